Context: an optimization exercise on an open-source flow, tuned for small area, a short achievable clock period and few clock cycles per item. The choices shown serve that exercise and are no tape-out recipe. RTL that was checked went through simulation tests only; none was proved equivalent to the original. The runs stand in the order in which they began. Some may have run side by side, so a run need not build on the results above it, and the first need not be the original design. Some runs may be left out. An edit can pass the tests and still lose a function that they never use. For runs 5, 6, 12, 14 to 16, 18, 21, 27, 32 and 35, only the layout was checked, not whether the RTL still works.

### flow/run.sh
#!/bin/bash
# synth_recipe.tcl (not shown) runs the flow's synth.tcl, then flattens the netlist and writes it again
# the make line also repeats each setting of config.mk as NAME=value (left out here)
make -C /OpenROAD-flow-scripts/flow DESIGN_CONFIG=/design/flow/config.mk WORK_HOME=/design/flow/orfs CLKGATE_MAP_FILE= SYNTH_SCRIPT=/design/flow/synth_recipe.tcl finish
### flow/config.mk
export PLATFORM = sky130hd
export DESIGN_NAME = fast_power
export DESIGN_NICKNAME = fast_power
export VERILOG_FILES = /design/flow/design.v
export SDC_FILE = /design/flow/constraint.sdc
export NUM_CORES = 4
export LEC_CHECK = 0
export CAP_MARGIN = 20
export CORE_MARGIN = 2
export CORE_UTILIZATION = 40
export SLEW_MARGIN = 20
### flow/constraint.sdc
create_clock -name core_clock -period 24.0 [get_ports {clk}]
set_input_delay 4.8000 -clock core_clock [delete_from_list [all_inputs] [get_ports {clk}]]
set_output_delay 4.8000 -clock core_clock [all_outputs]
set_load 0.01 [all_outputs]
### flow/design.v
module fpu_multiply #(parameter
  double = 0
) (
  a,
  b,
  result
);
  localparam  size = (double == 0 ? 32 : 64);
  localparam exponent = (double == 0 ? 8: 11);
  localparam mantissa = (double == 0 ? 23 : 52);
  localparam bias = (double == 0 ? 127 : 1023);
  input [size-1:0] a;
  input [size-1:0] b;
  output [size-1:0] result;
  wire sign_a;
  wire [exponent-1:0] exp_a;
  wire [mantissa:0] frac_a;
  wire sign_b;
  wire [exponent-1:0] exp_b;
  wire [mantissa:0] frac_b;
  assign sign_a = a[size-1];
  assign sign_b = b[size-1];
  assign exp_a = a[size-2:size-2-exponent + 1];
  assign exp_b = b[size-2:size-2-exponent + 1];
  assign frac_a = ((exp_a == 0)) ? {1'b0, a[size-2-exponent:0]} : {1'b1, a[size-2-exponent:0]};
  assign frac_b = ((exp_b == 0)) ? {1'b0, b[size-2-exponent:0]} : {1'b1, b[size-2-exponent:0]};
  wire new_sign_bit;
  wire [exponent:0] sum_exp;
  wire [(mantissa+1)*2-1:0] prod_mantissa;
  assign new_sign_bit = sign_a ^ sign_b;
  assign sum_exp = exp_a + exp_b;
  assign prod_mantissa = {{(mantissa+1){1'b0}}, frac_a} * {{(mantissa+1){1'b0}}, frac_b} ;
  localparam steps = (mantissa + 1)*2;
  wire [(mantissa+1)*2-1:0] m_stage [0:steps];
  wire [exponent:0]         e_stage [0:steps];
  wire                      f_stage [0:steps];
  assign m_stage[0] = prod_mantissa;
  assign e_stage[0] = sum_exp - bias + 1;
  assign f_stage[0] = 1'b0;
  genvar i;
  generate
    for (i = 0; i < steps; i = i + 1) begin : norm_loop
      wire hit = f_stage[i] | m_stage[i][(mantissa + 1)*2 - 1];
      assign f_stage[i+1] = hit;
      localparam LO = (i + 1 > mantissa + 1) ? (i + 1 - (mantissa + 1)) : 0;
      if (LO == 0) begin : full
        assign m_stage[i+1] = hit ? m_stage[i] : (m_stage[i] << 1);
      end else begin : part
        assign m_stage[i+1][steps-1:LO] = hit ? m_stage[i][steps-1:LO] : m_stage[i][steps-2:LO-1];
        assign m_stage[i+1][LO-1:0] = {LO{1'b0}};
      end
      assign e_stage[i+1] = hit ? e_stage[i] : (e_stage[i] - 1'b1);
    end
  endgenerate
  wire [exponent:0] new_exp;
  wire [(mantissa+1)*2-1:0] diff_mantissa;
  assign new_exp = (prod_mantissa != 0) ? e_stage[steps] : {(exponent+1){1'b0}};
  assign diff_mantissa = m_stage[steps];
  assign result = {new_sign_bit, new_exp[exponent-1:0], diff_mantissa[(mantissa+1)*2-2:mantissa+1]};
endmodule
module fast_power #(
    parameter double = 0,
    parameter WIDTH = (double == 1) ? 64 : 32
)(
    input                   clk,
    input                   rst,
    input                   start,
    input      [WIDTH-1:0]  base,
    input      [31:0]       exponent,   
    output reg [WIDTH-1:0]  result,
    output reg              done
);
  localparam ONE = (double == 1) ? 64'h3ff0000000000000 : 32'h3f800000;
  localparam STATE_IDLE = 2'd0;
  localparam STATE_INIT = 2'd1;
  localparam STATE_CALC = 2'd2;
  localparam STATE_DONE = 2'd3;
  reg [1:0] state;
  reg [WIDTH-1:0] base_reg;
  reg [WIDTH-1:0] result_reg;
  reg [31:0]      exp_reg;
  wire [WIDTH-1:0] base_square;
  wire [WIDTH-1:0] result_mult;
  fpu_multiply #(.double(double)) mult_inst_base (
      .a(base_reg),
      .b(base_reg),
      .result(base_square)
  );
  fpu_multiply #(.double(double)) mult_inst_result (
      .a(result_reg),
      .b(base_reg),
      .result(result_mult)
  );
  always @(posedge clk) begin
    if (rst) begin
      state      <= STATE_IDLE;
      done       <= 1'b0;
      base_reg   <= {WIDTH{1'b0}};
      result_reg <= {WIDTH{1'b0}};
      exp_reg    <= 32'd0;
      result     <= {WIDTH{1'b0}};
    end else begin
      case (state)
        STATE_IDLE: begin
          done <= 1'b0;
          if (start)
            state <= STATE_INIT;
        end
        STATE_INIT: begin
          base_reg   <= base;
          result_reg <= ONE;
          exp_reg    <= exponent;
          state      <= STATE_CALC;
        end
        STATE_CALC: begin
          if (exp_reg == 0) begin
            state <= STATE_DONE;
          end else begin
            if (exp_reg[0])
              result_reg <= result_mult;
            base_reg <= base_square;
            exp_reg <= exp_reg >> 1;
            state <= STATE_CALC;
          end
        end
        STATE_DONE: begin
          result <= result_reg;
          done   <= 1'b1;
          if (!start) begin
            state <= STATE_IDLE;
            done  <= 1'b0;
          end
        end
        default: state <= STATE_IDLE;
      endcase
    end
  end
endmodule
==> results of run 1 <==
[per-layer routing]
| layer | track usage (%) | up-vias | wire length, um |
|---|---|---|---|
| met1 | 50.8 | 40200 | 153000 |
| li1 | - | 35000 | - |
| met5 | 0 | - | 80 |
| met4 | 10.3 | 10 | 11800 |
| met3 | 7.45 | 672 | 36200 |
| met2 | 52.3 | 4637 | 147000 |
[worst max-delay path: cells and delay by family (launching register included)]
| kind | cells | cell delay, ns |
|---|---|---|
| XOR/XNOR | 1 | 0.07 |
| AND/OR/NAND/NOR | 23 | 6.31 |
| adder cells (fa/ha/maj) | 13 | 5.45 |
| AO/OA/AOI/OAI | 16 | 6.90 |
| flip-flops | 1 | 0.59 |
| buffers and inverters | 6 | 1.44 |
| multiplexers | 3 | 0.89 |
[cell families after synthesis]
kind of cell             share of synthesized area (%)
AND/OR/NAND/NOR                                   23.0
AO/OA/AOI/OAI                                     26.6
buffers and inverters                             9.44
adder cells (fa/ha/maj)                           30.3
XOR/XNOR                                          4.31
multiplexers                                      2.87
flip-flops                                        3.45
[how the worst max path moves through the flow]
stage | start | to | slack (ns)
global placement | base_reg[28] | base_reg[27] | 2.71
CTS | base_reg[28] | base_reg[27] | 2.68
finish | base_reg[28] | base_reg[27] | 2.07
global route | base_reg[28] | base_reg[30] | 1.08
detailed placement | base_reg[28] | base_reg[27] | 2.71
floorplan | base_reg[23] | base_reg[29] | 7.64
[synthesized netlist by cell type (37+ instances only)]
master / instances
nand2_1: 1130
inv_1: 1081
fa_1: 905
nor2_1: 706
a21oi_1: 578
and2_1: 434
clkbuf_1: 430
o21ai_0: 405
ha_1: 387
nand3_1: 287
nor3_1: 253
a211oi_1: 232
xnor2_1: 204
o211ai_1: 167
mux2i_1: 158
o22ai_1: 134
dfxtp_1: 131
xor2_1: 113
buf_2: 111
a21o_1: 106
a22oi_1: 105
a31oi_1: 103
nand4_1: 102
nor4_1: 85
and3_1: 72
a221oi_1: 70
o21a_1: 64
or3_1: 64
o21ai_1: 63
o31ai_1: 61
o221ai_1: 59
mux2_2: 46
a211o_1: 40
nand2b_1: 39
a311oi_1: 38
buf_6: 37
[layout by cell type, fill, tap and decap left out, types with 105 or more instances in the layout]
master and instances:
o22ai_1 134, ha_1 385, xnor2_1 203, inv_1 1081
nor3_1 252, a211oi_1 232, buf_4 312, fa_1 905
nand3_1 287, mux2i_1 158, nor2_1 703, a21o_1 106
a21oi_1 577, o211ai_1 167, a22oi_1 105, o21ai_0 405
nand2_1 1130, and2_1 434, dfxtp_1 105, xor2_1 111
[area by class of cell]
cell class / instances / area (um2)
clock inverters: 14 / 229
repair buffers: 412 / 3360
multi-input cells: 8183 / 66400
clock buffers: 18 / 429
diodes: 2 / 5.00
flip-flops and latches: 131 / 2660
well taps: 2495 / 3120
fillers: 19500 / 108000
inverters: 1088 / 4080
[through the flow]
step	cell area [um2]	util (%)	instances	setup slack, ns
after floorplan	76000	-	10000	7.64
after global placement	79600	42.3	12300	2.71
after detailed placement	79600	42.3	12300	2.71
after CTS	80200	42.6	12300	2.68
after global routing	80300	42.6	12300	1.08
final	80300	42.6	12300	2.07
==> out/results.tsv, run 1 <==
metric	value	unit
Req. time, crit path	24.36	ns
Remaining DRCs	0	
Post-Syn Area	76000	um2
initial drt markers	10000	
Unique masters post-synth	176	
Syn. warnings	2	
flop2flop setup slack	2.07	ns
post-synth top area share	23.8	%
Post-synth EDFFs	0	
Hold Path Origin	base_reg[31]	
Worst-Skew Late Latency	0.54	ns
setup violators final	0	
sequential area share after synthesis	3.45	%
Max Fclk	45.6	MHz
Antenna Nets Post-Route	0	
initial antenna violation count	7	
CTS Sinks	131	
hold crit path type	flop to flop	
Final Slew Violations	0	
top cells by area, synth	fa_1 24%, ha_1 6.4%, nand2_1 5.6%	
Buffers on Ports	99	
Via-to-Cell Ratio	6.53	
RR Endpoint	base_reg[27]	
Via Count	80500	
final net count	11200	
crit end category	flop	
Resized cells post-CTS	0	
Crit Reg-Reg Startpoint	base_reg[28]	
Worst EP arrival	22.29	ns
Die Ht	440	um
largest net degree at the start of global routing	72	
Hold WS	0.465	ns
Net Count, Synth	11400	
Global Route Usage Sum	35.2	%
clock-pin slew on the worst setup and hold paths	0.07	ns
max-cap viol count	0	
die area	193000	um2
Worst Hold End	base_reg[31]	
most frequent CP cell	nor2_1	
Setup Skew	0.0214	ns
Startpoint Class	flop	
#FFs+latches synth	131	
crit-path max cell delay	0.93	ns
Top Ports	100	
Hold Crit Depth	2	
P&R area growth vs syn	5.62	%
Reg2Reg Depth	62	
GPL Wtd Cong	1.02	
final setup TNS	0	ns
Site Rows	159	
CTS tree	built	
vias in the first global route	78800	
Post-synth ARST share	0	%
CTS max path bufs	2	
clock root buffer	clkbuf_16	
# hold bufs at CTS	0	
flip-flop count of the largest register after layout	64	
Synth Instances	10000	
cell taking the most area after synthesis	fa_1	
share of layout cells above drive strength 1	8.75	%
synthesized area per cell	7.56	um2
unrepaired setup endpoints after global routing	false	
Final period util	91.4	%
initial core utilization	40.4	%
post-CTS setup buffers	0	
Routed WL	348000	um
CTS buffer count	17	
grt total ovfl	0	
Slew HR	16.3	%
first-pass GRT wire length	521000	um
chip width	440	um
Max stage delay cell, worst path	nor2_1	
HPWL Detailed	275000	um
Core Area	188000	um2
ys flop type	dfxtp_1	
critical-path maximum fanout	34	
status	timing/DRC/antenna clean	
routed len/inst	28.2	um
Slew @ Worst Pin	1.25	ns
Final min period	21.93	ns
final hold violations	0	
H-Tree Level Count	4	
Setup CP Type	flop to flop	
TritonRoute pass-1 iters	10	
Testbench counts, summed over its fixed seeds: cycles 50,679, items 2,400.
Power of run 1 is not shown: default switching activity piles up to over one toggle a cycle in this logic, so the estimate is an artifact.
==> run 2: changes to the inputs <==
==> flow/design.v (replaced) <==
module fpu_multiply (
  input  [22:0] x,
  input  [22:0] y,
  output [47:0] p
);
  wire neg0 = y[1];
  wire one0 = y[0] ^ 0;
  wire two0 = (y[1] & ~y[0] & ~0) | (~y[1] & y[0] & 0);
  wire pp0_0 = ((one0 & x[0])) ^ neg0;
  wire pp0_1 = ((one0 & x[1]) | (two0 & x[0])) ^ neg0;
  wire pp0_2 = ((one0 & x[2]) | (two0 & x[1])) ^ neg0;
  wire pp0_3 = ((one0 & x[3]) | (two0 & x[2])) ^ neg0;
  wire pp0_4 = ((one0 & x[4]) | (two0 & x[3])) ^ neg0;
  wire pp0_5 = ((one0 & x[5]) | (two0 & x[4])) ^ neg0;
  wire pp0_6 = ((one0 & x[6]) | (two0 & x[5])) ^ neg0;
  wire pp0_7 = ((one0 & x[7]) | (two0 & x[6])) ^ neg0;
  wire pp0_8 = ((one0 & x[8]) | (two0 & x[7])) ^ neg0;
  wire pp0_9 = ((one0 & x[9]) | (two0 & x[8])) ^ neg0;
  wire pp0_10 = ((one0 & x[10]) | (two0 & x[9])) ^ neg0;
  wire pp0_11 = ((one0 & x[11]) | (two0 & x[10])) ^ neg0;
  wire pp0_12 = ((one0 & x[12]) | (two0 & x[11])) ^ neg0;
  wire pp0_13 = ((one0 & x[13]) | (two0 & x[12])) ^ neg0;
  wire pp0_14 = ((one0 & x[14]) | (two0 & x[13])) ^ neg0;
  wire pp0_15 = ((one0 & x[15]) | (two0 & x[14])) ^ neg0;
  wire pp0_16 = ((one0 & x[16]) | (two0 & x[15])) ^ neg0;
  wire pp0_17 = ((one0 & x[17]) | (two0 & x[16])) ^ neg0;
  wire pp0_18 = ((one0 & x[18]) | (two0 & x[17])) ^ neg0;
  wire pp0_19 = ((one0 & x[19]) | (two0 & x[18])) ^ neg0;
  wire pp0_20 = ((one0 & x[20]) | (two0 & x[19])) ^ neg0;
  wire pp0_21 = ((one0 & x[21]) | (two0 & x[20])) ^ neg0;
  wire pp0_22 = ((one0 & x[22]) | (two0 & x[21])) ^ neg0;
  wire pp0_23 = (one0 | (two0 & x[22])) ^ neg0;
  wire pp0_24 = (two0) ^ neg0;
  wire ns0 = ~neg0;
  wire neg1 = y[3];
  wire one1 = y[2] ^ y[1];
  wire two1 = (y[3] & ~y[2] & ~y[1]) | (~y[3] & y[2] & y[1]);
  wire pp1_0 = ((one1 & x[0])) ^ neg1;
  wire pp1_1 = ((one1 & x[1]) | (two1 & x[0])) ^ neg1;
  wire pp1_2 = ((one1 & x[2]) | (two1 & x[1])) ^ neg1;
  wire pp1_3 = ((one1 & x[3]) | (two1 & x[2])) ^ neg1;
  wire pp1_4 = ((one1 & x[4]) | (two1 & x[3])) ^ neg1;
  wire pp1_5 = ((one1 & x[5]) | (two1 & x[4])) ^ neg1;
  wire pp1_6 = ((one1 & x[6]) | (two1 & x[5])) ^ neg1;
  wire pp1_7 = ((one1 & x[7]) | (two1 & x[6])) ^ neg1;
  wire pp1_8 = ((one1 & x[8]) | (two1 & x[7])) ^ neg1;
  wire pp1_9 = ((one1 & x[9]) | (two1 & x[8])) ^ neg1;
  wire pp1_10 = ((one1 & x[10]) | (two1 & x[9])) ^ neg1;
  wire pp1_11 = ((one1 & x[11]) | (two1 & x[10])) ^ neg1;
  wire pp1_12 = ((one1 & x[12]) | (two1 & x[11])) ^ neg1;
  wire pp1_13 = ((one1 & x[13]) | (two1 & x[12])) ^ neg1;
  wire pp1_14 = ((one1 & x[14]) | (two1 & x[13])) ^ neg1;
  wire pp1_15 = ((one1 & x[15]) | (two1 & x[14])) ^ neg1;
  wire pp1_16 = ((one1 & x[16]) | (two1 & x[15])) ^ neg1;
  wire pp1_17 = ((one1 & x[17]) | (two1 & x[16])) ^ neg1;
  wire pp1_18 = ((one1 & x[18]) | (two1 & x[17])) ^ neg1;
  wire pp1_19 = ((one1 & x[19]) | (two1 & x[18])) ^ neg1;
  wire pp1_20 = ((one1 & x[20]) | (two1 & x[19])) ^ neg1;
  wire pp1_21 = ((one1 & x[21]) | (two1 & x[20])) ^ neg1;
  wire pp1_22 = ((one1 & x[22]) | (two1 & x[21])) ^ neg1;
  wire pp1_23 = (one1 | (two1 & x[22])) ^ neg1;
  wire pp1_24 = (two1) ^ neg1;
  wire ns1 = ~neg1;
  wire neg2 = y[5];
  wire one2 = y[4] ^ y[3];
  wire two2 = (y[5] & ~y[4] & ~y[3]) | (~y[5] & y[4] & y[3]);
  wire pp2_0 = ((one2 & x[0])) ^ neg2;
  wire pp2_1 = ((one2 & x[1]) | (two2 & x[0])) ^ neg2;
  wire pp2_2 = ((one2 & x[2]) | (two2 & x[1])) ^ neg2;
  wire pp2_3 = ((one2 & x[3]) | (two2 & x[2])) ^ neg2;
  wire pp2_4 = ((one2 & x[4]) | (two2 & x[3])) ^ neg2;
  wire pp2_5 = ((one2 & x[5]) | (two2 & x[4])) ^ neg2;
  wire pp2_6 = ((one2 & x[6]) | (two2 & x[5])) ^ neg2;
  wire pp2_7 = ((one2 & x[7]) | (two2 & x[6])) ^ neg2;
  wire pp2_8 = ((one2 & x[8]) | (two2 & x[7])) ^ neg2;
  wire pp2_9 = ((one2 & x[9]) | (two2 & x[8])) ^ neg2;
  wire pp2_10 = ((one2 & x[10]) | (two2 & x[9])) ^ neg2;
  wire pp2_11 = ((one2 & x[11]) | (two2 & x[10])) ^ neg2;
  wire pp2_12 = ((one2 & x[12]) | (two2 & x[11])) ^ neg2;
  wire pp2_13 = ((one2 & x[13]) | (two2 & x[12])) ^ neg2;
  wire pp2_14 = ((one2 & x[14]) | (two2 & x[13])) ^ neg2;
  wire pp2_15 = ((one2 & x[15]) | (two2 & x[14])) ^ neg2;
  wire pp2_16 = ((one2 & x[16]) | (two2 & x[15])) ^ neg2;
  wire pp2_17 = ((one2 & x[17]) | (two2 & x[16])) ^ neg2;
  wire pp2_18 = ((one2 & x[18]) | (two2 & x[17])) ^ neg2;
  wire pp2_19 = ((one2 & x[19]) | (two2 & x[18])) ^ neg2;
  wire pp2_20 = ((one2 & x[20]) | (two2 & x[19])) ^ neg2;
  wire pp2_21 = ((one2 & x[21]) | (two2 & x[20])) ^ neg2;
  wire pp2_22 = ((one2 & x[22]) | (two2 & x[21])) ^ neg2;
  wire pp2_23 = (one2 | (two2 & x[22])) ^ neg2;
  wire pp2_24 = (two2) ^ neg2;
  wire ns2 = ~neg2;
  wire neg3 = y[7];
  wire one3 = y[6] ^ y[5];
  wire two3 = (y[7] & ~y[6] & ~y[5]) | (~y[7] & y[6] & y[5]);
  wire pp3_0 = ((one3 & x[0])) ^ neg3;
  wire pp3_1 = ((one3 & x[1]) | (two3 & x[0])) ^ neg3;
  wire pp3_2 = ((one3 & x[2]) | (two3 & x[1])) ^ neg3;
  wire pp3_3 = ((one3 & x[3]) | (two3 & x[2])) ^ neg3;
  wire pp3_4 = ((one3 & x[4]) | (two3 & x[3])) ^ neg3;
  wire pp3_5 = ((one3 & x[5]) | (two3 & x[4])) ^ neg3;
  wire pp3_6 = ((one3 & x[6]) | (two3 & x[5])) ^ neg3;
  wire pp3_7 = ((one3 & x[7]) | (two3 & x[6])) ^ neg3;
  wire pp3_8 = ((one3 & x[8]) | (two3 & x[7])) ^ neg3;
  wire pp3_9 = ((one3 & x[9]) | (two3 & x[8])) ^ neg3;
  wire pp3_10 = ((one3 & x[10]) | (two3 & x[9])) ^ neg3;
  wire pp3_11 = ((one3 & x[11]) | (two3 & x[10])) ^ neg3;
  wire pp3_12 = ((one3 & x[12]) | (two3 & x[11])) ^ neg3;
  wire pp3_13 = ((one3 & x[13]) | (two3 & x[12])) ^ neg3;
  wire pp3_14 = ((one3 & x[14]) | (two3 & x[13])) ^ neg3;
  wire pp3_15 = ((one3 & x[15]) | (two3 & x[14])) ^ neg3;
  wire pp3_16 = ((one3 & x[16]) | (two3 & x[15])) ^ neg3;
  wire pp3_17 = ((one3 & x[17]) | (two3 & x[16])) ^ neg3;
  wire pp3_18 = ((one3 & x[18]) | (two3 & x[17])) ^ neg3;
  wire pp3_19 = ((one3 & x[19]) | (two3 & x[18])) ^ neg3;
  wire pp3_20 = ((one3 & x[20]) | (two3 & x[19])) ^ neg3;
  wire pp3_21 = ((one3 & x[21]) | (two3 & x[20])) ^ neg3;
  wire pp3_22 = ((one3 & x[22]) | (two3 & x[21])) ^ neg3;
  wire pp3_23 = (one3 | (two3 & x[22])) ^ neg3;
  wire pp3_24 = (two3) ^ neg3;
  wire ns3 = ~neg3;
  wire neg4 = y[9];
  wire one4 = y[8] ^ y[7];
  wire two4 = (y[9] & ~y[8] & ~y[7]) | (~y[9] & y[8] & y[7]);
  wire pp4_0 = ((one4 & x[0])) ^ neg4;
  wire pp4_1 = ((one4 & x[1]) | (two4 & x[0])) ^ neg4;
  wire pp4_2 = ((one4 & x[2]) | (two4 & x[1])) ^ neg4;
  wire pp4_3 = ((one4 & x[3]) | (two4 & x[2])) ^ neg4;
  wire pp4_4 = ((one4 & x[4]) | (two4 & x[3])) ^ neg4;
  wire pp4_5 = ((one4 & x[5]) | (two4 & x[4])) ^ neg4;
  wire pp4_6 = ((one4 & x[6]) | (two4 & x[5])) ^ neg4;
  wire pp4_7 = ((one4 & x[7]) | (two4 & x[6])) ^ neg4;
  wire pp4_8 = ((one4 & x[8]) | (two4 & x[7])) ^ neg4;
  wire pp4_9 = ((one4 & x[9]) | (two4 & x[8])) ^ neg4;
  wire pp4_10 = ((one4 & x[10]) | (two4 & x[9])) ^ neg4;
  wire pp4_11 = ((one4 & x[11]) | (two4 & x[10])) ^ neg4;
  wire pp4_12 = ((one4 & x[12]) | (two4 & x[11])) ^ neg4;
  wire pp4_13 = ((one4 & x[13]) | (two4 & x[12])) ^ neg4;
  wire pp4_14 = ((one4 & x[14]) | (two4 & x[13])) ^ neg4;
  wire pp4_15 = ((one4 & x[15]) | (two4 & x[14])) ^ neg4;
  wire pp4_16 = ((one4 & x[16]) | (two4 & x[15])) ^ neg4;
  wire pp4_17 = ((one4 & x[17]) | (two4 & x[16])) ^ neg4;
  wire pp4_18 = ((one4 & x[18]) | (two4 & x[17])) ^ neg4;
  wire pp4_19 = ((one4 & x[19]) | (two4 & x[18])) ^ neg4;
  wire pp4_20 = ((one4 & x[20]) | (two4 & x[19])) ^ neg4;
  wire pp4_21 = ((one4 & x[21]) | (two4 & x[20])) ^ neg4;
  wire pp4_22 = ((one4 & x[22]) | (two4 & x[21])) ^ neg4;
  wire pp4_23 = (one4 | (two4 & x[22])) ^ neg4;
  wire pp4_24 = (two4) ^ neg4;
  wire ns4 = ~neg4;
  wire neg5 = y[11];
  wire one5 = y[10] ^ y[9];
  wire two5 = (y[11] & ~y[10] & ~y[9]) | (~y[11] & y[10] & y[9]);
  wire pp5_0 = ((one5 & x[0])) ^ neg5;
  wire pp5_1 = ((one5 & x[1]) | (two5 & x[0])) ^ neg5;
  wire pp5_2 = ((one5 & x[2]) | (two5 & x[1])) ^ neg5;
  wire pp5_3 = ((one5 & x[3]) | (two5 & x[2])) ^ neg5;
  wire pp5_4 = ((one5 & x[4]) | (two5 & x[3])) ^ neg5;
  wire pp5_5 = ((one5 & x[5]) | (two5 & x[4])) ^ neg5;
  wire pp5_6 = ((one5 & x[6]) | (two5 & x[5])) ^ neg5;
  wire pp5_7 = ((one5 & x[7]) | (two5 & x[6])) ^ neg5;
  wire pp5_8 = ((one5 & x[8]) | (two5 & x[7])) ^ neg5;
  wire pp5_9 = ((one5 & x[9]) | (two5 & x[8])) ^ neg5;
  wire pp5_10 = ((one5 & x[10]) | (two5 & x[9])) ^ neg5;
  wire pp5_11 = ((one5 & x[11]) | (two5 & x[10])) ^ neg5;
  wire pp5_12 = ((one5 & x[12]) | (two5 & x[11])) ^ neg5;
  wire pp5_13 = ((one5 & x[13]) | (two5 & x[12])) ^ neg5;
  wire pp5_14 = ((one5 & x[14]) | (two5 & x[13])) ^ neg5;
  wire pp5_15 = ((one5 & x[15]) | (two5 & x[14])) ^ neg5;
  wire pp5_16 = ((one5 & x[16]) | (two5 & x[15])) ^ neg5;
  wire pp5_17 = ((one5 & x[17]) | (two5 & x[16])) ^ neg5;
  wire pp5_18 = ((one5 & x[18]) | (two5 & x[17])) ^ neg5;
  wire pp5_19 = ((one5 & x[19]) | (two5 & x[18])) ^ neg5;
  wire pp5_20 = ((one5 & x[20]) | (two5 & x[19])) ^ neg5;
  wire pp5_21 = ((one5 & x[21]) | (two5 & x[20])) ^ neg5;
  wire pp5_22 = ((one5 & x[22]) | (two5 & x[21])) ^ neg5;
  wire pp5_23 = (one5 | (two5 & x[22])) ^ neg5;
  wire pp5_24 = (two5) ^ neg5;
  wire ns5 = ~neg5;
  wire neg6 = y[13];
  wire one6 = y[12] ^ y[11];
  wire two6 = (y[13] & ~y[12] & ~y[11]) | (~y[13] & y[12] & y[11]);
  wire pp6_0 = ((one6 & x[0])) ^ neg6;
  wire pp6_1 = ((one6 & x[1]) | (two6 & x[0])) ^ neg6;
  wire pp6_2 = ((one6 & x[2]) | (two6 & x[1])) ^ neg6;
  wire pp6_3 = ((one6 & x[3]) | (two6 & x[2])) ^ neg6;
  wire pp6_4 = ((one6 & x[4]) | (two6 & x[3])) ^ neg6;
  wire pp6_5 = ((one6 & x[5]) | (two6 & x[4])) ^ neg6;
  wire pp6_6 = ((one6 & x[6]) | (two6 & x[5])) ^ neg6;
  wire pp6_7 = ((one6 & x[7]) | (two6 & x[6])) ^ neg6;
  wire pp6_8 = ((one6 & x[8]) | (two6 & x[7])) ^ neg6;
  wire pp6_9 = ((one6 & x[9]) | (two6 & x[8])) ^ neg6;
  wire pp6_10 = ((one6 & x[10]) | (two6 & x[9])) ^ neg6;
  wire pp6_11 = ((one6 & x[11]) | (two6 & x[10])) ^ neg6;
  wire pp6_12 = ((one6 & x[12]) | (two6 & x[11])) ^ neg6;
  wire pp6_13 = ((one6 & x[13]) | (two6 & x[12])) ^ neg6;
  wire pp6_14 = ((one6 & x[14]) | (two6 & x[13])) ^ neg6;
  wire pp6_15 = ((one6 & x[15]) | (two6 & x[14])) ^ neg6;
  wire pp6_16 = ((one6 & x[16]) | (two6 & x[15])) ^ neg6;
  wire pp6_17 = ((one6 & x[17]) | (two6 & x[16])) ^ neg6;
  wire pp6_18 = ((one6 & x[18]) | (two6 & x[17])) ^ neg6;
  wire pp6_19 = ((one6 & x[19]) | (two6 & x[18])) ^ neg6;
  wire pp6_20 = ((one6 & x[20]) | (two6 & x[19])) ^ neg6;
  wire pp6_21 = ((one6 & x[21]) | (two6 & x[20])) ^ neg6;
  wire pp6_22 = ((one6 & x[22]) | (two6 & x[21])) ^ neg6;
  wire pp6_23 = (one6 | (two6 & x[22])) ^ neg6;
  wire pp6_24 = (two6) ^ neg6;
  wire ns6 = ~neg6;
  wire neg7 = y[15];
  wire one7 = y[14] ^ y[13];
  wire two7 = (y[15] & ~y[14] & ~y[13]) | (~y[15] & y[14] & y[13]);
  wire pp7_0 = ((one7 & x[0])) ^ neg7;
  wire pp7_1 = ((one7 & x[1]) | (two7 & x[0])) ^ neg7;
  wire pp7_2 = ((one7 & x[2]) | (two7 & x[1])) ^ neg7;
  wire pp7_3 = ((one7 & x[3]) | (two7 & x[2])) ^ neg7;
  wire pp7_4 = ((one7 & x[4]) | (two7 & x[3])) ^ neg7;
  wire pp7_5 = ((one7 & x[5]) | (two7 & x[4])) ^ neg7;
  wire pp7_6 = ((one7 & x[6]) | (two7 & x[5])) ^ neg7;
  wire pp7_7 = ((one7 & x[7]) | (two7 & x[6])) ^ neg7;
  wire pp7_8 = ((one7 & x[8]) | (two7 & x[7])) ^ neg7;
  wire pp7_9 = ((one7 & x[9]) | (two7 & x[8])) ^ neg7;
  wire pp7_10 = ((one7 & x[10]) | (two7 & x[9])) ^ neg7;
  wire pp7_11 = ((one7 & x[11]) | (two7 & x[10])) ^ neg7;
  wire pp7_12 = ((one7 & x[12]) | (two7 & x[11])) ^ neg7;
  wire pp7_13 = ((one7 & x[13]) | (two7 & x[12])) ^ neg7;
  wire pp7_14 = ((one7 & x[14]) | (two7 & x[13])) ^ neg7;
  wire pp7_15 = ((one7 & x[15]) | (two7 & x[14])) ^ neg7;
  wire pp7_16 = ((one7 & x[16]) | (two7 & x[15])) ^ neg7;
  wire pp7_17 = ((one7 & x[17]) | (two7 & x[16])) ^ neg7;
  wire pp7_18 = ((one7 & x[18]) | (two7 & x[17])) ^ neg7;
  wire pp7_19 = ((one7 & x[19]) | (two7 & x[18])) ^ neg7;
  wire pp7_20 = ((one7 & x[20]) | (two7 & x[19])) ^ neg7;
  wire pp7_21 = ((one7 & x[21]) | (two7 & x[20])) ^ neg7;
  wire pp7_22 = ((one7 & x[22]) | (two7 & x[21])) ^ neg7;
  wire pp7_23 = (one7 | (two7 & x[22])) ^ neg7;
  wire pp7_24 = (two7) ^ neg7;
  wire ns7 = ~neg7;
  wire neg8 = y[17];
  wire one8 = y[16] ^ y[15];
  wire two8 = (y[17] & ~y[16] & ~y[15]) | (~y[17] & y[16] & y[15]);
  wire pp8_0 = ((one8 & x[0])) ^ neg8;
  wire pp8_1 = ((one8 & x[1]) | (two8 & x[0])) ^ neg8;
  wire pp8_2 = ((one8 & x[2]) | (two8 & x[1])) ^ neg8;
  wire pp8_3 = ((one8 & x[3]) | (two8 & x[2])) ^ neg8;
  wire pp8_4 = ((one8 & x[4]) | (two8 & x[3])) ^ neg8;
  wire pp8_5 = ((one8 & x[5]) | (two8 & x[4])) ^ neg8;
  wire pp8_6 = ((one8 & x[6]) | (two8 & x[5])) ^ neg8;
  wire pp8_7 = ((one8 & x[7]) | (two8 & x[6])) ^ neg8;
  wire pp8_8 = ((one8 & x[8]) | (two8 & x[7])) ^ neg8;
  wire pp8_9 = ((one8 & x[9]) | (two8 & x[8])) ^ neg8;
  wire pp8_10 = ((one8 & x[10]) | (two8 & x[9])) ^ neg8;
  wire pp8_11 = ((one8 & x[11]) | (two8 & x[10])) ^ neg8;
  wire pp8_12 = ((one8 & x[12]) | (two8 & x[11])) ^ neg8;
  wire pp8_13 = ((one8 & x[13]) | (two8 & x[12])) ^ neg8;
  wire pp8_14 = ((one8 & x[14]) | (two8 & x[13])) ^ neg8;
  wire pp8_15 = ((one8 & x[15]) | (two8 & x[14])) ^ neg8;
  wire pp8_16 = ((one8 & x[16]) | (two8 & x[15])) ^ neg8;
  wire pp8_17 = ((one8 & x[17]) | (two8 & x[16])) ^ neg8;
  wire pp8_18 = ((one8 & x[18]) | (two8 & x[17])) ^ neg8;
  wire pp8_19 = ((one8 & x[19]) | (two8 & x[18])) ^ neg8;
  wire pp8_20 = ((one8 & x[20]) | (two8 & x[19])) ^ neg8;
  wire pp8_21 = ((one8 & x[21]) | (two8 & x[20])) ^ neg8;
  wire pp8_22 = ((one8 & x[22]) | (two8 & x[21])) ^ neg8;
  wire pp8_23 = (one8 | (two8 & x[22])) ^ neg8;
  wire pp8_24 = (two8) ^ neg8;
  wire ns8 = ~neg8;
  wire neg9 = y[19];
  wire one9 = y[18] ^ y[17];
  wire two9 = (y[19] & ~y[18] & ~y[17]) | (~y[19] & y[18] & y[17]);
  wire pp9_0 = ((one9 & x[0])) ^ neg9;
  wire pp9_1 = ((one9 & x[1]) | (two9 & x[0])) ^ neg9;
  wire pp9_2 = ((one9 & x[2]) | (two9 & x[1])) ^ neg9;
  wire pp9_3 = ((one9 & x[3]) | (two9 & x[2])) ^ neg9;
  wire pp9_4 = ((one9 & x[4]) | (two9 & x[3])) ^ neg9;
  wire pp9_5 = ((one9 & x[5]) | (two9 & x[4])) ^ neg9;
  wire pp9_6 = ((one9 & x[6]) | (two9 & x[5])) ^ neg9;
  wire pp9_7 = ((one9 & x[7]) | (two9 & x[6])) ^ neg9;
  wire pp9_8 = ((one9 & x[8]) | (two9 & x[7])) ^ neg9;
  wire pp9_9 = ((one9 & x[9]) | (two9 & x[8])) ^ neg9;
  wire pp9_10 = ((one9 & x[10]) | (two9 & x[9])) ^ neg9;
  wire pp9_11 = ((one9 & x[11]) | (two9 & x[10])) ^ neg9;
  wire pp9_12 = ((one9 & x[12]) | (two9 & x[11])) ^ neg9;
  wire pp9_13 = ((one9 & x[13]) | (two9 & x[12])) ^ neg9;
  wire pp9_14 = ((one9 & x[14]) | (two9 & x[13])) ^ neg9;
  wire pp9_15 = ((one9 & x[15]) | (two9 & x[14])) ^ neg9;
  wire pp9_16 = ((one9 & x[16]) | (two9 & x[15])) ^ neg9;
  wire pp9_17 = ((one9 & x[17]) | (two9 & x[16])) ^ neg9;
  wire pp9_18 = ((one9 & x[18]) | (two9 & x[17])) ^ neg9;
  wire pp9_19 = ((one9 & x[19]) | (two9 & x[18])) ^ neg9;
  wire pp9_20 = ((one9 & x[20]) | (two9 & x[19])) ^ neg9;
  wire pp9_21 = ((one9 & x[21]) | (two9 & x[20])) ^ neg9;
  wire pp9_22 = ((one9 & x[22]) | (two9 & x[21])) ^ neg9;
  wire pp9_23 = (one9 | (two9 & x[22])) ^ neg9;
  wire pp9_24 = (two9) ^ neg9;
  wire ns9 = ~neg9;
  wire neg10 = y[21];
  wire one10 = y[20] ^ y[19];
  wire two10 = (y[21] & ~y[20] & ~y[19]) | (~y[21] & y[20] & y[19]);
  wire pp10_0 = ((one10 & x[0])) ^ neg10;
  wire pp10_1 = ((one10 & x[1]) | (two10 & x[0])) ^ neg10;
  wire pp10_2 = ((one10 & x[2]) | (two10 & x[1])) ^ neg10;
  wire pp10_3 = ((one10 & x[3]) | (two10 & x[2])) ^ neg10;
  wire pp10_4 = ((one10 & x[4]) | (two10 & x[3])) ^ neg10;
  wire pp10_5 = ((one10 & x[5]) | (two10 & x[4])) ^ neg10;
  wire pp10_6 = ((one10 & x[6]) | (two10 & x[5])) ^ neg10;
  wire pp10_7 = ((one10 & x[7]) | (two10 & x[6])) ^ neg10;
  wire pp10_8 = ((one10 & x[8]) | (two10 & x[7])) ^ neg10;
  wire pp10_9 = ((one10 & x[9]) | (two10 & x[8])) ^ neg10;
  wire pp10_10 = ((one10 & x[10]) | (two10 & x[9])) ^ neg10;
  wire pp10_11 = ((one10 & x[11]) | (two10 & x[10])) ^ neg10;
  wire pp10_12 = ((one10 & x[12]) | (two10 & x[11])) ^ neg10;
  wire pp10_13 = ((one10 & x[13]) | (two10 & x[12])) ^ neg10;
  wire pp10_14 = ((one10 & x[14]) | (two10 & x[13])) ^ neg10;
  wire pp10_15 = ((one10 & x[15]) | (two10 & x[14])) ^ neg10;
  wire pp10_16 = ((one10 & x[16]) | (two10 & x[15])) ^ neg10;
  wire pp10_17 = ((one10 & x[17]) | (two10 & x[16])) ^ neg10;
  wire pp10_18 = ((one10 & x[18]) | (two10 & x[17])) ^ neg10;
  wire pp10_19 = ((one10 & x[19]) | (two10 & x[18])) ^ neg10;
  wire pp10_20 = ((one10 & x[20]) | (two10 & x[19])) ^ neg10;
  wire pp10_21 = ((one10 & x[21]) | (two10 & x[20])) ^ neg10;
  wire pp10_22 = ((one10 & x[22]) | (two10 & x[21])) ^ neg10;
  wire pp10_23 = (one10 | (two10 & x[22])) ^ neg10;
  wire pp10_24 = (two10) ^ neg10;
  wire ns10 = ~neg10;
  wire neg11 = 1;
  wire one11 = y[22] ^ y[21];
  wire two11 = (1 & ~y[22] & ~y[21]) | (~1 & y[22] & y[21]);
  wire pp11_0 = ((one11 & x[0])) ^ neg11;
  wire pp11_1 = ((one11 & x[1]) | (two11 & x[0])) ^ neg11;
  wire pp11_2 = ((one11 & x[2]) | (two11 & x[1])) ^ neg11;
  wire pp11_3 = ((one11 & x[3]) | (two11 & x[2])) ^ neg11;
  wire pp11_4 = ((one11 & x[4]) | (two11 & x[3])) ^ neg11;
  wire pp11_5 = ((one11 & x[5]) | (two11 & x[4])) ^ neg11;
  wire pp11_6 = ((one11 & x[6]) | (two11 & x[5])) ^ neg11;
  wire pp11_7 = ((one11 & x[7]) | (two11 & x[6])) ^ neg11;
  wire pp11_8 = ((one11 & x[8]) | (two11 & x[7])) ^ neg11;
  wire pp11_9 = ((one11 & x[9]) | (two11 & x[8])) ^ neg11;
  wire pp11_10 = ((one11 & x[10]) | (two11 & x[9])) ^ neg11;
  wire pp11_11 = ((one11 & x[11]) | (two11 & x[10])) ^ neg11;
  wire pp11_12 = ((one11 & x[12]) | (two11 & x[11])) ^ neg11;
  wire pp11_13 = ((one11 & x[13]) | (two11 & x[12])) ^ neg11;
  wire pp11_14 = ((one11 & x[14]) | (two11 & x[13])) ^ neg11;
  wire pp11_15 = ((one11 & x[15]) | (two11 & x[14])) ^ neg11;
  wire pp11_16 = ((one11 & x[16]) | (two11 & x[15])) ^ neg11;
  wire pp11_17 = ((one11 & x[17]) | (two11 & x[16])) ^ neg11;
  wire pp11_18 = ((one11 & x[18]) | (two11 & x[17])) ^ neg11;
  wire pp11_19 = ((one11 & x[19]) | (two11 & x[18])) ^ neg11;
  wire pp11_20 = ((one11 & x[20]) | (two11 & x[19])) ^ neg11;
  wire pp11_21 = ((one11 & x[21]) | (two11 & x[20])) ^ neg11;
  wire pp11_22 = ((one11 & x[22]) | (two11 & x[21])) ^ neg11;
  wire pp11_23 = (one11 | (two11 & x[22])) ^ neg11;
  wire pp11_24 = (two11) ^ neg11;
  wire ns11 = ~neg11;
  wire hs0 = ns0 ^ pp1_23;
  wire hc0 = ns0 & pp1_23;
  wire hs1 = pp1_24 ^ pp2_22;
  wire hc1 = pp1_24 & pp2_22;
  wire hs2 = pp0_16 ^ pp1_14;
  wire hc2 = pp0_16 & pp1_14;
  wire hs3 = pp0_17 ^ pp1_15;
  wire hc3 = pp0_17 & pp1_15;
  wire fs4 = pp0_18 ^ pp1_16 ^ pp2_14;
  wire fc4 = (pp0_18 & pp1_16) | (pp0_18 & pp2_14) | (pp1_16 & pp2_14);
  wire hs5 = pp3_12 ^ pp4_10;
  wire hc5 = pp3_12 & pp4_10;
  wire fs6 = pp0_19 ^ pp1_17 ^ pp2_15;
  wire fc6 = (pp0_19 & pp1_17) | (pp0_19 & pp2_15) | (pp1_17 & pp2_15);
  wire hs7 = pp3_13 ^ pp4_11;
  wire hc7 = pp3_13 & pp4_11;
  wire fs8 = pp0_20 ^ pp1_18 ^ pp2_16;
  wire fc8 = (pp0_20 & pp1_18) | (pp0_20 & pp2_16) | (pp1_18 & pp2_16);
  wire fs9 = pp3_14 ^ pp4_12 ^ pp5_10;
  wire fc9 = (pp3_14 & pp4_12) | (pp3_14 & pp5_10) | (pp4_12 & pp5_10);
  wire hs10 = pp6_8 ^ pp7_6;
  wire hc10 = pp6_8 & pp7_6;
  wire fs11 = pp0_21 ^ pp1_19 ^ pp2_17;
  wire fc11 = (pp0_21 & pp1_19) | (pp0_21 & pp2_17) | (pp1_19 & pp2_17);
  wire fs12 = pp3_15 ^ pp4_13 ^ pp5_11;
  wire fc12 = (pp3_15 & pp4_13) | (pp3_15 & pp5_11) | (pp4_13 & pp5_11);
  wire hs13 = pp6_9 ^ pp7_7;
  wire hc13 = pp6_9 & pp7_7;
  wire fs14 = pp0_22 ^ pp1_20 ^ pp2_18;
  wire fc14 = (pp0_22 & pp1_20) | (pp0_22 & pp2_18) | (pp1_20 & pp2_18);
  wire fs15 = pp3_16 ^ pp4_14 ^ pp5_12;
  wire fc15 = (pp3_16 & pp4_14) | (pp3_16 & pp5_12) | (pp4_14 & pp5_12);
  wire fs16 = pp6_10 ^ pp7_8 ^ pp8_6;
  wire fc16 = (pp6_10 & pp7_8) | (pp6_10 & pp8_6) | (pp7_8 & pp8_6);
  wire hs17 = pp9_4 ^ pp10_2;
  wire hc17 = pp9_4 & pp10_2;
  wire fs18 = pp0_23 ^ pp1_21 ^ pp2_19;
  wire fc18 = (pp0_23 & pp1_21) | (pp0_23 & pp2_19) | (pp1_21 & pp2_19);
  wire fs19 = pp3_17 ^ pp4_15 ^ pp5_13;
  wire fc19 = (pp3_17 & pp4_15) | (pp3_17 & pp5_13) | (pp4_15 & pp5_13);
  wire fs20 = pp6_11 ^ pp7_9 ^ pp8_7;
  wire fc20 = (pp6_11 & pp7_9) | (pp6_11 & pp8_7) | (pp7_9 & pp8_7);
  wire hs21 = pp9_5 ^ pp10_3;
  wire hc21 = pp9_5 & pp10_3;
  wire fs22 = pp0_24 ^ pp1_22 ^ pp2_20;
  wire fc22 = (pp0_24 & pp1_22) | (pp0_24 & pp2_20) | (pp1_22 & pp2_20);
  wire fs23 = pp3_18 ^ pp4_16 ^ pp5_14;
  wire fc23 = (pp3_18 & pp4_16) | (pp3_18 & pp5_14) | (pp4_16 & pp5_14);
  wire fs24 = pp6_12 ^ pp7_10 ^ pp8_8;
  wire fc24 = (pp6_12 & pp7_10) | (pp6_12 & pp8_8) | (pp7_10 & pp8_8);
  wire fs25 = pp9_6 ^ pp10_4 ^ pp11_2;
  wire fc25 = (pp9_6 & pp10_4) | (pp9_6 & pp11_2) | (pp10_4 & pp11_2);
  wire fs26 = pp2_21 ^ pp3_19 ^ pp4_17;
  wire fc26 = (pp2_21 & pp3_19) | (pp2_21 & pp4_17) | (pp3_19 & pp4_17);
  wire fs27 = pp5_15 ^ pp6_13 ^ pp7_11;
  wire fc27 = (pp5_15 & pp6_13) | (pp5_15 & pp7_11) | (pp6_13 & pp7_11);
  wire fs28 = pp8_9 ^ pp9_7 ^ pp10_5;
  wire fc28 = (pp8_9 & pp9_7) | (pp8_9 & pp10_5) | (pp9_7 & pp10_5);
  wire fs29 = pp11_3 ^ x[1] ^ 1'b1;
  wire fc29 = (pp11_3 & x[1]) | (pp11_3 & 1'b1) | (x[1] & 1'b1);
  wire fs30 = pp3_20 ^ pp4_18 ^ pp5_16;
  wire fc30 = (pp3_20 & pp4_18) | (pp3_20 & pp5_16) | (pp4_18 & pp5_16);
  wire fs31 = pp6_14 ^ pp7_12 ^ pp8_10;
  wire fc31 = (pp6_14 & pp7_12) | (pp6_14 & pp8_10) | (pp7_12 & pp8_10);
  wire fs32 = pp9_8 ^ pp10_6 ^ pp11_4;
  wire fc32 = (pp9_8 & pp10_6) | (pp9_8 & pp11_4) | (pp10_6 & pp11_4);
  wire fs33 = x[2] ^ 1'b1 ^ hs1;
  wire fc33 = (x[2] & 1'b1) | (x[2] & hs1) | (1'b1 & hs1);
  wire fs34 = ns1 ^ pp2_23 ^ pp3_21;
  wire fc34 = (ns1 & pp2_23) | (ns1 & pp3_21) | (pp2_23 & pp3_21);
  wire fs35 = pp4_19 ^ pp5_17 ^ pp6_15;
  wire fc35 = (pp4_19 & pp5_17) | (pp4_19 & pp6_15) | (pp5_17 & pp6_15);
  wire fs36 = pp7_13 ^ pp8_11 ^ pp9_9;
  wire fc36 = (pp7_13 & pp8_11) | (pp7_13 & pp9_9) | (pp8_11 & pp9_9);
  wire fs37 = pp10_7 ^ pp11_5 ^ x[3];
  wire fc37 = (pp10_7 & pp11_5) | (pp10_7 & x[3]) | (pp11_5 & x[3]);
  wire fs38 = pp2_24 ^ pp3_22 ^ pp4_20;
  wire fc38 = (pp2_24 & pp3_22) | (pp2_24 & pp4_20) | (pp3_22 & pp4_20);
  wire fs39 = pp5_18 ^ pp6_16 ^ pp7_14;
  wire fc39 = (pp5_18 & pp6_16) | (pp5_18 & pp7_14) | (pp6_16 & pp7_14);
  wire fs40 = pp8_12 ^ pp9_10 ^ pp10_8;
  wire fc40 = (pp8_12 & pp9_10) | (pp8_12 & pp10_8) | (pp9_10 & pp10_8);
  wire hs41 = pp11_6 ^ x[4];
  wire hc41 = pp11_6 & x[4];
  wire fs42 = ns2 ^ pp3_23 ^ pp4_21;
  wire fc42 = (ns2 & pp3_23) | (ns2 & pp4_21) | (pp3_23 & pp4_21);
  wire fs43 = pp5_19 ^ pp6_17 ^ pp7_15;
  wire fc43 = (pp5_19 & pp6_17) | (pp5_19 & pp7_15) | (pp6_17 & pp7_15);
  wire fs44 = pp8_13 ^ pp9_11 ^ pp10_9;
  wire fc44 = (pp8_13 & pp9_11) | (pp8_13 & pp10_9) | (pp9_11 & pp10_9);
  wire fs45 = pp3_24 ^ pp4_22 ^ pp5_20;
  wire fc45 = (pp3_24 & pp4_22) | (pp3_24 & pp5_20) | (pp4_22 & pp5_20);
  wire fs46 = pp6_18 ^ pp7_16 ^ pp8_14;
  wire fc46 = (pp6_18 & pp7_16) | (pp6_18 & pp8_14) | (pp7_16 & pp8_14);
  wire hs47 = pp9_12 ^ pp10_10;
  wire hc47 = pp9_12 & pp10_10;
  wire fs48 = ns3 ^ pp4_23 ^ pp5_21;
  wire fc48 = (ns3 & pp4_23) | (ns3 & pp5_21) | (pp4_23 & pp5_21);
  wire fs49 = pp6_19 ^ pp7_17 ^ pp8_15;
  wire fc49 = (pp6_19 & pp7_17) | (pp6_19 & pp8_15) | (pp7_17 & pp8_15);
  wire fs50 = pp4_24 ^ pp5_22 ^ pp6_20;
  wire fc50 = (pp4_24 & pp5_22) | (pp4_24 & pp6_20) | (pp5_22 & pp6_20);
  wire hs51 = pp7_18 ^ pp8_16;
  wire hc51 = pp7_18 & pp8_16;
  wire fs52 = ns4 ^ pp5_23 ^ pp6_21;
  wire fc52 = (ns4 & pp5_23) | (ns4 & pp6_21) | (pp5_23 & pp6_21);
  wire hs53 = pp5_24 ^ pp6_22;
  wire hc53 = pp5_24 & pp6_22;
  wire hs54 = pp0_10 ^ pp1_8;
  wire hc54 = pp0_10 & pp1_8;
  wire hs55 = pp0_11 ^ pp1_9;
  wire hc55 = pp0_11 & pp1_9;
  wire fs56 = pp0_12 ^ pp1_10 ^ pp2_8;
  wire fc56 = (pp0_12 & pp1_10) | (pp0_12 & pp2_8) | (pp1_10 & pp2_8);
  wire hs57 = pp3_6 ^ pp4_4;
  wire hc57 = pp3_6 & pp4_4;
  wire fs58 = pp0_13 ^ pp1_11 ^ pp2_9;
  wire fc58 = (pp0_13 & pp1_11) | (pp0_13 & pp2_9) | (pp1_11 & pp2_9);
  wire hs59 = pp3_7 ^ pp4_5;
  wire hc59 = pp3_7 & pp4_5;
  wire fs60 = pp0_14 ^ pp1_12 ^ pp2_10;
  wire fc60 = (pp0_14 & pp1_12) | (pp0_14 & pp2_10) | (pp1_12 & pp2_10);
  wire fs61 = pp3_8 ^ pp4_6 ^ pp5_4;
  wire fc61 = (pp3_8 & pp4_6) | (pp3_8 & pp5_4) | (pp4_6 & pp5_4);
  wire hs62 = pp6_2 ^ pp7_0;
  wire hc62 = pp6_2 & pp7_0;
  wire fs63 = pp0_15 ^ pp1_13 ^ pp2_11;
  wire fc63 = (pp0_15 & pp1_13) | (pp0_15 & pp2_11) | (pp1_13 & pp2_11);
  wire fs64 = pp3_9 ^ pp4_7 ^ pp5_5;
  wire fc64 = (pp3_9 & pp4_7) | (pp3_9 & pp5_5) | (pp4_7 & pp5_5);
  wire hs65 = pp6_3 ^ pp7_1;
  wire hc65 = pp6_3 & pp7_1;
  wire fs66 = pp2_12 ^ pp3_10 ^ pp4_8;
  wire fc66 = (pp2_12 & pp3_10) | (pp2_12 & pp4_8) | (pp3_10 & pp4_8);
  wire fs67 = pp5_6 ^ pp6_4 ^ pp7_2;
  wire fc67 = (pp5_6 & pp6_4) | (pp5_6 & pp7_2) | (pp6_4 & pp7_2);
  wire fs68 = pp8_0 ^ neg8 ^ hs2;
  wire fc68 = (pp8_0 & neg8) | (pp8_0 & hs2) | (neg8 & hs2);
  wire fs69 = pp2_13 ^ pp3_11 ^ pp4_9;
  wire fc69 = (pp2_13 & pp3_11) | (pp2_13 & pp4_9) | (pp3_11 & pp4_9);
  wire fs70 = pp5_7 ^ pp6_5 ^ pp7_3;
  wire fc70 = (pp5_7 & pp6_5) | (pp5_7 & pp7_3) | (pp6_5 & pp7_3);
  wire fs71 = pp8_1 ^ hs3 ^ hc2;
  wire fc71 = (pp8_1 & hs3) | (pp8_1 & hc2) | (hs3 & hc2);
  wire fs72 = pp5_8 ^ pp6_6 ^ pp7_4;
  wire fc72 = (pp5_8 & pp6_6) | (pp5_8 & pp7_4) | (pp6_6 & pp7_4);
  wire fs73 = pp8_2 ^ pp9_0 ^ neg9;
  wire fc73 = (pp8_2 & pp9_0) | (pp8_2 & neg9) | (pp9_0 & neg9);
  wire fs74 = fs4 ^ hs5 ^ hc3;
  wire fc74 = (fs4 & hs5) | (fs4 & hc3) | (hs5 & hc3);
  wire fs75 = pp5_9 ^ pp6_7 ^ pp7_5;
  wire fc75 = (pp5_9 & pp6_7) | (pp5_9 & pp7_5) | (pp6_7 & pp7_5);
  wire fs76 = pp8_3 ^ pp9_1 ^ fs6;
  wire fc76 = (pp8_3 & pp9_1) | (pp8_3 & fs6) | (pp9_1 & fs6);
  wire fs77 = hs7 ^ fc4 ^ hc5;
  wire fc77 = (hs7 & fc4) | (hs7 & hc5) | (fc4 & hc5);
  wire fs78 = pp8_4 ^ pp9_2 ^ pp10_0;
  wire fc78 = (pp8_4 & pp9_2) | (pp8_4 & pp10_0) | (pp9_2 & pp10_0);
  wire fs79 = neg10 ^ fs8 ^ fs9;
  wire fc79 = (neg10 & fs8) | (neg10 & fs9) | (fs8 & fs9);
  wire fs80 = hs10 ^ fc6 ^ hc7;
  wire fc80 = (hs10 & fc6) | (hs10 & hc7) | (fc6 & hc7);
  wire fs81 = pp8_5 ^ pp9_3 ^ pp10_1;
  wire fc81 = (pp8_5 & pp9_3) | (pp8_5 & pp10_1) | (pp9_3 & pp10_1);
  wire fs82 = fs11 ^ fs12 ^ hs13;
  wire fc82 = (fs11 & fs12) | (fs11 & hs13) | (fs12 & hs13);
  wire fs83 = fc8 ^ fc9 ^ hc10;
  wire fc83 = (fc8 & fc9) | (fc8 & hc10) | (fc9 & hc10);
  wire fs84 = pp11_0 ^ neg11 ^ fs14;
  wire fc84 = (pp11_0 & neg11) | (pp11_0 & fs14) | (neg11 & fs14);
  wire fs85 = fs15 ^ fs16 ^ hs17;
  wire fc85 = (fs15 & fs16) | (fs15 & hs17) | (fs16 & hs17);
  wire fs86 = fc11 ^ fc12 ^ hc13;
  wire fc86 = (fc11 & fc12) | (fc11 & hc13) | (fc12 & hc13);
  wire fs87 = pp11_1 ^ fs18 ^ fs19;
  wire fc87 = (pp11_1 & fs18) | (pp11_1 & fs19) | (fs18 & fs19);
  wire fs88 = fs20 ^ hs21 ^ fc14;
  wire fc88 = (fs20 & hs21) | (fs20 & fc14) | (hs21 & fc14);
  wire fs89 = fc15 ^ fc16 ^ hc17;
  wire fc89 = (fc15 & fc16) | (fc15 & hc17) | (fc16 & hc17);
  wire fs90 = x[0] ^ fs22 ^ fs23;
  wire fc90 = (x[0] & fs22) | (x[0] & fs23) | (fs22 & fs23);
  wire fs91 = fs24 ^ fs25 ^ fc18;
  wire fc91 = (fs24 & fs25) | (fs24 & fc18) | (fs25 & fc18);
  wire fs92 = fc19 ^ fc20 ^ hc21;
  wire fc92 = (fc19 & fc20) | (fc19 & hc21) | (fc20 & hc21);
  wire fs93 = hs0 ^ fs26 ^ fs27;
  wire fc93 = (hs0 & fs26) | (hs0 & fs27) | (fs26 & fs27);
  wire fs94 = fs28 ^ fs29 ^ fc22;
  wire fc94 = (fs28 & fs29) | (fs28 & fc22) | (fs29 & fc22);
  wire fs95 = fc23 ^ fc24 ^ fc25;
  wire fc95 = (fc23 & fc24) | (fc23 & fc25) | (fc24 & fc25);
  wire fs96 = hc0 ^ fs30 ^ fs31;
  wire fc96 = (hc0 & fs30) | (hc0 & fs31) | (fs30 & fs31);
  wire fs97 = fs32 ^ fs33 ^ fc26;
  wire fc97 = (fs32 & fs33) | (fs32 & fc26) | (fs33 & fc26);
  wire fs98 = fc27 ^ fc28 ^ fc29;
  wire fc98 = (fc27 & fc28) | (fc27 & fc29) | (fc28 & fc29);
  wire fs99 = hc1 ^ fs34 ^ fs35;
  wire fc99 = (hc1 & fs34) | (hc1 & fs35) | (fs34 & fs35);
  wire fs100 = fs36 ^ fs37 ^ fc30;
  wire fc100 = (fs36 & fs37) | (fs36 & fc30) | (fs37 & fc30);
  wire fs101 = fc31 ^ fc32 ^ fc33;
  wire fc101 = (fc31 & fc32) | (fc31 & fc33) | (fc32 & fc33);
  wire fs102 = 1'b1 ^ fs38 ^ fs39;
  wire fc102 = (1'b1 & fs38) | (1'b1 & fs39) | (fs38 & fs39);
  wire fs103 = fs40 ^ hs41 ^ fc34;
  wire fc103 = (fs40 & hs41) | (fs40 & fc34) | (hs41 & fc34);
  wire fs104 = fc35 ^ fc36 ^ fc37;
  wire fc104 = (fc35 & fc36) | (fc35 & fc37) | (fc36 & fc37);
  wire fs105 = pp11_7 ^ x[5] ^ fs42;
  wire fc105 = (pp11_7 & x[5]) | (pp11_7 & fs42) | (x[5] & fs42);
  wire fs106 = fs43 ^ fs44 ^ fc38;
  wire fc106 = (fs43 & fs44) | (fs43 & fc38) | (fs44 & fc38);
  wire fs107 = fc39 ^ fc40 ^ hc41;
  wire fc107 = (fc39 & fc40) | (fc39 & hc41) | (fc40 & hc41);
  wire fs108 = pp11_8 ^ x[6] ^ 1'b1;
  wire fc108 = (pp11_8 & x[6]) | (pp11_8 & 1'b1) | (x[6] & 1'b1);
  wire fs109 = fs45 ^ fs46 ^ hs47;
  wire fc109 = (fs45 & fs46) | (fs45 & hs47) | (fs46 & hs47);
  wire fs110 = fc42 ^ fc43 ^ fc44;
  wire fc110 = (fc42 & fc43) | (fc42 & fc44) | (fc43 & fc44);
  wire fs111 = pp9_13 ^ pp10_11 ^ pp11_9;
  wire fc111 = (pp9_13 & pp10_11) | (pp9_13 & pp11_9) | (pp10_11 & pp11_9);
  wire fs112 = x[7] ^ fs48 ^ fs49;
  wire fc112 = (x[7] & fs48) | (x[7] & fs49) | (fs48 & fs49);
  wire fs113 = fc45 ^ fc46 ^ hc47;
  wire fc113 = (fc45 & fc46) | (fc45 & hc47) | (fc46 & hc47);
  wire fs114 = pp9_14 ^ pp10_12 ^ pp11_10;
  wire fc114 = (pp9_14 & pp10_12) | (pp9_14 & pp11_10) | (pp10_12 & pp11_10);
  wire fs115 = x[8] ^ 1'b1 ^ fs50;
  wire fc115 = (x[8] & 1'b1) | (x[8] & fs50) | (1'b1 & fs50);
  wire fs116 = hs51 ^ fc48 ^ fc49;
  wire fc116 = (hs51 & fc48) | (hs51 & fc49) | (fc48 & fc49);
  wire fs117 = pp7_19 ^ pp8_17 ^ pp9_15;
  wire fc117 = (pp7_19 & pp8_17) | (pp7_19 & pp9_15) | (pp8_17 & pp9_15);
  wire fs118 = pp10_13 ^ pp11_11 ^ x[9];
  wire fc118 = (pp10_13 & pp11_11) | (pp10_13 & x[9]) | (pp11_11 & x[9]);
  wire fs119 = fs52 ^ fc50 ^ hc51;
  wire fc119 = (fs52 & fc50) | (fs52 & hc51) | (fc50 & hc51);
  wire fs120 = pp7_20 ^ pp8_18 ^ pp9_16;
  wire fc120 = (pp7_20 & pp8_18) | (pp7_20 & pp9_16) | (pp8_18 & pp9_16);
  wire fs121 = pp10_14 ^ pp11_12 ^ x[10];
  wire fc121 = (pp10_14 & pp11_12) | (pp10_14 & x[10]) | (pp11_12 & x[10]);
  wire fs122 = 1'b1 ^ hs53 ^ fc52;
  wire fc122 = (1'b1 & hs53) | (1'b1 & fc52) | (hs53 & fc52);
  wire fs123 = ns5 ^ pp6_23 ^ pp7_21;
  wire fc123 = (ns5 & pp6_23) | (ns5 & pp7_21) | (pp6_23 & pp7_21);
  wire fs124 = pp8_19 ^ pp9_17 ^ pp10_15;
  wire fc124 = (pp8_19 & pp9_17) | (pp8_19 & pp10_15) | (pp9_17 & pp10_15);
  wire fs125 = pp11_13 ^ x[11] ^ hc53;
  wire fc125 = (pp11_13 & x[11]) | (pp11_13 & hc53) | (x[11] & hc53);
  wire fs126 = pp6_24 ^ pp7_22 ^ pp8_20;
  wire fc126 = (pp6_24 & pp7_22) | (pp6_24 & pp8_20) | (pp7_22 & pp8_20);
  wire fs127 = pp9_18 ^ pp10_16 ^ pp11_14;
  wire fc127 = (pp9_18 & pp10_16) | (pp9_18 & pp11_14) | (pp10_16 & pp11_14);
  wire hs128 = x[12] ^ 1'b1;
  wire hc128 = x[12] & 1'b1;
  wire fs129 = ns6 ^ pp7_23 ^ pp8_21;
  wire fc129 = (ns6 & pp7_23) | (ns6 & pp8_21) | (pp7_23 & pp8_21);
  wire fs130 = pp9_19 ^ pp10_17 ^ pp11_15;
  wire fc130 = (pp9_19 & pp10_17) | (pp9_19 & pp11_15) | (pp10_17 & pp11_15);
  wire fs131 = pp7_24 ^ pp8_22 ^ pp9_20;
  wire fc131 = (pp7_24 & pp8_22) | (pp7_24 & pp9_20) | (pp8_22 & pp9_20);
  wire hs132 = pp10_18 ^ pp11_16;
  wire hc132 = pp10_18 & pp11_16;
  wire fs133 = ns7 ^ pp8_23 ^ pp9_21;
  wire fc133 = (ns7 & pp8_23) | (ns7 & pp9_21) | (pp8_23 & pp9_21);
  wire hs134 = pp8_24 ^ pp9_22;
  wire hc134 = pp8_24 & pp9_22;
  wire hs135 = pp0_6 ^ pp1_4;
  wire hc135 = pp0_6 & pp1_4;
  wire hs136 = pp0_7 ^ pp1_5;
  wire hc136 = pp0_7 & pp1_5;
  wire fs137 = pp0_8 ^ pp1_6 ^ pp2_4;
  wire fc137 = (pp0_8 & pp1_6) | (pp0_8 & pp2_4) | (pp1_6 & pp2_4);
  wire hs138 = pp3_2 ^ pp4_0;
  wire hc138 = pp3_2 & pp4_0;
  wire fs139 = pp0_9 ^ pp1_7 ^ pp2_5;
  wire fc139 = (pp0_9 & pp1_7) | (pp0_9 & pp2_5) | (pp1_7 & pp2_5);
  wire hs140 = pp3_3 ^ pp4_1;
  wire hc140 = pp3_3 & pp4_1;
  wire fs141 = pp2_6 ^ pp3_4 ^ pp4_2;
  wire fc141 = (pp2_6 & pp3_4) | (pp2_6 & pp4_2) | (pp3_4 & pp4_2);
  wire fs142 = pp5_0 ^ neg5 ^ hs54;
  wire fc142 = (pp5_0 & neg5) | (pp5_0 & hs54) | (neg5 & hs54);
  wire fs143 = pp2_7 ^ pp3_5 ^ pp4_3;
  wire fc143 = (pp2_7 & pp3_5) | (pp2_7 & pp4_3) | (pp3_5 & pp4_3);
  wire fs144 = pp5_1 ^ hs55 ^ hc54;
  wire fc144 = (pp5_1 & hs55) | (pp5_1 & hc54) | (hs55 & hc54);
  wire fs145 = pp5_2 ^ pp6_0 ^ neg6;
  wire fc145 = (pp5_2 & pp6_0) | (pp5_2 & neg6) | (pp6_0 & neg6);
  wire fs146 = fs56 ^ hs57 ^ hc55;
  wire fc146 = (fs56 & hs57) | (fs56 & hc55) | (hs57 & hc55);
  wire fs147 = pp5_3 ^ pp6_1 ^ fs58;
  wire fc147 = (pp5_3 & pp6_1) | (pp5_3 & fs58) | (pp6_1 & fs58);
  wire fs148 = hs59 ^ fc56 ^ hc57;
  wire fc148 = (hs59 & fc56) | (hs59 & hc57) | (fc56 & hc57);
  wire fs149 = neg7 ^ fs60 ^ fs61;
  wire fc149 = (neg7 & fs60) | (neg7 & fs61) | (fs60 & fs61);
  wire fs150 = hs62 ^ fc58 ^ hc59;
  wire fc150 = (hs62 & fc58) | (hs62 & hc59) | (fc58 & hc59);
  wire fs151 = fs63 ^ fs64 ^ hs65;
  wire fc151 = (fs63 & fs64) | (fs63 & hs65) | (fs64 & hs65);
  wire fs152 = fc60 ^ fc61 ^ hc62;
  wire fc152 = (fc60 & fc61) | (fc60 & hc62) | (fc61 & hc62);
  wire fs153 = fs66 ^ fs67 ^ fs68;
  wire fc153 = (fs66 & fs67) | (fs66 & fs68) | (fs67 & fs68);
  wire fs154 = fc63 ^ fc64 ^ hc65;
  wire fc154 = (fc63 & fc64) | (fc63 & hc65) | (fc64 & hc65);
  wire fs155 = fs69 ^ fs70 ^ fs71;
  wire fc155 = (fs69 & fs70) | (fs69 & fs71) | (fs70 & fs71);
  wire fs156 = fc66 ^ fc67 ^ fc68;
  wire fc156 = (fc66 & fc67) | (fc66 & fc68) | (fc67 & fc68);
  wire fs157 = fs72 ^ fs73 ^ fs74;
  wire fc157 = (fs72 & fs73) | (fs72 & fs74) | (fs73 & fs74);
  wire fs158 = fc69 ^ fc70 ^ fc71;
  wire fc158 = (fc69 & fc70) | (fc69 & fc71) | (fc70 & fc71);
  wire fs159 = fs75 ^ fs76 ^ fs77;
  wire fc159 = (fs75 & fs76) | (fs75 & fs77) | (fs76 & fs77);
  wire fs160 = fc72 ^ fc73 ^ fc74;
  wire fc160 = (fc72 & fc73) | (fc72 & fc74) | (fc73 & fc74);
  wire fs161 = fs78 ^ fs79 ^ fs80;
  wire fc161 = (fs78 & fs79) | (fs78 & fs80) | (fs79 & fs80);
  wire fs162 = fc75 ^ fc76 ^ fc77;
  wire fc162 = (fc75 & fc76) | (fc75 & fc77) | (fc76 & fc77);
  wire fs163 = fs81 ^ fs82 ^ fs83;
  wire fc163 = (fs81 & fs82) | (fs81 & fs83) | (fs82 & fs83);
  wire fs164 = fc78 ^ fc79 ^ fc80;
  wire fc164 = (fc78 & fc79) | (fc78 & fc80) | (fc79 & fc80);
  wire fs165 = fs84 ^ fs85 ^ fs86;
  wire fc165 = (fs84 & fs85) | (fs84 & fs86) | (fs85 & fs86);
  wire fs166 = fc81 ^ fc82 ^ fc83;
  wire fc166 = (fc81 & fc82) | (fc81 & fc83) | (fc82 & fc83);
  wire fs167 = fs87 ^ fs88 ^ fs89;
  wire fc167 = (fs87 & fs88) | (fs87 & fs89) | (fs88 & fs89);
  wire fs168 = fc84 ^ fc85 ^ fc86;
  wire fc168 = (fc84 & fc85) | (fc84 & fc86) | (fc85 & fc86);
  wire fs169 = fs90 ^ fs91 ^ fs92;
  wire fc169 = (fs90 & fs91) | (fs90 & fs92) | (fs91 & fs92);
  wire fs170 = fc87 ^ fc88 ^ fc89;
  wire fc170 = (fc87 & fc88) | (fc87 & fc89) | (fc88 & fc89);
  wire fs171 = fs93 ^ fs94 ^ fs95;
  wire fc171 = (fs93 & fs94) | (fs93 & fs95) | (fs94 & fs95);
  wire fs172 = fc90 ^ fc91 ^ fc92;
  wire fc172 = (fc90 & fc91) | (fc90 & fc92) | (fc91 & fc92);
  wire fs173 = fs96 ^ fs97 ^ fs98;
  wire fc173 = (fs96 & fs97) | (fs96 & fs98) | (fs97 & fs98);
  wire fs174 = fc93 ^ fc94 ^ fc95;
  wire fc174 = (fc93 & fc94) | (fc93 & fc95) | (fc94 & fc95);
  wire fs175 = fs99 ^ fs100 ^ fs101;
  wire fc175 = (fs99 & fs100) | (fs99 & fs101) | (fs100 & fs101);
  wire fs176 = fc96 ^ fc97 ^ fc98;
  wire fc176 = (fc96 & fc97) | (fc96 & fc98) | (fc97 & fc98);
  wire fs177 = fs102 ^ fs103 ^ fs104;
  wire fc177 = (fs102 & fs103) | (fs102 & fs104) | (fs103 & fs104);
  wire fs178 = fc99 ^ fc100 ^ fc101;
  wire fc178 = (fc99 & fc100) | (fc99 & fc101) | (fc100 & fc101);
  wire fs179 = fs105 ^ fs106 ^ fs107;
  wire fc179 = (fs105 & fs106) | (fs105 & fs107) | (fs106 & fs107);
  wire fs180 = fc102 ^ fc103 ^ fc104;
  wire fc180 = (fc102 & fc103) | (fc102 & fc104) | (fc103 & fc104);
  wire fs181 = fs108 ^ fs109 ^ fs110;
  wire fc181 = (fs108 & fs109) | (fs108 & fs110) | (fs109 & fs110);
  wire fs182 = fc105 ^ fc106 ^ fc107;
  wire fc182 = (fc105 & fc106) | (fc105 & fc107) | (fc106 & fc107);
  wire fs183 = fs111 ^ fs112 ^ fs113;
  wire fc183 = (fs111 & fs112) | (fs111 & fs113) | (fs112 & fs113);
  wire fs184 = fc108 ^ fc109 ^ fc110;
  wire fc184 = (fc108 & fc109) | (fc108 & fc110) | (fc109 & fc110);
  wire fs185 = fs114 ^ fs115 ^ fs116;
  wire fc185 = (fs114 & fs115) | (fs114 & fs116) | (fs115 & fs116);
  wire fs186 = fc111 ^ fc112 ^ fc113;
  wire fc186 = (fc111 & fc112) | (fc111 & fc113) | (fc112 & fc113);
  wire fs187 = fs117 ^ fs118 ^ fs119;
  wire fc187 = (fs117 & fs118) | (fs117 & fs119) | (fs118 & fs119);
  wire fs188 = fc114 ^ fc115 ^ fc116;
  wire fc188 = (fc114 & fc115) | (fc114 & fc116) | (fc115 & fc116);
  wire fs189 = fs120 ^ fs121 ^ fs122;
  wire fc189 = (fs120 & fs121) | (fs120 & fs122) | (fs121 & fs122);
  wire fs190 = fc117 ^ fc118 ^ fc119;
  wire fc190 = (fc117 & fc118) | (fc117 & fc119) | (fc118 & fc119);
  wire fs191 = fs123 ^ fs124 ^ fs125;
  wire fc191 = (fs123 & fs124) | (fs123 & fs125) | (fs124 & fs125);
  wire fs192 = fc120 ^ fc121 ^ fc122;
  wire fc192 = (fc120 & fc121) | (fc120 & fc122) | (fc121 & fc122);
  wire fs193 = fs126 ^ fs127 ^ hs128;
  wire fc193 = (fs126 & fs127) | (fs126 & hs128) | (fs127 & hs128);
  wire fs194 = fc123 ^ fc124 ^ fc125;
  wire fc194 = (fc123 & fc124) | (fc123 & fc125) | (fc124 & fc125);
  wire fs195 = x[13] ^ fs129 ^ fs130;
  wire fc195 = (x[13] & fs129) | (x[13] & fs130) | (fs129 & fs130);
  wire fs196 = fc126 ^ fc127 ^ hc128;
  wire fc196 = (fc126 & fc127) | (fc126 & hc128) | (fc127 & hc128);
  wire fs197 = x[14] ^ 1'b1 ^ fs131;
  wire fc197 = (x[14] & 1'b1) | (x[14] & fs131) | (1'b1 & fs131);
  wire fs198 = hs132 ^ fc129 ^ fc130;
  wire fc198 = (hs132 & fc129) | (hs132 & fc130) | (fc129 & fc130);
  wire fs199 = pp10_19 ^ pp11_17 ^ x[15];
  wire fc199 = (pp10_19 & pp11_17) | (pp10_19 & x[15]) | (pp11_17 & x[15]);
  wire fs200 = fs133 ^ fc131 ^ hc132;
  wire fc200 = (fs133 & fc131) | (fs133 & hc132) | (fc131 & hc132);
  wire fs201 = pp10_20 ^ pp11_18 ^ x[16];
  wire fc201 = (pp10_20 & pp11_18) | (pp10_20 & x[16]) | (pp11_18 & x[16]);
  wire fs202 = 1'b1 ^ hs134 ^ fc133;
  wire fc202 = (1'b1 & hs134) | (1'b1 & fc133) | (hs134 & fc133);
  wire fs203 = ns8 ^ pp9_23 ^ pp10_21;
  wire fc203 = (ns8 & pp9_23) | (ns8 & pp10_21) | (pp9_23 & pp10_21);
  wire fs204 = pp11_19 ^ x[17] ^ hc134;
  wire fc204 = (pp11_19 & x[17]) | (pp11_19 & hc134) | (x[17] & hc134);
  wire fs205 = pp9_24 ^ pp10_22 ^ pp11_20;
  wire fc205 = (pp9_24 & pp10_22) | (pp9_24 & pp11_20) | (pp10_22 & pp11_20);
  wire hs206 = x[18] ^ 1'b1;
  wire hc206 = x[18] & 1'b1;
  wire fs207 = ns9 ^ pp10_23 ^ pp11_21;
  wire fc207 = (ns9 & pp10_23) | (ns9 & pp11_21) | (pp10_23 & pp11_21);
  wire hs208 = pp10_24 ^ pp11_22;
  wire hc208 = pp10_24 & pp11_22;
  wire hs209 = pp0_4 ^ pp1_2;
  wire hc209 = pp0_4 & pp1_2;
  wire hs210 = pp0_5 ^ pp1_3;
  wire hc210 = pp0_5 & pp1_3;
  wire fs211 = pp2_2 ^ pp3_0 ^ neg3;
  wire fc211 = (pp2_2 & pp3_0) | (pp2_2 & neg3) | (pp3_0 & neg3);
  wire fs212 = pp2_3 ^ pp3_1 ^ hs136;
  wire fc212 = (pp2_3 & pp3_1) | (pp2_3 & hs136) | (pp3_1 & hs136);
  wire fs213 = neg4 ^ fs137 ^ hs138;
  wire fc213 = (neg4 & fs137) | (neg4 & hs138) | (fs137 & hs138);
  wire fs214 = fs139 ^ hs140 ^ fc137;
  wire fc214 = (fs139 & hs140) | (fs139 & fc137) | (hs140 & fc137);
  wire fs215 = fs141 ^ fs142 ^ fc139;
  wire fc215 = (fs141 & fs142) | (fs141 & fc139) | (fs142 & fc139);
  wire fs216 = fs143 ^ fs144 ^ fc141;
  wire fc216 = (fs143 & fs144) | (fs143 & fc141) | (fs144 & fc141);
  wire fs217 = fs145 ^ fs146 ^ fc143;
  wire fc217 = (fs145 & fs146) | (fs145 & fc143) | (fs146 & fc143);
  wire fs218 = fs147 ^ fs148 ^ fc145;
  wire fc218 = (fs147 & fs148) | (fs147 & fc145) | (fs148 & fc145);
  wire fs219 = fs149 ^ fs150 ^ fc147;
  wire fc219 = (fs149 & fs150) | (fs149 & fc147) | (fs150 & fc147);
  wire fs220 = fs151 ^ fs152 ^ fc149;
  wire fc220 = (fs151 & fs152) | (fs151 & fc149) | (fs152 & fc149);
  wire fs221 = fs153 ^ fs154 ^ fc151;
  wire fc221 = (fs153 & fs154) | (fs153 & fc151) | (fs154 & fc151);
  wire fs222 = fs155 ^ fs156 ^ fc153;
  wire fc222 = (fs155 & fs156) | (fs155 & fc153) | (fs156 & fc153);
  wire fs223 = fs157 ^ fs158 ^ fc155;
  wire fc223 = (fs157 & fs158) | (fs157 & fc155) | (fs158 & fc155);
  wire fs224 = fs159 ^ fs160 ^ fc157;
  wire fc224 = (fs159 & fs160) | (fs159 & fc157) | (fs160 & fc157);
  wire fs225 = fs161 ^ fs162 ^ fc159;
  wire fc225 = (fs161 & fs162) | (fs161 & fc159) | (fs162 & fc159);
  wire fs226 = fs163 ^ fs164 ^ fc161;
  wire fc226 = (fs163 & fs164) | (fs163 & fc161) | (fs164 & fc161);
  wire fs227 = fs165 ^ fs166 ^ fc163;
  wire fc227 = (fs165 & fs166) | (fs165 & fc163) | (fs166 & fc163);
  wire fs228 = fs167 ^ fs168 ^ fc165;
  wire fc228 = (fs167 & fs168) | (fs167 & fc165) | (fs168 & fc165);
  wire fs229 = fs169 ^ fs170 ^ fc167;
  wire fc229 = (fs169 & fs170) | (fs169 & fc167) | (fs170 & fc167);
  wire fs230 = fs171 ^ fs172 ^ fc169;
  wire fc230 = (fs171 & fs172) | (fs171 & fc169) | (fs172 & fc169);
  wire fs231 = fs173 ^ fs174 ^ fc171;
  wire fc231 = (fs173 & fs174) | (fs173 & fc171) | (fs174 & fc171);
  wire fs232 = fs175 ^ fs176 ^ fc173;
  wire fc232 = (fs175 & fs176) | (fs175 & fc173) | (fs176 & fc173);
  wire fs233 = fs177 ^ fs178 ^ fc175;
  wire fc233 = (fs177 & fs178) | (fs177 & fc175) | (fs178 & fc175);
  wire fs234 = fs179 ^ fs180 ^ fc177;
  wire fc234 = (fs179 & fs180) | (fs179 & fc177) | (fs180 & fc177);
  wire fs235 = fs181 ^ fs182 ^ fc179;
  wire fc235 = (fs181 & fs182) | (fs181 & fc179) | (fs182 & fc179);
  wire fs236 = fs183 ^ fs184 ^ fc181;
  wire fc236 = (fs183 & fs184) | (fs183 & fc181) | (fs184 & fc181);
  wire fs237 = fs185 ^ fs186 ^ fc183;
  wire fc237 = (fs185 & fs186) | (fs185 & fc183) | (fs186 & fc183);
  wire fs238 = fs187 ^ fs188 ^ fc185;
  wire fc238 = (fs187 & fs188) | (fs187 & fc185) | (fs188 & fc185);
  wire fs239 = fs189 ^ fs190 ^ fc187;
  wire fc239 = (fs189 & fs190) | (fs189 & fc187) | (fs190 & fc187);
  wire fs240 = fs191 ^ fs192 ^ fc189;
  wire fc240 = (fs191 & fs192) | (fs191 & fc189) | (fs192 & fc189);
  wire fs241 = fs193 ^ fs194 ^ fc191;
  wire fc241 = (fs193 & fs194) | (fs193 & fc191) | (fs194 & fc191);
  wire fs242 = fs195 ^ fs196 ^ fc193;
  wire fc242 = (fs195 & fs196) | (fs195 & fc193) | (fs196 & fc193);
  wire fs243 = fs197 ^ fs198 ^ fc195;
  wire fc243 = (fs197 & fs198) | (fs197 & fc195) | (fs198 & fc195);
  wire fs244 = fs199 ^ fs200 ^ fc197;
  wire fc244 = (fs199 & fs200) | (fs199 & fc197) | (fs200 & fc197);
  wire fs245 = fs201 ^ fs202 ^ fc199;
  wire fc245 = (fs201 & fs202) | (fs201 & fc199) | (fs202 & fc199);
  wire fs246 = fs203 ^ fs204 ^ fc201;
  wire fc246 = (fs203 & fs204) | (fs203 & fc201) | (fs204 & fc201);
  wire fs247 = fs205 ^ hs206 ^ fc203;
  wire fc247 = (fs205 & hs206) | (fs205 & fc203) | (hs206 & fc203);
  wire fs248 = x[19] ^ fs207 ^ fc205;
  wire fc248 = (x[19] & fs207) | (x[19] & fc205) | (fs207 & fc205);
  wire fs249 = x[20] ^ 1'b1 ^ hs208;
  wire fc249 = (x[20] & 1'b1) | (x[20] & hs208) | (1'b1 & hs208);
  wire fs250 = ns10 ^ pp11_23 ^ x[21];
  wire fc250 = (ns10 & pp11_23) | (ns10 & x[21]) | (pp11_23 & x[21]);
  wire hs251 = pp11_24 ^ x[22];
  wire hc251 = pp11_24 & x[22];
  wire hs252 = pp0_2 ^ pp1_0;
  wire hc252 = pp0_2 & pp1_0;
  wire hs253 = pp0_3 ^ pp1_1;
  wire hc253 = pp0_3 & pp1_1;
  wire fs254 = pp2_0 ^ neg2 ^ hs209;
  wire fc254 = (pp2_0 & neg2) | (pp2_0 & hs209) | (neg2 & hs209);
  wire fs255 = pp2_1 ^ hs210 ^ hc209;
  wire fc255 = (pp2_1 & hs210) | (pp2_1 & hc209) | (hs210 & hc209);
  wire fs256 = hs135 ^ fs211 ^ hc210;
  wire fc256 = (hs135 & fs211) | (hs135 & hc210) | (fs211 & hc210);
  wire fs257 = hc135 ^ fs212 ^ fc211;
  wire fc257 = (hc135 & fs212) | (hc135 & fc211) | (fs212 & fc211);
  wire fs258 = hc136 ^ fs213 ^ fc212;
  wire fc258 = (hc136 & fs213) | (hc136 & fc212) | (fs213 & fc212);
  wire fs259 = hc138 ^ fs214 ^ fc213;
  wire fc259 = (hc138 & fs214) | (hc138 & fc213) | (fs214 & fc213);
  wire fs260 = hc140 ^ fs215 ^ fc214;
  wire fc260 = (hc140 & fs215) | (hc140 & fc214) | (fs215 & fc214);
  wire fs261 = fc142 ^ fs216 ^ fc215;
  wire fc261 = (fc142 & fs216) | (fc142 & fc215) | (fs216 & fc215);
  wire fs262 = fc144 ^ fs217 ^ fc216;
  wire fc262 = (fc144 & fs217) | (fc144 & fc216) | (fs217 & fc216);
  wire fs263 = fc146 ^ fs218 ^ fc217;
  wire fc263 = (fc146 & fs218) | (fc146 & fc217) | (fs218 & fc217);
  wire fs264 = fc148 ^ fs219 ^ fc218;
  wire fc264 = (fc148 & fs219) | (fc148 & fc218) | (fs219 & fc218);
  wire fs265 = fc150 ^ fs220 ^ fc219;
  wire fc265 = (fc150 & fs220) | (fc150 & fc219) | (fs220 & fc219);
  wire fs266 = fc152 ^ fs221 ^ fc220;
  wire fc266 = (fc152 & fs221) | (fc152 & fc220) | (fs221 & fc220);
  wire fs267 = fc154 ^ fs222 ^ fc221;
  wire fc267 = (fc154 & fs222) | (fc154 & fc221) | (fs222 & fc221);
  wire fs268 = fc156 ^ fs223 ^ fc222;
  wire fc268 = (fc156 & fs223) | (fc156 & fc222) | (fs223 & fc222);
  wire fs269 = fc158 ^ fs224 ^ fc223;
  wire fc269 = (fc158 & fs224) | (fc158 & fc223) | (fs224 & fc223);
  wire fs270 = fc160 ^ fs225 ^ fc224;
  wire fc270 = (fc160 & fs225) | (fc160 & fc224) | (fs225 & fc224);
  wire fs271 = fc162 ^ fs226 ^ fc225;
  wire fc271 = (fc162 & fs226) | (fc162 & fc225) | (fs226 & fc225);
  wire fs272 = fc164 ^ fs227 ^ fc226;
  wire fc272 = (fc164 & fs227) | (fc164 & fc226) | (fs227 & fc226);
  wire fs273 = fc166 ^ fs228 ^ fc227;
  wire fc273 = (fc166 & fs228) | (fc166 & fc227) | (fs228 & fc227);
  wire fs274 = fc168 ^ fs229 ^ fc228;
  wire fc274 = (fc168 & fs229) | (fc168 & fc228) | (fs229 & fc228);
  wire fs275 = fc170 ^ fs230 ^ fc229;
  wire fc275 = (fc170 & fs230) | (fc170 & fc229) | (fs230 & fc229);
  wire fs276 = fc172 ^ fs231 ^ fc230;
  wire fc276 = (fc172 & fs231) | (fc172 & fc230) | (fs231 & fc230);
  wire fs277 = fc174 ^ fs232 ^ fc231;
  wire fc277 = (fc174 & fs232) | (fc174 & fc231) | (fs232 & fc231);
  wire fs278 = fc176 ^ fs233 ^ fc232;
  wire fc278 = (fc176 & fs233) | (fc176 & fc232) | (fs233 & fc232);
  wire fs279 = fc178 ^ fs234 ^ fc233;
  wire fc279 = (fc178 & fs234) | (fc178 & fc233) | (fs234 & fc233);
  wire fs280 = fc180 ^ fs235 ^ fc234;
  wire fc280 = (fc180 & fs235) | (fc180 & fc234) | (fs235 & fc234);
  wire fs281 = fc182 ^ fs236 ^ fc235;
  wire fc281 = (fc182 & fs236) | (fc182 & fc235) | (fs236 & fc235);
  wire fs282 = fc184 ^ fs237 ^ fc236;
  wire fc282 = (fc184 & fs237) | (fc184 & fc236) | (fs237 & fc236);
  wire fs283 = fc186 ^ fs238 ^ fc237;
  wire fc283 = (fc186 & fs238) | (fc186 & fc237) | (fs238 & fc237);
  wire fs284 = fc188 ^ fs239 ^ fc238;
  wire fc284 = (fc188 & fs239) | (fc188 & fc238) | (fs239 & fc238);
  wire fs285 = fc190 ^ fs240 ^ fc239;
  wire fc285 = (fc190 & fs240) | (fc190 & fc239) | (fs240 & fc239);
  wire fs286 = fc192 ^ fs241 ^ fc240;
  wire fc286 = (fc192 & fs241) | (fc192 & fc240) | (fs241 & fc240);
  wire fs287 = fc194 ^ fs242 ^ fc241;
  wire fc287 = (fc194 & fs242) | (fc194 & fc241) | (fs242 & fc241);
  wire fs288 = fc196 ^ fs243 ^ fc242;
  wire fc288 = (fc196 & fs243) | (fc196 & fc242) | (fs243 & fc242);
  wire fs289 = fc198 ^ fs244 ^ fc243;
  wire fc289 = (fc198 & fs244) | (fc198 & fc243) | (fs244 & fc243);
  wire fs290 = fc200 ^ fs245 ^ fc244;
  wire fc290 = (fc200 & fs245) | (fc200 & fc244) | (fs245 & fc244);
  wire fs291 = fc202 ^ fs246 ^ fc245;
  wire fc291 = (fc202 & fs246) | (fc202 & fc245) | (fs246 & fc245);
  wire fs292 = fc204 ^ fs247 ^ fc246;
  wire fc292 = (fc204 & fs247) | (fc204 & fc246) | (fs247 & fc246);
  wire fs293 = hc206 ^ fs248 ^ fc247;
  wire fc293 = (hc206 & fs248) | (hc206 & fc247) | (fs248 & fc247);
  wire fs294 = fc207 ^ fs249 ^ fc248;
  wire fc294 = (fc207 & fs249) | (fc207 & fc248) | (fs249 & fc248);
  wire fs295 = hc208 ^ fs250 ^ fc249;
  wire fc295 = (hc208 & fs250) | (hc208 & fc249) | (fs250 & fc249);
  wire fs296 = 1'b1 ^ hs251 ^ fc250;
  wire fc296 = (1'b1 & hs251) | (1'b1 & fc250) | (hs251 & fc250);
  wire fs297 = ns11 ^ 1'b1 ^ hc251;
  wire fc297 = (ns11 & 1'b1) | (ns11 & hc251) | (1'b1 & hc251);
  wire [47:0] ra = {fs297, fs296, fs295, fs294, fs293, fs292, fs291, fs290, fs289, fs288, fs287, fs286, fs285, fs284, fs283, fs282, fs281, fs280, fs279, fs278, fs277, fs276, fs275, fs274, fs273, fs272, fs271, fs270, fs269, fs268, fs267, fs266, fs265, fs264, fs263, fs262, fs261, fs260, fs259, fs258, fs257, fs256, fs255, fs254, hs253, neg1, pp0_1, pp0_0};
  wire [47:0] rb = {fc296, fc295, fc294, fc293, fc292, fc291, fc290, fc289, fc288, fc287, fc286, fc285, fc284, fc283, fc282, fc281, fc280, fc279, fc278, fc277, fc276, fc275, fc274, fc273, fc272, fc271, fc270, fc269, fc268, fc267, fc266, fc265, fc264, fc263, fc262, fc261, fc260, fc259, fc258, fc257, fc256, fc255, fc254, hc253, hc252, hs252, 1'b0, neg0};
  assign p = ra + rb;
endmodule
module fast_power (
    input             clk,
    input             rst,
    input             start,
    input      [31:0] base,
    input      [31:0] exponent,
    output     [31:0] result,
    output reg        done
);
  reg        busy;
  reg        r_one;    
  reg        ph;       
  reg [31:0] e;
  reg        b_s;
  reg  [7:0] b_e;
  reg        b_l;
  reg [22:0] b_f;
  reg        r_s;
  reg  [7:0] r_e;
  reg        r_l;
  reg [22:0] r_f;
  assign result = {r_s, r_e, r_f};
  wire b_den  = ~b_l & (|b_f);           
  wire r_den  = ~r_l & (|r_f);
  wire e_last = ~(|e[31:1]);
  wire op_r   = e[0] & ~r_one & ~ph;     
  wire        x_s = op_r ? r_s : b_s;
  wire  [7:0] x_e = op_r ? r_e : b_e;
  wire        x_l = op_r ? r_l : b_l;
  wire [22:0] x_f = op_r ? r_f : b_f;
  wire [47:0] p;
  fpu_multiply mul (.x(x_f), .y(b_f), .p(p));
  wire        m_zero = ~(x_l & b_l);
  wire  [7:0] e_sum  = x_e + b_e + 8'd130;           
  wire  [7:0] m_e    = m_zero ? 8'd0 : (p[47] ? e_sum : e_sum - 8'd1);
  wire [22:0] m_f    = m_zero ? 23'd0 : (p[47] ? p[46:24] : p[45:23]);
  wire        m_s    = x_s ^ b_s;
  wire        m_l    = |m_e;
  always @(posedge clk) begin
    if (rst) begin
      busy <= 1'b0;
      done <= 1'b0;
    end else if (!busy) begin
      if (done) begin
        if (!start) done <= 1'b0;
      end else if (start) begin
        busy <= 1'b1;
      end
    end else if (!start) begin
      busy <= 1'b0;
    end else if (e == 32'd0) begin
      busy <= 1'b0;
      done <= 1'b1;
    end else if (!b_den && op_r && !r_den) begin
      if (e_last) begin
        busy <= 1'b0;
        done <= 1'b1;
      end
    end else if (!b_den && !op_r) begin
      if (e_last) begin
        busy <= 1'b0;
        done <= 1'b1;
      end
    end
  end
  always @(posedge clk) begin
    if (!busy) begin
      if (!done && start) begin
        e     <= exponent;
        b_s   <= base[31];
        b_e   <= base[30:23];
        b_l   <= |base[30:23];
        b_f   <= base[22:0];
        r_s   <= 1'b0;
        r_e   <= 8'd127;
        r_l   <= 1'b1;
        r_f   <= 23'd0;
        r_one <= 1'b1;
        ph    <= 1'b0;
      end
    end else if (b_den) begin
      {b_l, b_f} <= {b_f, 1'b0};
      b_e        <= b_e - 8'd1;
    end else if (op_r) begin
      if (r_den) begin
        {r_l, r_f} <= {r_f, 1'b0};
        r_e        <= r_e - 8'd1;
      end else begin
        r_s <= m_s;
        r_e <= m_e;
        r_l <= m_l;
        r_f <= m_f;
        ph  <= 1'b1;
      end
    end else if (e != 32'd0) begin
      if (e[0] && r_one) begin
        r_s   <= b_s;
        r_e   <= b_e;
        r_l   <= b_l;
        r_f   <= b_f;
        r_one <= 1'b0;
      end
      if (!e_last) begin
        b_s <= m_s;
        b_e <= m_e;
        b_l <= m_l;
        b_f <= m_f;
      end
      e  <= e >> 1;
      ph <= 1'b0;
    end
  end
endmodule
--- a/flow/config.mk
+++ b/flow/config.mk
@@ -6,4 +6,5 @@
 export NUM_CORES = 4
 export LEC_CHECK = 0
+export ABC_AREA = 1
 export CAP_MARGIN = 20
 export CORE_MARGIN = 2
==> run 2 against run 1 <==
Highest routed layer is now met4. Maximum frequency rose by 140%. Die area fell by 72%. Still clean. First-iteration DRC count fell by 76%. Routed wire length fell by 76%. Sequential share of layout area rose by 9.9 points. Critical path type unchanged. Utilization rose by 2.0 points. Sequential cell count fell by 29. Largest cell class unchanged. Synthesized cell count fell by 73%.
==> out/results.tsv, run 2 <==
metric	value	unit
status	timing/DRC/antenna clean	
initial core utilization	40.6	%
max-cap viol count	0	
Buffers on Ports	99	
CTS buffer count	9	
routed len/inst	24.4	um
Via-to-Cell Ratio	5.98	
Synth Area in Simple Gates	15.6	%
clock root buffer	clkbuf_16	
final hold violations	0	
Setup CP Type	flop to flop	
die area	54300	um2
final net count	3142	
Setup Skew	0.00826	ns
top cells by area, synth	fa_1 23%, edfxtp_1 14%, xor2_1 12%	
GPL Wtd Cong	0.991	
Net Count, Synth	3139	
grt total ovfl	0	
post-synth top area share	23.0	%
cell area after layout	23000	um2
Global Route Usage Sum	30.9	%
Crit path max-delay family	adder cells	
Final period util	38.7	%
CTS tree	built	
sequential area share after synthesis	14.5	%
synthesized area per cell	7.70	um2
initial drt markers	2414	
Slew @ Worst Pin	1.14	ns
Routed WL	83400	um
setup violators final	0	
Fill cells	5240	
TritonRoute pass-1 iters	6	
clock-pin slew on the worst setup and hold paths	0.07	ns
# hold bufs at CTS	0	
Final Slew Violations	0	
commonest cells in the netlist	452 x nand2_1, 436 x inv_1, 278 x xor2_1	
area of the multi-input gates	15700	um2
Final min period	9.30	ns
vias in the first global route	20700	
cell taking the most area after synthesis	fa_1	
Post-synth ARST share	0	%
initial antenna violation count	0	
chip width	233	um
Synth Area in Compound Gates	16.7	%
Max stage delay cell, worst path	o21ai_0	
Slew HR	24.0	%
Worst-Skew Late Latency	0.36	ns
Site Rows	83	
#FFs+latches synth	102	
Top Ports	100	
Post-synth EDFFs	100	
Die Ht	233	um
Worst EP arrival	9.43	ns
Post-Syn Area	21000	um2
hold crit path type	flop to flop	
register area	3040	um2
Startpoint Class	flop	
placed cell area	22700	um2
P&R area growth vs syn	9.85	%
Resized cells post-CTS	0	
post-synthesis mux area share	0.143	%
H-Tree Level Count	3	
first-pass GRT wire length	126000	um
Max Fclk	108	MHz
commonest non-fill, non-tap cell in the layout	nand2_1	
Req. time, crit path	24.13	ns
CTS max path bufs	2	
share of layout cells above drive strength 1	4.98	%
Via Count	20400	
ys flop type	edfxtp_1	
Unique masters post-synth	48	
adder-cell area share of the yosys netlist	29.5	%
commonest non-fill, non-tap cells in the layout	452 x nand2_1, 435 x inv_1, 278 x xor2_1, 253 x o22ai_1, 241 x fa_1	
top-count cell post-synth	nand2_1	
critical-path maximum fanout	46	
diodes inserted	0	
HPWL Detailed	61300	um
Biggest register	e	
flip-flop count of the largest register after layout	32	
post-CTS setup buffers	0	
largest family of logic cells by synthesized area	adder cells	
largest net degree at the start of global routing	73	
Syn. warnings	1	
Core Area	51600	um2
final setup TNS	0	ns
Antenna Nets Post-Route	0	
post-synthesis xor/xnor area fraction	12.4	%
sum of buffers and inverters on the critical path	5	
unrepaired setup endpoints after global routing	false	
crit end category	flop	
crit-path max cell delay	0.92	ns
Remaining DRCs	0	
CTS Sinks	102	
Synth Instances	2723	
[run 2: cell types whose count changed in the layout (fill, tap and decap cells not counted), sizes merged, moves of 369 or more]
cell,previous run,this run
o21ai,478,109
nand2,1149,467
fa,905,241
a21oi,599,133
and2,447,1
inv,1086,443
nor2,743,182
[run 2: cell families after synthesis]
group / count (synthesis)
multiplexers: 3
AO/OA/AOI/OAI: 582
AND/OR/NAND/NOR: 779
flip-flops: 102
adder cells (fa/ha/maj): 349
buffers and inverters: 610
XOR/XNOR: 298
[run 2: per-stage QoR]
step / hold slack, ns / util (%) / setup slack [ns] / cells
2_1_floorplan: 0.518 / - / 17.04 / 2723
3_3_place_gp: 0.528 / 44.0 / 15.09 / 3394
3_5_place_dp: 0.542 / 44.0 / 14.94 / 3394
4_1_cts: 0.559 / 44.6 / 14.89 / 3410
5_1_grt: 0.582 / 44.6 / 14.22 / 3411
6_report: 0.556 / 44.6 / 14.70 / 3411
[run 2: tightest hold or removal path, stage by stage (launching register included)]
cell	delay (ns)
edfxtp_1	0.35
nand2_1	0.06
nand2_1	0.05
[run 2: final timing paths]
check / startpoint / end / slack (ns) / cells past startpoint
setup / recovery: r_one / r_l / 14.70 / 32
hold / removal: e[23] / e[22] / 0.56 / 2
setup reg to reg: r_one / r_l / 14.70 / 32
hold reg to reg: e[23] / e[22] / 0.56 / 2
[run 2: area by class of cell]
class | count | area share, %
Inverter | 441 | 7.19
Tap cell | 680 | 3.69
Multi-Input combinational cell | 2011 | 68.2
Clock inverter | 7 | 0.272
Timing Repair Buffer | 161 | 6.41
Sequential cell | 102 | 13.2
Clock buffer | 9 | 0.978
[run 2: routing by layer]
metal	global-route usage [%]	routed length, um	vias to the layer above
li1	-	-	8937
met1	40.7	34100	10000
met3	6.54	8050	220
met2	49.3	37900	1229
met4	12.3	3380	0
met5	0	0	-
Testbench counts for the RTL of run 2, summed over its fixed seeds: cycles 59,928, items 2,400.
Power of run 2 is left out for the same reason.
==> run 3: changes to the inputs <==
--- a/flow/config.mk
+++ b/flow/config.mk
@@ -7,6 +7,6 @@
 export LEC_CHECK = 0
 export ABC_AREA = 1
-export CAP_MARGIN = 20
+export CAP_MARGIN = 60
 export CORE_MARGIN = 2
 export CORE_UTILIZATION = 40
-export SLEW_MARGIN = 20
+export SLEW_MARGIN = 60
==> run 3 against run 2 <==
Still clean on timing, DRC and antenna. Final cell count increased by 0.18%. Non-clock buffer count is 6 higher. Register-to-register slack improved by 0.61 ns. Critical path depth is 1 lower. First-iteration DRC count shrank 2.8%. Sequential share of layout area barely moved. Synthesized cell count did not move. Critical path type unchanged. Critical endpoint unchanged. Highest routed layer unchanged.
==> out/results.tsv, run 3 <==
metric	value	unit
post-synthesis mux area share	0.143	%
post-synth top area share	23.0	%
synthesized area per cell	7.70	um2
Synth Area in Simple Gates	15.6	%
CTS tree	built	
Syn. warnings	1	
Global Route Usage Sum	30.9	%
# hold bufs at CTS	0	
Post-synth EDFFs	100	
Fill cells	5240	
CTS max path bufs	2	
sequential area share after synthesis	14.5	%
Synth Instances	2723	
first-pass GRT wire length	126000	um
Post-synth ARST share	0	%
diodes inserted	0	
Worst-Skew Late Latency	0.36	ns
HPWL Detailed	61800	um
initial drt markers	2347	
share of layout cells above drive strength 1	5.66	%
Via-to-Cell Ratio	5.96	
final hold violations	0	
cell taking the most area after synthesis	fa_1	
H-Tree Level Count	3	
ys flop type	edfxtp_1	
Die Ht	233	um
Core Area	51600	um2
Routed WL	83500	um
Final Slew Violations	0	
Max Fclk	115	MHz
Final period util	36.2	%
pre-CTS setup slack	15.35	ns
post-synthesis xor/xnor area fraction	12.4	%
Net Count, Synth	3139	
Remaining DRCs	0	
max-cap viol count	0	
CTS buffer count	9	
final setup TNS	0	ns
post-CTS setup buffers	0	
clock root buffer	clkbuf_16	
Biggest register	e	
Via Count	20400	
setup violators final	0	
most frequent CP cell	fa_1	
Final min period	8.69	ns
Antenna Nets Post-Route	0	
largest net degree at the start of global routing	73	
clock-pin slew on the worst setup and hold paths	0.07	ns
crit-path max cell delay	0.62	ns
Synth Area in Compound Gates	16.7	%
#FFs+latches synth	102	
Setup Skew	0.00950	ns
die area	54300	um2
Req. time, crit path	24.12	ns
Resized cells post-CTS	0	
Slew HR	58.9	%
Unique masters post-synth	48	
GPL Wtd Cong	0.991	
Util after Layout	44.7	%
P&R area growth vs syn	10.1	%
post-route worst setup slack	15.31	ns
hold crit path type	flop to flop	
commonest cells in the netlist	452 x nand2_1, 436 x inv_1, 278 x xor2_1	
vias in the first global route	20900	
Post-Syn Area	21000	um2
Buffers on Ports	99	
crit end category	flop	
chip width	233	um
Worst EP arrival	8.81	ns
CTS Sinks	102	
Slew @ Worst Pin	0.612	ns
routed len/inst	24.4	um
flip-flop count of the largest register after layout	32	
final net count	3148	
top-count cell post-synth	nand2_1	
initial antenna violation count	0	
grt total ovfl	0	
Setup CP Type	flop to flop	
TritonRoute pass-1 iters	6	
commonest non-fill, non-tap cells in the layout	450 x nand2_1, 425 x inv_1, 278 x xor2_1, 253 x o22ai_1, 241 x fa_1	
status	timing/DRC/antenna clean	
Max stage delay cell, worst path	clkinv_2	
Site Rows	83	
unrepaired setup endpoints after global routing	false	
adder-cell area share of the yosys netlist	29.5	%
Top Ports	100	
critical-path maximum fanout	46	
commonest non-fill, non-tap cell in the layout	nand2_1	
top cells by area, synth	fa_1 23%, edfxtp_1 14%, xor2_1 12%	
initial core utilization	40.6	%
Startpoint Class	flop	
largest family of logic cells by synthesized area	adder cells	
run 3: logic make-up after synthesis:
logic type | count (synthesis)
muxes | 3
buffers and inverters | 610
adders and majority gates | 349
DFF | 102
AOI/OAI and AO/OA | 582
and+or+nand+nor | 779
xor gates and xnor gates | 298
run 3: final timing paths:
kind         from  endpoint  slack (ns)  depth (start not counted)
max reg2reg  e[0]       r_l       15.31                         31
min          done      done        0.55                          2
min reg2reg  done      done        0.55                          2
max          e[0]       r_l       15.31                         31
run 3: layer usage:
layer  track usage [%]  up-vias  part of all wire (%)
li1                  -     8950                     -
met1              40.6     9937                    40
met2              49.2     1230                    45
met3              6.70      242                    10
met4              12.8        0                   4.5
met5                 0        -                     0
run 3: metrics by stage:
| stage | hold WS [ns] | cell area, um2 | instances |
|---|---|---|---|
| floorplan | 0.518 | 21000 | 2723 |
| global placement | 0.528 | 22700 | 3394 |
| detailed placement | 0.538 | 22800 | 3401 |
| global route | 0.582 | 23100 | 3417 |
| CTS | 0.553 | 23100 | 3417 |
| finish | 0.549 | 23100 | 3417 |
run 3: worst max-delay path: cells and delay by family (launching register included):
| family | cells | cell delay (ns) |
|---|---|---|
| AO/OA/AOI/OAI | 5 | 1.34 |
| buffers and inverters | 5 | 1.20 |
| flip-flops | 1 | 0.51 |
| AND/OR/NAND/NOR | 14 | 2.25 |
| XOR/XNOR | 1 | 0.13 |
| adder cells (fa/ha/maj) | 6 | 2.99 |
run 3: area by class of cell:
type                    instances  area [um2]  area share, %
inverters                     441        1670           7.22
clock buffers                   9         225          0.975
repair buffers                167        1510           6.53
clock inverters                 7        56.3          0.244
well taps                     680         851           3.68
multi-input cells            2011       15700           68.2
flip-flops and latches        102        3040           13.2
Power of run 3 is left out for the same reason.
==> run 4: changes to the inputs <==
--- a/flow/config.mk
+++ b/flow/config.mk
@@ -7,6 +7,6 @@
 export LEC_CHECK = 0
 export ABC_AREA = 1
-export CAP_MARGIN = 60
+export CAP_MARGIN = 85
 export CORE_MARGIN = 2
 export CORE_UTILIZATION = 40
-export SLEW_MARGIN = 60
+export SLEW_MARGIN = 85
==> run 4 against run 3 <==
Still clean. Maximum frequency shrank 11%. Final cell count grew 6.4%. Routed wire length grew 5.9%. Clock skew shrank 0.00081 ns. Utilization grew 14 points. Via count grew 5.7%. Critical path depth grew 8. Global-route usage grew 1.5 points. Synthesized area is the same. Critical endpoint is now r_f[18]. Largest cell class unchanged.
==> out/results.tsv, run 4 <==
metric	value	unit
status	timing/DRC/antenna clean	
chip width	233	um
Die Ht	233	um
Setup CP Type	flop to flop	
#FFs+latches synth	102	
ys flop type	edfxtp_1	
Final min period	9.73	ns
Worst Hold End	done	
Hold Path Origin	done	
commonest cells in the netlist	452 x nand2_1, 436 x inv_1, 278 x xor2_1	
Top Ports	100	
cell taking the most area after synthesis	fa_1	
P&R area growth vs syn	44.7	%
Slew HR	82.1	%
crit-path max cell delay	0.55	ns
post-route worst setup slack	14.27	ns
Worst-Skew Late Latency	0.37	ns
share of layout cells above drive strength 1	29.5	%
Post-Syn Area	21000	um2
final net count	3365	
placed cell area	28200	um2
clock-pin slew on the worst setup and hold paths	0.07	ns
pre-CTS setup slack	14.56	ns
initial antenna violation count	0	
CTS buffer count	9	
Unique masters post-synth	48	
Global Route Usage Sum	32.4	%
Biggest register	e	
Reg2Reg Depth	39	
diodes inserted	0	
CTS Sinks	102	
final setup TNS	0	ns
die area	54300	um2
Resized cells post-CTS	0	
setup violators final	0	
initial drt markers	2441	
TritonRoute pass-1 iters	6	
max-cap viol count	0	
Remaining DRCs	0	
Core Area	51600	um2
vias in the first global route	22200	
post-CTS setup buffers	0	
Synth Instances	2723	
Net Count, Synth	3139	
critical-path maximum fanout	21	
Crit Reg-Reg Startpoint	e[0]	
# hold bufs at CTS	0	
Slew @ Worst Pin	0.268	ns
Post-synth EDFFs	100	
largest net degree at the start of global routing	31	
HPWL Detailed	70200	um
post-synth top area share	23.0	%
Hold Crit Depth	2	
Max stage delay cell, worst path	fa_2	
Routed WL	88400	um
commonest non-fill, non-tap cells in the layout	427 x nand2_1, 410 x inv_1, 239 x fa_1, 176 x xor2_1, 123 x o22ai_1	
grt total ovfl	0	
top-count cell post-synth	nand2_1	
Buffers on Ports	99	
sequential area share after synthesis	14.5	%
most frequent CP cell	buf_2	
Post-synth ARST share	0	%
synthesized area per cell	7.70	um2
final hold violations	0	
flop2flop setup slack	14.27	ns
commonest non-fill, non-tap cell in the layout	nand2_1	
Site Rows	83	
CTS max path bufs	2	
flip-flop count of the largest register after layout	32	
routed len/inst	24.3	um
Via-to-Cell Ratio	5.92	
Max Fclk	103	MHz
Final period util	40.6	%
Syn. warnings	1	
hold crit path type	flop to flop	
first-pass GRT wire length	133000	um
GPL Wtd Cong	0.991	
Req. time, crit path	24.12	ns
H-Tree Level Count	3	
cell area after layout	30300	um2
RR Endpoint	r_f[18]	
Worst EP arrival	9.85	ns
Final Slew Violations	0	
Antenna Nets Post-Route	0	
Setup Skew	0.00868	ns
initial core utilization	40.6	%
top cells by area, synth	fa_1 23%, edfxtp_1 14%, xor2_1 12%	
unrepaired setup endpoints after global routing	false	
crit end category	flop	
clock root buffer	clkbuf_16	
Via Count	21500	
CTS tree	built	
Startpoint Class	flop	
==> run 4: worst max-delay path by stage <==
stage | startpoint | endpoint | slack (ns)
after CTS | e[0] | r_f[18] | 14.52
after detailed placement | e[0] | r_f[18] | 14.56
final | e[0] | r_f[18] | 14.27
after floorplan | r_one | r_l | 17.04
after global placement | r_one | r_l | 15.09
after global routing | e[0] | r_f[19] | 13.98
==> run 4: per-layer routing <==
metal  GRT usage (%)  up-vias  part of all wire, %
li1                -     9361                    -
met1            42.0    10500                   38
met2            52.9     1360                   47
met3            6.47      295                   11
met4            12.9        0                  4.8
met5               0        -                    0
==> run 4: worst max-delay path, delay by kind of cell, from the launching register on <==
kind            cells  cell delay [ns]
simple gates       10             1.30
flops               1             0.39
fa+ha+maj           6             2.93
compound gates      4             0.34
buf+inv            17             4.18
xor+xnor            2             0.30
==> run 4: stage by stage <==
| step | instances | hold WS (ns) | util (%) |
|---|---|---|---|
| after floorplan | 2723 | 0.518 | - |
| after global placement | 3394 | 0.528 | 44.0 |
| after detailed placement | 3591 | 0.542 | 54.6 |
| after CTS | 3607 | 0.555 | 55.1 |
| after global routing | 3634 | 0.584 | 58.8 |
| final | 3634 | 0.550 | 58.8 |
==> run 4: area by class of cell <==
class | count | area (um2)
well taps | 680 | 851
inverters | 441 | 1800
clock buffers | 9 | 225
multi-input cells | 2011 | 19900
repair buffers | 384 | 4480
fillers | 4263 | 21300
clock inverters | 7 | 66.3
flip-flops and latches | 102 | 3040
==> run 4: cell families (layout without fill, tap and decap cells) <==
logic type               Yosys count  in the layout  synth area share [%]
AO/OA/AOI/OAI                    582            582                  16.7
XOR/XNOR                         298            298                  12.4
adder cells (fa/ha/maj)          349            349                  29.5
buffers and inverters            610            841                  11.1
flip-flops                       102            102                  14.5
multiplexers                       3              3                 0.143
AND/OR/NAND/NOR                  779            779                  15.6
Power of run 4 is left out for the same reason.
--- run 5: outline of the changes from run 4 ---
flow/design.v: 1066 -> 1060 lines; modules unchanged: 0
  fpu_multiply: edited, 953 -> 949 lines, not shown
  fast_power: edited, 113 -> 111 lines, not shown
--- a/flow/config.mk
+++ b/flow/config.mk
@@ -7,6 +7,6 @@
 export LEC_CHECK = 0
 export ABC_AREA = 1
-export CAP_MARGIN = 85
+export CAP_MARGIN = 40
 export CORE_MARGIN = 2
 export CORE_UTILIZATION = 40
-export SLEW_MARGIN = 85
+export SLEW_MARGIN = 40
==> run 5 against run 4 <==
Highest routed layer unchanged. Critical path depth fell by 7. Utilization decreased by 15 points. Synthesized area increased by 7.1%. Maximum frequency grew 4.3%. Synthesized cell count up 11%. Sequential cell count unchanged. Routed wire length increased by 0.85%.
==> out/results.tsv, run 5 <==
metric	value	unit
status	timing/DRC/antenna clean	
Fill cells	5744	
post-CTS setup buffers	0	
Max stage delay cell, worst path	buf_4	
post-synth top area share	21.9	%
Die Ht	241	um
# hold bufs at CTS	0	
sequential area share after synthesis	13.6	%
Core Area	55300	um2
Startpoint Class	flop	
initial drt markers	2371	
Slew @ Worst Pin	0.901	ns
Synth Instances	3010	
Final min period	9.33	ns
Antenna Nets Post-Route	0	
Resized cells post-CTS	0	
Worst-Skew Late Latency	0.37	ns
placed cell count	3724	
share of layout cells above drive strength 1	5.75	%
Top Ports	100	
TritonRoute pass-1 iters	6	
flip-flop count of the largest register after layout	32	
die area	58000	um2
max-cap viol count	0	
final setup TNS	0	ns
Remaining DRCs	0	
HPWL Detailed	66400	um
GPL Wtd Cong	0.966	
most frequent CP cell	nand2_1	
Post-Syn Area	22500	um2
Global Route Usage Sum	30.5	%
Post-synth ARST share	0	%
Hold Path Origin	done	
#FFs+latches synth	102	
final net count	3403	
Via-to-Cell Ratio	5.94	
unrepaired setup endpoints after global routing	false	
Setup Skew	0.0140	ns
first-pass GRT wire length	133000	um
crit end category	flop	
hold crit path type	flop to flop	
Slew HR	39.7	%
Final Slew Violations	0	
synthesized area per cell	7.46	um2
Worst EP arrival	9.45	ns
largest net degree at the start of global routing	77	
critical-path maximum fanout	66	
setup violators final	0	
Routed WL	89100	um
Req. time, crit path	24.12	ns
Setup CP Type	flop to flop	
Crit Reg-Reg Startpoint	op_r	
Final period util	38.9	%
CTS Sinks	102	
commonest non-fill, non-tap cell in the layout	nand2_1	
top cells by area, synth	fa_1 22%, edfxtp_1 13%, nand2_1 11%	
Site Rows	86	
P&R area growth vs syn	7.69	%
Biggest register	e	
routed len/inst	23.8	um
crit-path max cell delay	0.63	ns
commonest non-fill, non-tap cells in the layout	632 x nand2_1, 440 x inv_1, 272 x xor2_1, 249 x o22ai_1, 246 x fa_1	
Post-Layout Cell Count	3742	
CTS tree	built	
Unique masters post-synth	45	
Hold Crit Depth	2	
Syn. warnings	1	
chip width	241	um
vias in the first global route	21900	
final hold violations	0	
H-Tree Level Count	3	
Max Fclk	107	MHz
Net Count, Synth	3425	
Buffers on Ports	99	
grt total ovfl	0	
CTS buffer count	9	
ys flop type	edfxtp_1	
commonest cells in the netlist	644 x nand2_1, 444 x inv_1, 272 x xor2_1	
Post-synth EDFFs	100	
initial core utilization	40.6	%
clock root buffer	clkbuf_16	
CTS max path bufs	2	
cell taking the most area after synthesis	fa_1	
initial antenna violation count	0	
Reg2Reg Depth	32	
Via Count	22200	
top-count cell post-synth	nand2_1	
clock-pin slew on the worst setup and hold paths	0.08	ns
crit path launch	op_r	
==> run 5: changes by cell type after synthesis, sizes merged, moves of 12 or more <==
cell    delta
o22ai     +23
nand2    +197
nor2      -14
o21ai     +26
clkbuf    -64
nand4     +65
inv       +30
nand3     +28
clkinv    +12
buf       +64
o221ai    -25
a21oi     -34
==> run 5: final timing paths <==
path,endpoint,slack (ns)
max,r_l,14.67
min reg2reg,done,0.53
min,done,0.53
max reg2reg,r_l,14.67
==> run 5: worst max-delay path, delay by kind of cell (launching register included) <==
| kind | cells | cell delay [ns] |
|---|---|---|
| adders and majority gates | 6 | 3.07 |
| AOI/OAI and AO/OA | 5 | 1.13 |
| DFF | 1 | 0.33 |
| and+or+nand+nor | 14 | 2.72 |
| xor gates and xnor gates | 1 | 0.21 |
| buffers and inverters | 6 | 1.57 |
==> run 5: stage by stage <==
step	cell area, um2	utilization, %	hold WS (ns)	worst slack [ns]
finish	24200	43.7	0.532	14.67
global route	24200	43.7	0.558	14.33
global placement	23800	43.1	0.509	14.61
detailed placement	23900	43.2	0.515	14.91
floorplan	22500	-	0.517	17.10
CTS	24200	43.7	0.530	14.87
==> run 5: routing by layer <==
metal	GRT usage, %	share of wire [%]	wire length [um]	vias to the layer above
met5	0	0	0	-
met4	16.1	5.7	5120	0
met3	5.57	10	9270	258
met2	47.6	45	39900	1460
met1	40.3	39	34800	10700
li1	-	-	-	9783
==> run 5: kinds of logic (layout without fill, tap and decap cells) <==
family                     after synthesis  after routing  synth area share (%)
xor gates and xnor gates               287            287                  11.2
AOI/OAI and AO/OA                      552            552                  15.3
adders and majority gates              348            348                  27.6
DFF                                    102            102                  13.6
and+or+nand+nor                       1066           1066                  20.3
other                                    0              1                     0
muxes                                    3              3                 0.134
buffers and inverters                  652            635                  11.8
==> run 5: layout make-up <==
cell class / count / area, um2 / area share (%)
Clock inverter: 7 / 68.8 / 0.285
Inverter: 483 / 1820 / 7.52
Timing Repair Buffer: 136 / 1270 / 5.26
Antenna cell: 1 / 2.50 / 0.0103
Tap cell: 748 / 936 / 3.87
Clock buffer: 9 / 225 / 0.931
Sequential cell: 102 / 3040 / 12.6
Multi-Input combinational cell: 2256 / 16800 / 69.5
Power of run 5 is left out for the same reason.
==> run 6: changes to the inputs <==
--- a/flow/config.mk
+++ b/flow/config.mk
@@ -7,6 +7,6 @@
 export LEC_CHECK = 0
 export ABC_AREA = 1
-export CAP_MARGIN = 40
+export CAP_MARGIN = 60
 export CORE_MARGIN = 2
 export CORE_UTILIZATION = 40
-export SLEW_MARGIN = 40
+export SLEW_MARGIN = 60
==> run 6 against run 5 <==
Global-route usage increased by 0.066 points. Synthesized cell count unchanged. Clock-buffer cell count unchanged. Non-clock buffer count increased by 2. Highest routed layer unchanged.
==> out/results.tsv, run 6 <==
metric	value	unit
Post-Layout Cell Count	3744	
grt total ovfl	0	
Hold WS	0.547	ns
CTS buffer count	9	
Net Count, Synth	3425	
Slew @ Worst Pin	0.638	ns
setup violators final	0	
GPL Wtd Cong	0.966	
initial core utilization	40.6	%
Crit path max-delay family	adder cells	
Max Fclk	116	MHz
flip-flop count of the largest register after layout	32	
CTS tree	built	
unrepaired setup endpoints after global routing	false	
TritonRoute pass-1 iters	7	
routed len/inst	23.8	um
initial antenna violation count	0	
synthesized area per cell	7.46	um2
Setup Skew	0.0127	ns
Remaining DRCs	0	
Antenna Nets Post-Route	0	
hold crit path type	flop to flop	
Final period util	36.0	%
Synth Instances	3010	
Via-to-Cell Ratio	5.91	
Setup CP Type	flop to flop	
die area	58000	um2
Max stage delay cell, worst path	fa_1	
Slew HR	57.0	%
Worst-Skew Late Latency	0.38	ns
max-cap viol count	0	
area of the multi-input gates	16900	um2
post-CTS setup buffers	0	
commonest non-fill, non-tap cell in the layout	nand2_1	
sequential area share after synthesis	13.6	%
Routed WL	89200	um
HPWL Detailed	66500	um
Fill cells	5697	
Die Ht	241	um
Hold Path Origin	done	
Via Count	22100	
Top Ports	100	
sum of buffers and inverters on the critical path	6	
Unique masters post-synth	45	
final hold violations	0	
chip width	241	um
Startpoint Class	flop	
critical-path maximum fanout	66	
#FFs+latches synth	102	
crit path launch	op_r	
initial drt markers	2552	
Core Area	55300	um2
Final min period	8.64	ns
register area	3040	um2
final setup TNS	0	ns
first-pass GRT wire length	133000	um
ys flop type	edfxtp_1	
post-synth top area share	21.9	%
top cells by area, synth	fa_1 22%, edfxtp_1 13%, nand2_1 11%	
CTS Sinks	102	
Resized cells post-CTS	0	
largest net degree at the start of global routing	77	
Biggest register	e	
H-Tree Level Count	3	
CTS max path bufs	2	
crit-path max cell delay	0.61	ns
P&R area growth vs syn	8.53	%
Final Slew Violations	0	
status	timing/DRC/antenna clean	
Buffers on Ports	99	
top-count cell post-synth	nand2_1	
commonest cells in the netlist	644 x nand2_1, 444 x inv_1, 272 x xor2_1	
Req. time, crit path	24.13	ns
vias in the first global route	21600	
placed cell count	3726	
# hold bufs at CTS	0	
Site Rows	86	
crit end category	flop	
Post-Syn Area	22500	um2
Post-synth ARST share	0	%
clock-pin slew on the worst setup and hold paths	0.08	ns
Syn. warnings	1	
cell taking the most area after synthesis	fa_1	
share of layout cells above drive strength 1	6.04	%
final net count	3405	
commonest non-fill, non-tap cells in the layout	631 x nand2_1, 439 x inv_1, 272 x xor2_1, 249 x o22ai_1, 246 x fa_1	
Worst EP arrival	8.77	ns
Global Route Usage Sum	30.6	%
Post-synth EDFFs	100	
Crit Reg-Reg Startpoint	op_r	
clock root buffer	clkbuf_16	
most frequent CP cell	nand2_1	
-- run 6: path summary, 6_finish.rpt --
| check | endpoint | slack [ns] | cells after the start |
|---|---|---|---|
| hold / removal | done | 0.55 | 2 |
| hold reg to reg | done | 0.55 | 2 |
| setup reg to reg | r_l | 15.36 | 33 |
| setup / recovery | r_l | 15.36 | 33 |
-- run 6: worst reg2reg max path: cells and delay by family (launching register included) --
kind                       cells  cell delay [ns]
AOI/OAI and AO/OA              5             1.24
adders and majority gates      6             3.03
xor gates and xnor gates       1             0.13
buffers and inverters          6             1.30
DFF                            1             0.34
and+or+nand+nor               15             2.36
-- run 6: kinds of logic (layout without fill, tap and decap cells) --
logic type | Yosys count | in the layout | synth area share (%)
flops | 102 | 102 | 13.6
fa+ha+maj | 348 | 348 | 27.6
xor+xnor | 287 | 287 | 11.2
mux | 3 | 3 | 0.134
compound gates | 552 | 552 | 15.3
simple gates | 1066 | 1066 | 20.3
buf+inv | 652 | 637 | 11.8
other cells | 0 | 1 | 0
-- run 6: final cells by class --
class                           instances  area share [%]
Timing Repair Buffer                  138            5.45
Tap cell                              748            3.84
Clock buffer                            9           0.924
Clock inverter                          7           0.257
Multi-Input combinational cell       2256            69.4
Sequential cell                       102            12.5
Inverter                              483            7.62
Antenna cell                            1          0.0103
-- run 6: metal layers --
layer  up-vias  global-route usage (%)  wire, um
met5         -                       0         0
met3       308                    5.89      9220
li1       9796                       -         -
met4         0                    15.4      5400
met2      1430                    47.4     39500
met1     10600                    40.6     35100
-- run 6: metrics by stage --
| step | setup slack (ns) | utilization (%) | instance area (um2) |
|---|---|---|---|
| 2_1_floorplan | 17.10 | - | 22500 |
| 3_3_place_gp | 14.61 | 43.1 | 23800 |
| 3_5_place_dp | 15.50 | 43.4 | 24000 |
| 4_1_cts | 15.46 | 44.0 | 24300 |
| 5_1_grt | 15.02 | 44.1 | 24400 |
| 6_report | 15.36 | 44.1 | 24400 |
Power of run 6 is left out for the same reason.
==> run 7: changes to the inputs <==
--- a/flow/design.v
+++ b/flow/design.v
@@ -969,4 +969,5 @@
   reg        r_l;
   reg [22:0] r_f;
+  reg [22:0] x_f;
   assign result = {r_s, r_e, r_f};
   wire b_den  = ~b_l & (|b_f);           
@@ -977,5 +978,4 @@
   wire  [7:0] x_e = op_r ? r_e : b_e;
   wire        x_l = op_r ? r_l : b_l;
-  wire [22:0] x_f = op_r ? r_f : b_f;
   wire [47:0] p;
   fpu_multiply mul (.x(b_f), .y(x_f), .p(p));
@@ -987,10 +987,69 @@
   wire        m_s    = x_s ^ b_s;
   wire        m_l    = ~m_zero & (p[47] ? (|e_hi) : (|e_lo));
-  wire do_bnorm = b_den;
-  wire do_rnorm = ~b_den & op_r & r_den;
-  wire do_rmul  = ~b_den & op_r & ~r_den;
-  wire do_step  = ~b_den & ~op_r & ~e_zero;    
+  wire cap      = ~busy & ~done;               
+  wire do_bnorm = busy & b_den;
+  wire do_rnorm = busy & ~b_den & op_r & r_den;
+  wire do_rmul  = busy & ~b_den & op_r & ~r_den;
+  wire do_step  = busy & ~b_den & ~op_r & ~e_zero;    
   wire do_copy  = do_step & e[0] & r_one;
   wire finish   = e_zero | ((do_rmul | do_step) & e_last);
+  reg        b_s_n, r_s_n, b_l_n, r_l_n, op_r_n, r_one_n;
+  reg  [7:0] b_e_n, r_e_n;
+  reg [22:0] b_f_n, r_f_n;
+  reg [31:0] e_n;
+  always @(*) begin
+    b_s_n = b_s;  b_e_n = b_e;  b_l_n = b_l;  b_f_n = b_f;
+    r_s_n = r_s;  r_e_n = r_e;  r_l_n = r_l;  r_f_n = r_f;
+    e_n = e;  op_r_n = op_r;  r_one_n = r_one;
+    if (cap) begin
+      e_n   = exponent;
+      b_s_n = base[31];
+      b_e_n = base[30:23];
+      b_l_n = |base[30:23];
+      b_f_n = base[22:0];
+      r_s_n = 1'b0;
+      r_e_n = 8'd127;
+      r_l_n = 1'b1;
+      r_f_n = 23'd0;
+      r_one_n = 1'b1;
+      op_r_n  = 1'b0;
+    end
+    if (do_bnorm) begin
+      {b_l_n, b_f_n} = {b_f, 1'b0};
+      b_e_n          = b_e - 8'd1;
+    end
+    if (do_rnorm) begin
+      {r_l_n, r_f_n} = {r_f, 1'b0};
+      r_e_n          = r_e - 8'd1;
+    end
+    if (do_rmul) begin
+      r_s_n  = m_s;
+      r_e_n  = m_e;
+      r_l_n  = m_l;
+      r_f_n  = m_f;
+      op_r_n = 1'b0;
+    end
+    if (do_step) begin
+      if (do_copy) begin
+        r_s_n   = b_s;
+        r_e_n   = b_e;
+        r_l_n   = b_l;
+        r_f_n   = b_f;
+        r_one_n = 1'b0;
+      end
+      b_s_n  = m_s;
+      b_e_n  = m_e;
+      b_l_n  = m_l;
+      b_f_n  = m_f;
+      e_n    = e >> 1;
+      op_r_n = e[1] & ~(r_one & ~e[0]);
+    end
+  end
+  always @(posedge clk) begin
+    b_s <= b_s_n;  b_e <= b_e_n;  b_l <= b_l_n;  b_f <= b_f_n;
+    r_s <= r_s_n;  r_e <= r_e_n;  r_l <= r_l_n;  r_f <= r_f_n;
+    e <= e_n;  op_r <= op_r_n;  r_one <= r_one_n;
+    x_f <= op_r_n ? r_f_n : b_f_n;
+  end
   always @(posedge clk) begin
     if (rst) begin
@@ -1010,51 +1069,3 @@
     end
   end
-  always @(posedge clk) begin
-    if (!busy) begin
-      if (!done && start) begin
-        e     <= exponent;
-        b_s   <= base[31];
-        b_e   <= base[30:23];
-        b_l   <= |base[30:23];
-        b_f   <= base[22:0];
-        r_s   <= 1'b0;
-        r_e   <= 8'd127;
-        r_l   <= 1'b1;
-        r_f   <= 23'd0;
-        r_one <= 1'b1;
-        op_r  <= 1'b0;
-      end
-    end else begin
-      if (do_bnorm) begin
-        {b_l, b_f} <= {b_f, 1'b0};
-        b_e        <= b_e - 8'd1;
-      end
-      if (do_rnorm) begin
-        {r_l, r_f} <= {r_f, 1'b0};
-        r_e        <= r_e - 8'd1;
-      end
-      if (do_rmul) begin
-        r_s  <= m_s;
-        r_e  <= m_e;
-        r_l  <= m_l;
-        r_f  <= m_f;
-        op_r <= 1'b0;
-      end
-      if (do_step) begin
-        if (do_copy) begin
-          r_s   <= b_s;
-          r_e   <= b_e;
-          r_l   <= b_l;
-          r_f   <= b_f;
-          r_one <= 1'b0;
-        end
-        b_s  <= m_s;
-        b_e  <= m_e;
-        b_l  <= m_l;
-        b_f  <= m_f;
-        e    <= e >> 1;
-        op_r <= e[1] & ~(r_one & ~e[0]);
-      end
-    end
-  end
 endmodule
==> run 7 against run 6 <==
Clock-buffer cell count is 13 higher. Routed wire length down 2.2%. Still clean on timing, DRC and antenna. Die area is 2.6% higher. Critical path depth is 6 lower. Sequential cell count up 23. Via count rose by 2.4%. Synthesized area grew 2.6%. Utilization up 0.77 points. Highest routed layer unchanged.
==> out/results.tsv, run 7 <==
metric	value	unit
commonest cells in the netlist	772 x nand2_1, 544 x inv_1, 273 x xor2_1	
CTS tree	built	
TritonRoute pass-1 iters	6	
largest net degree at the start of global routing	64	
CTS buffer count	17	
Post-Syn Area	23000	um2
placed cell count	4014	
Post-synth EDFFs	41	
top-count cell post-synth	nand2_1	
met2 routed wirelength	39600	um
max-cap viol count	0	
Fill cells	5832	
Top Ports	100	
met3 wire length	7600	um
final net count	3693	
crit end category	flop	
final hold violations	0	
initial core utilization	40.6	%
Routed WL	87200	um
hold crit path type	flop to flop	
grt total ovfl	0	
Unique masters post-synth	47	
Resized cells post-CTS	0	
Hold WS	0.488	ns
Remaining DRCs	0	
vias in the first global route	22100	
Setup CP Type	flop to flop	
unrepaired setup endpoints after global routing	false	
Startpoint Class	flop	
sum of buffers and inverters on the critical path	7	
cell area after layout	25400	um2
Synth Instances	3295	
area of the multi-input gates	17300	um2
Site Rows	87	
top routing layer used	met4	
Via-to-Cell Ratio	5.60	
CTS max path bufs	2	
M1 WL	35800	um
clock-pin slew on the worst setup and hold paths	0.06	ns
Max Fclk	133	MHz
Antenna Nets Post-Route	0	
final setup TNS	0	ns
post-CTS setup buffers	0	
ys flop type	dfxtp_1	
routed len/inst	21.6	um
Post-synth ARST share	0	%
critical-path maximum fanout	26	
Buffers on Ports	99	
top cells by area, synth	fa_1 22%, nand2_1 13%, xor2_1 10%	
flip-flop count of the largest register after layout	32	
share of layout cells above drive strength 1	5.81	%
GPL Wtd Cong	1.02	
H-Tree Level Count	4	
Syn. warnings	1	
register area	2920	um2
Post-Layout Cell Count	4046	
# hold bufs at CTS	0	
die area	59600	um2
#FFs+latches synth	125	
synthesized area per cell	6.99	um2
Final Slew Violations	0	
sequential area share after synthesis	12.6	%
commonest non-fill, non-tap cell in the layout	nand2_1	
chip width	244	um
Slew @ Worst Pin	0.618	ns
setup violators final	0	
Final min period	7.54	ns
Via Count	22600	
Worst EP arrival	7.70	ns
placed cell area	24800	um2
initial antenna violation count	0	
initial drt markers	2421	
post-synth top area share	21.5	%
P&R area growth vs syn	10.3	%
crit-path max cell delay	0.54	ns
Biggest register	e	
Net Count, Synth	3710	
most frequent CP cell	fa_1	
Core Area	56700	um2
Crit path max-delay family	adder cells	
commonest non-fill, non-tap cells in the layout	762 x nand2_1, 538 x inv_1, 273 x xor2_1, 264 x o22ai_1, 248 x fa_1	
Setup Skew	0.0119	ns
Worst-Skew Late Latency	0.43	ns
clock root buffer	clkbuf_16	
HPWL Detailed	64600	um
Final period util	31.4	%
Max stage delay cell, worst path	o21ai_2	
CTS Sinks	125	
Die Ht	244	um
Global Route Usage Sum	29.0	%
status	timing/DRC/antenna clean	
Slew HR	58.7	%
diodes inserted	0	
cell taking the most area after synthesis	fa_1	
first-pass GRT wire length	133000	um
Req. time, crit path	24.16	ns
run 7: worst min-delay path, cell delays in order (launching register included):
cell,delay (ns)
dfxtp_1,0.32
inv_1,0.07
a21oi_1,0.06
run 7: metal layers:
metal	global-route usage [%]	vias to the layer above
met1	37.9	10700
li1	-	10500
met5	0	-
met3	4.98	247
met2	47.0	1218
met4	12.7	0
run 7: worst paths after layout:
check        slack [ns]  endpoint  cells after the start    from
max               16.46    b_e[4]                     27  x_f[3]
min                0.49     r_one                      2   r_one
max reg2reg       16.46    b_e[4]                     27  x_f[3]
min reg2reg        0.49     r_one                      2   r_one
run 7: metrics by stage:
step	util, %	setup slack (ns)
after floorplan	-	17.76
after global placement	43.4	16.41
after detailed placement	43.7	16.67
after CTS	44.8	16.64
after global routing	44.8	16.10
final	44.8	16.46
run 7: area by class of cell:
class | count | area share, %
Clock buffer | 22 | 2.09
Clock inverter | 9 | 0.281
Inverter | 573 | 8.54
Multi-Input combinational cell | 2401 | 68.0
Sequential cell | 125 | 11.5
Tap cell | 756 | 3.72
Timing Repair Buffer | 160 | 5.93
run 7: cells by family after synthesis:
family | synth area share [%]
XOR/XNOR | 10.7
AND/OR/NAND/NOR | 22.1
adder cells (fa/ha/maj) | 27.0
AO/OA/AOI/OAI | 14.6
buffers and inverters | 12.8
multiplexers | 0.130
flip-flops | 12.6
Testbench counts for the RTL of run 7, summed over its fixed seeds: cycles 59,928, items 2,400.
Power of run 7 is left out for the same reason.
==> run 8: changes to the inputs <==
--- a/flow/config.mk
+++ b/flow/config.mk
@@ -9,4 +9,4 @@
 export CAP_MARGIN = 60
 export CORE_MARGIN = 2
-export CORE_UTILIZATION = 40
+export CORE_UTILIZATION = 60
 export SLEW_MARGIN = 60
==> run 8 against run 7 <==
First-iteration DRC count rose by 12%. Worst setup slack got worse by 0.10 ns. Via count rose by 4.8%. Synthesized cell count did not move. Critical path type unchanged. Critical endpoint is now b_e[6]. Highest routed layer unchanged.
==> out/results.tsv, run 8 <==
metric	value	unit
Buffers on Ports	99	
Die Ht	200	um
commonest non-fill, non-tap cell in the layout	nand2_1	
commonest cells in the netlist	772 x nand2_1, 544 x inv_1, 273 x xor2_1	
vias in the first global route	22800	
hold crit path type	flop to flop	
Via Count	23700	
Slew @ Worst Pin	0.601	ns
Net Count, Synth	3710	
synthesized area per cell	6.99	um2
Final Slew Violations	0	
flip-flop count of the largest register after layout	32	
Core Area	37800	um2
top cells by area, synth	fa_1 22%, nand2_1 13%, xor2_1 10%	
Resized cells post-CTS	0	
adder-cell area share of the yosys netlist	27.0	%
H-Tree Level Count	4	
setup violators final	0	
chip width	200	um
Worst-Skew Late Latency	0.43	ns
#FFs+latches synth	125	
Startpoint Class	flop	
Fill cells	3359	
initial antenna violation count	0	
CTS tree	built	
largest net degree at the start of global routing	69	
CTS Sinks	125	
Global Route Usage Sum	43.8	%
HPWL Detailed	63300	um
Routed WL	87500	um
Final period util	31.8	%
sequential area share after synthesis	12.6	%
post-synthesis xor/xnor area fraction	10.7	%
Slew HR	58.8	%
CTS max path bufs	2	
Setup CP Type	flop to flop	
top-count cell post-synth	nand2_1	
first-pass GRT wire length	132000	um
Max Fclk	131	MHz
CTS buffer count	17	
GPL Wtd Cong	1.05	
Top Ports	100	
status	timing/DRC/antenna clean	
TritonRoute pass-1 iters	7	
max-cap viol count	0	
Util after Layout	66.2	%
Worst EP arrival	7.80	ns
Hold WS	0.493	ns
Synth Instances	3295	
Biggest register	e	
crit end category	flop	
Req. time, crit path	24.16	ns
diodes inserted	0	
P&R area growth vs syn	8.49	%
post-synthesis mux area share	0.130	%
Post-synth ARST share	0	%
clock-pin slew on the worst setup and hold paths	0.07	ns
Unique masters post-synth	47	
post-CTS setup buffers	0	
Synth Area in Compound Gates	14.6	%
share of layout cells above drive strength 1	5.61	%
crit-path max cell delay	0.62	ns
grt total ovfl	0	
cell taking the most area after synthesis	fa_1	
post-synth top area share	21.5	%
initial core utilization	61.0	%
routed len/inst	23.1	um
most frequent CP cell	nand2_1	
Antenna Nets Post-Route	0	
Remaining DRCs	0	
unrepaired setup endpoints after global routing	false	
Synth Area in Simple Gates	22.1	%
final setup TNS	0	ns
Setup Skew	0.00923	ns
Final min period	7.64	ns
Post-Layout Cell Count	3793	
largest family of logic cells by synthesized area	adder cells	
Post-synth EDFFs	41	
final net count	3684	
clock root buffer	clkbuf_16	
die area	40000	um2
Via-to-Cell Ratio	6.26	
critical-path maximum fanout	26	
ys flop type	dfxtp_1	
commonest non-fill, non-tap cells in the layout	760 x nand2_1, 539 x inv_1, 273 x xor2_1, 264 x o22ai_1, 248 x fa_1	
placed cell count	3758	
initial drt markers	2712	
# hold bufs at CTS	0	
Post-Syn Area	23000	um2
Site Rows	71	
final hold violations	0	
Max stage delay cell, worst path	fa_1	
Syn. warnings	1	
-- run 8: cell counts after synthesis --
Identical to the previous run, type by type.
-- run 8: worst paths after layout --
path / start / end / slack, ns / cells past startpoint
worst max-delay path: x_f[9] / b_e[6] / 16.36 / 29
worst min register to register: r_one / r_one / 0.49 / 2
worst min-delay path: r_one / r_one / 0.49 / 2
worst max register to register: x_f[9] / b_e[6] / 16.36 / 29
-- run 8: routing by layer --
layer  vias to the layer above  wire length, um  part of all wire (%)  GRT usage (%)
met1                     11000            32100                    37           55.9
met5                         -                0                     0              0
met2                      1836            37200                    43           66.4
li1                      10500                -                     -              -
met3                       418            11600                    13           11.4
met4                         0             6610                   7.6           27.7
-- run 8: worst max-delay path: cells and delay by family, from the launching register on --
kind | cells | cell delay [ns]
compound gates | 4 | 0.73
xor+xnor | 1 | 0.18
fa+ha+maj | 6 | 2.91
buf+inv | 8 | 1.47
flops | 1 | 0.39
simple gates | 10 | 1.63
-- run 8: stage by stage --
| stage | area, um2 | setup slack, ns |
|---|---|---|
| after floorplan | 23000 | 17.76 |
| after global placement | 24200 | 15.63 |
| after detailed placement | 24300 | 16.57 |
| after CTS | 24900 | 16.56 |
| after global routing | 25000 | 16.17 |
| final | 25000 | 16.36 |
-- run 8: cell type report --
class | count | area (um2) | share of cell area, %
Sequential cell | 125 | 2920 | 11.7
Clock inverter | 14 | 160 | 0.641
Inverter | 573 | 2180 | 8.71
Multi-Input combinational cell | 2401 | 17300 | 69.0
Timing Repair Buffer | 151 | 1410 | 5.64
Tap cell | 511 | 639 | 2.56
Clock buffer | 18 | 439 | 1.76
-- run 8: cells by family after synthesis --
kind of cell	after synthesis
simple gates	1201
buf+inv	769
compound gates	567
fa+ha+maj	348
xor+xnor	282
flops	125
mux	3
Power of run 8 is left out for the same reason.
==> run 9: changes to the inputs <==
--- a/flow/config.mk
+++ b/flow/config.mk
@@ -6,7 +6,7 @@
 export NUM_CORES = 4
 export LEC_CHECK = 0
-export ABC_AREA = 1
+export ABC_AREA = 0
 export CAP_MARGIN = 60
 export CORE_MARGIN = 2
-export CORE_UTILIZATION = 60
+export CORE_UTILIZATION = 40
 export SLEW_MARGIN = 60
==> run 9 against run 8 <==
Register-to-register slack got worse by 0.74 ns. Utilization fell by 23 points. Clock skew rose by 0.0068 ns. Maximum frequency fell by 8.8%. Synthesized cell count rose by 5.3%. Worst setup slack got worse by 0.74 ns. Synthesized area rose by 10%. Non-clock buffer count rose by 40.
==> out/results.tsv, run 9 <==
metric	value	unit
status	timing/DRC/antenna clean	
clock-pin slew on the worst setup and hold paths	0.06	ns
Slew @ Worst Pin	0.618	ns
most frequent CP cell	fa_1	
Req. time, crit path	24.32	ns
Syn. warnings	1	
CTS max path bufs	2	
Site Rows	92	
post-CTS setup buffers	0	
HPWL Detailed	71400	um
initial antenna violation count	2	
# hold bufs at CTS	0	
cell area after layout	27500	um2
ys flop type	dfxtp_1	
Slew HR	58.7	%
routed len/inst	24.5	um
post-synth top area share	19.5	%
Setup Skew	0.0160	ns
Antenna Nets Post-Route	0	
Worst-Skew Late Latency	0.44	ns
Unique masters post-synth	90	
commonest non-fill, non-tap cells in the layout	355 x nand2_1, 341 x a21oi_1, 337 x o21ai_0, 296 x nor2_1, 248 x fa_1	
initial core utilization	40.4	%
Buffers on Ports	99	
post-route worst setup slack	15.62	ns
Post-Syn Area	25400	um2
Global Route Usage Sum	30.1	%
sum of buffers and inverters on the critical path	7	
Post-synth EDFFs	41	
Remaining DRCs	0	
crit-path max cell delay	0.57	ns
Final Slew Violations	0	
flip-flop count of the largest register after layout	32	
Max Fclk	119	MHz
Top Ports	100	
die area	65600	um2
share of layout cells above drive strength 1	7.28	%
Final period util	34.9	%
CTS Sinks	125	
chip width	256	um
cell taking the most area after synthesis	fa_1	
unrepaired setup endpoints after global routing	false	
Resized cells post-CTS	0	
TritonRoute pass-1 iters	8	
CTS buffer count	17	
final net count	3699	
sequential area share after synthesis	11.5	%
clock root buffer	clkbuf_16	
#FFs+latches synth	125	
Post-synth ARST share	0	%
Via Count	26500	
largest net degree at the start of global routing	93	
setup violators final	0	
Final min period	8.38	ns
first-pass GRT wire length	154000	um
grt total ovfl	0	
Max stage delay cell, worst path	a2111oi_4	
P&R area growth vs syn	8.26	%
initial drt markers	3496	
placed cell area	26900	um2
Biggest register	e	
Die Ht	256	um
Crit path max-delay family	adder cells	
Post-Layout Cell Count	4144	
Synth Instances	3470	
top cells by area, synth	fa_1 20%, a21oi_1 6.7%, o21ai_0 6.7%	
hold crit path type	flop to flop	
Core Area	63000	um2
commonest cells in the netlist	358 x nand2_1, 342 x a21oi_1, 340 x o21ai_0	
critical-path maximum fanout	51	
top-count cell post-synth	nand2_1	
Net Count, Synth	3885	
Setup CP Type	flop to flop	
commonest non-fill, non-tap cell in the layout	nand2_1	
GPL Wtd Cong	0.973	
final setup TNS	0	ns
CTS tree	built	
final hold violations	0	
H-Tree Level Count	4	
crit end category	flop	
max-cap viol count	0	
vias in the first global route	24500	
Routed WL	102000	um
Startpoint Class	flop	
placed cell count	4109	
Worst EP arrival	8.71	ns
pre-CTS setup slack	15.75	ns
synthesized area per cell	7.33	um2
Via-to-Cell Ratio	6.40	
## run 9: changes by cell type after synthesis, sizes merged, moves of 155 or more
cell | before | now
nand2 | 794 | 358
a21oi | 83 | 343
xor2 | 273 | 26
nor2 | 146 | 301
a22oi | 6 | 165
clkbuf | 120 | 320
o21ai | 162 | 349
inv | 564 | 236
## run 9: metal layers
| layer | global-route usage, % | up-vias | wire length, um | share of wire, % |
|---|---|---|---|---|
| li1 | - | 12100 | - | - |
| met1 | 42.2 | 12700 | 42000 | 41 |
| met2 | 45.7 | 1600 | 44800 | 44 |
| met3 | 6.29 | 197 | 11300 | 11 |
| met4 | 10.5 | 4 | 3560 | 3.5 |
| met5 | 0 | - | 27 | 0.027 |
## run 9: kinds of logic (layout without fill, tap and decap cells)
| kind of cell | after synthesis | count (layout) | share of synthesized area, % |
|---|---|---|---|
| AO/OA/AOI/OAI | 1337 | 1337 | 33.6 |
| AND/OR/NAND/NOR | 874 | 874 | 15.1 |
| XOR/XNOR | 54 | 54 | 1.89 |
| buffers and inverters | 635 | 462 | 9.56 |
| multiplexers | 61 | 61 | 2.56 |
| flip-flops | 125 | 125 | 11.5 |
| other | 0 | 1 | 0 |
| adder cells (fa/ha/maj) | 384 | 384 | 25.9 |
## run 9: layout make-up
type / instances / area [um2]
Timing Repair Buffer: 191 / 1790
Inverter: 239 / 898
Fill cell: 6424 / 35400
Antenna cell: 1 / 2.50
Clock inverter: 13 / 116
Clock buffer: 19 / 437
Sequential cell: 125 / 2980
Tap cell: 846 / 1060
Multi-Input combinational cell: 2710 / 20300
## run 9: worst register-to-register path, cell delays in order, from the launching register on
cell	delay (ns)
dfxtp_2	0.34
buf_4	0.39
buf_4	0.58
nor2_1	0.15
buf_4	0.27
a211oi_1	0.25
a21oi_1	0.09
fa_1	0.54
inv_1	0.06
fa_1	0.53
inv_1	0.08
fa_1	0.51
fa_1	0.46
fa_1	0.54
inv_1	0.09
ha_1	0.45
a21oi_1	0.30
o21ai_1	0.16
a41oi_4	0.30
a21oi_2	0.11
a2111oi_4	0.57
xnor2_4	0.26
buf_4	0.40
mux2_2	0.41
o21a_1	0.18
mux2_2	0.26
## run 9: worst paths after layout
| kind | startpoint | to | cells after the start | slack [ns] |
|---|---|---|---|---|
| hold / removal | r_one | r_one | 2 | 0.48 |
| setup / recovery | x_f[9] | x_f[3] | 25 | 15.62 |
| hold reg to reg | r_one | r_one | 2 | 0.48 |
| setup reg to reg | x_f[9] | x_f[3] | 25 | 15.62 |
## run 9: metrics by stage
stage,utilization (%),hold slack [ns]
after floorplan,-,0.450
after global routing,43.7,0.506
after global placement,42.4,0.467
after CTS,43.6,0.478
final,43.7,0.477
after detailed placement,42.7,0.470
Power of run 9 is left out for the same reason.
==> run 10: changes to the inputs <==
--- a/flow/config.mk
+++ b/flow/config.mk
@@ -6,7 +6,7 @@
 export NUM_CORES = 4
 export LEC_CHECK = 0
-export ABC_AREA = 0
-export CAP_MARGIN = 60
+export ABC_AREA = 1
+export CAP_MARGIN = 20
 export CORE_MARGIN = 2
 export CORE_UTILIZATION = 40
-export SLEW_MARGIN = 60
+export SLEW_MARGIN = 90
==> run 10 against run 9 <==
The run now fails in 5_1_grt. Synthesized cell count is 5.0% lower. Synthesized area is 9.4% lower.
==> out/results.tsv, run 10 <==
metric	value	unit
Error	[ERROR GRT-0116] Global routing finished with congestion. Check the congestion regions in the DRC Viewer.	
Post-synth EDFFs	41	
initial core utilization	40.6	%
sequential area share after synthesis	12.6	%
Unique masters post-synth	47	
Top Ports	100	
first-pass GRT wire length	268000	um
grt total ovfl	161	
Syn. warnings	1	
chip width	244	um
stage reached	5_1_grt	
Post-synth ARST share	0	%
synthesized area per cell	6.99	um2
top cells by area, synth	fa_1 22%, nand2_1 13%, xor2_1 10%	
ys flop type	dfxtp_1	
Buffers on Ports	99	
Site Rows	87	
#FFs+latches synth	125	
# hold bufs at CTS	0	
largest net degree at the start of global routing	20	
post-CTS setup buffers	0	
status	stopped before the end	
Die Ht	244	um
Synth Instances	3295	
Post-Syn Area	23000	um2
CTS Sinks	125	
Net Count, Synth	3710	
clock root buffer	clkbuf_16	
top-count cell post-synth	nand2_1	
H-Tree Level Count	4	
Resized cells post-CTS	0	
CTS buffer count	17	
CTS max path bufs	2	
Global Route Usage Sum	63.0	%
GPL Wtd Cong	1.02	
post-synth top area share	21.5	%
vias in the first global route	36500	
HPWL Detailed	119000	um
cell taking the most area after synthesis	fa_1	
commonest cells in the netlist	772 x nand2_1, 544 x inv_1, 273 x xor2_1	
[run 10: cell types whose count changed after synthesis, moves of 151 or more]
cell | before | now
clkbuf_1 | 318 | 119
a22oi_1 | 165 | 6
o21ai_0 | 340 | 135
nand2_1 | 358 | 772
a21oi_1 | 342 | 81
inv_1 | 236 | 544
xor2_1 | 25 | 273
o22ai_1 | 113 | 264
nor2_1 | 301 | 138
[run 10: cell families after synthesis]
family,synth area share (%)
compound gates,14.6
fa+ha+maj,27.0
xor+xnor,10.7
flops,12.6
simple gates,22.1
buf+inv,12.8
mux,0.130
[run 10: how the worst max path moves through the flow]
stage	endpoint	slack, ns	cells past startpoint
CTS	x_f[22]	14.66	38
detailed placement	x_f[22]	14.74	39
global placement	b_e[6]	16.41	27
floorplan	b_e[1]	17.76	29
[run 10: metal layers]
layer,GRT usage (%),overflow
met1,59.8,5
met2,77.6,79
met3,55.1,6
met4,60.0,70
met5,28.5,1
[run 10: stage by stage]
step           setup WS, ns  instances  hold WS [ns]  util, %  area [um2]
2_1_floorplan         17.76       3295         0.459        -       23000
4_1_cts               14.66       4830         0.502     75.6       42900
3_3_place_gp          16.41       4008         0.474     43.4       24600
3_5_place_dp          14.74       4798         0.491     74.5       42300
==> run 11: changes to the inputs <==
--- a/flow/config.mk
+++ b/flow/config.mk
@@ -7,6 +7,6 @@
 export LEC_CHECK = 0
 export ABC_AREA = 1
-export CAP_MARGIN = 20
+export CAP_MARGIN = 60
 export CORE_MARGIN = 2
 export CORE_UTILIZATION = 40
-export SLEW_MARGIN = 90
+export SLEW_MARGIN = 85
==> run 11 against run 10 <==
Now clean on timing, DRC and antenna. Synthesized area stayed put. Synthesized cell count stayed put.
==> out/results.tsv, run 11 <==
metric	value	unit
status	timing/DRC/antenna clean	
crit end category	flop	
clock-pin slew on the worst setup and hold paths	0.06	ns
Unique masters post-synth	47	
max-cap viol count	0	
Synth Area in Simple Gates	22.1	%
first-pass GRT wire length	143000	um
Setup CP Type	flop to flop	
post-CTS setup buffers	0	
critical-path maximum fanout	16	
Antenna Nets Post-Route	0	
adder-cell area share of the yosys netlist	27.0	%
cell taking the most area after synthesis	fa_1	
most frequent CP cell	nand2_1	
Core Area	56700	um2
unrepaired setup endpoints after global routing	false	
Post-synth ARST share	0	%
Slew @ Worst Pin	0.265	ns
Setup Skew	0.0111	ns
Final Slew Violations	0	
Worst EP arrival	7.82	ns
Post-Syn Area	23000	um2
final setup TNS	0	ns
Routed WL	95400	um
CTS buffer count	17	
#FFs+latches synth	125	
Fill cells	4899	
Worst-Skew Late Latency	0.44	ns
# hold bufs at CTS	0	
post-synth top area share	21.5	%
RR Endpoint	b_l	
chip width	244	um
Synth Instances	3295	
crit-path max cell delay	0.58	ns
top cells by area, synth	fa_1 22%, nand2_1 13%, xor2_1 10%	
largest net degree at the start of global routing	31	
flop2flop setup slack	16.37	ns
Die Ht	244	um
Global Route Usage Sum	31.1	%
placed cell area	30700	um2
final hold violations	0	
diodes inserted	0	
CTS tree	built	
CTS Sinks	125	
HPWL Detailed	76100	um
synthesized area per cell	6.99	um2
Site Rows	87	
H-Tree Level Count	4	
Net Count, Synth	3710	
CTS max path bufs	2	
initial drt markers	2269	
crit path launch	x_f[5]	
Synth Area in Compound Gates	14.6	%
Via-to-Cell Ratio	5.70	
initial antenna violation count	0	
TritonRoute pass-1 iters	8	
cell area after layout	32600	um2
post-synthesis xor/xnor area fraction	10.7	%
Via Count	24100	
Reg2Reg Depth	38	
Buffers on Ports	99	
Remaining DRCs	0	
Slew HR	82.3	%
largest family of logic cells by synthesized area	adder cells	
Syn. warnings	1	
Final period util	31.8	%
die area	59600	um2
final net count	3881	
share of layout cells above drive strength 1	25.4	%
Post-synth EDFFs	41	
Final min period	7.64	ns
Max stage delay cell, worst path	fa_1	
ys flop type	dfxtp_1	
P&R area growth vs syn	41.3	%
sequential area share after synthesis	12.6	%
top-count cell post-synth	nand2_1	
Biggest register	e	
vias in the first global route	24100	
commonest non-fill, non-tap cell in the layout	nand2_1	
clock root buffer	clkbuf_16	
Req. time, crit path	24.18	ns
setup violators final	0	
Max Fclk	131	MHz
routed len/inst	22.5	um
grt total ovfl	0	
Startpoint Class	flop	
Resized cells post-CTS	0	
Setup crit end	b_l	
flip-flop count of the largest register after layout	32	
GPL Wtd Cong	1.02	
hold crit path type	flop to flop	
Top Ports	100	
commonest cells in the netlist	772 x nand2_1, 544 x inv_1, 273 x xor2_1	
initial core utilization	40.6	%
Crit Reg-Reg Startpoint	x_f[5]	
commonest non-fill, non-tap cells in the layout	748 x nand2_1, 527 x inv_1, 244 x fa_1, 158 x xor2_1, 136 x nand3_1	
post-synthesis mux area share	0.130	%
Util after Layout	57.4	%
run 11: cell counts after synthesis:
No cell type changed its count.
run 11: per-stage QoR:
| step | hold slack (ns) | worst slack (ns) | std cells |
|---|---|---|---|
| after floorplan | 0.459 | 17.76 | 3295 |
| after global routing | 0.558 | 16.07 | 4235 |
| after CTS | 0.506 | 16.60 | 4209 |
| after detailed placement | 0.498 | 16.61 | 4177 |
| after global placement | 0.474 | 16.41 | 4008 |
| final | 0.526 | 16.37 | 4235 |
run 11: worst max-delay path, delay by kind of cell, from the launching register on:
kind	cells	cell delay (ns)
fa+ha+maj	6	2.86
compound gates	3	0.33
buf+inv	13	2.10
flops	1	0.30
xor+xnor	1	0.16
simple gates	15	1.55
run 11: area by class of cell:
class | count | area [um2] | share of cell area (%)
Clock buffer | 23 | 522 | 1.60
Clock inverter | 9 | 53.8 | 0.165
Inverter | 573 | 2310 | 7.09
Multi-Input combinational cell | 2401 | 21300 | 65.5
Sequential cell | 125 | 2970 | 9.11
Tap cell | 756 | 946 | 2.90
Timing Repair Buffer | 348 | 4440 | 13.6
run 11: layer usage:
metal / vias to the layer above / global-route usage (%) / routed length, um
li1: 10900 / - / -
met1: 11500 / 39.6 / 36600
met3: 348 / 5.38 / 8500
met5: - / 0 / 0
met2: 1378 / 49.9 / 44400
met4: 0 / 17.5 / 5880
run 11: kinds of logic (layout without fill, tap and decap cells):
group / count (synthesis) / in the layout
compound gates: 567 / 567
xor+xnor: 282 / 282
fa+ha+maj: 348 / 348
buf+inv: 769 / 953
flops: 125 / 125
mux: 3 / 3
simple gates: 1201 / 1201
run 11: worst min-delay path by stage:
| stage | to | cells past startpoint | from | slack [ns] |
|---|---|---|---|---|
| 2_1_floorplan | r_one | 2 | r_one | 0.46 |
| 3_3_place_gp | r_one | 2 | r_one | 0.47 |
| 3_5_place_dp | r_one | 2 | r_one | 0.50 |
| 4_1_cts | r_one | 2 | r_one | 0.51 |
| 5_1_grt | r_one | 2 | r_one | 0.56 |
| 6_report | busy | 2 | busy | 0.53 |
Power of run 11 is left out for the same reason.
==> run 12: changes to the inputs <==
--- a/flow/design.v
+++ b/flow/design.v
@@ -1,10 +1,54 @@
+module fpu_booth (
+  input  [22:0] y,
+  output [10:0] neg,
+  output [11:0] one,
+  output [11:0] two
+);
+  assign neg[0] = y[1];
+  assign one[0] = y[0] ^ 1'b0;
+  assign two[0] = (y[1] & ~y[0] & ~1'b0) | (~y[1] & y[0] & 1'b0);
+  assign neg[1] = y[3];
+  assign one[1] = y[2] ^ y[1];
+  assign two[1] = (y[3] & ~y[2] & ~y[1]) | (~y[3] & y[2] & y[1]);
+  assign neg[2] = y[5];
+  assign one[2] = y[4] ^ y[3];
+  assign two[2] = (y[5] & ~y[4] & ~y[3]) | (~y[5] & y[4] & y[3]);
+  assign neg[3] = y[7];
+  assign one[3] = y[6] ^ y[5];
+  assign two[3] = (y[7] & ~y[6] & ~y[5]) | (~y[7] & y[6] & y[5]);
+  assign neg[4] = y[9];
+  assign one[4] = y[8] ^ y[7];
+  assign two[4] = (y[9] & ~y[8] & ~y[7]) | (~y[9] & y[8] & y[7]);
+  assign neg[5] = y[11];
+  assign one[5] = y[10] ^ y[9];
+  assign two[5] = (y[11] & ~y[10] & ~y[9]) | (~y[11] & y[10] & y[9]);
+  assign neg[6] = y[13];
+  assign one[6] = y[12] ^ y[11];
+  assign two[6] = (y[13] & ~y[12] & ~y[11]) | (~y[13] & y[12] & y[11]);
+  assign neg[7] = y[15];
+  assign one[7] = y[14] ^ y[13];
+  assign two[7] = (y[15] & ~y[14] & ~y[13]) | (~y[15] & y[14] & y[13]);
+  assign neg[8] = y[17];
+  assign one[8] = y[16] ^ y[15];
+  assign two[8] = (y[17] & ~y[16] & ~y[15]) | (~y[17] & y[16] & y[15]);
+  assign neg[9] = y[19];
+  assign one[9] = y[18] ^ y[17];
+  assign two[9] = (y[19] & ~y[18] & ~y[17]) | (~y[19] & y[18] & y[17]);
+  assign neg[10] = y[21];
+  assign one[10] = y[20] ^ y[19];
+  assign two[10] = (y[21] & ~y[20] & ~y[19]) | (~y[21] & y[20] & y[19]);
+  assign one[11] = y[22] ^ y[21];
+  assign two[11] = (1'b1 & ~y[22] & ~y[21]) | (~1'b1 & y[22] & y[21]);
+endmodule
 module fpu_multiply (
   input  [22:0] x,
-  input  [22:0] y,
+  input  [10:0] neg,
+  input  [11:0] one,
+  input  [11:0] two,
   output [47:0] p
 );
-  wire neg0 = y[1];
-  wire one0 = y[0] ^ 0;
-  wire two0 = (y[1] & ~y[0] & ~0) | (~y[1] & y[0] & 0);
+  wire neg0 = neg[0];
+  wire one0 = one[0];
+  wire two0 = two[0];
   wire pp0_0 = ((one0 & x[0])) ^ neg0;
   wire pp0_1 = ((one0 & x[1]) | (two0 & x[0])) ^ neg0;
@@ -33,7 +77,7 @@
   wire pp0_24 = (two0) ^ neg0;
   wire ns0 = ~neg0;
-  wire neg1 = y[3];
-  wire one1 = y[2] ^ y[1];
-  wire two1 = (y[3] & ~y[2] & ~y[1]) | (~y[3] & y[2] & y[1]);
+  wire neg1 = neg[1];
+  wire one1 = one[1];
+  wire two1 = two[1];
   wire pp1_0 = ((one1 & x[0])) ^ neg1;
   wire pp1_1 = ((one1 & x[1]) | (two1 & x[0])) ^ neg1;
@@ -62,7 +106,7 @@
   wire pp1_24 = (two1) ^ neg1;
   wire ns1 = ~neg1;
-  wire neg2 = y[5];
-  wire one2 = y[4] ^ y[3];
-  wire two2 = (y[5] & ~y[4] & ~y[3]) | (~y[5] & y[4] & y[3]);
+  wire neg2 = neg[2];
+  wire one2 = one[2];
+  wire two2 = two[2];
   wire pp2_0 = ((one2 & x[0])) ^ neg2;
   wire pp2_1 = ((one2 & x[1]) | (two2 & x[0])) ^ neg2;
@@ -91,7 +135,7 @@
   wire pp2_24 = (two2) ^ neg2;
   wire ns2 = ~neg2;
-  wire neg3 = y[7];
-  wire one3 = y[6] ^ y[5];
-  wire two3 = (y[7] & ~y[6] & ~y[5]) | (~y[7] & y[6] & y[5]);
+  wire neg3 = neg[3];
+  wire one3 = one[3];
+  wire two3 = two[3];
   wire pp3_0 = ((one3 & x[0])) ^ neg3;
   wire pp3_1 = ((one3 & x[1]) | (two3 & x[0])) ^ neg3;
@@ -120,7 +164,7 @@
   wire pp3_24 = (two3) ^ neg3;
   wire ns3 = ~neg3;
-  wire neg4 = y[9];
-  wire one4 = y[8] ^ y[7];
-  wire two4 = (y[9] & ~y[8] & ~y[7]) | (~y[9] & y[8] & y[7]);
+  wire neg4 = neg[4];
+  wire one4 = one[4];
+  wire two4 = two[4];
   wire pp4_0 = ((one4 & x[0])) ^ neg4;
   wire pp4_1 = ((one4 & x[1]) | (two4 & x[0])) ^ neg4;
@@ -149,7 +193,7 @@
   wire pp4_24 = (two4) ^ neg4;
   wire ns4 = ~neg4;
-  wire neg5 = y[11];
-  wire one5 = y[10] ^ y[9];
-  wire two5 = (y[11] & ~y[10] & ~y[9]) | (~y[11] & y[10] & y[9]);
+  wire neg5 = neg[5];
+  wire one5 = one[5];
+  wire two5 = two[5];
   wire pp5_0 = ((one5 & x[0])) ^ neg5;
   wire pp5_1 = ((one5 & x[1]) | (two5 & x[0])) ^ neg5;
@@ -178,7 +222,7 @@
   wire pp5_24 = (two5) ^ neg5;
   wire ns5 = ~neg5;
-  wire neg6 = y[13];
-  wire one6 = y[12] ^ y[11];
-  wire two6 = (y[13] & ~y[12] & ~y[11]) | (~y[13] & y[12] & y[11]);
+  wire neg6 = neg[6];
+  wire one6 = one[6];
+  wire two6 = two[6];
   wire pp6_0 = ((one6 & x[0])) ^ neg6;
   wire pp6_1 = ((one6 & x[1]) | (two6 & x[0])) ^ neg6;
@@ -207,7 +251,7 @@
   wire pp6_24 = (two6) ^ neg6;
   wire ns6 = ~neg6;
-  wire neg7 = y[15];
-  wire one7 = y[14] ^ y[13];
-  wire two7 = (y[15] & ~y[14] & ~y[13]) | (~y[15] & y[14] & y[13]);
+  wire neg7 = neg[7];
+  wire one7 = one[7];
+  wire two7 = two[7];
   wire pp7_0 = ((one7 & x[0])) ^ neg7;
   wire pp7_1 = ((one7 & x[1]) | (two7 & x[0])) ^ neg7;
@@ -236,7 +280,7 @@
   wire pp7_24 = (two7) ^ neg7;
   wire ns7 = ~neg7;
-  wire neg8 = y[17];
-  wire one8 = y[16] ^ y[15];
-  wire two8 = (y[17] & ~y[16] & ~y[15]) | (~y[17] & y[16] & y[15]);
+  wire neg8 = neg[8];
+  wire one8 = one[8];
+  wire two8 = two[8];
   wire pp8_0 = ((one8 & x[0])) ^ neg8;
   wire pp8_1 = ((one8 & x[1]) | (two8 & x[0])) ^ neg8;
@@ -265,7 +309,7 @@
   wire pp8_24 = (two8) ^ neg8;
   wire ns8 = ~neg8;
-  wire neg9 = y[19];
-  wire one9 = y[18] ^ y[17];
-  wire two9 = (y[19] & ~y[18] & ~y[17]) | (~y[19] & y[18] & y[17]);
+  wire neg9 = neg[9];
+  wire one9 = one[9];
+  wire two9 = two[9];
   wire pp9_0 = ((one9 & x[0])) ^ neg9;
   wire pp9_1 = ((one9 & x[1]) | (two9 & x[0])) ^ neg9;
@@ -294,7 +338,7 @@
   wire pp9_24 = (two9) ^ neg9;
   wire ns9 = ~neg9;
-  wire neg10 = y[21];
-  wire one10 = y[20] ^ y[19];
-  wire two10 = (y[21] & ~y[20] & ~y[19]) | (~y[21] & y[20] & y[19]);
+  wire neg10 = neg[10];
+  wire one10 = one[10];
+  wire two10 = two[10];
   wire pp10_0 = ((one10 & x[0])) ^ neg10;
   wire pp10_1 = ((one10 & x[1]) | (two10 & x[0])) ^ neg10;
@@ -323,7 +367,7 @@
   wire pp10_24 = (two10) ^ neg10;
   wire ns10 = ~neg10;
-  wire neg11 = 1;
-  wire one11 = y[22] ^ y[21];
-  wire two11 = (1 & ~y[22] & ~y[21]) | (~1 & y[22] & y[21]);
+  wire neg11 = 1'b1;
+  wire one11 = one[11];
+  wire two11 = two[11];
   wire pp11_0 = ((one11 & x[0])) ^ neg11;
   wire pp11_1 = ((one11 & x[1]) | (two11 & x[0])) ^ neg11;
@@ -969,5 +1013,7 @@
   reg        r_l;
   reg [22:0] r_f;
-  reg [22:0] x_f;
+  reg [10:0] x_neg;
+  reg [11:0] x_one;
+  reg [11:0] x_two;
   assign result = {r_s, r_e, r_f};
   wire b_den  = ~b_l & (|b_f);           
@@ -979,5 +1025,5 @@
   wire        x_l = op_r ? r_l : b_l;
   wire [47:0] p;
-  fpu_multiply mul (.x(b_f), .y(x_f), .p(p));
+  fpu_multiply mul (.x(b_f), .neg(x_neg), .one(x_one), .two(x_two), .p(p));
   wire        m_zero = ~(x_l & b_l);
   wire  [7:0] e_hi   = x_e + b_e + 8'd130;           
@@ -1050,6 +1096,24 @@
     r_s <= r_s_n;  r_e <= r_e_n;  r_l <= r_l_n;  r_f <= r_f_n;
     e <= e_n;  op_r <= op_r_n;  r_one <= r_one_n;
-    x_f <= op_r_n ? r_f_n : b_f_n;
+    x_neg <= x_late ? (p[47] ? hi_neg : lo_neg) : ea_neg;
+    x_one <= x_late ? (p[47] ? hi_one : lo_one) : ea_one;
+    x_two <= x_late ? (p[47] ? hi_two : lo_two) : ea_two;
+  end
+  wire        x_late = do_step & ~op_r_n;
+  reg  [22:0] x_ea;
+  always @(*) begin
+    if (cap)           x_ea = base[22:0];
+    else if (do_bnorm) x_ea = op_r ? r_f : {b_f[21:0], 1'b0};
+    else if (do_rnorm) x_ea = {r_f[21:0], 1'b0};
+    else if (do_rmul)  x_ea = b_f;
+    else if (do_copy)  x_ea = b_f;
+    else               x_ea = r_f;
   end
+  wire [10:0] ea_neg, hi_neg, lo_neg;
+  wire [11:0] ea_one, hi_one, lo_one;
+  wire [11:0] ea_two, hi_two, lo_two;
+  fpu_booth enc_ea (.y(x_ea), .neg(ea_neg), .one(ea_one), .two(ea_two));
+  fpu_booth enc_hi (.y(p[46:24]), .neg(hi_neg), .one(hi_one), .two(hi_two));
+  fpu_booth enc_lo (.y(p[45:23]), .neg(lo_neg), .one(lo_one), .two(lo_two));
   always @(posedge clk) begin
     if (rst) begin
--- a/flow/config.mk
+++ b/flow/config.mk
@@ -10,3 +10,3 @@
 export CORE_MARGIN = 2
 export CORE_UTILIZATION = 40
-export SLEW_MARGIN = 85
+export SLEW_MARGIN = 75
==> run 12 against run 11 <==
Maximum frequency grew 11%. Worst hold slack lost 0.055 ns. Synthesized area grew 7.5%. Worst setup slack gained 0.79 ns. Die area grew 7.4%. Largest cell class unchanged. Synthesized cell count grew 9.3%. Register-to-register slack gained 0.79 ns. Final cell count grew 3.7%. Critical endpoint is now b_f[15]. Highest routed layer unchanged. Non-clock buffer count shrank 178.
==> out/results.tsv, run 12 <==
metric	value	unit
CTS buffer count	17	
Syn. warnings	1	
Startpoint Class	flop	
vias in the first global route	24500	
final hold violations	0	
critical-path maximum fanout	25	
adder-cell area share of the yosys netlist	25.1	%
post-synth top area share	20.0	%
commonest non-fill, non-tap cells in the layout	895 x nand2_1, 461 x inv_1, 275 x o22ai_1, 273 x xor2_1, 248 x fa_1	
P&R area growth vs syn	11.3	%
die area	64000	um2
chip width	253	um
setup violators final	0	
Remaining DRCs	0	
Net Count, Synth	4016	
Biggest register	e	
CTS tree	built	
Post-Syn Area	24800	um2
Crit Reg-Reg Startpoint	b_f[21]	
status	timing/DRC/antenna clean	
Max Fclk	146	MHz
Final period util	28.5	%
H-Tree Level Count	4	
routed len/inst	22.7	um
post-synthesis mux area share	0.0909	%
RR Endpoint	b_f[15]	
cell taking the most area after synthesis	fa_1	
initial drt markers	2882	
Worst EP arrival	7.06	ns
#FFs+latches synth	137	
GPL Wtd Cong	0.986	
# hold bufs at CTS	0	
initial antenna violation count	1	
Die Ht	253	um
Core Area	61500	um2
Synth Area in Simple Gates	24.3	%
Worst-Skew Late Latency	0.46	ns
clock-pin slew on the worst setup and hold paths	0.07	ns
final setup TNS	0	ns
Antenna Nets Post-Route	0	
post-synthesis xor/xnor area fraction	10.2	%
commonest cells in the netlist	902 x nand2_1, 489 x inv_1, 276 x xor2_1	
Post-synth ARST share	0	%
most frequent CP cell	fa_1	
worst-path cell chain	clkinv_1 > buf_6 > o22ai_1 > xor2_1 > fa_1 > inv_1 > fa_1 > inv_1 > fa_1 > fa_1 > fa_1 > inv_1 > ha_1 > nand2_1 > nor2_1 > nand3_1 > nor2_1 > nand4_1 > nand3_1 > nand2_1 > nand2_1 > nand2_1 > nand4_1 > o21ai_0	
Setup Skew	0.0102	ns
CTS Sinks	137	
Routed WL	99600	um
crit end category	flop	
Final Slew Violations	0	
crit-path max cell delay	0.58	ns
unrepaired setup endpoints after global routing	false	
Req. time, crit path	24.21	ns
TritonRoute pass-1 iters	6	
flip-flop count of the largest register after layout	32	
Post-synth EDFFs	64	
Max stage delay cell, worst path	fa_1	
Hold Path Origin	r_one	
Hold WS	0.471	ns
HPWL Detailed	72200	um
post-CTS setup buffers	0	
Slew @ Worst Pin	0.390	ns
Resized cells post-CTS	0	
largest net degree at the start of global routing	56	
Worst Hold End	r_one	
Site Rows	91	
share of layout cells above drive strength 1	6.00	%
top cells by area, synth	fa_1 20%, nand2_1 14%, xor2_1 9.8%	
Via-to-Cell Ratio	5.82	
commonest non-fill, non-tap cell in the layout	nand2_1	
Final min period	6.85	ns
largest family of logic cells by synthesized area	adder cells	
initial core utilization	40.3	%
Synth Area in Compound Gates	15.2	%
Slew HR	73.9	%
Setup CP Type	flop to flop	
CTS max path bufs	2	
Via Count	25600	
final net count	4000	
clock root buffer	clkbuf_16	
Global Route Usage Sum	31.2	%
synthesized area per cell	6.88	um2
hold crit path type	flop to flop	
flop2flop setup slack	17.15	ns
Buffers on Ports	99	
Top Ports	100	
max-cap viol count	0	
sequential area share after synthesis	13.7	%
top-count cell post-synth	nand2_1	
Unique masters post-synth	51	
first-pass GRT wire length	152000	um
Hold Crit Depth	2	
Synth Instances	3601	
grt total ovfl	0	
ys flop type	dfxtp_1	
Reg2Reg Depth	24	
[run 12: cell count changes after synthesis, moves of 12 or more]
cell | previous run | this run
inv_1 | 544 | 489
a21boi_0 | 18 | 2
edfxtp_1 | 41 | 64
nand2_2 | 19 | 4
o21ai_2 | 12 | 0
a21oi_1 | 81 | 139
nand3_1 | 140 | 199
buf_1 | 53 | 24
o21ai_0 | 135 | 169
clkbuf_1 | 119 | 147
nor2_1 | 138 | 233
nand2_1 | 772 | 902
[run 12: logic make-up (layout without fill, tap and decap cells)]
group	count (synthesis)	count (layout)
adder cells (fa/ha/maj)	348	348
AO/OA/AOI/OAI	648	648
other	0	2
AND/OR/NAND/NOR	1453	1453
multiplexers	2	2
buffers and inverters	725	722
XOR/XNOR	288	288
flip-flops	137	137
[run 12: metal layers]
| layer | GRT usage [%] | wire, um |
|---|---|---|
| met5 | 0 | 0 |
| met4 | 13.7 | 4580 |
| met1 | 42.1 | 41300 |
| met2 | 49.0 | 44400 |
| met3 | 5.43 | 9260 |
[run 12: worst max-delay path by stage]
| stage | start | endpoint | cells past startpoint |
|---|---|---|---|
| final | b_f[21] | b_f[15] | 24 |
| after CTS | b_f[12] | x_one[6] | 28 |
| after global placement | b_f[18] | x_one[6] | 26 |
| after floorplan | x_neg[4] | b_e[5] | 26 |
| after global routing | b_f[12] | x_one[6] | 30 |
| after detailed placement | b_f[12] | x_one[6] | 28 |
[run 12: metrics by stage]
step	cells	worst slack, ns	instance area, um2	util, %
after global placement	4327	16.41	26200	42.6
after global routing	4388	16.91	27600	44.9
after floorplan	3601	17.89	24800	-
after detailed placement	4350	17.26	26800	43.6
after CTS	4382	17.26	27400	44.6
final	4390	17.15	27600	44.9
[run 12: cell type report]
class,instances,area (um2)
well taps,790,988
multi-input cells,2739,18800
inverters,520,2090
clock inverters,15,190
clock buffers,17,425
diodes,2,5.00
repair buffers,170,1730
flip-flops and latches,137,3410
fillers,6456,33900
[run 12: worst max-delay path: cells and delay by family (launching register included)]
kind / cells / cell delay, ns
adders and majority gates: 6 / 3.10
and+or+nand+nor: 10 / 1.96
buffers and inverters: 5 / 0.57
DFF: 1 / 0.50
AOI/OAI and AO/OA: 2 / 0.24
xor gates and xnor gates: 1 / 0.18
Power of run 12 is left out for the same reason.
==> run 13: changes to the inputs <==
==> flow/design.v: back to that of run 7 <==
==> run 13 against run 12 <==
Routed wire length is 12% lower. Sequential cell count is 12 lower. Global-route usage decreased by 2.1 points. Synthesized cell count shrank 8.5%. Critical path depth rose by 8. Utilization increased by 0.59 points. Worst hold slack improved by 0.039 ns. Critical path type unchanged. Highest routed layer unchanged.
==> out/results.tsv, run 13 <==
metric	value	unit
P&R area growth vs syn	11.9	%
clock root buffer	clkbuf_16	
most frequent CP cell	nand2_1	
vias in the first global route	22200	
Final Slew Violations	0	
chip width	244	um
Setup Skew	0.0121	ns
Final min period	7.11	ns
Setup CP Type	flop to flop	
critical-path maximum fanout	23	
flip-flop count of the largest register after layout	32	
max-cap viol count	0	
Remaining DRCs	0	
CTS Sinks	125	
status	timing/DRC/antenna clean	
initial antenna violation count	0	
Crit path max-delay family	adder cells	
Slew HR	73.8	%
final setup TNS	0	ns
Startpoint Class	flop	
Routed WL	87400	um
die area	59600	um2
synthesized area per cell	6.99	um2
top cells by area, synth	fa_1 22%, nand2_1 13%, xor2_1 10%	
CTS tree	built	
sequential area share after synthesis	12.6	%
Final period util	29.6	%
largest net degree at the start of global routing	57	
TritonRoute pass-1 iters	6	
Core Area	56700	um2
Syn. warnings	1	
diodes inserted	0	
Buffers on Ports	99	
Max stage delay cell, worst path	fa_1	
commonest non-fill, non-tap cells in the layout	762 x nand2_1, 537 x inv_1, 271 x xor2_1, 264 x o22ai_1, 248 x fa_1	
initial core utilization	40.6	%
Post-synth EDFFs	41	
Worst EP arrival	7.42	ns
commonest non-fill, non-tap cell in the layout	nand2_1	
Resized cells post-CTS	0	
clock-pin slew on the worst setup and hold paths	0.06	ns
crit end category	flop	
hold crit path type	flop to flop	
HPWL Detailed	64600	um
Antenna Nets Post-Route	0	
Top Ports	100	
ys flop type	dfxtp_1	
final net count	3696	
sum of buffers and inverters on the critical path	8	
Via Count	22700	
Post-Syn Area	23000	um2
Post-synth ARST share	0	%
post-CTS setup buffers	0	
post-synth top area share	21.5	%
first-pass GRT wire length	134000	um
cell taking the most area after synthesis	fa_1	
Synth Instances	3295	
top-count cell post-synth	nand2_1	
final hold violations	0	
Req. time, crit path	24.31	ns
routed len/inst	21.6	um
Max Fclk	141	MHz
unrepaired setup endpoints after global routing	false	
Slew @ Worst Pin	0.393	ns
GPL Wtd Cong	1.02	
Worst-Skew Late Latency	0.43	ns
#FFs+latches synth	125	
Site Rows	87	
Biggest register	e	
CTS max path bufs	2	
Global Route Usage Sum	29.1	%
share of layout cells above drive strength 1	6.41	%
CTS buffer count	17	
Unique masters post-synth	47	
Via-to-Cell Ratio	5.61	
grt total ovfl	0	
crit-path max cell delay	0.55	ns
Die Ht	244	um
# hold bufs at CTS	0	
H-Tree Level Count	4	
commonest cells in the netlist	772 x nand2_1, 544 x inv_1, 273 x xor2_1	
initial drt markers	2326	
setup violators final	0	
Net Count, Synth	3710	
==> run 13: area by class of cell <==
class                      count  area (um2)
fill                        5840       30900
multi-input combinational   2401       17400
sequential                   125        2930
inverter                     573        2210
timing repair buffer         163        1630
tap                          756         946
clock buffer                  23         533
clock inverter                 9        95.1
==> run 13: tightest hold or removal path, cell delays in order (launching register included) <==
cell and delay, ns:
dfxtp_1 0.33, inv_1 0.07, a21oi_1 0.06
==> run 13: cells by family (layout without fill, tap and decap cells) <==
| logic type | Yosys count | after routing | share of synthesized area (%) |
|---|---|---|---|
| AO/OA/AOI/OAI | 567 | 567 | 14.6 |
| XOR/XNOR | 282 | 282 | 10.7 |
| adder cells (fa/ha/maj) | 348 | 348 | 27.0 |
| buffers and inverters | 769 | 768 | 12.8 |
| flip-flops | 125 | 125 | 12.6 |
| multiplexers | 3 | 3 | 0.130 |
| AND/OR/NAND/NOR | 1201 | 1201 | 22.1 |
==> run 13: final timing paths <==
kind	from	endpoint	slack, ns	cells after the start
setup reg to reg	x_f[13]	x_f[18]	16.89	32
setup / recovery	x_f[13]	x_f[18]	16.89	32
hold / removal	r_one	r_one	0.51	2
hold reg to reg	r_one	r_one	0.51	2
==> run 13: metrics by stage <==
step / setup WS [ns] / area (um2) / hold WS [ns] / cells / util [%]
2_1_floorplan: 17.76 / 23000 / 0.459 / 3295 / -
3_3_place_gp: 16.41 / 24600 / 0.474 / 4008 / 43.4
3_5_place_dp: 17.00 / 25000 / 0.498 / 4014 / 44.1
4_1_cts: 16.99 / 25600 / 0.507 / 4046 / 45.2
5_1_grt: 16.52 / 25800 / 0.538 / 4050 / 45.5
6_report: 16.89 / 25800 / 0.509 / 4050 / 45.5
==> run 13: routing by layer <==
layer	part of all wire, %	GRT usage (%)	vias up	wire length (um)
met3	8.8	4.95	207	7730
met4	4.5	12.2	0	3910
li1	-	-	10500	-
met5	0	0	-	0
met1	41	38.3	10800	36000
met2	45	47.1	1202	39700
Testbench counts for the RTL of run 13, summed over its fixed seeds: cycles 59,928, items 2,400.
Power of run 13 is left out for the same reason.
==> run 14: changes to the inputs <==
--- a/flow/design.v
+++ b/flow/design.v
@@ -969,5 +969,4 @@
   reg        r_l;
   reg [22:0] r_f;
-  reg [22:0] x_f;
   assign result = {r_s, r_e, r_f};
   wire b_den  = ~b_l & (|b_f);           
@@ -978,6 +977,7 @@
   wire  [7:0] x_e = op_r ? r_e : b_e;
   wire        x_l = op_r ? r_l : b_l;
+  wire [22:0] x_f = op_r ? r_f : b_f;
   wire [47:0] p;
-  fpu_multiply mul (.x(b_f), .y(x_f), .p(p));
+  fpu_multiply mul (.x(x_f), .y(b_f), .p(p));
   wire        m_zero = ~(x_l & b_l);
   wire  [7:0] e_hi   = x_e + b_e + 8'd130;           
@@ -994,61 +994,27 @@
   wire do_copy  = do_step & e[0] & r_one;
   wire finish   = e_zero | ((do_rmul | do_step) & e_last);
-  reg        b_s_n, r_s_n, b_l_n, r_l_n, op_r_n, r_one_n;
-  reg  [7:0] b_e_n, r_e_n;
-  reg [22:0] b_f_n, r_f_n;
-  reg [31:0] e_n;
-  always @(*) begin
-    b_s_n = b_s;  b_e_n = b_e;  b_l_n = b_l;  b_f_n = b_f;
-    r_s_n = r_s;  r_e_n = r_e;  r_l_n = r_l;  r_f_n = r_f;
-    e_n = e;  op_r_n = op_r;  r_one_n = r_one;
-    if (cap) begin
-      e_n   = exponent;
-      b_s_n = base[31];
-      b_e_n = base[30:23];
-      b_l_n = |base[30:23];
-      b_f_n = base[22:0];
-      r_s_n = 1'b0;
-      r_e_n = 8'd127;
-      r_l_n = 1'b1;
-      r_f_n = 23'd0;
-      r_one_n = 1'b1;
-      op_r_n  = 1'b0;
-    end
-    if (do_bnorm) begin
-      {b_l_n, b_f_n} = {b_f, 1'b0};
-      b_e_n          = b_e - 8'd1;
-    end
-    if (do_rnorm) begin
-      {r_l_n, r_f_n} = {r_f, 1'b0};
-      r_e_n          = r_e - 8'd1;
-    end
-    if (do_rmul) begin
-      r_s_n  = m_s;
-      r_e_n  = m_e;
-      r_l_n  = m_l;
-      r_f_n  = m_f;
-      op_r_n = 1'b0;
-    end
-    if (do_step) begin
-      if (do_copy) begin
-        r_s_n   = b_s;
-        r_e_n   = b_e;
-        r_l_n   = b_l;
-        r_f_n   = b_f;
-        r_one_n = 1'b0;
-      end
-      b_s_n  = m_s;
-      b_e_n  = m_e;
-      b_l_n  = m_l;
-      b_f_n  = m_f;
-      e_n    = e >> 1;
-      op_r_n = e[1] & ~(r_one & ~e[0]);
-    end
-  end
+  wire [32:0] b_v    = {b_s, b_e, b_l, b_f};
+  wire [32:0] r_v    = {r_s, r_e, r_l, r_f};
+  wire [32:0] m_v    = {m_s, m_e, m_l, m_f};
+  wire [32:0] base_v = {base[31], base[30:23], |base[30:23], base[22:0]};
+  wire [32:0] one_v  = {1'b0, 8'd127, 1'b1, 23'd0};
+  wire [32:0] b_sh   = {b_s, b_e - 8'd1, b_f, 1'b0};
+  wire [32:0] r_sh   = {r_s, r_e - 8'd1, r_f, 1'b0};
+  wire b_hold = ~(cap | do_bnorm | do_step);
+  wire r_hold = ~(cap | do_rnorm | do_rmul | do_copy);
+  wire [32:0] b_n = ({33{cap}} & base_v) | ({33{do_bnorm}} & b_sh) |
+                    ({33{do_step}} & m_v) | ({33{b_hold}} & b_v);
+  wire [32:0] r_n = ({33{cap}} & one_v) | ({33{do_rnorm}} & r_sh) |
+                    ({33{do_rmul}} & m_v) | ({33{do_copy}} & b_v) |
+                    ({33{r_hold}} & r_v);
+  wire        op_r_n  = cap ? 1'b0 :
+                        do_rmul ? 1'b0 :
+                        do_step ? (e[1] & ~(r_one & ~e[0])) : op_r;
+  wire        r_one_n = cap | (r_one & ~do_copy);
+  wire [31:0] e_n     = cap ? exponent : (do_step ? {1'b0, e[31:1]} : e);
   always @(posedge clk) begin
-    b_s <= b_s_n;  b_e <= b_e_n;  b_l <= b_l_n;  b_f <= b_f_n;
-    r_s <= r_s_n;  r_e <= r_e_n;  r_l <= r_l_n;  r_f <= r_f_n;
+    {b_s, b_e, b_l, b_f} <= b_n;
+    {r_s, r_e, r_l, r_f} <= r_n;
     e <= e_n;  op_r <= op_r_n;  r_one <= r_one_n;
-    x_f <= op_r_n ? r_f_n : b_f_n;
   end
   always @(posedge clk) begin
==> run 14 against run 13 <==
Synthesized cell count decreased by 9.4%. Utilization increased by 0.17 points. Worst setup slack got worse by 0.10 ns. First-iteration DRC count decreased by 7.9%. Register-to-register slack got worse by 0.10 ns. Sequential cell count decreased by 23. Clock-buffer cell count decreased by 13. Clock skew increased by 0.0027 ns. Critical path type unchanged. Largest cell class unchanged.
==> out/results.tsv, run 14 <==
metric	value	unit
Syn. warnings	1	
crit-path max cell delay	0.61	ns
sequential area share after synthesis	11.1	%
H-Tree Level Count	3	
flip-flop count of the largest register after layout	32	
diodes inserted	0	
post-synth top area share	23.3	%
ys flop type	dfxtp_1	
grt total ovfl	0	
initial drt markers	2142	
top cells by area, synth	fa_1 23%, nand2_1 12%, xor2_1 11%	
post-CTS setup buffers	0	
# hold bufs at CTS	0	
commonest non-fill, non-tap cell in the layout	nand2_1	
Site Rows	84	
GRT met2 Usage	51.3	%
crit end category	flop	
Startpoint Class	flop	
Slew @ Worst Pin	0.393	ns
vias in the first global route	22100	
Via Count	21900	
P&R area growth vs syn	12.7	%
Biggest register	e	
Resized cells post-CTS	0	
hold crit path type	flop to flop	
Global Route Usage Sum	31.5	%
final hold violations	0	
Routed WL	89300	um
Die Ht	235	um
GPL Wtd Cong	0.998	
HPWL Detailed	67000	um
chip width	235	um
Net Count, Synth	3397	
CTS tree	built	
#FFs+latches synth	102	
Util after Layout	45.6	%
Final min period	7.21	ns
Slew HR	73.8	%
Unique masters post-synth	48	
register area	2380	um2
Remaining DRCs	0	
Final period util	30.0	%
commonest cells in the netlist	657 x nand2_1, 426 x inv_1, 271 x xor2_1	
Setup crit end	r_e[7]	
Worst EP arrival	7.49	ns
Reg2Reg Depth	28	
busiest grt layer	met2	
largest net degree at the start of global routing	53	
Global Route met1 Usage	40.5	%
area of the multi-input gates	16900	um2
max-cap viol count	0	
CTS buffer count	9	
share of layout cells above drive strength 1	8.03	%
top-count cell post-synth	nand2_1	
routed len/inst	24.2	um
TritonRoute pass-1 iters	6	
first-pass GRT wire length	134000	um
final net count	3408	
Fill cells	5329	
Setup Skew	0.0148	ns
Req. time, crit path	24.28	ns
Worst-Skew Late Latency	0.38	ns
die area	55200	um2
flop2flop setup slack	16.79	ns
initial antenna violation count	1	
synthesized area per cell	7.15	um2
initial core utilization	40.5	%
critical-path maximum fanout	34	
crit path launch	op_r	
Setup CP Type	flop to flop	
CTS max path bufs	2	
Buffers on Ports	99	
Max Fclk	139	MHz
Via-to-Cell Ratio	5.95	
Post-synth ARST share	0	%
Core Area	52700	um2
Post-Syn Area	21300	um2
CTS Sinks	102	
Final Slew Violations	0	
RR Endpoint	r_e[7]	
Synth Instances	2984	
final setup TNS	0	ns
most frequent CP cell	fa_1	
clock root buffer	clkbuf_16	
cell taking the most area after synthesis	fa_1	
unrepaired setup endpoints after global routing	false	
commonest non-fill, non-tap cells in the layout	652 x nand2_1, 417 x inv_1, 263 x o22ai_1, 260 x xor2_1, 248 x fa_1	
met3 usage in global routing	4.55	%
Post-synth EDFFs	32	
Top Ports	100	
setup violators final	0	
Max stage delay cell, worst path	fa_1	
status	timing/DRC/antenna clean	
clock-pin slew on the worst setup and hold paths	0.09	ns
Antenna Nets Post-Route	0	
Crit Reg-Reg Startpoint	op_r	
==> run 14: changes by cell type after synthesis, sizes merged, moves of 14 or more <==
cell,change
a21boi,-19
nand2,-125
nand4,+20
a31o,+21
o21ai,-14
inv,-124
a21oi,+41
nand3,-86
o211ai,-17
clkbuf,-22
nor2,+19
dfxtp,-14
==> run 14: worst min path at each step <==
stage	depth (start not counted)	to	slack [ns]	start
detailed placement	2	r_l	0.46	r_l
global route	2	r_l	0.51	r_l
CTS	2	r_l	0.48	r_l
finish	2	r_l	0.49	r_l
global placement	2	r_l	0.45	r_l
floorplan	2	r_l	0.44	r_l
==> run 14: area by class of cell <==
class	count	area share (%)
clock buffer	10	1.04
clock inverter	6	0.359
inverter	453	7.41
multi-input combinational	2249	70.3
sequential	102	9.91
tap	688	3.58
timing repair buffer	180	7.40
==> run 14: worst max-delay path: cells and delay by family (launching register included) <==
family / cells / cell delay (ns)
compound gates: 6 / 1.04
xor+xnor: 1 / 0.21
fa+ha+maj: 6 / 2.93
buf+inv: 8 / 1.40
flops: 1 / 0.36
simple gates: 7 / 1.12
==> run 14: routing by layer <==
metal | share of wire, % | vias up
met1 | 40 | 10700
met5 | 0 | -
met2 | 46 | 1238
li1 | - | 9724
met3 | 8.6 | 261
met4 | 5.7 | 0
==> run 14: logic make-up after synthesis <==
kind of cell,after synthesis,share of synthesized area (%)
adders and majority gates,346,29.0
DFF,102,11.1
buffers and inverters,633,11.7
AOI/OAI and AO/OA,588,16.1
and+or+nand+nor,1033,20.5
muxes,1,0.0469
xor gates and xnor gates,281,11.5
==> run 14: per-stage QoR <==
step                      hold slack, ns  setup WS (ns)  cells  area, um2
after detailed placement           0.461          16.87   3672      23600
after global routing               0.509          16.43   3688      24000
after floorplan                    0.435          17.81   2984      21300
final                              0.485          16.79   3688      24000
after CTS                          0.481          16.84   3688      24000
after global placement             0.454          15.70   3642      22900
Power of run 14 is left out for the same reason.
==> run 15: changes to the inputs <==
--- a/flow/design.v
+++ b/flow/design.v
@@ -946,5 +946,230 @@
   wire [47:0] ra = {fs295, fs294, fs293, fs292, fs291, fs290, fs289, fs288, fs287, fs286, fs285, fs284, fs283, fs282, fs281, fs280, fs279, fs278, fs277, fs276, fs275, fs274, fs273, fs272, fs271, fs270, fs269, fs268, fs267, fs266, fs265, fs264, fs263, fs262, fs261, fs260, fs259, fs258, fs257, fs256, fs255, fs254, fs253, fs252, hs251, neg1, pp0_1, pp0_0};
   wire [47:0] rb = {fc294, fc293, fc292, fc291, fc290, fc289, fc288, fc287, fc286, fc285, fc284, fc283, fc282, fc281, fc280, fc279, fc278, fc277, fc276, fc275, fc274, fc273, fc272, fc271, fc270, fc269, fc268, fc267, fc266, fc265, fc264, fc263, fc262, fc261, fc260, fc259, fc258, fc257, fc256, fc255, fc254, fc253, fc252, hc251, hc250, hs250, 1'b0, neg0};
-  assign p = ra + rb;
+  wire [47:0] g0 = ra & rb;
+  wire [47:0] t0 = ra ^ rb;
+  wire g1_1 = g0[1] | (t0[1] & g0[0]);
+  wire p1_1 = t0[1] & t0[0];
+  wire g1_3 = g0[3] | (t0[3] & g0[2]);
+  wire p1_3 = t0[3] & t0[2];
+  wire g1_5 = g0[5] | (t0[5] & g0[4]);
+  wire p1_5 = t0[5] & t0[4];
+  wire g1_7 = g0[7] | (t0[7] & g0[6]);
+  wire p1_7 = t0[7] & t0[6];
+  wire g1_9 = g0[9] | (t0[9] & g0[8]);
+  wire p1_9 = t0[9] & t0[8];
+  wire g1_11 = g0[11] | (t0[11] & g0[10]);
+  wire p1_11 = t0[11] & t0[10];
+  wire g1_13 = g0[13] | (t0[13] & g0[12]);
+  wire p1_13 = t0[13] & t0[12];
+  wire g1_15 = g0[15] | (t0[15] & g0[14]);
+  wire p1_15 = t0[15] & t0[14];
+  wire g1_17 = g0[17] | (t0[17] & g0[16]);
+  wire p1_17 = t0[17] & t0[16];
+  wire g1_19 = g0[19] | (t0[19] & g0[18]);
+  wire p1_19 = t0[19] & t0[18];
+  wire g1_21 = g0[21] | (t0[21] & g0[20]);
+  wire p1_21 = t0[21] & t0[20];
+  wire g1_23 = g0[23] | (t0[23] & g0[22]);
+  wire p1_23 = t0[23] & t0[22];
+  wire g1_25 = g0[25] | (t0[25] & g0[24]);
+  wire p1_25 = t0[25] & t0[24];
+  wire g1_27 = g0[27] | (t0[27] & g0[26]);
+  wire p1_27 = t0[27] & t0[26];
+  wire g1_29 = g0[29] | (t0[29] & g0[28]);
+  wire p1_29 = t0[29] & t0[28];
+  wire g1_31 = g0[31] | (t0[31] & g0[30]);
+  wire p1_31 = t0[31] & t0[30];
+  wire g1_33 = g0[33] | (t0[33] & g0[32]);
+  wire p1_33 = t0[33] & t0[32];
+  wire g1_35 = g0[35] | (t0[35] & g0[34]);
+  wire p1_35 = t0[35] & t0[34];
+  wire g1_37 = g0[37] | (t0[37] & g0[36]);
+  wire p1_37 = t0[37] & t0[36];
+  wire g1_39 = g0[39] | (t0[39] & g0[38]);
+  wire p1_39 = t0[39] & t0[38];
+  wire g1_41 = g0[41] | (t0[41] & g0[40]);
+  wire p1_41 = t0[41] & t0[40];
+  wire g1_43 = g0[43] | (t0[43] & g0[42]);
+  wire p1_43 = t0[43] & t0[42];
+  wire g1_45 = g0[45] | (t0[45] & g0[44]);
+  wire p1_45 = t0[45] & t0[44];
+  wire g1_47 = g0[47] | (t0[47] & g0[46]);
+  wire p1_47 = t0[47] & t0[46];
+  wire g2_3 = g1_3 | (p1_3 & g1_1);
+  wire p2_3 = p1_3 & p1_1;
+  wire g2_7 = g1_7 | (p1_7 & g1_5);
+  wire p2_7 = p1_7 & p1_5;
+  wire g2_11 = g1_11 | (p1_11 & g1_9);
+  wire p2_11 = p1_11 & p1_9;
+  wire g2_15 = g1_15 | (p1_15 & g1_13);
+  wire p2_15 = p1_15 & p1_13;
+  wire g2_19 = g1_19 | (p1_19 & g1_17);
+  wire p2_19 = p1_19 & p1_17;
+  wire g2_23 = g1_23 | (p1_23 & g1_21);
+  wire p2_23 = p1_23 & p1_21;
+  wire g2_27 = g1_27 | (p1_27 & g1_25);
+  wire p2_27 = p1_27 & p1_25;
+  wire g2_31 = g1_31 | (p1_31 & g1_29);
+  wire p2_31 = p1_31 & p1_29;
+  wire g2_35 = g1_35 | (p1_35 & g1_33);
+  wire p2_35 = p1_35 & p1_33;
+  wire g2_39 = g1_39 | (p1_39 & g1_37);
+  wire p2_39 = p1_39 & p1_37;
+  wire g2_43 = g1_43 | (p1_43 & g1_41);
+  wire p2_43 = p1_43 & p1_41;
+  wire g2_47 = g1_47 | (p1_47 & g1_45);
+  wire p2_47 = p1_47 & p1_45;
+  wire g3_7 = g2_7 | (p2_7 & g2_3);
+  wire p3_7 = p2_7 & p2_3;
+  wire g3_15 = g2_15 | (p2_15 & g2_11);
+  wire p3_15 = p2_15 & p2_11;
+  wire g3_23 = g2_23 | (p2_23 & g2_19);
+  wire p3_23 = p2_23 & p2_19;
+  wire g3_31 = g2_31 | (p2_31 & g2_27);
+  wire p3_31 = p2_31 & p2_27;
+  wire g3_39 = g2_39 | (p2_39 & g2_35);
+  wire p3_39 = p2_39 & p2_35;
+  wire g3_47 = g2_47 | (p2_47 & g2_43);
+  wire p3_47 = p2_47 & p2_43;
+  wire g4_15 = g3_15 | (p3_15 & g3_7);
+  wire p4_15 = p3_15 & p3_7;
+  wire g4_31 = g3_31 | (p3_31 & g3_23);
+  wire p4_31 = p3_31 & p3_23;
+  wire g4_47 = g3_47 | (p3_47 & g3_39);
+  wire p4_47 = p3_47 & p3_39;
+  wire g5_31 = g4_31 | (p4_31 & g4_15);
+  wire p5_31 = p4_31 & p4_15;
+  wire g8_47 = g4_47 | (p4_47 & g5_31);
+  wire p8_47 = p4_47 & p5_31;
+  wire g9_23 = g3_23 | (p3_23 & g4_15);
+  wire p9_23 = p3_23 & p4_15;
+  wire g9_39 = g3_39 | (p3_39 & g5_31);
+  wire p9_39 = p3_39 & p5_31;
+  wire g10_11 = g2_11 | (p2_11 & g3_7);
+  wire p10_11 = p2_11 & p3_7;
+  wire g10_19 = g2_19 | (p2_19 & g4_15);
+  wire p10_19 = p2_19 & p4_15;
+  wire g10_27 = g2_27 | (p2_27 & g9_23);
+  wire p10_27 = p2_27 & p9_23;
+  wire g10_35 = g2_35 | (p2_35 & g5_31);
+  wire p10_35 = p2_35 & p5_31;
+  wire g10_43 = g2_43 | (p2_43 & g9_39);
+  wire p10_43 = p2_43 & p9_39;
+  wire g11_5 = g1_5 | (p1_5 & g2_3);
+  wire p11_5 = p1_5 & p2_3;
+  wire g11_9 = g1_9 | (p1_9 & g3_7);
+  wire p11_9 = p1_9 & p3_7;
+  wire g11_13 = g1_13 | (p1_13 & g10_11);
+  wire p11_13 = p1_13 & p10_11;
+  wire g11_17 = g1_17 | (p1_17 & g4_15);
+  wire p11_17 = p1_17 & p4_15;
+  wire g11_21 = g1_21 | (p1_21 & g10_19);
+  wire p11_21 = p1_21 & p10_19;
+  wire g11_25 = g1_25 | (p1_25 & g9_23);
+  wire p11_25 = p1_25 & p9_23;
+  wire g11_29 = g1_29 | (p1_29 & g10_27);
+  wire p11_29 = p1_29 & p10_27;
+  wire g11_33 = g1_33 | (p1_33 & g5_31);
+  wire p11_33 = p1_33 & p5_31;
+  wire g11_37 = g1_37 | (p1_37 & g10_35);
+  wire p11_37 = p1_37 & p10_35;
+  wire g11_41 = g1_41 | (p1_41 & g9_39);
+  wire p11_41 = p1_41 & p9_39;
+  wire g11_45 = g1_45 | (p1_45 & g10_43);
+  wire p11_45 = p1_45 & p10_43;
+  wire g12_2 = g0[2] | (t0[2] & g1_1);
+  wire p12_2 = t0[2] & p1_1;
+  wire g12_4 = g0[4] | (t0[4] & g2_3);
+  wire p12_4 = t0[4] & p2_3;
+  wire g12_6 = g0[6] | (t0[6] & g11_5);
+  wire p12_6 = t0[6] & p11_5;
+  wire g12_8 = g0[8] | (t0[8] & g3_7);
+  wire p12_8 = t0[8] & p3_7;
+  wire g12_10 = g0[10] | (t0[10] & g11_9);
+  wire p12_10 = t0[10] & p11_9;
+  wire g12_12 = g0[12] | (t0[12] & g10_11);
+  wire p12_12 = t0[12] & p10_11;
+  wire g12_14 = g0[14] | (t0[14] & g11_13);
+  wire p12_14 = t0[14] & p11_13;
+  wire g12_16 = g0[16] | (t0[16] & g4_15);
+  wire p12_16 = t0[16] & p4_15;
+  wire g12_18 = g0[18] | (t0[18] & g11_17);
+  wire p12_18 = t0[18] & p11_17;
+  wire g12_20 = g0[20] | (t0[20] & g10_19);
+  wire p12_20 = t0[20] & p10_19;
+  wire g12_22 = g0[22] | (t0[22] & g11_21);
+  wire p12_22 = t0[22] & p11_21;
+  wire g12_24 = g0[24] | (t0[24] & g9_23);
+  wire p12_24 = t0[24] & p9_23;
+  wire g12_26 = g0[26] | (t0[26] & g11_25);
+  wire p12_26 = t0[26] & p11_25;
+  wire g12_28 = g0[28] | (t0[28] & g10_27);
+  wire p12_28 = t0[28] & p10_27;
+  wire g12_30 = g0[30] | (t0[30] & g11_29);
+  wire p12_30 = t0[30] & p11_29;
+  wire g12_32 = g0[32] | (t0[32] & g5_31);
+  wire p12_32 = t0[32] & p5_31;
+  wire g12_34 = g0[34] | (t0[34] & g11_33);
+  wire p12_34 = t0[34] & p11_33;
+  wire g12_36 = g0[36] | (t0[36] & g10_35);
+  wire p12_36 = t0[36] & p10_35;
+  wire g12_38 = g0[38] | (t0[38] & g11_37);
+  wire p12_38 = t0[38] & p11_37;
+  wire g12_40 = g0[40] | (t0[40] & g9_39);
+  wire p12_40 = t0[40] & p9_39;
+  wire g12_42 = g0[42] | (t0[42] & g11_41);
+  wire p12_42 = t0[42] & p11_41;
+  wire g12_44 = g0[44] | (t0[44] & g10_43);
+  wire p12_44 = t0[44] & p10_43;
+  wire g12_46 = g0[46] | (t0[46] & g11_45);
+  wire p12_46 = t0[46] & p11_45;
+  assign p[0] = t0[0];
+  assign p[1] = t0[1] ^ g0[0];
+  assign p[2] = t0[2] ^ g1_1;
+  assign p[3] = t0[3] ^ g12_2;
+  assign p[4] = t0[4] ^ g2_3;
+  assign p[5] = t0[5] ^ g12_4;
+  assign p[6] = t0[6] ^ g11_5;
+  assign p[7] = t0[7] ^ g12_6;
+  assign p[8] = t0[8] ^ g3_7;
+  assign p[9] = t0[9] ^ g12_8;
+  assign p[10] = t0[10] ^ g11_9;
+  assign p[11] = t0[11] ^ g12_10;
+  assign p[12] = t0[12] ^ g10_11;
+  assign p[13] = t0[13] ^ g12_12;
+  assign p[14] = t0[14] ^ g11_13;
+  assign p[15] = t0[15] ^ g12_14;
+  assign p[16] = t0[16] ^ g4_15;
+  assign p[17] = t0[17] ^ g12_16;
+  assign p[18] = t0[18] ^ g11_17;
+  assign p[19] = t0[19] ^ g12_18;
+  assign p[20] = t0[20] ^ g10_19;
+  assign p[21] = t0[21] ^ g12_20;
+  assign p[22] = t0[22] ^ g11_21;
+  assign p[23] = t0[23] ^ g12_22;
+  assign p[24] = t0[24] ^ g9_23;
+  assign p[25] = t0[25] ^ g12_24;
+  assign p[26] = t0[26] ^ g11_25;
+  assign p[27] = t0[27] ^ g12_26;
+  assign p[28] = t0[28] ^ g10_27;
+  assign p[29] = t0[29] ^ g12_28;
+  assign p[30] = t0[30] ^ g11_29;
+  assign p[31] = t0[31] ^ g12_30;
+  assign p[32] = t0[32] ^ g5_31;
+  assign p[33] = t0[33] ^ g12_32;
+  assign p[34] = t0[34] ^ g11_33;
+  assign p[35] = t0[35] ^ g12_34;
+  assign p[36] = t0[36] ^ g10_35;
+  assign p[37] = t0[37] ^ g12_36;
+  assign p[38] = t0[38] ^ g11_37;
+  assign p[39] = t0[39] ^ g12_38;
+  assign p[40] = t0[40] ^ g9_39;
+  assign p[41] = t0[41] ^ g12_40;
+  assign p[42] = t0[42] ^ g11_41;
+  assign p[43] = t0[43] ^ g12_42;
+  assign p[44] = t0[44] ^ g10_43;
+  assign p[45] = t0[45] ^ g12_44;
+  assign p[46] = t0[46] ^ g11_45;
+  assign p[47] = t0[47] ^ g12_46;
 endmodule
 module fast_power (
==> run 15 against run 14 <==
Largest cell class unchanged. Synthesized area down 9.9%. Sequential share of layout area up 1.0 points. Routed wire length down 20%. Sequential cell count unchanged. Register-to-register slack worse by 1.2 ns. Worst setup slack worse by 1.2 ns. Clock-buffer cell count up 1. Final cell count down 17%.
==> out/results.tsv, run 15 <==
metric	value	unit
initial antenna violation count	0	
Slew @ Worst Pin	0.396	ns
final setup TNS	0	ns
Biggest register	e	
Req. time, crit path	24.23	ns
P&R area growth vs syn	13.5	%
flip-flop count of the largest register after layout	32	
top-count cell post-synth	nand2_1	
die area	49800	um2
Routed WL	71200	um
# hold bufs at CTS	0	
cell taking the most area after synthesis	fa_1	
Synth Instances	2427	
Net Count, Synth	2853	
Buffers on Ports	99	
TritonRoute pass-1 iters	6	
setup violators final	0	
commonest non-fill, non-tap cells in the layout	397 x nand2_1, 336 x inv_1, 260 x fa_1, 258 x o22ai_1, 257 x xor2_1	
max-cap viol count	0	
Syn. warnings	1	
hold crit path type	flop to flop	
CTS Sinks	102	
sequential area share after synthesis	12.3	%
Setup CP Type	flop to flop	
top cells by area, synth	fa_1 27%, xor2_1 12%, o22ai_1 8.4%	
Final period util	35.0	%
Resized cells post-CTS	0	
share of layout cells above drive strength 1	8.38	%
routed len/inst	23.2	um
unrepaired setup endpoints after global routing	false	
largest family of logic cells by synthesized area	adder cells	
Antenna Nets Post-Route	0	
diodes inserted	0	
Via-to-Cell Ratio	5.97	
Max Fclk	119	MHz
adder-cell area share of the yosys netlist	33.5	%
placed cell count	3056	
flop2flop setup slack	15.60	ns
post-synth top area share	27.1	%
final hold violations	0	
Die Ht	223	um
Post-Layout Cell Count	3073	
crit end category	flop	
Top Ports	100	
clock root buffer	clkbuf_16	
Global Route Usage Sum	28.7	%
crit-path max cell delay	0.53	ns
synthesized area per cell	7.92	um2
status	timing/DRC/antenna clean	
Synth Area in Compound Gates	15.4	%
commonest cells in the netlist	401 x nand2_1, 347 x inv_1, 260 x fa_1	
first-pass GRT wire length	109000	um
initial core utilization	40.4	%
Slew HR	73.6	%
CTS tree	built	
Via Count	18400	
chip width	223	um
#FFs+latches synth	102	
post-CTS setup buffers	0	
commonest non-fill, non-tap cell in the layout	nand2_1	
Core Area	47500	um2
Post-synth EDFFs	32	
Setup Skew	0.0135	ns
Worst EP arrival	8.63	ns
critical-path maximum fanout	34	
Unique masters post-synth	51	
Worst-Skew Late Latency	0.36	ns
Post-synth ARST share	0	%
Synth Area in Simple Gates	14.9	%
Final min period	8.40	ns
Remaining DRCs	0	
final net count	2879	
CTS max path bufs	2	
Max stage delay cell, worst path	fa_1	
Startpoint Class	flop	
GPL Wtd Cong	0.948	
Site Rows	80	
H-Tree Level Count	3	
ys flop type	dfxtp_1	
largest net degree at the start of global routing	44	
Post-Syn Area	19200	um2
clock-pin slew on the worst setup and hold paths	0.08	ns
HPWL Detailed	51500	um
CTS buffer count	9	
vias in the first global route	18700	
post-synthesis xor/xnor area fraction	12.7	%
post-synthesis mux area share	0.208	%
Final Slew Violations	0	
grt total ovfl	0	
initial drt markers	1981	
==> run 15: cell types whose count changed after synthesis, sizes merged, moves of 12 or more <==
cell,delta
a21oi,-63
a31o,-20
buf,-22
clkbuf,+19
fa,+12
inv,-85
nand2,-266
nand3,-19
nand4,-17
nor2,-70
o2111ai,+20
o21ai,-21
xor2,-12
==> run 15: cell families after synthesis <==
family | after synthesis
simple gates | 651
buf+inv | 536
compound gates | 496
fa+ha+maj | 359
xor+xnor | 279
flops | 102
mux | 4
==> run 15: path summary, 6_finish.rpt <==
| check | from | to | cells after the start |
|---|---|---|---|
| hold reg to reg | r_one | r_one | 2 |
| setup reg to reg | b_f[7] | r_e[1] | 37 |
| hold / removal | r_one | r_one | 2 |
| setup / recovery | b_f[7] | r_e[1] | 37 |
==> run 15: metal layers <==
metal / up-vias / part of all wire, % / global-route usage [%] / wire length [um]
met5: - / 0 / 0 / 0
met4: 0 / 5.1 / 13.5 / 3630
met3: 276 / 10 / 5.77 / 7230
met2: 1059 / 45 / 45.5 / 32100
met1: 8988 / 40 / 37.5 / 28200
li1: 8036 / - / - / -
==> run 15: critical path, delay by kind of cell, from the launching register on <==
kind | cells | cell delay, ns
compound gates | 6 | 0.96
xor+xnor | 1 | 0.17
simple gates | 12 | 1.50
fa+ha+maj | 7 | 3.24
flops | 1 | 0.40
buf+inv | 11 | 1.95
==> run 15: final cells by class <==
type | count | area [um2]
fill | 4636 | 25700
multi-input combinational | 1789 | 15100
sequential | 102 | 2380
timing repair buffer | 192 | 1890
inverter | 359 | 1410
tap | 615 | 769
clock buffer | 11 | 233
clock inverter | 5 | 57.6
==> run 15: stage by stage <==
stage                     utilization (%)  setup slack (ns)  hold WS (ns)  cell area, um2
after floorplan                         -             16.78         0.441           19200
after global placement               43.7             14.66         0.456           20800
after CTS                            45.7             15.71         0.467           21700
after detailed placement             45.0             15.73         0.455           21400
final                                45.9             15.60         0.464           21800
after global routing                 45.9             15.06         0.499           21800
Power of run 15 is left out for the same reason.
==> run 16: changes to the inputs <==
--- a/flow/design.v
+++ b/flow/design.v
@@ -948,228 +948,210 @@
   wire [47:0] g0 = ra & rb;
   wire [47:0] t0 = ra ^ rb;
-  wire g1_1 = g0[1] | (t0[1] & g0[0]);
-  wire p1_1 = t0[1] & t0[0];
-  wire g1_3 = g0[3] | (t0[3] & g0[2]);
-  wire p1_3 = t0[3] & t0[2];
-  wire g1_5 = g0[5] | (t0[5] & g0[4]);
-  wire p1_5 = t0[5] & t0[4];
-  wire g1_7 = g0[7] | (t0[7] & g0[6]);
-  wire p1_7 = t0[7] & t0[6];
-  wire g1_9 = g0[9] | (t0[9] & g0[8]);
-  wire p1_9 = t0[9] & t0[8];
-  wire g1_11 = g0[11] | (t0[11] & g0[10]);
-  wire p1_11 = t0[11] & t0[10];
-  wire g1_13 = g0[13] | (t0[13] & g0[12]);
-  wire p1_13 = t0[13] & t0[12];
-  wire g1_15 = g0[15] | (t0[15] & g0[14]);
-  wire p1_15 = t0[15] & t0[14];
-  wire g1_17 = g0[17] | (t0[17] & g0[16]);
-  wire p1_17 = t0[17] & t0[16];
-  wire g1_19 = g0[19] | (t0[19] & g0[18]);
-  wire p1_19 = t0[19] & t0[18];
-  wire g1_21 = g0[21] | (t0[21] & g0[20]);
-  wire p1_21 = t0[21] & t0[20];
-  wire g1_23 = g0[23] | (t0[23] & g0[22]);
-  wire p1_23 = t0[23] & t0[22];
-  wire g1_25 = g0[25] | (t0[25] & g0[24]);
-  wire p1_25 = t0[25] & t0[24];
-  wire g1_27 = g0[27] | (t0[27] & g0[26]);
-  wire p1_27 = t0[27] & t0[26];
-  wire g1_29 = g0[29] | (t0[29] & g0[28]);
-  wire p1_29 = t0[29] & t0[28];
-  wire g1_31 = g0[31] | (t0[31] & g0[30]);
-  wire p1_31 = t0[31] & t0[30];
-  wire g1_33 = g0[33] | (t0[33] & g0[32]);
-  wire p1_33 = t0[33] & t0[32];
-  wire g1_35 = g0[35] | (t0[35] & g0[34]);
-  wire p1_35 = t0[35] & t0[34];
-  wire g1_37 = g0[37] | (t0[37] & g0[36]);
-  wire p1_37 = t0[37] & t0[36];
-  wire g1_39 = g0[39] | (t0[39] & g0[38]);
-  wire p1_39 = t0[39] & t0[38];
-  wire g1_41 = g0[41] | (t0[41] & g0[40]);
-  wire p1_41 = t0[41] & t0[40];
-  wire g1_43 = g0[43] | (t0[43] & g0[42]);
-  wire p1_43 = t0[43] & t0[42];
-  wire g1_45 = g0[45] | (t0[45] & g0[44]);
-  wire p1_45 = t0[45] & t0[44];
-  wire g1_47 = g0[47] | (t0[47] & g0[46]);
-  wire p1_47 = t0[47] & t0[46];
-  wire g2_3 = g1_3 | (p1_3 & g1_1);
-  wire p2_3 = p1_3 & p1_1;
-  wire g2_7 = g1_7 | (p1_7 & g1_5);
-  wire p2_7 = p1_7 & p1_5;
-  wire g2_11 = g1_11 | (p1_11 & g1_9);
-  wire p2_11 = p1_11 & p1_9;
-  wire g2_15 = g1_15 | (p1_15 & g1_13);
-  wire p2_15 = p1_15 & p1_13;
-  wire g2_19 = g1_19 | (p1_19 & g1_17);
-  wire p2_19 = p1_19 & p1_17;
-  wire g2_23 = g1_23 | (p1_23 & g1_21);
-  wire p2_23 = p1_23 & p1_21;
-  wire g2_27 = g1_27 | (p1_27 & g1_25);
-  wire p2_27 = p1_27 & p1_25;
-  wire g2_31 = g1_31 | (p1_31 & g1_29);
-  wire p2_31 = p1_31 & p1_29;
-  wire g2_35 = g1_35 | (p1_35 & g1_33);
-  wire p2_35 = p1_35 & p1_33;
-  wire g2_39 = g1_39 | (p1_39 & g1_37);
-  wire p2_39 = p1_39 & p1_37;
-  wire g2_43 = g1_43 | (p1_43 & g1_41);
-  wire p2_43 = p1_43 & p1_41;
-  wire g2_47 = g1_47 | (p1_47 & g1_45);
-  wire p2_47 = p1_47 & p1_45;
-  wire g3_7 = g2_7 | (p2_7 & g2_3);
-  wire p3_7 = p2_7 & p2_3;
-  wire g3_15 = g2_15 | (p2_15 & g2_11);
-  wire p3_15 = p2_15 & p2_11;
-  wire g3_23 = g2_23 | (p2_23 & g2_19);
-  wire p3_23 = p2_23 & p2_19;
-  wire g3_31 = g2_31 | (p2_31 & g2_27);
-  wire p3_31 = p2_31 & p2_27;
-  wire g3_39 = g2_39 | (p2_39 & g2_35);
-  wire p3_39 = p2_39 & p2_35;
-  wire g3_47 = g2_47 | (p2_47 & g2_43);
-  wire p3_47 = p2_47 & p2_43;
-  wire g4_15 = g3_15 | (p3_15 & g3_7);
-  wire p4_15 = p3_15 & p3_7;
-  wire g4_31 = g3_31 | (p3_31 & g3_23);
-  wire p4_31 = p3_31 & p3_23;
-  wire g4_47 = g3_47 | (p3_47 & g3_39);
-  wire p4_47 = p3_47 & p3_39;
-  wire g5_31 = g4_31 | (p4_31 & g4_15);
-  wire p5_31 = p4_31 & p4_15;
-  wire g8_47 = g4_47 | (p4_47 & g5_31);
-  wire p8_47 = p4_47 & p5_31;
-  wire g9_23 = g3_23 | (p3_23 & g4_15);
-  wire p9_23 = p3_23 & p4_15;
-  wire g9_39 = g3_39 | (p3_39 & g5_31);
-  wire p9_39 = p3_39 & p5_31;
-  wire g10_11 = g2_11 | (p2_11 & g3_7);
-  wire p10_11 = p2_11 & p3_7;
-  wire g10_19 = g2_19 | (p2_19 & g4_15);
-  wire p10_19 = p2_19 & p4_15;
-  wire g10_27 = g2_27 | (p2_27 & g9_23);
-  wire p10_27 = p2_27 & p9_23;
-  wire g10_35 = g2_35 | (p2_35 & g5_31);
-  wire p10_35 = p2_35 & p5_31;
-  wire g10_43 = g2_43 | (p2_43 & g9_39);
-  wire p10_43 = p2_43 & p9_39;
-  wire g11_5 = g1_5 | (p1_5 & g2_3);
-  wire p11_5 = p1_5 & p2_3;
-  wire g11_9 = g1_9 | (p1_9 & g3_7);
-  wire p11_9 = p1_9 & p3_7;
-  wire g11_13 = g1_13 | (p1_13 & g10_11);
-  wire p11_13 = p1_13 & p10_11;
-  wire g11_17 = g1_17 | (p1_17 & g4_15);
-  wire p11_17 = p1_17 & p4_15;
-  wire g11_21 = g1_21 | (p1_21 & g10_19);
-  wire p11_21 = p1_21 & p10_19;
-  wire g11_25 = g1_25 | (p1_25 & g9_23);
-  wire p11_25 = p1_25 & p9_23;
-  wire g11_29 = g1_29 | (p1_29 & g10_27);
-  wire p11_29 = p1_29 & p10_27;
-  wire g11_33 = g1_33 | (p1_33 & g5_31);
-  wire p11_33 = p1_33 & p5_31;
-  wire g11_37 = g1_37 | (p1_37 & g10_35);
-  wire p11_37 = p1_37 & p10_35;
-  wire g11_41 = g1_41 | (p1_41 & g9_39);
-  wire p11_41 = p1_41 & p9_39;
-  wire g11_45 = g1_45 | (p1_45 & g10_43);
-  wire p11_45 = p1_45 & p10_43;
-  wire g12_2 = g0[2] | (t0[2] & g1_1);
-  wire p12_2 = t0[2] & p1_1;
-  wire g12_4 = g0[4] | (t0[4] & g2_3);
-  wire p12_4 = t0[4] & p2_3;
-  wire g12_6 = g0[6] | (t0[6] & g11_5);
-  wire p12_6 = t0[6] & p11_5;
-  wire g12_8 = g0[8] | (t0[8] & g3_7);
-  wire p12_8 = t0[8] & p3_7;
-  wire g12_10 = g0[10] | (t0[10] & g11_9);
-  wire p12_10 = t0[10] & p11_9;
-  wire g12_12 = g0[12] | (t0[12] & g10_11);
-  wire p12_12 = t0[12] & p10_11;
-  wire g12_14 = g0[14] | (t0[14] & g11_13);
-  wire p12_14 = t0[14] & p11_13;
-  wire g12_16 = g0[16] | (t0[16] & g4_15);
-  wire p12_16 = t0[16] & p4_15;
-  wire g12_18 = g0[18] | (t0[18] & g11_17);
-  wire p12_18 = t0[18] & p11_17;
-  wire g12_20 = g0[20] | (t0[20] & g10_19);
-  wire p12_20 = t0[20] & p10_19;
-  wire g12_22 = g0[22] | (t0[22] & g11_21);
-  wire p12_22 = t0[22] & p11_21;
-  wire g12_24 = g0[24] | (t0[24] & g9_23);
-  wire p12_24 = t0[24] & p9_23;
-  wire g12_26 = g0[26] | (t0[26] & g11_25);
-  wire p12_26 = t0[26] & p11_25;
-  wire g12_28 = g0[28] | (t0[28] & g10_27);
-  wire p12_28 = t0[28] & p10_27;
-  wire g12_30 = g0[30] | (t0[30] & g11_29);
-  wire p12_30 = t0[30] & p11_29;
-  wire g12_32 = g0[32] | (t0[32] & g5_31);
-  wire p12_32 = t0[32] & p5_31;
-  wire g12_34 = g0[34] | (t0[34] & g11_33);
-  wire p12_34 = t0[34] & p11_33;
-  wire g12_36 = g0[36] | (t0[36] & g10_35);
-  wire p12_36 = t0[36] & p10_35;
-  wire g12_38 = g0[38] | (t0[38] & g11_37);
-  wire p12_38 = t0[38] & p11_37;
-  wire g12_40 = g0[40] | (t0[40] & g9_39);
-  wire p12_40 = t0[40] & p9_39;
-  wire g12_42 = g0[42] | (t0[42] & g11_41);
-  wire p12_42 = t0[42] & p11_41;
-  wire g12_44 = g0[44] | (t0[44] & g10_43);
-  wire p12_44 = t0[44] & p10_43;
-  wire g12_46 = g0[46] | (t0[46] & g11_45);
-  wire p12_46 = t0[46] & p11_45;
-  assign p[0] = t0[0];
-  assign p[1] = t0[1] ^ g0[0];
-  assign p[2] = t0[2] ^ g1_1;
-  assign p[3] = t0[3] ^ g12_2;
-  assign p[4] = t0[4] ^ g2_3;
-  assign p[5] = t0[5] ^ g12_4;
-  assign p[6] = t0[6] ^ g11_5;
-  assign p[7] = t0[7] ^ g12_6;
-  assign p[8] = t0[8] ^ g3_7;
-  assign p[9] = t0[9] ^ g12_8;
-  assign p[10] = t0[10] ^ g11_9;
-  assign p[11] = t0[11] ^ g12_10;
-  assign p[12] = t0[12] ^ g10_11;
-  assign p[13] = t0[13] ^ g12_12;
-  assign p[14] = t0[14] ^ g11_13;
-  assign p[15] = t0[15] ^ g12_14;
-  assign p[16] = t0[16] ^ g4_15;
-  assign p[17] = t0[17] ^ g12_16;
-  assign p[18] = t0[18] ^ g11_17;
-  assign p[19] = t0[19] ^ g12_18;
-  assign p[20] = t0[20] ^ g10_19;
-  assign p[21] = t0[21] ^ g12_20;
-  assign p[22] = t0[22] ^ g11_21;
-  assign p[23] = t0[23] ^ g12_22;
-  assign p[24] = t0[24] ^ g9_23;
-  assign p[25] = t0[25] ^ g12_24;
-  assign p[26] = t0[26] ^ g11_25;
-  assign p[27] = t0[27] ^ g12_26;
-  assign p[28] = t0[28] ^ g10_27;
-  assign p[29] = t0[29] ^ g12_28;
-  assign p[30] = t0[30] ^ g11_29;
-  assign p[31] = t0[31] ^ g12_30;
-  assign p[32] = t0[32] ^ g5_31;
-  assign p[33] = t0[33] ^ g12_32;
-  assign p[34] = t0[34] ^ g11_33;
-  assign p[35] = t0[35] ^ g12_34;
-  assign p[36] = t0[36] ^ g10_35;
-  assign p[37] = t0[37] ^ g12_36;
-  assign p[38] = t0[38] ^ g11_37;
-  assign p[39] = t0[39] ^ g12_38;
-  assign p[40] = t0[40] ^ g9_39;
-  assign p[41] = t0[41] ^ g12_40;
-  assign p[42] = t0[42] ^ g11_41;
-  assign p[43] = t0[43] ^ g12_42;
-  assign p[44] = t0[44] ^ g10_43;
-  assign p[45] = t0[45] ^ g12_44;
-  assign p[46] = t0[46] ^ g11_45;
-  assign p[47] = t0[47] ^ g12_46;
+  wire gt1 = g0[1] | (t0[1] & g0[0]);
+  wire pt1 = t0[1] & t0[0];
+  wire gt2 = g0[4] | (t0[4] & g0[3]);
+  wire pt2 = t0[4] & t0[3];
+  wire gt3 = gt2 | (pt2 & g0[2]);
+  wire pt3 = pt2 & t0[2];
+  wire gt4 = gt3 | (pt3 & gt1);
+  wire pt4 = pt3 & pt1;
+  wire gt5 = g0[7] | (t0[7] & g0[6]);
+  wire pt5 = t0[7] & t0[6];
+  wire gt6 = gt5 | (pt5 & g0[5]);
+  wire pt6 = pt5 & t0[5];
+  wire gt7 = g0[10] | (t0[10] & g0[9]);
+  wire pt7 = t0[10] & t0[9];
+  wire gt8 = gt7 | (pt7 & g0[8]);
+  wire pt8 = pt7 & t0[8];
+  wire gt9 = gt8 | (pt8 & gt6);
+  wire pt9 = pt8 & pt6;
+  wire gt10 = gt9 | (pt9 & gt4);
+  wire pt10 = pt9 & pt4;
+  wire gt11 = g0[13] | (t0[13] & g0[12]);
+  wire pt11 = t0[13] & t0[12];
+  wire gt12 = gt11 | (pt11 & g0[11]);
+  wire pt12 = pt11 & t0[11];
+  wire gt13 = g0[16] | (t0[16] & g0[15]);
+  wire pt13 = t0[16] & t0[15];
+  wire gt14 = gt13 | (pt13 & g0[14]);
+  wire pt14 = pt13 & t0[14];
+  wire gt15 = gt14 | (pt14 & gt12);
+  wire pt15 = pt14 & pt12;
+  wire gt16 = g0[19] | (t0[19] & g0[18]);
+  wire pt16 = t0[19] & t0[18];
+  wire gt17 = gt16 | (pt16 & g0[17]);
+  wire pt17 = pt16 & t0[17];
+  wire gt18 = g0[22] | (t0[22] & g0[21]);
+  wire pt18 = t0[22] & t0[21];
+  wire gt19 = gt18 | (pt18 & g0[20]);
+  wire pt19 = pt18 & t0[20];
+  wire gt20 = gt19 | (pt19 & gt17);
+  wire pt20 = pt19 & pt17;
+  wire gt21 = gt20 | (pt20 & gt15);
+  wire pt21 = pt20 & pt15;
+  wire gt22 = gt21 | (pt21 & gt10);
+  wire pt22 = pt21 & pt10;
+  wire g23_1 = g0[23] | (t0[23] & gt22);
+  wire p23_1 = t0[23] & 1'b0;
+  wire g23_3 = g0[25] | (t0[25] & g0[24]);
+  wire p23_3 = t0[25] & t0[24];
+  wire g23_5 = g0[27] | (t0[27] & g0[26]);
+  wire p23_5 = t0[27] & t0[26];
+  wire g23_7 = g0[29] | (t0[29] & g0[28]);
+  wire p23_7 = t0[29] & t0[28];
+  wire g23_9 = g0[31] | (t0[31] & g0[30]);
+  wire p23_9 = t0[31] & t0[30];
+  wire g23_11 = g0[33] | (t0[33] & g0[32]);
+  wire p23_11 = t0[33] & t0[32];
+  wire g23_13 = g0[35] | (t0[35] & g0[34]);
+  wire p23_13 = t0[35] & t0[34];
+  wire g23_15 = g0[37] | (t0[37] & g0[36]);
+  wire p23_15 = t0[37] & t0[36];
+  wire g23_17 = g0[39] | (t0[39] & g0[38]);
+  wire p23_17 = t0[39] & t0[38];
+  wire g23_19 = g0[41] | (t0[41] & g0[40]);
+  wire p23_19 = t0[41] & t0[40];
+  wire g23_21 = g0[43] | (t0[43] & g0[42]);
+  wire p23_21 = t0[43] & t0[42];
+  wire g23_23 = g0[45] | (t0[45] & g0[44]);
+  wire p23_23 = t0[45] & t0[44];
+  wire g23_25 = g0[47] | (t0[47] & g0[46]);
+  wire p23_25 = t0[47] & t0[46];
+  wire g24_2 = g0[24] | (t0[24] & g23_1);
+  wire p24_2 = t0[24] & p23_1;
+  wire g24_3 = g23_3 | (p23_3 & g23_1);
+  wire p24_3 = p23_3 & p23_1;
+  wire g24_6 = g0[28] | (t0[28] & g23_5);
+  wire p24_6 = t0[28] & p23_5;
+  wire g24_7 = g23_7 | (p23_7 & g23_5);
+  wire p24_7 = p23_7 & p23_5;
+  wire g24_10 = g0[32] | (t0[32] & g23_9);
+  wire p24_10 = t0[32] & p23_9;
+  wire g24_11 = g23_11 | (p23_11 & g23_9);
+  wire p24_11 = p23_11 & p23_9;
+  wire g24_14 = g0[36] | (t0[36] & g23_13);
+  wire p24_14 = t0[36] & p23_13;
+  wire g24_15 = g23_15 | (p23_15 & g23_13);
+  wire p24_15 = p23_15 & p23_13;
+  wire g24_18 = g0[40] | (t0[40] & g23_17);
+  wire p24_18 = t0[40] & p23_17;
+  wire g24_19 = g23_19 | (p23_19 & g23_17);
+  wire p24_19 = p23_19 & p23_17;
+  wire g24_22 = g0[44] | (t0[44] & g23_21);
+  wire p24_22 = t0[44] & p23_21;
+  wire g24_23 = g23_23 | (p23_23 & g23_21);
+  wire p24_23 = p23_23 & p23_21;
+  wire g25_4 = g0[26] | (t0[26] & g24_3);
+  wire p25_4 = t0[26] & p24_3;
+  wire g25_5 = g23_5 | (p23_5 & g24_3);
+  wire p25_5 = p23_5 & p24_3;
+  wire g25_6 = g24_6 | (p24_6 & g24_3);
+  wire p25_6 = p24_6 & p24_3;
+  wire g25_7 = g24_7 | (p24_7 & g24_3);
+  wire p25_7 = p24_7 & p24_3;
+  wire g25_12 = g0[34] | (t0[34] & g24_11);
+  wire p25_12 = t0[34] & p24_11;
+  wire g25_13 = g23_13 | (p23_13 & g24_11);
+  wire p25_13 = p23_13 & p24_11;
+  wire g25_14 = g24_14 | (p24_14 & g24_11);
+  wire p25_14 = p24_14 & p24_11;
+  wire g25_15 = g24_15 | (p24_15 & g24_11);
+  wire p25_15 = p24_15 & p24_11;
+  wire g25_20 = g0[42] | (t0[42] & g24_19);
+  wire p25_20 = t0[42] & p24_19;
+  wire g25_21 = g23_21 | (p23_21 & g24_19);
+  wire p25_21 = p23_21 & p24_19;
+  wire g25_22 = g24_22 | (p24_22 & g24_19);
+  wire p25_22 = p24_22 & p24_19;
+  wire g25_23 = g24_23 | (p24_23 & g24_19);
+  wire p25_23 = p24_23 & p24_19;
+  wire g26_8 = g0[30] | (t0[30] & g25_7);
+  wire p26_8 = t0[30] & p25_7;
+  wire g26_9 = g23_9 | (p23_9 & g25_7);
+  wire p26_9 = p23_9 & p25_7;
+  wire g26_10 = g24_10 | (p24_10 & g25_7);
+  wire p26_10 = p24_10 & p25_7;
+  wire g26_11 = g24_11 | (p24_11 & g25_7);
+  wire p26_11 = p24_11 & p25_7;
+  wire g26_12 = g25_12 | (p25_12 & g25_7);
+  wire p26_12 = p25_12 & p25_7;
+  wire g26_13 = g25_13 | (p25_13 & g25_7);
+  wire p26_13 = p25_13 & p25_7;
+  wire g26_14 = g25_14 | (p25_14 & g25_7);
+  wire p26_14 = p25_14 & p25_7;
+  wire g26_15 = g25_15 | (p25_15 & g25_7);
+  wire p26_15 = p25_15 & p25_7;
+  wire g26_24 = g0[46] | (t0[46] & g25_23);
+  wire p26_24 = t0[46] & p25_23;
+  wire g26_25 = g23_25 | (p23_25 & g25_23);
+  wire p26_25 = p23_25 & p25_23;
+  wire g27_16 = g0[38] | (t0[38] & g26_15);
+  wire p27_16 = t0[38] & p26_15;
+  wire g27_17 = g23_17 | (p23_17 & g26_15);
+  wire p27_17 = p23_17 & p26_15;
+  wire g27_18 = g24_18 | (p24_18 & g26_15);
+  wire p27_18 = p24_18 & p26_15;
+  wire g27_19 = g24_19 | (p24_19 & g26_15);
+  wire p27_19 = p24_19 & p26_15;
+  wire g27_20 = g25_20 | (p25_20 & g26_15);
+  wire p27_20 = p25_20 & p26_15;
+  wire g27_21 = g25_21 | (p25_21 & g26_15);
+  wire p27_21 = p25_21 & p26_15;
+  wire g27_22 = g25_22 | (p25_22 & g26_15);
+  wire p27_22 = p25_22 & p26_15;
+  wire g27_23 = g25_23 | (p25_23 & g26_15);
+  wire p27_23 = p25_23 & p26_15;
+  wire g27_24 = g26_24 | (p26_24 & g26_15);
+  wire p27_24 = p26_24 & p26_15;
+  wire g27_25 = g26_25 | (p26_25 & g26_15);
+  wire p27_25 = p26_25 & p26_15;
+  assign p[0] = 1'b0;
+  assign p[1] = 1'b0;
+  assign p[2] = 1'b0;
+  assign p[3] = 1'b0;
+  assign p[4] = 1'b0;
+  assign p[5] = 1'b0;
+  assign p[6] = 1'b0;
+  assign p[7] = 1'b0;
+  assign p[8] = 1'b0;
+  assign p[9] = 1'b0;
+  assign p[10] = 1'b0;
+  assign p[11] = 1'b0;
+  assign p[12] = 1'b0;
+  assign p[13] = 1'b0;
+  assign p[14] = 1'b0;
+  assign p[15] = 1'b0;
+  assign p[16] = 1'b0;
+  assign p[17] = 1'b0;
+  assign p[18] = 1'b0;
+  assign p[19] = 1'b0;
+  assign p[20] = 1'b0;
+  assign p[21] = 1'b0;
+  assign p[22] = 1'b0;
+  assign p[23] = t0[23] ^ gt22;
+  assign p[24] = t0[24] ^ g23_1;
+  assign p[25] = t0[25] ^ g24_2;
+  assign p[26] = t0[26] ^ g24_3;
+  assign p[27] = t0[27] ^ g25_4;
+  assign p[28] = t0[28] ^ g25_5;
+  assign p[29] = t0[29] ^ g25_6;
+  assign p[30] = t0[30] ^ g25_7;
+  assign p[31] = t0[31] ^ g26_8;
+  assign p[32] = t0[32] ^ g26_9;
+  assign p[33] = t0[33] ^ g26_10;
+  assign p[34] = t0[34] ^ g26_11;
+  assign p[35] = t0[35] ^ g26_12;
+  assign p[36] = t0[36] ^ g26_13;
+  assign p[37] = t0[37] ^ g26_14;
+  assign p[38] = t0[38] ^ g26_15;
+  assign p[39] = t0[39] ^ g27_16;
+  assign p[40] = t0[40] ^ g27_17;
+  assign p[41] = t0[41] ^ g27_18;
+  assign p[42] = t0[42] ^ g27_19;
+  assign p[43] = t0[43] ^ g27_20;
+  assign p[44] = t0[44] ^ g27_21;
+  assign p[45] = t0[45] ^ g27_22;
+  assign p[46] = t0[46] ^ g27_23;
+  assign p[47] = t0[47] ^ g27_24;
 endmodule
 module fast_power (
==> run 16 against run 15 <==
Still clean on timing, DRC and antenna. Worst setup slack gained 0.81 ns. Via count rose by 1.4%. Non-clock buffer count down 19. Design area increased by 0.80%. Clock skew is 0.0036 ns higher. Sequential cell count is the same. First-iteration DRC count fell by 10%. Global-route usage shrank 1.4 points. Clock-buffer cell count shrank 2. Utilization down 0.68 points. Sequential share of layout area decreased by 0.12 points. Final cell count up 3.4%.
==> out/results.tsv, run 16 <==
metric	value	unit
#FFs+latches synth	102	
top-count cell post-synth	nand2_1	
Slew @ Worst Pin	0.404	ns
Remaining DRCs	0	
clock root buffer	clkbuf_16	
# hold bufs at CTS	0	
Resized cells post-CTS	0	
Top Ports	100	
post-synth top area share	25.8	%
commonest non-fill, non-tap cell in the layout	nand2_1	
chip width	225	um
Slew HR	72.8	%
Global Route Usage Sum	27.3	%
Setup CP Type	flop to flop	
commonest non-fill, non-tap cells in the layout	438 x nand2_1, 367 x inv_1, 266 x o22ai_1, 263 x xor2_1, 253 x fa_1	
die area	50800	um2
CTS max path bufs	2	
Final Slew Violations	0	
status	timing/DRC/antenna clean	
Startpoint Class	flop	
Biggest register	e	
sequential area share after synthesis	12.0	%
most frequent CP cell	fa_1	
vias in the first global route	19300	
setup violators final	0	
clock-pin slew on the worst setup and hold paths	0.08	ns
Syn. warnings	1	
cell taking the most area after synthesis	fa_1	
TritonRoute pass-1 iters	6	
max-cap viol count	0	
Die Ht	225	um
H-Tree Level Count	3	
Worst EP arrival	7.85	ns
Worst-Skew Late Latency	0.37	ns
hold crit path type	flop to flop	
critical-path maximum fanout	34	
unrepaired setup endpoints after global routing	false	
Final min period	7.59	ns
Net Count, Synth	2963	
pre-CTS setup slack	16.45	ns
Synth Instances	2544	
Hold Crit Depth	2	
flop2flop setup slack	16.41	ns
largest net degree at the start of global routing	50	
Unique masters post-synth	51	
crit end category	flop	
RR Endpoint	b_l	
Max Fclk	132	MHz
Req. time, crit path	24.26	ns
final setup TNS	0	ns
CTS tree	built	
Post-Syn Area	19600	um2
post-CTS setup buffers	0	
Via-to-Cell Ratio	5.86	
Routed WL	68700	um
grt total ovfl	0	
P&R area growth vs syn	12.2	%
initial drt markers	1780	
crit-path max cell delay	0.51	ns
initial antenna violation count	1	
Hold Path Origin	r_s	
final hold violations	0	
diodes inserted	0	
Max stage delay cell, worst path	fa_1	
Post-synth ARST share	0	%
Antenna Nets Post-Route	0	
Via Count	18600	
CTS buffer count	9	
Crit Reg-Reg Startpoint	b_f[13]	
Reg2Reg Depth	38	
GPL Wtd Cong	0.933	
Site Rows	81	
top cells by area, synth	fa_1 26%, xor2_1 12%, o22ai_1 8.5%	
post-route worst setup slack	16.41	ns
Setup Skew	0.0171	ns
first-pass GRT wire length	107000	um
routed len/inst	21.6	um
ys flop type	dfxtp_1	
Fill cells	4847	
commonest cells in the netlist	440 x nand2_1, 374 x inv_1, 267 x xor2_1	
share of layout cells above drive strength 1	7.59	%
Final period util	31.6	%
final net count	2969	
synthesized area per cell	7.71	um2
Core Area	48600	um2
Post-synth EDFFs	32	
Worst Hold End	r_s	
flip-flop count of the largest register after layout	32	
HPWL Detailed	49700	um
initial core utilization	40.3	%
Buffers on Ports	99	
CTS Sinks	102	
Hold WS	0.482	ns
run 16: cell types whose count changed after synthesis, moves of 15 or more:
| cell | before | now |
|---|---|---|
| o2111ai_1 | 20 | 1 |
| buf_2 | 30 | 51 |
| inv_1 | 347 | 374 |
| nand4_1 | 71 | 86 |
| clkbuf_1 | 117 | 92 |
| nand2_1 | 401 | 440 |
| nand3_1 | 41 | 82 |
run 16: critical path, delay by kind of cell (launching register included):
kind / cells / cell delay (ns)
fa+ha+maj: 7 / 3.13
simple gates: 17 / 2.01
buf+inv: 9 / 1.24
compound gates: 4 / 0.52
flops: 1 / 0.31
xor+xnor: 1 / 0.20
run 16: worst max path at each step:
stage / depth (start not counted) / slack (ns) / to / start
after floorplan: 35 / 17.16 / r_f[15] / b_f[1]
after detailed placement: 35 / 16.45 / b_l / b_f[19]
after global routing: 38 / 15.96 / b_e[3] / b_f[13]
after global placement: 36 / 16.19 / b_e[3] / b_f[19]
final: 38 / 16.41 / b_l / b_f[13]
after CTS: 34 / 16.40 / r_l / b_f[19]
run 16: area by class of cell:
type	count	area, um2	share of cell area (%)
Clock inverter	7	67.6	0.307
Inverter	392	1520	6.91
Tap cell	622	778	3.54
Clock buffer	9	225	1.02
Timing Repair Buffer	173	1740	7.89
Sequential cell	102	2380	10.8
Multi-Input combinational cell	1872	15300	69.5
run 16: metal layers:
| layer | vias to the layer above | wire, um | GRT usage, % |
|---|---|---|---|
| met1 | 9142 | 27500 | 34.2 |
| met4 | 2 | 3140 | 12.4 |
| met5 | - | 14 | 0 |
| met2 | 911 | 32100 | 45.6 |
| met3 | 187 | 5920 | 4.97 |
| li1 | 8369 | - | - |
run 16: kinds of logic after synthesis:
logic type / Yosys count / share of synthesized area (%)
AOI/OAI and AO/OA: 483 / 14.6
buffers and inverters: 570 / 11.7
and+or+nand+nor: 756 / 17.0
muxes: 2 / 0.102
DFF: 102 / 12.0
adders and majority gates: 352 / 32.2
xor gates and xnor gates: 279 / 12.5
run 16: through the flow:
| stage | cells | area (um2) | util [%] |
|---|---|---|---|
| 2_1_floorplan | 2544 | 19600 | - |
| 3_3_place_gp | 3148 | 21200 | 43.5 |
| 3_5_place_dp | 3159 | 21600 | 44.4 |
| 4_1_cts | 3175 | 21900 | 45.0 |
| 5_1_grt | 3177 | 22000 | 45.2 |
| 6_report | 3177 | 22000 | 45.2 |
Power of run 16 is left out for the same reason.
==> run 17: changes to the inputs <==
--- a/flow/design.v
+++ b/flow/design.v
@@ -948,210 +948,308 @@
   wire [47:0] g0 = ra & rb;
   wire [47:0] t0 = ra ^ rb;
-  wire gt1 = g0[1] | (t0[1] & g0[0]);
-  wire pt1 = t0[1] & t0[0];
-  wire gt2 = g0[4] | (t0[4] & g0[3]);
-  wire pt2 = t0[4] & t0[3];
-  wire gt3 = gt2 | (pt2 & g0[2]);
-  wire pt3 = pt2 & t0[2];
-  wire gt4 = gt3 | (pt3 & gt1);
-  wire pt4 = pt3 & pt1;
-  wire gt5 = g0[7] | (t0[7] & g0[6]);
-  wire pt5 = t0[7] & t0[6];
-  wire gt6 = gt5 | (pt5 & g0[5]);
-  wire pt6 = pt5 & t0[5];
-  wire gt7 = g0[10] | (t0[10] & g0[9]);
-  wire pt7 = t0[10] & t0[9];
-  wire gt8 = gt7 | (pt7 & g0[8]);
-  wire pt8 = pt7 & t0[8];
-  wire gt9 = gt8 | (pt8 & gt6);
-  wire pt9 = pt8 & pt6;
-  wire gt10 = gt9 | (pt9 & gt4);
-  wire pt10 = pt9 & pt4;
-  wire gt11 = g0[13] | (t0[13] & g0[12]);
-  wire pt11 = t0[13] & t0[12];
-  wire gt12 = gt11 | (pt11 & g0[11]);
-  wire pt12 = pt11 & t0[11];
-  wire gt13 = g0[16] | (t0[16] & g0[15]);
-  wire pt13 = t0[16] & t0[15];
-  wire gt14 = gt13 | (pt13 & g0[14]);
-  wire pt14 = pt13 & t0[14];
-  wire gt15 = gt14 | (pt14 & gt12);
-  wire pt15 = pt14 & pt12;
-  wire gt16 = g0[19] | (t0[19] & g0[18]);
-  wire pt16 = t0[19] & t0[18];
-  wire gt17 = gt16 | (pt16 & g0[17]);
-  wire pt17 = pt16 & t0[17];
-  wire gt18 = g0[22] | (t0[22] & g0[21]);
-  wire pt18 = t0[22] & t0[21];
-  wire gt19 = gt18 | (pt18 & g0[20]);
-  wire pt19 = pt18 & t0[20];
-  wire gt20 = gt19 | (pt19 & gt17);
-  wire pt20 = pt19 & pt17;
-  wire gt21 = gt20 | (pt20 & gt15);
-  wire pt21 = pt20 & pt15;
-  wire gt22 = gt21 | (pt21 & gt10);
-  wire pt22 = pt21 & pt10;
-  wire g23_1 = g0[23] | (t0[23] & gt22);
-  wire p23_1 = t0[23] & 1'b0;
-  wire g23_3 = g0[25] | (t0[25] & g0[24]);
-  wire p23_3 = t0[25] & t0[24];
-  wire g23_5 = g0[27] | (t0[27] & g0[26]);
-  wire p23_5 = t0[27] & t0[26];
-  wire g23_7 = g0[29] | (t0[29] & g0[28]);
-  wire p23_7 = t0[29] & t0[28];
-  wire g23_9 = g0[31] | (t0[31] & g0[30]);
-  wire p23_9 = t0[31] & t0[30];
-  wire g23_11 = g0[33] | (t0[33] & g0[32]);
-  wire p23_11 = t0[33] & t0[32];
-  wire g23_13 = g0[35] | (t0[35] & g0[34]);
-  wire p23_13 = t0[35] & t0[34];
-  wire g23_15 = g0[37] | (t0[37] & g0[36]);
-  wire p23_15 = t0[37] & t0[36];
-  wire g23_17 = g0[39] | (t0[39] & g0[38]);
-  wire p23_17 = t0[39] & t0[38];
-  wire g23_19 = g0[41] | (t0[41] & g0[40]);
-  wire p23_19 = t0[41] & t0[40];
-  wire g23_21 = g0[43] | (t0[43] & g0[42]);
-  wire p23_21 = t0[43] & t0[42];
-  wire g23_23 = g0[45] | (t0[45] & g0[44]);
-  wire p23_23 = t0[45] & t0[44];
-  wire g23_25 = g0[47] | (t0[47] & g0[46]);
-  wire p23_25 = t0[47] & t0[46];
-  wire g24_2 = g0[24] | (t0[24] & g23_1);
-  wire p24_2 = t0[24] & p23_1;
-  wire g24_3 = g23_3 | (p23_3 & g23_1);
-  wire p24_3 = p23_3 & p23_1;
-  wire g24_6 = g0[28] | (t0[28] & g23_5);
-  wire p24_6 = t0[28] & p23_5;
-  wire g24_7 = g23_7 | (p23_7 & g23_5);
-  wire p24_7 = p23_7 & p23_5;
-  wire g24_10 = g0[32] | (t0[32] & g23_9);
-  wire p24_10 = t0[32] & p23_9;
-  wire g24_11 = g23_11 | (p23_11 & g23_9);
-  wire p24_11 = p23_11 & p23_9;
-  wire g24_14 = g0[36] | (t0[36] & g23_13);
-  wire p24_14 = t0[36] & p23_13;
-  wire g24_15 = g23_15 | (p23_15 & g23_13);
-  wire p24_15 = p23_15 & p23_13;
-  wire g24_18 = g0[40] | (t0[40] & g23_17);
-  wire p24_18 = t0[40] & p23_17;
-  wire g24_19 = g23_19 | (p23_19 & g23_17);
-  wire p24_19 = p23_19 & p23_17;
-  wire g24_22 = g0[44] | (t0[44] & g23_21);
-  wire p24_22 = t0[44] & p23_21;
-  wire g24_23 = g23_23 | (p23_23 & g23_21);
-  wire p24_23 = p23_23 & p23_21;
-  wire g25_4 = g0[26] | (t0[26] & g24_3);
-  wire p25_4 = t0[26] & p24_3;
-  wire g25_5 = g23_5 | (p23_5 & g24_3);
-  wire p25_5 = p23_5 & p24_3;
-  wire g25_6 = g24_6 | (p24_6 & g24_3);
-  wire p25_6 = p24_6 & p24_3;
-  wire g25_7 = g24_7 | (p24_7 & g24_3);
-  wire p25_7 = p24_7 & p24_3;
-  wire g25_12 = g0[34] | (t0[34] & g24_11);
-  wire p25_12 = t0[34] & p24_11;
-  wire g25_13 = g23_13 | (p23_13 & g24_11);
-  wire p25_13 = p23_13 & p24_11;
-  wire g25_14 = g24_14 | (p24_14 & g24_11);
-  wire p25_14 = p24_14 & p24_11;
-  wire g25_15 = g24_15 | (p24_15 & g24_11);
-  wire p25_15 = p24_15 & p24_11;
-  wire g25_20 = g0[42] | (t0[42] & g24_19);
-  wire p25_20 = t0[42] & p24_19;
-  wire g25_21 = g23_21 | (p23_21 & g24_19);
-  wire p25_21 = p23_21 & p24_19;
-  wire g25_22 = g24_22 | (p24_22 & g24_19);
-  wire p25_22 = p24_22 & p24_19;
-  wire g25_23 = g24_23 | (p24_23 & g24_19);
-  wire p25_23 = p24_23 & p24_19;
-  wire g26_8 = g0[30] | (t0[30] & g25_7);
-  wire p26_8 = t0[30] & p25_7;
-  wire g26_9 = g23_9 | (p23_9 & g25_7);
-  wire p26_9 = p23_9 & p25_7;
-  wire g26_10 = g24_10 | (p24_10 & g25_7);
-  wire p26_10 = p24_10 & p25_7;
-  wire g26_11 = g24_11 | (p24_11 & g25_7);
-  wire p26_11 = p24_11 & p25_7;
-  wire g26_12 = g25_12 | (p25_12 & g25_7);
-  wire p26_12 = p25_12 & p25_7;
-  wire g26_13 = g25_13 | (p25_13 & g25_7);
-  wire p26_13 = p25_13 & p25_7;
-  wire g26_14 = g25_14 | (p25_14 & g25_7);
-  wire p26_14 = p25_14 & p25_7;
-  wire g26_15 = g25_15 | (p25_15 & g25_7);
-  wire p26_15 = p25_15 & p25_7;
-  wire g26_24 = g0[46] | (t0[46] & g25_23);
-  wire p26_24 = t0[46] & p25_23;
-  wire g26_25 = g23_25 | (p23_25 & g25_23);
-  wire p26_25 = p23_25 & p25_23;
-  wire g27_16 = g0[38] | (t0[38] & g26_15);
-  wire p27_16 = t0[38] & p26_15;
-  wire g27_17 = g23_17 | (p23_17 & g26_15);
-  wire p27_17 = p23_17 & p26_15;
-  wire g27_18 = g24_18 | (p24_18 & g26_15);
-  wire p27_18 = p24_18 & p26_15;
-  wire g27_19 = g24_19 | (p24_19 & g26_15);
-  wire p27_19 = p24_19 & p26_15;
-  wire g27_20 = g25_20 | (p25_20 & g26_15);
-  wire p27_20 = p25_20 & p26_15;
-  wire g27_21 = g25_21 | (p25_21 & g26_15);
-  wire p27_21 = p25_21 & p26_15;
-  wire g27_22 = g25_22 | (p25_22 & g26_15);
-  wire p27_22 = p25_22 & p26_15;
-  wire g27_23 = g25_23 | (p25_23 & g26_15);
-  wire p27_23 = p25_23 & p26_15;
-  wire g27_24 = g26_24 | (p26_24 & g26_15);
-  wire p27_24 = p26_24 & p26_15;
-  wire g27_25 = g26_25 | (p26_25 & g26_15);
-  wire p27_25 = p26_25 & p26_15;
-  assign p[0] = 1'b0;
-  assign p[1] = 1'b0;
-  assign p[2] = 1'b0;
-  assign p[3] = 1'b0;
-  assign p[4] = 1'b0;
-  assign p[5] = 1'b0;
-  assign p[6] = 1'b0;
-  assign p[7] = 1'b0;
-  assign p[8] = 1'b0;
-  assign p[9] = 1'b0;
-  assign p[10] = 1'b0;
-  assign p[11] = 1'b0;
-  assign p[12] = 1'b0;
-  assign p[13] = 1'b0;
-  assign p[14] = 1'b0;
-  assign p[15] = 1'b0;
-  assign p[16] = 1'b0;
-  assign p[17] = 1'b0;
-  assign p[18] = 1'b0;
-  assign p[19] = 1'b0;
-  assign p[20] = 1'b0;
-  assign p[21] = 1'b0;
-  assign p[22] = 1'b0;
-  assign p[23] = t0[23] ^ gt22;
-  assign p[24] = t0[24] ^ g23_1;
-  assign p[25] = t0[25] ^ g24_2;
-  assign p[26] = t0[26] ^ g24_3;
-  assign p[27] = t0[27] ^ g25_4;
-  assign p[28] = t0[28] ^ g25_5;
-  assign p[29] = t0[29] ^ g25_6;
-  assign p[30] = t0[30] ^ g25_7;
-  assign p[31] = t0[31] ^ g26_8;
-  assign p[32] = t0[32] ^ g26_9;
-  assign p[33] = t0[33] ^ g26_10;
-  assign p[34] = t0[34] ^ g26_11;
-  assign p[35] = t0[35] ^ g26_12;
-  assign p[36] = t0[36] ^ g26_13;
-  assign p[37] = t0[37] ^ g26_14;
-  assign p[38] = t0[38] ^ g26_15;
-  assign p[39] = t0[39] ^ g27_16;
-  assign p[40] = t0[40] ^ g27_17;
-  assign p[41] = t0[41] ^ g27_18;
-  assign p[42] = t0[42] ^ g27_19;
-  assign p[43] = t0[43] ^ g27_20;
-  assign p[44] = t0[44] ^ g27_21;
-  assign p[45] = t0[45] ^ g27_22;
-  assign p[46] = t0[46] ^ g27_23;
-  assign p[47] = t0[47] ^ g27_24;
+  wire g1_1 = g0[1] | (t0[1] & g0[0]);
+  wire p1_1 = t0[1] & t0[0];
+  wire g1_3 = g0[3] | (t0[3] & g0[2]);
+  wire p1_3 = t0[3] & t0[2];
+  wire g1_5 = g0[5] | (t0[5] & g0[4]);
+  wire p1_5 = t0[5] & t0[4];
+  wire g1_7 = g0[7] | (t0[7] & g0[6]);
+  wire p1_7 = t0[7] & t0[6];
+  wire g1_9 = g0[9] | (t0[9] & g0[8]);
+  wire p1_9 = t0[9] & t0[8];
+  wire g1_11 = g0[11] | (t0[11] & g0[10]);
+  wire p1_11 = t0[11] & t0[10];
+  wire g1_13 = g0[13] | (t0[13] & g0[12]);
+  wire p1_13 = t0[13] & t0[12];
+  wire g1_15 = g0[15] | (t0[15] & g0[14]);
+  wire p1_15 = t0[15] & t0[14];
+  wire g1_17 = g0[17] | (t0[17] & g0[16]);
+  wire p1_17 = t0[17] & t0[16];
+  wire g1_19 = g0[19] | (t0[19] & g0[18]);
+  wire p1_19 = t0[19] & t0[18];
+  wire g1_21 = g0[21] | (t0[21] & g0[20]);
+  wire p1_21 = t0[21] & t0[20];
+  wire g1_23 = g0[23] | (t0[23] & g0[22]);
+  wire p1_23 = t0[23] & t0[22];
+  wire g1_25 = g0[25] | (t0[25] & g0[24]);
+  wire p1_25 = t0[25] & t0[24];
+  wire g1_27 = g0[27] | (t0[27] & g0[26]);
+  wire p1_27 = t0[27] & t0[26];
+  wire g1_29 = g0[29] | (t0[29] & g0[28]);
+  wire p1_29 = t0[29] & t0[28];
+  wire g1_31 = g0[31] | (t0[31] & g0[30]);
+  wire p1_31 = t0[31] & t0[30];
+  wire g1_33 = g0[33] | (t0[33] & g0[32]);
+  wire p1_33 = t0[33] & t0[32];
+  wire g1_35 = g0[35] | (t0[35] & g0[34]);
+  wire p1_35 = t0[35] & t0[34];
+  wire g1_37 = g0[37] | (t0[37] & g0[36]);
+  wire p1_37 = t0[37] & t0[36];
+  wire g1_39 = g0[39] | (t0[39] & g0[38]);
+  wire p1_39 = t0[39] & t0[38];
+  wire g1_41 = g0[41] | (t0[41] & g0[40]);
+  wire p1_41 = t0[41] & t0[40];
+  wire g1_43 = g0[43] | (t0[43] & g0[42]);
+  wire p1_43 = t0[43] & t0[42];
+  wire g1_45 = g0[45] | (t0[45] & g0[44]);
+  wire p1_45 = t0[45] & t0[44];
+  wire g1_47 = g0[47] | (t0[47] & g0[46]);
+  wire p1_47 = t0[47] & t0[46];
+  wire g2_2 = g0[2] | (t0[2] & g1_1);
+  wire p2_2 = t0[2] & p1_1;
+  wire g2_3 = g1_3 | (p1_3 & g1_1);
+  wire p2_3 = p1_3 & p1_1;
+  wire g2_6 = g0[6] | (t0[6] & g1_5);
+  wire p2_6 = t0[6] & p1_5;
+  wire g2_7 = g1_7 | (p1_7 & g1_5);
+  wire p2_7 = p1_7 & p1_5;
+  wire g2_10 = g0[10] | (t0[10] & g1_9);
+  wire p2_10 = t0[10] & p1_9;
+  wire g2_11 = g1_11 | (p1_11 & g1_9);
+  wire p2_11 = p1_11 & p1_9;
+  wire g2_14 = g0[14] | (t0[14] & g1_13);
+  wire p2_14 = t0[14] & p1_13;
+  wire g2_15 = g1_15 | (p1_15 & g1_13);
+  wire p2_15 = p1_15 & p1_13;
+  wire g2_18 = g0[18] | (t0[18] & g1_17);
+  wire p2_18 = t0[18] & p1_17;
+  wire g2_19 = g1_19 | (p1_19 & g1_17);
+  wire p2_19 = p1_19 & p1_17;
+  wire g2_22 = g0[22] | (t0[22] & g1_21);
+  wire p2_22 = t0[22] & p1_21;
+  wire g2_23 = g1_23 | (p1_23 & g1_21);
+  wire p2_23 = p1_23 & p1_21;
+  wire g2_26 = g0[26] | (t0[26] & g1_25);
+  wire p2_26 = t0[26] & p1_25;
+  wire g2_27 = g1_27 | (p1_27 & g1_25);
+  wire p2_27 = p1_27 & p1_25;
+  wire g2_30 = g0[30] | (t0[30] & g1_29);
+  wire p2_30 = t0[30] & p1_29;
+  wire g2_31 = g1_31 | (p1_31 & g1_29);
+  wire p2_31 = p1_31 & p1_29;
+  wire g2_34 = g0[34] | (t0[34] & g1_33);
+  wire p2_34 = t0[34] & p1_33;
+  wire g2_35 = g1_35 | (p1_35 & g1_33);
+  wire p2_35 = p1_35 & p1_33;
+  wire g2_38 = g0[38] | (t0[38] & g1_37);
+  wire p2_38 = t0[38] & p1_37;
+  wire g2_39 = g1_39 | (p1_39 & g1_37);
+  wire p2_39 = p1_39 & p1_37;
+  wire g2_42 = g0[42] | (t0[42] & g1_41);
+  wire p2_42 = t0[42] & p1_41;
+  wire g2_43 = g1_43 | (p1_43 & g1_41);
+  wire p2_43 = p1_43 & p1_41;
+  wire g2_46 = g0[46] | (t0[46] & g1_45);
+  wire p2_46 = t0[46] & p1_45;
+  wire g2_47 = g1_47 | (p1_47 & g1_45);
+  wire p2_47 = p1_47 & p1_45;
+  wire g3_4 = g0[4] | (t0[4] & g2_3);
+  wire p3_4 = t0[4] & p2_3;
+  wire g3_5 = g1_5 | (p1_5 & g2_3);
+  wire p3_5 = p1_5 & p2_3;
+  wire g3_6 = g2_6 | (p2_6 & g2_3);
+  wire p3_6 = p2_6 & p2_3;
+  wire g3_7 = g2_7 | (p2_7 & g2_3);
+  wire p3_7 = p2_7 & p2_3;
+  wire g3_12 = g0[12] | (t0[12] & g2_11);
+  wire p3_12 = t0[12] & p2_11;
+  wire g3_13 = g1_13 | (p1_13 & g2_11);
+  wire p3_13 = p1_13 & p2_11;
+  wire g3_14 = g2_14 | (p2_14 & g2_11);
+  wire p3_14 = p2_14 & p2_11;
+  wire g3_15 = g2_15 | (p2_15 & g2_11);
+  wire p3_15 = p2_15 & p2_11;
+  wire g3_20 = g0[20] | (t0[20] & g2_19);
+  wire p3_20 = t0[20] & p2_19;
+  wire g3_21 = g1_21 | (p1_21 & g2_19);
+  wire p3_21 = p1_21 & p2_19;
+  wire g3_22 = g2_22 | (p2_22 & g2_19);
+  wire p3_22 = p2_22 & p2_19;
+  wire g3_23 = g2_23 | (p2_23 & g2_19);
+  wire p3_23 = p2_23 & p2_19;
+  wire g3_28 = g0[28] | (t0[28] & g2_27);
+  wire p3_28 = t0[28] & p2_27;
+  wire g3_29 = g1_29 | (p1_29 & g2_27);
+  wire p3_29 = p1_29 & p2_27;
+  wire g3_30 = g2_30 | (p2_30 & g2_27);
+  wire p3_30 = p2_30 & p2_27;
+  wire g3_31 = g2_31 | (p2_31 & g2_27);
+  wire p3_31 = p2_31 & p2_27;
+  wire g3_36 = g0[36] | (t0[36] & g2_35);
+  wire p3_36 = t0[36] & p2_35;
+  wire g3_37 = g1_37 | (p1_37 & g2_35);
+  wire p3_37 = p1_37 & p2_35;
+  wire g3_38 = g2_38 | (p2_38 & g2_35);
+  wire p3_38 = p2_38 & p2_35;
+  wire g3_39 = g2_39 | (p2_39 & g2_35);
+  wire p3_39 = p2_39 & p2_35;
+  wire g3_44 = g0[44] | (t0[44] & g2_43);
+  wire p3_44 = t0[44] & p2_43;
+  wire g3_45 = g1_45 | (p1_45 & g2_43);
+  wire p3_45 = p1_45 & p2_43;
+  wire g3_46 = g2_46 | (p2_46 & g2_43);
+  wire p3_46 = p2_46 & p2_43;
+  wire g3_47 = g2_47 | (p2_47 & g2_43);
+  wire p3_47 = p2_47 & p2_43;
+  wire g4_8 = g0[8] | (t0[8] & g3_7);
+  wire p4_8 = t0[8] & p3_7;
+  wire g4_9 = g1_9 | (p1_9 & g3_7);
+  wire p4_9 = p1_9 & p3_7;
+  wire g4_10 = g2_10 | (p2_10 & g3_7);
+  wire p4_10 = p2_10 & p3_7;
+  wire g4_11 = g2_11 | (p2_11 & g3_7);
+  wire p4_11 = p2_11 & p3_7;
+  wire g4_12 = g3_12 | (p3_12 & g3_7);
+  wire p4_12 = p3_12 & p3_7;
+  wire g4_13 = g3_13 | (p3_13 & g3_7);
+  wire p4_13 = p3_13 & p3_7;
+  wire g4_14 = g3_14 | (p3_14 & g3_7);
+  wire p4_14 = p3_14 & p3_7;
+  wire g4_15 = g3_15 | (p3_15 & g3_7);
+  wire p4_15 = p3_15 & p3_7;
+  wire g4_24 = g0[24] | (t0[24] & g3_23);
+  wire p4_24 = t0[24] & p3_23;
+  wire g4_25 = g1_25 | (p1_25 & g3_23);
+  wire p4_25 = p1_25 & p3_23;
+  wire g4_26 = g2_26 | (p2_26 & g3_23);
+  wire p4_26 = p2_26 & p3_23;
+  wire g4_27 = g2_27 | (p2_27 & g3_23);
+  wire p4_27 = p2_27 & p3_23;
+  wire g4_28 = g3_28 | (p3_28 & g3_23);
+  wire p4_28 = p3_28 & p3_23;
+  wire g4_29 = g3_29 | (p3_29 & g3_23);
+  wire p4_29 = p3_29 & p3_23;
+  wire g4_30 = g3_30 | (p3_30 & g3_23);
+  wire p4_30 = p3_30 & p3_23;
+  wire g4_31 = g3_31 | (p3_31 & g3_23);
+  wire p4_31 = p3_31 & p3_23;
+  wire g4_40 = g0[40] | (t0[40] & g3_39);
+  wire p4_40 = t0[40] & p3_39;
+  wire g4_41 = g1_41 | (p1_41 & g3_39);
+  wire p4_41 = p1_41 & p3_39;
+  wire g4_42 = g2_42 | (p2_42 & g3_39);
+  wire p4_42 = p2_42 & p3_39;
+  wire g4_43 = g2_43 | (p2_43 & g3_39);
+  wire p4_43 = p2_43 & p3_39;
+  wire g4_44 = g3_44 | (p3_44 & g3_39);
+  wire p4_44 = p3_44 & p3_39;
+  wire g4_45 = g3_45 | (p3_45 & g3_39);
+  wire p4_45 = p3_45 & p3_39;
+  wire g4_46 = g3_46 | (p3_46 & g3_39);
+  wire p4_46 = p3_46 & p3_39;
+  wire g4_47 = g3_47 | (p3_47 & g3_39);
+  wire p4_47 = p3_47 & p3_39;
+  wire g5_16 = g0[16] | (t0[16] & g4_15);
+  wire p5_16 = t0[16] & p4_15;
+  wire g5_17 = g1_17 | (p1_17 & g4_15);
+  wire p5_17 = p1_17 & p4_15;
+  wire g5_18 = g2_18 | (p2_18 & g4_15);
+  wire p5_18 = p2_18 & p4_15;
+  wire g5_19 = g2_19 | (p2_19 & g4_15);
+  wire p5_19 = p2_19 & p4_15;
+  wire g5_20 = g3_20 | (p3_20 & g4_15);
+  wire p5_20 = p3_20 & p4_15;
+  wire g5_21 = g3_21 | (p3_21 & g4_15);
+  wire p5_21 = p3_21 & p4_15;
+  wire g5_22 = g3_22 | (p3_22 & g4_15);
+  wire p5_22 = p3_22 & p4_15;
+  wire g5_23 = g3_23 | (p3_23 & g4_15);
+  wire p5_23 = p3_23 & p4_15;
+  wire g5_24 = g4_24 | (p4_24 & g4_15);
+  wire p5_24 = p4_24 & p4_15;
+  wire g5_25 = g4_25 | (p4_25 & g4_15);
+  wire p5_25 = p4_25 & p4_15;
+  wire g5_26 = g4_26 | (p4_26 & g4_15);
+  wire p5_26 = p4_26 & p4_15;
+  wire g5_27 = g4_27 | (p4_27 & g4_15);
+  wire p5_27 = p4_27 & p4_15;
+  wire g5_28 = g4_28 | (p4_28 & g4_15);
+  wire p5_28 = p4_28 & p4_15;
+  wire g5_29 = g4_29 | (p4_29 & g4_15);
+  wire p5_29 = p4_29 & p4_15;
+  wire g5_30 = g4_30 | (p4_30 & g4_15);
+  wire p5_30 = p4_30 & p4_15;
+  wire g5_31 = g4_31 | (p4_31 & g4_15);
+  wire p5_31 = p4_31 & p4_15;
+  wire g6_32 = g0[32] | (t0[32] & g5_31);
+  wire p6_32 = t0[32] & p5_31;
+  wire g6_33 = g1_33 | (p1_33 & g5_31);
+  wire p6_33 = p1_33 & p5_31;
+  wire g6_34 = g2_34 | (p2_34 & g5_31);
+  wire p6_34 = p2_34 & p5_31;
+  wire g6_35 = g2_35 | (p2_35 & g5_31);
+  wire p6_35 = p2_35 & p5_31;
+  wire g6_36 = g3_36 | (p3_36 & g5_31);
+  wire p6_36 = p3_36 & p5_31;
+  wire g6_37 = g3_37 | (p3_37 & g5_31);
+  wire p6_37 = p3_37 & p5_31;
+  wire g6_38 = g3_38 | (p3_38 & g5_31);
+  wire p6_38 = p3_38 & p5_31;
+  wire g6_39 = g3_39 | (p3_39 & g5_31);
+  wire p6_39 = p3_39 & p5_31;
+  wire g6_40 = g4_40 | (p4_40 & g5_31);
+  wire p6_40 = p4_40 & p5_31;
+  wire g6_41 = g4_41 | (p4_41 & g5_31);
+  wire p6_41 = p4_41 & p5_31;
+  wire g6_42 = g4_42 | (p4_42 & g5_31);
+  wire p6_42 = p4_42 & p5_31;
+  wire g6_43 = g4_43 | (p4_43 & g5_31);
+  wire p6_43 = p4_43 & p5_31;
+  wire g6_44 = g4_44 | (p4_44 & g5_31);
+  wire p6_44 = p4_44 & p5_31;
+  wire g6_45 = g4_45 | (p4_45 & g5_31);
+  wire p6_45 = p4_45 & p5_31;
+  wire g6_46 = g4_46 | (p4_46 & g5_31);
+  wire p6_46 = p4_46 & p5_31;
+  wire g6_47 = g4_47 | (p4_47 & g5_31);
+  wire p6_47 = p4_47 & p5_31;
+  assign p[0] = t0[0];
+  assign p[1] = t0[1] ^ g0[0];
+  assign p[2] = t0[2] ^ g1_1;
+  assign p[3] = t0[3] ^ g2_2;
+  assign p[4] = t0[4] ^ g2_3;
+  assign p[5] = t0[5] ^ g3_4;
+  assign p[6] = t0[6] ^ g3_5;
+  assign p[7] = t0[7] ^ g3_6;
+  assign p[8] = t0[8] ^ g3_7;
+  assign p[9] = t0[9] ^ g4_8;
+  assign p[10] = t0[10] ^ g4_9;
+  assign p[11] = t0[11] ^ g4_10;
+  assign p[12] = t0[12] ^ g4_11;
+  assign p[13] = t0[13] ^ g4_12;
+  assign p[14] = t0[14] ^ g4_13;
+  assign p[15] = t0[15] ^ g4_14;
+  assign p[16] = t0[16] ^ g4_15;
+  assign p[17] = t0[17] ^ g5_16;
+  assign p[18] = t0[18] ^ g5_17;
+  assign p[19] = t0[19] ^ g5_18;
+  assign p[20] = t0[20] ^ g5_19;
+  assign p[21] = t0[21] ^ g5_20;
+  assign p[22] = t0[22] ^ g5_21;
+  assign p[23] = t0[23] ^ g5_22;
+  assign p[24] = t0[24] ^ g5_23;
+  assign p[25] = t0[25] ^ g5_24;
+  assign p[26] = t0[26] ^ g5_25;
+  assign p[27] = t0[27] ^ g5_26;
+  assign p[28] = t0[28] ^ g5_27;
+  assign p[29] = t0[29] ^ g5_28;
+  assign p[30] = t0[30] ^ g5_29;
+  assign p[31] = t0[31] ^ g5_30;
+  assign p[32] = t0[32] ^ g5_31;
+  assign p[33] = t0[33] ^ g6_32;
+  assign p[34] = t0[34] ^ g6_33;
+  assign p[35] = t0[35] ^ g6_34;
+  assign p[36] = t0[36] ^ g6_35;
+  assign p[37] = t0[37] ^ g6_36;
+  assign p[38] = t0[38] ^ g6_37;
+  assign p[39] = t0[39] ^ g6_38;
+  assign p[40] = t0[40] ^ g6_39;
+  assign p[41] = t0[41] ^ g6_40;
+  assign p[42] = t0[42] ^ g6_41;
+  assign p[43] = t0[43] ^ g6_42;
+  assign p[44] = t0[44] ^ g6_43;
+  assign p[45] = t0[45] ^ g6_44;
+  assign p[46] = t0[46] ^ g6_45;
+  assign p[47] = t0[47] ^ g6_46;
 endmodule
 module fast_power (
--- a/flow/config.mk
+++ b/flow/config.mk
@@ -10,3 +10,3 @@
 export CORE_MARGIN = 2
 export CORE_UTILIZATION = 40
-export SLEW_MARGIN = 75
+export SLEW_MARGIN = 65
==> run 17 against run 16 <==
Non-clock buffer count fell by 16. Sequential cell count unchanged. Clock-buffer cell count unchanged. Via count up 2.2%. First-iteration DRC count up 0.17%.
==> out/results.tsv, run 17 <==
metric	value	unit
top-count cell post-synth	nand2_1	
Biggest register	e	
unrepaired setup endpoints after global routing	false	
post-CTS setup buffers	0	
HPWL Detailed	50400	um
setup violators final	0	
Slew HR	65.7	%
initial drt markers	1783	
RR Endpoint	b_f[10]	
largest family of logic cells by synthesized area	adder cells	
top routing layer used	met4	
Via-to-Cell Ratio	5.69	
Unique masters post-synth	48	
Net Count, Synth	3104	
M1 WL	29700	um
final hold violations	0	
met3 wire length	5140	um
Buffers on Ports	99	
adder-cell area share of the yosys netlist	31.3	%
CTS max path bufs	2	
crit-path max cell delay	0.62	ns
commonest non-fill, non-tap cells in the layout	601 x nand2_1, 365 x inv_1, 270 x xor2_1, 266 x o22ai_1, 249 x fa_1	
synthesized area per cell	7.42	um2
final setup TNS	0	ns
vias in the first global route	19300	
Setup CP Type	flop to flop	
Reg2Reg Depth	28	
area of the multi-input gates	15500	um2
Die Ht	227	um
Site Rows	81	
cell taking the most area after synthesis	fa_1	
top cells by area, synth	fa_1 25%, xor2_1 12%, nand2_1 11%	
pre-CTS setup slack	16.45	ns
post-synthesis mux area share	0.100	%
hold crit path type	flop to flop	
Crit Reg-Reg Startpoint	b_f[15]	
register area	2370	um2
sequential area share after synthesis	11.8	%
TritonRoute pass-1 iters	5	
# hold bufs at CTS	0	
commonest non-fill, non-tap cell in the layout	nand2_1	
initial core utilization	40.7	%
Post-synth EDFFs	32	
Worst EP arrival	8.05	ns
largest net degree at the start of global routing	71	
Slew @ Worst Pin	0.514	ns
die area	51700	um2
routed len/inst	21.1	um
Synth Area in Compound Gates	12.7	%
Final min period	7.79	ns
final net count	3093	
status	timing/DRC/antenna clean	
CP Depth	28	
flop2flop setup slack	16.21	ns
Hold Crit Depth	2	
Req. time, crit path	24.26	ns
Post-Syn Area	20000	um2
Core Area	49100	um2
max-cap viol count	0	
post-synth top area share	25.0	%
clock-pin slew on the worst setup and hold paths	0.08	ns
most frequent CP cell	nand2_1	
Fill cells	5024	
Synth Instances	2688	
Syn. warnings	1	
diodes inserted	0	
P&R area growth vs syn	10.4	%
Synth Area in Simple Gates	20.2	%
Final period util	32.5	%
Resized cells post-CTS	0	
Max stage delay cell, worst path	fa_1	
met2 routed wirelength	32600	um
CTS tree	built	
Worst Hold End	r_s	
grt total ovfl	0	
chip width	227	um
crit end category	flop	
GPL Wtd Cong	0.952	
post-synthesis xor/xnor area fraction	12.4	%
Via Count	19000	
commonest cells in the netlist	605 x nand2_1, 378 x inv_1, 271 x xor2_1	
critical-path maximum fanout	32	
Setup Skew	0.0124	ns
Top Ports	100	
Post-synth ARST share	0	%
Max Fclk	128	MHz
ys flop type	dfxtp_1	
initial antenna violation count	0	
Routed WL	70600	um
#FFs+latches synth	102	
Startpoint Class	flop	
flip-flop count of the largest register after layout	32	
Final Slew Violations	0	
post-route worst setup slack	16.21	ns
Antenna Nets Post-Route	0	
Hold Path Origin	r_s	
CTS buffer count	9	
clock root buffer	clkbuf_16	
Crit path max-delay family	adder cells	
sum of buffers and inverters on the critical path	5	
H-Tree Level Count	3	
Worst-Skew Late Latency	0.37	ns
first-pass GRT wire length	109000	um
Remaining DRCs	0	
CTS Sinks	102	
share of layout cells above drive strength 1	5.89	%
Global Route Usage Sum	27.6	%
-- run 17: cell types whose count changed in the layout (fill, tap and decap cells not counted), moves of 6 or more --
cell / previous run / this run
nor2_2: 9 / 2
clkinv_1: 2 / 8
o21ai_0: 86 / 48
xor2_1: 263 / 270
buf_4: 34 / 53
nand2_1: 438 / 601
nand4_1: 86 / 76
a22oi_1: 14 / 0
buf_6: 31 / 4
nor2_1: 97 / 137
-- run 17: worst register-to-register path, delay by kind of cell, from the launching register on --
kind	cells	cell delay [ns]
DFF	1	0.56
and+or+nand+nor	13	2.20
adders and majority gates	6	2.86
buffers and inverters	5	1.09
xor gates and xnor gates	1	0.12
AOI/OAI and AO/OA	3	0.87
-- run 17: final cells by class --
| cell class | count | share of cell area [%] |
|---|---|---|
| well taps | 664 | 3.77 |
| clock buffers | 9 | 1.02 |
| repair buffers | 157 | 6.58 |
| flip-flops and latches | 102 | 10.8 |
| multi-input cells | 2010 | 70.4 |
| inverters | 397 | 7.04 |
| clock inverters | 7 | 0.380 |
-- run 17: worst max-delay path by stage --
stage	startpoint	endpoint	slack, ns
final	b_f[15]	b_f[10]	16.21
after global routing	b_f[15]	b_f[0]	15.82
after CTS	b_f[7]	b_f[9]	16.42
after detailed placement	b_f[7]	b_f[9]	16.45
after global placement	b_f[7]	b_e[3]	15.78
after floorplan	b_f[21]	b_f[10]	17.21
-- run 17: cells by family (layout without fill, tap and decap cells) --
logic type,Yosys count,in the layout
multiplexers,2,2
AND/OR/NAND/NOR,950,950
adder cells (fa/ha/maj),349,349
buffers and inverters,576,570
AO/OA/AOI/OAI,427,427
XOR/XNOR,282,282
flip-flops,102,102
-- run 17: metal layers --
metal  vias up  global-route usage, %
met3       178                   3.30
met1      9282                   36.7
li1       8660                      -
met5         -                      0
met4         0                   12.4
met2       909                   45.0
-- run 17: per-stage QoR --
step	utilization (%)	instance area, um2	hold slack [ns]	instances
2_1_floorplan	-	20000	0.468	2688
3_3_place_gp	43.9	21500	0.487	3323
3_5_place_dp	44.2	21700	0.504	3330
4_1_cts	44.9	22000	0.517	3346
5_1_grt	44.9	22000	0.557	3346
6_report	44.9	22000	0.519	3346
Testbench counts for the RTL of run 17, summed over its fixed seeds: cycles 59,928, items 2,400.
Power of run 17 is left out for the same reason.
==> run 18: changes to the inputs <==
--- a/flow/design.v
+++ b/flow/design.v
@@ -1274,4 +1274,5 @@
   reg        r_l;
   reg [22:0] r_f;
+  reg [22:0] x_f;
   assign result = {r_s, r_e, r_f};
   wire b_den  = ~b_l & (|b_f);           
@@ -1282,7 +1283,6 @@
   wire  [7:0] x_e = op_r ? r_e : b_e;
   wire        x_l = op_r ? r_l : b_l;
-  wire [22:0] x_f = op_r ? r_f : b_f;
   wire [47:0] p;
-  fpu_multiply mul (.x(x_f), .y(b_f), .p(p));
+  fpu_multiply mul (.x(b_f), .y(x_f), .p(p));
   wire        m_zero = ~(x_l & b_l);
   wire  [7:0] e_hi   = x_e + b_e + 8'd130;           
@@ -1318,8 +1318,18 @@
   wire        r_one_n = cap | (r_one & ~do_copy);
   wire [31:0] e_n     = cap ? exponent : (do_step ? {1'b0, e[31:1]} : e);
+  wire x_m   = do_step & ~op_r_n;                       
+  wire x_bsh = do_bnorm & ~op_r;
+  wire x_rsh = do_rnorm;
+  wire x_b   = do_rmul | (do_step & op_r_n & do_copy);
+  wire x_cap = cap;
+  wire x_r   = ~(x_m | x_bsh | x_rsh | x_b | x_cap);
+  wire [22:0] x_n = ({23{x_cap}} & base[22:0]) | ({23{x_bsh}} & {b_f[21:0], 1'b0}) |
+                    ({23{x_rsh}} & {r_f[21:0], 1'b0}) | ({23{x_b}} & b_f) |
+                    ({23{x_r}} & r_f) | ({23{x_m}} & m_f);
   always @(posedge clk) begin
     {b_s, b_e, b_l, b_f} <= b_n;
     {r_s, r_e, r_l, r_f} <= r_n;
     e <= e_n;  op_r <= op_r_n;  r_one <= r_one_n;
+    x_f <= x_n;
   end
   always @(posedge clk) begin
--- a/flow/config.mk
+++ b/flow/config.mk
@@ -10,3 +10,3 @@
 export CORE_MARGIN = 2
 export CORE_UTILIZATION = 40
-export SLEW_MARGIN = 65
+export SLEW_MARGIN = 75
==> run 18 against run 17 <==
Synthesized cell count is 5.1% higher. Via count is 8.7% higher. Die area is 5.4% higher. Global-route usage is 0.81 points higher. Clock skew is 0.0039 ns lower. Still clean on timing, DRC and antenna. First-iteration DRC count is 21% higher. Clock-buffer cell count is 8 higher. Worst hold slack worse by 0.014 ns. Non-clock buffer count is 9 higher. Final cell count is 5.1% higher. Synthesized area is 5.5% higher.
==> out/results.tsv, run 18 <==
metric	value	unit
sequential area share after synthesis	13.4	%
grt total ovfl	0	
crit path launch	x_f[13]	
status	timing/DRC/antenna clean	
post-synth top area share	23.7	%
Final period util	30.5	%
Worst EP arrival	7.66	ns
Die Ht	233	um
max-cap viol count	0	
synthesized area per cell	7.45	um2
Fill cells	5259	
Worst-Skew Late Latency	0.45	ns
largest net degree at the start of global routing	52	
Buffers on Ports	99	
crit-path max cell delay	0.56	ns
share of layout cells above drive strength 1	6.82	%
Hold Path Origin	r_one	
diodes inserted	0	
Setup Skew	0.00851	ns
initial antenna violation count	0	
Hold WS	0.505	ns
post-CTS setup buffers	0	
Synth Instances	2826	
crit end category	flop	
P&R area growth vs syn	13.2	%
CTS Sinks	125	
HPWL Detailed	54900	um
placed cell count	3484	
initial drt markers	2161	
hold crit path type	flop to flop	
Crit Reg-Reg Startpoint	x_f[13]	
routed len/inst	21.8	um
Post-Layout Cell Count	3516	
H-Tree Level Count	4	
Startpoint Class	flop	
clock root buffer	clkbuf_16	
Via Count	20700	
top cells by area, synth	fa_1 24%, xor2_1 11%, nand2_1 9.8%	
Via-to-Cell Ratio	5.88	
Req. time, crit path	24.34	ns
Post-synth EDFFs	32	
die area	54500	um2
final net count	3231	
Top Ports	100	
clock-pin slew on the worst setup and hold paths	0.06	ns
Global Route Usage Sum	28.4	%
Syn. warnings	1	
Site Rows	84	
ys flop type	dfxtp_1	
CTS tree	built	
Core Area	52300	um2
commonest non-fill, non-tap cells in the layout	538 x nand2_1, 393 x inv_1, 307 x o22ai_1, 262 x xor2_1, 249 x fa_1	
Post-synth ARST share	0	%
vias in the first global route	20900	
CTS buffer count	17	
Final Slew Violations	0	
# hold bufs at CTS	0	
commonest non-fill, non-tap cell in the layout	nand2_1	
Net Count, Synth	3242	
top-count cell post-synth	nand2_1	
Biggest register	e	
CTS max path bufs	2	
critical-path maximum fanout	19	
Max Fclk	137	MHz
final hold violations	0	
Antenna Nets Post-Route	0	
Remaining DRCs	0	
TritonRoute pass-1 iters	7	
unrepaired setup endpoints after global routing	false	
Max stage delay cell, worst path	fa_1	
Slew @ Worst Pin	0.386	ns
first-pass GRT wire length	119000	um
Resized cells post-CTS	0	
chip width	233	um
Unique masters post-synth	45	
Setup CP Type	flop to flop	
Routed WL	76700	um
flip-flop count of the largest register after layout	32	
#FFs+latches synth	125	
Final min period	7.32	ns
setup violators final	0	
cell taking the most area after synthesis	fa_1	
commonest cells in the netlist	548 x nand2_1, 402 x inv_1, 307 x o22ai_1	
Post-Syn Area	21100	um2
initial core utilization	40.2	%
GPL Wtd Cong	0.938	
final setup TNS	0	ns
Slew HR	74.2	%
run 18: changes by cell type after synthesis, moves of 12 or more:
cell / change
nand2_1: -57
o22ai_1: +41
nor2_1: +37
nand4_1: +33
buf_1: +31
o221ai_1: +27
inv_1: +24
dfxtp_1: +23
nand3_1: -23
clkbuf_1: -13
o21ai_0: +13
a21oi_1: +12
run 18: cell type report:
cell class                 instances  area (um2)  share of cell area, %
timing repair buffer             166        1690                   7.08
inverter                         431        1710                   7.16
multi-input combinational       2074       16100                   67.7
sequential                       125        2850                   12.0
clock buffer                      17         425                   1.79
tap                              688         861                   3.61
clock inverter                    15         161                  0.678
run 18: worst paths after layout:
check	endpoint	slack, ns	cells after the start
worst min-delay path	r_one	0.51	2
worst min register to register	r_one	0.51	2
worst max register to register	r_f[17]	16.68	28
worst max-delay path	r_f[17]	16.68	28
run 18: critical path: cells and delay by family (launching register included):
family | cells | cell delay, ns
adder cells (fa/ha/maj) | 6 | 2.95
buffers and inverters | 7 | 1.47
AND/OR/NAND/NOR | 10 | 1.45
AO/OA/AOI/OAI | 4 | 0.83
flip-flops | 1 | 0.30
XOR/XNOR | 1 | 0.18
run 18: kinds of logic after synthesis:
| family | Yosys count | synth area share, % |
|---|---|---|
| AO/OA/AOI/OAI | 507 | 14.7 |
| AND/OR/NAND/NOR | 935 | 19.0 |
| XOR/XNOR | 280 | 11.6 |
| flip-flops | 125 | 13.4 |
| buffers and inverters | 627 | 11.5 |
| multiplexers | 3 | 0.143 |
| adder cells (fa/ha/maj) | 349 | 29.6 |
run 18: metal layers:
metal / routed length, um / share of wire, % / vias up / track usage (%)
met5: 0 / 0 / - / 0
met2: 35700 / 47 / 1165 / 46.7
li1: - / - / 9254 / -
met3: 7050 / 9.2 / 218 / 5.46
met1: 30600 / 40 / 10000 / 36.3
met4: 3390 / 4.4 / 0 / 12.2
run 18: through the flow:
step,utilization [%],worst slack [ns],instance area (um2)
final,45.5,16.68,23800
after detailed placement,44.3,16.82,23200
after global placement,43.0,15.76,22500
after CTS,45.4,16.77,23800
after global routing,45.5,16.39,23800
after floorplan,-,17.29,21100
Power of run 18 is left out for the same reason.
==> run 19: changes to the inputs <==
--- a/flow/design.v
+++ b/flow/design.v
@@ -1274,5 +1274,4 @@
   reg        r_l;
   reg [22:0] r_f;
-  reg [22:0] x_f;
   assign result = {r_s, r_e, r_f};
   wire b_den  = ~b_l & (|b_f);           
@@ -1283,6 +1282,7 @@
   wire  [7:0] x_e = op_r ? r_e : b_e;
   wire        x_l = op_r ? r_l : b_l;
+  wire [22:0] x_f = op_r ? r_f : b_f;
   wire [47:0] p;
-  fpu_multiply mul (.x(b_f), .y(x_f), .p(p));
+  fpu_multiply mul (.x(x_f), .y(b_f), .p(p));
   wire        m_zero = ~(x_l & b_l);
   wire  [7:0] e_hi   = x_e + b_e + 8'd130;           
@@ -1318,18 +1318,8 @@
   wire        r_one_n = cap | (r_one & ~do_copy);
   wire [31:0] e_n     = cap ? exponent : (do_step ? {1'b0, e[31:1]} : e);
-  wire x_m   = do_step & ~op_r_n;                       
-  wire x_bsh = do_bnorm & ~op_r;
-  wire x_rsh = do_rnorm;
-  wire x_b   = do_rmul | (do_step & op_r_n & do_copy);
-  wire x_cap = cap;
-  wire x_r   = ~(x_m | x_bsh | x_rsh | x_b | x_cap);
-  wire [22:0] x_n = ({23{x_cap}} & base[22:0]) | ({23{x_bsh}} & {b_f[21:0], 1'b0}) |
-                    ({23{x_rsh}} & {r_f[21:0], 1'b0}) | ({23{x_b}} & b_f) |
-                    ({23{x_r}} & r_f) | ({23{x_m}} & m_f);
   always @(posedge clk) begin
     {b_s, b_e, b_l, b_f} <= b_n;
     {r_s, r_e, r_l, r_f} <= r_n;
     e <= e_n;  op_r <= op_r_n;  r_one <= r_one_n;
-    x_f <= x_n;
   end
   always @(posedge clk) begin
--- a/flow/config.mk
+++ b/flow/config.mk
@@ -10,3 +10,3 @@
 export CORE_MARGIN = 2
 export CORE_UTILIZATION = 40
-export SLEW_MARGIN = 75
+export SLEW_MARGIN = 80
==> run 19 against run 18 <==
Still clean. Utilization up 1.3 points. Maximum frequency rose by 1.2%. First-iteration DRC count down 17%. Critical endpoint is now r_f[6]. Critical path depth grew 3. Global-route usage fell by 0.57 points. Sequential share of layout area is 1.5 points lower. Clock skew increased by 0.00080 ns. Routed wire length decreased by 7.2%. Synthesized cell count is 4.9% lower. Non-clock buffer count rose by 25.
==> out/results.tsv, run 19 <==
metric	value	unit
Buffers on Ports	99	
TritonRoute pass-1 iters	5	
Antenna Nets Post-Route	0	
Setup Skew	0.00931	ns
routed len/inst	21.1	um
flop2flop setup slack	16.76	ns
# hold bufs at CTS	0	
Final Slew Violations	0	
unrepaired setup endpoints after global routing	false	
Max Fclk	138	MHz
Syn. warnings	1	
diodes inserted	0	
Max stage delay cell, worst path	fa_1	
P&R area growth vs syn	15.2	%
Post-synth ARST share	0	%
Final period util	30.2	%
synthesized area per cell	7.42	um2
Die Ht	227	um
top-count cell post-synth	nand2_1	
CTS max path bufs	2	
Util after Layout	46.8	%
die area	51700	um2
Crit Reg-Reg Startpoint	op_r	
Worst-Skew Late Latency	0.36	ns
vias in the first global route	19500	
Core Area	49100	um2
Routed WL	71200	um
final hold violations	0	
Startpoint Class	flop	
Via-to-Cell Ratio	5.72	
final setup TNS	0	ns
Via Count	19300	
initial core utilization	40.7	%
share of layout cells above drive strength 1	9.17	%
GPL Wtd Cong	0.952	
crit end category	flop	
post-synth top area share	25.0	%
largest net degree at the start of global routing	40	
clock root buffer	clkbuf_16	
Synth Instances	2688	
Net Count, Synth	3104	
max-cap viol count	0	
Slew HR	79.3	%
placed cell count	3359	
cell taking the most area after synthesis	fa_1	
grt total ovfl	0	
flip-flop count of the largest register after layout	32	
crit-path max cell delay	0.59	ns
#FFs+latches synth	102	
commonest non-fill, non-tap cells in the layout	599 x nand2_1, 365 x inv_1, 265 x o22ai_1, 256 x xor2_1, 249 x fa_1	
clock-pin slew on the worst setup and hold paths	0.07	ns
post-CTS setup buffers	0	
initial antenna violation count	0	
CTS buffer count	9	
Unique masters post-synth	48	
commonest cells in the netlist	605 x nand2_1, 378 x inv_1, 271 x xor2_1	
initial drt markers	1790	
Worst EP arrival	7.49	ns
Post-Syn Area	20000	um2
CTS tree	built	
Post-synth EDFFs	32	
Slew @ Worst Pin	0.311	ns
Final min period	7.24	ns
Req. time, crit path	24.25	ns
Setup CP Type	flop to flop	
H-Tree Level Count	3	
Site Rows	81	
commonest non-fill, non-tap cell in the layout	nand2_1	
crit path launch	op_r	
CTS Sinks	102	
RR Endpoint	r_f[6]	
setup violators final	0	
sequential area share after synthesis	11.8	%
ys flop type	dfxtp_1	
most frequent CP cell	nand2_1	
Reg2Reg Depth	31	
status	timing/DRC/antenna clean	
Resized cells post-CTS	0	
first-pass GRT wire length	110000	um
HPWL Detailed	51400	um
Remaining DRCs	0	
Setup crit end	r_f[6]	
Post-Layout Cell Count	3380	
final net count	3127	
hold crit path type	flop to flop	
Fill cells	4931	
Global Route Usage Sum	27.8	%
critical-path maximum fanout	31	
Top Ports	100	
Biggest register	e	
top cells by area, synth	fa_1 25%, xor2_1 12%, nand2_1 11%	
chip width	227	um
[run 19: metrics by stage]
stage | hold slack [ns] | instance area (um2) | worst slack, ns
6_report | 0.498 | 23000 | 16.76
2_1_floorplan | 0.468 | 20000 | 17.21
5_1_grt | 0.552 | 23000 | 16.45
3_5_place_dp | 0.492 | 22400 | 16.94
4_1_cts | 0.502 | 22700 | 16.91
3_3_place_gp | 0.487 | 21500 | 15.78
[run 19: cell families (layout without fill, tap and decap cells)]
group	count (synthesis)	in the layout	share of synthesized area [%]
AND/OR/NAND/NOR	950	950	20.2
buffers and inverters	576	604	11.6
AO/OA/AOI/OAI	427	427	12.7
adder cells (fa/ha/maj)	349	349	31.3
XOR/XNOR	282	282	12.4
flip-flops	102	102	11.8
multiplexers	2	2	0.100
[run 19: layer usage]
metal | vias up | GRT usage [%] | part of all wire [%]
met5 | - | 0 | 0
met4 | 0 | 11.7 | 4.2
met3 | 199 | 3.45 | 7.3
met2 | 929 | 45.4 | 46
met1 | 9498 | 37.2 | 42
li1 | 8719 | - | -
[run 19: worst min path at each step]
stage / startpoint / end / slack, ns / cells past startpoint
6_report: r_s / r_s / 0.50 / 2
5_1_grt: r_s / r_s / 0.55 / 2
2_1_floorplan: r_s / r_s / 0.47 / 2
3_3_place_gp: r_s / r_s / 0.49 / 2
3_5_place_dp: r_s / r_s / 0.49 / 2
4_1_cts: r_s / r_s / 0.50 / 2
[run 19: cell type report]
| class | count | area, um2 | area share, % |
|---|---|---|---|
| clock buffer | 10 | 229 | 0.997 |
| sequential | 102 | 2410 | 10.5 |
| tap | 664 | 831 | 3.62 |
| inverter | 397 | 1620 | 7.06 |
| timing repair buffer | 191 | 1960 | 8.51 |
| multi-input combinational | 2010 | 15900 | 69.0 |
| clock inverter | 6 | 76.3 | 0.332 |
[run 19: critical path: cells and delay by family (launching register included)]
kind	cells	cell delay, ns
flip-flops	1	0.50
adder cells (fa/ha/maj)	6	2.99
XOR/XNOR	1	0.18
AND/OR/NAND/NOR	14	1.86
AO/OA/AOI/OAI	2	0.19
buffers and inverters	8	1.36
Testbench counts for the RTL of run 19, summed over its fixed seeds: cycles 59,928, items 2,400.
Power of run 19 is left out for the same reason.
==> run 20: changes to the inputs <==
--- a/flow/config.mk
+++ b/flow/config.mk
@@ -10,3 +10,3 @@
 export CORE_MARGIN = 2
 export CORE_UTILIZATION = 40
-export SLEW_MARGIN = 80
+export SLEW_MARGIN = 75
==> run 20 against run 19 <==
Worst hold slack better by 0.027 ns. Clock-buffer cell count did not move. Highest routed layer is now met5. Sequential cell count unchanged. Design area down 2.2%. Sequential share of layout area grew 0.17 points. Synthesized cell count unchanged. Die area unchanged. Via count is 0.58% lower. Non-clock buffer count down 18. Register-to-register slack got worse by 0.10 ns. First-iteration DRC count grew 3.5%. Utilization down 1.1 points.
==> out/results.tsv, run 20 <==
metric	value	unit
Hold Crit Depth	2	
Buffers on Ports	99	
top cells by area, synth	fa_1 25%, xor2_1 12%, nand2_1 11%	
top-count cell post-synth	nand2_1	
final hold violations	0	
Final Slew Violations	0	
Setup CP Type	flop to flop	
Req. time, crit path	24.26	ns
Biggest register	e	
Hold Path Origin	r_s	
synthesized area per cell	7.42	um2
critical-path maximum fanout	31	
commonest cells in the netlist	605 x nand2_1, 378 x inv_1, 271 x xor2_1	
first-pass GRT wire length	110000	um
die area	51700	um2
status	timing/DRC/antenna clean	
Post-synth EDFFs	32	
Max stage delay cell, worst path	fa_1	
Final period util	30.6	%
crit-path max cell delay	0.55	ns
unrepaired setup endpoints after global routing	false	
Via-to-Cell Ratio	5.72	
# hold bufs at CTS	0	
cell area after layout	22500	um2
vias in the first global route	19300	
Unique masters post-synth	48	
post-synth top area share	25.0	%
setup violators final	0	
clock root buffer	clkbuf_16	
GPL Wtd Cong	0.952	
flop2flop setup slack	16.66	ns
cell taking the most area after synthesis	fa_1	
commonest non-fill, non-tap cells in the layout	601 x nand2_1, 365 x inv_1, 270 x xor2_1, 266 x o22ai_1, 249 x fa_1	
Top Ports	100	
Crit Reg-Reg Startpoint	op_r	
routed len/inst	21.0	um
Routed WL	70700	um
clock-pin slew on the worst setup and hold paths	0.08	ns
Via Count	19200	
Post-Syn Area	20000	um2
#FFs+latches synth	102	
most frequent CP cell	fa_1	
RR Endpoint	b_f[9]	
Slew HR	73.4	%
Die Ht	227	um
initial drt markers	1852	
Core Area	49100	um2
H-Tree Level Count	3	
TritonRoute pass-1 iters	8	
CTS max path bufs	2	
commonest non-fill, non-tap cell in the layout	nand2_1	
ys flop type	dfxtp_1	
Worst Hold End	r_s	
hold crit path type	flop to flop	
Reg2Reg Depth	28	
Site Rows	81	
chip width	227	um
Slew @ Worst Pin	0.396	ns
Post-synth ARST share	0	%
post-CTS setup buffers	0	
Syn. warnings	1	
Remaining DRCs	0	
final setup TNS	0	ns
Global Route Usage Sum	27.6	%
final net count	3109	
sequential area share after synthesis	11.8	%
Resized cells post-CTS	0	
placed cell area	22000	um2
Worst-Skew Late Latency	0.37	ns
P&R area growth vs syn	12.6	%
share of layout cells above drive strength 1	7.08	%
CTS Sinks	102	
max-cap viol count	0	
CTS buffer count	9	
flip-flop count of the largest register after layout	32	
largest net degree at the start of global routing	40	
crit end category	flop	
initial antenna violation count	1	
CTS tree	built	
Setup Skew	0.0104	ns
Final min period	7.34	ns
Startpoint Class	flop	
Net Count, Synth	3104	
grt total ovfl	0	
initial core utilization	40.7	%
Worst EP arrival	7.60	ns
Synth Instances	2688	
HPWL Detailed	51100	um
Max Fclk	136	MHz
Antenna Nets Post-Route	0	
diodes inserted	0	
Fill cells	4963	
-- run 20: cell types whose count changed in the layout (fill, tap and decap cells not counted), moves of 4 or more --
| cell | previous run | this run |
|---|---|---|
| buf_8 | 13 | 5 |
| dfxtp_1 | 49 | 57 |
| inv_8 | 6 | 1 |
| inv_6 | 14 | 6 |
| nor4_2 | 8 | 3 |
| buf_4 | 13 | 35 |
| clkbuf_8 | 7 | 0 |
| inv_4 | 2 | 14 |
| xor2_2 | 14 | 0 |
| o21ai_2 | 22 | 18 |
| xor2_1 | 256 | 270 |
| buf_16 | 5 | 1 |
| dfxtp_2 | 14 | 8 |
| buf_2 | 20 | 4 |
-- run 20: layout make-up --
class	instances	area (um2)	area share [%]
well taps	664	831	3.70
clock buffers	10	250	1.11
flip-flops and latches	102	2390	10.6
multi-input cells	2010	15600	69.7
repair buffers	173	1700	7.55
clock inverters	6	70.1	0.312
inverters	397	1570	7.00
-- run 20: routing by layer --
| layer | global-route usage [%] | part of all wire (%) |
|---|---|---|
| met1 | 37.0 | 42 |
| met2 | 44.7 | 46 |
| met3 | 3.03 | 7.6 |
| met4 | 12.8 | 4.7 |
| met5 | 0 | 0.016 |
-- run 20: logic make-up after synthesis --
group           after synthesis  share of synthesized area, %
fa+ha+maj                   349                          31.3
mux                           2                         0.100
xor+xnor                    282                          12.4
flops                       102                          11.8
buf+inv                     576                          11.6
compound gates              427                          12.7
simple gates                950                          20.2
-- run 20: worst max path at each step --
stage	cells after the start	startpoint	slack (ns)	to
final	28	op_r	16.66	b_f[9]
after CTS	28	op_r	16.82	b_f[9]
after global routing	31	op_r	16.32	b_e[1]
after floorplan	26	b_f[21]	17.21	b_f[10]
after detailed placement	28	op_r	16.86	b_f[9]
after global placement	30	b_f[7]	15.78	b_e[3]
-- run 20: worst max-delay path: cells and delay by family, from the launching register on --
kind	cells	cell delay (ns)
compound gates	3	0.59
xor+xnor	2	0.47
fa+ha+maj	7	3.30
buf+inv	8	1.28
flops	1	0.51
simple gates	8	1.04
-- run 20: stage by stage --
stage / utilization (%) / cells / setup slack, ns / hold WS (ns)
floorplan: - / 2688 / 17.21 / 0.468
CTS: 45.6 / 3360 / 16.82 / 0.513
detailed placement: 44.9 / 3344 / 16.86 / 0.502
global placement: 43.9 / 3323 / 15.78 / 0.487
finish: 45.8 / 3362 / 16.66 / 0.525
global route: 45.8 / 3362 / 16.32 / 0.567
Power of run 20 is left out for the same reason.
==> run 21: changes to the inputs <==
--- a/flow/design.v
+++ b/flow/design.v
@@ -1265,4 +1265,5 @@
   reg        r_one;    
   reg        op_r;     
+  reg        op_b;     
   reg [31:0] e;        
   reg        b_s;
@@ -1282,5 +1283,5 @@
   wire  [7:0] x_e = op_r ? r_e : b_e;
   wire        x_l = op_r ? r_l : b_l;
-  wire [22:0] x_f = op_r ? r_f : b_f;
+  wire [22:0] x_f = ({23{op_r}} & r_f) | ({23{op_b}} & b_f);
   wire [47:0] p;
   fpu_multiply mul (.x(x_f), .y(b_f), .p(p));
@@ -1288,8 +1289,9 @@
   wire  [7:0] e_hi   = x_e + b_e + 8'd130;           
   wire  [7:0] e_lo   = x_e + b_e + 8'd129;
-  wire  [7:0] m_e    = m_zero ? 8'd0 : (p[47] ? e_hi : e_lo);
-  wire [22:0] m_f    = m_zero ? 23'd0 : (p[47] ? p[46:24] : p[45:23]);
+  wire        l_hi   = |e_hi;
+  wire        l_lo   = |e_lo;
   wire        m_s    = x_s ^ b_s;
-  wire        m_l    = ~m_zero & (p[47] ? (|e_hi) : (|e_lo));
+  wire [32:0] m_v    = p[47] ? {m_s, e_hi, l_hi, p[46:24]} : {m_s, e_lo, l_lo, p[45:23]};
+  wire [32:0] z_v    = {m_s, 32'd0};
   wire cap      = ~busy & ~done;               
   wire do_bnorm = busy & b_den;
@@ -1301,5 +1303,4 @@
   wire [32:0] b_v    = {b_s, b_e, b_l, b_f};
   wire [32:0] r_v    = {r_s, r_e, r_l, r_f};
-  wire [32:0] m_v    = {m_s, m_e, m_l, m_f};
   wire [32:0] base_v = {base[31], base[30:23], |base[30:23], base[22:0]};
   wire [32:0] one_v  = {1'b0, 8'd127, 1'b1, 23'd0};
@@ -1308,9 +1309,11 @@
   wire b_hold = ~(cap | do_bnorm | do_step);
   wire r_hold = ~(cap | do_rnorm | do_rmul | do_copy);
-  wire [32:0] b_n = ({33{cap}} & base_v) | ({33{do_bnorm}} & b_sh) |
-                    ({33{do_step}} & m_v) | ({33{b_hold}} & b_v);
-  wire [32:0] r_n = ({33{cap}} & one_v) | ({33{do_rnorm}} & r_sh) |
-                    ({33{do_rmul}} & m_v) | ({33{do_copy}} & b_v) |
-                    ({33{r_hold}} & r_v);
+  wire [32:0] b_alt = ({33{cap}} & base_v) | ({33{do_bnorm}} & b_sh) |
+                      ({33{do_step}} & z_v) | ({33{b_hold}} & b_v);
+  wire [32:0] r_alt = ({33{cap}} & one_v) | ({33{do_rnorm}} & r_sh) |
+                      ({33{do_rmul}} & z_v) | ({33{do_copy}} & b_v) |
+                      ({33{r_hold}} & r_v);
+  wire [32:0] b_n = (do_step & ~m_zero) ? m_v : b_alt;
+  wire [32:0] r_n = (do_rmul & ~m_zero) ? m_v : r_alt;
   wire        op_r_n  = cap ? 1'b0 :
                         do_rmul ? 1'b0 :
@@ -1321,5 +1324,5 @@
     {b_s, b_e, b_l, b_f} <= b_n;
     {r_s, r_e, r_l, r_f} <= r_n;
-    e <= e_n;  op_r <= op_r_n;  r_one <= r_one_n;
+    e <= e_n;  op_r <= op_r_n;  op_b <= ~op_r_n;  r_one <= r_one_n;
   end
   always @(posedge clk) begin
==> run 21 against run 20 <==
Largest cell class unchanged. Sequential cell count up 1. Utilization down 0.62 points. Clock-buffer cell count unchanged. Via count up 1.3%. Highest routed layer is now met4. Worst setup slack worse by 0.092 ns. Register-to-register slack worse by 0.09 ns. Sequential share of layout area down 0.085 points. Still clean on timing, DRC and antenna.
==> out/results.tsv, run 21 <==
metric	value	unit
hold crit path type	flop to flop	
crit-path max cell delay	0.65	ns
clock-pin slew on the worst setup and hold paths	0.07	ns
Final min period	7.43	ns
Fill cells	5079	
Site Rows	82	
routed len/inst	20.9	um
initial drt markers	2198	
Die Ht	229	um
Post-synth ARST share	0	%
commonest cells in the netlist	507 x nand2_1, 448 x inv_1, 290 x o22ai_1	
status	timing/DRC/antenna clean	
Setup CP Type	flop to flop	
final hold violations	0	
Buffers on Ports	99	
top routing layer used	met4	
met2 routed wirelength	32500	um
met3 wire length	6810	um
Worst EP arrival	7.67	ns
RR Endpoint	r_f[8]	
share of layout cells above drive strength 1	6.23	%
ys flop type	dfxtp_1	
crit path launch	b_f[13]	
CTS max path bufs	2	
M1 WL	28600	um
Startpoint Class	flop	
Core Area	50100	um2
Resized cells post-CTS	0	
initial antenna violation count	0	
Final Slew Violations	0	
register area	2390	um2
Remaining DRCs	0	
post-CTS setup buffers	0	
first-pass GRT wire length	111000	um
CTS Sinks	103	
# hold bufs at CTS	0	
HPWL Detailed	49500	um
Synth Instances	2721	
Reg2Reg Depth	29	
Hold WS	0.464	ns
unrepaired setup endpoints after global routing	false	
sequential area share after synthesis	11.8	%
Slew HR	73.6	%
P&R area growth vs syn	11.9	%
die area	52300	um2
commonest non-fill, non-tap cell in the layout	nand2_1	
Setup Skew	0.0142	ns
top-count cell post-synth	nand2_1	
critical-path maximum fanout	32	
Max stage delay cell, worst path	fa_1	
most frequent CP cell	nand2_1	
Post-Syn Area	20200	um2
clock root buffer	clkbuf_16	
Slew @ Worst Pin	0.397	ns
post-synth top area share	24.4	%
Routed WL	71000	um
Unique masters post-synth	49	
Via-to-Cell Ratio	5.73	
flip-flop count of the largest register after layout	32	
Post-synth EDFFs	32	
top cells by area, synth	fa_1 24%, xor2_1 12%, nand2_1 9.4%	
grt total ovfl	0	
initial core utilization	40.4	%
area of the multi-input gates	15600	um2
Syn. warnings	1	
placed cell area	22200	um2
TritonRoute pass-1 iters	8	
setup violators final	0	
Global Route Usage Sum	27.0	%
Worst-Skew Late Latency	0.36	ns
GPL Wtd Cong	0.920	
cell area after layout	22600	um2
final setup TNS	0	ns
cell taking the most area after synthesis	fa_1	
Antenna Nets Post-Route	0	
synthesized area per cell	7.43	um2
largest net degree at the start of global routing	50	
Req. time, crit path	24.24	ns
Via Count	19500	
Max Fclk	135	MHz
Final period util	31.0	%
CTS tree	built	
chip width	229	um
max-cap viol count	0	
Hold Path Origin	r_one	
CTS buffer count	9	
Setup crit end	r_f[8]	
Top Ports	100	
flop2flop setup slack	16.57	ns
final net count	3139	
Crit Reg-Reg Startpoint	b_f[13]	
Biggest register	e	
crit end category	flop	
vias in the first global route	20000	
Net Count, Synth	3137	
diodes inserted	0	
commonest non-fill, non-tap cells in the layout	502 x nand2_1, 444 x inv_1, 281 x o22ai_1, 275 x xor2_1, 245 x fa_1	
H-Tree Level Count	3	
#FFs+latches synth	103	
## run 21: worst max-delay path: cells and delay by family (launching register included)
kind            cells  cell delay, ns
fa+ha+maj           6            2.86
simple gates       12            1.89
buf+inv             6            1.39
compound gates      4            0.63
flops               1            0.30
xor+xnor            1            0.19
## run 21: per-layer routing
metal	up-vias	GRT usage (%)
li1	8740	-
met3	233	4.63
met5	-	0
met4	0	11.1
met2	1113	44.1
met1	9389	35.3
## run 21: how the worst min path moves through the flow
stage	to	slack [ns]	cells past startpoint
floorplan	r_one	0.44	2
global placement	r_one	0.45	2
detailed placement	r_one	0.46	2
CTS	r_one	0.47	2
global route	r_one	0.52	2
finish	r_one	0.46	2
## run 21: cells by family after synthesis
logic type / after synthesis / share of synthesized area [%]
buffers and inverters: 649 / 12.9
AO/OA/AOI/OAI: 494 / 14.3
flip-flops: 103 / 11.8
XOR/XNOR: 287 / 12.4
adder cells (fa/ha/maj): 349 / 30.7
AND/OR/NAND/NOR: 836 / 17.7
multiplexers: 3 / 0.149
## run 21: layout make-up
class / count / share of cell area, %
sequential: 103 / 10.6
multi-input combinational: 1969 / 68.8
clock buffer: 10 / 1.01
inverter: 476 / 8.44
tap: 672 / 3.72
clock inverter: 6 / 0.326
timing repair buffer: 164 / 7.13
## run 21: through the flow
stage	std cells	util [%]	worst slack, ns
after floorplan	2721	-	17.23
after global placement	3367	43.2	15.64
after detailed placement	3380	44.3	16.79
after CTS	3396	44.9	16.75
after global routing	3400	45.2	16.33
final	3400	45.2	16.57
Power of run 21 is left out for the same reason.
==> run 22: changes to the inputs <==
==> flow/design.v: back to that of run 17 <==
==> flow/flow/run.sh (new file) <==
#!/bin/bash
# Standard layout, with the port buffers made of buf_1 cells instead of
# the default delay buffers. Each tool's output goes to a log file here.
set -e
cp standard.sh standard_copy.sh.txt
export BUFFER_PORTS_ARGS="-buffer_cell sky130_fd_sc_hd__buf_1"
bash standard.sh > standard.log 2>&1
==> flow/standard.sh (new file) <==
#!/bin/bash
# synth_recipe.tcl (not shown) runs the flow's synth.tcl, then flattens the netlist and writes it again
# the make line also repeats each setting of config.mk as NAME=value (left out here)
make -C /OpenROAD-flow-scripts/flow DESIGN_CONFIG=/design/flow/config.mk WORK_HOME=/design/flow/orfs CLKGATE_MAP_FILE= SYNTH_SCRIPT=/design/flow/synth_recipe.tcl "${@:-finish}"
removed: flow/run.sh
==> run 22 against run 21 <==
Maximum frequency increased by 3.5%. Non-clock buffer count increased by 10. Clock skew decreased by 0.0015 ns. Routed wire length increased by 0.38%. Utilization decreased by 0.64 points. Sequential share of layout area increased by 0.33 points. Final cell count decreased by 1.1%. First-iteration DRC count decreased by 9.9%. Via count decreased by 0.94%. Worst setup slack improved by 0.25 ns. Largest cell class unchanged. Highest routed layer unchanged.
==> out/results.tsv, run 22 <==
metric	value	unit
Remaining DRCs	0	
#FFs+latches synth	102	
CTS tree	built	
Max Fclk	139	MHz
Unique masters post-synth	48	
commonest non-fill, non-tap cell in the layout	nand2_1	
Worst EP arrival	7.44	ns
grt total ovfl	0	
cell taking the most area after synthesis	fa_1	
initial core utilization	40.7	%
final net count	3110	
Setup Skew	0.0127	ns
pre-CTS setup slack	16.85	ns
Biggest register	e	
initial antenna violation count	0	
Post-Syn Area	20000	um2
Startpoint Class	flop	
vias in the first global route	19300	
post-synth top area share	25.0	%
routed len/inst	21.2	um
final setup TNS	0	ns
Max stage delay cell, worst path	fa_1	
first-pass GRT wire length	110000	um
Resized cells post-CTS	0	
Site Rows	81	
setup violators final	0	
Global Route met1 Usage	37.4	%
post-route worst setup slack	16.82	ns
CTS max path bufs	2	
Synth Instances	2688	
ys flop type	dfxtp_1	
Via Count	19300	
Antenna Nets Post-Route	0	
sequential area share after synthesis	11.8	%
largest net degree at the start of global routing	43	
GPL Wtd Cong	0.950	
TritonRoute pass-1 iters	6	
initial drt markers	1981	
Post-synth EDFFs	32	
CTS buffer count	9	
Syn. warnings	1	
Final Slew Violations	0	
commonest cells in the netlist	605 x nand2_1, 378 x inv_1, 271 x xor2_1	
Req. time, crit path	24.26	ns
Final period util	29.9	%
synthesized area per cell	7.42	um2
share of layout cells above drive strength 1	7.04	%
unrepaired setup endpoints after global routing	false	
P&R area growth vs syn	9.46	%
Slew @ Worst Pin	0.387	ns
status	timing/DRC/antenna clean	
Setup CP Type	flop to flop	
met3 usage in global routing	4.94	%
diodes inserted	0	
busiest grt layer	met2	
critical-path maximum fanout	28	
Worst-Skew Late Latency	0.37	ns
Buffers on Ports	99	
GRT met2 Usage	44.5	%
Global Route Usage Sum	27.9	%
Core Area	49100	um2
Net Count, Synth	3104	
top-count cell post-synth	nand2_1	
hold crit path type	flop to flop	
max-cap viol count	0	
Slew HR	74.2	%
chip width	227	um
clock-pin slew on the worst setup and hold paths	0.08	ns
flip-flop count of the largest register after layout	32	
Via-to-Cell Ratio	5.74	
post-CTS setup buffers	0	
Routed WL	71200	um
clock root buffer	clkbuf_16	
top cells by area, synth	fa_1 25%, xor2_1 12%, nand2_1 11%	
die area	51700	um2
crit-path max cell delay	0.55	ns
crit end category	flop	
Post-synth ARST share	0	%
commonest non-fill, non-tap cells in the layout	603 x nand2_1, 369 x inv_1, 267 x xor2_1, 266 x o22ai_1, 249 x fa_1	
Top Ports	100	
Final min period	7.18	ns
Die Ht	227	um
final hold violations	0	
H-Tree Level Count	3	
HPWL Detailed	49700	um
Fill cells	5036	
# hold bufs at CTS	0	
CTS Sinks	102	
-- run 22: cell count changes in the layout (fill, tap and decap cells not counted), sizes merged, moves of 4 or more --
cell,previous run,this run
a21oi,48,62
clkinv,6,13
o21ai,132,73
nand2,518,616
clkdlybuf4s50,99,0
xor2,280,271
nor2,135,141
nand4,28,76
nand3,118,84
o22ai,290,266
inv,475,390
xnor2,7,11
buf,62,173
-- run 22: through the flow --
stage	cells	hold WS [ns]	util, %	instance area, um2
floorplan	2688	0.468	-	20000
global placement	3330	0.485	42.7	20900
detailed placement	3346	0.498	43.8	21500
CTS	3362	0.513	44.4	21800
global route	3363	0.546	44.5	21800
finish	3363	0.512	44.5	21800
-- run 22: logic make-up (layout without fill, tap and decap cells) --
family | count (synthesis) | in the layout | share of synthesized area (%)
and+or+nand+nor | 950 | 950 | 20.2
DFF | 102 | 102 | 11.8
AOI/OAI and AO/OA | 427 | 427 | 12.7
muxes | 2 | 2 | 0.100
buffers and inverters | 576 | 587 | 11.6
adders and majority gates | 349 | 349 | 31.3
xor gates and xnor gates | 282 | 282 | 12.4
-- run 22: final cells by class --
type / count / area (um2) / share of cell area (%)
Multi-Input combinational cell: 2010 / 15600 / 71.5
Tap cell: 664 / 831 / 3.80
Clock inverter: 7 / 66.3 / 0.304
Sequential cell: 102 / 2380 / 10.9
Inverter: 397 / 1570 / 7.19
Timing Repair Buffer: 174 / 1150 / 5.25
Clock buffer: 9 / 225 / 1.03
-- run 22: path summary, 6_finish.rpt --
path                            start      end  slack (ns)  cells past startpoint
worst max register to register   op_r  r_f[10]       16.82                     29
worst min register to register    r_s      r_s        0.51                      2
worst min-delay path              r_s      r_s        0.51                      2
worst max-delay path             op_r  r_f[10]       16.82                     29
-- run 22: worst max-delay path, delay by kind of cell, from the launching register on --
| kind | cells | cell delay [ns] |
|---|---|---|
| buf+inv | 7 | 1.32 |
| xor+xnor | 2 | 0.41 |
| flops | 1 | 0.34 |
| fa+ha+maj | 7 | 3.32 |
| simple gates | 9 | 1.06 |
| compound gates | 4 | 0.55 |
-- run 22: layer usage --
layer  vias to the layer above  routed length, um
met2                      1052              32400
met1                      9344              28700
li1                       8717                  -
met4                         0               2810
met5                         -                  0
met3                       179               7380
Testbench counts for the RTL of run 22, summed over its fixed seeds: cycles 59,928, items 2,400.
Power of run 22 is left out for the same reason.
==> run 23: changes to the inputs <==
==> flow/flow/run.sh (replaced) <==
#!/bin/bash
# Standard layout with two changes: the port buffers are buf_1 cells instead
# of the default delay buffers, and after the standard synthesis the netlist's
# inverters around full adders are removed by flow/fa_polarity.py (a full
# adder with all inputs inverted gives both outputs inverted). Each tool's
# output goes to a log file of its own here.
set -euo pipefail
export BUFFER_PORTS_ARGS="-buffer_cell sky130_fd_sc_hd__buf_1"
bash standard.sh synth > synth.log 2>&1
R=orfs/results/sky130hd/fast_power/base
cp $R/1_2_yosys.v 1_2_yosys.standard.v
python3 flow/fa_polarity.py 1_2_yosys.standard.v $R/1_2_yosys.v > fa_polarity.log 2>&1
rm -f $R/1_synth.odb $R/1_synth.sdc
bash standard.sh > layout.log 2>&1
==> flow/flow/fa_polarity.py (new file) <==
#!/usr/bin/env python3
"""Remove inverters around full adders in a mapped sky130hd netlist.

A full adder is self-dual: fa(~a, ~b, ~c) gives ~sum and ~carry. Yosys maps
adders with inverters on many of their inputs and outputs. This script looks
through inverters and buffers to the signal that drives them (its "root"),
chooses for each full adder whether it computes its outputs true or inverted
(all three inputs then taken inverted), and takes xor2/xnor2 inputs in
whichever polarity is at hand (swapping xor2 and xnor2 as the parity needs).
Then it builds one inverter for each root whose inverse is still needed.
Registers, ports and every other cell are kept as they are.

usage: fa_polarity.py in.v out.v
"""
import re
import sys

src = open(sys.argv[1]).read()

m = re.search(r'^\s*sky130_fd_sc_hd__\w+\s+\S+\s*\(', src, re.M)
head = src[:m.start()]
body = src[m.start():]
end = body.rindex('endmodule')
tail = body[end:]
body = body[:end]

inst_re = re.compile(r'\s*(sky130_fd_sc_hd__\w+)\s+(\S+)\s*\((.*?)\);', re.S)
pin_re = re.compile(r'\.(\w+)\(\s*([^()]*?)\s*\)')
insts = []
pos = 0
for im in inst_re.finditer(body):
    assert body[pos:im.start()].strip() == '', body[pos:im.start()][:200]
    pos = im.end()
    typ, name, pins = im.group(1), im.group(2), im.group(3)
    insts.append([typ, name, dict(pin_re.findall(pins))])
assert body[pos:].strip() == ''

OUTS = {'X', 'Y', 'Q', 'Q_N', 'SUM', 'COUT', 'HI', 'LO'}

def base(t):
    return t[len('sky130_fd_sc_hd__'):]

def is_inv(t):
    b = base(t)
    return re.fullmatch(r'(clk)?inv_\d+', b) is not None

def is_buf(t):
    b = base(t)
    return re.fullmatch(r'(clk)?buf_\d+', b) is not None

def is_fa(t):
    return re.fullmatch(r'fa_\d+', base(t)) is not None

def is_xor(t):
    return re.fullmatch(r'x(n)?or2_\d+', base(t)) is not None

# ports: nets named in the module header as inputs/outputs
ports_out = set()
ports_in = set()
for d, rng, names in re.findall(r'^\s*(input|output)\s+(\[\d+:\d+\])?\s*([^;]+);', head, re.M):
    for n in names.split(','):
        n = n.strip()
        if rng:
            hi, lo = map(int, rng[1:-1].split(':'))
            bits = ['%s[%d]' % (n, i) for i in range(min(hi, lo), max(hi, lo) + 1)]
        else:
            bits = [n]
        (ports_out if d == 'output' else ports_in).update(bits)

driver = {}
for k, (t, n, pins) in enumerate(insts):
    for p, net in pins.items():
        if p in OUTS:
            assert net not in driver, net
            driver[net] = (k, p)

# transparent cells: inverters and buffers not driving an output port
transp = set()
for k, (t, n, pins) in enumerate(insts):
    if (is_inv(t) or is_buf(t)):
        out = pins.get('Y', pins.get('X'))
        if out not in ports_out:
            transp.add(k)

def root_of(net):
    """(root net, polarity) of a net seen through transparent cells."""
    pol = 0
    while net in driver and driver[net][0] in transp:
        k = driver[net][0]
        t, _, pins = insts[k]
        if is_inv(t):
            pol ^= 1
        net = pins['A']
    return net, pol

fa_ids = [k for k, (t, n, p) in enumerate(insts) if is_fa(t)]
xor_ids = [k for k, (t, n, p) in enumerate(insts) if is_xor(t)]
fa_of_root = {}
for k in fa_ids:
    pins = insts[k][2]
    fa_of_root[pins['SUM']] = k
    fa_of_root[pins['COUT']] = k
xor_out = {insts[k][2]['X' if 'X' in insts[k][2] else 'Y'] for k in xor_ids}

# consumers: (root, needed polarity, kind, fa index or None)
# kind 'fix' needs the polarity; 'fa' toggles with the adder's flip;
# 'any' (xor inputs) takes either.
cons = {}
for k, (t, n, pins) in enumerate(insts):
    if k in transp:
        continue
    for p, net in pins.items():
        if p in OUTS or net == '' or net.startswith("1'b"):
            continue
        r, pol = root_of(net)
        if is_fa(t):
            kind = 'fa'
        elif is_xor(t):
            kind = 'any'
        else:
            kind = 'fix'
        cons.setdefault(r, []).append((pol, kind, k))
for net in ports_out:
    if net in driver and driver[net][0] in transp:
        raise SystemExit('output port driven by a transparent cell')

flip = {k: 0 for k in fa_ids}

def produced(r):
    k = fa_of_root.get(r)
    return flip[k] if k is not None else 0

def root_cost(r):
    need = set()
    for pol, kind, k in cons.get(r, []):
        if kind == 'any':
            continue
        if kind == 'fa':
            pol ^= flip[k]
        need.add(pol)
    if r in xor_out:
        return 0 if len(need) <= 1 else 1
    return 1 if (need - {produced(r)}) else 0

roots_of_fa = {}
for r, lst in cons.items():
    for pol, kind, k in lst:
        if kind == 'fa':
            roots_of_fa.setdefault(k, set()).add(r)
for k in fa_ids:
    pins = insts[k][2]
    roots_of_fa.setdefault(k, set()).update([pins['SUM'], pins['COUT']])

def total():
    return sum(root_cost(r) for r in cons)

before = total()
improved = True
rounds = 0
while improved and rounds < 50:
    improved = False
    rounds += 1
    for k in fa_ids:
        rs = roots_of_fa[k]
        c0 = sum(root_cost(r) for r in rs)
        flip[k] ^= 1
        c1 = sum(root_cost(r) for r in rs)
        if c1 < c0:
            improved = True
        else:
            flip[k] ^= 1
after = total()

# choose the polarity each xor output carries (the one its fixed users want)
xpol = {}
for r in xor_out:
    need = set()
    for pol, kind, k in cons.get(r, []):
        if kind == 'any':
            continue
        if kind == 'fa':
            pol ^= flip[k]
        need.add(pol)
    xpol[r] = 1 if need == {1} else 0

def avail(r):
    return xpol[r] if r in xpol else produced(r)

# rebuild
inv_net = {}
new_insts = []
counter = [0]

def get(r, pol):
    """net carrying root r at polarity pol (relative to the original)."""
    if pol == avail(r):
        return r
    if r not in inv_net:
        counter[0] += 1
        net = 'fapol_n%d' % counter[0]
        inv_net[r] = net
        new_insts.append(['sky130_fd_sc_hd__inv_1', 'fapol_i%d' % counter[0], {'A': r, 'Y': net}])
    return inv_net[r]

out_insts = []
for k, (t, n, pins) in enumerate(insts):
    if k in transp:
        continue
    newp = {}
    if is_xor(t):
        par = 0 if base(t).startswith('xor') else 1
        for p, net in pins.items():
            if p in OUTS:
                continue
            r, pol = root_of(net)
            newp[p] = r
            par ^= pol ^ avail(r)
        o = 'X' if 'X' in pins else 'Y'
        par ^= xpol[pins[o]]
        newp[o] = pins[o]
        drive = re.search(r'_(\d+)$', t).group(1)
        nt = 'sky130_fd_sc_hd__%s2_%s' % ('xnor' if par else 'xor', drive)
        onew = 'Y' if par else 'X'
        newp = {('A' if p == 'A' else 'B' if p == 'B' else onew): v for p, v in newp.items()}
        out_insts.append([nt, n, newp])
        continue
    f = flip.get(k, 0) if is_fa(t) else 0
    for p, net in pins.items():
        if p in OUTS or net == '' or net.startswith("1'b"):
            newp[p] = net
            continue
        r, pol = root_of(net)
        newp[p] = get(r, pol ^ f)
    out_insts.append([t, n, newp])
out_insts += new_insts

# wires: keep the header's declarations, add the new nets
decl = set(re.findall(r'^\s*wire\s+(?:\[\d+:\d+\]\s*)?(\S+?)\s*;', head, re.M))
extra = [v for v in inv_net.values() if v not in decl]
lines = [head.rstrip('\n')]
for v in extra:
    lines.append('  wire %s;' % v)
for t, n, pins in out_insts:
    pl = ',\n'.join('    .%s(%s%s)' % (p, v, ' ' if v.startswith('\\') else '')
                    for p, v in pins.items())
    lines.append('  %s %s (\n%s\n  );' % (t, n, pl))
lines.append(tail)
open(sys.argv[2], 'w').write('\n'.join(lines))
ninv0 = sum(1 for k in transp if is_inv(insts[k][0]))
nbuf0 = sum(1 for k in transp if is_buf(insts[k][0]))
print('inverters removed %d, buffers removed %d, inverters added %d; '
      'roots needing an inverse %d -> %d; adders flipped %d in %d rounds'
      % (ninv0, nbuf0, len(new_insts), before, after, sum(flip.values()), rounds))
==> run 23 against run 22 <==
Maximum frequency shrank 2.1%. Utilization up 1.7 points. Critical path depth up 3. Synthesized cell count down 9.5%. Clock-buffer cell count did not move. Via count decreased by 2.4%. Sequential cell count unchanged. Final cell count shrank 3.7%. Non-clock buffer count up 10. Routed wire length down 5.0%. Register-to-register slack worse by 0.15 ns. Critical path type unchanged. Critical endpoint is now b_f[9].
==> out/results.tsv, run 23 <==
metric	value	unit
Max stage delay cell, worst path	fa_1	
flop2flop setup slack	16.66	ns
Req. time, crit path	24.25	ns
RR Endpoint	b_f[9]	
Resized cells post-CTS	0	
Syn. warnings	1	
GPL Wtd Cong	0.913	
setup violators final	0	
Slew @ Worst Pin	0.385	ns
Antenna Nets Post-Route	0	
crit path launch	op_r	
HPWL Detailed	47600	um
CTS buffer count	9	
Final min period	7.34	ns
final hold violations	0	
Routed WL	67700	um
Global Route Usage Sum	27.5	%
max-cap viol count	0	
crit end category	flop	
Die Ht	221	um
Slew HR	74.3	%
Net Count, Synth	2848	
routed len/inst	20.9	um
Crit Reg-Reg Startpoint	op_r	
Final Slew Violations	0	
area of the multi-input gates	15600	um2
Via-to-Cell Ratio	5.81	
initial core utilization	40.5	%
CTS tree	built	
CTS Sinks	102	
Via Count	18800	
status	timing/DRC/antenna clean	
grt total ovfl	0	
die area	48900	um2
Site Rows	79	
post-CTS setup buffers	0	
Worst EP arrival	7.59	ns
H-Tree Level Count	3	
Post-Syn Area	18900	um2
commonest non-fill, non-tap cells in the layout	604 x nand2_1, 308 x inv_1, 266 x o22ai_1, 249 x fa_1, 208 x xnor2_1	
P&R area growth vs syn	14.2	%
hold crit path type	flop to flop	
Max Fclk	136	MHz
share of layout cells above drive strength 1	6.88	%
Setup Skew	0.0114	ns
CTS max path bufs	2	
commonest non-fill, non-tap cell in the layout	nand2_1	
clock root buffer	clkbuf_16	
initial antenna violation count	1	
Fill cells	4639	
register area	2390	um2
Remaining DRCs	0	
Startpoint Class	flop	
initial drt markers	1815	
Buffers on Ports	99	
largest net degree at the start of global routing	41	
Top Ports	100	
Reg2Reg Depth	32	
chip width	221	um
# hold bufs at CTS	0	
final setup TNS	0	ns
flip-flop count of the largest register after layout	32	
TritonRoute pass-1 iters	6	
vias in the first global route	19200	
first-pass GRT wire length	108000	um
critical-path maximum fanout	26	
final net count	3042	
Setup crit end	b_f[9]	
Worst-Skew Late Latency	0.36	ns
Synth Instances	2432	
Core Area	46600	um2
synthesized area per cell	7.75	um2
Setup CP Type	flop to flop	
diodes inserted	0	
clock-pin slew on the worst setup and hold paths	0.08	ns
crit-path max cell delay	0.54	ns
Final period util	30.6	%
Biggest register	e	
unrepaired setup endpoints after global routing	false	
## run 23: layout make-up
cell class	instances	share of cell area [%]
clock inverters	7	0.267
repair buffers	184	6.15
well taps	607	3.53
inverters	319	5.67
clock buffers	9	1.05
flip-flops and latches	102	11.1
multi-input cells	2010	72.3
## run 23: worst min-delay path by stage
| stage | from | end | slack, ns | cells after the start |
|---|---|---|---|---|
| after floorplan | r_s | r_s | 0.47 | 2 |
| after global placement | r_s | r_s | 0.49 | 2 |
| after detailed placement | r_s | r_s | 0.51 | 2 |
| after CTS | r_s | r_s | 0.52 | 2 |
| after global routing | r_s | r_s | 0.57 | 2 |
| final | r_s | r_s | 0.52 | 2 |
## run 23: metal layers
layer  global-route usage [%]  vias to the layer above  wire (um)
met3                     5.82                      145       6530
met5                        0                        -          0
met4                     7.82                        0       1920
li1                         -                     8566          -
met2                     45.1                      976      31400
met1                     36.7                     9136      27800
## run 23: critical path: cells and delay by family (launching register included)
| kind | cells | cell delay, ns |
|---|---|---|
| xor gates and xnor gates | 2 | 0.43 |
| and+or+nand+nor | 9 | 0.95 |
| buffers and inverters | 10 | 1.70 |
| AOI/OAI and AO/OA | 4 | 0.48 |
| adders and majority gates | 7 | 3.28 |
| DFF | 1 | 0.34 |
## run 23: through the flow
step	std cells	utilization [%]	hold slack [ns]	setup slack, ns	area, um2
after floorplan	2432	-	0.469	16.38	18900
after global placement	3194	44.2	0.488	16.32	20600
after detailed placement	3218	45.3	0.509	16.76	21100
after CTS	3234	45.9	0.518	16.73	21400
after global routing	3238	46.2	0.566	16.29	21500
final	3238	46.2	0.518	16.66	21500
Power of run 23 is left out for the same reason.
==> run 24: changes to the inputs <==
==> flow/flow/run.sh (replaced) <==
#!/bin/bash
# Standard layout, with the port buffers made of buf_1 cells instead of
# the default delay buffers. Each tool's output goes to a log file here.
set -e
cp standard.sh standard_copy.sh.txt
export BUFFER_PORTS_ARGS="-buffer_cell sky130_fd_sc_hd__buf_1"
bash standard.sh > standard.log 2>&1
--- a/flow/config.mk
+++ b/flow/config.mk
@@ -6,5 +6,5 @@
 export NUM_CORES = 4
 export LEC_CHECK = 0
-export ABC_AREA = 1
+export ABC_AREA = 0
 export CAP_MARGIN = 60
 export CORE_MARGIN = 2
removed: flow/flow/fa_polarity.py
==> run 24 against run 23 <==
First-iteration DRC count up 77%. Clock skew up 0.0020 ns. Still clean. Design area is 27% higher. Final cell count rose by 24%. Register-to-register slack got worse by 1.4 ns. Critical path type unchanged. Worst setup slack got worse by 1.4 ns.
==> out/results.tsv, run 24 <==
metric	value	unit
flip-flop count of the largest register after layout	32	
hold crit path type	flop to flop	
initial drt markers	3219	
top cells by area, synth	fa_1 20%, nand2_1 6.7%, a21oi_1 5.9%	
Core Area	61500	um2
unrepaired setup endpoints after global routing	false	
routed len/inst	24.0	um
max-cap viol count	0	
Site Rows	91	
Routed WL	96300	um
Setup Skew	0.0134	ns
Post-synth ARST share	0	%
post-CTS setup buffers	0	
crit end category	flop	
commonest non-fill, non-tap cells in the layout	444 x nand2_1, 288 x a21oi_1, 249 x fa_1, 237 x nor2_1, 235 x o21ai_0	
Post-Syn Area	24800	um2
RR Endpoint	r_e[7]	
Via-to-Cell Ratio	6.50	
#FFs+latches synth	102	
sequential area share after synthesis	9.52	%
vias in the first global route	24100	
Reg2Reg Depth	32	
clock root buffer	clkbuf_16	
grt total ovfl	0	
ys flop type	dfxtp_1	
Post-synth EDFFs	32	
most frequent CP cell	fa_1	
Resized cells post-CTS	0	
Crit Reg-Reg Startpoint	op_r	
Final min period	8.76	ns
HPWL Detailed	68100	um
Antenna Nets Post-Route	0	
Syn. warnings	1	
Biggest register	e	
CTS Sinks	102	
Top Ports	100	
Req. time, crit path	24.25	ns
commonest non-fill, non-tap cell in the layout	nand2_1	
status	timing/DRC/antenna clean	
GPL Wtd Cong	0.946	
Startpoint Class	flop	
post-route worst setup slack	15.24	ns
flop2flop setup slack	15.24	ns
initial antenna violation count	1	
Final period util	36.5	%
final setup TNS	0	ns
initial core utilization	40.4	%
Unique masters post-synth	76	
cell taking the most area after synthesis	fa_1	
CTS tree	built	
critical-path maximum fanout	37	
H-Tree Level Count	3	
crit-path max cell delay	0.56	ns
Hold WS	0.496	ns
pre-CTS setup slack	15.39	ns
CTS buffer count	9	
Die Ht	253	um
P&R area growth vs syn	10.5	%
Via Count	26100	
placed cell count	3985	
Setup crit end	r_e[7]	
# hold bufs at CTS	0	
Max stage delay cell, worst path	fa_1	
commonest cells in the netlist	445 x nand2_1, 332 x clkbuf_1, 291 x a21oi_1	
Setup CP Type	flop to flop	
Net Count, Synth	3777	
Final Slew Violations	0	
Buffers on Ports	99	
clock-pin slew on the worst setup and hold paths	0.08	ns
synthesized area per cell	7.39	um2
largest net degree at the start of global routing	65	
Fill cells	6247	
Post-Layout Cell Count	4014	
register area	2430	um2
crit path launch	op_r	
Global Route Usage Sum	29.6	%
setup violators final	0	
final hold violations	0	
Worst-Skew Late Latency	0.36	ns
Slew HR	74.2	%
area of the multi-input gates	20600	um2
post-synth top area share	20.1	%
CTS max path bufs	2	
first-pass GRT wire length	147000	um
TritonRoute pass-1 iters	9	
Slew @ Worst Pin	0.386	ns
top-count cell post-synth	nand2_1	
final net count	3635	
Remaining DRCs	0	
Worst EP arrival	9.01	ns
Synth Instances	3361	
Max Fclk	114	MHz
diodes inserted	0	
share of layout cells above drive strength 1	10.7	%
die area	64100	um2
chip width	253	um
## run 24: cell type report
cell class                 instances  area share (%)
sequential                       102            8.84
multi-input combinational       2629            75.2
tap                              790            3.60
timing repair buffer             249            8.00
clock buffer                      12           0.976
inverter                         228            3.27
clock inverter                     4          0.0958
## run 24: cell families after synthesis
kind of cell    synth area share (%)
compound gates                  28.9
xor+xnor                        2.68
fa+ha+maj                       30.4
buf+inv                         9.65
flops                           9.52
mux                             3.43
simple gates                    15.3
## run 24: worst max-delay path, delay by kind of cell, from the launching register on
kind            cells  cell delay [ns]
fa+ha+maj           6             2.96
buf+inv            11             2.17
compound gates      5             1.24
simple gates        8             1.12
flops               1             0.50
mux                 1             0.39
xor+xnor            1             0.21
## run 24: through the flow
stage	cell area (um2)	utilization [%]
after floorplan	24800	-
after global placement	25500	41.4
after detailed placement	26700	43.4
after CTS	27000	43.9
after global routing	27400	44.6
final	27400	44.6
## run 24: worst min path at each step
stage,cells after the start,start,endpoint,slack (ns)
floorplan,2,r_one,r_one,0.45
global placement,2,r_one,r_one,0.47
detailed placement,2,r_one,r_one,0.48
CTS,2,r_one,r_one,0.49
global route,2,b_s,b_s,0.54
finish,2,r_one,r_one,0.50
## run 24: metal layers
metal | GRT usage (%) | vias to the layer above | wire length (um)
met5 | 0 | - | 10
met4 | 13.5 | 2 | 4950
met3 | 5.03 | 284 | 9450
met2 | 45.6 | 1439 | 42300
met1 | 40.4 | 12600 | 39600
li1 | - | 11700 | -
Power of run 24 is left out for the same reason.
==> run 25: changes to the inputs <==
==> flow/flow/run.sh (replaced) <==
#!/bin/bash
# Standard layout with two changes: the port buffers are buf_1 cells instead
# of the default delay buffers, and after the standard synthesis the netlist's
# inverters around full adders are removed by flow/fa_polarity.py (a full
# adder with all inputs inverted gives both outputs inverted). Each tool's
# output goes to a log file of its own here.
set -euo pipefail
export BUFFER_PORTS_ARGS="-buffer_cell sky130_fd_sc_hd__buf_1"
bash standard.sh synth > synth.log 2>&1
R=orfs/results/sky130hd/fast_power/base
cp $R/1_2_yosys.v 1_2_yosys.standard.v
python3 flow/fa_polarity.py 1_2_yosys.standard.v $R/1_2_yosys.v > fa_polarity.log 2>&1
rm -f $R/1_synth.odb $R/1_synth.sdc
bash standard.sh > layout.log 2>&1
==> flow/flow/fa_polarity.py (new file) <==
#!/usr/bin/env python3
"""Remove inverters around full adders in a mapped sky130hd netlist.

A full adder is self-dual: fa(~a, ~b, ~c) gives ~sum and ~carry. Yosys maps
adders with inverters on many of their inputs and outputs. This script looks
through inverters and buffers to the signal that drives them (its "root"),
chooses for each full adder whether it computes its outputs true or inverted
(all three inputs then taken inverted), and takes xor2/xnor2 inputs in
whichever polarity is at hand (swapping xor2 and xnor2 as the parity needs).
Then it builds one inverter for each root whose inverse is still needed.
Registers, ports and every other cell are kept as they are.

usage: fa_polarity.py in.v out.v
"""
import re
import sys

src = open(sys.argv[1]).read()

m = re.search(r'^\s*sky130_fd_sc_hd__\w+\s+\S+\s*\(', src, re.M)
head = src[:m.start()]
body = src[m.start():]
end = body.rindex('endmodule')
tail = body[end:]
body = body[:end]

inst_re = re.compile(r'\s*(sky130_fd_sc_hd__\w+)\s+(\S+)\s*\((.*?)\);', re.S)
pin_re = re.compile(r'\.(\w+)\(\s*([^()]*?)\s*\)')
insts = []
pos = 0
for im in inst_re.finditer(body):
    assert body[pos:im.start()].strip() == '', body[pos:im.start()][:200]
    pos = im.end()
    typ, name, pins = im.group(1), im.group(2), im.group(3)
    insts.append([typ, name, dict(pin_re.findall(pins))])
assert body[pos:].strip() == ''

OUTS = {'X', 'Y', 'Q', 'Q_N', 'SUM', 'COUT', 'HI', 'LO'}

def base(t):
    return t[len('sky130_fd_sc_hd__'):]

def is_inv(t):
    b = base(t)
    return re.fullmatch(r'(clk)?inv_\d+', b) is not None

def is_buf(t):
    b = base(t)
    return re.fullmatch(r'(clk)?buf_\d+', b) is not None

def is_fa(t):
    return re.fullmatch(r'fa_\d+', base(t)) is not None

def is_xor(t):
    return re.fullmatch(r'x(n)?or2_\d+', base(t)) is not None

def is_ha(t):
    return re.fullmatch(r'ha_\d+', base(t)) is not None

# ports: nets named in the module header as inputs/outputs
ports_out = set()
ports_in = set()
for d, rng, names in re.findall(r'^\s*(input|output)\s+(\[\d+:\d+\])?\s*([^;]+);', head, re.M):
    for n in names.split(','):
        n = n.strip()
        if rng:
            hi, lo = map(int, rng[1:-1].split(':'))
            bits = ['%s[%d]' % (n, i) for i in range(min(hi, lo), max(hi, lo) + 1)]
        else:
            bits = [n]
        (ports_out if d == 'output' else ports_in).update(bits)

driver = {}
for k, (t, n, pins) in enumerate(insts):
    for p, net in pins.items():
        if p in OUTS:
            assert net not in driver, net
            driver[net] = (k, p)

# transparent cells: inverters and buffers not driving an output port
transp = set()
for k, (t, n, pins) in enumerate(insts):
    if (is_inv(t) or is_buf(t)):
        out = pins.get('Y', pins.get('X'))
        if out not in ports_out:
            transp.add(k)

def root_of(net):
    """(root net, polarity) of a net seen through transparent cells."""
    pol = 0
    while net in driver and driver[net][0] in transp:
        k = driver[net][0]
        t, _, pins = insts[k]
        if is_inv(t):
            pol ^= 1
        net = pins['A']
    return net, pol

fa_ids = [k for k, (t, n, p) in enumerate(insts) if is_fa(t)]
xor_ids = [k for k, (t, n, p) in enumerate(insts) if is_xor(t)]
fa_of_root = {}
for k in fa_ids:
    pins = insts[k][2]
    fa_of_root[pins['SUM']] = k
    fa_of_root[pins['COUT']] = k
xor_out = {insts[k][2]['X' if 'X' in insts[k][2] else 'Y'] for k in xor_ids}
ha_ids = [k for k, (t, n, p) in enumerate(insts) if is_ha(t)]
for k in ha_ids:
    xor_out.add(insts[k][2]['SUM'])
    xor_out.add(insts[k][2]['COUT'])

# consumers: (root, needed polarity, kind, fa index or None)
# kind 'fix' needs the polarity; 'fa' toggles with the adder's flip;
# 'any' (xor inputs) takes either.
cons = {}
for k, (t, n, pins) in enumerate(insts):
    if k in transp:
        continue
    for p, net in pins.items():
        if p in OUTS or net == '' or net.startswith("1'b"):
            continue
        r, pol = root_of(net)
        if is_fa(t):
            kind = 'fa'
        elif is_xor(t) or is_ha(t):
            kind = 'any'
        else:
            kind = 'fix'
        cons.setdefault(r, []).append((pol, kind, k))
for net in ports_out:
    if net in driver and driver[net][0] in transp:
        raise SystemExit('output port driven by a transparent cell')

flip = {k: 0 for k in fa_ids}

def produced(r):
    k = fa_of_root.get(r)
    return flip[k] if k is not None else 0

def root_cost(r):
    need = set()
    for pol, kind, k in cons.get(r, []):
        if kind == 'any':
            continue
        if kind == 'fa':
            pol ^= flip[k]
        need.add(pol)
    if r in xor_out:
        return 0 if len(need) <= 1 else 1
    return 1 if (need - {produced(r)}) else 0

roots_of_fa = {}
for r, lst in cons.items():
    for pol, kind, k in lst:
        if kind == 'fa':
            roots_of_fa.setdefault(k, set()).add(r)
for k in fa_ids:
    pins = insts[k][2]
    roots_of_fa.setdefault(k, set()).update([pins['SUM'], pins['COUT']])

def total():
    return sum(root_cost(r) for r in cons)

before = total()
improved = True
rounds = 0
while improved and rounds < 50:
    improved = False
    rounds += 1
    for k in fa_ids:
        rs = roots_of_fa[k]
        c0 = sum(root_cost(r) for r in rs)
        flip[k] ^= 1
        c1 = sum(root_cost(r) for r in rs)
        if c1 < c0:
            improved = True
        else:
            flip[k] ^= 1
after = total()

# choose the polarity each xor output carries (the one its fixed users want)
xpol = {}
for r in xor_out:
    need = set()
    for pol, kind, k in cons.get(r, []):
        if kind == 'any':
            continue
        if kind == 'fa':
            pol ^= flip[k]
        need.add(pol)
    xpol[r] = 1 if need == {1} else 0

def avail(r):
    return xpol[r] if r in xpol else produced(r)

# rebuild
inv_net = {}
new_insts = []
counter = [0]

def get(r, pol):
    """net carrying root r at polarity pol (relative to the original)."""
    if pol == avail(r):
        return r
    if r not in inv_net:
        counter[0] += 1
        net = 'fapol_n%d' % counter[0]
        inv_net[r] = net
        new_insts.append(['sky130_fd_sc_hd__inv_1', 'fapol_i%d' % counter[0], {'A': r, 'Y': net}])
    return inv_net[r]

out_insts = []
for k, (t, n, pins) in enumerate(insts):
    if k in transp:
        continue
    newp = {}
    if is_xor(t):
        par = 0 if base(t).startswith('xor') else 1
        for p, net in pins.items():
            if p in OUTS:
                continue
            r, pol = root_of(net)
            newp[p] = r
            par ^= pol ^ avail(r)
        o = 'X' if 'X' in pins else 'Y'
        par ^= xpol[pins[o]]
        newp[o] = pins[o]
        drive = re.search(r'_(\d+)$', t).group(1)
        nt = 'sky130_fd_sc_hd__%s2_%s' % ('xnor' if par else 'xor', drive)
        onew = 'Y' if par else 'X'
        newp = {('A' if p == 'A' else 'B' if p == 'B' else onew): v for p, v in newp.items()}
        out_insts.append([nt, n, newp])
        continue
    if is_ha(t):
        # half adder: sum as xor2/xnor2, carry as a two-input gate, each
        # taking its inputs and giving its output in the polarity at hand
        d = {}
        ins = {}
        for p in ('A', 'B'):
            r, pol = root_of(pins[p])
            ins[p] = r
            d[p] = pol ^ avail(r)
        so, co = pins['SUM'], pins['COUT']
        par = d['A'] ^ d['B'] ^ xpol[so]
        if par:
            out_insts.append(['sky130_fd_sc_hd__xnor2_1', n + '_hs', {'A': ins['A'], 'B': ins['B'], 'Y': so}])
        else:
            out_insts.append(['sky130_fd_sc_hd__xor2_1', n + '_hs', {'A': ins['A'], 'B': ins['B'], 'X': so}])
        po = xpol[co]
        a, b = ins['A'], ins['B']
        if d['A'] == 0 and d['B'] == 1:
            a, b = b, a
            da, db = 1, 0
        else:
            da, db = d['A'], d['B']
        if (da, db) == (0, 0):
            cell = ('nand2_1', {'A': a, 'B': b, 'Y': co}) if po else ('and2_0', {'A': a, 'B': b, 'X': co})
        elif (da, db) == (1, 1):
            cell = ('or2_0', {'A': a, 'B': b, 'X': co}) if po else ('nor2_1', {'A': a, 'B': b, 'Y': co})
        else:
            # a holds the inverted input
            cell = ('nand2b_1', {'A_N': a, 'B': b, 'Y': co}) if po else ('nor2b_1', {'A': a, 'B_N': b, 'Y': co})
        out_insts.append(['sky130_fd_sc_hd__' + cell[0], n + '_hc', cell[1]])
        continue
    f = flip.get(k, 0) if is_fa(t) else 0
    for p, net in pins.items():
        if p in OUTS or net == '' or net.startswith("1'b"):
            newp[p] = net
            continue
        r, pol = root_of(net)
        newp[p] = get(r, pol ^ f)
    out_insts.append([t, n, newp])
out_insts += new_insts

# wires: keep the header's declarations, add the new nets
decl = set(re.findall(r'^\s*wire\s+(?:\[\d+:\d+\]\s*)?(\S+?)\s*;', head, re.M))
extra = [v for v in inv_net.values() if v not in decl]
lines = [head.rstrip('\n')]
for v in extra:
    lines.append('  wire %s;' % v)
for t, n, pins in out_insts:
    pl = ',\n'.join('    .%s(%s%s)' % (p, v, ' ' if v.startswith('\\') else '')
                    for p, v in pins.items())
    lines.append('  %s %s (\n%s\n  );' % (t, n, pl))
lines.append(tail)
open(sys.argv[2], 'w').write('\n'.join(lines))
ninv0 = sum(1 for k in transp if is_inv(insts[k][0]))
nbuf0 = sum(1 for k in transp if is_buf(insts[k][0]))
print('inverters removed %d, buffers removed %d, inverters added %d; '
      'roots needing an inverse %d -> %d; adders flipped %d in %d rounds'
      % (ninv0, nbuf0, len(new_insts), before, after, sum(flip.values()), rounds))
print('half adders split %d' % len(ha_ids))
--- a/flow/config.mk
+++ b/flow/config.mk
@@ -6,5 +6,5 @@
 export NUM_CORES = 4
 export LEC_CHECK = 0
-export ABC_AREA = 0
+export ABC_AREA = 1
 export CAP_MARGIN = 60
 export CORE_MARGIN = 2
==> run 25 against run 24 <==
Register-to-register slack improved by 1.6 ns. Die area decreased by 25%. Final cell count decreased by 20%. Maximum frequency increased by 22%. Utilization increased by 2.3 points. Synthesized cell count decreased by 28%. Sequential cell count unchanged. Highest routed layer is now met4. Worst hold slack improved by 0.018 ns. Still clean. Critical path depth decreased by 3.
==> out/results.tsv, run 25 <==
metric	value	unit
Fill cells	4578	
clock root buffer	clkbuf_16	
critical-path maximum fanout	19	
crit end category	flop	
Synth Instances	2408	
HPWL Detailed	47100	um
Syn. warnings	1	
sum of buffers and inverters on the critical path	7	
Worst EP arrival	7.45	ns
Buffers on Ports	99	
commonest non-fill, non-tap cell in the layout	nand2_1	
Post-Syn Area	18500	um2
Slew HR	74.3	%
Net Count, Synth	2724	
share of layout cells above drive strength 1	8.05	%
Top Ports	100	
unrepaired setup endpoints after global routing	false	
GPL Wtd Cong	0.901	
TritonRoute pass-1 iters	5	
first-pass GRT wire length	106000	um
Die Ht	219	um
flop2flop setup slack	16.80	ns
final hold violations	0	
Routed WL	67400	um
Antenna Nets Post-Route	0	
Setup CP Type	flop to flop	
crit path launch	op_r	
CTS max path bufs	2	
Via-to-Cell Ratio	5.87	
CTS Sinks	102	
Remaining DRCs	0	
CP Depth	29	
flip-flop count of the largest register after layout	32	
initial core utilization	40.7	%
M1 WL	27900	um
Slew @ Worst Pin	0.385	ns
# hold bufs at CTS	0	
routed len/inst	21.0	um
setup violators final	0	
Final Slew Violations	0	
H-Tree Level Count	3	
post-CTS setup buffers	0	
Via Count	18800	
die area	48000	um2
Reg2Reg Depth	29	
hold crit path type	flop to flop	
crit-path max cell delay	0.62	ns
diodes inserted	0	
largest net degree at the start of global routing	47	
Startpoint Class	flop	
Setup crit end	b_f[9]	
CTS buffer count	9	
initial drt markers	1765	
Crit path max-delay family	adder cells	
Max stage delay cell, worst path	fa_1	
top routing layer used	met4	
Crit Reg-Reg Startpoint	op_r	
Final min period	7.20	ns
grt total ovfl	0	
vias in the first global route	18900	
clock-pin slew on the worst setup and hold paths	0.08	ns
Biggest register	e	
commonest non-fill, non-tap cells in the layout	620 x nand2_1, 266 x o22ai_1, 249 x fa_1, 233 x xnor2_1, 186 x inv_1	
max-cap viol count	0	
met3 wire length	5530	um
initial antenna violation count	0	
chip width	219	um
Req. time, crit path	24.25	ns
Resized cells post-CTS	0	
Global Route Usage Sum	28.3	%
synthesized area per cell	7.68	um2
P&R area growth vs syn	15.4	%
Max Fclk	139	MHz
RR Endpoint	b_f[9]	
Worst-Skew Late Latency	0.36	ns
met2 routed wirelength	31400	um
final setup TNS	0	ns
final net count	2920	
CTS tree	built	
Core Area	45500	um2
Setup Skew	0.0169	ns
Site Rows	78	
Final period util	30.0	%
status	timing/DRC/antenna clean	
run 25: worst min path at each step:
stage | endpoint | slack (ns) | cells after the start | startpoint
2_1_floorplan | r_s | 0.47 | 2 | r_s
3_3_place_gp | r_s | 0.49 | 2 | r_s
3_5_place_dp | r_s | 0.50 | 2 | r_s
4_1_cts | r_s | 0.52 | 2 | r_s
5_1_grt | r_s | 0.55 | 2 | r_s
6_report | r_s | 0.51 | 2 | r_s
run 25: metrics by stage:
step,instance area [um2],std cells,setup slack [ns],utilization [%],hold slack [ns]
finish,21400,3209,16.80,47.0,0.514
global route,21400,3209,16.40,47.0,0.550
CTS,21100,3200,16.83,46.3,0.520
detailed placement,20800,3184,16.87,45.7,0.499
global placement,20200,3160,16.36,44.3,0.487
floorplan,18500,2408,16.41,-,0.469
run 25: worst reg2reg max path, delay by kind of cell (launching register included):
kind	cells	cell delay (ns)
buffers and inverters	7	1.36
AOI/OAI and AO/OA	4	0.44
and+or+nand+nor	9	1.07
xor gates and xnor gates	3	0.72
adders and majority gates	6	2.97
DFF	1	0.52
run 25: routing by layer:
metal / global-route usage, % / up-vias
met1: 38.1 / 9202
li1: - / 8523
met2: 45.7 / 911
met4: 10.9 / 0
met5: 0 / -
met3: 4.35 / 186
run 25: layout make-up:
| class | instances | area (um2) | area share (%) |
|---|---|---|---|
| flip-flops and latches | 102 | 2380 | 11.2 |
| multi-input cells | 2107 | 15800 | 74.0 |
| well taps | 600 | 751 | 3.52 |
| inverters | 198 | 768 | 3.60 |
| clock buffers | 9 | 225 | 1.05 |
| repair buffers | 186 | 1360 | 6.36 |
| clock inverters | 7 | 70.1 | 0.328 |
Power of run 25 is left out for the same reason.
==> run 26: changes to the inputs <==
--- a/flow/config.mk
+++ b/flow/config.mk
@@ -10,3 +10,3 @@
 export CORE_MARGIN = 2
 export CORE_UTILIZATION = 40
-export SLEW_MARGIN = 75
+export SLEW_MARGIN = 70
==> run 26 against run 25 <==
Clock-buffer cell count is the same. Non-clock buffer count shrank 15. Clock skew shrank 0.00072 ns. Design area shrank 1.7%. Still clean on timing, DRC and antenna. Sequential cell count is the same. Worst setup slack lost 0.18 ns.
==> out/results.tsv, run 26 <==
metric	value	unit
routed len/inst	21.2	um
clock root buffer	clkbuf_16	
vias in the first global route	19000	
final hold violations	0	
critical-path maximum fanout	34	
initial core utilization	40.7	%
sum of buffers and inverters on the critical path	7	
Final Slew Violations	0	
Startpoint Class	flop	
clock-pin slew on the worst setup and hold paths	0.08	ns
first-pass GRT wire length	106000	um
Routed WL	67700	um
Remaining DRCs	0	
Die Ht	219	um
share of layout cells above drive strength 1	6.52	%
Syn. warnings	1	
P&R area growth vs syn	13.5	%
CTS buffer count	9	
most frequent CP cell	nand2_1	
Top Ports	100	
TritonRoute pass-1 iters	6	
Max Fclk	136	MHz
Fill cells	4611	
Site Rows	78	
unrepaired setup endpoints after global routing	false	
HPWL Detailed	46600	um
Slew @ Worst Pin	0.470	ns
Post-Syn Area	18500	um2
initial drt markers	1830	
hold crit path type	flop to flop	
grt total ovfl	0	
Worst-Skew Late Latency	0.36	ns
Final period util	30.7	%
Setup Skew	0.0161	ns
Slew HR	68.7	%
final setup TNS	0	ns
Antenna Nets Post-Route	0	
max-cap viol count	0	
Resized cells post-CTS	0	
status	timing/DRC/antenna clean	
GPL Wtd Cong	0.901	
Core Area	45500	um2
final net count	2905	
post-CTS setup buffers	0	
crit-path max cell delay	0.59	ns
setup violators final	0	
CTS Sinks	102	
Crit path max-delay family	adder cells	
Max stage delay cell, worst path	fa_1	
Setup CP Type	flop to flop	
Biggest register	e	
commonest non-fill, non-tap cell in the layout	nand2_1	
CTS tree	built	
# hold bufs at CTS	0	
Via Count	18900	
largest net degree at the start of global routing	71	
Global Route Usage Sum	28.5	%
synthesized area per cell	7.68	um2
CTS max path bufs	2	
die area	48000	um2
crit end category	flop	
Synth Instances	2408	
Net Count, Synth	2724	
initial antenna violation count	1	
Worst EP arrival	7.63	ns
H-Tree Level Count	3	
flip-flop count of the largest register after layout	32	
commonest non-fill, non-tap cells in the layout	620 x nand2_1, 266 x o22ai_1, 249 x fa_1, 237 x xnor2_1, 187 x inv_1	
Final min period	7.38	ns
chip width	219	um
Buffers on Ports	99	
Via-to-Cell Ratio	5.90	
Req. time, crit path	24.25	ns
-- run 26: per-stage QoR --
stage | util [%] | cells | hold slack, ns | worst slack [ns] | area, um2
after global placement | 44.3 | 3160 | 0.487 | 16.36 | 20200
after detailed placement | 45.1 | 3174 | 0.494 | 16.79 | 20500
after global routing | 46.2 | 3194 | 0.537 | 16.21 | 21000
after CTS | 45.8 | 3190 | 0.512 | 16.75 | 20900
final | 46.2 | 3195 | 0.508 | 16.62 | 21000
after floorplan | - | 2408 | 0.469 | 16.41 | 18500
-- run 26: final timing paths --
check / from / endpoint / slack, ns / cells past startpoint
setup reg to reg: op_r / r_e[6] / 16.62 / 30
setup / recovery: op_r / r_e[6] / 16.62 / 30
hold / removal: r_s / r_s / 0.51 / 2
hold reg to reg: r_s / r_s / 0.51 / 2
-- run 26: per-layer routing --
layer | GRT usage [%] | up-vias | routed length [um]
met5 | 0 | - | 0
met4 | 10.8 | 0 | 2350
met3 | 4.44 | 174 | 5810
met2 | 46.4 | 972 | 31600
met1 | 38.2 | 9222 | 28000
li1 | - | 8485 | -
-- run 26: worst min-delay path, delay by kind of cell (launching register included) --
kind / cells / cell delay (ns)
flip-flops: 1 / 0.34
AND/OR/NAND/NOR: 2 / 0.12
-- run 26: cell type report --
type	count	area [um2]	area share, %
Tap cell	600	751	3.58
Antenna cell	1	2.50	0.0119
Clock inverter	7	95.1	0.453
Timing Repair Buffer	171	1100	5.23
Clock buffer	9	225	1.07
Multi-Input combinational cell	2107	15700	74.7
Inverter	198	766	3.65
Sequential cell	102	2380	11.3
Power of run 26 is left out for the same reason.
==> run 27: changes to the inputs <==
--- a/flow/design.v
+++ b/flow/design.v
@@ -1282,5 +1282,5 @@
   wire  [7:0] x_e = op_r ? r_e : b_e;
   wire        x_l = op_r ? r_l : b_l;
-  wire [22:0] x_f = op_r ? r_f : b_f;
+  reg  [22:0] x_f;
   wire [47:0] p;
   fpu_multiply mul (.x(x_f), .y(b_f), .p(p));
@@ -1313,4 +1313,10 @@
                     ({33{do_rmul}} & m_v) | ({33{do_copy}} & b_v) |
                     ({33{r_hold}} & r_v);
+  wire        x_m   = do_step & ~op_r_n;
+  wire [32:0] b_ea  = ({33{cap}} & base_v) | ({33{do_bnorm}} & b_sh) | ({33{~cap & ~do_bnorm}} & b_v);
+  wire [32:0] r_ea  = ({33{cap}} & one_v) | ({33{do_rnorm}} & r_sh) | ({33{do_copy}} & b_v) |
+                      ({33{~cap & ~do_rnorm & ~do_copy}} & r_v);
+  wire [22:0] x_ea  = op_r_n ? r_ea[22:0] : b_ea[22:0];
+  wire [22:0] x_n   = x_m ? m_v[22:0] : x_ea;
   wire        op_r_n  = cap ? 1'b0 :
                         do_rmul ? 1'b0 :
@@ -1322,4 +1328,5 @@
     {r_s, r_e, r_l, r_f} <= r_n;
     e <= e_n;  op_r <= op_r_n;  r_one <= r_one_n;
+    x_f <= x_n;
   end
   always @(posedge clk) begin
--- a/flow/config.mk
+++ b/flow/config.mk
@@ -10,3 +10,3 @@
 export CORE_MARGIN = 2
 export CORE_UTILIZATION = 40
-export SLEW_MARGIN = 70
+export SLEW_MARGIN = 75
==> run 27 against run 26 <==
Critical endpoint is now r_f[8]. Utilization grew 0.92 points. Final cell count grew 3.6%. Die area up 4.7%. First-iteration DRC count grew 12%. Design area up 7.1%. Synthesized area rose by 4.8%.
==> out/results.tsv, run 27 <==
metric	value	unit
register area	2840	um2
Via-to-Cell Ratio	5.95	
CTS tree	built	
Max stage delay cell, worst path	fa_1	
Max Fclk	139	MHz
Worst-Skew Late Latency	0.43	ns
# hold bufs at CTS	0	
clock root buffer	clkbuf_16	
grt total ovfl	0	
initial drt markers	2043	
cell area after layout	22500	um2
most frequent CP cell	nand2_1	
vias in the first global route	20200	
chip width	224	um
setup violators final	0	
Setup CP Type	flop to flop	
critical-path maximum fanout	27	
HPWL Detailed	49800	um
final hold violations	0	
area of the multi-input gates	16100	um2
crit end category	flop	
Site Rows	80	
Syn. warnings	1	
Antenna Nets Post-Route	0	
Top Ports	100	
Startpoint Class	flop	
initial core utilization	40.6	%
flip-flop count of the largest register after layout	32	
Crit Reg-Reg Startpoint	b_f[1]	
flop2flop setup slack	16.80	ns
Req. time, crit path	24.32	ns
CTS Sinks	125	
Remaining DRCs	0	
GPL Wtd Cong	0.888	
Slew HR	73.4	%
Via Count	19700	
CTS max path bufs	2	
Final Slew Violations	0	
routed len/inst	21.6	um
post-CTS setup buffers	0	
first-pass GRT wire length	112000	um
CTS buffer count	17	
final setup TNS	0	ns
Resized cells post-CTS	0	
Synth Instances	2493	
Hold Path Origin	b_s	
Slew @ Worst Pin	0.399	ns
Hold WS	0.480	ns
synthesized area per cell	7.77	um2
initial antenna violation count	0	
commonest non-fill, non-tap cell in the layout	nand2_1	
Net Count, Synth	2809	
H-Tree Level Count	4	
hold crit path type	flop to flop	
share of layout cells above drive strength 1	7.27	%
unrepaired setup endpoints after global routing	false	
P&R area growth vs syn	16.0	%
Fill cells	4698	
crit path launch	b_f[1]	
die area	50200	um2
clock-pin slew on the worst setup and hold paths	0.06	ns
Setup Skew	0.0150	ns
max-cap viol count	0	
largest net degree at the start of global routing	46	
Final period util	30.0	%
TritonRoute pass-1 iters	5	
Final min period	7.20	ns
Post-Syn Area	19400	um2
crit-path max cell delay	0.53	ns
Util after Layout	47.1	%
Worst EP arrival	7.52	ns
status	timing/DRC/antenna clean	
commonest non-fill, non-tap cells in the layout	611 x nand2_1, 272 x o22ai_1, 249 x fa_1, 239 x xnor2_1, 186 x inv_1	
Buffers on Ports	99	
diodes inserted	0	
final net count	2999	
Routed WL	71400	um
Core Area	47700	um2
Die Ht	224	um
Global Route Usage Sum	28.7	%
placed cell area	21600	um2
Biggest register	e	
-- run 27: cell count changes in the layout (fill, tap and decap cells not counted), moves of 11 or more --
cell     change
o21ai_0     +30
buf_4       -20
buf_8       +12
dfxtp_1     +27
nor2_1      -19
nand3_1     -20
a31oi_1     +23
o21ai_1     +36
xor2_1      -17
o21ai_2     -14
buf_6       +11
xor2_2      +11
nand4_1     +28
-- run 27: critical path, delay by kind of cell, from the launching register on --
family | cells | cell delay (ns)
fa+ha+maj | 5 | 2.52
simple gates | 12 | 1.95
buf+inv | 4 | 1.15
compound gates | 4 | 0.70
xor+xnor | 2 | 0.40
flops | 1 | 0.35
-- run 27: path summary, 6_finish.rpt --
check | end | cells past startpoint
min | b_s | 2
max | r_f[8] | 27
min reg2reg | b_s | 2
max reg2reg | r_f[8] | 27
-- run 27: layout make-up --
cell class | count | share of cell area [%]
clock inverters | 14 | 0.919
well taps | 615 | 3.42
repair buffers | 172 | 5.71
inverters | 202 | 3.54
flip-flops and latches | 125 | 12.7
multi-input cells | 2165 | 71.8
clock buffers | 18 | 1.91
-- run 27: per-layer routing --
layer  routed length [um]  track usage (%)  up-vias
met3                 5840             4.59      220
met2                33400             47.1     1011
met5                    0            0.196        -
li1                     -                -     8912
met4                 3110             11.7        0
met1                29000             37.7     9560
-- run 27: stage by stage --
step | cells | setup WS [ns]
2_1_floorplan | 2493 | 16.61
3_3_place_gp | 3256 | 15.94
3_5_place_dp | 3275 | 16.68
4_1_cts | 3307 | 16.61
5_1_grt | 3311 | 16.41
6_report | 3311 | 16.80
Power of run 27 is left out for the same reason.
==> run 28: changes to the inputs <==
--- a/flow/design.v
+++ b/flow/design.v
@@ -1282,5 +1282,5 @@
   wire  [7:0] x_e = op_r ? r_e : b_e;
   wire        x_l = op_r ? r_l : b_l;
-  reg  [22:0] x_f;
+  wire [22:0] x_f = op_r ? r_f : b_f;
   wire [47:0] p;
   fpu_multiply mul (.x(x_f), .y(b_f), .p(p));
@@ -1313,10 +1313,4 @@
                     ({33{do_rmul}} & m_v) | ({33{do_copy}} & b_v) |
                     ({33{r_hold}} & r_v);
-  wire        x_m   = do_step & ~op_r_n;
-  wire [32:0] b_ea  = ({33{cap}} & base_v) | ({33{do_bnorm}} & b_sh) | ({33{~cap & ~do_bnorm}} & b_v);
-  wire [32:0] r_ea  = ({33{cap}} & one_v) | ({33{do_rnorm}} & r_sh) | ({33{do_copy}} & b_v) |
-                      ({33{~cap & ~do_rnorm & ~do_copy}} & r_v);
-  wire [22:0] x_ea  = op_r_n ? r_ea[22:0] : b_ea[22:0];
-  wire [22:0] x_n   = x_m ? m_v[22:0] : x_ea;
   wire        op_r_n  = cap ? 1'b0 :
                         do_rmul ? 1'b0 :
@@ -1328,5 +1322,4 @@
     {r_s, r_e, r_l, r_f} <= r_n;
     e <= e_n;  op_r <= op_r_n;  r_one <= r_one_n;
-    x_f <= x_n;
   end
   always @(posedge clk) begin
--- a/flow/config.mk
+++ b/flow/config.mk
@@ -10,3 +10,4 @@
 export CORE_MARGIN = 2
 export CORE_UTILIZATION = 40
+export CTS_BUF_LIST = sky130_fd_sc_hd__clkbuf_8
 export SLEW_MARGIN = 75
==> run 28 against run 27 <==
Worst hold slack better by 0.038 ns. Clock-buffer cell count is 9 lower. Sequential share of layout area decreased by 1.4 points. Highest routed layer unchanged. First-iteration DRC count fell by 22%. Synthesized cell count shrank 3.4%. Routed wire length shrank 5.6%. Sequential cell count is 23 lower. Via count decreased by 4.2%. Final cell count down 3.1%.
==> out/results.tsv, run 28 <==
metric	value	unit
status	timing/DRC/antenna clean	
Core Area	45500	um2
Via Count	18900	
Buffers on Ports	99	
Net Count, Synth	2724	
# hold bufs at CTS	0	
H-Tree Level Count	3	
Antenna Nets Post-Route	0	
Setup Skew	0.0178	ns
CTS Sinks	102	
crit-path max cell delay	0.62	ns
chip width	219	um
Slew HR	74.7	%
Worst-Skew Late Latency	0.39	ns
clock-pin slew on the worst setup and hold paths	0.11	ns
initial core utilization	40.7	%
TritonRoute pass-1 iters	6	
Biggest register	e	
Req. time, crit path	24.30	ns
share of layout cells above drive strength 1	8.05	%
largest net degree at the start of global routing	47	
Final period util	30.0	%
grt total ovfl	0	
final net count	2920	
clock root buffer	clkbuf_8	
Global Route Usage Sum	28.3	%
Slew @ Worst Pin	0.380	ns
max-cap viol count	0	
setup violators final	0	
Synth Instances	2408	
P&R area growth vs syn	14.9	%
met3 wire length	5740	um
Post-Syn Area	18500	um2
M1 WL	27800	um
Die Ht	219	um
vias in the first global route	18900	
Syn. warnings	1	
commonest non-fill, non-tap cells in the layout	620 x nand2_1, 266 x o22ai_1, 249 x fa_1, 233 x xnor2_1, 186 x inv_1	
final setup TNS	0	ns
first-pass GRT wire length	106000	um
Top Ports	100	
Site Rows	78	
Worst EP arrival	7.50	ns
Max stage delay cell, worst path	fa_1	
diodes inserted	0	
Via-to-Cell Ratio	5.88	
commonest non-fill, non-tap cell in the layout	nand2_1	
top routing layer used	met4	
initial antenna violation count	0	
HPWL Detailed	47100	um
CTS max path bufs	2	
Resized cells post-CTS	0	
hold crit path type	flop to flop	
Final Slew Violations	0	
Final min period	7.21	ns
initial drt markers	1601	
GPL Wtd Cong	0.901	
Hold WS	0.518	ns
Remaining DRCs	0	
CTS tree	built	
die area	48000	um2
CTS buffer count	9	
Routed WL	67400	um
routed len/inst	21.0	um
Setup CP Type	flop to flop	
post-CTS setup buffers	0	
final hold violations	0	
met2 routed wirelength	31400	um
crit end category	flop	
Max Fclk	139	MHz
flip-flop count of the largest register after layout	32	
Startpoint Class	flop	
synthesized area per cell	7.68	um2
unrepaired setup endpoints after global routing	false	
critical-path maximum fanout	19	
run 28: cell type report:
cell class	instances	area (um2)
Sequential cell	102	2380
Tap cell	600	751
Multi-Input combinational cell	2107	15800
Clock buffer	9	124
Inverter	198	768
Timing Repair Buffer	186	1360
Clock inverter	7	70.1
Fill cell	4594	24200
run 28: per-layer routing:
layer	track usage (%)	vias to the layer above
met2	45.7	979
met3	4.59	185
met5	0	-
li1	-	8513
met4	11.0	0
met1	38.1	9202
run 28: path summary, 6_finish.rpt:
path	start	to	slack, ns	cells past startpoint
hold / removal	r_s	r_s	0.52	2
setup / recovery	op_r	b_f[10]	16.79	29
setup reg to reg	op_r	b_f[10]	16.79	29
hold reg to reg	r_s	r_s	0.52	2
run 28: critical path, delay by kind of cell (launching register included):
family / cells / cell delay [ns]
AND/OR/NAND/NOR: 9 / 1.08
adder cells (fa/ha/maj): 6 / 2.97
AO/OA/AOI/OAI: 4 / 0.43
buffers and inverters: 7 / 1.34
flip-flops: 1 / 0.54
XOR/XNOR: 3 / 0.72
run 28: through the flow:
step / cells / area [um2] / setup slack, ns / util [%]
5_1_grt: 3209 / 21300 / 16.40 / 46.7
4_1_cts: 3200 / 21000 / 16.84 / 46.1
3_5_place_dp: 3184 / 20800 / 16.87 / 45.7
3_3_place_gp: 3160 / 20200 / 16.36 / 44.3
2_1_floorplan: 2408 / 18500 / 16.41 / -
6_report: 3209 / 21300 / 16.79 / 46.7
Testbench counts for the RTL of run 28, summed over its fixed seeds: cycles 59,928, items 2,400.
Power of run 28 is left out for the same reason.
==> run 29: changes to the inputs <==
--- a/flow/config.mk
+++ b/flow/config.mk
@@ -10,4 +10,5 @@
 export CORE_MARGIN = 2
 export CORE_UTILIZATION = 40
-export CTS_BUF_LIST = sky130_fd_sc_hd__clkbuf_8
+export GPL_ROUTABILITY_DRIVEN = 0
+export GPL_TIMING_DRIVEN = 1
 export SLEW_MARGIN = 75
==> run 29 against run 28 <==
Worst hold slack got worse by 0.0097 ns. Critical path depth decreased by 1. Final cell count about the same. Routed wire length increased by 0.87%. Sequential cell count unchanged. Non-clock buffer count decreased by 2. Clock-buffer cell count increased by 1. Clock skew decreased by 0.0029 ns. Global-route usage increased by 0.26 points.
==> out/results.tsv, run 29 <==
metric	value	unit
Max stage delay cell, worst path	fa_1	
Core Area	45500	um2
Post-Syn Area	18500	um2
Buffers on Ports	99	
crit end category	flop	
Req. time, crit path	24.25	ns
most frequent CP cell	fa_1	
Syn. warnings	1	
Final Slew Violations	0	
Synth Instances	2408	
commonest non-fill, non-tap cells in the layout	620 x nand2_1, 266 x o22ai_1, 249 x fa_1, 234 x xnor2_1, 184 x inv_1	
Via Count	18800	
Setup Skew	0.0149	ns
status	timing/DRC/antenna clean	
initial core utilization	40.7	%
clock root buffer	clkbuf_16	
crit path launch	b_f[8]	
Fill cells	4552	
Top Ports	100	
Setup CP Type	flop to flop	
CTS buffer count	9	
initial antenna violation count	0	
grt total ovfl	0	
CTS Sinks	102	
chip width	219	um
Routed WL	68000	um
clock-pin slew on the worst setup and hold paths	0.07	ns
final setup TNS	0	ns
Antenna Nets Post-Route	0	
vias in the first global route	19100	
RR Endpoint	r_f[10]	
diodes inserted	0	
flop2flop setup slack	16.62	ns
P&R area growth vs syn	15.2	%
Via-to-Cell Ratio	5.87	
Reg2Reg Depth	28	
Worst-Skew Late Latency	0.36	ns
CTS tree	built	
max-cap viol count	0	
critical-path maximum fanout	16	
post-CTS setup buffers	0	
Net Count, Synth	2724	
Resized cells post-CTS	0	
# hold bufs at CTS	0	
sum of buffers and inverters on the critical path	7	
Final min period	7.38	ns
largest net degree at the start of global routing	45	
CTS max path bufs	2	
Slew @ Worst Pin	0.402	ns
Site Rows	78	
Global Route Usage Sum	28.6	%
H-Tree Level Count	3	
share of layout cells above drive strength 1	8.02	%
Remaining DRCs	0	
final net count	2918	
Worst Hold End	r_s	
Hold WS	0.508	ns
commonest non-fill, non-tap cell in the layout	nand2_1	
Crit path max-delay family	adder cells	
hold crit path type	flop to flop	
placed cell area	20800	um2
Die Ht	219	um
unrepaired setup endpoints after global routing	false	
Slew HR	73.2	%
initial drt markers	1820	
synthesized area per cell	7.68	um2
Startpoint Class	flop	
HPWL Detailed	47700	um
routed len/inst	21.2	um
setup violators final	0	
Crit Reg-Reg Startpoint	b_f[8]	
Worst EP arrival	7.64	ns
Hold Crit Depth	2	
Biggest register	e	
die area	48000	um2
Max Fclk	135	MHz
flip-flop count of the largest register after layout	32	
Final period util	30.8	%
TritonRoute pass-1 iters	6	
crit-path max cell delay	0.62	ns
Hold Path Origin	r_s	
cell area after layout	21300	um2
first-pass GRT wire length	107000	um
final hold violations	0	
[run 29: worst max path at each step]
stage	slack, ns	end	cells after the start
2_1_floorplan	16.41	b_e[0]	25
3_3_place_gp	16.25	r_e[2]	25
3_5_place_dp	16.72	b_f[9]	26
4_1_cts	16.68	b_f[9]	26
5_1_grt	16.29	r_f[10]	26
6_report	16.62	r_f[10]	28
[run 29: final cells by class]
class	count	area, um2	share of cell area (%)
sequential	102	2390	11.2
tap	600	751	3.52
multi-input combinational	2107	15800	74.2
clock inverter	6	61.3	0.288
clock buffer	10	229	1.07
inverter	198	768	3.60
timing repair buffer	184	1290	6.08
[run 29: worst register-to-register path, delay by kind of cell, from the launching register on]
| family | cells | cell delay (ns) |
|---|---|---|
| compound gates | 3 | 0.46 |
| buf+inv | 7 | 1.36 |
| flops | 1 | 0.48 |
| simple gates | 9 | 1.24 |
| fa+ha+maj | 6 | 2.97 |
| xor+xnor | 3 | 0.76 |
[run 29: metal layers]
layer,track usage [%],wire (um),vias up
met5,0,0,-
met4,12.1,2920,0
met3,4.62,6220,196
met2,47.0,31700,1021
met1,37.3,27200,9098
li1,-,-,8510
[run 29: metrics by stage]
| stage | cells | setup WS (ns) | utilization [%] |
|---|---|---|---|
| after global placement | 3161 | 16.25 | 44.4 |
| after CTS | 3204 | 16.68 | 46.5 |
| final | 3207 | 16.62 | 46.9 |
| after global routing | 3207 | 16.29 | 46.9 |
| after floorplan | 2408 | 16.41 | - |
| after detailed placement | 3188 | 16.72 | 45.8 |
Power of run 29 is left out for the same reason.
==> run 30: changes to the inputs <==
--- a/flow/config.mk
+++ b/flow/config.mk
@@ -9,6 +9,5 @@
 export CAP_MARGIN = 60
 export CORE_MARGIN = 2
-export CORE_UTILIZATION = 40
-export GPL_ROUTABILITY_DRIVEN = 0
-export GPL_TIMING_DRIVEN = 1
+export CORE_UTILIZATION = 60
+export PLACE_DENSITY = 0.75
 export SLEW_MARGIN = 75
==> run 30 against run 29 <==
Sequential cell count unchanged. Utilization is 22 points higher. Worst setup slack improved by 0.099 ns. Via count is 3.3% higher. Critical path depth grew 2. Routed wire length is 5.5% lower. Design area shrank 1.4%. First-iteration DRC count is 25% higher. Critical path type unchanged.
==> out/results.tsv, run 30 <==
metric	value	unit
flop2flop setup slack	16.72	ns
commonest non-fill, non-tap cell in the layout	nand2_1	
die area	32300	um2
CTS buffer count	9	
Slew HR	72.2	%
Crit Reg-Reg Startpoint	op_r	
P&R area growth vs syn	13.6	%
Remaining DRCs	0	
Post-Syn Area	18500	um2
Final min period	7.28	ns
H-Tree Level Count	3	
Biggest register	e	
final hold violations	0	
status	timing/DRC/antenna clean	
initial core utilization	60.6	%
Startpoint Class	flop	
commonest non-fill, non-tap cells in the layout	622 x nand2_1, 266 x o22ai_1, 249 x fa_1, 233 x xnor2_1, 183 x inv_1	
CTS Sinks	102	
Routed WL	64300	um
Hold WS	0.508	ns
Site Rows	64	
flip-flop count of the largest register after layout	32	
setup violators final	0	
register area	2390	um2
Slew @ Worst Pin	0.417	ns
Req. time, crit path	24.25	ns
clock-pin slew on the worst setup and hold paths	0.08	ns
Core Area	30500	um2
final setup TNS	0	ns
TritonRoute pass-1 iters	8	
crit path launch	op_r	
Worst EP arrival	7.53	ns
Final period util	30.4	%
Worst-Skew Late Latency	0.36	ns
Net Count, Synth	2724	
CTS tree	built	
share of layout cells above drive strength 1	7.82	%
crit end category	flop	
CTS max path bufs	2	
Final Slew Violations	0	
max-cap viol count	0	
synthesized area per cell	7.68	um2
Buffers on Ports	99	
Util after Layout	68.9	%
Via Count	19500	
Synth Instances	2408	
# hold bufs at CTS	0	
Reg2Reg Depth	30	
diodes inserted	0	
clock root buffer	clkbuf_16	
Max Fclk	137	MHz
final net count	2906	
Setup CP Type	flop to flop	
chip width	180	um
Die Ht	180	um
HPWL Detailed	44600	um
initial antenna violation count	1	
first-pass GRT wire length	102000	um
grt total ovfl	0	
Top Ports	100	
routed len/inst	21.5	um
crit-path max cell delay	0.61	ns
Resized cells post-CTS	0	
critical-path maximum fanout	33	
vias in the first global route	19300	
Global Route Usage Sum	39.7	%
Via-to-Cell Ratio	6.50	
initial drt markers	2270	
Max stage delay cell, worst path	fa_1	
Setup Skew	0.0125	ns
Worst Hold End	r_s	
post-CTS setup buffers	0	
Fill cells	2585	
Syn. warnings	1	
unrepaired setup endpoints after global routing	false	
post-route worst setup slack	16.72	ns
Antenna Nets Post-Route	0	
pre-CTS setup slack	16.90	ns
area of the multi-input gates	15800	um2
GPL Wtd Cong	0.962	
Hold Path Origin	r_s	
hold crit path type	flop to flop	
RR Endpoint	r_f[9]	
largest net degree at the start of global routing	46	
Hold Crit Depth	2	
==> run 30: worst max path at each step <==
| stage | endpoint | slack [ns] | cells after the start |
|---|---|---|---|
| floorplan | b_e[0] | 16.41 | 25 |
| global placement | r_e[4] | 16.43 | 23 |
| detailed placement | r_f[9] | 16.90 | 29 |
| CTS | r_f[9] | 16.88 | 29 |
| global route | b_f[9] | 16.41 | 30 |
| finish | r_f[9] | 16.72 | 30 |
==> run 30: metal layers <==
layer	vias to the layer above	track usage [%]	share of wire, %
met5	-	0	0.016
met4	2	19.4	6.0
met3	359	9.89	14
met2	1510	62.5	45
met1	9088	51.4	35
li1	8494	-	-
==> run 30: worst max-delay path: cells and delay by family, from the launching register on <==
family | cells | cell delay [ns]
DFF | 1 | 0.51
AOI/OAI and AO/OA | 4 | 0.37
and+or+nand+nor | 9 | 1.08
xor gates and xnor gates | 3 | 0.70
buffers and inverters | 8 | 1.51
adders and majority gates | 6 | 2.97
==> run 30: area by class of cell <==
cell class,instances,share of cell area (%)
well taps,396,2.36
flip-flops and latches,102,11.4
repair buffers,172,5.72
clock buffers,9,1.07
clock inverters,7,0.453
multi-input cells,2107,75.3
inverters,198,3.70
==> run 30: through the flow <==
stage	instance area, um2	cells
6_report	21000	2991
4_1_cts	20800	2988
2_1_floorplan	18500	2408
5_1_grt	21000	2991
3_5_place_dp	20500	2972
3_3_place_gp	19900	2955
Power of run 30 is left out for the same reason.
==> run 31: changes to the inputs <==
--- a/flow/config.mk
+++ b/flow/config.mk
@@ -9,5 +9,4 @@
 export CAP_MARGIN = 60
 export CORE_MARGIN = 2
-export CORE_UTILIZATION = 60
-export PLACE_DENSITY = 0.75
-export SLEW_MARGIN = 75
+export CORE_UTILIZATION = 40
+export SLEW_MARGIN = 80
==> run 31 against run 30 <==
Critical path depth down 1. First-iteration DRC count down 12%. Clock skew down 0.0010 ns. Final cell count up 8.0%. Maximum frequency up 2.7%. Synthesized area unchanged. Register-to-register slack better by 0.19 ns. Via count down 2.5%. Synthesized cell count unchanged. Critical path type unchanged. Largest cell class unchanged. Highest routed layer is now met4.
==> out/results.tsv, run 31 <==
metric	value	unit
Setup Skew	0.0115	ns
Remaining DRCs	0	
routed len/inst	21.0	um
initial drt markers	1994	
Setup CP Type	flop to flop	
clock-pin slew on the worst setup and hold paths	0.08	ns
largest net degree at the start of global routing	47	
synthesized area per cell	7.68	um2
Slew @ Worst Pin	0.310	ns
Site Rows	78	
Slew HR	79.4	%
initial antenna violation count	0	
hold crit path type	flop to flop	
Reg2Reg Depth	29	
final setup TNS	0	ns
area of the multi-input gates	16200	um2
H-Tree Level Count	3	
Biggest register	e	
final hold violations	0	
CTS buffer count	9	
commonest non-fill, non-tap cells in the layout	617 x nand2_1, 266 x o22ai_1, 248 x fa_1, 221 x xnor2_1, 182 x inv_1	
flip-flop count of the largest register after layout	32	
clock root buffer	clkbuf_16	
Fill cells	4456	
Antenna Nets Post-Route	0	
register area	2400	um2
Synth Instances	2408	
CTS max path bufs	2	
CTS Sinks	102	
Final period util	29.6	%
Hold Crit Depth	2	
chip width	219	um
post-CTS setup buffers	0	
Post-Syn Area	18500	um2
crit-path max cell delay	0.58	ns
max-cap viol count	0	
initial core utilization	40.7	%
busiest grt layer	met2	
Die Ht	219	um
final net count	2942	
Global Route met1 Usage	38.7	%
Core Area	45500	um2
GRT met2 Usage	46.7	%
first-pass GRT wire length	108000	um
met3 usage in global routing	4.12	%
Worst EP arrival	7.35	ns
GPL Wtd Cong	0.901	
HPWL Detailed	48900	um
share of layout cells above drive strength 1	11.3	%
Startpoint Class	flop	
Final min period	7.09	ns
Via Count	19000	
TritonRoute pass-1 iters	6	
setup violators final	0	
Worst-Skew Late Latency	0.36	ns
Global Route Usage Sum	28.7	%
Net Count, Synth	2724	
unrepaired setup endpoints after global routing	false	
Max stage delay cell, worst path	fa_1	
CTS tree	built	
die area	48000	um2
Req. time, crit path	24.25	ns
Max Fclk	141	MHz
critical-path maximum fanout	19	
status	timing/DRC/antenna clean	
Syn. warnings	1	
Via-to-Cell Ratio	5.87	
grt total ovfl	0	
vias in the first global route	19500	
P&R area growth vs syn	20.3	%
Routed WL	67900	um
Resized cells post-CTS	0	
diodes inserted	0	
commonest non-fill, non-tap cell in the layout	nand2_1	
Buffers on Ports	99	
crit end category	flop	
Top Ports	100	
# hold bufs at CTS	0	
Final Slew Violations	0	
[run 31: critical path, delay by kind of cell, from the launching register on]
family          cells  cell delay (ns)
simple gates        9             1.17
compound gates      4             0.43
buf+inv             7             1.26
fa+ha+maj           6             2.99
flops               1             0.47
xor+xnor            3             0.63
[run 31: worst paths after layout]
check | from | endpoint | slack, ns
worst min-delay path | r_s | r_s | 0.51
worst max register to register | op_r | r_f[10] | 16.91
worst max-delay path | op_r | r_f[10] | 16.91
worst min register to register | r_s | r_s | 0.51
[run 31: layout make-up]
cell class,count,area share (%)
Timing Repair Buffer,208,8.07
Inverter,198,3.55
Clock buffer,9,1.01
Sequential cell,102,10.8
Tap cell,600,3.37
Clock inverter,7,0.315
Multi-Input combinational cell,2107,72.9
[run 31: metrics by stage]
step	setup slack, ns	std cells	util [%]	instance area (um2)	hold slack, ns
4_1_cts	17.03	3226	48.1	21900	0.516
3_3_place_gp	16.36	3160	44.3	20200	0.487
5_1_grt	16.52	3231	48.9	22300	0.545
3_5_place_dp	17.05	3210	47.5	21600	0.495
2_1_floorplan	16.41	2408	-	18500	0.469
6_report	16.91	3231	48.9	22300	0.510
[run 31: layer usage]
| layer | vias to the layer above | part of all wire, % |
|---|---|---|
| li1 | 8545 | - |
| met1 | 9255 | 41 |
| met2 | 977 | 47 |
| met3 | 184 | 8.9 |
| met4 | 0 | 3.6 |
| met5 | - | 0 |
Power of run 31 is left out for the same reason.
==> run 32: too many edits to list; what changed since run 31 <==
flow/design.v: 1342 -> 1328 lines; modules unchanged: 1
  fpu_multiply: edited, 1254 -> 1240 lines, shown in part
==> module fpu_multiply, changes in run 32, first 48 of 598 lines <==
@@ -948,307 +948,293 @@
   wire [47:0] g0 = ra & rb;
   wire [47:0] t0 = ra ^ rb;
-  wire g1_1 = g0[1] | (t0[1] & g0[0]);
-  wire p1_1 = t0[1] & t0[0];
-  wire g1_3 = g0[3] | (t0[3] & g0[2]);
-  wire p1_3 = t0[3] & t0[2];
-  wire g1_5 = g0[5] | (t0[5] & g0[4]);
-  wire p1_5 = t0[5] & t0[4];
-  wire g1_7 = g0[7] | (t0[7] & g0[6]);
-  wire p1_7 = t0[7] & t0[6];
-  wire g1_9 = g0[9] | (t0[9] & g0[8]);
-  wire p1_9 = t0[9] & t0[8];
-  wire g1_11 = g0[11] | (t0[11] & g0[10]);
-  wire p1_11 = t0[11] & t0[10];
-  wire g1_13 = g0[13] | (t0[13] & g0[12]);
-  wire p1_13 = t0[13] & t0[12];
-  wire g1_15 = g0[15] | (t0[15] & g0[14]);
-  wire p1_15 = t0[15] & t0[14];
-  wire g1_17 = g0[17] | (t0[17] & g0[16]);
-  wire p1_17 = t0[17] & t0[16];
-  wire g1_19 = g0[19] | (t0[19] & g0[18]);
-  wire p1_19 = t0[19] & t0[18];
-  wire g1_21 = g0[21] | (t0[21] & g0[20]);
-  wire p1_21 = t0[21] & t0[20];
-  wire g1_23 = g0[23] | (t0[23] & g0[22]);
-  wire p1_23 = t0[23] & t0[22];
-  wire g1_25 = g0[25] | (t0[25] & g0[24]);
-  wire p1_25 = t0[25] & t0[24];
-  wire g1_27 = g0[27] | (t0[27] & g0[26]);
-  wire p1_27 = t0[27] & t0[26];
-  wire g1_29 = g0[29] | (t0[29] & g0[28]);
-  wire p1_29 = t0[29] & t0[28];
-  wire g1_31 = g0[31] | (t0[31] & g0[30]);
-  wire p1_31 = t0[31] & t0[30];
-  wire g1_33 = g0[33] | (t0[33] & g0[32]);
-  wire p1_33 = t0[33] & t0[32];
-  wire g1_35 = g0[35] | (t0[35] & g0[34]);
-  wire p1_35 = t0[35] & t0[34];
-  wire g1_37 = g0[37] | (t0[37] & g0[36]);
-  wire p1_37 = t0[37] & t0[36];
-  wire g1_39 = g0[39] | (t0[39] & g0[38]);
-  wire p1_39 = t0[39] & t0[38];
-  wire g1_41 = g0[41] | (t0[41] & g0[40]);
-  wire p1_41 = t0[41] & t0[40];
-  wire g1_43 = g0[43] | (t0[43] & g0[42]);
-  wire p1_43 = t0[43] & t0[42];
-  wire g1_45 = g0[45] | (t0[45] & g0[44]);
--- a/flow/config.mk
+++ b/flow/config.mk
@@ -10,3 +10,3 @@
 export CORE_MARGIN = 2
 export CORE_UTILIZATION = 40
-export SLEW_MARGIN = 80
+export SLEW_MARGIN = 75
==> run 32 against run 31 <==
Still clean on timing, DRC and antenna. Critical path depth is 6 higher. First-iteration DRC count decreased by 8.2%. Global-route usage fell by 0.073 points. Utilization is 1.8 points lower. Register-to-register slack got worse by 0.54 ns. Maximum frequency down 7.0%. Critical endpoint is now b_f[19]. Highest routed layer unchanged.
==> out/results.tsv, run 32 <==
metric	value	unit
max-cap viol count	0	
Max stage delay cell, worst path	fa_1	
commonest non-fill, non-tap cells in the layout	510 x nand2_1, 258 x o22ai_1, 249 x fa_1, 228 x xnor2_1, 176 x nor2_1	
grt total ovfl	0	
CTS buffer count	9	
placed cell count	3132	
GPL Wtd Cong	0.962	
HPWL Detailed	50100	um
Slew HR	74.4	%
clock-pin slew on the worst setup and hold paths	0.08	ns
final setup TNS	0	ns
Final period util	31.8	%
chip width	219	um
synthesized area per cell	7.84	um2
Post-Syn Area	18500	um2
Worst EP arrival	7.88	ns
Net Count, Synth	2671	
final hold violations	0	
commonest non-fill, non-tap cell in the layout	nand2_1	
RR Endpoint	b_f[19]	
Setup Skew	0.0128	ns
Worst Hold End	b_s	
first-pass GRT wire length	106000	um
Startpoint Class	flop	
hold crit path type	flop to flop	
Max Fclk	131	MHz
CTS Sinks	102	
Synth Instances	2355	
Setup CP Type	flop to flop	
share of layout cells above drive strength 1	8.89	%
crit-path max cell delay	0.53	ns
largest net degree at the start of global routing	45	
Worst-Skew Late Latency	0.36	ns
P&R area growth vs syn	16.2	%
CTS tree	built	
status	timing/DRC/antenna clean	
diodes inserted	0	
Remaining DRCs	0	
Hold Crit Depth	2	
Site Rows	78	
clock root buffer	clkbuf_16	
Crit Reg-Reg Startpoint	op_r	
Crit path max-delay family	adder cells	
initial antenna violation count	0	
sum of buffers and inverters on the critical path	7	
final net count	2864	
unrepaired setup endpoints after global routing	false	
Biggest register	e	
H-Tree Level Count	3	
Resized cells post-CTS	0	
Req. time, crit path	24.25	ns
flip-flop count of the largest register after layout	32	
TritonRoute pass-1 iters	6	
Post-Layout Cell Count	3153	
Via Count	18500	
Buffers on Ports	99	
Slew @ Worst Pin	0.383	ns
Syn. warnings	1	
# hold bufs at CTS	0	
Via-to-Cell Ratio	5.87	
post-CTS setup buffers	0	
most frequent CP cell	nand2_1	
crit end category	flop	
Hold Path Origin	b_s	
critical-path maximum fanout	30	
CTS max path bufs	2	
Global Route Usage Sum	28.6	%
Core Area	45500	um2
Hold WS	0.508	ns
initial drt markers	1831	
die area	47900	um2
Reg2Reg Depth	35	
Fill cells	4653	
Die Ht	219	um
flop2flop setup slack	16.37	ns
Routed WL	68200	um
Top Ports	100	
Final Slew Violations	0	
Final min period	7.63	ns
routed len/inst	21.6	um
vias in the first global route	18600	
Antenna Nets Post-Route	0	
initial core utilization	40.6	%
setup violators final	0	
## run 32: worst register-to-register path, delay by kind of cell (launching register included)
kind | cells | cell delay, ns
AO/OA/AOI/OAI | 5 | 0.66
XOR/XNOR | 3 | 0.62
adder cells (fa/ha/maj) | 6 | 2.89
buffers and inverters | 7 | 1.24
flip-flops | 1 | 0.52
AND/OR/NAND/NOR | 14 | 1.61
## run 32: how the worst max path moves through the flow
stage	startpoint	end	slack [ns]	depth (start not counted)
global route	op_r	r_f[18]	15.91	33
floorplan	b_f[3]	b_f[19]	16.07	32
CTS	op_r	r_f[18]	16.33	33
global placement	b_f[9]	r_f[19]	15.95	34
detailed placement	op_r	r_f[18]	16.36	33
finish	op_r	b_f[19]	16.37	35
## run 32: layout make-up
class	instances	area, um2	area share (%)
multi-input cells	2072	16000	74.6
clock inverters	7	129	0.601
repair buffers	183	1250	5.84
flip-flops and latches	102	2390	11.1
clock buffers	9	225	1.05
inverters	180	701	3.27
well taps	600	751	3.50
## run 32: layer usage
layer | wire (um) | vias up | share of wire (%) | global-route usage (%)
met1 | 27200 | 9023 | 40 | 37.5
li1 | - | 8426 | - | -
met4 | 2850 | 0 | 4.2 | 11.1
met2 | 32400 | 902 | 48 | 47.7
met5 | 0 | - | 0 | 0
met3 | 5700 | 162 | 8.4 | 4.26
## run 32: per-stage QoR
| stage | utilization (%) | worst slack, ns | instance area, um2 |
|---|---|---|---|
| after global placement | 44.2 | 15.95 | 20100 |
| final | 47.1 | 16.37 | 21400 |
| after floorplan | - | 16.07 | 18500 |
| after global routing | 47.1 | 15.91 | 21400 |
| after CTS | 46.6 | 16.33 | 21200 |
| after detailed placement | 45.8 | 16.36 | 20800 |
Power of run 32 is left out for the same reason.
==> run 33: changes to the inputs <==
==> flow/design.v: back to that of run 17 <==
--- a/flow/config.mk
+++ b/flow/config.mk
@@ -7,5 +7,5 @@
 export LEC_CHECK = 0
 export ABC_AREA = 1
-export CAP_MARGIN = 60
+export CAP_MARGIN = 40
 export CORE_MARGIN = 2
 export CORE_UTILIZATION = 40
==> run 33 against run 32 <==
First-iteration DRC count shrank 8.1%. Largest cell class unchanged. Non-clock buffer count grew 2. Worst setup slack gained 0.37 ns. Routed wire length shrank 1.1%.
==> out/results.tsv, run 33 <==
metric	value	unit
grt total ovfl	0	
Routed WL	67400	um
Max Fclk	138	MHz
Post-Syn Area	18500	um2
TritonRoute pass-1 iters	6	
Global Route Usage Sum	28.3	%
Synth Instances	2408	
Resized cells post-CTS	0	
Worst EP arrival	7.51	ns
sum of buffers and inverters on the critical path	7	
P&R area growth vs syn	15.5	%
Final period util	30.2	%
Biggest register	e	
Slew HR	74.8	%
Crit path max-delay family	adder cells	
unrepaired setup endpoints after global routing	false	
crit end category	flop	
Max stage delay cell, worst path	fa_1	
CTS buffer count	9	
crit-path max cell delay	0.62	ns
H-Tree Level Count	3	
diodes inserted	0	
HPWL Detailed	47100	um
largest net degree at the start of global routing	47	
Top Ports	100	
Slew @ Worst Pin	0.379	ns
initial core utilization	40.7	%
commonest non-fill, non-tap cell in the layout	nand2_1	
Via-to-Cell Ratio	5.87	
post-CTS setup buffers	0	
clock root buffer	clkbuf_16	
share of layout cells above drive strength 1	8.13	%
chip width	219	um
flip-flop count of the largest register after layout	32	
Startpoint Class	flop	
vias in the first global route	18900	
Buffers on Ports	99	
Req. time, crit path	24.25	ns
die area	48000	um2
commonest non-fill, non-tap cells in the layout	620 x nand2_1, 266 x o22ai_1, 249 x fa_1, 232 x xnor2_1, 186 x inv_1	
Setup CP Type	flop to flop	
max-cap viol count	0	
CTS Sinks	102	
Final Slew Violations	0	
Site Rows	78	
final hold violations	0	
Net Count, Synth	2724	
GPL Wtd Cong	0.901	
status	timing/DRC/antenna clean	
Die Ht	219	um
# hold bufs at CTS	0	
CTS max path bufs	2	
synthesized area per cell	7.68	um2
Remaining DRCs	0	
final net count	2919	
Syn. warnings	1	
final setup TNS	0	ns
clock-pin slew on the worst setup and hold paths	0.08	ns
Final min period	7.26	ns
Setup Skew	0.0184	ns
critical-path maximum fanout	19	
CTS tree	built	
Via Count	18800	
Core Area	45500	um2
initial antenna violation count	0	
first-pass GRT wire length	106000	um
Antenna Nets Post-Route	0	
initial drt markers	1683	
Worst-Skew Late Latency	0.37	ns
setup violators final	0	
hold crit path type	flop to flop	
routed len/inst	21.0	um
[run 33: worst register-to-register path: cells and delay by family (launching register included)]
family / cells / cell delay [ns]
and+or+nand+nor: 9 / 1.11
adders and majority gates: 6 / 2.97
buffers and inverters: 7 / 1.36
DFF: 1 / 0.54
xor gates and xnor gates: 3 / 0.71
AOI/OAI and AO/OA: 4 / 0.44
[run 33: metal layers]
layer | part of all wire, % | vias to the layer above | wire (um) | GRT usage, %
met5 | 0 | - | 0 | 0
met1 | 41 | 9202 | 27500 | 37.8
met4 | 3.7 | 0 | 2480 | 10.8
met2 | 47 | 936 | 31400 | 46.0
li1 | - | 8518 | - | -
met3 | 8.8 | 170 | 5960 | 4.67
[run 33: worst paths after layout]
kind | from | to | slack (ns) | cells past startpoint
worst max register to register | op_r | b_f[9] | 16.74 | 29
worst min-delay path | b_s | r_s | 0.52 | 2
worst min register to register | b_s | r_s | 0.52 | 2
worst max-delay path | op_r | b_f[9] | 16.74 | 29
[run 33: metrics by stage]
step	util [%]	instances	cell area, um2	setup WS, ns	hold WS (ns)
after floorplan	-	2408	18500	16.41	0.469
after global placement	44.3	3160	20200	16.36	0.487
after detailed placement	45.7	3184	20800	16.85	0.514
after CTS	46.3	3200	21100	16.82	0.516
after global routing	47.0	3208	21400	16.41	0.556
final	47.0	3208	21400	16.74	0.516
[run 33: cell type report]
type                       count  area [um2]
clock buffer                   9         225
clock inverter                 7        67.6
fill                        4622       24100
inverter                     198         768
multi-input combinational   2107       15800
sequential                   102        2380
tap                          600         751
timing repair buffer         185        1340
Testbench counts for the RTL of run 33, summed over its fixed seeds: cycles 59,928, items 2,400.
Power of run 33 is left out for the same reason.
==> run 34: changes to the inputs <==
--- a/flow/config.mk
+++ b/flow/config.mk
@@ -7,5 +7,5 @@
 export LEC_CHECK = 0
 export ABC_AREA = 1
-export CAP_MARGIN = 40
+export CAP_MARGIN = 80
 export CORE_MARGIN = 2
 export CORE_UTILIZATION = 40
==> run 34 against run 33 <==
Maximum frequency up 1.8%. Worst setup slack improved by 0.13 ns. First-iteration DRC count rose by 10%. Highest routed layer unchanged. Synthesized cell count is the same. Clock skew fell by 0.0067 ns. Utilization increased by 2.2 points.
==> out/results.tsv, run 34 <==
metric	value	unit
status	timing/DRC/antenna clean	
Startpoint Class	flop	
Max Fclk	140	MHz
H-Tree Level Count	3	
commonest non-fill, non-tap cells in the layout	620 x nand2_1, 266 x o22ai_1, 249 x fa_1, 234 x xnor2_1, 187 x inv_1	
Core Area	45500	um2
setup violators final	0	
Top Ports	100	
clock-pin slew on the worst setup and hold paths	0.08	ns
crit path launch	op_r	
first-pass GRT wire length	107000	um
P&R area growth vs syn	21.0	%
Site Rows	78	
Syn. warnings	1	
CTS buffer count	9	
area of the multi-input gates	15800	um2
# hold bufs at CTS	0	
clock root buffer	clkbuf_16	
CTS Sinks	102	
Global Route Usage Sum	28.5	%
Die Ht	219	um
hold crit path type	flop to flop	
Final period util	29.7	%
unrepaired setup endpoints after global routing	false	
share of layout cells above drive strength 1	9.61	%
Remaining DRCs	0	
initial drt markers	1854	
die area	48000	um2
Final Slew Violations	0	
Req. time, crit path	24.25	ns
chip width	219	um
final net count	3005	
commonest non-fill, non-tap cell in the layout	nand2_1	
Slew @ Worst Pin	0.381	ns
Slew HR	74.6	%
Routed WL	68400	um
Setup CP Type	flop to flop	
synthesized area per cell	7.68	um2
initial core utilization	40.7	%
Antenna Nets Post-Route	0	
Via-to-Cell Ratio	5.86	
GPL Wtd Cong	0.901	
Hold Path Origin	r_s	
Fill cells	4448	
final setup TNS	0	ns
crit-path max cell delay	0.58	ns
Biggest register	e	
routed len/inst	20.8	um
post-CTS setup buffers	0	
Worst-Skew Late Latency	0.36	ns
diodes inserted	0	
largest net degree at the start of global routing	45	
CTS tree	built	
Post-Syn Area	18500	um2
Via Count	19300	
initial antenna violation count	0	
flip-flop count of the largest register after layout	32	
final hold violations	0	
Synth Instances	2408	
Max stage delay cell, worst path	fa_1	
sum of buffers and inverters on the critical path	7	
crit end category	flop	
TritonRoute pass-1 iters	6	
grt total ovfl	0	
max-cap viol count	0	
Worst EP arrival	7.38	ns
CTS max path bufs	2	
register area	2380	um2
Net Count, Synth	2724	
Resized cells post-CTS	0	
Buffers on Ports	99	
most frequent CP cell	nand2_1	
Final min period	7.13	ns
critical-path maximum fanout	32	
Crit path max-delay family	adder cells	
Setup Skew	0.0117	ns
HPWL Detailed	49600	um
Crit Reg-Reg Startpoint	op_r	
vias in the first global route	19200	
==> run 34: path summary, 6_finish.rpt <==
kind,depth (start not counted),to,slack (ns)
max reg2reg,29,b_l,16.87
max,29,b_l,16.87
min,2,r_s,0.51
min reg2reg,2,r_s,0.51
==> run 34: final cells by class <==
cell class / instances / area share [%]
clock inverters: 7 / 0.291
well taps: 600 / 3.35
inverters: 198 / 3.43
clock buffers: 9 / 1.01
repair buffers: 271 / 10.8
multi-input cells: 2107 / 70.4
flip-flops and latches: 102 / 10.7
==> run 34: through the flow <==
| stage | util (%) | cell area, um2 | hold WS (ns) | instances | worst slack (ns) |
|---|---|---|---|---|---|
| floorplan | - | 18500 | 0.469 | 2408 | 16.41 |
| global placement | 44.3 | 20200 | 0.487 | 3160 | 16.36 |
| detailed placement | 47.0 | 21400 | 0.496 | 3234 | 16.94 |
| CTS | 47.7 | 21700 | 0.518 | 3250 | 16.94 |
| global route | 49.2 | 22400 | 0.536 | 3294 | 16.50 |
| finish | 49.2 | 22400 | 0.515 | 3294 | 16.87 |
==> run 34: worst register-to-register path, delay by kind of cell, from the launching register on <==
kind            cells  cell delay [ns]
simple gates       11             1.44
flops               1             0.35
fa+ha+maj           5             2.57
compound gates      4             0.77
xor+xnor            2             0.37
buf+inv             7             1.52
==> run 34: routing by layer <==
layer / routed length (um) / vias to the layer above / global-route usage [%]
met5: 0 / - / 0
met4: 2530 / 0 / 11.1
met3: 5860 / 188 / 4.55
met2: 32100 / 980 / 46.6
met1: 27900 / 9446 / 37.8
li1: - / 8688 / -
Power of run 34 is left out for the same reason.
==> run 35: changes to the inputs <==
--- a/flow/design.v
+++ b/flow/design.v
@@ -1,10 +1,54 @@
+module fpu_booth (
+  input  [22:0] y,
+  output [10:0] neg,
+  output [11:0] one,
+  output [11:0] two
+);
+  assign neg[0] = y[1];
+  assign one[0] = y[0] ^ 1'b0;
+  assign two[0] = (y[1] & ~y[0] & ~1'b0) | (~y[1] & y[0] & 1'b0);
+  assign neg[1] = y[3];
+  assign one[1] = y[2] ^ y[1];
+  assign two[1] = (y[3] & ~y[2] & ~y[1]) | (~y[3] & y[2] & y[1]);
+  assign neg[2] = y[5];
+  assign one[2] = y[4] ^ y[3];
+  assign two[2] = (y[5] & ~y[4] & ~y[3]) | (~y[5] & y[4] & y[3]);
+  assign neg[3] = y[7];
+  assign one[3] = y[6] ^ y[5];
+  assign two[3] = (y[7] & ~y[6] & ~y[5]) | (~y[7] & y[6] & y[5]);
+  assign neg[4] = y[9];
+  assign one[4] = y[8] ^ y[7];
+  assign two[4] = (y[9] & ~y[8] & ~y[7]) | (~y[9] & y[8] & y[7]);
+  assign neg[5] = y[11];
+  assign one[5] = y[10] ^ y[9];
+  assign two[5] = (y[11] & ~y[10] & ~y[9]) | (~y[11] & y[10] & y[9]);
+  assign neg[6] = y[13];
+  assign one[6] = y[12] ^ y[11];
+  assign two[6] = (y[13] & ~y[12] & ~y[11]) | (~y[13] & y[12] & y[11]);
+  assign neg[7] = y[15];
+  assign one[7] = y[14] ^ y[13];
+  assign two[7] = (y[15] & ~y[14] & ~y[13]) | (~y[15] & y[14] & y[13]);
+  assign neg[8] = y[17];
+  assign one[8] = y[16] ^ y[15];
+  assign two[8] = (y[17] & ~y[16] & ~y[15]) | (~y[17] & y[16] & y[15]);
+  assign neg[9] = y[19];
+  assign one[9] = y[18] ^ y[17];
+  assign two[9] = (y[19] & ~y[18] & ~y[17]) | (~y[19] & y[18] & y[17]);
+  assign neg[10] = y[21];
+  assign one[10] = y[20] ^ y[19];
+  assign two[10] = (y[21] & ~y[20] & ~y[19]) | (~y[21] & y[20] & y[19]);
+  assign one[11] = y[22] ^ y[21];
+  assign two[11] = (1'b1 & ~y[22] & ~y[21]) | (~1'b1 & y[22] & y[21]);
+endmodule
 module fpu_multiply (
   input  [22:0] x,
-  input  [22:0] y,
+  input  [10:0] neg,
+  input  [11:0] one,
+  input  [11:0] two,
   output [47:0] p
 );
-  wire neg0 = y[1];
-  wire one0 = y[0] ^ 0;
-  wire two0 = (y[1] & ~y[0] & ~0) | (~y[1] & y[0] & 0);
+  wire neg0 = neg[0];
+  wire one0 = one[0];
+  wire two0 = two[0];
   wire pp0_0 = ((one0 & x[0])) ^ neg0;
   wire pp0_1 = ((one0 & x[1]) | (two0 & x[0])) ^ neg0;
@@ -33,7 +77,7 @@
   wire pp0_24 = (two0) ^ neg0;
   wire ns0 = ~neg0;
-  wire neg1 = y[3];
-  wire one1 = y[2] ^ y[1];
-  wire two1 = (y[3] & ~y[2] & ~y[1]) | (~y[3] & y[2] & y[1]);
+  wire neg1 = neg[1];
+  wire one1 = one[1];
+  wire two1 = two[1];
   wire pp1_0 = ((one1 & x[0])) ^ neg1;
   wire pp1_1 = ((one1 & x[1]) | (two1 & x[0])) ^ neg1;
@@ -62,7 +106,7 @@
   wire pp1_24 = (two1) ^ neg1;
   wire ns1 = ~neg1;
-  wire neg2 = y[5];
-  wire one2 = y[4] ^ y[3];
-  wire two2 = (y[5] & ~y[4] & ~y[3]) | (~y[5] & y[4] & y[3]);
+  wire neg2 = neg[2];
+  wire one2 = one[2];
+  wire two2 = two[2];
   wire pp2_0 = ((one2 & x[0])) ^ neg2;
   wire pp2_1 = ((one2 & x[1]) | (two2 & x[0])) ^ neg2;
@@ -91,7 +135,7 @@
   wire pp2_24 = (two2) ^ neg2;
   wire ns2 = ~neg2;
-  wire neg3 = y[7];
-  wire one3 = y[6] ^ y[5];
-  wire two3 = (y[7] & ~y[6] & ~y[5]) | (~y[7] & y[6] & y[5]);
+  wire neg3 = neg[3];
+  wire one3 = one[3];
+  wire two3 = two[3];
   wire pp3_0 = ((one3 & x[0])) ^ neg3;
   wire pp3_1 = ((one3 & x[1]) | (two3 & x[0])) ^ neg3;
@@ -120,7 +164,7 @@
   wire pp3_24 = (two3) ^ neg3;
   wire ns3 = ~neg3;
-  wire neg4 = y[9];
-  wire one4 = y[8] ^ y[7];
-  wire two4 = (y[9] & ~y[8] & ~y[7]) | (~y[9] & y[8] & y[7]);
+  wire neg4 = neg[4];
+  wire one4 = one[4];
+  wire two4 = two[4];
   wire pp4_0 = ((one4 & x[0])) ^ neg4;
   wire pp4_1 = ((one4 & x[1]) | (two4 & x[0])) ^ neg4;
@@ -149,7 +193,7 @@
   wire pp4_24 = (two4) ^ neg4;
   wire ns4 = ~neg4;
-  wire neg5 = y[11];
-  wire one5 = y[10] ^ y[9];
-  wire two5 = (y[11] & ~y[10] & ~y[9]) | (~y[11] & y[10] & y[9]);
+  wire neg5 = neg[5];
+  wire one5 = one[5];
+  wire two5 = two[5];
   wire pp5_0 = ((one5 & x[0])) ^ neg5;
   wire pp5_1 = ((one5 & x[1]) | (two5 & x[0])) ^ neg5;
@@ -178,7 +222,7 @@
   wire pp5_24 = (two5) ^ neg5;
   wire ns5 = ~neg5;
-  wire neg6 = y[13];
-  wire one6 = y[12] ^ y[11];
-  wire two6 = (y[13] & ~y[12] & ~y[11]) | (~y[13] & y[12] & y[11]);
+  wire neg6 = neg[6];
+  wire one6 = one[6];
+  wire two6 = two[6];
   wire pp6_0 = ((one6 & x[0])) ^ neg6;
   wire pp6_1 = ((one6 & x[1]) | (two6 & x[0])) ^ neg6;
@@ -207,7 +251,7 @@
   wire pp6_24 = (two6) ^ neg6;
   wire ns6 = ~neg6;
-  wire neg7 = y[15];
-  wire one7 = y[14] ^ y[13];
-  wire two7 = (y[15] & ~y[14] & ~y[13]) | (~y[15] & y[14] & y[13]);
+  wire neg7 = neg[7];
+  wire one7 = one[7];
+  wire two7 = two[7];
   wire pp7_0 = ((one7 & x[0])) ^ neg7;
   wire pp7_1 = ((one7 & x[1]) | (two7 & x[0])) ^ neg7;
@@ -236,7 +280,7 @@
   wire pp7_24 = (two7) ^ neg7;
   wire ns7 = ~neg7;
-  wire neg8 = y[17];
-  wire one8 = y[16] ^ y[15];
-  wire two8 = (y[17] & ~y[16] & ~y[15]) | (~y[17] & y[16] & y[15]);
+  wire neg8 = neg[8];
+  wire one8 = one[8];
+  wire two8 = two[8];
   wire pp8_0 = ((one8 & x[0])) ^ neg8;
   wire pp8_1 = ((one8 & x[1]) | (two8 & x[0])) ^ neg8;
@@ -265,7 +309,7 @@
   wire pp8_24 = (two8) ^ neg8;
   wire ns8 = ~neg8;
-  wire neg9 = y[19];
-  wire one9 = y[18] ^ y[17];
-  wire two9 = (y[19] & ~y[18] & ~y[17]) | (~y[19] & y[18] & y[17]);
+  wire neg9 = neg[9];
+  wire one9 = one[9];
+  wire two9 = two[9];
   wire pp9_0 = ((one9 & x[0])) ^ neg9;
   wire pp9_1 = ((one9 & x[1]) | (two9 & x[0])) ^ neg9;
@@ -294,7 +338,7 @@
   wire pp9_24 = (two9) ^ neg9;
   wire ns9 = ~neg9;
-  wire neg10 = y[21];
-  wire one10 = y[20] ^ y[19];
-  wire two10 = (y[21] & ~y[20] & ~y[19]) | (~y[21] & y[20] & y[19]);
+  wire neg10 = neg[10];
+  wire one10 = one[10];
+  wire two10 = two[10];
   wire pp10_0 = ((one10 & x[0])) ^ neg10;
   wire pp10_1 = ((one10 & x[1]) | (two10 & x[0])) ^ neg10;
@@ -323,7 +367,7 @@
   wire pp10_24 = (two10) ^ neg10;
   wire ns10 = ~neg10;
-  wire neg11 = 1;
-  wire one11 = y[22] ^ y[21];
-  wire two11 = (1 & ~y[22] & ~y[21]) | (~1 & y[22] & y[21]);
+  wire neg11 = 1'b1;
+  wire one11 = one[11];
+  wire two11 = two[11];
   wire pp11_0 = ((one11 & x[0])) ^ neg11;
   wire pp11_1 = ((one11 & x[1]) | (two11 & x[0])) ^ neg11;
@@ -1282,7 +1326,10 @@
   wire  [7:0] x_e = op_r ? r_e : b_e;
   wire        x_l = op_r ? r_l : b_l;
-  wire [22:0] x_f = op_r ? r_f : b_f;
+  reg  [22:0] x_f;
+  reg  [10:0] b_neg;
+  reg  [11:0] b_one;
+  reg  [11:0] b_two;
   wire [47:0] p;
-  fpu_multiply mul (.x(x_f), .y(b_f), .p(p));
+  fpu_multiply mul (.x(x_f), .neg(b_neg), .one(b_one), .two(b_two), .p(p));
   wire        m_zero = ~(x_l & b_l);
   wire  [7:0] e_hi   = x_e + b_e + 8'd130;           
@@ -1313,4 +1360,16 @@
                     ({33{do_rmul}} & m_v) | ({33{do_copy}} & b_v) |
                     ({33{r_hold}} & r_v);
+  wire        x_m   = do_step & ~op_r_n;
+  wire [32:0] b_ea  = ({33{cap}} & base_v) | ({33{do_bnorm}} & b_sh) | ({33{~cap & ~do_bnorm}} & b_v);
+  wire [32:0] r_ea  = ({33{cap}} & one_v) | ({33{do_rnorm}} & r_sh) | ({33{do_copy}} & b_v) |
+                      ({33{~cap & ~do_rnorm & ~do_copy}} & r_v);
+  wire [22:0] x_ea  = op_r_n ? r_ea[22:0] : b_ea[22:0];
+  wire [22:0] x_n   = x_m ? m_v[22:0] : x_ea;
+  wire [10:0] ea_neg, hi_neg, lo_neg;
+  wire [11:0] ea_one, hi_one, lo_one;
+  wire [11:0] ea_two, hi_two, lo_two;
+  fpu_booth enc_ea (.y(b_ea[22:0]), .neg(ea_neg), .one(ea_one), .two(ea_two));
+  fpu_booth enc_hi (.y(p[46:24]), .neg(hi_neg), .one(hi_one), .two(hi_two));
+  fpu_booth enc_lo (.y(p[45:23]), .neg(lo_neg), .one(lo_one), .two(lo_two));
   wire        op_r_n  = cap ? 1'b0 :
                         do_rmul ? 1'b0 :
@@ -1322,4 +1381,8 @@
     {r_s, r_e, r_l, r_f} <= r_n;
     e <= e_n;  op_r <= op_r_n;  r_one <= r_one_n;
+    x_f <= x_n;
+    b_neg <= do_step ? (p[47] ? hi_neg : lo_neg) : ea_neg;
+    b_one <= do_step ? (p[47] ? hi_one : lo_one) : ea_one;
+    b_two <= do_step ? (p[47] ? hi_two : lo_two) : ea_two;
   end
   always @(posedge clk) begin
--- a/flow/config.mk
+++ b/flow/config.mk
@@ -7,5 +7,5 @@
 export LEC_CHECK = 0
 export ABC_AREA = 1
-export CAP_MARGIN = 80
+export CAP_MARGIN = 60
 export CORE_MARGIN = 2
 export CORE_UTILIZATION = 40
==> run 35 against run 34 <==
Routed wire length rose by 11%. Register-to-register slack improved by 0.18 ns. Non-clock buffer count down 115. Still clean. Final cell count up 9.0%. Via count up 8.5%.
==> out/results.tsv, run 35 <==
metric	value	unit
status	timing/DRC/antenna clean	
sum of buffers and inverters on the critical path	2	
Routed WL	75800	um
Synth Instances	2715	
Startpoint Class	flop	
CTS max path bufs	2	
TritonRoute pass-1 iters	7	
final net count	3205	
synthesized area per cell	7.75	um2
diodes inserted	0	
HPWL Detailed	54400	um
crit end category	flop	
flop2flop setup slack	17.05	ns
flip-flop count of the largest register after layout	32	
commonest non-fill, non-tap cells in the layout	633 x nand2_1, 272 x o22ai_1, 249 x fa_1, 239 x xnor2_1, 219 x inv_1	
Crit path max-delay family	adder cells	
largest net degree at the start of global routing	49	
Remaining DRCs	0	
Via Count	20900	
Top Ports	100	
initial core utilization	40.3	%
Buffers on Ports	99	
Slew @ Worst Pin	0.389	ns
Hold Crit Depth	2	
chip width	233	um
Die Ht	233	um
crit-path max cell delay	0.62	ns
Worst Hold End	b_s	
max-cap viol count	0	
share of layout cells above drive strength 1	7.75	%
# hold bufs at CTS	0	
CTS Sinks	160	
CTS buffer count	17	
RR Endpoint	x_f[17]	
Syn. warnings	1	
Slew HR	74.0	%
final hold violations	0	
first-pass GRT wire length	118000	um
Setup Skew	0.0193	ns
Resized cells post-CTS	0	
P&R area growth vs syn	14.6	%
most frequent CP cell	nand2_1	
Antenna Nets Post-Route	0	
pre-CTS setup slack	17.34	ns
Setup CP Type	flop to flop	
Worst-Skew Late Latency	0.46	ns
Reg2Reg Depth	25	
post-route worst setup slack	17.05	ns
Max Fclk	144	MHz
clock root buffer	clkbuf_16	
initial antenna violation count	0	
CTS tree	built	
Final Slew Violations	0	
Global Route Usage Sum	28.0	%
routed len/inst	21.1	um
CP Depth	25	
commonest non-fill, non-tap cell in the layout	nand2_1	
initial drt markers	2058	
post-CTS setup buffers	0	
Via-to-Cell Ratio	5.83	
grt total ovfl	0	
GPL Wtd Cong	0.944	
Worst EP arrival	7.24	ns
setup violators final	0	
clock-pin slew on the worst setup and hold paths	0.09	ns
Hold Path Origin	b_s	
Max stage delay cell, worst path	fa_1	
Net Count, Synth	3031	
critical-path maximum fanout	48	
unrepaired setup endpoints after global routing	false	
Biggest register	e	
vias in the first global route	21000	
Final period util	29.0	%
Post-Syn Area	21000	um2
H-Tree Level Count	4	
Site Rows	84	
Req. time, crit path	24.29	ns
die area	54400	um2
Final min period	6.95	ns
Core Area	52200	um2
final setup TNS	0	ns
hold crit path type	flop to flop	
Crit Reg-Reg Startpoint	b_one[10]	
## run 35: how the worst max path moves through the flow
stage               startpoint        to  slack (ns)
finish               b_one[10]   x_f[17]       17.05
global route         b_one[10]   x_f[17]       16.65
CTS                   b_one[3]   x_f[17]       17.34
detailed placement    b_one[3]   x_f[17]       17.34
global placement       x_f[22]  b_one[0]       16.33
floorplan             b_neg[4]    b_f[9]       17.77
## run 35: layout make-up
type	count	area, um2
fill	5149	28100
sequential	160	3540
multi-input combinational	2295	17100
inverter	259	1060
timing repair buffer	156	1000
clock inverter	15	154
tap	688	861
clock buffer	17	425
## run 35: per-layer routing
layer	GRT usage, %	vias to the layer above	routed length (um)
li1	-	9531	-
met1	36.5	10100	31300
met2	45.7	1090	35300
met3	5.40	214	6440
met4	10.6	0	2840
met5	0	-	0
## run 35: per-stage QoR
step | hold WS, ns | instances | util (%) | instance area, um2
floorplan | 0.456 | 2715 | - | 21000
global placement | 0.471 | 3542 | 43.2 | 22600
detailed placement | 0.485 | 3556 | 44.5 | 23300
CTS | 0.503 | 3588 | 45.6 | 23800
global route | 0.543 | 3590 | 46.1 | 24100
finish | 0.505 | 3590 | 46.1 | 24100
## run 35: worst min-delay path: stages (launching register included)
cell	delay, ns
dfxtp_1	0.34
nand3_1	0.08
nand2_1	0.04
Power of run 35 is left out for the same reason.

static timing again, ports no longer ideal:
The results above use ideal ports. As a check the final layouts listed here were re-extracted and re-timed, cells and wires unchanged.
Step 1 sets driving cells, clkbuf_16 on the clock port and buf_2 on the other inputs (assumed; they add their load-dependent delay and slew).
Step 2 moves the port delays by t, midway between the first and last clock arrival at a register: inputs arrive t later, outputs are due t later. That takes back most of the time a late clock gives input paths.
Three values: no drivers, after step 1, after step 2; two values: the first two.
run | shift t [ns] | setup WS [ns] | hold WS [ns] | clock arrival spread, ns | worst register clock-pin slew, ns
run 1 | 0.594 | 2.068 / 2.068 / 2.068 | 0.465 / 0.465 / 0.465 | 0.022 / 0.022 | 0.08 / 0.08
run 2 | 0.402 | 14.701 / 14.701 / 14.701 | 0.556 / 0.556 / 0.556 | 0.009 / 0.009 | 0.08 / 0.08
run 3 | 0.399 | 15.308 / 15.308 / 15.308 | 0.549 / 0.549 / 0.549 | 0.009 / 0.010 | 0.08 / 0.08
run 4 | 0.409 | 14.268 / 14.268 / 14.268 | 0.550 / 0.550 / 0.550 | 0.008 / 0.008 | 0.08 / 0.08
run 5 | 0.407 | 14.673 / 14.673 / 14.673 | 0.532 / 0.532 / 0.532 | 0.014 / 0.014 | 0.08 / 0.08
run 6 | 0.413 | 15.359 / 15.359 / 15.359 | 0.547 / 0.547 / 0.547 | 0.012 / 0.012 | 0.08 / 0.08
run 7 | 0.470 | 16.461 / 16.461 / 16.461 | 0.488 / 0.488 / 0.488 | 0.012 / 0.011 | 0.07 / 0.07
run 8 | 0.479 | 16.358 / 16.358 / 16.358 | 0.493 / 0.493 / 0.493 | 0.009 / 0.009 | 0.07 / 0.07
run 9 | 0.484 | 15.618 / 15.618 / 15.618 | 0.477 / 0.477 / 0.477 | 0.016 / 0.016 | 0.06 / 0.06
run 11 | 0.475 | 16.365 / 16.365 / 16.365 | 0.526 / 0.526 / 0.526 | 0.011 / 0.011 | 0.06 / 0.06
run 12 | 0.505 | 17.151 / 17.151 / 17.151 | 0.471 / 0.471 / 0.471 | 0.010 / 0.010 | 0.07 / 0.07
run 13 | 0.468 | 16.892 / 16.892 / 16.892 | 0.509 / 0.509 / 0.509 | 0.012 / 0.012 | 0.07 / 0.07
run 14 | 0.417 | 16.790 / 16.790 / 16.790 | 0.485 / 0.485 / 0.485 | 0.015 / 0.015 | 0.09 / 0.09
run 15 | 0.399 | 15.602 / 15.602 / 15.602 | 0.464 / 0.464 / 0.464 | 0.013 / 0.014 | 0.08 / 0.08
run 16 | 0.412 | 16.414 / 16.414 / 16.414 | 0.482 / 0.482 / 0.482 | 0.017 / 0.018 | 0.08 / 0.08
run 17 | 0.407 | 16.209 / 16.209 / 16.209 | 0.519 / 0.519 / 0.519 | 0.013 / 0.012 | 0.09 / 0.09
run 18 | 0.492 | 16.679 / 16.679 / 16.679 | 0.505 / 0.505 / 0.505 | 0.008 / 0.008 | 0.06 / 0.06
run 19 | 0.404 | 16.763 / 16.763 / 16.763 | 0.498 / 0.498 / 0.498 | 0.009 / 0.009 | 0.08 / 0.08
run 20 | 0.404 | 16.659 / 16.659 / 16.659 | 0.525 / 0.525 / 0.525 | 0.011 / 0.010 | 0.08 / 0.08
run 21 | 0.398 | 16.567 / 16.567 / 16.567 | 0.464 / 0.464 / 0.464 | 0.014 / 0.014 | 0.08 / 0.08
run 22 | 0.405 | 16.816 / 16.816 / 16.816 | 0.512 / 0.512 / 0.512 | 0.013 / 0.013 | 0.08 / 0.08
run 23 | 0.401 | 16.665 / 16.665 / 16.665 | 0.518 / 0.518 / 0.518 | 0.011 / 0.012 | 0.08 / 0.08
run 24 | 0.402 | 15.238 / 15.238 / 15.238 | 0.496 / 0.496 / 0.496 | 0.013 / 0.013 | 0.08 / 0.08
run 25 | 0.395 | 16.802 / 16.802 / 16.802 | 0.514 / 0.514 / 0.514 | 0.016 / 0.017 | 0.08 / 0.08
run 26 | 0.397 | 16.620 / 16.620 / 16.620 | 0.508 / 0.508 / 0.508 | 0.016 / 0.016 | 0.08 / 0.08
run 27 | 0.475 | 16.796 / 16.796 / 16.796 | 0.480 / 0.480 / 0.480 | 0.015 / 0.015 | 0.07 / 0.07
run 28 | 0.425 | 16.795 / 16.795 / 16.795 | 0.518 / 0.518 / 0.518 | 0.018 / 0.018 | 0.12 / 0.12
run 29 | 0.399 | 16.616 / 16.616 / 16.616 | 0.508 / 0.508 / 0.508 | 0.015 / 0.015 | 0.08 / 0.08
run 30 | 0.395 | 16.716 / 16.716 / 16.716 | 0.508 / 0.508 / 0.508 | 0.013 / 0.013 | 0.08 / 0.08
run 31 | 0.398 | 16.907 / 16.907 / 16.907 | 0.510 / 0.510 / 0.510 | 0.011 / 0.012 | 0.08 / 0.08
run 32 | 0.397 | 16.370 / 16.370 / 16.370 | 0.508 / 0.508 / 0.508 | 0.013 / 0.013 | 0.08 / 0.08
run 33 | 0.402 | 16.742 / 16.742 / 16.742 | 0.516 / 0.516 / 0.516 | 0.019 / 0.019 | 0.09 / 0.09
run 34 | 0.402 | 16.871 / 16.871 / 16.871 | 0.515 / 0.515 / 0.515 | 0.012 / 0.012 | 0.08 / 0.08
run 35 | 0.499 | 17.050 / 17.050 / 17.050 | 0.505 / 0.505 / 0.505 | 0.019 / 0.019 | 0.09 / 0.09
After both steps setup and hold are still met in every run listed.
